Background: an optimization exercise with open tools, aiming at small area. Do not read the settings as production practice.
Where RTL was checked, it was by simulation tests only, not by an equivalence proof against the original.
The runs stand in the order in which they began. Some may have run side by side, so a run need not build on the results above it, and the first need not be the original design.
Not every run is shown, and edits may drop behaviour that the tests do not exercise.
For runs 2, 4, 7 to 15 and 18, only the layout was checked, not whether the RTL still works.
Power is estimated from default activity; no workload was simulated.

==> design.v <==
module PluseDection(
		input 	clk				,       	
		input 	in_sig			,	
		output 	out_sig			,	
		output 	pos_sig			,	
		output  ext_pos_sig		,
		output 	neg_sig			,
		output  ext_neg_sig	
	);
reg[1:0] in_sig_r;
reg   		[9:0]		rPosSig;
reg   		[9:0]		rNegSig ;
always @(posedge clk)
	in_sig_r <= {in_sig_r[0],in_sig};
always@(posedge clk)
begin
	rPosSig<={rPosSig[8:0],pos_sig};
	rNegSig<={rNegSig[8:0],neg_sig};
end
assign pos_sig = ~in_sig_r[1] & in_sig_r[0];
assign neg_sig = in_sig_r[1] & ~in_sig_r[0];
assign out_sig = in_sig_r[1];
assign ext_pos_sig=|rPosSig;
assign ext_neg_sig=|rNegSig;
endmodule
module LineBuf
#(
    parameter       IMAGE_W         =   128
)
(
    input  wire                         InClk            ,
    input  wire                         InEn             ,
    input  wire [7:0]                   InData           ,
    output wire [7:0]                   OutData
);
reg             [8*IMAGE_W-1:0]         rShift               ;
always@(posedge InClk)
begin
    if(InEn)
        rShift<={rShift[8*IMAGE_W-9:0],InData};
end
assign OutData=rShift[8*IMAGE_W-1 -:8];
endmodule
module Matrix
#(
    parameter       IMAGE_W         =   640     ,
    parameter       IMAGE_H         =   480     
)
(
    input  wire                         InClk            ,
    input  wire                         InClr            ,
    input  wire                         InDe             ,
    input  wire [8 -1 :0]               InData           ,
    output reg [8*3-1 :0]               OutMatrixData1     ,
    output reg [8*3-1 :0]               OutMatrixData2     ,
    output reg [8*3-1 :0]               OutMatrixData3     ,
    output reg                          OutMatrixDe          
);
localparam          LINE_NUM    =   3;
reg             [15:0]          RowCnt                ;
wire                            NegDe                ;
wire            [7:0]           DataLine3         ;
wire            [7:0]           DataLine2         ;
wire            [7:0]           DataLine1         ;
wire                            FifoRdEn1         ;
wire                            FifoRdEn2         ;
PluseDection PluseDection
(
	.clk			  (InClk    ),       	
	.in_sig			  (InDe     ),	
	.neg_sig		  (NegDe    ) 
);
always@(posedge InClk)
begin
    if(InClr)
        RowCnt<='d0;
    else if(NegDe)
        RowCnt<=RowCnt+1'b1;
end
assign   FifoRdEn1=InDe&&(|RowCnt)  ;
assign   FifoRdEn2=InDe&&(RowCnt>1) ;
assign   DataLine3=InDe ? InData : 8'd0;
wire            [7:0]           BufLine2          ;
wire            [7:0]           BufLine1          ;
LineBuf
#(
    .IMAGE_W          (IMAGE_W     )
)
u0_LineBuf
(
    .InClk            (InClk       ),
    .InEn             (InDe        ),
    .InData           (InData      ),
    .OutData          (BufLine2    )
);
LineBuf
#(
    .IMAGE_W          (IMAGE_W     )
)
u1_LineBuf
(
    .InClk            (InClk       ),
    .InEn             (InDe        ),
    .InData           (BufLine2    ),
    .OutData          (BufLine1    )
);
assign   DataLine2=FifoRdEn1 ? BufLine2 : 8'd0;
assign   DataLine1=FifoRdEn2 ? BufLine1 : 8'd0;
always@(posedge InClk)
begin
    OutMatrixData1<={OutMatrixData1[15:0],DataLine1}; 
    OutMatrixData2<={OutMatrixData2[15:0],DataLine2};
    OutMatrixData3<={OutMatrixData3[15:0],DataLine3};
end
always@(posedge InClk)
begin
    OutMatrixDe<=InDe;
end
endmodule
module CalCore
(
    input                       InClk       ,
    input       signed [8:0]    InData1     ,
    input       signed [8:0]    InData2     ,
    input       signed [8:0]    InData3     ,
    input       signed [2:0]    InK1        ,
    input       signed [2:0]    InK2        ,
    input       signed [2:0]    InK3        ,   
    input                       InDataDe    , 
    output     signed [15:0]   OutData      ,
    output                      OutDataDe         
);
reg  signed    [15:0]  rInData1;
reg  signed    [15:0]  rInData2;
reg  signed    [15:0]  rInData3;
reg  signed    [15:0]  rOutData;
reg         [2:0]           rInDataDe;
always@(posedge InClk)
begin
    if(InDataDe)
        begin
            rInData1<=InData1*InK1;
            rInData2<=InData2*InK2;
            rInData3<=InData3*InK3;
        end
    else
        begin
            rInData1<='d0;
            rInData2<='d0;
            rInData3<='d0;
        end
end
always@(posedge InClk)
begin
    rOutData<=rInData1+rInData2+rInData3;
end
assign OutData=rOutData;
always@(posedge InClk)
begin
    rInDataDe<={rInDataDe[1:0],InDataDe};
end
assign OutDataDe = rInDataDe[1];
endmodule
module SquareRoot
(
    input                       InClk       ,
    input                       InDataDe    ,
    input       [31:0]          InData      ,
    output                      OutDataDe   ,
    output      [16:0]          OutData
);
reg     [31:0]      rRad    [0:16]  ;
reg     [17:0]      rRem    [0:16]  ;
reg     [15:0]      rRoot   [0:16]  ;
reg     [16:0]      rDe             ;
wire    [17:0]      Trial   [0:15]  ;
wire    [17:0]      Part    [0:15]  ;
always@(posedge InClk)
begin
    rRad[0]  <= InData;
    rRem[0]  <= 18'd0;
    rRoot[0] <= 16'd0;
    rDe[0]   <= InDataDe;
end
genvar i;
generate
for(i=0;i<16;i=i+1)
begin: g_stage
    assign Part[i]  = {rRem[i][15:0],rRad[i][31:30]};
    assign Trial[i] = {rRoot[i],2'b01};
    always@(posedge InClk)
    begin
        rRad[i+1] <= {rRad[i][29:0],2'b00};
        rDe[i+1]  <= rDe[i];
        if(Part[i]>=Trial[i])
            begin
                rRem[i+1]  <= Part[i]-Trial[i];
                rRoot[i+1] <= {rRoot[i][14:0],1'b1};
            end
        else
            begin
                rRem[i+1]  <= Part[i];
                rRoot[i+1] <= {rRoot[i][14:0],1'b0};
            end
    end
end
endgenerate
assign OutData   = {1'b0,rRoot[16]};
assign OutDataDe = rDe[16];
endmodule
module Sobel
#(
    parameter IMAGE_W   =   128  ,
    parameter IMAGE_H   =   480  ,
    parameter IMAGE_DW  =   8
)
(
    input                           InVideoClk  ,
    input                           InVideoVs   ,
    input                           InVideoDe   ,
    input   [IMAGE_DW -1 :0]        InVideoData ,
    output                          OutVideoVs  ,
    output                          OutVideoDe  ,
    output  [IMAGE_DW -1 :0]        OutVideoData
);
wire                                PosVsExt       ;
wire [8*3-1 :0]                     OutMatrixData1 ;
wire [8*3-1 :0]                     OutMatrixData2 ;
wire [8*3-1 :0]                     OutMatrixData3 ;
wire                                OutMatrixDe    ; 
wire  signed [15:0]                 X1Sum          ;
wire                                X1De           ;
wire  signed [15:0]                 X2Sum          ;
wire                                X2De           ;
wire  signed [15:0]                 X3Sum          ;
wire                                X3De           ;
reg   signed [15:0]                 rXSum           ;
reg                                 rXDe            ;
reg   signed [15:0]                 XSum           ;
reg                                 XDe            ;
wire  signed [15:0]                 Y1Sum          ;
wire                                Y1De           ;
wire  signed [15:0]                 Y2Sum          ;
wire                                Y2De           ;
wire  signed [15:0]                 Y3Sum          ;
wire                                Y3De           ;
reg   signed [15:0]                 rYSum           ;
reg                                 rYDe            ;
reg   signed [15:0]                 YSum            ;
reg                                 YDe             ; 
reg   [15:0]        AbsYSum     ;
reg   [15:0]        AbsXSum     ;
reg   [31:0]        SquareAbsYSum;
reg   [31:0]        SquareAbsXSum;
reg   [31:0]        SquareAbsXYSum;
reg   [2 :0]        rSquareAbsXYSumDe;
wire    [16:0]        SquareRootXY;
wire                  SquareRootXYDe;
reg     [7:0]         SobelResult ;
reg                   SobelResultDe ;
PluseDection PluseDection(
		.clk				(InVideoClk),       	
		.in_sig			    (InVideoVs),	
		.ext_pos_sig		(PosVsExt)
	);
Matrix
#(
    .IMAGE_W         (IMAGE_W),
    .IMAGE_H         (IMAGE_H)  
)
u_Matrix
(
    .InClk           (InVideoClk    ),
    .InClr           (PosVsExt      ),
    .InDe            (InVideoDe     ),
    .InData          (InVideoData   ),
    .OutMatrixData1  (OutMatrixData1),
    .OutMatrixData2  (OutMatrixData2),
    .OutMatrixData3  (OutMatrixData3),
    .OutMatrixDe     (OutMatrixDe   ) 
);
CalCore x1_CalCore                                                      
(
    .InClk     (InVideoClk                  ),
    .InData1   ({1'b0,OutMatrixData1[23:16]}),
    .InData2   ({1'b0,OutMatrixData1[15: 8]}),
    .InData3   ({1'b0,OutMatrixData1[7 : 0]}),
    .InK1      (-1                          ),
    .InK2      (0                           ),
    .InK3      (1                           ),   
    .InDataDe  (OutMatrixDe                 ), 
    .OutData   (X1Sum                       ),
    .OutDataDe (X1De                        )      
);
CalCore x2_CalCore
(
    .InClk     (InVideoClk                  ),
    .InData1   ({1'b0,OutMatrixData2[23:16]}),
    .InData2   ({1'b0,OutMatrixData2[15: 8]}),
    .InData3   ({1'b0,OutMatrixData2[7 : 0]}),
    .InK1      (-2                          ),
    .InK2      (0                           ),
    .InK3      (2                           ),   
    .InDataDe  (OutMatrixDe                 ), 
    .OutData   (X2Sum                       ),
    .OutDataDe (X2De                        )      
);
CalCore x3_CalCore
(
    .InClk     (InVideoClk                  ),
    .InData1   ({1'b0,OutMatrixData3[23:16]}),
    .InData2   ({1'b0,OutMatrixData3[15: 8]}),
    .InData3   ({1'b0,OutMatrixData3[7 : 0]}),
    .InK1      (-1                          ),
    .InK2      (0                           ),
    .InK3      (1                           ),   
    .InDataDe  (OutMatrixDe                 ), 
    .OutData   (X3Sum                       ),
    .OutDataDe (X3De                        )      
);
always@(posedge InVideoClk)
begin
    XSum<=X1Sum+X2Sum+X3Sum;
    XDe<=X3De&&X2De&&X1De;
end
always@(posedge InVideoClk)
begin
    if(XSum[15])
        AbsXSum<=65535-XSum;
    else 
        AbsXSum<=XSum;
end
always@(posedge InVideoClk)
begin
    SquareAbsXSum<=AbsXSum*AbsXSum;
end
CalCore y1_CalCore
(
    .InClk     (InVideoClk                  ),
    .InData1   ({1'b0,OutMatrixData1[23:16]}),
    .InData2   ({1'b0,OutMatrixData1[15: 8]}),
    .InData3   ({1'b0,OutMatrixData1[7 : 0]}),
    .InK1      (1                          ),
    .InK2      (2                           ),
    .InK3      (1                           ),   
    .InDataDe  (OutMatrixDe                 ), 
    .OutData   (Y1Sum                       ),
    .OutDataDe (Y1De                        )      
);
CalCore y2_CalCore
(
    .InClk     (InVideoClk                  ),
    .InData1   ({1'b0,OutMatrixData2[23:16]}),
    .InData2   ({1'b0,OutMatrixData2[15: 8]}),
    .InData3   ({1'b0,OutMatrixData2[7 : 0]}),
    .InK1      (0                          ),
    .InK2      (0                           ),
    .InK3      (0                           ),   
    .InDataDe  (OutMatrixDe                 ), 
    .OutData   (Y2Sum                       ),
    .OutDataDe (Y2De                        )      
);
CalCore y3_CalCore
(
    .InClk     (InVideoClk                  ),
    .InData1   ({1'b0,OutMatrixData3[23:16]}),
    .InData2   ({1'b0,OutMatrixData3[15: 8]}),
    .InData3   ({1'b0,OutMatrixData3[7 : 0]}),
    .InK1      (-1                          ),
    .InK2      (-2                           ),
    .InK3      (-1                           ),   
    .InDataDe  (OutMatrixDe                 ), 
    .OutData   (Y3Sum                       ),
    .OutDataDe (Y3De                        )      
);
always@(posedge InVideoClk)
begin
    YSum  <=    Y1Sum+Y2Sum+Y3Sum     ;
    YDe  <=    Y3De&&Y2De&&Y1De;
end
always@(posedge InVideoClk)
begin
    if(YSum[15])
        AbsYSum<=65535-YSum;
    else 
        AbsYSum<=YSum;
end
always@(posedge InVideoClk)
begin
    SquareAbsYSum<=AbsYSum*AbsYSum;
end
always@(posedge InVideoClk)
begin
    SquareAbsXYSum<=SquareAbsXSum+SquareAbsYSum;
end
always@(posedge InVideoClk)
begin
    rSquareAbsXYSumDe<={rSquareAbsXYSumDe[1:0],YDe&&XDe};
end
SquareRoot Square_Root (
  .InClk                    (InVideoClk          ),
  .InDataDe                 (rSquareAbsXYSumDe[2]),
  .InData                   (SquareAbsXYSum      ),
  .OutDataDe                (SquareRootXYDe      ),
  .OutData                  (SquareRootXY        )
);
always@(posedge InVideoClk)
begin
    if(SquareRootXY>255)
        SobelResult<=255;
    else 
        SobelResult<=SquareRootXY[7:0];
end
always@(posedge InVideoClk)
begin
    SobelResultDe<=SquareRootXYDe;
end
assign OutVideoData=SobelResult;
assign OutVideoVs=InVideoVs;
assign OutVideoDe=SobelResultDe;
endmodule
==> run.sh <==
#!/bin/bash
# synth_recipe.tcl (not shown) runs the flow's synth.tcl, then flattens the netlist and writes it again
# the make line also repeats each setting of config.mk as NAME=value (left out here)
make -C /OpenROAD-flow-scripts/flow DESIGN_CONFIG=/design/flow/config.mk WORK_HOME=/design/flow/orfs CLKGATE_MAP_FILE= SYNTH_SCRIPT=/design/flow/synth_recipe.tcl finish
==> config.mk <==
export PLATFORM = sky130hd
export DESIGN_NAME = Sobel
export DESIGN_NICKNAME = Sobel
export VERILOG_FILES = /design/flow/design.v
export SDC_FILE = /design/flow/constraint.sdc
export NUM_CORES = 4
export LEC_CHECK = 0
export CAP_MARGIN = 20
export CORE_MARGIN = 2
export CORE_UTILIZATION = 40
export SLEW_MARGIN = 20
==> constraint.sdc <==
create_clock -name core_clock -period 8.0 [get_ports {InVideoClk}]
set_input_delay 1.6000 -clock core_clock [delete_from_list [all_inputs] [get_ports {InVideoClk}]]
set_output_delay 1.6000 -clock core_clock [all_outputs]
set_load 0.01 [all_outputs]
==> run_results.csv, run 1 <==
group,metric,value,unit
placed_design,port_buffers,20,
hold_path,holdPathEnd,"Square_Root.rRad[1][21]",
timing,timing.final.ws_setup,0.975,ns
floorplan,start_util,0.402,
timing,post-route-min-period,7.03,ns
synth,ys_seq_area_frac,0.730,
hold_path,hold-path-cell-count,0,
global_routing,grt_pass1_wl,288000,um
timing,slew_violations,0,
floorplan,rows,196,
routing,detail_route.first_pass.iterations,5,
critical_path,rr_endpoint,"SquareAbsXSum[29]",
critical_path,worstPathArrival,7.73,ns
timing,finalCritPeriodShare,0.878,
cts,clkLatencyLatePin,0.85,ns
placed_design,gp_congestion,0.847,
synth,synth_ff_type,"edfxtp_1",
routing,routedWlPerCell,15.5,um
synth,yosysWarnings,27,
cts,htree_levels,5,
hold_path,hold_class,"flop to flop",
floorplan,io_pins,21,
critical_path,crit_required,8.70,ns
global_routing,overflow,0,
synth,synth-edff-count,2048,
status,status,"timing/DRC/antenna clean",
routing,vias,53037,
critical_path,reg2regPathDepth,20,
cts,cts_buffer_depth,4,
placed_design,preCtsSetupSlack,1.01,ns
synth,avgSynthCellArea,15.9,um^2
cells_and_area,final.fill_count,24502,
placed_design,dp_hpwl,112000,um
cts,cts_buffers,319,
global_routing,antenna_found_initial,4,
timing,skew,0.0759,ns
cells_and_area,multi_input_area,0.0277,mm^2
routing,drc,0,
floorplan,fp.dieArea,0.290,mm^2
cells_and_area,syn_to_final_growth,13.4,%
timing,hold_viol,0,
synth,syn_inst,7187,
timing,slew_headroom,0.299,
synth,async_flop_share,0,
cts,cts_tree,"built",
timing,setup_viol,0,
routing,drt_iter0_drc,3678,
critical_path,end_kind,"flop",
cts,clock-sinks,3145,
critical_path,cp_max_fo,18,
critical_path,reg2reg_slack,0.97,ns
cts,cts_setup_buffers,0,
routing,vias_per_cell,4.62,
global_routing,grtUsageTotal,0.121,
timing,rsz0062_at_grt,"false",
critical_path,r2r-start,"AbsXSum[4]",
floorplan,die_h,539,um
routing,drt-total-wl,178000,um
timing,fin_setup_tns,0,ns
cells_and_area,nets,8317,
cells_and_area,drive_above_1_share,0.0737,
timing,tightest_slew,1.05,ns
timing,max_freq,142,MHz
critical_path,crit_path_start_kind,"flop",
flow_run,drv_cap,0,
cts,clkTransAtPathRegs,0.06,ns
synth,syn_area,0.114,mm^2
cts,cts-root-buf,"clkbuf_16",
cts,post_cts_resized,0,
global_routing,grt_pass1_vias,54521,
cells_and_area,ff_latch_area,0.0835,mm^2
floorplan,fp.coreArea,0.285,mm^2
synth,ys_ff_latch,3145,
synth,synth_cell_type_count,83,
floorplan,die_w,539,um
global_routing,grt_max_degree,218,
cts,ctsHoldBuffers,0,
critical_path,setup.worst_path.class,"flop to flop",
routing,ant_nets,0,
hold_path,hp-start,"Square_Root.rRad[0][19]",
critical path, stage by stage, from the launching register on:
cell      delay, ns
dfxtp_1        0.92
nand2_1        0.19
fa_1           0.63
inv_1          0.07
fa_1           0.42
fa_1           0.57
fa_1           0.44
fa_1           0.54
inv_1          0.05
fa_1           0.52
inv_1          0.04
ha_1           0.35
and4_1         0.24
a21oi_1        0.20
nand3_1        0.12
o211ai_1       0.25
a21oi_1        0.16
a221oi_1       0.56
o21ai_0        0.23
a31oi_1        0.23
xnor2_1        0.13
registers in the layout, summed over array words and instances (netlist names), 17 cells and up:
name                        count
SquareAbsXSum                  31
SquareAbsXYSum                 32
SquareAbsYSum                  31
Square_Root.rDe                17
Square_Root.rRad              272
Square_Root.rRem              217
Square_Root.rRoot             136
u_Matrix.OutMatrixData1        24
u_Matrix.OutMatrixData2        24
u_Matrix.OutMatrixData3        24
u_Matrix.u0_LineBuf.rShift   1024
u_Matrix.u1_LineBuf.rShift   1024
worst max path at each step:
stage                     startpoint                end  slack (ns)  cells after the start
after floorplan           AbsYSum[4]  SquareAbsYSum[28]        1.61                     22
after global placement    AbsXSum[4]  SquareAbsXSum[29]        1.02                     20
after detailed placement  AbsXSum[4]  SquareAbsXSum[29]        1.01                     20
after CTS                 AbsXSum[4]  SquareAbsXSum[29]        0.89                     20
after global routing      AbsXSum[4]  SquareAbsXSum[29]        0.42                     20
final                     AbsXSum[4]  SquareAbsXSum[29]        0.97                     20
metal layers:
metal	vias to the layer above	wire length, um	global-route usage
met5	-	0	0
met4	0	5660	0.0437
met3	378	6370	0.0192
met2	839	80100	0.190
met1	26215	85700	0.171
li1	25605	-	-
per-stage QoR:
stage / std cells / cell area, um^2 / utilization / hold WS (ns)
finish: 11488 / 130000 / 0.456 / 0.262
global route: 11488 / 130000 / 0.456 / 0.285
CTS: 11485 / 130000 / 0.456 / 0.254
detailed placement: 10915 / 119000 / 0.419 / 0.312
global placement: 10915 / 119000 / 0.419 / 0.310
floorplan: 7189 / 114000 / - / 0.310
placed cells by master, fill, tap and decap left out, drive strengths merged, types with 13 or more instances in the layout:
master | netlist | routed
o31ai | 26 | 26
nand3 | 66 | 66
o211ai | 15 | 15
or3 | 28 | 28
a21boi | 29 | 29
dfxtp | 1097 | 1097
o21bai | 23 | 23
nor2b | 64 | 64
mux2 | 23 | 23
ha | 459 | 459
nor3 | 68 | 68
clkinv | 0 | 114
a31oi | 17 | 17
nand2b | 56 | 56
a21oi | 211 | 211
bufinv | 0 | 29
nand2 | 313 | 313
a21o | 91 | 91
fa | 372 | 372
clkdlybuf4s50 | 0 | 19
clkbuf | 79 | 408
o21ai | 172 | 172
xor2 | 159 | 159
or4 | 15 | 15
and3 | 35 | 35
inv | 760 | 770
and2 | 179 | 179
o31a | 13 | 13
nand4 | 30 | 30
xnor2 | 226 | 226
edfxtp | 2048 | 2048
buf | 12 | 37
nor2 | 257 | 257
nor4 | 37 | 37
or2 | 21 | 21
a211oi | 16 | 16
o21a | 74 | 74
kinds of logic (layout without fill, tap and decap cells):
family | after synthesis | in the layout | share of synthesized area
AND/OR/NAND/NOR | 1201 | 1201 | 0.0526
buffers and inverters | 851 | 1386 | 0.0283
flip-flops | 3145 | 3145 | 0.730
multiplexers | 31 | 31 | 0.00319
adder cells (fa/ha/maj) | 831 | 831 | 0.115
XOR/XNOR | 385 | 385 | 0.0295
other | 1 | 5 | 0.0000328
AO/OA/AOI/OAI | 742 | 742 | 0.0414
cells in the mapped netlist, types with 7 or more instances:
| cell type | n | area [um^2] |
|---|---|---|
| edfxtp_1 | 2048 | 61500 |
| dfxtp_1 | 1097 | 22000 |
| inv_1 | 759 | 2850 |
| ha_1 | 459 | 5740 |
| fa_1 | 372 | 7450 |
| nand2_1 | 313 | 1170 |
| nor2_1 | 257 | 965 |
| xnor2_1 | 225 | 1970 |
| a21oi_1 | 209 | 1050 |
| and2_1 | 179 | 1120 |
| o21ai_0 | 167 | 836 |
| xor2_1 | 159 | 1390 |
| a21o_1 | 91 | 683 |
| clkbuf_1 | 79 | 297 |
| o21a_1 | 74 | 556 |
| nor3_1 | 68 | 340 |
| nand3_1 | 66 | 330 |
| nor2b_1 | 63 | 394 |
| nand2b_1 | 56 | 350 |
| nor4_1 | 37 | 231 |
| and3_1 | 35 | 219 |
| nand4_1 | 30 | 188 |
| or3_1 | 28 | 175 |
| a21boi_0 | 27 | 203 |
| o31ai_1 | 26 | 195 |
| o21bai_1 | 22 | 165 |
| or2_2 | 21 | 131 |
| a31oi_1 | 17 | 106 |
| mux2_2 | 16 | 180 |
| a211oi_1 | 15 | 113 |
| o211ai_1 | 15 | 113 |
| or4_1 | 14 | 105 |
| o31a_1 | 13 | 114 |
| and4_1 | 9 | 78.8 |
| nand3b_1 | 9 | 67.6 |
| mux2i_1 | 8 | 80.1 |
| mux2_4 | 7 | 105 |
| nor3b_1 | 7 | 52.6 |
| o2111ai_1 | 7 | 61.3 |
layout make-up:
class                      instances  area share
inverter                         760      0.0220
tap                             3762      0.0363
clock buffer                     408      0.0666
clock inverter                   162      0.0139
multi-input combinational       3193       0.213
timing repair buffer              56     0.00449
sequential                      3145       0.643
antenna                            2   0.0000386
Power of run 1 is left out: the tool's default activity adds up to more than one toggle a clock period on the data nets, which glitch-free logic cannot reach.
==> inputs of run 2 (changes only) <==
==> design.v (replaced) <==
module PluseDection(
    input   clk     ,
    input   in_sig  ,
    output  pos_sig
);
reg in_sig_r;
always @(posedge clk)
    in_sig_r <= in_sig;
assign pos_sig = in_sig & ~in_sig_r;
endmodule
module LineBuf
#(
    parameter       IMAGE_W         =   128
)
(
    input  wire                         InClk            ,
    input  wire                         InEn             ,
    input  wire [7:0]                   InData           ,
    output wire [7:0]                   OutData
);
reg             [8*IMAGE_W-1:0]         rShift               ;
always@(posedge InClk)
begin
    if(InEn)
        rShift<={rShift[8*IMAGE_W-9:0],InData};
end
assign OutData=rShift[8*IMAGE_W-1 -:8];
endmodule
module Matrix
#(
    parameter       IMAGE_W         =   128
)
(
    input  wire                         InClk       ,
    input  wire                         InClr       ,
    input  wire                         InDe        ,
    input  wire [7:0]                   InData      ,
    output wire [7:0]                   OutP2       ,    
    output wire [7:0]                   OutP1       ,    
    output wire [7:0]                   OutP0       ,    
    output reg  [9:0]                   OutV2       ,    
    output reg  signed [8:0]            OutH1       ,    
    output reg  signed [8:0]            OutH2       ,    
    output reg                          OutDe            
);
reg                             rRowOk      ;    
reg             [9:0]           rV1         ;
wire            [7:0]           BufLine1    ;
wire            [7:0]           BufLine2    ;
always@(posedge InClk)
begin
    if(InClr)
        rRowOk<=1'b0;
    else if(OutDe&&!InDe)
        rRowOk<=1'b1;
end
assign OutP0 = InDe           ? InData   : 8'd0;
assign OutP1 = (InDe&&rRowOk) ? BufLine1 : 8'd0;
assign OutP2 = (InDe&&rRowOk) ? BufLine2 : 8'd0;
LineBuf #(.IMAGE_W(IMAGE_W)) u0_LineBuf
(
    .InClk      (InClk      ),
    .InEn       (InDe       ),
    .InData     (InData     ),
    .OutData    (BufLine1   )
);
LineBuf #(.IMAGE_W(IMAGE_W)) u1_LineBuf
(
    .InClk      (InClk      ),
    .InEn       (InDe       ),
    .InData     (OutP1      ),
    .OutData    (BufLine2   )
);
wire [9:0]          V = {2'b00,OutP2} + {1'b0,OutP1,1'b0} + {2'b00,OutP0};
wire signed [8:0]   H = $signed({1'b0,OutP2}) - $signed({1'b0,OutP0});
always@(posedge InClk)
begin
    rV1   <= V;
    OutV2 <= rV1;
    OutH1 <= H;
    OutH2 <= OutH1;
    OutDe <= InDe;
end
endmodule
module CalCore
(
    input                       InClk       ,
    input       [7:0]           InP2        ,
    input       [7:0]           InP1        ,
    input       [7:0]           InP0        ,
    input       [9:0]           InV2        ,
    input  signed [8:0]         InH1        ,
    input  signed [8:0]         InH2        ,
    output reg  [7:0]           OutAbsX     ,
    output reg  [7:0]           OutAbsY     ,
    output reg                  OutSat
);
wire signed [11:0]  XPart = $signed({4'd0,InP2}) + $signed({3'd0,InP1,1'b0}) - $signed({2'd0,InV2});
wire signed [11:0]  YPart = $signed(InH2) + $signed({InH1,1'b0}) + $signed({4'd0,InP2});
wire signed [11:0]  Gx = XPart + $signed({4'd0,InP0});
wire signed [11:0]  Gy = YPart - $signed({4'd0,InP0});
wire        [9:0]   Ax = Gx[9:0] ^ {10{Gx[11]}};
wire        [9:0]   Ay = Gy[9:0] ^ {10{Gy[11]}};
always@(posedge InClk)
begin
    OutAbsX <= Ax[7:0];
    OutAbsY <= Ay[7:0];
    OutSat  <= |{Ax[9:8],Ay[9:8]};
end
endmodule
module SquareRoot
#(
    parameter   SPLIT   =   3
)
(
    input                       InClk       ,
    input       [7:0]           InAbsX      ,
    input       [7:0]           InAbsY      ,
    input                       InSat       ,
    output      [7:0]           OutData
);
wire    [16:0]      Sum = InAbsX*InAbsX + InAbsY*InAbsY;
wire                Sat = InSat | Sum[16];
wire    [15:0]      Rad     [0:8]   ;
wire    [8:0]       Rem     [0:8]   ;
wire    [7:0]       Root    [0:8]   ;
wire                SatS    [0:8]   ;
reg     [15:0]      rRad            ;
reg     [8:0]       rRem            ;
reg     [7:0]       rRoot           ;
reg                 rSat            ;
assign Rad[0]  = Sum[15:0];
assign Rem[0]  = 9'd0;
assign Root[0] = 8'd0;
assign SatS[0] = Sat;
genvar k;
generate
for(k=0;k<8;k=k+1)
begin: g_step
    wire    [15:0]  RadIn  ;
    wire    [8:0]   RemIn  ;
    wire    [7:0]   RootIn ;
    wire            SatIn  ;
    if(k==SPLIT)
    begin: g_reg
        always@(posedge InClk)
        begin
            rRad  <= Rad[k];
            rRem  <= Rem[k];
            rRoot <= Root[k];
            rSat  <= SatS[k];
        end
        assign RadIn  = rRad;
        assign RemIn  = rRem;
        assign RootIn = rRoot;
        assign SatIn  = rSat;
    end
    else
    begin: g_wire
        assign RadIn  = Rad[k];
        assign RemIn  = Rem[k];
        assign RootIn = Root[k];
        assign SatIn  = SatS[k];
    end
    wire    [k+2:0] Part  = {RemIn[k:0],RadIn[15:14]};
    wire    [k+1:0] Trial = {RootIn[k:0],2'b01};
    wire    [k+2:0] Diff  = Part - {1'b0,Trial};
    wire            Ge    = ~Diff[k+2];
    assign Rad[k+1]  = {RadIn[13:0],2'b00};
    assign Root[k+1] = {RootIn[6:0],Ge};
    assign SatS[k+1] = SatIn;
    if(k<7)
    begin: g_rem
        wire [k+1:0] RemNext = Ge ? Diff[k+1:0] : Part[k+1:0];
        assign Rem[k+1] = {{(7-k){1'b0}},RemNext};
    end
    else
    begin: g_last
        assign Rem[k+1] = 9'd0;
    end
end
endgenerate
assign OutData = SatS[8] ? 8'hff : Root[8];
endmodule
module Sobel
#(
    parameter IMAGE_W   =   128  ,
    parameter IMAGE_H   =   480  ,
    parameter IMAGE_DW  =   8
)
(
    input                           InVideoClk  ,
    input                           InVideoVs   ,
    input                           InVideoDe   ,
    input   [IMAGE_DW -1 :0]        InVideoData ,
    output                          OutVideoVs  ,
    output                          OutVideoDe  ,
    output  [IMAGE_DW -1 :0]        OutVideoData
);
wire                PosVs       ;
wire    [7:0]       P2          ;
wire    [7:0]       P1          ;
wire    [7:0]       P0          ;
wire    [9:0]       V2          ;
wire signed [8:0]   H1          ;
wire signed [8:0]   H2          ;
wire                De1         ;
wire    [7:0]       AbsX        ;
wire    [7:0]       AbsY        ;
wire                Sat         ;
reg                 rDe         ;
PluseDection PluseDection
(
    .clk        (InVideoClk ),
    .in_sig     (InVideoVs  ),
    .pos_sig    (PosVs      )
);
Matrix #(.IMAGE_W(IMAGE_W)) u_Matrix
(
    .InClk      (InVideoClk ),
    .InClr      (PosVs      ),
    .InDe       (InVideoDe  ),
    .InData     (InVideoData),
    .OutP2      (P2         ),
    .OutP1      (P1         ),
    .OutP0      (P0         ),
    .OutV2      (V2         ),
    .OutH1      (H1         ),
    .OutH2      (H2         ),
    .OutDe      (De1        )
);
CalCore u_CalCore
(
    .InClk      (InVideoClk ),
    .InP2       (P2         ),
    .InP1       (P1         ),
    .InP0       (P0         ),
    .InV2       (V2         ),
    .InH1       (H1         ),
    .InH2       (H2         ),
    .OutAbsX    (AbsX       ),
    .OutAbsY    (AbsY       ),
    .OutSat     (Sat        )
);
SquareRoot u_SquareRoot
(
    .InClk      (InVideoClk ),
    .InAbsX     (AbsX       ),
    .InAbsY     (AbsY       ),
    .InSat      (Sat        ),
    .OutData    (OutVideoData)
);
always@(posedge InVideoClk)
begin
    rDe <= De1;
end
assign OutVideoVs = InVideoVs;
assign OutVideoDe = rDe;
endmodule
--- a/config.mk
+++ b/config.mk
@@ -9,3 +9,5 @@
 export CORE_MARGIN = 2
-export CORE_UTILIZATION = 40
+export CORE_UTILIZATION = 70
+export CTS_BUF_LIST = sky130_fd_sc_hd__clkbuf_4 sky130_fd_sc_hd__clkbuf_8
+export PLACE_DENSITY = 0.75
 export SLEW_MARGIN = 20
==> run 2 against run 1 <==
Now fails the layout checks on negative setup slack. Non-clock buffer count grew 70. Worst hold slack gained 0.063 ns. Synthesized cell count shrank 56%. Area after synthesis shrank 38%. Critical path depth grew 19. Clock skew grew 0.0056 ns. Utilization grew 33 points. Final cell count shrank 55%. Sequential share of layout area grew 14 points. Highest routed layer unchanged.
==> run_results.csv, run 2 <==
group,metric,value,unit
hold_path,holdPathEnd,"u_Matrix.OutV2[4]",
synth,synth.top_cell.area_share,0.863,
synth,netlist_top_cells_area,"edfxtp_1, ha_1, fa_1, dfxtp_1, xnor2_1",
synth,syn_inst,3139,
timing,post-route-min-period,10.05,ns
global_routing,antenna_found_initial,5,
placed_design,dp_hpwl,49200,um
global_routing,overflow,0,
cts,ctsHoldBuffers,0,
timing,rsz0062_at_grt,"true",
routing,detail_route.first_pass.iterations,5,
timing,fin_setup_tns,-2.88,ns
critical_path,rr_endpoint,"u_SquareRoot.rRem[3]",
critical_path,end_kind,"primary output",
status,so_faults,"negative setup slack",
flow_run,drv_cap,0,
synth,ys_seq_area_frac,0.884,
routing,drc,0,
floorplan,fp.coreArea,0.101,mm^2
timing,max_freq,99.5,MHz
cells_and_area,syn_to_final_growth,12.5,%
routing,ant_nets,0,
synth,yosysMostFrequentCell,"edfxtp_1",
synth,async_flop_share,0,
hold_path,hold_class,"flop to flop",
floorplan,fp.dieArea,0.104,mm^2
critical_path,max_stage_delay,0.40,ns
synth,avgSynthCellArea,22.7,um^2
synth,synth_cell_type_count,66,
cells_and_area,ff_latch_area,0.0630,mm^2
cts,htree_levels,5,
synth,synth_common_cells,"edfxtp_1, inv_1, ha_1",
critical_path,reg2reg_slack,0.47,ns
cells_and_area,final_common_cell,"edfxtp_1",
critical_path,r2r-start,"u_CalCore.OutAbsY[3]",
cells_and_area,multi_input_area,0.00773,mm^2
timing,slew_headroom,0.280,
routing,drt-total-wl,97000,um
cts,cts_buffers,319,
critical_path,crit_path_start_kind,"flop",
timing,finalCritPeriodShare,1.26,
critical_path,cp_slowest_cell,"a221o_1",
hold_path,hp-start,"u_Matrix.rV1[4]",
synth,synth-edff-count,2048,
status,status,"complete, but fails checks",
cells_and_area,final.fill_count,4629,
cells_and_area,drive_above_1_share,0.172,
timing,slew_violations,0,
critical_path,setup.worst_path.class,"flop to primary output",
synth,yosysWarnings,6,
global_routing,grtUsageTotal,0.188,
cells_and_area,largest_registers,"u_Matrix.u0_LineBuf.rShift (1024), u_Matrix.u1_LineBuf.rShift (1024)",
routing,vias_per_cell,5.38,
critical_path,reg2regPathDepth,30,
cells_and_area,nets,3822,
floorplan,die_w,323,um
synth,yosysTopAreaCell,"edfxtp_1",
cts,cts_tree,"built",
cts,clkLatencyLatePin,0.93,ns
synth,ys_ff_latch,2123,
cts,cts-root-buf,"clkbuf_8",
timing,tightest_slew,1.08,ns
placed_design,port_buffers,20,
cts,clock-sinks,2123,
timing,skew,0.0816,ns
floorplan,io_pins,21,
floorplan,die_h,323,um
synth,synth_ff_type,"edfxtp_1",
cts,cts_buffer_depth,4,
timing,setup_viol,2,
cells_and_area,mostFrequentLayoutCells,"edfxtp_1, clkbuf_8, inv_1, ha_1, clkbuf_4",
routing,drt_iter0_drc,2342,
routing,routedWlPerCell,18.8,um
critical_path,cp_max_fo,6,
floorplan,start_util,0.703,
global_routing,grt_max_degree,215,
placed_design,preCtsSetupSlack,-1.85,ns
placed_design,gp_congestion,0.823,
hold_path,hold-path-cell-count,0,
synth,syn_area,0.0713,mm^2
critical_path,worstPathArrival,8.45,ns
floorplan,rows,117,
cts,clkTransAtPathRegs,0.06,ns
critical_path,crit_required,6.40,ns
global_routing,grt_pass1_wl,151000,um
timing,hold_viol,0,
global_routing,grt_pass1_vias,28421,
routing,vias,27765,
timing,timing.final.ws_setup,-2.05,ns
-- run 2: cell count changes in the layout (fill, tap and decap cells not counted), sizes merged, moves of 219 or more --
cell	previous run	this run
nand2	313	47
fa	372	79
nor2	257	38
ha	459	161
dfxtp	1097	75
inv	770	192
-- run 2: worst max-delay path by stage --
stage / startpoint / end / slack [ns] / cells after the start
global placement: u_SquareRoot.rRoot[0] / OutVideoData[0] / -1.61 / 42
detailed placement: u_SquareRoot.rRoot[0] / OutVideoData[0] / -1.85 / 41
global route: u_SquareRoot.rRoot[0] / OutVideoData[0] / -2.56 / 43
CTS: u_SquareRoot.rRoot[0] / OutVideoData[0] / -2.19 / 41
floorplan: u_SquareRoot.rRoot[0] / OutVideoData[0] / -1.23 / 44
finish: u_SquareRoot.rRoot[0] / OutVideoData[0] / -2.05 / 39
-- run 2: per-layer routing --
metal / global-route usage / vias up / routed length [um]
met5: 0 / - / 0
met4: 0.0742 / 0 / 2060
met3: 0.0421 / 186 / 4300
met2: 0.270 / 561 / 43900
met1: 0.289 / 14114 / 46800
li1: - / 12904 / -
-- run 2: worst max-delay path, delay by kind of cell, from the launching register on --
family	cells	cell delay, ns
buffers and inverters	6	0.61
XOR/XNOR	7	1.23
AO/OA/AOI/OAI	14	2.67
flip-flops	1	0.36
multiplexers	1	0.32
AND/OR/NAND/NOR	6	1.08
adder cells (fa/ha/maj)	5	1.28
-- run 2: stage by stage --
stage | utilization | area (um^2) | hold slack (ns) | std cells
finish | 0.790 | 80200 | 0.324 | 5161
global route | 0.790 | 80200 | 0.338 | 5161
CTS | 0.789 | 80000 | 0.326 | 5156
detailed placement | 0.729 | 73900 | 0.314 | 4599
global placement | 0.729 | 73900 | 0.311 | 4599
floorplan | - | 71400 | 0.310 | 3139
-- run 2: layout make-up --
cell class | instances | area share
inverter | 187 | 0.00885
timing repair buffer | 126 | 0.0138
clock inverter | 112 | 0.00775
antenna | 1 | 0.0000312
multi-input combinational | 814 | 0.0964
sequential | 2123 | 0.786
tap | 1368 | 0.0213
clock buffer | 430 | 0.0658
-- run 2: cells by family (layout without fill, tap and decap cells) --
group | count (synthesis) | in the layout | synth area share
other | 0 | 1 | 0
buffers and inverters | 202 | 855 | 0.0107
AOI/OAI and AO/OA | 207 | 207 | 0.0190
and+or+nand+nor | 224 | 224 | 0.0170
DFF | 2123 | 2123 | 0.884
muxes | 10 | 10 | 0.00165
adders and majority gates | 244 | 244 | 0.0510
xor gates and xnor gates | 129 | 129 | 0.0168
-- run 2: timing repair --
item,CTS,global route
resized for setup,28,33
setup endpoints to repair,2,8
pin swaps,17,11
buffers inserted,15,4
Power of run 2 is left out for the same reason.
==> inputs of run 3 (changes only) <==
--- a/design.v
+++ b/design.v
@@ -74,3 +74,5 @@
 wire [9:0]          V = {2'b00,OutP2} + {1'b0,OutP1,1'b0} + {2'b00,OutP0};
-wire signed [8:0]   H = $signed({1'b0,OutP2}) - $signed({1'b0,OutP0});
+wire signed [8:0]   SP2 = {1'b0,OutP2};
+wire signed [8:0]   SP0 = {1'b0,OutP0};
+wire signed [8:0]   H = SP2 - SP0;
 always@(posedge InClk)
@@ -97,6 +99,12 @@
 );
-wire signed [11:0]  XPart = $signed({4'd0,InP2}) + $signed({3'd0,InP1,1'b0}) - $signed({2'd0,InV2});
-wire signed [11:0]  YPart = $signed(InH2) + $signed({InH1,1'b0}) + $signed({4'd0,InP2});
-wire signed [11:0]  Gx = XPart + $signed({4'd0,InP0});
-wire signed [11:0]  Gy = YPart - $signed({4'd0,InP0});
+wire signed [11:0]  P2 = {4'd0,InP2};
+wire signed [11:0]  P1x2 = {3'd0,InP1,1'b0};
+wire signed [11:0]  P0 = {4'd0,InP0};
+wire signed [11:0]  V2 = {2'd0,InV2};
+wire signed [11:0]  H2 = {{3{InH2[8]}},InH2};
+wire signed [11:0]  H1x2 = {{2{InH1[8]}},InH1,1'b0};
+wire signed [11:0]  XPart = P2 + P1x2 - V2;
+wire signed [11:0]  YPart = H2 + H1x2 + P2;
+wire signed [11:0]  Gx = XPart + P0;
+wire signed [11:0]  Gy = YPart - P0;
 wire        [9:0]   Ax = Gx[9:0] ^ {10{Gx[11]}};
--- a/config.mk
+++ b/config.mk
@@ -9,5 +9,3 @@
 export CORE_MARGIN = 2
-export CORE_UTILIZATION = 70
-export CTS_BUF_LIST = sky130_fd_sc_hd__clkbuf_4 sky130_fd_sc_hd__clkbuf_8
-export PLACE_DENSITY = 0.75
+export CORE_UTILIZATION = 40
 export SLEW_MARGIN = 20
==> run 3 against run 2 <==
Final cell count rose by 16%. Global-route usage down 8.6 points. Clock skew down 0.041 ns. The layout still fails its checks (negative setup slack). Flip-flop and latch count did not move. Register-to-register slack gained 0.28 ns. Worst hold slack lost 0.0054 ns. Design area is 2.7% higher. Critical endpoint unchanged. First-iteration DRC count grew 1.6%. Synthesized cell count fell by 0.13%. Non-clock buffer count grew 43. Sequential share of layout area decreased by 2.1 points. Via count fell by 2.9%.
==> run_results.csv, run 3 <==
group,metric,value,unit
status,status,"complete, but fails checks",
status,so_faults,"negative setup slack",
timing,tightest_slew,1.10,ns
cells_and_area,stdcell_area,0.0824,mm^2
cts,cts_tree,"built",
cts,clkTransAtPathRegs,0.07,ns
cells_and_area,final_common_cell,"edfxtp_1",
synth,ys_ff_latch,2123,
floorplan,start_util,0.404,
floorplan,fp.dieArea,0.182,mm^2
floorplan,io_pins,21,
floorplan,rows,154,
synth,avgSynthCellArea,22.7,um^2
flow_run,drv_cap,0,
synth,netlist_top_cells_area,"edfxtp_1, ha_1, fa_1, dfxtp_1, xnor2_1",
cells_and_area,drive_above_1_share,0.142,
routing,drt-total-wl,93200,um
routing,drt_iter0_drc,2379,
timing,hold_viol,0,
critical_path,crit_required,6.40,ns
cells_and_area,nets,3743,
timing,setup_viol,2,
global_routing,grtUsageTotal,0.102,
placed_design,dp_hpwl,48400,um
cells_and_area,syn_to_final_growth,15.6,%
critical_path,cp_max_fo,7,
routing,vias,26954,
critical_path,max_stage_delay,0.38,ns
routing,vias_per_cell,4.49,
cts,cts_buffer_depth,3,
timing,fin_setup_tns,-3.67,ns
synth,synth_cell_type_count,70,
critical_path,setup.worst_path.class,"flop to primary output",
floorplan,die_w,426,um
routing,ant_nets,0,
synth,synth.top_cell.area_share,0.863,
cts,htree_levels,4,
cells_and_area,post-route-util,0.466,
placed_design,postPlaceCellArea,0.0755,mm^2
cts,clkLatencyLatePin,0.81,ns
critical_path,end_kind,"primary output",
critical_path,cp_slowest_cell,"o32a_4",
timing,skew,0.0407,ns
cts,cts-root-buf,"clkbuf_16",
floorplan,die_h,426,um
synth,async_flop_share,0,
timing,rsz0062_at_grt,"true",
critical_path,crit_buf_inv,5,
timing,max_freq,94.7,MHz
synth,yosysWarnings,6,
timing,timing.final.ws_setup,-2.55,ns
floorplan,fp.coreArea,0.177,mm^2
routing,routedWlPerCell,15.5,um
timing,finalCritPeriodShare,1.32,
critical_path,crit_path_start_kind,"flop",
cells_and_area,mostFrequentLayoutCells,"edfxtp_1, clkbuf_16, inv_1, ha_1, buf_4",
synth,synth-edff-count,2048,
global_routing,grt_pass1_vias,26480,
synth,yosysMostFrequentCell,"edfxtp_1",
global_routing,grt_pass1_wl,147000,um
critical_path,worstPathArrival,8.95,ns
cells_and_area,largest_registers,"u_Matrix.u0_LineBuf.rShift (1024), u_Matrix.u1_LineBuf.rShift (1024)",
synth,syn_area,0.0713,mm^2
cts,cts_buffers,199,
synth,ys_seq_area_frac,0.884,
timing,slew_headroom,0.266,
hold_path,hold_class,"flop to flop",
cells_and_area,final.fill_count,14392,
synth,yosysTopAreaCell,"edfxtp_1",
cts,clock-sinks,2123,
timing,post-route-min-period,10.55,ns
synth,synth_common_cells,"edfxtp_1, inv_1, ha_1",
placed_design,gp_congestion,0.732,
global_routing,grt_max_degree,192,
routing,detail_route.first_pass.iterations,5,
timing,slew_violations,0,
global_routing,overflow,0,
synth,syn_inst,3135,
critical_path,critical_path.most_common_cell,"ha_4",
placed_design,port_buffers,20,
routing,drc,0,
critical_path,cpLargestDelayFamily,"compound AO/OA/AOI/OAI gates",
synth,synth_ff_type,"edfxtp_1",
global_routing,antenna_found_initial,6,
==> run 3: area by class of cell <==
class                           count  area, um^2  share of cell area
Tap cell                         2340        2930              0.0355
Clock inverter                    123        1350              0.0164
Multi-Input combinational cell    819        7850              0.0952
Antenna cell                        2        5.00           0.0000607
Timing Repair Buffer              169        1390              0.0168
Sequential cell                  2123       63000               0.765
Inverter                          180         683             0.00829
Clock buffer                      245        5180              0.0629
==> run 3: final timing paths <==
kind | start | endpoint | slack (ns) | cells after the start
worst max-delay path | u_SquareRoot.rRoot[0] | OutVideoData[0] | -2.55 | 42
worst min-delay path | u_Matrix.rV1[1] | u_Matrix.OutV2[1] | 0.32 | 0
worst max register to register | u_CalCore.OutAbsY[2] | u_SquareRoot.rRem[3] | 0.75 | 31
worst min register to register | u_Matrix.rV1[1] | u_Matrix.OutV2[1] | 0.32 | 0
==> run 3: layer usage <==
layer  GRT usage  vias up  routed length, um
li1            -    12733                  -
met2       0.134      361              37600
met4      0.0342        0               1900
met5           0        -                  0
met1       0.164    13705              49900
met3      0.0254      155               3820
==> run 3: worst reg2reg max path: cells and delay by family, from the launching register on <==
family	cells	cell delay, ns
AOI/OAI and AO/OA	10	1.68
xor gates and xnor gates	4	0.88
adders and majority gates	7	2.47
buffers and inverters	5	0.46
DFF	1	0.61
muxes	2	0.58
and+or+nand+nor	3	0.46
==> run 3: kinds of logic (layout without fill, tap and decap cells) <==
| kind of cell | Yosys count | in the layout | share of synthesized area |
|---|---|---|---|
| mux | 15 | 15 | 0.00230 |
| buf+inv | 193 | 717 | 0.0105 |
| flops | 2123 | 2123 | 0.884 |
| other cells | 0 | 2 | 0 |
| compound gates | 219 | 219 | 0.0200 |
| xor+xnor | 131 | 131 | 0.0168 |
| fa+ha+maj | 240 | 240 | 0.0504 |
| simple gates | 214 | 214 | 0.0164 |
==> run 3: what timing repair did <==
action	4_1_cts	5_1_grt
hold buffers	0	0
setup buffers	17	6
gates resized for setup	43	12
setup endpoints to repair	3	2
pin swaps	25	31
==> run 3: stage by stage <==
step | hold slack, ns | cells | setup slack (ns)
CTS | 0.313 | 5993 | -2.63
global route | 0.308 | 6000 | -3.15
global placement | 0.310 | 5609 | -2.58
floorplan | 0.310 | 3135 | -1.89
detailed placement | 0.312 | 5609 | -2.59
finish | 0.319 | 6001 | -2.55
Power of run 3 is left out for the same reason.
==> inputs of run 4 (changes only) <==
--- a/design.v
+++ b/design.v
@@ -120,3 +120,3 @@
 #(
-    parameter   SPLIT   =   3
+    parameter   SPLIT   =   4
 )
@@ -129,4 +129,31 @@
 );
-wire    [16:0]      Sum = InAbsX*InAbsX + InAbsY*InAbsY;
-wire                Sat = InSat | Sum[16];
+function [15:0] Square;
+    input [7:0] x;
+    integer i;
+    begin
+        Square = 16'd0;
+        for(i=0;i<8;i=i+1)
+            Square[2*i] = x[i];
+    end
+endfunction
+function [15:0] Cross;
+    input [7:0] x;
+    input integer i;
+    begin
+        Cross = ({8'd0,x} >> (i+1)) & {16{x[i]}};
+        Cross = Cross << (2*i+2);
+    end
+endfunction
+wire    [16:0]      Sum = Square(InAbsX) + Square(InAbsY)
+                        + Cross(InAbsX,0) + Cross(InAbsX,1) + Cross(InAbsX,2) + Cross(InAbsX,3)
+                        + Cross(InAbsX,4) + Cross(InAbsX,5) + Cross(InAbsX,6)
+                        + Cross(InAbsY,0) + Cross(InAbsY,1) + Cross(InAbsY,2) + Cross(InAbsY,3)
+                        + Cross(InAbsY,4) + Cross(InAbsY,5) + Cross(InAbsY,6);
+reg     [15:0]      rSum            ;
+reg                 rSumSat         ;
+always@(posedge InClk)
+begin
+    rSum    <= Sum[15:0];
+    rSumSat <= InSat | Sum[16];
+end
 wire    [15:0]      Rad     [0:8]   ;
@@ -139,6 +166,6 @@
 reg                 rSat            ;
-assign Rad[0]  = Sum[15:0];
+assign Rad[0]  = rSum;
 assign Rem[0]  = 9'd0;
 assign Root[0] = 8'd0;
-assign SatS[0] = Sat;
+assign SatS[0] = rSumSat;
 genvar k;
@@ -218,3 +245,3 @@
 wire                Sat         ;
-reg                 rDe         ;
+reg     [1:0]       rDe         ;
 PluseDection PluseDection
@@ -262,6 +289,6 @@
 begin
-    rDe <= De1;
+    rDe <= {rDe[0],De1};
 end
 assign OutVideoVs = InVideoVs;
-assign OutVideoDe = rDe;
-endmodule
+assign OutVideoDe = rDe[1];
+endmodule
==> run 4 against run 3 <==
The layout still fails its checks (negative setup slack). Global-route usage fell by 0.15 points. Worst hold slack improved by 0.0046 ns. Register-to-register slack improved by 2.0 ns. Non-clock buffer count fell by 29.
==> run_results.csv, run 4 <==
group,metric,value,unit
routing,vias_per_cell,4.53,
global_routing,grtUsageTotal,0.101,
cts,clkTransAtPathRegs,0.06,ns
synth,avgSynthCellArea,23.7,um^2
timing,fin_setup_tns,-0.922,ns
synth,syn_inst,2955,
cells_and_area,final.fill_count,14136,
critical_path,setup.worst_path.class,"flop to primary output",
floorplan,die_h,423,um
timing,setup_viol,1,
critical_path,crit_path_start_kind,"flop",
cells_and_area,drive_above_1_share,0.136,
cts,cts_buffer_depth,3,
synth,ys_seq_area_frac,0.904,
timing,timing.final.ws_setup,-0.922,ns
synth,synthSimpleGateAreaFrac,0.0145,
cts,clkLatencyLatePin,0.81,ns
timing,finalCritPeriodShare,1.12,
cts,cts_tree,"built",
timing,skew,0.0572,ns
critical_path,max_stage_delay,0.33,ns
synth,synth_ff_type,"edfxtp_1",
synth,ys_ff_latch,2141,
cts,htree_levels,4,
critical_path,end_kind,"primary output",
hold_path,hold_class,"flop to flop",
flow_run,drv_cap,0,
critical_path,crit_required,6.40,ns
timing,hold_viol,0,
placed_design,port_buffers,20,
cells_and_area,largest_registers,"u_Matrix.u0_LineBuf.rShift (1024), u_Matrix.u1_LineBuf.rShift (1024), u_SquareRoot.rSum (16)",
cells_and_area,post-route-util,0.465,
global_routing,grt_max_degree,190,
routing,drt-total-wl,91200,um
timing,post-route-min-period,8.92,ns
timing,tightest_slew,1.04,ns
synth,yosysTopAreaCell,"edfxtp_1",
synth,synth_common_cells,"edfxtp_1, inv_1, ha_1",
status,so_faults,"negative setup slack",
routing,ant_nets,0,
timing,hold_ws,0.324,ns
synth,synth.top_cell.area_share,0.877,
cells_and_area,antenna_cells,0,
critical_path,startpoint,"u_SquareRoot.rRoot[0]",
global_routing,overflow,0,
synth,syn_area,0.0701,mm^2
synth,yosysMostFrequentCell,"edfxtp_1",
routing,vias,26137,
global_routing,antenna_found_initial,6,
timing,slew_headroom,0.305,
synth,yosysWarnings,6,
synth,synth-compound-area-share,0.0157,
synth,synth_cell_type_count,67,
floorplan,fp.coreArea,0.174,mm^2
routing,routedWlPerCell,15.8,um
global_routing,grt_pass1_wl,144000,um
critical_path,r2r-start,"u_CalCore.OutAbsY[3]",
synth,async_flop_share,0,
routing,detail_route.first_pass.iterations,5,
placed_design,dp_hpwl,45500,um
hold_path,hp-start,"u_SquareRoot.rSum[6]",
global_routing,grt_pass1_vias,25600,
synth,synth-edff-count,2048,
routing,drt_iter0_drc,2523,
cells_and_area,syn_to_final_growth,15.3,%
floorplan,io_pins,21,
cts,cts-root-buf,"clkbuf_16",
timing,slew_violations,0,
synth,synth_xor_xnor_area_share,0.0126,
cells_and_area,final_common_cell,"edfxtp_1",
critical_path,worstPathArrival,7.32,ns
critical_path,cp_slowest_cell,"dfxtp_2",
critical_path,cp_max_fo,6,
floorplan,fp.dieArea,0.179,mm^2
routing,drc,0,
placed_design,gp_congestion,0.755,
timing,rsz0062_at_grt,"true",
cts,clock-sinks,2141,
synth,synth_top_family_by_area,"adder cells",
synth,muxShareOfSynthArea,0.00221,
floorplan,die_w,423,um
cells_and_area,nets,3493,
floorplan,rows,153,
synth,netlist_top_cells_area,"edfxtp_1, dfxtp_1, ha_1, fa_1, xnor2_1",
synth,synth_fa_ha_area_frac,0.0432,
timing,max_freq,112,MHz
critical_path,crit_buf_inv,7,
critical_path,cpLargestDelayFamily,"compound AO/OA/AOI/OAI gates",
status,status,"complete, but fails checks",
cts,cts_buffers,198,
cells_and_area,mostFrequentLayoutCells,"edfxtp_1, clkbuf_16, inv_1, ha_1, buf_4",
floorplan,start_util,0.403,
-- run 4: per-layer routing --
metal / vias to the layer above / track usage / share of wire
li1: 12058 / - / -
met3: 206 / 0.0251 / 0.045
met2: 429 / 0.129 / 0.40
met1: 13444 / 0.163 / 0.53
met4: 0 / 0.0368 / 0.025
met5: - / 0 / 0
-- run 4: timing repair --
action                     in CTS  in global routing
setup endpoints to repair       2                  2
hold buffers                    0                  0
gates resized for setup        48                 16
gates cloned                    1                  0
pin swaps                      27                 27
setup buffers                  20                  7
-- run 4: final timing paths --
kind         slack, ns               endpoint  cells past startpoint
min               0.32  u_SquareRoot.rRad[14]                      0
max reg2reg       2.73   u_SquareRoot.rSumSat                     19
min reg2reg       0.32  u_SquareRoot.rRad[14]                      0
max              -0.92        OutVideoData[0]                     35
-- run 4: logic make-up (layout without fill, tap and decap cells) --
family / Yosys count / count (layout)
compound gates: 169 / 169
xor+xnor: 95 / 95
fa+ha+maj: 198 / 198
buf+inv: 140 / 628
flops: 2141 / 2141
mux: 14 / 14
simple gates: 198 / 198
-- run 4: worst reg2reg max path, stage by stage (launching register included) --
cell      delay (ns)
dfxtp_1         0.53
ha_1            0.23
inv_1           0.06
fa_1            0.53
inv_1           0.06
fa_1            0.51
fa_1            0.52
fa_1            0.55
fa_1            0.48
a21o_1          0.17
a21oi_1         0.23
o21bai_1        0.10
a21oi_1         0.24
nor2b_1         0.08
o21a_1          0.18
o21ai_0         0.14
nand2b_1        0.08
a21oi_1         0.18
xnor2_1         0.13
nand2b_1        0.13
-- run 4: final cells by class --
cell class	instances	area, um^2	share of cell area
Tap cell	2325	2910	0.0360
Inverter	129	484	0.00599
Timing Repair Buffer	140	1190	0.0147
Multi-Input combinational cell	674	6500	0.0804
Sequential cell	2141	63400	0.784
Clock inverter	113	1230	0.0152
Clock buffer	246	5160	0.0639
-- run 4: through the flow --
stage	area (um^2)	instances	setup WS, ns
3_5_place_dp	73900	5381	-0.707
6_report	80800	5768	-0.922
4_1_cts	80700	5761	-1.11
2_1_floorplan	70200	2955	-0.132
3_3_place_gp	73900	5381	-0.515
5_1_grt	80800	5768	-1.23
Power of run 4 is left out for the same reason.
==> inputs of run 5 (changes only) <==
--- a/design.v
+++ b/design.v
@@ -120,3 +120,4 @@
 #(
-    parameter   SPLIT   =   4
+    parameter   SPLIT1  =   1   ,
+    parameter   SPLIT2  =   5
 )
@@ -151,9 +152,2 @@
                         + Cross(InAbsY,4) + Cross(InAbsY,5) + Cross(InAbsY,6);
-reg     [15:0]      rSum            ;
-reg                 rSumSat         ;
-always@(posedge InClk)
-begin
-    rSum    <= Sum[15:0];
-    rSumSat <= InSat | Sum[16];
-end
 wire    [15:0]      Rad     [0:8]   ;
@@ -162,10 +156,6 @@
 wire                SatS    [0:8]   ;
-reg     [15:0]      rRad            ;
-reg     [8:0]       rRem            ;
-reg     [7:0]       rRoot           ;
-reg                 rSat            ;
-assign Rad[0]  = rSum;
+assign Rad[0]  = Sum[15:0];
 assign Rem[0]  = 9'd0;
 assign Root[0] = 8'd0;
-assign SatS[0] = rSumSat;
+assign SatS[0] = InSat | Sum[16];
 genvar k;
@@ -178,4 +168,8 @@
     wire            SatIn  ;
-    if(k==SPLIT)
+    if(k==SPLIT1||k==SPLIT2)
     begin: g_reg
+        reg     [15:0]      rRad    ;
+        reg     [8:0]       rRem    ;
+        reg     [7:0]       rRoot   ;
+        reg                 rSat    ;
         always@(posedge InClk)
==> run 5 against run 4 <==
Now clean on timing, DRC and antenna. Routed wire length decreased by 2.6%. Area after synthesis is 0.16% higher. Global-route usage shrank 0.30 points. Register-to-register slack worse by 1.8 ns. Design area is 0.80% lower. Non-clock buffer count shrank 87. Critical path depth fell by 7. Clock skew fell by 0.015 ns. Highest routed layer unchanged. First-iteration DRC count decreased by 5.1%. Flip-flop and latch count grew 1. Setup slack improved by 1.3 ns. Die area up 0.16%.
==> run_results.csv, run 5 <==
group,metric,value,unit
status,status,"timing/DRC/antenna clean",
timing,hold_ws,0.318,ns
routing,drt_iter0_drc,2394,
flow_run,drv_cap,0,
global_routing,grt_pass1_vias,25068,
timing,finalCritPeriodShare,0.956,
cells_and_area,mostFrequentLayoutCells,"edfxtp_1, clkbuf_16, inv_1, ha_1, dfxtp_1",
timing,slew_headroom,0.326,
synth,synth_common_cells,"edfxtp_1, inv_1, ha_1",
routing,vias,25737,
hold_path,hold_class,"flop to flop",
synth,ys_seq_area_frac,0.903,
floorplan,fp.coreArea,0.174,mm^2
cells_and_area,drive_above_1_share,0.104,
synth,synth.top_cell.area_share,0.876,
cells_and_area,nets,3424,
critical_path,critical_path.most_common_cell,"a21oi_2",
cells_and_area,syn_to_final_growth,14.2,%
placed_design,dp_hpwl,43800,um
cts,clkLatencyLatePin,0.81,ns
cts,clock-sinks,2142,
timing,hold_viol,0,
timing,post-route-min-period,7.65,ns
routing,drc,0,
floorplan,die_w,423,um
cts,clkTransAtPathRegs,0.06,ns
floorplan,fp.dieArea,0.179,mm^2
timing,setup_viol,0,
critical_path,crit_path_start_kind,"flop",
synth,syn_inst,2972,
floorplan,rows,153,
timing,slew_violations,0,
routing,vias_per_cell,4.51,
synth,ys_ff_latch,2142,
floorplan,io_pins,21,
synth,synth_ff_type,"edfxtp_1",
cts,cts_tree,"built",
critical_path,setup.worst_path.class,"flop to primary output",
cts,cts-root-buf,"clkbuf_16",
floorplan,start_util,0.403,
synth,async_flop_share,0,
synth,synth_cell_type_count,63,
global_routing,grt_pass1_wl,140000,um
placed_design,port_buffers,20,
timing,skew,0.0420,ns
critical_path,max_stage_delay,0.45,ns
routing,routedWlPerCell,15.6,um
critical_path,crit_required,6.40,ns
timing,max_freq,131,MHz
synth,yosysTopAreaCell,"edfxtp_1",
placed_design,postPlaceCellArea,0.0735,mm^2
synth,syn_area,0.0702,mm^2
routing,drt-total-wl,88900,um
global_routing,overflow,0,
cts,cts_buffers,199,
critical_path,cp_max_fo,7,
routing,ant_nets,0,
global_routing,antenna_found_initial,3,
synth,yosysMostFrequentCell,"edfxtp_1",
critical_path,worstPathArrival,6.05,ns
global_routing,grt_max_degree,216,
critical_path,cp_slowest_cell,"or4_4",
cells_and_area,largest_registers,"u_Matrix.u0_LineBuf.rShift (1024), u_Matrix.u1_LineBuf.rShift (1024), u_SquareRoot.g_step.g_reg.rRad (20)",
cells_and_area,final_common_cell,"edfxtp_1",
placed_design,preCtsSetupSlack,0.0622,ns
synth,synth-edff-count,2048,
cells_and_area,final.fill_count,14349,
synth,yosysWarnings,6,
floorplan,die_h,423,um
cts,cts_buffer_depth,3,
timing,tightest_slew,1.01,ns
critical_path,end_kind,"primary output",
timing,timing.final.ws_setup,0.350,ns
routing,detail_route.first_pass.iterations,5,
synth,avgSynthCellArea,23.6,um^2
cells_and_area,stdcell_area,0.0802,mm^2
synth,netlist_top_cells_area,"edfxtp_1, dfxtp_1, ha_1, fa_1, xnor2_1",
placed_design,gp_congestion,0.756,
global_routing,grtUsageTotal,0.0976,
cts,htree_levels,4,
[run 5: cell families after synthesis]
group | synth area share
buffers and inverters | 0.00811
DFF | 0.903
xor gates and xnor gates | 0.0128
muxes | 0.00253
and+or+nand+nor | 0.0155
adders and majority gates | 0.0433
AOI/OAI and AO/OA | 0.0148
[run 5: area by class of cell]
class | count | area [um^2] | area share
timing repair buffer | 53 | 549 | 0.00685
inverter | 140 | 528 | 0.00658
antenna | 1 | 2.50 | 0.0000312
sequential | 2142 | 63400 | 0.790
tap | 2325 | 2910 | 0.0363
clock inverter | 124 | 1260 | 0.0157
multi-input combinational | 680 | 6330 | 0.0790
clock buffer | 242 | 5240 | 0.0653
[run 5: layer usage]
metal / share of wire / up-vias / track usage
met5: 0 / - / 0
met4: 0.024 / 0 / 0.0364
li1: - / 11979 / -
met1: 0.54 / 13169 / 0.160
met2: 0.39 / 397 / 0.121
met3: 0.050 / 192 / 0.0264
[run 5: per-stage QoR]
step           TNS (ns)  cells   util
6_report              0   5707  0.460
5_1_grt         -0.0245   5706  0.460
4_1_cts               0   5702  0.460
3_5_place_dp          0   5333  0.422
3_3_place_gp          0   5333  0.422
2_1_floorplan         0   2972      -
[run 5: critical path: cells and delay by family, from the launching register on]
kind / cells / cell delay (ns)
flops: 1 / 0.30
xor+xnor: 3 / 0.53
fa+ha+maj: 3 / 0.92
buf+inv: 3 / 0.51
simple gates: 6 / 0.87
compound gates: 13 / 2.13
[run 5: path summary, 6_finish.rpt]
path	startpoint	endpoint	slack [ns]	cells after the start
worst max-delay path	u_SquareRoot.g_step[5].g_reg.rRoot[0]	OutVideoData[0]	0.35	28
worst min-delay path	u_Matrix.rV1[5]	u_Matrix.OutV2[5]	0.32	0
worst max register to register	u_SquareRoot.g_step[1].g_reg.rRoot[0]	u_SquareRoot.g_step[5].g_reg.rRem[5]	0.93	25
worst min register to register	u_Matrix.rV1[5]	u_Matrix.OutV2[5]	0.32	0
[run 5: timing repair]
action | CTS | global route
hold buffers | 0 | 0
buffers inserted | 3 | 2
resized for setup | 9 | 13
setup endpoints to repair | 1 | 1
pin swaps | 3 | 9
cloned | 0 | 0
Power of run 5 is not shown: the default activity estimate is doubtful for this run.
==> inputs of run 6 (changes only) <==
--- a/config.mk
+++ b/config.mk
@@ -9,3 +9,6 @@
 export CORE_MARGIN = 2
-export CORE_UTILIZATION = 40
+export CORE_UTILIZATION = 60
+export CTS_BUF_LIST = sky130_fd_sc_hd__clkbuf_8
+export CTS_CLUSTER_DIAMETER = 50
+export CTS_CLUSTER_SIZE = 20
 export SLEW_MARGIN = 20
==> run 6 against run 5 <==
Synthesized cell count is the same. Register-to-register slack lost 0.16 ns. Die area shrank 33%. Sequential share of layout area grew 4.5 points. Area after synthesis is the same. Clock-buffer cell count shrank 84. Non-clock buffer count shrank 4. Critical path depth shrank 1. Global-route usage grew 4.8 points. Routed wire length shrank 2.7%. Critical path type unchanged.
==> run_results.csv, run 6 <==
group,metric,value,unit
synth,yosysWarnings,6,
floorplan,fp.dieArea,0.120,mm^2
cts,ctsHoldBuffers,0,
synth,synth-compound-area-share,0.0148,
critical_path,crit_required,6.40,ns
global_routing,grtUsageTotal,0.145,
timing,max_freq,133,MHz
status,status,"timing/DRC/antenna clean",
timing,rsz0062_at_grt,"false",
timing,finalCritPeriodShare,0.940,
synth,syn_area,0.0702,mm^2
cells_and_area,drive_above_1_share,0.0927,
critical_path,cpLargestDelayFamily,"compound AO/OA/AOI/OAI gates",
synth,synth_fa_ha_area_frac,0.0433,
critical_path,end_kind,"primary output",
global_routing,grt_max_degree,198,
critical_path,cp_max_fo,5,
synth,yosysMostFrequentCell,"edfxtp_1",
timing,slew_violations,0,
cells_and_area,mostFrequentLayoutCells,"edfxtp_1, clkbuf_8, inv_1, ha_1, dfxtp_1",
critical_path,worstPathArrival,5.92,ns
floorplan,die_w,346,um
synth,synth-edff-count,2048,
hold_path,hp-start,"u_Matrix.rV1[8]",
cells_and_area,final.fill_count,7495,
synth,muxShareOfSynthArea,0.00253,
global_routing,overflow,0,
cts,cts_tree,"built",
synth,synth_cell_type_count,63,
cts,clkLatencyLatePin,0.84,ns
synth,ys_ff_latch,2142,
critical_path,critical_path.most_common_cell,"a21oi_2",
timing,skew,0.0284,ns
cts,cts_buffers,150,
routing,drt_iter0_drc,2362,
timing,hold_viol,0,
synth,synth_xor_xnor_area_share,0.0128,
synth,async_flop_share,0,
cts,cts_buffer_depth,3,
cells_and_area,final_common_cell,"edfxtp_1",
cells_and_area,nets,3371,
synth,avgSynthCellArea,23.6,um^2
floorplan,start_util,0.605,
placed_design,port_buffers,20,
placed_design,dp_hpwl,43300,um
cts,htree_levels,4,
timing,post-route-min-period,7.52,ns
critical_path,crit_buf_inv,4,
routing,drc,0,
critical_path,cp.depth,27,
synth,synth_top_family_by_area,"adder cells",
synth,synthSimpleGateAreaFrac,0.0155,
critical_path,setup.worst_path.class,"flop to primary output",
routing,ant_nets,0,
critical_path,r2r-start,"u_SquareRoot.g_step[1].g_reg.rRoot[0]",
cells_and_area,post-route-util,0.653,
critical_path,cp_slowest_cell,"a2111o_1",
synth,netlist_top_cells_area,"edfxtp_1, dfxtp_1, ha_1, fa_1, xnor2_1",
routing,drt-total-wl,86500,um
critical_path,crit_path_start_kind,"flop",
critical_path,max_stage_delay,0.44,ns
routing,routedWlPerCell,18.1,um
placed_design,gp_congestion,0.753,
synth,synth_ff_type,"edfxtp_1",
global_routing,grt_pass1_vias,24767,
cts,cts-root-buf,"clkbuf_8",
placed_design,dpl.cell_count,4528,
timing,timing.final.ws_setup,0.480,ns
timing,setup_viol,0,
timing,slew_headroom,0.288,
synth,synth_common_cells,"edfxtp_1, inv_1, ha_1",
global_routing,antenna_found_initial,1,
global_routing,grt_pass1_wl,138000,um
cells_and_area,fin_cells,4782,
synth,ys_seq_area_frac,0.903,
flow_run,drv_cap,0,
hold_path,hold_class,"flop to flop",
critical_path,startpoint,"u_SquareRoot.g_step[5].g_reg.rRoot[0]",
floorplan,rows,125,
synth,yosysTopAreaCell,"edfxtp_1",
cells_and_area,largest_registers,"u_Matrix.u0_LineBuf.rShift (1024), u_Matrix.u1_LineBuf.rShift (1024), u_SquareRoot.g_step.g_reg.rRad (20)",
synth,syn_inst,2972,
floorplan,die_h,346,um
routing,detail_route.first_pass.iterations,5,
floorplan,fp.coreArea,0.116,mm^2
timing,tightest_slew,1.07,ns
critical_path,reg2regPathDepth,25,
placed_design,preCtsSetupSlack,-0.0329,ns
routing,vias_per_cell,5.27,
routing,vias,25222,
hold_path,hold-path-cell-count,0,
floorplan,io_pins,21,
synth,synth.top_cell.area_share,0.876,
cts,clock-sinks,2142,
cells_and_area,syn_to_final_growth,8.03,%
cts,clkTransAtPathRegs,0.10,ns
## run 6: cell counts after synthesis
Identical to the previous run, type by type.
## run 6: per-stage QoR
stage / hold slack (ns) / area [um^2] / setup TNS (ns)
finish: 0.333 / 75800 / 0
global route: 0.339 / 75800 / 0
CTS: 0.335 / 75800 / 0
detailed placement: 0.312 / 72500 / -0.0329
global placement: 0.312 / 72500 / -0.0753
floorplan: 0.310 / 70200 / 0
## run 6: what timing repair did
action / 4_1_cts / 5_1_grt
setup buffers: 4 / 3
pin swaps: 4 / 8
gates resized for setup: 14 / 11
endpoints found under the setup margin: 1 / 1
## run 6: kinds of logic (layout without fill, tap and decap cells)
kind of cell    Yosys count  after routing
simple gates            214            214
buf+inv                 150            435
mux                      14             14
other cells               0              1
xor+xnor                 94             94
fa+ha+maj               200            200
flops                  2142           2142
compound gates          158            158
## run 6: cell type report
class                           instances  area (um^2)  area share
Sequential cell                      2142        63400       0.836
Multi-Input combinational cell        680         6350      0.0838
Clock buffer                          158         2170      0.0287
Tap cell                             1524         1910      0.0251
Clock inverter                         88          970      0.0128
Inverter                              140          528     0.00696
Timing Repair Buffer                   49          519     0.00685
Antenna cell                            1         2.50   0.0000330
## run 6: path summary, 6_finish.rpt
kind | endpoint | slack, ns
setup / recovery | OutVideoData[0] | 0.48
hold reg to reg | u_Matrix.OutV2[8] | 0.33
hold / removal | u_Matrix.OutV2[8] | 0.33
setup reg to reg | u_SquareRoot.g_step[5].g_reg.rRem[2] | 0.77
## run 6: routing by layer
layer	wire length, um	global-route usage	part of all wire
met5	0	0	0
met4	2130	0.0520	0.025
met3	3070	0.0269	0.035
met2	35100	0.191	0.41
met1	46200	0.245	0.53
## run 6: worst reg2reg max path: stages (launching register included)
cell and delay [ns]:
dfxtp_1 0.34, inv_1 0.12, ha_1 0.38, o21ai_1 0.36
o22ai_4 0.24, o21ai_0 0.36, ha_1 0.35, nor3b_1 0.17
o221ai_1 0.12, o311ai_4 0.21, xnor2_4 0.37, nand2_1 0.11
xor2_1 0.18, ha_1 0.40, a21oi_2 0.12, xnor2_2 0.43
nor2_1 0.08, a21oi_1 0.22, ha_1 0.35, nor2b_1 0.22
and4_1 0.21, a2111oi_0 0.52, a21oi_1 0.21, a311oi_4 0.47
mux2i_1 0.16, nor4_1 0.39
Power of run 6 is not shown: the default activity estimate is doubtful for this run.
==> inputs of run 7 (changes only) <==
==> design.v (replaced) <==
module PluseDection(
    input   clk     ,
    input   in_sig  ,
    output  pos_sig
);
reg in_sig_r;
always @(posedge clk)
    in_sig_r <= in_sig;
assign pos_sig = in_sig & ~in_sig_r;
endmodule
module LineBuf
#(
    parameter       IMAGE_W         =   128
)
(
    input  wire                         InClk            ,
    input  wire                         InEn             ,
    input  wire [7:0]                   InData           ,
    output wire [7:0]                   OutData
);
reg             [8*IMAGE_W-1:0]         rShift               ;
always@(posedge InClk)
begin
    if(InEn)
        rShift<={rShift[8*IMAGE_W-9:0],InData};
end
assign OutData=rShift[8*IMAGE_W-1 -:8];
endmodule
module Matrix
#(
    parameter       IMAGE_W         =   128
)
(
    input  wire                         InClk       ,
    input  wire                         InClr       ,
    input  wire                         InDe        ,
    input  wire [7:0]                   InData      ,
    output wire [7:0]                   OutP2       ,    
    output wire [7:0]                   OutP1       ,    
    output wire [7:0]                   OutP0       ,    
    output wire [9:0]                   OutV        ,    
    output wire [8:0]                   OutH        ,    
    output reg  [9:0]                   OutV2       ,    
    output reg  [8:0]                   OutH1       ,    
    output reg  [8:0]                   OutH2       ,    
    output reg                          OutDe            
);
reg                             rRowOk      ;    
reg             [9:0]           rV1         ;
wire            [7:0]           BufLine1    ;
wire            [7:0]           BufLine2    ;
always@(posedge InClk)
begin
    if(InClr)
        rRowOk<=1'b0;
    else if(OutDe&&!InDe)
        rRowOk<=1'b1;
end
assign OutP0 = InDe           ? InData   : 8'd0;
assign OutP1 = (InDe&&rRowOk) ? BufLine1 : 8'd0;
assign OutP2 = (InDe&&rRowOk) ? BufLine2 : 8'd0;
LineBuf #(.IMAGE_W(IMAGE_W)) u0_LineBuf
(
    .InClk      (InClk      ),
    .InEn       (InDe       ),
    .InData     (InData     ),
    .OutData    (BufLine1   )
);
LineBuf #(.IMAGE_W(IMAGE_W)) u1_LineBuf
(
    .InClk      (InClk      ),
    .InEn       (InDe       ),
    .InData     (OutP1      ),
    .OutData    (BufLine2   )
);
function [11:0] Add;
    input [11:0] a;
    input [11:0] b;
    input        cin;
    reg          c;
    integer      i;
    begin
        c = cin;
        for(i=0;i<12;i=i+1)
        begin
            Add[i] = a[i]^b[i]^c;
            c      = (a[i]&b[i])|(c&(a[i]^b[i]));
        end
    end
endfunction
wire [11:0]         T  = Add({4'd0,OutP2},{3'd0,OutP1,1'b0},1'b0);     
wire [11:0]         VA = Add(T,{4'd0,OutP0},1'b0);                       
wire [11:0]         HA = Add({4'd0,OutP2},~{4'd0,OutP0},1'b1);           
assign OutV = VA[9:0];
assign OutH = HA[8:0];
always@(posedge InClk)
begin
    rV1   <= OutV;
    OutV2 <= rV1;
    OutH1 <= OutH;
    OutH2 <= OutH1;
    OutDe <= InDe;
end
endmodule
module CalCore
(
    input                       InClk       ,
    input       [9:0]           InV         ,
    input       [8:0]           InH         ,
    input       [9:0]           InV2        ,
    input       [8:0]           InH1        ,
    input       [8:0]           InH2        ,
    output reg  [7:0]           OutAbsX     ,
    output reg  [7:0]           OutAbsY     ,
    output reg                  OutSat
);
function [10:0] Add;
    input [10:0] a;
    input [10:0] b;
    input        cin;
    reg          c;
    integer      i;
    begin
        c = cin;
        for(i=0;i<11;i=i+1)
        begin
            Add[i] = a[i]^b[i]^c;
            c      = (a[i]&b[i])|(c&(a[i]^b[i]));
        end
    end
endfunction
wire [10:0]         Gx = Add({1'b0,InV},~{1'b0,InV2},1'b1);
wire [10:0]         W  = Add({{2{InH2[8]}},InH2},{InH1[8],InH1,1'b0},1'b0);
wire [10:0]         Gy = Add(W,{{2{InH[8]}},InH},1'b0);
wire [9:0]          Ax = Gx[9:0] ^ {10{Gx[10]}};
wire [9:0]          Ay = Gy[9:0] ^ {10{Gy[10]}};
always@(posedge InClk)
begin
    OutAbsX <= Ax[7:0];
    OutAbsY <= Ay[7:0];
    OutSat  <= |{Ax[9:8],Ay[9:8]};
end
endmodule
module SquareRoot
(
    input                       InClk       ,
    input       [7:0]           InAbsX      ,
    input       [7:0]           InAbsY      ,
    input                       InSat       ,
    output      [7:0]           OutData
);
wire pp1 = InAbsX[0] & InAbsX[1];
wire pp2 = InAbsX[0] & InAbsX[2];
wire pp3 = InAbsX[0] & InAbsX[3];
wire pp4 = InAbsX[0] & InAbsX[4];
wire pp5 = InAbsX[0] & InAbsX[5];
wire pp6 = InAbsX[0] & InAbsX[6];
wire pp7 = InAbsX[0] & InAbsX[7];
wire pp8 = InAbsX[1] & InAbsX[2];
wire pp9 = InAbsX[1] & InAbsX[3];
wire pp10 = InAbsX[1] & InAbsX[4];
wire pp11 = InAbsX[1] & InAbsX[5];
wire pp12 = InAbsX[1] & InAbsX[6];
wire pp13 = InAbsX[1] & InAbsX[7];
wire pp14 = InAbsX[2] & InAbsX[3];
wire pp15 = InAbsX[2] & InAbsX[4];
wire pp16 = InAbsX[2] & InAbsX[5];
wire pp17 = InAbsX[2] & InAbsX[6];
wire pp18 = InAbsX[2] & InAbsX[7];
wire pp19 = InAbsX[3] & InAbsX[4];
wire pp20 = InAbsX[3] & InAbsX[5];
wire pp21 = InAbsX[3] & InAbsX[6];
wire pp22 = InAbsX[3] & InAbsX[7];
wire pp23 = InAbsX[4] & InAbsX[5];
wire pp24 = InAbsX[4] & InAbsX[6];
wire pp25 = InAbsX[4] & InAbsX[7];
wire pp26 = InAbsX[5] & InAbsX[6];
wire pp27 = InAbsX[5] & InAbsX[7];
wire pp28 = InAbsX[6] & InAbsX[7];
wire pp29 = InAbsY[0] & InAbsY[1];
wire pp30 = InAbsY[0] & InAbsY[2];
wire pp31 = InAbsY[0] & InAbsY[3];
wire pp32 = InAbsY[0] & InAbsY[4];
wire pp33 = InAbsY[0] & InAbsY[5];
wire pp34 = InAbsY[0] & InAbsY[6];
wire pp35 = InAbsY[0] & InAbsY[7];
wire pp36 = InAbsY[1] & InAbsY[2];
wire pp37 = InAbsY[1] & InAbsY[3];
wire pp38 = InAbsY[1] & InAbsY[4];
wire pp39 = InAbsY[1] & InAbsY[5];
wire pp40 = InAbsY[1] & InAbsY[6];
wire pp41 = InAbsY[1] & InAbsY[7];
wire pp42 = InAbsY[2] & InAbsY[3];
wire pp43 = InAbsY[2] & InAbsY[4];
wire pp44 = InAbsY[2] & InAbsY[5];
wire pp45 = InAbsY[2] & InAbsY[6];
wire pp46 = InAbsY[2] & InAbsY[7];
wire pp47 = InAbsY[3] & InAbsY[4];
wire pp48 = InAbsY[3] & InAbsY[5];
wire pp49 = InAbsY[3] & InAbsY[6];
wire pp50 = InAbsY[3] & InAbsY[7];
wire pp51 = InAbsY[4] & InAbsY[5];
wire pp52 = InAbsY[4] & InAbsY[6];
wire pp53 = InAbsY[4] & InAbsY[7];
wire pp54 = InAbsY[5] & InAbsY[6];
wire pp55 = InAbsY[5] & InAbsY[7];
wire pp56 = InAbsY[6] & InAbsY[7];
wire hs57 = pp7 ^ pp12;
wire hc58 = pp7 & pp12;
wire fs59 = pp5 ^ pp10 ^ pp14;
wire fc60 = (pp5 & pp10) | (pp5 & pp14) | (pp10 & pp14);
wire hs61 = pp6 ^ pp11;
wire hc62 = pp6 & pp11;
wire fs63 = pp16 ^ pp19 ^ InAbsX[4];
wire fc64 = (pp16 & pp19) | (pp16 & InAbsX[4]) | (pp19 & InAbsX[4]);
wire fs65 = pp35 ^ pp40 ^ pp44;
wire fc66 = (pp35 & pp40) | (pp35 & pp44) | (pp40 & pp44);
wire fs67 = pp13 ^ pp17 ^ pp20;
wire fc68 = (pp13 & pp17) | (pp13 & pp20) | (pp17 & pp20);
wire hs69 = pp41 ^ pp45;
wire hc70 = pp41 & pp45;
wire fs71 = pp18 ^ pp21 ^ pp23;
wire fc72 = (pp18 & pp21) | (pp18 & pp23) | (pp21 & pp23);
wire fs73 = InAbsX[5] ^ pp46 ^ pp49;
wire fc74 = (InAbsX[5] & pp46) | (InAbsX[5] & pp49) | (pp46 & pp49);
wire fs75 = pp3 ^ pp8 ^ InAbsX[2];
wire fc76 = (pp3 & pp8) | (pp3 & InAbsX[2]) | (pp8 & InAbsX[2]);
wire hs77 = pp4 ^ pp9;
wire hc78 = pp4 & pp9;
wire fs79 = InAbsX[3] ^ pp33 ^ pp38;
wire fc80 = (InAbsX[3] & pp33) | (InAbsX[3] & pp38) | (pp33 & pp38);
wire hs81 = pp42 ^ InAbsY[3];
wire hc82 = pp42 & InAbsY[3];
wire fs83 = pp15 ^ pp34 ^ pp39;
wire fc84 = (pp15 & pp34) | (pp15 & pp39) | (pp34 & pp39);
wire fs85 = pp43 ^ hs61 ^ fc60;
wire fc86 = (pp43 & hs61) | (pp43 & fc60) | (hs61 & fc60);
wire fs87 = pp47 ^ InAbsY[4] ^ hs57;
wire fc88 = (pp47 & InAbsY[4]) | (pp47 & hs57) | (InAbsY[4] & hs57);
wire fs89 = fs63 ^ fs65 ^ hc62;
wire fc90 = (fs63 & fs65) | (fs63 & hc62) | (fs65 & hc62);
wire fs91 = pp48 ^ hc58 ^ fs67;
wire fc92 = (pp48 & hc58) | (pp48 & fs67) | (hc58 & fs67);
wire fs93 = hs69 ^ fc64 ^ fc66;
wire fc94 = (hs69 & fc64) | (hs69 & fc66) | (fc64 & fc66);
wire fs95 = pp51 ^ InAbsY[5] ^ fs71;
wire fc96 = (pp51 & InAbsY[5]) | (pp51 & fs71) | (InAbsY[5] & fs71);
wire fs97 = fs73 ^ fc68 ^ hc70;
wire fc98 = (fs73 & fc68) | (fs73 & hc70) | (fc68 & hc70);
wire fs99 = pp22 ^ pp24 ^ pp50;
wire fc100 = (pp22 & pp24) | (pp22 & pp50) | (pp24 & pp50);
wire fs101 = pp52 ^ fc72 ^ fc74;
wire fc102 = (pp52 & fc72) | (pp52 & fc74) | (fc72 & fc74);
wire fs103 = pp25 ^ pp26 ^ InAbsX[6];
wire fc104 = (pp25 & pp26) | (pp25 & InAbsX[6]) | (pp26 & InAbsX[6]);
wire fs105 = pp53 ^ pp54 ^ InAbsY[6];
wire fc106 = (pp53 & pp54) | (pp53 & InAbsY[6]) | (pp54 & InAbsY[6]);
wire hs107 = pp1 ^ InAbsX[1];
wire hc108 = pp1 & InAbsX[1];
wire hs109 = pp31 ^ pp36;
wire hc110 = pp31 & pp36;
wire fs111 = pp32 ^ pp37 ^ hs77;
wire fc112 = (pp32 & pp37) | (pp32 & hs77) | (pp37 & hs77);
wire fs113 = fs59 ^ fs79 ^ hs81;
wire fc114 = (fs59 & fs79) | (fs59 & hs81) | (fs79 & hs81);
wire fs115 = fs83 ^ fs85 ^ fc80;
wire fc116 = (fs83 & fs85) | (fs83 & fc80) | (fs85 & fc80);
wire fs117 = fs87 ^ fs89 ^ fc84;
wire fc118 = (fs87 & fs89) | (fs87 & fc84) | (fs89 & fc84);
wire fs119 = fs91 ^ fs93 ^ fc88;
wire fc120 = (fs91 & fs93) | (fs91 & fc88) | (fs93 & fc88);
wire fs121 = fs95 ^ fs97 ^ fc92;
wire fc122 = (fs95 & fs97) | (fs95 & fc92) | (fs97 & fc92);
wire fs123 = fs99 ^ fs101 ^ fc96;
wire fc124 = (fs99 & fs101) | (fs99 & fc96) | (fs101 & fc96);
wire fs125 = fs103 ^ fs105 ^ fc100;
wire fc126 = (fs103 & fs105) | (fs103 & fc100) | (fs105 & fc100);
wire fs127 = pp27 ^ pp55 ^ fc104;
wire fc128 = (pp27 & pp55) | (pp27 & fc104) | (pp55 & fc104);
wire fs129 = pp28 ^ InAbsX[7] ^ pp56;
wire fc130 = (pp28 & InAbsX[7]) | (pp28 & pp56) | (InAbsX[7] & pp56);
wire hs131 = pp29 ^ InAbsY[1];
wire hc132 = pp29 & InAbsY[1];
wire fs133 = pp2 ^ pp30 ^ hc108;
wire fc134 = (pp2 & pp30) | (pp2 & hc108) | (pp30 & hc108);
wire fs135 = InAbsY[2] ^ fs75 ^ hs109;
wire fc136 = (InAbsY[2] & fs75) | (InAbsY[2] & hs109) | (fs75 & hs109);
wire fs137 = fc76 ^ fs111 ^ hc110;
wire fc138 = (fc76 & fs111) | (fc76 & hc110) | (fs111 & hc110);
wire fs139 = hc78 ^ fs113 ^ fc112;
wire fc140 = (hc78 & fs113) | (hc78 & fc112) | (fs113 & fc112);
wire fs141 = hc82 ^ fs115 ^ fc114;
wire fc142 = (hc82 & fs115) | (hc82 & fc114) | (fs115 & fc114);
wire fs143 = fc86 ^ fs117 ^ fc116;
wire fc144 = (fc86 & fs117) | (fc86 & fc116) | (fs117 & fc116);
wire fs145 = fc90 ^ fs119 ^ fc118;
wire fc146 = (fc90 & fs119) | (fc90 & fc118) | (fs119 & fc118);
wire fs147 = fc94 ^ fs121 ^ fc120;
wire fc148 = (fc94 & fs121) | (fc94 & fc120) | (fs121 & fc120);
wire fs149 = fc98 ^ fs123 ^ fc122;
wire fc150 = (fc98 & fs123) | (fc98 & fc122) | (fs123 & fc122);
wire fs151 = fc102 ^ fs125 ^ fc124;
wire fc152 = (fc102 & fs125) | (fc102 & fc124) | (fs125 & fc124);
wire fs153 = fc106 ^ fs127 ^ fc126;
wire fc154 = (fc106 & fs127) | (fc106 & fc126) | (fs127 & fc126);
wire fs155 = InAbsY[7] ^ fs129 ^ fc128;
wire fc156 = (InAbsY[7] & fs129) | (InAbsY[7] & fc128) | (fs129 & fc128);
wire [16:0] RowA = {1'b0,fc130,fs155,fs153,fs151,fs149,fs147,fs145,fs143,fs141,fs139,fs137,fs135,fs133,hs107,1'b0,InAbsX[0]};
wire [16:0] RowB = {1'b0,fc156,fc154,fc152,fc150,fc148,fc146,fc144,fc142,fc140,fc138,fc136,fc134,hc132,hs131,1'b0,InAbsY[0]};
wire [16:0] Sum;
assign Sum[0] = RowA[0] ^ RowB[0] ^ 1'b0;
wire rc157 = (RowA[0] & RowB[0]) | (1'b0 & (RowA[0] ^ RowB[0]));
assign Sum[1] = RowA[1] ^ RowB[1] ^ rc157;
wire rc158 = (RowA[1] & RowB[1]) | (rc157 & (RowA[1] ^ RowB[1]));
assign Sum[2] = RowA[2] ^ RowB[2] ^ rc158;
wire rc159 = (RowA[2] & RowB[2]) | (rc158 & (RowA[2] ^ RowB[2]));
assign Sum[3] = RowA[3] ^ RowB[3] ^ rc159;
wire rc160 = (RowA[3] & RowB[3]) | (rc159 & (RowA[3] ^ RowB[3]));
assign Sum[4] = RowA[4] ^ RowB[4] ^ rc160;
wire rc161 = (RowA[4] & RowB[4]) | (rc160 & (RowA[4] ^ RowB[4]));
assign Sum[5] = RowA[5] ^ RowB[5] ^ rc161;
wire rc162 = (RowA[5] & RowB[5]) | (rc161 & (RowA[5] ^ RowB[5]));
assign Sum[6] = RowA[6] ^ RowB[6] ^ rc162;
wire rc163 = (RowA[6] & RowB[6]) | (rc162 & (RowA[6] ^ RowB[6]));
assign Sum[7] = RowA[7] ^ RowB[7] ^ rc163;
wire rc164 = (RowA[7] & RowB[7]) | (rc163 & (RowA[7] ^ RowB[7]));
assign Sum[8] = RowA[8] ^ RowB[8] ^ rc164;
wire rc165 = (RowA[8] & RowB[8]) | (rc164 & (RowA[8] ^ RowB[8]));
assign Sum[9] = RowA[9] ^ RowB[9] ^ rc165;
wire rc166 = (RowA[9] & RowB[9]) | (rc165 & (RowA[9] ^ RowB[9]));
assign Sum[10] = RowA[10] ^ RowB[10] ^ rc166;
wire rc167 = (RowA[10] & RowB[10]) | (rc166 & (RowA[10] ^ RowB[10]));
assign Sum[11] = RowA[11] ^ RowB[11] ^ rc167;
wire rc168 = (RowA[11] & RowB[11]) | (rc167 & (RowA[11] ^ RowB[11]));
assign Sum[12] = RowA[12] ^ RowB[12] ^ rc168;
wire rc169 = (RowA[12] & RowB[12]) | (rc168 & (RowA[12] ^ RowB[12]));
assign Sum[13] = RowA[13] ^ RowB[13] ^ rc169;
wire rc170 = (RowA[13] & RowB[13]) | (rc169 & (RowA[13] ^ RowB[13]));
assign Sum[14] = RowA[14] ^ RowB[14] ^ rc170;
wire rc171 = (RowA[14] & RowB[14]) | (rc170 & (RowA[14] ^ RowB[14]));
assign Sum[15] = RowA[15] ^ RowB[15] ^ rc171;
wire rc172 = (RowA[15] & RowB[15]) | (rc171 & (RowA[15] ^ RowB[15]));
assign Sum[16] = RowA[16] ^ RowB[16] ^ rc172;
wire rc173 = (RowA[16] & RowB[16]) | (rc172 & (RowA[16] ^ RowB[16]));
wire [2:0] Part174 = {1'b0,Sum[15:0][15:14]};
wire [1:0] Trial175 = 2'b01;
wire [2:0] Diff176;
assign Diff176[0] = Part174[0] ^ ~Trial175[0] ^ 1'b1;
wire bc177 = (Part174[0] & ~Trial175[0]) | (1'b1 & (Part174[0] ^ ~Trial175[0]));
assign Diff176[1] = Part174[1] ^ ~Trial175[1] ^ bc177;
wire bc178 = (Part174[1] & ~Trial175[1]) | (bc177 & (Part174[1] ^ ~Trial175[1]));
assign Diff176[2] = Part174[2] ^ 1'b1 ^ bc178;
wire Ge179 = ~Diff176[2];
wire [1:0] Rem180 = Ge179 ? Diff176[1:0] : Part174[1:0];
wire [0:0] Root181 = Ge179;
wire [13:0] Rad182 = Sum[15:0][13:0];
reg [13:0] rS1_Rad; 
reg [1:0] rS1_Rem;
reg [0:0] rS1_Root;
reg rS1_Sat;
always@(posedge InClk)
begin
    rS1_Rad <= Rad182;
    rS1_Rem <= Rem180;
    rS1_Root <= Root181;
    rS1_Sat <= (InSat | Sum[16]);
end
wire [3:0] Part183 = {rS1_Rem,rS1_Rad[13:12]};
wire [2:0] Trial184 = {rS1_Root,2'b01};
wire [3:0] Diff185;
assign Diff185[0] = Part183[0] ^ ~Trial184[0] ^ 1'b1;
wire bc186 = (Part183[0] & ~Trial184[0]) | (1'b1 & (Part183[0] ^ ~Trial184[0]));
assign Diff185[1] = Part183[1] ^ ~Trial184[1] ^ bc186;
wire bc187 = (Part183[1] & ~Trial184[1]) | (bc186 & (Part183[1] ^ ~Trial184[1]));
assign Diff185[2] = Part183[2] ^ ~Trial184[2] ^ bc187;
wire bc188 = (Part183[2] & ~Trial184[2]) | (bc187 & (Part183[2] ^ ~Trial184[2]));
assign Diff185[3] = Part183[3] ^ 1'b1 ^ bc188;
wire Ge189 = ~Diff185[3];
wire [2:0] Rem190 = Ge189 ? Diff185[2:0] : Part183[2:0];
wire [1:0] Root191 = {rS1_Root,Ge189};
wire [11:0] Rad192 = rS1_Rad[11:0];
wire [4:0] Part193 = {Rem190,Rad192[11:10]};
wire [3:0] Trial194 = {Root191,2'b01};
wire [4:0] Diff195;
assign Diff195[0] = Part193[0] ^ ~Trial194[0] ^ 1'b1;
wire bc196 = (Part193[0] & ~Trial194[0]) | (1'b1 & (Part193[0] ^ ~Trial194[0]));
assign Diff195[1] = Part193[1] ^ ~Trial194[1] ^ bc196;
wire bc197 = (Part193[1] & ~Trial194[1]) | (bc196 & (Part193[1] ^ ~Trial194[1]));
assign Diff195[2] = Part193[2] ^ ~Trial194[2] ^ bc197;
wire bc198 = (Part193[2] & ~Trial194[2]) | (bc197 & (Part193[2] ^ ~Trial194[2]));
assign Diff195[3] = Part193[3] ^ ~Trial194[3] ^ bc198;
wire bc199 = (Part193[3] & ~Trial194[3]) | (bc198 & (Part193[3] ^ ~Trial194[3]));
assign Diff195[4] = Part193[4] ^ 1'b1 ^ bc199;
wire Ge200 = ~Diff195[4];
wire [3:0] Rem201 = Ge200 ? Diff195[3:0] : Part193[3:0];
wire [2:0] Root202 = {Root191,Ge200};
wire [9:0] Rad203 = Rad192[9:0];
wire [5:0] Part204 = {Rem201,Rad203[9:8]};
wire [4:0] Trial205 = {Root202,2'b01};
wire [5:0] Diff206;
assign Diff206[0] = Part204[0] ^ ~Trial205[0] ^ 1'b1;
wire bc207 = (Part204[0] & ~Trial205[0]) | (1'b1 & (Part204[0] ^ ~Trial205[0]));
assign Diff206[1] = Part204[1] ^ ~Trial205[1] ^ bc207;
wire bc208 = (Part204[1] & ~Trial205[1]) | (bc207 & (Part204[1] ^ ~Trial205[1]));
assign Diff206[2] = Part204[2] ^ ~Trial205[2] ^ bc208;
wire bc209 = (Part204[2] & ~Trial205[2]) | (bc208 & (Part204[2] ^ ~Trial205[2]));
assign Diff206[3] = Part204[3] ^ ~Trial205[3] ^ bc209;
wire bc210 = (Part204[3] & ~Trial205[3]) | (bc209 & (Part204[3] ^ ~Trial205[3]));
assign Diff206[4] = Part204[4] ^ ~Trial205[4] ^ bc210;
wire bc211 = (Part204[4] & ~Trial205[4]) | (bc210 & (Part204[4] ^ ~Trial205[4]));
assign Diff206[5] = Part204[5] ^ 1'b1 ^ bc211;
wire Ge212 = ~Diff206[5];
wire [4:0] Rem213 = Ge212 ? Diff206[4:0] : Part204[4:0];
wire [3:0] Root214 = {Root202,Ge212};
wire [7:0] Rad215 = Rad203[7:0];
wire [6:0] Part216 = {Rem213,Rad215[7:6]};
wire [5:0] Trial217 = {Root214,2'b01};
wire [6:0] Diff218;
assign Diff218[0] = Part216[0] ^ ~Trial217[0] ^ 1'b1;
wire bc219 = (Part216[0] & ~Trial217[0]) | (1'b1 & (Part216[0] ^ ~Trial217[0]));
assign Diff218[1] = Part216[1] ^ ~Trial217[1] ^ bc219;
wire bc220 = (Part216[1] & ~Trial217[1]) | (bc219 & (Part216[1] ^ ~Trial217[1]));
assign Diff218[2] = Part216[2] ^ ~Trial217[2] ^ bc220;
wire bc221 = (Part216[2] & ~Trial217[2]) | (bc220 & (Part216[2] ^ ~Trial217[2]));
assign Diff218[3] = Part216[3] ^ ~Trial217[3] ^ bc221;
wire bc222 = (Part216[3] & ~Trial217[3]) | (bc221 & (Part216[3] ^ ~Trial217[3]));
assign Diff218[4] = Part216[4] ^ ~Trial217[4] ^ bc222;
wire bc223 = (Part216[4] & ~Trial217[4]) | (bc222 & (Part216[4] ^ ~Trial217[4]));
assign Diff218[5] = Part216[5] ^ ~Trial217[5] ^ bc223;
wire bc224 = (Part216[5] & ~Trial217[5]) | (bc223 & (Part216[5] ^ ~Trial217[5]));
assign Diff218[6] = Part216[6] ^ 1'b1 ^ bc224;
wire Ge225 = ~Diff218[6];
wire [5:0] Rem226 = Ge225 ? Diff218[5:0] : Part216[5:0];
wire [4:0] Root227 = {Root214,Ge225};
wire [5:0] Rad228 = Rad215[5:0];
reg [5:0] rS5_Rad; 
reg [5:0] rS5_Rem;
reg [4:0] rS5_Root;
reg rS5_Sat;
always@(posedge InClk)
begin
    rS5_Rad <= Rad228;
    rS5_Rem <= Rem226;
    rS5_Root <= Root227;
    rS5_Sat <= rS1_Sat;
end
wire [7:0] Part229 = {rS5_Rem,rS5_Rad[5:4]};
wire [6:0] Trial230 = {rS5_Root,2'b01};
wire [7:0] Diff231;
assign Diff231[0] = Part229[0] ^ ~Trial230[0] ^ 1'b1;
wire bc232 = (Part229[0] & ~Trial230[0]) | (1'b1 & (Part229[0] ^ ~Trial230[0]));
assign Diff231[1] = Part229[1] ^ ~Trial230[1] ^ bc232;
wire bc233 = (Part229[1] & ~Trial230[1]) | (bc232 & (Part229[1] ^ ~Trial230[1]));
assign Diff231[2] = Part229[2] ^ ~Trial230[2] ^ bc233;
wire bc234 = (Part229[2] & ~Trial230[2]) | (bc233 & (Part229[2] ^ ~Trial230[2]));
assign Diff231[3] = Part229[3] ^ ~Trial230[3] ^ bc234;
wire bc235 = (Part229[3] & ~Trial230[3]) | (bc234 & (Part229[3] ^ ~Trial230[3]));
assign Diff231[4] = Part229[4] ^ ~Trial230[4] ^ bc235;
wire bc236 = (Part229[4] & ~Trial230[4]) | (bc235 & (Part229[4] ^ ~Trial230[4]));
assign Diff231[5] = Part229[5] ^ ~Trial230[5] ^ bc236;
wire bc237 = (Part229[5] & ~Trial230[5]) | (bc236 & (Part229[5] ^ ~Trial230[5]));
assign Diff231[6] = Part229[6] ^ ~Trial230[6] ^ bc237;
wire bc238 = (Part229[6] & ~Trial230[6]) | (bc237 & (Part229[6] ^ ~Trial230[6]));
assign Diff231[7] = Part229[7] ^ 1'b1 ^ bc238;
wire Ge239 = ~Diff231[7];
wire [6:0] Rem240 = Ge239 ? Diff231[6:0] : Part229[6:0];
wire [5:0] Root241 = {rS5_Root,Ge239};
wire [3:0] Rad242 = rS5_Rad[3:0];
wire [8:0] Part243 = {Rem240,Rad242[3:2]};
wire [7:0] Trial244 = {Root241,2'b01};
wire [8:0] Diff245;
assign Diff245[0] = Part243[0] ^ ~Trial244[0] ^ 1'b1;
wire bc246 = (Part243[0] & ~Trial244[0]) | (1'b1 & (Part243[0] ^ ~Trial244[0]));
assign Diff245[1] = Part243[1] ^ ~Trial244[1] ^ bc246;
wire bc247 = (Part243[1] & ~Trial244[1]) | (bc246 & (Part243[1] ^ ~Trial244[1]));
assign Diff245[2] = Part243[2] ^ ~Trial244[2] ^ bc247;
wire bc248 = (Part243[2] & ~Trial244[2]) | (bc247 & (Part243[2] ^ ~Trial244[2]));
assign Diff245[3] = Part243[3] ^ ~Trial244[3] ^ bc248;
wire bc249 = (Part243[3] & ~Trial244[3]) | (bc248 & (Part243[3] ^ ~Trial244[3]));
assign Diff245[4] = Part243[4] ^ ~Trial244[4] ^ bc249;
wire bc250 = (Part243[4] & ~Trial244[4]) | (bc249 & (Part243[4] ^ ~Trial244[4]));
assign Diff245[5] = Part243[5] ^ ~Trial244[5] ^ bc250;
wire bc251 = (Part243[5] & ~Trial244[5]) | (bc250 & (Part243[5] ^ ~Trial244[5]));
assign Diff245[6] = Part243[6] ^ ~Trial244[6] ^ bc251;
wire bc252 = (Part243[6] & ~Trial244[6]) | (bc251 & (Part243[6] ^ ~Trial244[6]));
assign Diff245[7] = Part243[7] ^ ~Trial244[7] ^ bc252;
wire bc253 = (Part243[7] & ~Trial244[7]) | (bc252 & (Part243[7] ^ ~Trial244[7]));
assign Diff245[8] = Part243[8] ^ 1'b1 ^ bc253;
wire Ge254 = ~Diff245[8];
wire [7:0] Rem255 = Ge254 ? Diff245[7:0] : Part243[7:0];
wire [6:0] Root256 = {Root241,Ge254};
wire [1:0] Rad257 = Rad242[1:0];
wire [9:0] Part258 = {Rem255,Rad257[1:0]};
wire [8:0] Trial259 = {Root256,2'b01};
wire [9:0] Diff260;
assign Diff260[0] = Part258[0] ^ ~Trial259[0] ^ 1'b1;
wire bc261 = (Part258[0] & ~Trial259[0]) | (1'b1 & (Part258[0] ^ ~Trial259[0]));
assign Diff260[1] = Part258[1] ^ ~Trial259[1] ^ bc261;
wire bc262 = (Part258[1] & ~Trial259[1]) | (bc261 & (Part258[1] ^ ~Trial259[1]));
assign Diff260[2] = Part258[2] ^ ~Trial259[2] ^ bc262;
wire bc263 = (Part258[2] & ~Trial259[2]) | (bc262 & (Part258[2] ^ ~Trial259[2]));
assign Diff260[3] = Part258[3] ^ ~Trial259[3] ^ bc263;
wire bc264 = (Part258[3] & ~Trial259[3]) | (bc263 & (Part258[3] ^ ~Trial259[3]));
assign Diff260[4] = Part258[4] ^ ~Trial259[4] ^ bc264;
wire bc265 = (Part258[4] & ~Trial259[4]) | (bc264 & (Part258[4] ^ ~Trial259[4]));
assign Diff260[5] = Part258[5] ^ ~Trial259[5] ^ bc265;
wire bc266 = (Part258[5] & ~Trial259[5]) | (bc265 & (Part258[5] ^ ~Trial259[5]));
assign Diff260[6] = Part258[6] ^ ~Trial259[6] ^ bc266;
wire bc267 = (Part258[6] & ~Trial259[6]) | (bc266 & (Part258[6] ^ ~Trial259[6]));
assign Diff260[7] = Part258[7] ^ ~Trial259[7] ^ bc267;
wire bc268 = (Part258[7] & ~Trial259[7]) | (bc267 & (Part258[7] ^ ~Trial259[7]));
assign Diff260[8] = Part258[8] ^ ~Trial259[8] ^ bc268;
wire bc269 = (Part258[8] & ~Trial259[8]) | (bc268 & (Part258[8] ^ ~Trial259[8]));
assign Diff260[9] = Part258[9] ^ 1'b1 ^ bc269;
wire Ge270 = ~Diff260[9];
wire [7:0] Root271 = {Root256,Ge270};
assign OutData = rS5_Sat ? 8'hff : Root271;
endmodule
module Sobel
#(
    parameter IMAGE_W   =   128  ,
    parameter IMAGE_H   =   480  ,
    parameter IMAGE_DW  =   8
)
(
    input                           InVideoClk  ,
    input                           InVideoVs   ,
    input                           InVideoDe   ,
    input   [IMAGE_DW -1 :0]        InVideoData ,
    output                          OutVideoVs  ,
    output                          OutVideoDe  ,
    output  [IMAGE_DW -1 :0]        OutVideoData
);
wire                PosVs       ;
wire    [9:0]       V           ;
wire    [8:0]       H           ;
wire    [9:0]       V2          ;
wire    [8:0]       H1          ;
wire    [8:0]       H2          ;
wire                De1         ;
wire    [7:0]       AbsX        ;
wire    [7:0]       AbsY        ;
wire                Sat         ;
reg     [1:0]       rDe         ;
PluseDection PluseDection
(
    .clk        (InVideoClk ),
    .in_sig     (InVideoVs  ),
    .pos_sig    (PosVs      )
);
Matrix #(.IMAGE_W(IMAGE_W)) u_Matrix
(
    .InClk      (InVideoClk ),
    .InClr      (PosVs      ),
    .InDe       (InVideoDe  ),
    .InData     (InVideoData),
    .OutP2      (           ),
    .OutP1      (           ),
    .OutP0      (           ),
    .OutV       (V          ),
    .OutH       (H          ),
    .OutV2      (V2         ),
    .OutH1      (H1         ),
    .OutH2      (H2         ),
    .OutDe      (De1        )
);
CalCore u_CalCore
(
    .InClk      (InVideoClk ),
    .InV        (V          ),
    .InH        (H          ),
    .InV2       (V2         ),
    .InH1       (H1         ),
    .InH2       (H2         ),
    .OutAbsX    (AbsX       ),
    .OutAbsY    (AbsY       ),
    .OutSat     (Sat        )
);
SquareRoot u_SquareRoot
(
    .InClk      (InVideoClk ),
    .InAbsX     (AbsX       ),
    .InAbsY     (AbsY       ),
    .InSat      (Sat        ),
    .OutData    (OutVideoData)
);
always@(posedge InVideoClk)
begin
    rDe <= {rDe[0],De1};
end
assign OutVideoVs = InVideoVs;
assign OutVideoDe = rDe[1];
endmodule
==> run 7 against run 6 <==
Worst hold slack got worse by 0.011 ns. Fmax fell by 12%. Global-route usage fell by 0.73 points. The layout now fails its checks (negative setup slack).
==> run_results.csv, run 7 <==
group,metric,value,unit
status,status,"complete, but fails checks",
status,so_faults,"negative setup slack",
placed_design,preCtsSetupSlack,-0.674,ns
global_routing,antenna_found_initial,2,
synth,synth.top_cell.area_share,0.903,
routing,routedWlPerCell,17.7,um
synth,synth_ff_type,"edfxtp_1",
critical_path,max_stage_delay,0.38,ns
cells_and_area,syn_to_final_growth,8.60,%
timing,finalCritPeriodShare,1.07,
synth,avgSynthCellArea,25.8,um^2
cts,htree_levels,4,
cells_and_area,final_common_cell,"edfxtp_1",
critical_path,worstPathArrival,6.94,ns
routing,drt-total-wl,79000,um
cells_and_area,stdcell_area,0.0740,mm^2
cells_and_area,drive_above_1_share,0.114,
timing,rsz0062_at_grt,"true",
power,irDropWorstVdd,0.472,mV
floorplan,io_pins,21,
placed_design,dp_hpwl,37600,um
cells_and_area,nets,3003,
global_routing,grt_pass1_wl,126000,um
critical_path,setup.worst_path.class,"flop to primary output",
routing,vias,22951,
cts,cts_buffer_depth,3,
critical_path,cp_max_fo,6,
routing,wl_met1,42000,um
synth,synth_top_family_by_area,"adder cells",
routing,maxUsedRoutingLayer,"met4",
synth,synthSimpleGateAreaFrac,0.0106,
routing,detail_route.first_pass.iterations,5,
synth,syn_inst,2640,
placed_design,gp_congestion,0.744,
flow_run,drv_cap,0,
cells_and_area,largest_registers,"u_Matrix.u0_LineBuf.rShift (1024), u_Matrix.u1_LineBuf.rShift (1024), u_SquareRoot.rS1_Rad (14)",
synth,muxShareOfSynthArea,0.00386,
synth,syn_area,0.0681,mm^2
cts,clkTransAtPathRegs,0.09,ns
cts,ctsHoldBuffers,0,
routing,met3_length,3040,um
synth,synth_fa_ha_area_frac,0.0385,
synth,async_flop_share,0,
synth,ys_ff_latch,2144,
global_routing,overflow,0,
timing,tightest_slew,1.09,ns
cts,clkLatencyLatePin,0.86,ns
power,p_leak,0.0253,uW
timing,post-route-min-period,8.54,ns
routing,wl_met2,32200,um
placed_design,port_buffers,20,
floorplan,fp.dieArea,0.116,mm^2
critical_path,cp_slowest_cell,"fa_2",
critical_path,crit_required,6.40,ns
timing,setup_viol,1,
global_routing,grtUsageTotal,0.138,
cells_and_area,multi_input_area,0.00423,mm^2
timing,skew,0.0354,ns
cells_and_area,final.fill_count,7082,
cts,clock-sinks,2144,
hold_path,hold_class,"flop to flop",
synth,yosysMostFrequentCell,"edfxtp_1",
power,power_density,347,mW/mm^2
floorplan,start_util,0.605,
placed_design,postPlaceCellArea,0.0705,mm^2
synth,synth_cell_type_count,44,
global_routing,grt_pass1_vias,22892,
floorplan,die_w,341,um
critical_path,critical_path.most_common_cell,"fa_2",
critical_path,end_kind,"primary output",
timing,slew_violations,0,
floorplan,die_h,341,um
global_routing,grt_max_degree,202,
cells_and_area,mostFrequentLayoutCells,"edfxtp_1, clkbuf_8, inv_1, fa_1, dfxtp_1",
routing,drt_iter0_drc,1949,
synth,synth-compound-area-share,0.00288,
synth,yosysTopAreaCell,"edfxtp_1",
routing,drc,0,
critical_path,crit_path_start_kind,"flop",
cells_and_area,ff_latch_area,0.0634,mm^2
synth,synth_common_cells,"edfxtp_1, inv_1, fa_1",
synth,synth_xor_xnor_area_share,0.00492,
synth,ys_seq_area_frac,0.931,
timing,max_freq,117,MHz
timing,hold_viol,0,
cts,cts_tree,"built",
synth,yosysWarnings,6,
cts,cts_buffers,152,
timing,timing.final.ws_setup,-0.544,ns
floorplan,fp.coreArea,0.112,mm^2
routing,ant_nets,0,
synth,synth-edff-count,2048,
cts,cts-root-buf,"clkbuf_8",
synth,netlist_top_cells_area,"edfxtp_1, fa_1, dfxtp_1, inv_1, ha_1",
floorplan,rows,123,
routing,vias_per_cell,5.14,
timing,slew_headroom,0.273,
## run 7: cell count changes after synthesis, moves of 12 or more
cell,before,now
nand2_1,61,31
xor2_1,23,10
a21o_1,20,0
xnor2_1,66,22
inv_1,139,127
o21ai_0,22,10
and2_1,32,50
and3_1,15,3
a21oi_1,60,12
ha_1,124,29
o21bai_1,20,0
nor2_1,38,7
fa_1,73,113
## run 7: cell type report
cell class / instances / area share
Antenna cell: 3 / 0.000102
Sequential cell: 2144 / 0.858
Timing Repair Buffer: 65 / 0.00853
Clock buffer: 154 / 0.0287
Inverter: 128 / 0.00653
Clock inverter: 108 / 0.0160
Tap cell: 1500 / 0.0254
Multi-Input combinational cell: 359 / 0.0572
## run 7: power by group
part           switching [uW]  internal, uW  leakage (uW)  total, uW
registers                 382         13300        0.0209      13700
clock network            3420          2380       0.00167       5800
logic                    3140          3030       0.00273       6170
## run 7: through the flow
step | instances | hold slack, ns | TNS, ns | total power [uW] | util
2_1_floorplan | 2640 | 0.310 | 0 | 18400 | -
3_3_place_gp | 4192 | 0.312 | -0.626 | 20100 | 0.627
3_5_place_dp | 4192 | 0.312 | -0.674 | 20100 | 0.627
4_1_cts | 4457 | 0.326 | -0.726 | 26200 | 0.657
5_1_grt | 4459 | 0.323 | -0.910 | 27600 | 0.657
6_report | 4461 | 0.322 | -0.544 | 25600 | 0.657
## run 7: path summary, 6_finish.rpt
check / from / to / slack, ns / cells past startpoint
max: u_SquareRoot.rS5_Rad[5] / OutVideoData[0] / -0.54 / 29
min: u_SquareRoot.rS1_Rad[0] / u_SquareRoot.rS5_Rad[0] / 0.32 / 0
max reg2reg: u_SquareRoot.rS1_Rad[12] / u_SquareRoot.rS5_Rem[2] / 0.82 / 26
min reg2reg: u_SquareRoot.rS1_Rad[0] / u_SquareRoot.rS5_Rad[0] / 0.32 / 0
## run 7: critical path: cells and delay by family (launching register included)
kind / cells / cell delay [ns]
AO/OA/AOI/OAI: 6 / 0.76
XOR/XNOR: 2 / 0.37
adder cells (fa/ha/maj): 12 / 3.58
buffers and inverters: 7 / 0.63
flip-flops: 1 / 0.33
AND/OR/NAND/NOR: 2 / 0.41
## run 7: metal layers
| metal | GRT usage | vias up |
|---|---|---|
| met3 | 0.0296 | 151 |
| met2 | 0.180 | 296 |
| met1 | 0.232 | 11983 |
| li1 | - | 10521 |
| met4 | 0.0488 | 0 |
| met5 | 0 | - |
## run 7: logic make-up (layout without fill, tap and decap cells)
family / Yosys count / after routing
flip-flops: 2144 / 2144
adder cells (fa/ha/maj): 142 / 142
buffers and inverters: 137 / 455
AND/OR/NAND/NOR: 129 / 129
XOR/XNOR: 34 / 34
AO/OA/AOI/OAI: 32 / 32
multiplexers: 22 / 22
other: 0 / 3
## run 7: what timing repair did
| action | 4_1_cts | 5_1_grt |
|---|---|---|
| resized for setup | 22 | 3 |
| pin swaps | 16 | 0 |
| setup endpoints to repair | 2 | 1 |
| hold endpoints to repair | 0 | 0 |
| setup buffers | 3 | 1 |
==> inputs of run 8 (changes only) <==
--- a/design.v
+++ b/design.v
@@ -309,49 +309,15 @@
 wire [16:0] RowB = {1'b0,fc156,fc154,fc152,fc150,fc148,fc146,fc144,fc142,fc140,fc138,fc136,fc134,hc132,hs131,1'b0,InAbsY[0]};
-wire [16:0] Sum;
-assign Sum[0] = RowA[0] ^ RowB[0] ^ 1'b0;
-wire rc157 = (RowA[0] & RowB[0]) | (1'b0 & (RowA[0] ^ RowB[0]));
-assign Sum[1] = RowA[1] ^ RowB[1] ^ rc157;
-wire rc158 = (RowA[1] & RowB[1]) | (rc157 & (RowA[1] ^ RowB[1]));
-assign Sum[2] = RowA[2] ^ RowB[2] ^ rc158;
-wire rc159 = (RowA[2] & RowB[2]) | (rc158 & (RowA[2] ^ RowB[2]));
-assign Sum[3] = RowA[3] ^ RowB[3] ^ rc159;
-wire rc160 = (RowA[3] & RowB[3]) | (rc159 & (RowA[3] ^ RowB[3]));
-assign Sum[4] = RowA[4] ^ RowB[4] ^ rc160;
-wire rc161 = (RowA[4] & RowB[4]) | (rc160 & (RowA[4] ^ RowB[4]));
-assign Sum[5] = RowA[5] ^ RowB[5] ^ rc161;
-wire rc162 = (RowA[5] & RowB[5]) | (rc161 & (RowA[5] ^ RowB[5]));
-assign Sum[6] = RowA[6] ^ RowB[6] ^ rc162;
-wire rc163 = (RowA[6] & RowB[6]) | (rc162 & (RowA[6] ^ RowB[6]));
-assign Sum[7] = RowA[7] ^ RowB[7] ^ rc163;
-wire rc164 = (RowA[7] & RowB[7]) | (rc163 & (RowA[7] ^ RowB[7]));
-assign Sum[8] = RowA[8] ^ RowB[8] ^ rc164;
-wire rc165 = (RowA[8] & RowB[8]) | (rc164 & (RowA[8] ^ RowB[8]));
-assign Sum[9] = RowA[9] ^ RowB[9] ^ rc165;
-wire rc166 = (RowA[9] & RowB[9]) | (rc165 & (RowA[9] ^ RowB[9]));
-assign Sum[10] = RowA[10] ^ RowB[10] ^ rc166;
-wire rc167 = (RowA[10] & RowB[10]) | (rc166 & (RowA[10] ^ RowB[10]));
-assign Sum[11] = RowA[11] ^ RowB[11] ^ rc167;
-wire rc168 = (RowA[11] & RowB[11]) | (rc167 & (RowA[11] ^ RowB[11]));
-assign Sum[12] = RowA[12] ^ RowB[12] ^ rc168;
-wire rc169 = (RowA[12] & RowB[12]) | (rc168 & (RowA[12] ^ RowB[12]));
-assign Sum[13] = RowA[13] ^ RowB[13] ^ rc169;
-wire rc170 = (RowA[13] & RowB[13]) | (rc169 & (RowA[13] ^ RowB[13]));
-assign Sum[14] = RowA[14] ^ RowB[14] ^ rc170;
-wire rc171 = (RowA[14] & RowB[14]) | (rc170 & (RowA[14] ^ RowB[14]));
-assign Sum[15] = RowA[15] ^ RowB[15] ^ rc171;
-wire rc172 = (RowA[15] & RowB[15]) | (rc171 & (RowA[15] ^ RowB[15]));
-assign Sum[16] = RowA[16] ^ RowB[16] ^ rc172;
-wire rc173 = (RowA[16] & RowB[16]) | (rc172 & (RowA[16] ^ RowB[16]));
-wire [2:0] Part174 = {1'b0,Sum[15:0][15:14]};
-wire [1:0] Trial175 = 2'b01;
-wire [2:0] Diff176;
-assign Diff176[0] = Part174[0] ^ ~Trial175[0] ^ 1'b1;
-wire bc177 = (Part174[0] & ~Trial175[0]) | (1'b1 & (Part174[0] ^ ~Trial175[0]));
-assign Diff176[1] = Part174[1] ^ ~Trial175[1] ^ bc177;
-wire bc178 = (Part174[1] & ~Trial175[1]) | (bc177 & (Part174[1] ^ ~Trial175[1]));
-assign Diff176[2] = Part174[2] ^ 1'b1 ^ bc178;
-wire Ge179 = ~Diff176[2];
-wire [1:0] Rem180 = Ge179 ? Diff176[1:0] : Part174[1:0];
-wire [0:0] Root181 = Ge179;
-wire [13:0] Rad182 = Sum[15:0][13:0];
+wire [16:0] Sum = RowA + RowB;
+wire [2:0] Part157 = {1'b0,Sum[15:0][15:14]};
+wire [1:0] Trial158 = 2'b01;
+wire [2:0] Diff159;
+assign Diff159[0] = Part157[0] ^ ~Trial158[0] ^ 1'b1;
+wire bc160 = (Part157[0] & ~Trial158[0]) | (1'b1 & (Part157[0] ^ ~Trial158[0]));
+assign Diff159[1] = Part157[1] ^ ~Trial158[1] ^ bc160;
+wire bc161 = (Part157[1] & ~Trial158[1]) | (bc160 & (Part157[1] ^ ~Trial158[1]));
+assign Diff159[2] = Part157[2] ^ 1'b1 ^ bc161;
+wire Ge162 = ~Diff159[2];
+wire [1:0] Rem163 = Ge162 ? Diff159[1:0] : Part157[1:0];
+wire [0:0] Root164 = Ge162;
+wire [13:0] Rad165 = Sum[15:0][13:0];
 reg [13:0] rS1_Rad; 
@@ -362,75 +328,75 @@
 begin
-    rS1_Rad <= Rad182;
-    rS1_Rem <= Rem180;
-    rS1_Root <= Root181;
+    rS1_Rad <= Rad165;
+    rS1_Rem <= Rem163;
+    rS1_Root <= Root164;
     rS1_Sat <= (InSat | Sum[16]);
 end
-wire [3:0] Part183 = {rS1_Rem,rS1_Rad[13:12]};
-wire [2:0] Trial184 = {rS1_Root,2'b01};
-wire [3:0] Diff185;
-assign Diff185[0] = Part183[0] ^ ~Trial184[0] ^ 1'b1;
-wire bc186 = (Part183[0] & ~Trial184[0]) | (1'b1 & (Part183[0] ^ ~Trial184[0]));
-assign Diff185[1] = Part183[1] ^ ~Trial184[1] ^ bc186;
-wire bc187 = (Part183[1] & ~Trial184[1]) | (bc186 & (Part183[1] ^ ~Trial184[1]));
-assign Diff185[2] = Part183[2] ^ ~Trial184[2] ^ bc187;
-wire bc188 = (Part183[2] & ~Trial184[2]) | (bc187 & (Part183[2] ^ ~Trial184[2]));
-assign Diff185[3] = Part183[3] ^ 1'b1 ^ bc188;
-wire Ge189 = ~Diff185[3];
-wire [2:0] Rem190 = Ge189 ? Diff185[2:0] : Part183[2:0];
-wire [1:0] Root191 = {rS1_Root,Ge189};
-wire [11:0] Rad192 = rS1_Rad[11:0];
-wire [4:0] Part193 = {Rem190,Rad192[11:10]};
-wire [3:0] Trial194 = {Root191,2'b01};
-wire [4:0] Diff195;
-assign Diff195[0] = Part193[0] ^ ~Trial194[0] ^ 1'b1;
-wire bc196 = (Part193[0] & ~Trial194[0]) | (1'b1 & (Part193[0] ^ ~Trial194[0]));
-assign Diff195[1] = Part193[1] ^ ~Trial194[1] ^ bc196;
-wire bc197 = (Part193[1] & ~Trial194[1]) | (bc196 & (Part193[1] ^ ~Trial194[1]));
-assign Diff195[2] = Part193[2] ^ ~Trial194[2] ^ bc197;
-wire bc198 = (Part193[2] & ~Trial194[2]) | (bc197 & (Part193[2] ^ ~Trial194[2]));
-assign Diff195[3] = Part193[3] ^ ~Trial194[3] ^ bc198;
-wire bc199 = (Part193[3] & ~Trial194[3]) | (bc198 & (Part193[3] ^ ~Trial194[3]));
-assign Diff195[4] = Part193[4] ^ 1'b1 ^ bc199;
-wire Ge200 = ~Diff195[4];
-wire [3:0] Rem201 = Ge200 ? Diff195[3:0] : Part193[3:0];
-wire [2:0] Root202 = {Root191,Ge200};
-wire [9:0] Rad203 = Rad192[9:0];
-wire [5:0] Part204 = {Rem201,Rad203[9:8]};
-wire [4:0] Trial205 = {Root202,2'b01};
-wire [5:0] Diff206;
-assign Diff206[0] = Part204[0] ^ ~Trial205[0] ^ 1'b1;
-wire bc207 = (Part204[0] & ~Trial205[0]) | (1'b1 & (Part204[0] ^ ~Trial205[0]));
-assign Diff206[1] = Part204[1] ^ ~Trial205[1] ^ bc207;
-wire bc208 = (Part204[1] & ~Trial205[1]) | (bc207 & (Part204[1] ^ ~Trial205[1]));
-assign Diff206[2] = Part204[2] ^ ~Trial205[2] ^ bc208;
-wire bc209 = (Part204[2] & ~Trial205[2]) | (bc208 & (Part204[2] ^ ~Trial205[2]));
-assign Diff206[3] = Part204[3] ^ ~Trial205[3] ^ bc209;
-wire bc210 = (Part204[3] & ~Trial205[3]) | (bc209 & (Part204[3] ^ ~Trial205[3]));
-assign Diff206[4] = Part204[4] ^ ~Trial205[4] ^ bc210;
-wire bc211 = (Part204[4] & ~Trial205[4]) | (bc210 & (Part204[4] ^ ~Trial205[4]));
-assign Diff206[5] = Part204[5] ^ 1'b1 ^ bc211;
-wire Ge212 = ~Diff206[5];
-wire [4:0] Rem213 = Ge212 ? Diff206[4:0] : Part204[4:0];
-wire [3:0] Root214 = {Root202,Ge212};
-wire [7:0] Rad215 = Rad203[7:0];
-wire [6:0] Part216 = {Rem213,Rad215[7:6]};
-wire [5:0] Trial217 = {Root214,2'b01};
-wire [6:0] Diff218;
-assign Diff218[0] = Part216[0] ^ ~Trial217[0] ^ 1'b1;
-wire bc219 = (Part216[0] & ~Trial217[0]) | (1'b1 & (Part216[0] ^ ~Trial217[0]));
-assign Diff218[1] = Part216[1] ^ ~Trial217[1] ^ bc219;
-wire bc220 = (Part216[1] & ~Trial217[1]) | (bc219 & (Part216[1] ^ ~Trial217[1]));
-assign Diff218[2] = Part216[2] ^ ~Trial217[2] ^ bc220;
-wire bc221 = (Part216[2] & ~Trial217[2]) | (bc220 & (Part216[2] ^ ~Trial217[2]));
-assign Diff218[3] = Part216[3] ^ ~Trial217[3] ^ bc221;
-wire bc222 = (Part216[3] & ~Trial217[3]) | (bc221 & (Part216[3] ^ ~Trial217[3]));
-assign Diff218[4] = Part216[4] ^ ~Trial217[4] ^ bc222;
-wire bc223 = (Part216[4] & ~Trial217[4]) | (bc222 & (Part216[4] ^ ~Trial217[4]));
-assign Diff218[5] = Part216[5] ^ ~Trial217[5] ^ bc223;
-wire bc224 = (Part216[5] & ~Trial217[5]) | (bc223 & (Part216[5] ^ ~Trial217[5]));
-assign Diff218[6] = Part216[6] ^ 1'b1 ^ bc224;
-wire Ge225 = ~Diff218[6];
-wire [5:0] Rem226 = Ge225 ? Diff218[5:0] : Part216[5:0];
-wire [4:0] Root227 = {Root214,Ge225};
-wire [5:0] Rad228 = Rad215[5:0];
+wire [3:0] Part166 = {rS1_Rem,rS1_Rad[13:12]};
+wire [2:0] Trial167 = {rS1_Root,2'b01};
+wire [3:0] Diff168;
+assign Diff168[0] = Part166[0] ^ ~Trial167[0] ^ 1'b1;
+wire bc169 = (Part166[0] & ~Trial167[0]) | (1'b1 & (Part166[0] ^ ~Trial167[0]));
+assign Diff168[1] = Part166[1] ^ ~Trial167[1] ^ bc169;
+wire bc170 = (Part166[1] & ~Trial167[1]) | (bc169 & (Part166[1] ^ ~Trial167[1]));
+assign Diff168[2] = Part166[2] ^ ~Trial167[2] ^ bc170;
+wire bc171 = (Part166[2] & ~Trial167[2]) | (bc170 & (Part166[2] ^ ~Trial167[2]));
+assign Diff168[3] = Part166[3] ^ 1'b1 ^ bc171;
+wire Ge172 = ~Diff168[3];
+wire [2:0] Rem173 = Ge172 ? Diff168[2:0] : Part166[2:0];
+wire [1:0] Root174 = {rS1_Root,Ge172};
+wire [11:0] Rad175 = rS1_Rad[11:0];
+wire [4:0] Part176 = {Rem173,Rad175[11:10]};
+wire [3:0] Trial177 = {Root174,2'b01};
+wire [4:0] Diff178;
+assign Diff178[0] = Part176[0] ^ ~Trial177[0] ^ 1'b1;
+wire bc179 = (Part176[0] & ~Trial177[0]) | (1'b1 & (Part176[0] ^ ~Trial177[0]));
+assign Diff178[1] = Part176[1] ^ ~Trial177[1] ^ bc179;
+wire bc180 = (Part176[1] & ~Trial177[1]) | (bc179 & (Part176[1] ^ ~Trial177[1]));
+assign Diff178[2] = Part176[2] ^ ~Trial177[2] ^ bc180;
+wire bc181 = (Part176[2] & ~Trial177[2]) | (bc180 & (Part176[2] ^ ~Trial177[2]));
+assign Diff178[3] = Part176[3] ^ ~Trial177[3] ^ bc181;
+wire bc182 = (Part176[3] & ~Trial177[3]) | (bc181 & (Part176[3] ^ ~Trial177[3]));
+assign Diff178[4] = Part176[4] ^ 1'b1 ^ bc182;
+wire Ge183 = ~Diff178[4];
+wire [3:0] Rem184 = Ge183 ? Diff178[3:0] : Part176[3:0];
+wire [2:0] Root185 = {Root174,Ge183};
+wire [9:0] Rad186 = Rad175[9:0];
+wire [5:0] Part187 = {Rem184,Rad186[9:8]};
+wire [4:0] Trial188 = {Root185,2'b01};
+wire [5:0] Diff189;
+assign Diff189[0] = Part187[0] ^ ~Trial188[0] ^ 1'b1;
+wire bc190 = (Part187[0] & ~Trial188[0]) | (1'b1 & (Part187[0] ^ ~Trial188[0]));
+assign Diff189[1] = Part187[1] ^ ~Trial188[1] ^ bc190;
+wire bc191 = (Part187[1] & ~Trial188[1]) | (bc190 & (Part187[1] ^ ~Trial188[1]));
+assign Diff189[2] = Part187[2] ^ ~Trial188[2] ^ bc191;
+wire bc192 = (Part187[2] & ~Trial188[2]) | (bc191 & (Part187[2] ^ ~Trial188[2]));
+assign Diff189[3] = Part187[3] ^ ~Trial188[3] ^ bc192;
+wire bc193 = (Part187[3] & ~Trial188[3]) | (bc192 & (Part187[3] ^ ~Trial188[3]));
+assign Diff189[4] = Part187[4] ^ ~Trial188[4] ^ bc193;
+wire bc194 = (Part187[4] & ~Trial188[4]) | (bc193 & (Part187[4] ^ ~Trial188[4]));
+assign Diff189[5] = Part187[5] ^ 1'b1 ^ bc194;
+wire Ge195 = ~Diff189[5];
+wire [4:0] Rem196 = Ge195 ? Diff189[4:0] : Part187[4:0];
+wire [3:0] Root197 = {Root185,Ge195};
+wire [7:0] Rad198 = Rad186[7:0];
+wire [6:0] Part199 = {Rem196,Rad198[7:6]};
+wire [5:0] Trial200 = {Root197,2'b01};
+wire [6:0] Diff201;
+assign Diff201[0] = Part199[0] ^ ~Trial200[0] ^ 1'b1;
+wire bc202 = (Part199[0] & ~Trial200[0]) | (1'b1 & (Part199[0] ^ ~Trial200[0]));
+assign Diff201[1] = Part199[1] ^ ~Trial200[1] ^ bc202;
+wire bc203 = (Part199[1] & ~Trial200[1]) | (bc202 & (Part199[1] ^ ~Trial200[1]));
+assign Diff201[2] = Part199[2] ^ ~Trial200[2] ^ bc203;
+wire bc204 = (Part199[2] & ~Trial200[2]) | (bc203 & (Part199[2] ^ ~Trial200[2]));
+assign Diff201[3] = Part199[3] ^ ~Trial200[3] ^ bc204;
+wire bc205 = (Part199[3] & ~Trial200[3]) | (bc204 & (Part199[3] ^ ~Trial200[3]));
+assign Diff201[4] = Part199[4] ^ ~Trial200[4] ^ bc205;
+wire bc206 = (Part199[4] & ~Trial200[4]) | (bc205 & (Part199[4] ^ ~Trial200[4]));
+assign Diff201[5] = Part199[5] ^ ~Trial200[5] ^ bc206;
+wire bc207 = (Part199[5] & ~Trial200[5]) | (bc206 & (Part199[5] ^ ~Trial200[5]));
+assign Diff201[6] = Part199[6] ^ 1'b1 ^ bc207;
+wire Ge208 = ~Diff201[6];
+wire [5:0] Rem209 = Ge208 ? Diff201[5:0] : Part199[5:0];
+wire [4:0] Root210 = {Root197,Ge208};
+wire [5:0] Rad211 = Rad198[5:0];
 reg [5:0] rS5_Rad; 
@@ -441,78 +407,78 @@
 begin
-    rS5_Rad <= Rad228;
-    rS5_Rem <= Rem226;
-    rS5_Root <= Root227;
+    rS5_Rad <= Rad211;
+    rS5_Rem <= Rem209;
+    rS5_Root <= Root210;
     rS5_Sat <= rS1_Sat;
 end
-wire [7:0] Part229 = {rS5_Rem,rS5_Rad[5:4]};
-wire [6:0] Trial230 = {rS5_Root,2'b01};
-wire [7:0] Diff231;
-assign Diff231[0] = Part229[0] ^ ~Trial230[0] ^ 1'b1;
-wire bc232 = (Part229[0] & ~Trial230[0]) | (1'b1 & (Part229[0] ^ ~Trial230[0]));
-assign Diff231[1] = Part229[1] ^ ~Trial230[1] ^ bc232;
-wire bc233 = (Part229[1] & ~Trial230[1]) | (bc232 & (Part229[1] ^ ~Trial230[1]));
-assign Diff231[2] = Part229[2] ^ ~Trial230[2] ^ bc233;
-wire bc234 = (Part229[2] & ~Trial230[2]) | (bc233 & (Part229[2] ^ ~Trial230[2]));
-assign Diff231[3] = Part229[3] ^ ~Trial230[3] ^ bc234;
-wire bc235 = (Part229[3] & ~Trial230[3]) | (bc234 & (Part229[3] ^ ~Trial230[3]));
-assign Diff231[4] = Part229[4] ^ ~Trial230[4] ^ bc235;
-wire bc236 = (Part229[4] & ~Trial230[4]) | (bc235 & (Part229[4] ^ ~Trial230[4]));
-assign Diff231[5] = Part229[5] ^ ~Trial230[5] ^ bc236;
-wire bc237 = (Part229[5] & ~Trial230[5]) | (bc236 & (Part229[5] ^ ~Trial230[5]));
-assign Diff231[6] = Part229[6] ^ ~Trial230[6] ^ bc237;
-wire bc238 = (Part229[6] & ~Trial230[6]) | (bc237 & (Part229[6] ^ ~Trial230[6]));
-assign Diff231[7] = Part229[7] ^ 1'b1 ^ bc238;
-wire Ge239 = ~Diff231[7];
-wire [6:0] Rem240 = Ge239 ? Diff231[6:0] : Part229[6:0];
-wire [5:0] Root241 = {rS5_Root,Ge239};
-wire [3:0] Rad242 = rS5_Rad[3:0];
-wire [8:0] Part243 = {Rem240,Rad242[3:2]};
-wire [7:0] Trial244 = {Root241,2'b01};
-wire [8:0] Diff245;
-assign Diff245[0] = Part243[0] ^ ~Trial244[0] ^ 1'b1;
-wire bc246 = (Part243[0] & ~Trial244[0]) | (1'b1 & (Part243[0] ^ ~Trial244[0]));
-assign Diff245[1] = Part243[1] ^ ~Trial244[1] ^ bc246;
-wire bc247 = (Part243[1] & ~Trial244[1]) | (bc246 & (Part243[1] ^ ~Trial244[1]));
-assign Diff245[2] = Part243[2] ^ ~Trial244[2] ^ bc247;
-wire bc248 = (Part243[2] & ~Trial244[2]) | (bc247 & (Part243[2] ^ ~Trial244[2]));
-assign Diff245[3] = Part243[3] ^ ~Trial244[3] ^ bc248;
-wire bc249 = (Part243[3] & ~Trial244[3]) | (bc248 & (Part243[3] ^ ~Trial244[3]));
-assign Diff245[4] = Part243[4] ^ ~Trial244[4] ^ bc249;
-wire bc250 = (Part243[4] & ~Trial244[4]) | (bc249 & (Part243[4] ^ ~Trial244[4]));
-assign Diff245[5] = Part243[5] ^ ~Trial244[5] ^ bc250;
-wire bc251 = (Part243[5] & ~Trial244[5]) | (bc250 & (Part243[5] ^ ~Trial244[5]));
-assign Diff245[6] = Part243[6] ^ ~Trial244[6] ^ bc251;
-wire bc252 = (Part243[6] & ~Trial244[6]) | (bc251 & (Part243[6] ^ ~Trial244[6]));
-assign Diff245[7] = Part243[7] ^ ~Trial244[7] ^ bc252;
-wire bc253 = (Part243[7] & ~Trial244[7]) | (bc252 & (Part243[7] ^ ~Trial244[7]));
-assign Diff245[8] = Part243[8] ^ 1'b1 ^ bc253;
-wire Ge254 = ~Diff245[8];
-wire [7:0] Rem255 = Ge254 ? Diff245[7:0] : Part243[7:0];
-wire [6:0] Root256 = {Root241,Ge254};
-wire [1:0] Rad257 = Rad242[1:0];
-wire [9:0] Part258 = {Rem255,Rad257[1:0]};
-wire [8:0] Trial259 = {Root256,2'b01};
-wire [9:0] Diff260;
-assign Diff260[0] = Part258[0] ^ ~Trial259[0] ^ 1'b1;
-wire bc261 = (Part258[0] & ~Trial259[0]) | (1'b1 & (Part258[0] ^ ~Trial259[0]));
-assign Diff260[1] = Part258[1] ^ ~Trial259[1] ^ bc261;
-wire bc262 = (Part258[1] & ~Trial259[1]) | (bc261 & (Part258[1] ^ ~Trial259[1]));
-assign Diff260[2] = Part258[2] ^ ~Trial259[2] ^ bc262;
-wire bc263 = (Part258[2] & ~Trial259[2]) | (bc262 & (Part258[2] ^ ~Trial259[2]));
-assign Diff260[3] = Part258[3] ^ ~Trial259[3] ^ bc263;
-wire bc264 = (Part258[3] & ~Trial259[3]) | (bc263 & (Part258[3] ^ ~Trial259[3]));
-assign Diff260[4] = Part258[4] ^ ~Trial259[4] ^ bc264;
-wire bc265 = (Part258[4] & ~Trial259[4]) | (bc264 & (Part258[4] ^ ~Trial259[4]));
-assign Diff260[5] = Part258[5] ^ ~Trial259[5] ^ bc265;
-wire bc266 = (Part258[5] & ~Trial259[5]) | (bc265 & (Part258[5] ^ ~Trial259[5]));
-assign Diff260[6] = Part258[6] ^ ~Trial259[6] ^ bc266;
-wire bc267 = (Part258[6] & ~Trial259[6]) | (bc266 & (Part258[6] ^ ~Trial259[6]));
-assign Diff260[7] = Part258[7] ^ ~Trial259[7] ^ bc267;
-wire bc268 = (Part258[7] & ~Trial259[7]) | (bc267 & (Part258[7] ^ ~Trial259[7]));
-assign Diff260[8] = Part258[8] ^ ~Trial259[8] ^ bc268;
-wire bc269 = (Part258[8] & ~Trial259[8]) | (bc268 & (Part258[8] ^ ~Trial259[8]));
-assign Diff260[9] = Part258[9] ^ 1'b1 ^ bc269;
-wire Ge270 = ~Diff260[9];
-wire [7:0] Root271 = {Root256,Ge270};
-assign OutData = rS5_Sat ? 8'hff : Root271;
+wire [7:0] Part212 = {rS5_Rem,rS5_Rad[5:4]};
+wire [6:0] Trial213 = {rS5_Root,2'b01};
+wire [7:0] Diff214;
+assign Diff214[0] = Part212[0] ^ ~Trial213[0] ^ 1'b1;
+wire bc215 = (Part212[0] & ~Trial213[0]) | (1'b1 & (Part212[0] ^ ~Trial213[0]));
+assign Diff214[1] = Part212[1] ^ ~Trial213[1] ^ bc215;
+wire bc216 = (Part212[1] & ~Trial213[1]) | (bc215 & (Part212[1] ^ ~Trial213[1]));
+assign Diff214[2] = Part212[2] ^ ~Trial213[2] ^ bc216;
+wire bc217 = (Part212[2] & ~Trial213[2]) | (bc216 & (Part212[2] ^ ~Trial213[2]));
+assign Diff214[3] = Part212[3] ^ ~Trial213[3] ^ bc217;
+wire bc218 = (Part212[3] & ~Trial213[3]) | (bc217 & (Part212[3] ^ ~Trial213[3]));
+assign Diff214[4] = Part212[4] ^ ~Trial213[4] ^ bc218;
+wire bc219 = (Part212[4] & ~Trial213[4]) | (bc218 & (Part212[4] ^ ~Trial213[4]));
+assign Diff214[5] = Part212[5] ^ ~Trial213[5] ^ bc219;
+wire bc220 = (Part212[5] & ~Trial213[5]) | (bc219 & (Part212[5] ^ ~Trial213[5]));
+assign Diff214[6] = Part212[6] ^ ~Trial213[6] ^ bc220;
+wire bc221 = (Part212[6] & ~Trial213[6]) | (bc220 & (Part212[6] ^ ~Trial213[6]));
+assign Diff214[7] = Part212[7] ^ 1'b1 ^ bc221;
+wire Ge222 = ~Diff214[7];
+wire [6:0] Rem223 = Ge222 ? Diff214[6:0] : Part212[6:0];
+wire [5:0] Root224 = {rS5_Root,Ge222};
+wire [3:0] Rad225 = rS5_Rad[3:0];
+wire [8:0] Part226 = {Rem223,Rad225[3:2]};
+wire [7:0] Trial227 = {Root224,2'b01};
+wire [8:0] Diff228;
+assign Diff228[0] = Part226[0] ^ ~Trial227[0] ^ 1'b1;
+wire bc229 = (Part226[0] & ~Trial227[0]) | (1'b1 & (Part226[0] ^ ~Trial227[0]));
+assign Diff228[1] = Part226[1] ^ ~Trial227[1] ^ bc229;
+wire bc230 = (Part226[1] & ~Trial227[1]) | (bc229 & (Part226[1] ^ ~Trial227[1]));
+assign Diff228[2] = Part226[2] ^ ~Trial227[2] ^ bc230;
+wire bc231 = (Part226[2] & ~Trial227[2]) | (bc230 & (Part226[2] ^ ~Trial227[2]));
+assign Diff228[3] = Part226[3] ^ ~Trial227[3] ^ bc231;
+wire bc232 = (Part226[3] & ~Trial227[3]) | (bc231 & (Part226[3] ^ ~Trial227[3]));
+assign Diff228[4] = Part226[4] ^ ~Trial227[4] ^ bc232;
+wire bc233 = (Part226[4] & ~Trial227[4]) | (bc232 & (Part226[4] ^ ~Trial227[4]));
+assign Diff228[5] = Part226[5] ^ ~Trial227[5] ^ bc233;
+wire bc234 = (Part226[5] & ~Trial227[5]) | (bc233 & (Part226[5] ^ ~Trial227[5]));
+assign Diff228[6] = Part226[6] ^ ~Trial227[6] ^ bc234;
+wire bc235 = (Part226[6] & ~Trial227[6]) | (bc234 & (Part226[6] ^ ~Trial227[6]));
+assign Diff228[7] = Part226[7] ^ ~Trial227[7] ^ bc235;
+wire bc236 = (Part226[7] & ~Trial227[7]) | (bc235 & (Part226[7] ^ ~Trial227[7]));
+assign Diff228[8] = Part226[8] ^ 1'b1 ^ bc236;
+wire Ge237 = ~Diff228[8];
+wire [7:0] Rem238 = Ge237 ? Diff228[7:0] : Part226[7:0];
+wire [6:0] Root239 = {Root224,Ge237};
+wire [1:0] Rad240 = Rad225[1:0];
+wire [9:0] Part241 = {Rem238,Rad240[1:0]};
+wire [8:0] Trial242 = {Root239,2'b01};
+wire [9:0] Diff243;
+assign Diff243[0] = Part241[0] ^ ~Trial242[0] ^ 1'b1;
+wire bc244 = (Part241[0] & ~Trial242[0]) | (1'b1 & (Part241[0] ^ ~Trial242[0]));
+assign Diff243[1] = Part241[1] ^ ~Trial242[1] ^ bc244;
+wire bc245 = (Part241[1] & ~Trial242[1]) | (bc244 & (Part241[1] ^ ~Trial242[1]));
+assign Diff243[2] = Part241[2] ^ ~Trial242[2] ^ bc245;
+wire bc246 = (Part241[2] & ~Trial242[2]) | (bc245 & (Part241[2] ^ ~Trial242[2]));
+assign Diff243[3] = Part241[3] ^ ~Trial242[3] ^ bc246;
+wire bc247 = (Part241[3] & ~Trial242[3]) | (bc246 & (Part241[3] ^ ~Trial242[3]));
+assign Diff243[4] = Part241[4] ^ ~Trial242[4] ^ bc247;
+wire bc248 = (Part241[4] & ~Trial242[4]) | (bc247 & (Part241[4] ^ ~Trial242[4]));
+assign Diff243[5] = Part241[5] ^ ~Trial242[5] ^ bc248;
+wire bc249 = (Part241[5] & ~Trial242[5]) | (bc248 & (Part241[5] ^ ~Trial242[5]));
+assign Diff243[6] = Part241[6] ^ ~Trial242[6] ^ bc249;
+wire bc250 = (Part241[6] & ~Trial242[6]) | (bc249 & (Part241[6] ^ ~Trial242[6]));
+assign Diff243[7] = Part241[7] ^ ~Trial242[7] ^ bc250;
+wire bc251 = (Part241[7] & ~Trial242[7]) | (bc250 & (Part241[7] ^ ~Trial242[7]));
+assign Diff243[8] = Part241[8] ^ ~Trial242[8] ^ bc251;
+wire bc252 = (Part241[8] & ~Trial242[8]) | (bc251 & (Part241[8] ^ ~Trial242[8]));
+assign Diff243[9] = Part241[9] ^ 1'b1 ^ bc252;
+wire Ge253 = ~Diff243[9];
+wire [7:0] Root254 = {Root239,Ge253};
+assign OutData = rS5_Sat ? 8'hff : Root254;
 endmodule
==> run 8 against run 7 <==
Still fails the layout checks on negative setup slack. Design area barely moved. Flip-flop and latch count did not move. Via count rose by 1.9%. First-iteration DRC count rose by 16%. Synthesized cell count rose by 2.5%. Die area rose by 0.42%. Register-to-register slack improved by 0.03 ns. Clock-buffer cell count fell by 1. Highest routed layer unchanged.
==> run_results.csv, run 8 <==
group,metric,value,unit
cts,cts_buffers,148,
synth,synth_ff_type,"edfxtp_1",
cts,cts-root-buf,"clkbuf_8",
cells_and_area,drive_above_1_share,0.106,
timing,rsz0062_at_grt,"true",
critical_path,end_kind,"primary output",
placed_design,port_buffers,20,
timing,finalCritPeriodShare,1.05,
global_routing,grt_pass1_wl,130000,um
critical_path,cpLargestDelayFamily,"adder cells",
critical_path,crit_required,6.40,ns
placed_design,dpl.cell_count,4251,
routing,vias_per_cell,5.19,
synth,syn_inst,2705,
timing,max_freq,119,MHz
cells_and_area,stdcell_area,0.0740,mm^2
synth,async_flop_share,0,
synth,yosysTopAreaCell,"edfxtp_1",
cts,clock-sinks,2144,
cts,clkTransAtPathRegs,0.10,ns
critical_path,max_stage_delay,0.36,ns
floorplan,die_h,342,um
status,so_faults,"negative setup slack",
timing,hold_ws,0.305,ns
routing,drt_iter0_drc,2262,
routing,drc,0,
synth,yosysWarnings,6,
routing,vias,23398,
global_routing,overflow,0,
timing,tightest_slew,1.06,ns
routing,routedWlPerCell,18.1,um
timing,timing.final.ws_setup,-0.411,ns
global_routing,grt_max_degree,216,
cts,clkLatencyLatePin,0.84,ns
synth,ys_seq_area_frac,0.927,
floorplan,io_pins,21,
synth,yosysMostFrequentCell,"edfxtp_1",
synth,avgSynthCellArea,25.3,um^2
timing,hold_viol,0,
routing,ant_nets,0,
timing,skew,0.0414,ns
timing,post-route-min-period,8.41,ns
synth,synth_common_cells,"edfxtp_1, inv_1, fa_1",
critical_path,crit_buf_inv,6,
critical_path,cp_max_fo,5,
timing,slew_headroom,0.294,
cells_and_area,fin_cells,4504,
cells_and_area,mostFrequentLayoutCells,"edfxtp_1, clkbuf_8, inv_1, dfxtp_1, fa_1",
critical_path,setup.worst_path.class,"flop to primary output",
timing,slew_violations,0,
cells_and_area,syn_to_final_growth,8.25,%
placed_design,dp_hpwl,38900,um
hold_path,hold_class,"flop to flop",
critical_path,critical_path.most_common_cell,"fa_2",
cts,cts_buffer_depth,3,
cells_and_area,final_common_cell,"edfxtp_1",
cells_and_area,largest_registers,"u_Matrix.u0_LineBuf.rShift (1024), u_Matrix.u1_LineBuf.rShift (1024), u_SquareRoot.rS1_Rad (14)",
floorplan,fp.coreArea,0.113,mm^2
floorplan,start_util,0.606,
cts,htree_levels,4,
placed_design,gp_congestion,0.735,
cts,cts_tree,"built",
floorplan,die_w,342,um
flow_run,drv_cap,0,
global_routing,grtUsageTotal,0.142,
routing,drt-total-wl,81600,um
global_routing,grt_pass1_vias,23262,
synth,netlist_top_cells_area,"edfxtp_1, fa_1, dfxtp_1, ha_1, inv_1",
critical_path,crit_path_start_kind,"flop",
timing,setup_viol,1,
synth,synth_cell_type_count,54,
routing,detail_route.first_pass.iterations,5,
synth,synth-edff-count,2048,
status,status,"complete, but fails checks",
synth,syn_area,0.0684,mm^2
global_routing,antenna_found_initial,1,
critical_path,worstPathArrival,6.81,ns
synth,ys_ff_latch,2144,
cells_and_area,nets,3060,
cells_and_area,post-route-util,0.656,
placed_design,postPlaceCellArea,0.0708,mm^2
cts,ctsHoldBuffers,0,
floorplan,rows,123,
critical_path,cp_slowest_cell,"fa_2",
synth,synth.top_cell.area_share,0.899,
floorplan,fp.dieArea,0.117,mm^2
run 8: through the flow:
step                      setup TNS [ns]  worst slack (ns)
after floorplan                        0            0.0391
after global placement            -0.572            -0.572
after detailed placement          -0.617            -0.617
after CTS                         -0.533            -0.533
after global routing              -0.689            -0.689
final                             -0.411            -0.411
run 8: layout make-up:
cell class,instances,area (um^2)
diodes,1,2.50
clock buffers,153,2110
clock inverters,94,970
fillers,7138,38800
inverters,141,529
multi-input cells,410,4490
flip-flops and latches,2144,63400
well taps,1500,1880
repair buffers,61,627
run 8: cells by family (layout without fill, tap and decap cells):
logic type / after synthesis / count (layout) / synth area share
xor+xnor: 46 / 46 / 0.00639
fa+ha+maj: 143 / 143 / 0.0373
compound gates: 71 / 71 / 0.00675
simple gates: 132 / 132 / 0.0107
other cells: 0 / 1 / 0
flops: 2144 / 2144 / 0.927
mux: 18 / 18 / 0.00315
buf+inv: 151 / 449 / 0.00834
run 8: final timing paths:
kind / startpoint / slack [ns] / cells after the start / endpoint
max: u_SquareRoot.rS5_Rad[5] / -0.41 / 27 / OutVideoData[0]
min: u_SquareRoot.rS1_Sat / 0.31 / 0 / u_SquareRoot.rS5_Sat
max reg2reg: u_SquareRoot.rS1_Rad[12] / 0.85 / 25 / u_SquareRoot.rS5_Rem[3]
min reg2reg: u_SquareRoot.rS1_Sat / 0.31 / 0 / u_SquareRoot.rS5_Sat
run 8: what timing repair did:
| action | CTS | global route |
|---|---|---|
| gates resized for setup | 23 | 3 |
| pin swaps | 20 | 5 |
| hold endpoints to repair | 0 | 0 |
| endpoints found under the setup margin | 2 | 2 |
| buffers inserted | 1 | 2 |
run 8: worst reg2reg max path, stage by stage, from the launching register on:
cell	delay, ns
dfxtp_1	0.30
inv_1	0.13
ha_1	0.17
inv_1	0.06
fa_1	0.46
xnor2_2	0.42
mux2_4	0.27
inv_2	0.06
fa_1	0.50
nor2b_1	0.17
o21ai_1	0.34
nand2_1	0.26
mux2_2	0.34
fa_1	0.38
inv_1	0.08
fa_1	0.29
nor2_1	0.08
o2bb2ai_1	0.25
nand3_4	0.16
inv_1	0.15
a21oi_1	0.13
fa_1	0.47
fa_1	0.43
fa_1	0.52
xnor2_4	0.34
mux2_4	0.33
run 8: per-layer routing:
layer	wire, um	vias to the layer above	global-route usage
met5	0	-	0
met4	2300	0	0.0538
met3	2820	166	0.0279
met2	33600	303	0.187
met1	42900	12185	0.237
li1	-	10744	-
Power of run 8 is not shown: the default activity estimate is doubtful for this run.
==> inputs of run 9 (changes only) <==
--- a/design.v
+++ b/design.v
@@ -309,15 +309,49 @@
 wire [16:0] RowB = {1'b0,fc156,fc154,fc152,fc150,fc148,fc146,fc144,fc142,fc140,fc138,fc136,fc134,hc132,hs131,1'b0,InAbsY[0]};
-wire [16:0] Sum = RowA + RowB;
-wire [2:0] Part157 = {1'b0,Sum[15:0][15:14]};
-wire [1:0] Trial158 = 2'b01;
-wire [2:0] Diff159;
-assign Diff159[0] = Part157[0] ^ ~Trial158[0] ^ 1'b1;
-wire bc160 = (Part157[0] & ~Trial158[0]) | (1'b1 & (Part157[0] ^ ~Trial158[0]));
-assign Diff159[1] = Part157[1] ^ ~Trial158[1] ^ bc160;
-wire bc161 = (Part157[1] & ~Trial158[1]) | (bc160 & (Part157[1] ^ ~Trial158[1]));
-assign Diff159[2] = Part157[2] ^ 1'b1 ^ bc161;
-wire Ge162 = ~Diff159[2];
-wire [1:0] Rem163 = Ge162 ? Diff159[1:0] : Part157[1:0];
-wire [0:0] Root164 = Ge162;
-wire [13:0] Rad165 = Sum[15:0][13:0];
+wire [16:0] Sum;
+assign Sum[0] = RowA[0] ^ RowB[0] ^ 1'b0;
+wire rc157 = (RowA[0] & RowB[0]) | (1'b0 & (RowA[0] ^ RowB[0]));
+assign Sum[1] = RowA[1] ^ RowB[1] ^ rc157;
+wire rc158 = (RowA[1] & RowB[1]) | (rc157 & (RowA[1] ^ RowB[1]));
+assign Sum[2] = RowA[2] ^ RowB[2] ^ rc158;
+wire rc159 = (RowA[2] & RowB[2]) | (rc158 & (RowA[2] ^ RowB[2]));
+assign Sum[3] = RowA[3] ^ RowB[3] ^ rc159;
+wire rc160 = (RowA[3] & RowB[3]) | (rc159 & (RowA[3] ^ RowB[3]));
+assign Sum[4] = RowA[4] ^ RowB[4] ^ rc160;
+wire rc161 = (RowA[4] & RowB[4]) | (rc160 & (RowA[4] ^ RowB[4]));
+assign Sum[5] = RowA[5] ^ RowB[5] ^ rc161;
+wire rc162 = (RowA[5] & RowB[5]) | (rc161 & (RowA[5] ^ RowB[5]));
+assign Sum[6] = RowA[6] ^ RowB[6] ^ rc162;
+wire rc163 = (RowA[6] & RowB[6]) | (rc162 & (RowA[6] ^ RowB[6]));
+assign Sum[7] = RowA[7] ^ RowB[7] ^ rc163;
+wire rc164 = (RowA[7] & RowB[7]) | (rc163 & (RowA[7] ^ RowB[7]));
+assign Sum[8] = RowA[8] ^ RowB[8] ^ rc164;
+wire rc165 = (RowA[8] & RowB[8]) | (rc164 & (RowA[8] ^ RowB[8]));
+assign Sum[9] = RowA[9] ^ RowB[9] ^ rc165;
+wire rc166 = (RowA[9] & RowB[9]) | (rc165 & (RowA[9] ^ RowB[9]));
+assign Sum[10] = RowA[10] ^ RowB[10] ^ rc166;
+wire rc167 = (RowA[10] & RowB[10]) | (rc166 & (RowA[10] ^ RowB[10]));
+assign Sum[11] = RowA[11] ^ RowB[11] ^ rc167;
+wire rc168 = (RowA[11] & RowB[11]) | (rc167 & (RowA[11] ^ RowB[11]));
+assign Sum[12] = RowA[12] ^ RowB[12] ^ rc168;
+wire rc169 = (RowA[12] & RowB[12]) | (rc168 & (RowA[12] ^ RowB[12]));
+assign Sum[13] = RowA[13] ^ RowB[13] ^ rc169;
+wire rc170 = (RowA[13] & RowB[13]) | (rc169 & (RowA[13] ^ RowB[13]));
+assign Sum[14] = RowA[14] ^ RowB[14] ^ rc170;
+wire rc171 = (RowA[14] & RowB[14]) | (rc170 & (RowA[14] ^ RowB[14]));
+assign Sum[15] = RowA[15] ^ RowB[15] ^ rc171;
+wire rc172 = (RowA[15] & RowB[15]) | (rc171 & (RowA[15] ^ RowB[15]));
+assign Sum[16] = RowA[16] ^ RowB[16] ^ rc172;
+wire rc173 = (RowA[16] & RowB[16]) | (rc172 & (RowA[16] ^ RowB[16]));
+wire [2:0] Part174 = {1'b0,Sum[15:0][15:14]};
+wire [1:0] Trial175 = 2'b01;
+wire [2:0] Diff176;
+assign Diff176[0] = Part174[0] ^ ~Trial175[0] ^ 1'b1;
+wire bc177 = (Part174[0] & ~Trial175[0]) | (1'b1 & (Part174[0] ^ ~Trial175[0]));
+assign Diff176[1] = Part174[1] ^ ~Trial175[1] ^ bc177;
+wire bc178 = (Part174[1] & ~Trial175[1]) | (bc177 & (Part174[1] ^ ~Trial175[1]));
+assign Diff176[2] = Part174[2] ^ 1'b1 ^ bc178;
+wire Ge179 = ~Diff176[2];
+wire [1:0] Rem180 = Ge179 ? Diff176[1:0] : Part174[1:0];
+wire [0:0] Root181 = Ge179;
+wire [13:0] Rad182 = Sum[15:0][13:0];
 reg [13:0] rS1_Rad; 
@@ -328,75 +362,75 @@
 begin
-    rS1_Rad <= Rad165;
-    rS1_Rem <= Rem163;
-    rS1_Root <= Root164;
+    rS1_Rad <= Rad182;
+    rS1_Rem <= Rem180;
+    rS1_Root <= Root181;
     rS1_Sat <= (InSat | Sum[16]);
 end
-wire [3:0] Part166 = {rS1_Rem,rS1_Rad[13:12]};
-wire [2:0] Trial167 = {rS1_Root,2'b01};
-wire [3:0] Diff168;
-assign Diff168[0] = Part166[0] ^ ~Trial167[0] ^ 1'b1;
-wire bc169 = (Part166[0] & ~Trial167[0]) | (1'b1 & (Part166[0] ^ ~Trial167[0]));
-assign Diff168[1] = Part166[1] ^ ~Trial167[1] ^ bc169;
-wire bc170 = (Part166[1] & ~Trial167[1]) | (bc169 & (Part166[1] ^ ~Trial167[1]));
-assign Diff168[2] = Part166[2] ^ ~Trial167[2] ^ bc170;
-wire bc171 = (Part166[2] & ~Trial167[2]) | (bc170 & (Part166[2] ^ ~Trial167[2]));
-assign Diff168[3] = Part166[3] ^ 1'b1 ^ bc171;
-wire Ge172 = ~Diff168[3];
-wire [2:0] Rem173 = Ge172 ? Diff168[2:0] : Part166[2:0];
-wire [1:0] Root174 = {rS1_Root,Ge172};
-wire [11:0] Rad175 = rS1_Rad[11:0];
-wire [4:0] Part176 = {Rem173,Rad175[11:10]};
-wire [3:0] Trial177 = {Root174,2'b01};
-wire [4:0] Diff178;
-assign Diff178[0] = Part176[0] ^ ~Trial177[0] ^ 1'b1;
-wire bc179 = (Part176[0] & ~Trial177[0]) | (1'b1 & (Part176[0] ^ ~Trial177[0]));
-assign Diff178[1] = Part176[1] ^ ~Trial177[1] ^ bc179;
-wire bc180 = (Part176[1] & ~Trial177[1]) | (bc179 & (Part176[1] ^ ~Trial177[1]));
-assign Diff178[2] = Part176[2] ^ ~Trial177[2] ^ bc180;
-wire bc181 = (Part176[2] & ~Trial177[2]) | (bc180 & (Part176[2] ^ ~Trial177[2]));
-assign Diff178[3] = Part176[3] ^ ~Trial177[3] ^ bc181;
-wire bc182 = (Part176[3] & ~Trial177[3]) | (bc181 & (Part176[3] ^ ~Trial177[3]));
-assign Diff178[4] = Part176[4] ^ 1'b1 ^ bc182;
-wire Ge183 = ~Diff178[4];
-wire [3:0] Rem184 = Ge183 ? Diff178[3:0] : Part176[3:0];
-wire [2:0] Root185 = {Root174,Ge183};
-wire [9:0] Rad186 = Rad175[9:0];
-wire [5:0] Part187 = {Rem184,Rad186[9:8]};
-wire [4:0] Trial188 = {Root185,2'b01};
-wire [5:0] Diff189;
-assign Diff189[0] = Part187[0] ^ ~Trial188[0] ^ 1'b1;
-wire bc190 = (Part187[0] & ~Trial188[0]) | (1'b1 & (Part187[0] ^ ~Trial188[0]));
-assign Diff189[1] = Part187[1] ^ ~Trial188[1] ^ bc190;
-wire bc191 = (Part187[1] & ~Trial188[1]) | (bc190 & (Part187[1] ^ ~Trial188[1]));
-assign Diff189[2] = Part187[2] ^ ~Trial188[2] ^ bc191;
-wire bc192 = (Part187[2] & ~Trial188[2]) | (bc191 & (Part187[2] ^ ~Trial188[2]));
-assign Diff189[3] = Part187[3] ^ ~Trial188[3] ^ bc192;
-wire bc193 = (Part187[3] & ~Trial188[3]) | (bc192 & (Part187[3] ^ ~Trial188[3]));
-assign Diff189[4] = Part187[4] ^ ~Trial188[4] ^ bc193;
-wire bc194 = (Part187[4] & ~Trial188[4]) | (bc193 & (Part187[4] ^ ~Trial188[4]));
-assign Diff189[5] = Part187[5] ^ 1'b1 ^ bc194;
-wire Ge195 = ~Diff189[5];
-wire [4:0] Rem196 = Ge195 ? Diff189[4:0] : Part187[4:0];
-wire [3:0] Root197 = {Root185,Ge195};
-wire [7:0] Rad198 = Rad186[7:0];
-wire [6:0] Part199 = {Rem196,Rad198[7:6]};
-wire [5:0] Trial200 = {Root197,2'b01};
-wire [6:0] Diff201;
-assign Diff201[0] = Part199[0] ^ ~Trial200[0] ^ 1'b1;
-wire bc202 = (Part199[0] & ~Trial200[0]) | (1'b1 & (Part199[0] ^ ~Trial200[0]));
-assign Diff201[1] = Part199[1] ^ ~Trial200[1] ^ bc202;
-wire bc203 = (Part199[1] & ~Trial200[1]) | (bc202 & (Part199[1] ^ ~Trial200[1]));
-assign Diff201[2] = Part199[2] ^ ~Trial200[2] ^ bc203;
-wire bc204 = (Part199[2] & ~Trial200[2]) | (bc203 & (Part199[2] ^ ~Trial200[2]));
-assign Diff201[3] = Part199[3] ^ ~Trial200[3] ^ bc204;
-wire bc205 = (Part199[3] & ~Trial200[3]) | (bc204 & (Part199[3] ^ ~Trial200[3]));
-assign Diff201[4] = Part199[4] ^ ~Trial200[4] ^ bc205;
-wire bc206 = (Part199[4] & ~Trial200[4]) | (bc205 & (Part199[4] ^ ~Trial200[4]));
-assign Diff201[5] = Part199[5] ^ ~Trial200[5] ^ bc206;
-wire bc207 = (Part199[5] & ~Trial200[5]) | (bc206 & (Part199[5] ^ ~Trial200[5]));
-assign Diff201[6] = Part199[6] ^ 1'b1 ^ bc207;
-wire Ge208 = ~Diff201[6];
-wire [5:0] Rem209 = Ge208 ? Diff201[5:0] : Part199[5:0];
-wire [4:0] Root210 = {Root197,Ge208};
-wire [5:0] Rad211 = Rad198[5:0];
+wire [3:0] Part183 = {rS1_Rem,rS1_Rad[13:12]};
+wire [2:0] Trial184 = {rS1_Root,2'b01};
+wire [3:0] Diff185;
+assign Diff185[0] = Part183[0] ^ ~Trial184[0] ^ 1'b1;
+wire bc186 = (Part183[0] & ~Trial184[0]) | (1'b1 & (Part183[0] ^ ~Trial184[0]));
+assign Diff185[1] = Part183[1] ^ ~Trial184[1] ^ bc186;
+wire bc187 = (Part183[1] & ~Trial184[1]) | (bc186 & (Part183[1] ^ ~Trial184[1]));
+assign Diff185[2] = Part183[2] ^ ~Trial184[2] ^ bc187;
+wire bc188 = (Part183[2] & ~Trial184[2]) | (bc187 & (Part183[2] ^ ~Trial184[2]));
+assign Diff185[3] = Part183[3] ^ 1'b1 ^ bc188;
+wire Ge189 = ~Diff185[3];
+wire [2:0] Rem190 = Ge189 ? Diff185[2:0] : Part183[2:0];
+wire [1:0] Root191 = {rS1_Root,Ge189};
+wire [11:0] Rad192 = rS1_Rad[11:0];
+wire [4:0] Part193 = {Rem190,Rad192[11:10]};
+wire [3:0] Trial194 = {Root191,2'b01};
+wire [4:0] Diff195;
+assign Diff195[0] = Part193[0] ^ ~Trial194[0] ^ 1'b1;
+wire bc196 = (Part193[0] & ~Trial194[0]) | (1'b1 & (Part193[0] ^ ~Trial194[0]));
+assign Diff195[1] = Part193[1] ^ ~Trial194[1] ^ bc196;
+wire bc197 = (Part193[1] & ~Trial194[1]) | (bc196 & (Part193[1] ^ ~Trial194[1]));
+assign Diff195[2] = Part193[2] ^ ~Trial194[2] ^ bc197;
+wire bc198 = (Part193[2] & ~Trial194[2]) | (bc197 & (Part193[2] ^ ~Trial194[2]));
+assign Diff195[3] = Part193[3] ^ ~Trial194[3] ^ bc198;
+wire bc199 = (Part193[3] & ~Trial194[3]) | (bc198 & (Part193[3] ^ ~Trial194[3]));
+assign Diff195[4] = Part193[4] ^ 1'b1 ^ bc199;
+wire Ge200 = ~Diff195[4];
+wire [3:0] Rem201 = Ge200 ? Diff195[3:0] : Part193[3:0];
+wire [2:0] Root202 = {Root191,Ge200};
+wire [9:0] Rad203 = Rad192[9:0];
+wire [5:0] Part204 = {Rem201,Rad203[9:8]};
+wire [4:0] Trial205 = {Root202,2'b01};
+wire [5:0] Diff206;
+assign Diff206[0] = Part204[0] ^ ~Trial205[0] ^ 1'b1;
+wire bc207 = (Part204[0] & ~Trial205[0]) | (1'b1 & (Part204[0] ^ ~Trial205[0]));
+assign Diff206[1] = Part204[1] ^ ~Trial205[1] ^ bc207;
+wire bc208 = (Part204[1] & ~Trial205[1]) | (bc207 & (Part204[1] ^ ~Trial205[1]));
+assign Diff206[2] = Part204[2] ^ ~Trial205[2] ^ bc208;
+wire bc209 = (Part204[2] & ~Trial205[2]) | (bc208 & (Part204[2] ^ ~Trial205[2]));
+assign Diff206[3] = Part204[3] ^ ~Trial205[3] ^ bc209;
+wire bc210 = (Part204[3] & ~Trial205[3]) | (bc209 & (Part204[3] ^ ~Trial205[3]));
+assign Diff206[4] = Part204[4] ^ ~Trial205[4] ^ bc210;
+wire bc211 = (Part204[4] & ~Trial205[4]) | (bc210 & (Part204[4] ^ ~Trial205[4]));
+assign Diff206[5] = Part204[5] ^ 1'b1 ^ bc211;
+wire Ge212 = ~Diff206[5];
+wire [4:0] Rem213 = Ge212 ? Diff206[4:0] : Part204[4:0];
+wire [3:0] Root214 = {Root202,Ge212};
+wire [7:0] Rad215 = Rad203[7:0];
+wire [6:0] Part216 = {Rem213,Rad215[7:6]};
+wire [5:0] Trial217 = {Root214,2'b01};
+wire [6:0] Diff218;
+assign Diff218[0] = Part216[0] ^ ~Trial217[0] ^ 1'b1;
+wire bc219 = (Part216[0] & ~Trial217[0]) | (1'b1 & (Part216[0] ^ ~Trial217[0]));
+assign Diff218[1] = Part216[1] ^ ~Trial217[1] ^ bc219;
+wire bc220 = (Part216[1] & ~Trial217[1]) | (bc219 & (Part216[1] ^ ~Trial217[1]));
+assign Diff218[2] = Part216[2] ^ ~Trial217[2] ^ bc220;
+wire bc221 = (Part216[2] & ~Trial217[2]) | (bc220 & (Part216[2] ^ ~Trial217[2]));
+assign Diff218[3] = Part216[3] ^ ~Trial217[3] ^ bc221;
+wire bc222 = (Part216[3] & ~Trial217[3]) | (bc221 & (Part216[3] ^ ~Trial217[3]));
+assign Diff218[4] = Part216[4] ^ ~Trial217[4] ^ bc222;
+wire bc223 = (Part216[4] & ~Trial217[4]) | (bc222 & (Part216[4] ^ ~Trial217[4]));
+assign Diff218[5] = Part216[5] ^ ~Trial217[5] ^ bc223;
+wire bc224 = (Part216[5] & ~Trial217[5]) | (bc223 & (Part216[5] ^ ~Trial217[5]));
+assign Diff218[6] = Part216[6] ^ 1'b1 ^ bc224;
+wire Ge225 = ~Diff218[6];
+wire [5:0] Rem226 = Ge225 ? Diff218[5:0] : Part216[5:0];
+wire [4:0] Root227 = {Root214,Ge225};
+wire [5:0] Rad228 = Rad215[5:0];
 reg [5:0] rS5_Rad; 
@@ -407,77 +441,41 @@
 begin
-    rS5_Rad <= Rad211;
-    rS5_Rem <= Rem209;
-    rS5_Root <= Root210;
+    rS5_Rad <= Rad228;
+    rS5_Rem <= Rem226;
+    rS5_Root <= Root227;
     rS5_Sat <= rS1_Sat;
 end
-wire [7:0] Part212 = {rS5_Rem,rS5_Rad[5:4]};
-wire [6:0] Trial213 = {rS5_Root,2'b01};
-wire [7:0] Diff214;
-assign Diff214[0] = Part212[0] ^ ~Trial213[0] ^ 1'b1;
-wire bc215 = (Part212[0] & ~Trial213[0]) | (1'b1 & (Part212[0] ^ ~Trial213[0]));
-assign Diff214[1] = Part212[1] ^ ~Trial213[1] ^ bc215;
-wire bc216 = (Part212[1] & ~Trial213[1]) | (bc215 & (Part212[1] ^ ~Trial213[1]));
-assign Diff214[2] = Part212[2] ^ ~Trial213[2] ^ bc216;
-wire bc217 = (Part212[2] & ~Trial213[2]) | (bc216 & (Part212[2] ^ ~Trial213[2]));
-assign Diff214[3] = Part212[3] ^ ~Trial213[3] ^ bc217;
-wire bc218 = (Part212[3] & ~Trial213[3]) | (bc217 & (Part212[3] ^ ~Trial213[3]));
-assign Diff214[4] = Part212[4] ^ ~Trial213[4] ^ bc218;
-wire bc219 = (Part212[4] & ~Trial213[4]) | (bc218 & (Part212[4] ^ ~Trial213[4]));
-assign Diff214[5] = Part212[5] ^ ~Trial213[5] ^ bc219;
-wire bc220 = (Part212[5] & ~Trial213[5]) | (bc219 & (Part212[5] ^ ~Trial213[5]));
-assign Diff214[6] = Part212[6] ^ ~Trial213[6] ^ bc220;
-wire bc221 = (Part212[6] & ~Trial213[6]) | (bc220 & (Part212[6] ^ ~Trial213[6]));
-assign Diff214[7] = Part212[7] ^ 1'b1 ^ bc221;
-wire Ge222 = ~Diff214[7];
-wire [6:0] Rem223 = Ge222 ? Diff214[6:0] : Part212[6:0];
-wire [5:0] Root224 = {rS5_Root,Ge222};
-wire [3:0] Rad225 = rS5_Rad[3:0];
-wire [8:0] Part226 = {Rem223,Rad225[3:2]};
-wire [7:0] Trial227 = {Root224,2'b01};
-wire [8:0] Diff228;
-assign Diff228[0] = Part226[0] ^ ~Trial227[0] ^ 1'b1;
-wire bc229 = (Part226[0] & ~Trial227[0]) | (1'b1 & (Part226[0] ^ ~Trial227[0]));
-assign Diff228[1] = Part226[1] ^ ~Trial227[1] ^ bc229;
-wire bc230 = (Part226[1] & ~Trial227[1]) | (bc229 & (Part226[1] ^ ~Trial227[1]));
-assign Diff228[2] = Part226[2] ^ ~Trial227[2] ^ bc230;
-wire bc231 = (Part226[2] & ~Trial227[2]) | (bc230 & (Part226[2] ^ ~Trial227[2]));
-assign Diff228[3] = Part226[3] ^ ~Trial227[3] ^ bc231;
-wire bc232 = (Part226[3] & ~Trial227[3]) | (bc231 & (Part226[3] ^ ~Trial227[3]));
-assign Diff228[4] = Part226[4] ^ ~Trial227[4] ^ bc232;
-wire bc233 = (Part226[4] & ~Trial227[4]) | (bc232 & (Part226[4] ^ ~Trial227[4]));
-assign Diff228[5] = Part226[5] ^ ~Trial227[5] ^ bc233;
-wire bc234 = (Part226[5] & ~Trial227[5]) | (bc233 & (Part226[5] ^ ~Trial227[5]));
-assign Diff228[6] = Part226[6] ^ ~Trial227[6] ^ bc234;
-wire bc235 = (Part226[6] & ~Trial227[6]) | (bc234 & (Part226[6] ^ ~Trial227[6]));
-assign Diff228[7] = Part226[7] ^ ~Trial227[7] ^ bc235;
-wire bc236 = (Part226[7] & ~Trial227[7]) | (bc235 & (Part226[7] ^ ~Trial227[7]));
-assign Diff228[8] = Part226[8] ^ 1'b1 ^ bc236;
-wire Ge237 = ~Diff228[8];
-wire [7:0] Rem238 = Ge237 ? Diff228[7:0] : Part226[7:0];
-wire [6:0] Root239 = {Root224,Ge237};
-wire [1:0] Rad240 = Rad225[1:0];
-wire [9:0] Part241 = {Rem238,Rad240[1:0]};
-wire [8:0] Trial242 = {Root239,2'b01};
-wire [9:0] Diff243;
-assign Diff243[0] = Part241[0] ^ ~Trial242[0] ^ 1'b1;
-wire bc244 = (Part241[0] & ~Trial242[0]) | (1'b1 & (Part241[0] ^ ~Trial242[0]));
-assign Diff243[1] = Part241[1] ^ ~Trial242[1] ^ bc244;
-wire bc245 = (Part241[1] & ~Trial242[1]) | (bc244 & (Part241[1] ^ ~Trial242[1]));
-assign Diff243[2] = Part241[2] ^ ~Trial242[2] ^ bc245;
-wire bc246 = (Part241[2] & ~Trial242[2]) | (bc245 & (Part241[2] ^ ~Trial242[2]));
-assign Diff243[3] = Part241[3] ^ ~Trial242[3] ^ bc246;
-wire bc247 = (Part241[3] & ~Trial242[3]) | (bc246 & (Part241[3] ^ ~Trial242[3]));
-assign Diff243[4] = Part241[4] ^ ~Trial242[4] ^ bc247;
-wire bc248 = (Part241[4] & ~Trial242[4]) | (bc247 & (Part241[4] ^ ~Trial242[4]));
-assign Diff243[5] = Part241[5] ^ ~Trial242[5] ^ bc248;
-wire bc249 = (Part241[5] & ~Trial242[5]) | (bc248 & (Part241[5] ^ ~Trial242[5]));
-assign Diff243[6] = Part241[6] ^ ~Trial242[6] ^ bc249;
-wire bc250 = (Part241[6] & ~Trial242[6]) | (bc249 & (Part241[6] ^ ~Trial242[6]));
-assign Diff243[7] = Part241[7] ^ ~Trial242[7] ^ bc250;
-wire bc251 = (Part241[7] & ~Trial242[7]) | (bc250 & (Part241[7] ^ ~Trial242[7]));
-assign Diff243[8] = Part241[8] ^ ~Trial242[8] ^ bc251;
-wire bc252 = (Part241[8] & ~Trial242[8]) | (bc251 & (Part241[8] ^ ~Trial242[8]));
-assign Diff243[9] = Part241[9] ^ 1'b1 ^ bc252;
-wire Ge253 = ~Diff243[9];
-wire [7:0] Root254 = {Root239,Ge253};
+wire [7:0] Part229 = {rS5_Rem,rS5_Rad[5:4]};
+wire [6:0] Trial230 = {rS5_Root,2'b01};
+wire [7:0] Diff231;
+assign Diff231[0] = Part229[0] ^ ~Trial230[0] ^ 1'b1;
+wire bc232 = (Part229[0] & ~Trial230[0]) | (1'b1 & (Part229[0] ^ ~Trial230[0]));
+assign Diff231[1] = Part229[1] ^ ~Trial230[1] ^ bc232;
+wire bc233 = (Part229[1] & ~Trial230[1]) | (bc232 & (Part229[1] ^ ~Trial230[1]));
+assign Diff231[2] = Part229[2] ^ ~Trial230[2] ^ bc233;
+wire bc234 = (Part229[2] & ~Trial230[2]) | (bc233 & (Part229[2] ^ ~Trial230[2]));
+assign Diff231[3] = Part229[3] ^ ~Trial230[3] ^ bc234;
+wire bc235 = (Part229[3] & ~Trial230[3]) | (bc234 & (Part229[3] ^ ~Trial230[3]));
+assign Diff231[4] = Part229[4] ^ ~Trial230[4] ^ bc235;
+wire bc236 = (Part229[4] & ~Trial230[4]) | (bc235 & (Part229[4] ^ ~Trial230[4]));
+assign Diff231[5] = Part229[5] ^ ~Trial230[5] ^ bc236;
+wire bc237 = (Part229[5] & ~Trial230[5]) | (bc236 & (Part229[5] ^ ~Trial230[5]));
+assign Diff231[6] = Part229[6] ^ ~Trial230[6] ^ bc237;
+wire bc238 = (Part229[6] & ~Trial230[6]) | (bc237 & (Part229[6] ^ ~Trial230[6]));
+assign Diff231[7] = Part229[7] ^ 1'b1 ^ bc238;
+wire Ge239 = ~Diff231[7];
+wire [6:0] Rem240 = Ge239 ? Diff231[6:0] : Part229[6:0];
+wire [5:0] Root241 = {rS5_Root,Ge239};
+wire [3:0] Rad242 = rS5_Rad[3:0];
+wire [8:0] Part243 = {Rem240,Rad242[3:2]};
+wire [7:0] Trial244 = {Root241,2'b01};
+wire [8:0] Diff245 = Part243 - {1'b0,Trial244};
+wire Ge246 = ~Diff245[8];
+wire [7:0] Rem247 = Ge246 ? Diff245[7:0] : Part243[7:0];
+wire [6:0] Root248 = {Root241,Ge246};
+wire [1:0] Rad249 = Rad242[1:0];
+wire [9:0] Part250 = {Rem247,Rad249[1:0]};
+wire [8:0] Trial251 = {Root248,2'b01};
+wire [9:0] Diff252 = Part250 - {1'b0,Trial251};
+wire Ge253 = ~Diff252[9];
+wire [7:0] Root254 = {Root248,Ge253};
 assign OutData = rS5_Sat ? 8'hff : Root254;
==> run 9 against run 8 <==
Still fails the layout checks on negative setup slack. Clock-buffer cell count fell by 1. Synthesized cell count rose by 0.55%. Flip-flop and latch count did not move.
==> run_results.csv, run 9 <==
group,metric,value,unit
critical_path,reg2reg_slack,0.77,ns
floorplan,die_w,342,um
placed_design,postPlaceCellArea,0.0709,mm^2
hold_path,hold_class,"flop to flop",
floorplan,fp.coreArea,0.113,mm^2
critical_path,end_kind,"primary output",
cts,cts-root-buf,"clkbuf_8",
global_routing,grt_pass1_vias,22847,
cts,cts_buffer_depth,3,
timing,max_freq,124,MHz
global_routing,antenna_found_initial,2,
floorplan,die_h,342,um
cells_and_area,mostFrequentLayoutCells,"edfxtp_1, inv_1, clkbuf_8, fa_1, dfxtp_1",
cells_and_area,final_common_cell,"edfxtp_1",
power,power_density,362,mW/mm^2
cts,ctsHoldBuffers,0,
synth,ys_ff_latch,2144,
synth,yosysTopAreaCell,"edfxtp_1",
global_routing,grt_max_degree,211,
synth,syn_inst,2720,
cts,htree_levels,4,
critical_path,cp_max_fo,6,
synth,ys_seq_area_frac,0.927,
timing,timing.final.ws_setup,-0.0707,ns
timing,rsz0062_at_grt,"true",
cells_and_area,final.fill_count,7148,
cells_and_area,nets,3088,
synth,synth_common_cells,"edfxtp_1, inv_1, fa_1",
timing,slew_violations,0,
cells_and_area,stdcell_area,0.0742,mm^2
routing,ant_nets,0,
synth,syn_area,0.0684,mm^2
placed_design,gp_congestion,0.748,
cells_and_area,post-route-util,0.658,
global_routing,grtUsageTotal,0.138,
routing,detail_route.first_pass.iterations,5,
timing,hold_viol,0,
timing,setup_viol,1,
cells_and_area,largest_registers,"u_Matrix.u0_LineBuf.rShift (1024), u_Matrix.u1_LineBuf.rShift (1024), u_SquareRoot.rS1_Rad (14)",
critical_path,critical_path.most_common_cell,"fa_2",
timing,skew,0.0436,ns
critical_path,setup.worst_path.class,"flop to primary output",
timing,tightest_slew,1.18,ns
critical_path,max_stage_delay,0.55,ns
routing,drc,0,
cells_and_area,drive_above_1_share,0.113,
floorplan,fp.dieArea,0.117,mm^2
critical_path,crit_path_start_kind,"flop",
floorplan,io_pins,21,
flow_run,drv_cap,0,
floorplan,start_util,0.606,
status,so_faults,"negative setup slack",
floorplan,rows,123,
routing,drt-total-wl,80400,um
routing,vias_per_cell,5.16,
placed_design,dp_hpwl,37800,um
synth,async_flop_share,0,
routing,drt_iter0_drc,2116,
cts,clock-sinks,2144,
timing,post-route-min-period,8.07,ns
cells_and_area,syn_to_final_growth,8.53,%
critical_path,worstPathArrival,6.47,ns
synth,synth.top_cell.area_share,0.899,
synth,synth_ff_type,"edfxtp_1",
synth,avgSynthCellArea,25.1,um^2
placed_design,port_buffers,20,
routing,vias,23407,
cts,clkLatencyLatePin,0.85,ns
synth,yosysWarnings,6,
global_routing,grt_pass1_wl,127000,um
critical_path,crit_required,6.40,ns
status,status,"complete, but fails checks",
synth,yosysMostFrequentCell,"edfxtp_1",
cts,cts_tree,"built",
critical_path,cp_slowest_cell,"or4_1",
cts,cts_buffers,150,
power,irDropWorstVdd,0.473,mV
timing,finalCritPeriodShare,1.01,
routing,routedWlPerCell,17.7,um
synth,synth_cell_type_count,54,
global_routing,overflow,0,
synth,netlist_top_cells_area,"edfxtp_1, fa_1, dfxtp_1, inv_1, ha_1",
timing,slew_headroom,0.212,
synth,synth-edff-count,2048,
cts,clkTransAtPathRegs,0.09,ns
power,p_leak,0.0254,uW
## run 9: cell types whose count changed in the layout (fill, tap and decap cells not counted), moves of 6 or more
cell,change
a21oi_1,-9
inv_8,+7
inv_6,+6
clkinvlp_4,-7
fa_1,+12
buf_4,+7
a21o_1,-7
inv_1,+10
and2_1,-8
nand2_1,+35
xor2_1,-8
ha_1,-11
## run 9: logic make-up (layout without fill, tap and decap cells)
logic type / Yosys count / after routing / synth area share
xor+xnor: 41 / 41 / 0.00618
compound gates: 50 / 50 / 0.00474
mux: 15 / 15 / 0.00256
buf+inv: 165 / 482 / 0.00913
fa+ha+maj: 143 / 143 / 0.0380
simple gates: 162 / 162 / 0.0120
other cells: 0 / 1 / 0
flops: 2144 / 2144 / 0.927
## run 9: layout make-up
class	count	area, um^2	area share
Sequential cell	2144	63400	0.855
Multi-Input combinational cell	411	4550	0.0613
Clock buffer	152	2090	0.0282
Tap cell	1500	1880	0.0253
Clock inverter	103	996	0.0134
Timing Repair Buffer	71	696	0.00937
Inverter	156	586	0.00789
Antenna cell	1	2.50	0.0000337
## run 9: routing by layer
layer,track usage,part of all wire,wire [um]
met2,0.183,0.42,33400
met1,0.231,0.52,42200
met3,0.0259,0.034,2730
met4,0.0528,0.026,2080
met5,0,0,0
## run 9: power breakdown
part	switching [uW]	internal, uW
clock	3380	2200
combinational	4000	3620
sequential	364	13300
## run 9: critical path, delay by kind of cell, from the launching register on
kind	cells	cell delay [ns]
adders and majority gates	8	2.40
and+or+nand+nor	8	1.08
buffers and inverters	9	0.88
xor gates and xnor gates	3	0.43
AOI/OAI and AO/OA	3	0.42
DFF	1	0.33
muxes	1	0.13
## run 9: path summary, 6_finish.rpt
| path | start | to | cells past startpoint |
|---|---|---|---|
| max | u_SquareRoot.rS5_Rad[5] | OutVideoData[0] | 32 |
| min | u_SquareRoot.rS1_Rad[4] | u_SquareRoot.rS5_Rad[4] | 0 |
| max reg2reg | u_SquareRoot.rS1_Rad[12] | u_SquareRoot.rS5_Rem[4] | 25 |
| min reg2reg | u_SquareRoot.rS1_Rad[4] | u_SquareRoot.rS5_Rad[4] | 0 |
## run 9: stage by stage
step	std cells	power (uW)	setup WS, ns	TNS (ns)	hold WS, ns
after floorplan	2720	18900	0.0352	0	0.310
after global placement	4276	20800	-0.327	-0.327	0.311
after detailed placement	4276	21000	-0.404	-0.404	0.312
after CTS	4537	27200	-0.256	-0.256	0.332
after global routing	4538	28700	-0.477	-0.477	0.335
final	4538	26800	-0.0707	-0.0707	0.333
## run 9: timing repair
item                                    in CTS  in global routing
setup buffers                                6                  1
endpoints found under the setup margin       1                  1
pin swaps                                   23                  8
resized for setup                           47                  9
==> inputs of run 10 (changes only) <==
--- a/design.v
+++ b/design.v
@@ -470,13 +470,30 @@
 wire [7:0] Trial244 = {Root241,2'b01};
-wire [8:0] Diff245 = Part243 - {1'b0,Trial244};
-wire Ge246 = ~Diff245[8];
-wire [7:0] Rem247 = Ge246 ? Diff245[7:0] : Part243[7:0];
-wire [6:0] Root248 = {Root241,Ge246};
-wire [1:0] Rad249 = Rad242[1:0];
-wire [9:0] Part250 = {Rem247,Rad249[1:0]};
-wire [8:0] Trial251 = {Root248,2'b01};
-wire [9:0] Diff252 = Part250 - {1'b0,Trial251};
-wire Ge253 = ~Diff252[9];
-wire [7:0] Root254 = {Root248,Ge253};
-assign OutData = rS5_Sat ? 8'hff : Root254;
+wire [8:0] Diff245;
+assign Diff245[0] = Part243[0] ^ ~Trial244[0] ^ 1'b1;
+wire bc246 = (Part243[0] & ~Trial244[0]) | (1'b1 & (Part243[0] ^ ~Trial244[0]));
+assign Diff245[1] = Part243[1] ^ ~Trial244[1] ^ bc246;
+wire bc247 = (Part243[1] & ~Trial244[1]) | (bc246 & (Part243[1] ^ ~Trial244[1]));
+assign Diff245[2] = Part243[2] ^ ~Trial244[2] ^ bc247;
+wire bc248 = (Part243[2] & ~Trial244[2]) | (bc247 & (Part243[2] ^ ~Trial244[2]));
+assign Diff245[3] = Part243[3] ^ ~Trial244[3] ^ bc248;
+wire bc249 = (Part243[3] & ~Trial244[3]) | (bc248 & (Part243[3] ^ ~Trial244[3]));
+assign Diff245[4] = Part243[4] ^ ~Trial244[4] ^ bc249;
+wire bc250 = (Part243[4] & ~Trial244[4]) | (bc249 & (Part243[4] ^ ~Trial244[4]));
+assign Diff245[5] = Part243[5] ^ ~Trial244[5] ^ bc250;
+wire bc251 = (Part243[5] & ~Trial244[5]) | (bc250 & (Part243[5] ^ ~Trial244[5]));
+assign Diff245[6] = Part243[6] ^ ~Trial244[6] ^ bc251;
+wire bc252 = (Part243[6] & ~Trial244[6]) | (bc251 & (Part243[6] ^ ~Trial244[6]));
+assign Diff245[7] = Part243[7] ^ ~Trial244[7] ^ bc252;
+wire bc253 = (Part243[7] & ~Trial244[7]) | (bc252 & (Part243[7] ^ ~Trial244[7]));
+assign Diff245[8] = Part243[8] ^ 1'b1 ^ bc253;
+wire Ge254 = ~Diff245[8];
+wire [7:0] Rem255 = Ge254 ? Diff245[7:0] : Part243[7:0];
+wire [6:0] Root256 = {Root241,Ge254};
+wire [1:0] Rad257 = Rad242[1:0];
+wire [9:0] Part258 = {Rem255,Rad257[1:0]};
+wire [8:0] Trial259 = {Root256,2'b01};
+wire [9:0] Diff260 = Part258 - {1'b0,Trial259};
+wire Ge261 = ~Diff260[9];
+wire [7:0] Root262 = {Root256,Ge261};
+assign OutData = rS5_Sat ? 8'hff : Root262;
 endmodule
==> run 10 against run 9 <==
Still fails the layout checks on negative setup slack. Final cell count decreased by 0.84%. Critical path depth is 5 higher. Clock-buffer cell count grew 11. Largest power group unchanged. Combinational power is 12% lower. Sequential power about the same.
==> run_results.csv, run 10 <==
group,metric,value,unit
power,power_density,353,mW/mm^2
critical_path,cp_slowest_cell,"or3b_4",
synth,synth.top_cell.area_share,0.903,
timing,max_freq,117,MHz
critical_path,setup.worst_path.class,"flop to primary output",
timing,hold_viol,0,
status,status,"complete, but fails checks",
cts,clkTransAtPathRegs,0.06,ns
critical_path,max_stage_delay,0.39,ns
placed_design,dp_hpwl,36900,um
synth,ys_seq_area_frac,0.931,
global_routing,overflow,0,
floorplan,fp.dieArea,0.116,mm^2
cells_and_area,nets,3038,
flow_run,drv_cap,0,
cts,clkLatencyLatePin,0.84,ns
cts,ctsHoldBuffers,0,
synth,yosysTopAreaCell,"edfxtp_1",
cts,cts_buffer_depth,3,
timing,post-route-min-period,8.57,ns
synth,synth_cell_type_count,45,
floorplan,start_util,0.606,
cts,cts-root-buf,"clkbuf_8",
synth,yosysMostFrequentCell,"edfxtp_1",
cts,cts_buffers,154,
timing,tightest_slew,1.07,ns
synth,yosysWarnings,6,
critical_path,end_kind,"primary output",
global_routing,grt_pass1_vias,22536,
synth,ys_ff_latch,2144,
cells_and_area,mostFrequentLayoutCells,"edfxtp_1, clkbuf_8, inv_1, fa_1, dfxtp_1",
synth,synth-edff-count,2048,
critical_path,startpoint,"u_SquareRoot.rS5_Rad[4]",
cells_and_area,drive_above_1_share,0.119,
cells_and_area,largest_registers,"u_Matrix.u0_LineBuf.rShift (1024), u_Matrix.u1_LineBuf.rShift (1024), u_SquareRoot.rS1_Rad (14)",
floorplan,fp.coreArea,0.112,mm^2
critical_path,r2r-start,"u_SquareRoot.rS1_Rad[12]",
routing,drt_iter0_drc,2155,
critical_path,crit_required,6.40,ns
routing,drc,0,
floorplan,rows,123,
global_routing,grt_max_degree,219,
global_routing,antenna_found_initial,4,
synth,synth_common_cells,"edfxtp_1, inv_1, fa_1",
placed_design,gp_congestion,0.735,
floorplan,io_pins,21,
power,power,26200,uW
global_routing,grt_pass1_wl,126000,um
power,p_leak,0.0254,uW
critical_path,critical_path.most_common_cell,"buf_4",
floorplan,die_w,341,um
synth,async_flop_share,0,
floorplan,die_h,341,um
timing,slew_headroom,0.288,
global_routing,grtUsageTotal,0.138,
synth,synth_ff_type,"edfxtp_1",
synth,netlist_top_cells_area,"edfxtp_1, fa_1, dfxtp_1, inv_1, ha_1",
timing,slew_violations,0,
routing,ant_nets,0,
cts,htree_levels,4,
timing,skew,0.0514,ns
routing,detail_route.first_pass.iterations,5,
critical_path,cp_max_fo,4,
critical_path,crit_path_start_kind,"flop",
placed_design,port_buffers,20,
timing,timing.final.ws_setup,-0.573,ns
synth,syn_inst,2660,
cells_and_area,final_common_cell,"edfxtp_1",
critical_path,worstPathArrival,6.97,ns
routing,vias,23023,
power,irDropWorstVdd,0.722,mV
cells_and_area,post-route-util,0.659,
cells_and_area,final.fill_count,7109,
synth,avgSynthCellArea,25.6,um^2
timing,setup_viol,1,
hold_path,hold_class,"flop to flop",
status,so_faults,"negative setup slack",
routing,routedWlPerCell,17.7,um
timing,finalCritPeriodShare,1.07,
hold_path,hp-start,"u_SquareRoot.rS1_Rad[5]",
routing,drt-total-wl,79500,um
cts,clock-sinks,2144,
timing,rsz0062_at_grt,"true",
cells_and_area,syn_to_final_growth,8.84,%
synth,syn_area,0.0681,mm^2
routing,vias_per_cell,5.12,
cts,cts_tree,"built",
run 10: where the power goes:
group	total (uW)	internal, uW	switching (uW)
logic	6680	3290	3390
clock network	5830	2440	3390
registers	13600	13300	361
run 10: final timing paths:
kind                                           endpoint  cells past startpoint  slack, ns
worst max-delay path                    OutVideoData[0]                     37      -0.57
worst min-delay path            u_SquareRoot.rS5_Rad[5]                      0       0.33
worst max register to register  u_SquareRoot.rS5_Rem[5]                     26       0.84
worst min register to register  u_SquareRoot.rS5_Rad[5]                      0       0.33
run 10: through the flow:
stage	std cells	setup TNS (ns)	hold WS (ns)	setup WS (ns)	cell area [um^2]
5_1_grt	4500	-0.884	0.336	-0.884	74100
3_3_place_gp	4209	-0.813	0.311	-0.813	70500
3_5_place_dp	4209	-0.812	0.312	-0.812	70500
4_1_cts	4499	-0.669	0.326	-0.669	74100
6_report	4500	-0.573	0.327	-0.573	74100
2_1_floorplan	2660	0	0.310	0.0319	68100
run 10: what timing repair did:
action | 4_1_cts | 5_1_grt
gates cloned | 0 | 0
hold endpoints to repair | 0 | 0
gates resized for setup | 32 | 2
buffers inserted | 20 | 0
setup endpoints to repair | 2 | 1
pin swaps | 17 | 0
run 10: kinds of logic (layout without fill, tap and decap cells):
family / count (synthesis) / count (layout) / synth area share
other: 0 / 1 / 0
XOR/XNOR: 34 / 34 / 0.00476
AO/OA/AOI/OAI: 39 / 39 / 0.00332
adder cells (fa/ha/maj): 142 / 142 / 0.0385
AND/OR/NAND/NOR: 134 / 134 / 0.0109
flip-flops: 2144 / 2144 / 0.931
buffers and inverters: 149 / 488 / 0.00830
multiplexers: 18 / 18 / 0.00316
run 10: cell type report:
type,count,area (um^2),area share
antenna,1,2.50,0.0000338
multi-input combinational,367,4240,0.0571
inverter,141,529,0.00714
timing repair buffer,77,722,0.00974
tap,1500,1880,0.0253
clock buffer,163,2240,0.0303
clock inverter,107,1110,0.0150
sequential,2144,63400,0.855
run 10: worst max-delay path, delay by kind of cell (launching register included):
family          cells  cell delay [ns]
compound gates      6             0.71
xor+xnor            1             0.21
simple gates        2             0.45
buf+inv            22             2.52
flops               1             0.33
fa+ha+maj           6             1.93
run 10: metal layers:
layer	GRT usage	wire (um)
met5	0	0
met2	0.180	32900
met3	0.0313	3020
met4	0.0457	1810
met1	0.233	41800
==> inputs of run 11 (changes only) <==
--- a/design.v
+++ b/design.v
@@ -494,6 +494,30 @@
 wire [8:0] Trial259 = {Root256,2'b01};
-wire [9:0] Diff260 = Part258 - {1'b0,Trial259};
-wire Ge261 = ~Diff260[9];
-wire [7:0] Root262 = {Root256,Ge261};
-assign OutData = rS5_Sat ? 8'hff : Root262;
+wire [9:0] Diff260;
+assign Diff260[0] = Part258[0] ^ ~Trial259[0] ^ 1'b1;
+wire bc261 = (Part258[0] & ~Trial259[0]) | (1'b1 & (Part258[0] ^ ~Trial259[0]));
+assign Diff260[1] = Part258[1] ^ ~Trial259[1] ^ bc261;
+wire bc262 = (Part258[1] & ~Trial259[1]) | (bc261 & (Part258[1] ^ ~Trial259[1]));
+assign Diff260[2] = Part258[2] ^ ~Trial259[2] ^ bc262;
+wire bc263 = (Part258[2] & ~Trial259[2]) | (bc262 & (Part258[2] ^ ~Trial259[2]));
+assign Diff260[3] = Part258[3] ^ ~Trial259[3] ^ bc263;
+wire bc264 = (Part258[3] & ~Trial259[3]) | (bc263 & (Part258[3] ^ ~Trial259[3]));
+assign Diff260[4] = Part258[4] ^ ~Trial259[4] ^ bc264;
+wire bc265 = (Part258[4] & ~Trial259[4]) | (bc264 & (Part258[4] ^ ~Trial259[4]));
+assign Diff260[5] = Part258[5] ^ ~Trial259[5] ^ bc265;
+wire bc266 = (Part258[5] & ~Trial259[5]) | (bc265 & (Part258[5] ^ ~Trial259[5]));
+assign Diff260[6] = Part258[6] ^ ~Trial259[6] ^ bc266;
+wire bc267 = (Part258[6] & ~Trial259[6]) | (bc266 & (Part258[6] ^ ~Trial259[6]));
+assign Diff260[7] = Part258[7] ^ ~Trial259[7] ^ bc267;
+wire bc268 = (Part258[7] & ~Trial259[7]) | (bc267 & (Part258[7] ^ ~Trial259[7]));
+assign Diff260[8] = Part258[8] ^ ~Trial259[8] ^ bc268;
+wire bc269 = (Part258[8] & ~Trial259[8]) | (bc268 & (Part258[8] ^ ~Trial259[8]));
+assign Diff260[9] = Part258[9] ^ 1'b1 ^ bc269;
+wire Ge270 = ~Diff260[9];
+wire [7:0] Root271 = {Root256,Ge270};
+reg [7:0] rOut;
+always@(posedge InClk)
+begin
+    rOut <= rS5_Sat ? 8'hff : Root271;
+end
+assign OutData = rOut;
 endmodule
@@ -524,3 +548,3 @@
 wire                Sat         ;
-reg     [1:0]       rDe         ;
+reg     [2:0]       rDe         ;
 PluseDection PluseDection
@@ -569,6 +593,6 @@
 begin
-    rDe <= {rDe[0],De1};
+    rDe <= {rDe[1:0],De1};
 end
 assign OutVideoVs = InVideoVs;
-assign OutVideoDe = rDe[1];
+assign OutVideoDe = rDe[2];
 endmodule
==> run 11 against run 10 <==
Flip-flop and latch count rose by 9. Register-to-register slack got worse by 0.08 ns. Die area rose by 0.30%. Area after synthesis rose by 0.30%. Synthesized cell count barely moved. Critical path depth fell by 11. The run now finishes clean. Clock power fell by 3.6%. Largest cell class unchanged. Clock skew fell by 0.0058 ns. Sequential power barely moved. Global-route usage rose by 0.064 points. Setup slack improved by 1.3 ns.
==> run_results.csv, run 11 <==
group,metric,value,unit
synth,avgSynthCellArea,25.7,um^2
routing,met3_length,3050,um
synth,yosysTopAreaCell,"edfxtp_1",
global_routing,grt_pass1_wl,127000,um
routing,ant_nets,0,
critical_path,critical_path.most_common_cell,"fa_1",
critical_path,cpLargestDelayFamily,"adder cells",
routing,vias,23077,
critical_path,r2r-start,"u_SquareRoot.rS1_Rad[12]",
synth,synth_cell_type_count,45,
critical_path,worstPathArrival,7.95,ns
synth,synth.top_cell.area_share,0.900,
synth,synth_top_family_by_area,"adder cells",
critical_path,end_kind,"flop",
critical_path,crit_required,8.71,ns
timing,slew_violations,0,
synth,syn_area,0.0683,mm^2
cells_and_area,final.fill_count,7196,
floorplan,die_w,341,um
routing,detail_route.first_pass.iterations,5,
global_routing,grt_pass1_vias,22742,
cells_and_area,ff_latch_area,0.0636,mm^2
routing,routedWlPerCell,18.0,um
routing,drc,0,
timing,hold_viol,0,
floorplan,die_h,341,um
routing,vias_per_cell,5.17,
power,irDropWorstVdd,0.546,mV
synth,synth_xor_xnor_area_share,0.00515,
cts,htree_levels,4,
cells_and_area,largest_registers,"u_Matrix.u0_LineBuf.rShift (1024), u_Matrix.u1_LineBuf.rShift (1024), u_SquareRoot.rS1_Rad (14)",
global_routing,grt_max_degree,206,
cells_and_area,final_common_cell,"edfxtp_1",
synth,netlist_top_cells_area,"edfxtp_1, fa_1, dfxtp_1, inv_1, ha_1",
synth,synth_fa_ha_area_frac,0.0384,
hold_path,hold_class,"flop to flop",
cts,cts_buffer_depth,3,
synth,synth_ff_type,"edfxtp_1",
floorplan,start_util,0.607,
synth,yosysMostFrequentCell,"edfxtp_1",
global_routing,grtUsageTotal,0.139,
cells_and_area,multi_input_area,0.00418,mm^2
cts,clkTransAtPathRegs,0.10,ns
hold_path,hold-path-cell-count,0,
flow_run,drv_cap,0,
cells_and_area,fin_cells,4467,
floorplan,io_pins,21,
synth,synth-compound-area-share,0.00368,
critical_path,reg2regPathDepth,26,
routing,drt-total-wl,80300,um
cells_and_area,mostFrequentLayoutCells,"edfxtp_1, clkbuf_8, inv_1, fa_1, dfxtp_1",
placed_design,gp_congestion,0.782,
synth,syn_inst,2661,
timing,rsz0062_at_grt,"false",
cts,clock-sinks,2153,
timing,fin_setup_tns,0,ns
floorplan,rows,123,
placed_design,dp_hpwl,38300,um
critical_path,crit_buf_inv,6,
critical_path,setup.worst_path.class,"flop to flop",
timing,finalCritPeriodShare,0.905,
timing,max_freq,138,MHz
power,power,25500,uW
timing,skew,0.0456,ns
synth,yosysWarnings,6,
power,power_density,346,mW/mm^2
placed_design,dpl.cell_count,4201,
synth,synthSimpleGateAreaFrac,0.0108,
power,p_leak,0.0252,uW
cts,cts-root-buf,"clkbuf_8",
cts,cts_setup_buffers,0,
timing,slew_headroom,0.300,
cts,cts_buffers,152,
floorplan,fp.dieArea,0.117,mm^2
routing,wl_met2,33400,um
floorplan,fp.coreArea,0.113,mm^2
timing,setup_viol,0,
cts,cts_tree,"built",
synth,ys_ff_latch,2153,
critical_path,cp_slowest_cell,"fa_1",
routing,maxUsedRoutingLayer,"met4",
placed_design,port_buffers,20,
timing,tightest_slew,1.05,ns
cells_and_area,syn_to_final_growth,8.01,%
routing,wl_met1,41900,um
critical_path,cp_max_fo,7,
hold_path,hp-start,"u_Matrix.rV1[2]",
routing,drt_iter0_drc,1914,
critical_path,crit_path_start_kind,"flop",
cts,ctsHoldBuffers,0,
cts,clkLatencyLatePin,0.85,ns
synth,async_flop_share,0,
cells_and_area,nets,3008,
cts,post_cts_resized,0,
critical_path,max_stage_delay,0.52,ns
cells_and_area,drive_above_1_share,0.101,
synth,synth-edff-count,2048,
global_routing,antenna_found_initial,4,
global_routing,overflow,0,
status,status,"timing/DRC/antenna clean",
synth,muxShareOfSynthArea,0.00315,
timing,post-route-min-period,7.24,ns
synth,ys_seq_area_frac,0.931,
critical_path,startpoint,"u_SquareRoot.rS1_Rad[12]",
synth,synth_common_cells,"edfxtp_1, inv_1, fa_1",
critical_path,cp.depth,26,
[run 11: logic make-up (layout without fill, tap and decap cells)]
kind of cell    after synthesis  in the layout
compound gates               38             38
xor+xnor                     35             35
fa+ha+maj                   142            142
buf+inv                     142            445
flops                      2153           2153
mux                          18             18
other cells                   0              3
simple gates                133            133
[run 11: area by class of cell]
cell class              count  share of cell area
flip-flops and latches   2153               0.862
multi-input cells         366              0.0566
well taps                1500              0.0254
clock inverters           106              0.0136
diodes                      3            0.000102
clock buffers             157              0.0293
repair buffers             50             0.00634
inverters                 132             0.00676
[run 11: where the power goes]
part / total (uW) / leakage (uW) / switching, uW / internal, uW
Sequential: 13700 / 0.0209 / 366 / 13300
Clock: 5620 / 0.00162 / 3400 / 2220
Combinational: 6180 / 0.00268 / 3260 / 2920
Total: 25500 / 0.0252 / 7030 / 18500
[run 11: per-layer routing]
layer	vias up	GRT usage
li1	10554	-
met1	12039	0.232
met2	344	0.182
met5	-	0
met3	140	0.0301
met4	0	0.0508
[run 11: worst register-to-register path, stage by stage (launching register included)]
cell	delay [ns]
dfxtp_1	0.34
inv_1	0.11
ha_1	0.15
inv_1	0.05
fa_1	0.50
xnor2_4	0.33
mux2_4	0.25
clkinv_2	0.10
fa_1	0.50
nor2b_1	0.18
o21ai_2	0.26
and2_1	0.30
inv_2	0.09
mux2_2	0.29
fa_1	0.39
inv_1	0.09
fa_1	0.33
nor2_1	0.12
o2bb2ai_1	0.27
nand3_4	0.17
inv_2	0.13
a21oi_1	0.11
fa_1	0.46
fa_1	0.43
fa_1	0.52
xnor2_4	0.33
mux2_4	0.33
[run 11: final timing paths]
path | slack, ns | end
min | 0.30 | u_Matrix.OutV2[2]
min reg2reg | 0.30 | u_Matrix.OutV2[2]
max reg2reg | 0.76 | u_SquareRoot.rS5_Rem[4]
max | 0.76 | u_SquareRoot.rS5_Rem[4]
[run 11: per-stage QoR]
| step | setup slack, ns | util | hold slack, ns | instance area (um^2) |
|---|---|---|---|---|
| global placement | 0.530 | 0.627 | 0.312 | 70600 |
| global route | 0.305 | 0.655 | 0.292 | 73800 |
| detailed placement | 0.571 | 0.627 | 0.312 | 70600 |
| CTS | 0.760 | 0.655 | 0.296 | 73800 |
| floorplan | 0.714 | - | 0.310 | 68300 |
| finish | 0.763 | 0.655 | 0.298 | 73800 |
==> inputs of run 12 (changes only) <==
--- a/config.mk
+++ b/config.mk
@@ -10,5 +10,5 @@
 export CORE_UTILIZATION = 60
-export CTS_BUF_LIST = sky130_fd_sc_hd__clkbuf_8
-export CTS_CLUSTER_DIAMETER = 50
-export CTS_CLUSTER_SIZE = 20
+export CTS_BUF_LIST = sky130_fd_sc_hd__clkbuf_16
+export CTS_CLUSTER_DIAMETER = 60
+export CTS_CLUSTER_SIZE = 30
 export SLEW_MARGIN = 20
==> run 12 against run 11 <==
Total power rose by 7.2%. Critical path depth did not move. Final cell count fell by 0.49%. Still clean. First-iteration DRC count rose by 0.16%. Largest power group unchanged. Die area did not move. Clock power rose by 32%. Routed wire length rose by 0.20%.
==> run_results.csv, run 12 <==
group,metric,value,unit
placed_design,gp_congestion,0.782,
floorplan,io_pins,21,
critical_path,cpLargestDelayFamily,"adder cells",
timing,skew,0.0421,ns
placed_design,dp_hpwl,38300,um
routing,drt_iter0_drc,1917,
critical_path,max_stage_delay,0.52,ns
power,irDropWorstVdd,0.524,mV
power,p_switching,7350,uW
cells_and_area,final.fill_count,7024,
synth,yosysMostFrequentCell,"edfxtp_1",
critical_path,end_kind,"flop",
cts,post_cts_resized,0,
synth,synthSimpleGateAreaFrac,0.0108,
global_routing,grt_max_degree,206,
synth,synth_cell_type_count,45,
cells_and_area,fin_cells,4445,
cts,cts_setup_buffers,0,
global_routing,antenna_found_initial,2,
cts,clock-sinks,2153,
floorplan,die_h,341,um
synth,avgSynthCellArea,25.7,um^2
power,intPower,20000,uW
placed_design,preCtsSetupSlack,0.571,ns
timing,tightest_slew,1.06,ns
timing,fin_setup_tns,0,ns
synth,ys_ff_latch,2153,
critical_path,crit_path_start_kind,"flop",
timing,max_freq,137,MHz
timing,timing.final.ws_setup,0.718,ns
power,p_sw_frac,0.269,
power,p_seq_frac,0.501,
timing,post-route-min-period,7.28,ns
global_routing,grtUsageTotal,0.139,
power,power,27400,uW
cells_and_area,largest_registers,"u_Matrix.u0_LineBuf.rShift (1024), u_Matrix.u1_LineBuf.rShift (1024), u_SquareRoot.rS1_Rad (14)",
timing,hold_viol,0,
routing,detail_route.first_pass.iterations,5,
floorplan,fp.coreArea,0.113,mm^2
cells_and_area,drive_above_1_share,0.0981,
status,status,"timing/DRC/antenna clean",
synth,synth_top_family_by_area,"adder cells",
synth,synth-compound-area-share,0.00368,
critical_path,crit_buf_inv,6,
routing,drt-total-wl,80500,um
synth,synth_ff_type,"edfxtp_1",
floorplan,start_util,0.607,
global_routing,grt_pass1_vias,22744,
routing,vias_per_cell,5.18,
placed_design,port_buffers,20,
cts,cts_buffer_depth,3,
power,p_clk_frac,0.272,
cts,clkLatencyLatePin,0.75,ns
timing,rsz0062_at_grt,"false",
cts,ctsHoldBuffers,0,
synth,synth_common_cells,"edfxtp_1, inv_1, fa_1",
power,p_leak,0.0259,uW
synth,syn_area,0.0683,mm^2
synth,synth-edff-count,2048,
cts,htree_levels,4,
synth,yosysWarnings,6,
synth,netlist_top_cells_area,"edfxtp_1, fa_1, dfxtp_1, inv_1, ha_1",
critical_path,critical_path.most_common_cell,"fa_1",
routing,vias,23014,
floorplan,die_w,341,um
cells_and_area,syn_to_final_growth,10.3,%
routing,drc,0,
timing,finalCritPeriodShare,0.910,
cells_and_area,mostFrequentLayoutCells,"edfxtp_1, clkbuf_16, inv_1, fa_1, dfxtp_1",
synth,synth_xor_xnor_area_share,0.00515,
synth,async_flop_share,0,
synth,muxShareOfSynthArea,0.00315,
cts,cts-root-buf,"clkbuf_16",
synth,yosysTopAreaCell,"edfxtp_1",
power,power_density,363,mW/mm^2
cells_and_area,nets,2989,
routing,ant_nets,0,
flow_run,drv_cap,0,
cts,cts_buffers,133,
cells_and_area,final_common_cell,"edfxtp_1",
critical_path,setup.worst_path.class,"flop to flop",
cells_and_area,antenna_cells,0,
critical_path,cp_slowest_cell,"fa_1",
critical_path,worstPathArrival,7.90,ns
synth,synth.top_cell.area_share,0.900,
timing,slew_headroom,0.291,
power,p_comb_frac,0.227,
timing,setup_viol,0,
placed_design,dpl.cell_count,4201,
timing,slew_violations,0,
routing,routedWlPerCell,18.1,um
critical_path,cp_max_fo,7,
synth,synth_fa_ha_area_frac,0.0384,
floorplan,fp.dieArea,0.117,mm^2
global_routing,overflow,0,
cts,clkTransAtPathRegs,0.10,ns
global_routing,grt_pass1_wl,127000,um
synth,syn_inst,2661,
floorplan,rows,123,
timing,hold_ws,0.329,ns
cts,cts_tree,"built",
critical_path,crit_required,8.62,ns
synth,ys_seq_area_frac,0.931,
hold_path,hold_class,"flop to flop",
-- run 12: stage by stage --
stage           util  instance area (um^2)
3_3_place_gp   0.627                 70600
4_1_cts        0.669                 75400
3_5_place_dp   0.627                 70600
6_report       0.669                 75400
5_1_grt        0.669                 75400
2_1_floorplan      -                 68300
-- run 12: kinds of logic (layout without fill, tap and decap cells) --
logic type                 count (synthesis)  count (layout)
buffers and inverters                    142             426
adders and majority gates                142             142
and+or+nand+nor                          133             133
AOI/OAI and AO/OA                         38              38
DFF                                     2153            2153
muxes                                     18              18
xor gates and xnor gates                  35              35
-- run 12: cell type report --
| cell class | instances | area (um^2) | area share |
|---|---|---|---|
| tap | 1500 | 1880 | 0.0249 |
| multi-input combinational | 366 | 4180 | 0.0554 |
| inverter | 132 | 499 | 0.00662 |
| clock inverter | 106 | 1290 | 0.0172 |
| timing repair buffer | 50 | 468 | 0.00621 |
| sequential | 2153 | 63600 | 0.844 |
| clock buffer | 138 | 3450 | 0.0458 |
-- run 12: final timing paths --
check	startpoint	endpoint	slack, ns	cells past startpoint
worst max register to register	u_SquareRoot.rS1_Rad[12]	u_SquareRoot.rS5_Rem[4]	0.72	26
worst min-delay path	rDe[0]	rDe[1]	0.33	0
worst min register to register	rDe[0]	rDe[1]	0.33	0
worst max-delay path	u_SquareRoot.rS1_Rad[12]	u_SquareRoot.rS5_Rem[4]	0.72	26
-- run 12: per-layer routing --
| metal | vias up | track usage | wire, um |
|---|---|---|---|
| li1 | 10538 | - | - |
| met1 | 12002 | 0.232 | 41900 |
| met2 | 321 | 0.183 | 33500 |
| met3 | 151 | 0.0286 | 2900 |
| met4 | 2 | 0.0504 | 2080 |
| met5 | - | 0 | 13 |
-- run 12: power groups by stage --
stage          clock network (uW)  logic (uW)  registers, uW
2_1_floorplan                   0        4910          13800
3_3_place_gp                    0        6030          14000
3_5_place_dp                    0        6320          13900
4_1_cts                      7730        6350          13700
5_1_grt                      8130        7240          13800
6_report                     7440        6210          13700
==> inputs of run 13 (changes only) <==
--- a/config.mk
+++ b/config.mk
@@ -11,4 +11,4 @@
 export CTS_BUF_LIST = sky130_fd_sc_hd__clkbuf_16
-export CTS_CLUSTER_DIAMETER = 60
-export CTS_CLUSTER_SIZE = 30
+export CTS_CLUSTER_DIAMETER = 100
+export CTS_CLUSTER_SIZE = 32
 export SLEW_MARGIN = 20
==> run 13 against run 12 <==
Clock power decreased by 36%. Critical path type unchanged. Largest cell class unchanged. First-iteration DRC count increased by 3.1%. Still clean on timing, DRC and antenna. Via count decreased by 2.4%. Final cell count fell by 3.3%. Fmax increased by 0.13%. Highest routed layer unchanged.
==> run_results.csv, run 13 <==
group,metric,value,unit
floorplan,io_pins,21,
critical_path,crit_buf_inv,5,
timing,skew,0.0245,ns
hold_path,hp-start,"u_Matrix.rV1[2]",
hold_path,hold_class,"flop to flop",
cells_and_area,largest_registers,"u_Matrix.u0_LineBuf.rShift (1024), u_Matrix.u1_LineBuf.rShift (1024), u_SquareRoot.rS1_Rad (14)",
routing,ant_nets,0,
cts,cts_tree,"built",
floorplan,die_h,341,um
synth,synth_common_cells,"edfxtp_1, inv_1, fa_1",
global_routing,overflow,0,
flow_run,drv_cap,0,
timing,hold_viol,0,
cells_and_area,final.fill_count,7291,
critical_path,max_stage_delay,0.48,ns
hold_path,hold-path-cell-count,0,
global_routing,grt_pass1_wl,124000,um
cells_and_area,syn_to_final_growth,6.43,%
timing,fin_setup_tns,0,ns
power,p_leak,0.0247,uW
placed_design,gp_congestion,0.782,
cts,cts-root-buf,"clkbuf_16",
cts,clkTransAtPathRegs,0.12,ns
status,status,"timing/DRC/antenna clean",
placed_design,port_buffers,20,
timing,post-route-min-period,7.27,ns
timing,rsz0062_at_grt,"false",
cts,clock-sinks,2153,
critical_path,r2r-start,"u_SquareRoot.rS5_Rad[4]",
global_routing,antenna_found_initial,3,
cells_and_area,final_common_cell,"edfxtp_1",
timing,slew_violations,0,
synth,avgSynthCellArea,25.7,um^2
synth,ys_ff_latch,2153,
power,power_density,339,mW/mm^2
power,power,24600,uW
floorplan,rows,123,
cts,cts_setup_buffers,0,
critical_path,crit_path_start_kind,"flop",
cells_and_area,fin_cells,4299,
routing,detail_route.first_pass.iterations,4,
timing,slew_headroom,0.274,
routing,drt_iter0_drc,1976,
synth,syn_inst,2661,
cts,htree_levels,3,
cells_and_area,post-route-util,0.645,
synth,yosysWarnings,6,
critical_path,rr_endpoint,"u_SquareRoot.rOut[0]",
cts,cts_buffer_depth,3,
critical_path,reg2regPathDepth,28,
cells_and_area,mostFrequentLayoutCells,"edfxtp_1, inv_1, fa_1, dfxtp_1, clkbuf_16",
synth,async_flop_share,0,
placed_design,dp_hpwl,38300,um
routing,vias_per_cell,5.23,
cts,ctsHoldBuffers,0,
critical_path,cp_max_fo,10,
critical_path,worstPathArrival,7.85,ns
cts,cts_buffers,77,
critical_path,critical_path.most_common_cell,"fa_1",
synth,yosysMostFrequentCell,"edfxtp_1",
timing,tightest_slew,1.09,ns
power,irDropWorstVdd,0.544,mV
routing,vias,22469,
cells_and_area,nets,2933,
synth,synth.top_cell.area_share,0.900,
timing,setup_viol,0,
placed_design,dpl.cell_count,4201,
routing,drc,0,
routing,drt-total-wl,78400,um
cts,clkLatencyLatePin,0.70,ns
synth,synth_cell_type_count,45,
critical_path,crit_required,8.58,ns
critical_path,cpLargestDelayFamily,"adder cells",
critical_path,reg2reg_slack,0.73,ns
routing,routedWlPerCell,18.2,um
synth,synth_ff_type,"edfxtp_1",
global_routing,grt_pass1_vias,21980,
timing,finalCritPeriodShare,0.909,
synth,ys_seq_area_frac,0.931,
synth,synth-edff-count,2048,
floorplan,fp.coreArea,0.113,mm^2
synth,syn_area,0.0683,mm^2
global_routing,grtUsageTotal,0.134,
floorplan,die_w,341,um
cts,post_cts_resized,0,
global_routing,grt_max_degree,206,
critical_path,cp_slowest_cell,"fa_1",
synth,netlist_top_cells_area,"edfxtp_1, fa_1, dfxtp_1, inv_1, ha_1",
cells_and_area,drive_above_1_share,0.0522,
floorplan,start_util,0.607,
timing,max_freq,138,MHz
hold_path,holdPathEnd,"u_Matrix.OutV2[2]",
floorplan,fp.dieArea,0.117,mm^2
synth,yosysTopAreaCell,"edfxtp_1",
critical_path,setup.worst_path.class,"flop to flop",
critical_path,end_kind,"flop",
[run 13: cell counts after synthesis]
No cell type changed its count.
[run 13: routing by layer]
metal  vias to the layer above  track usage  part of all wire
met3                       118       0.0234             0.030
li1                      10305            -                 -
met1                     11809        0.228              0.53
met5                         -            0           0.00010
met2                       235        0.182              0.42
met4                         2       0.0389             0.024
[run 13: how the worst max path moves through the flow]
stage / from / to / slack (ns) / cells past startpoint
after detailed placement: InVideoData[1] / u_CalCore.OutSat / 0.57 / 20
final: u_SquareRoot.rS5_Rad[4] / u_SquareRoot.rOut[0] / 0.73 / 28
after global placement: InVideoData[1] / u_CalCore.OutSat / 0.53 / 20
after floorplan: u_SquareRoot.rS5_Rad[4] / u_SquareRoot.rOut[0] / 0.71 / 29
after CTS: u_SquareRoot.rS5_Rad[4] / u_SquareRoot.rOut[0] / 0.72 / 28
after global routing: u_SquareRoot.rS5_Rad[4] / u_SquareRoot.rOut[0] / 0.25 / 28
[run 13: layout make-up]
type                            instances  area (um^2)  share of cell area
Sequential cell                      2153        63600               0.875
Multi-Input combinational cell        366         4180              0.0575
Clock buffer                           79         1980              0.0272
Tap cell                             1500         1880              0.0258
Inverter                              132          499             0.00687
Timing Repair Buffer                   50          468             0.00644
Clock inverter                         18          114             0.00157
Antenna cell                            1         2.50           0.0000344
[run 13: logic make-up (layout without fill, tap and decap cells)]
family / after synthesis / count (layout) / synth area share
fa+ha+maj: 142 / 142 / 0.0384
flops: 2153 / 2153 / 0.931
mux: 18 / 18 / 0.00315
compound gates: 38 / 38 / 0.00368
other cells: 0 / 1 / 0
xor+xnor: 35 / 35 / 0.00515
simple gates: 133 / 133 / 0.0108
buf+inv: 142 / 279 / 0.00797
[run 13: through the flow]
stage | setup WS [ns] | area, um^2 | hold WS (ns)
finish | 0.728 | 72700 | 0.336
global route | 0.252 | 72700 | 0.334
CTS | 0.722 | 72700 | 0.332
detailed placement | 0.571 | 70600 | 0.312
global placement | 0.530 | 70600 | 0.312
floorplan | 0.714 | 68300 | 0.310
[run 13: worst reg2reg max path, delay by kind of cell (launching register included)]
family | cells | cell delay, ns
buf+inv | 5 | 0.56
fa+ha+maj | 12 | 4.43
mux | 1 | 0.10
simple gates | 1 | 0.07
compound gates | 6 | 0.99
xor+xnor | 3 | 0.71
flops | 1 | 0.34
[run 13: report_power, final]
group | switching (uW) | total [uW] | leakage (uW) | internal, uW
Clock | 2930 | 4740 | 0.00107 | 1820
Sequential | 366 | 13700 | 0.0209 | 13300
Combinational | 3260 | 6180 | 0.00268 | 2930
==> inputs of run 14 (changes only) <==
--- a/config.mk
+++ b/config.mk
@@ -11,4 +11,4 @@
 export CTS_BUF_LIST = sky130_fd_sc_hd__clkbuf_16
-export CTS_CLUSTER_DIAMETER = 100
-export CTS_CLUSTER_SIZE = 32
+export CTS_CLUSTER_DIAMETER = 80
+export CTS_CLUSTER_SIZE = 36
 export SLEW_MARGIN = 20
==> run 14 against run 13 <==
First-iteration DRC count shrank 3.7%. Final cell count increased by 0.14%. Synthesized cell count is the same. Critical path depth is 2 lower. Critical endpoint is now u_SquareRoot.rS5_Rem[5].
==> run_results.csv, run 14 <==
group,metric,value,unit
synth,synth_xor_xnor_area_share,0.00515,
synth,synth-edff-count,2048,
synth,synth_cell_type_count,45,
synth,synthSimpleGateAreaFrac,0.0108,
synth,ys_ff_latch,2153,
power,power_density,339,mW/mm^2
cts,htree_levels,3,
cells_and_area,fin_cells,4305,
timing,fin_setup_tns,0,ns
power,p_leak,0.0247,uW
cts,post_cts_resized,0,
floorplan,fp.coreArea,0.113,mm^2
timing,slew_violations,0,
floorplan,die_h,341,um
synth,synth_fa_ha_area_frac,0.0384,
floorplan,fp.dieArea,0.117,mm^2
status,status,"timing/DRC/antenna clean",
synth,muxShareOfSynthArea,0.00315,
timing,max_freq,138,MHz
timing,rsz0062_at_grt,"false",
cells_and_area,mostFrequentLayoutCells,"edfxtp_1, inv_1, fa_1, dfxtp_1, clkbuf_16",
critical_path,worstPathArrival,7.81,ns
hold_path,hp-start,"u_SquareRoot.rS1_Rad[0]",
floorplan,io_pins,21,
placed_design,dp_hpwl,38300,um
timing,finalCritPeriodShare,0.907,
routing,vias_per_cell,5.23,
floorplan,start_util,0.607,
timing,post-route-min-period,7.26,ns
cts,clkLatencyLatePin,0.68,ns
cts,cts_setup_buffers,0,
hold_path,hold-path-cell-count,0,
synth,synth-compound-area-share,0.00368,
routing,drt_iter0_drc,1902,
cts,cts_tree,"built",
synth,yosysMostFrequentCell,"edfxtp_1",
synth,netlist_top_cells_area,"edfxtp_1, fa_1, dfxtp_1, inv_1, ha_1",
cells_and_area,syn_to_final_growth,6.59,%
global_routing,grt_pass1_vias,21970,
synth,ys_seq_area_frac,0.931,
synth,synth_top_family_by_area,"adder cells",
cells_and_area,drive_above_1_share,0.0546,
cts,clock-sinks,2153,
critical_path,crit_path_start_kind,"flop",
critical_path,setup.worst_path.class,"flop to flop",
routing,vias,22513,
cts,clkTransAtPathRegs,0.11,ns
synth,synth_common_cells,"edfxtp_1, inv_1, fa_1",
cells_and_area,nets,2930,
cells_and_area,ff_latch_area,0.0636,mm^2
synth,avgSynthCellArea,25.7,um^2
timing,skew,0.0215,ns
routing,detail_route.first_pass.iterations,5,
critical_path,end_kind,"flop",
synth,syn_inst,2661,
cells_and_area,final.fill_count,7285,
flow_run,drv_cap,0,
placed_design,port_buffers,20,
critical_path,cp_max_fo,7,
timing,tightest_slew,1.08,ns
critical_path,crit_required,8.55,ns
global_routing,antenna_found_initial,2,
placed_design,dpl.cell_count,4201,
cells_and_area,multi_input_area,0.00418,mm^2
routing,drc,0,
routing,drt-total-wl,78200,um
cts,cts-root-buf,"clkbuf_16",
timing,hold_viol,0,
cts,ctsHoldBuffers,0,
routing,ant_nets,0,
global_routing,grt_pass1_wl,124000,um
synth,yosysTopAreaCell,"edfxtp_1",
floorplan,rows,123,
floorplan,die_w,341,um
global_routing,overflow,0,
synth,yosysWarnings,6,
synth,async_flop_share,0,
global_routing,grtUsageTotal,0.134,
global_routing,grt_max_degree,206,
synth,synth_ff_type,"edfxtp_1",
critical_path,reg2regPathDepth,26,
timing,setup_viol,0,
cts,cts_buffers,74,
power,irDropWorstVdd,0.545,mV
hold_path,hold_class,"flop to flop",
cells_and_area,largest_registers,"u_Matrix.u0_LineBuf.rShift (1024), u_Matrix.u1_LineBuf.rShift (1024), u_SquareRoot.rS1_Rad (14)",
routing,routedWlPerCell,18.2,um
cells_and_area,final_common_cell,"edfxtp_1",
cts,cts_buffer_depth,3,
synth,synth.top_cell.area_share,0.900,
critical_path,startpoint,"u_SquareRoot.rS1_Rad[12]",
synth,syn_area,0.0683,mm^2
placed_design,gp_congestion,0.782,
critical_path,r2r-start,"u_SquareRoot.rS1_Rad[12]",
timing,slew_headroom,0.278,
run 14: through the flow:
stage,hold WS (ns),power [uW],area [um^2],setup WS (ns),util
6_report,0.334,24700,72800,0.745,0.646
3_5_place_dp,0.312,20300,70600,0.571,0.627
5_1_grt,0.343,26400,72800,0.286,0.646
3_3_place_gp,0.312,20000,70600,0.530,0.627
4_1_cts,0.337,25100,72800,0.749,0.646
2_1_floorplan,0.310,18700,68300,0.714,-
run 14: final cells by class:
cell class,count,share of cell area
clock inverters,26,0.00380
repair buffers,50,0.00643
clock buffers,77,0.0265
flip-flops and latches,2153,0.873
diodes,1,0.0000344
inverters,132,0.00685
multi-input cells,366,0.0574
well taps,1500,0.0258
run 14: cell families after synthesis:
kind of cell,count (synthesis)
xor+xnor,35
fa+ha+maj,142
flops,2153
mux,18
simple gates,133
buf+inv,142
compound gates,38
run 14: path summary, 6_finish.rpt:
kind                                           endpoint  slack [ns]
worst max-delay path            u_SquareRoot.rS5_Rem[5]        0.74
worst min-delay path            u_SquareRoot.rS5_Rad[0]        0.33
worst max register to register  u_SquareRoot.rS5_Rem[5]        0.74
worst min register to register  u_SquareRoot.rS5_Rad[0]        0.33
run 14: critical path: stages, from the launching register on:
cell and delay, ns:
dfxtp_1 0.35, inv_1 0.11, ha_1 0.15, inv_1 0.05
fa_1 0.50, xnor2_4 0.32, mux2_4 0.25, clkinv_2 0.09
fa_1 0.50, nor2b_1 0.18, o21ai_2 0.26, and2_1 0.30
inv_2 0.09, mux2_2 0.29, fa_1 0.39, inv_1 0.09
fa_1 0.33, nor2_1 0.12, o2bb2ai_1 0.27, nand3_4 0.17
inv_2 0.13, a21oi_1 0.11, fa_1 0.46, fa_1 0.43
fa_1 0.52, xnor2_4 0.33, mux2_4 0.32
run 14: metal layers:
metal | part of all wire | up-vias | track usage
li1 | - | 10313 | -
met1 | 0.53 | 11834 | 0.228
met2 | 0.42 | 253 | 0.180
met3 | 0.033 | 113 | 0.0218
met4 | 0.024 | 0 | 0.0426
met5 | 0 | - | 0
run 14: report_power, final:
| group | total [uW] | internal [uW] | switching [uW] |
|---|---|---|---|
| Clock | 4840 | 1830 | 3010 |
| Combinational | 6180 | 2920 | 3260 |
| Sequential | 13700 | 13300 | 365 |
| Total | 24700 | 18100 | 6640 |
==> inputs of run 15 (changes only) <==
--- a/config.mk
+++ b/config.mk
@@ -7,2 +7,3 @@
 export LEC_CHECK = 0
+export ABC_AREA = 1
 export CAP_MARGIN = 20
@@ -11,4 +12,4 @@
 export CTS_BUF_LIST = sky130_fd_sc_hd__clkbuf_16
-export CTS_CLUSTER_DIAMETER = 80
-export CTS_CLUSTER_SIZE = 36
+export CTS_CLUSTER_DIAMETER = 100
+export CTS_CLUSTER_SIZE = 32
 export SLEW_MARGIN = 20
==> run 15 against run 14 <==
Setup slack got worse by 0.023 ns. Flip-flop and latch count unchanged. Design area about the same. Sequential power about the same. Clock skew increased by 0.0065 ns. Synthesized cell count increased by 4.1%. Critical path type unchanged.
==> run_results.csv, run 15 <==
group,metric,value,unit
status,status,"timing/DRC/antenna clean",
timing,post-route-min-period,7.28,ns
critical_path,reg2reg_slack,0.72,ns
floorplan,die_h,342,um
routing,routedWlPerCell,17.7,um
floorplan,die_w,342,um
floorplan,io_pins,21,
synth,avgSynthCellArea,24.7,um^2
hold_path,hp-start,"u_SquareRoot.rS1_Rad[0]",
power,p_leak,0.0253,uW
cells_and_area,multi_input_area,0.00390,mm^2
flow_run,drv_cap,0,
cts,ctsHoldBuffers,0,
routing,ant_nets,0,
power,intPower,17500,uW
placed_design,dp_hpwl,38300,um
global_routing,grt_max_degree,213,
cts,cts-root-buf,"clkbuf_16",
placed_design,port_buffers,20,
synth,synth.top_cell.area_share,0.899,
timing,tightest_slew,1.10,ns
floorplan,fp.dieArea,0.117,mm^2
cts,cts_tree,"built",
cts,cts_buffer_depth,3,
global_routing,overflow,0,
routing,vias_per_cell,5.15,
critical_path,reg2regPathDepth,41,
cells_and_area,syn_to_final_growth,6.51,%
placed_design,gp_congestion,0.750,
timing,finalCritPeriodShare,0.910,
hold_path,hold-path-cell-count,0,
routing,vias,22683,
power,irDropWorstVdd,0.415,mV
timing,slew_headroom,0.269,
synth,syn_area,0.0684,mm^2
timing,max_freq,137,MHz
timing,rsz0062_at_grt,"false",
cts,clock-sinks,2153,
cts,cts_setup_buffers,0,
global_routing,antenna_found_initial,4,
synth,synth_cell_type_count,30,
critical_path,crit_path_start_kind,"flop",
critical_path,crit_required,8.55,ns
critical_path,end_kind,"flop",
cts,htree_levels,3,
power,p_clk_frac,0.199,
cells_and_area,final_common_cell,"edfxtp_1",
power,p_sw_frac,0.274,
floorplan,rows,123,
synth,yosysTopAreaCell,"edfxtp_1",
routing,drc,0,
power,p_comb_frac,0.232,
global_routing,grt_pass1_vias,22216,
power,p_seq_frac,0.569,
placed_design,dpl.cell_count,4297,
critical_path,cp_slowest_cell,"fa_1",
cells_and_area,ff_latch_area,0.0636,mm^2
critical_path,setup.worst_path.class,"flop to flop",
floorplan,fp.coreArea,0.113,mm^2
synth,synth-edff-count,2048,
routing,wl_met2,32000,um
routing,drt-total-wl,77800,um
synth,synth_common_cells,"edfxtp_1, inv_1, nand2_1",
cells_and_area,nets,3029,
floorplan,start_util,0.606,
critical_path,cp_max_fo,11,
critical_path,worstPathArrival,7.83,ns
cts,clkLatencyLatePin,0.69,ns
routing,met3_length,2760,um
timing,slew_violations,0,
cts,clkTransAtPathRegs,0.11,ns
cells_and_area,mostFrequentLayoutCells,"edfxtp_1, inv_1, nand2_1, fa_1, dfxtp_1",
synth,synth_ff_type,"edfxtp_1",
placed_design,preCtsSetupSlack,0.381,ns
cells_and_area,largest_registers,"u_Matrix.u0_LineBuf.rShift (1024), u_Matrix.u1_LineBuf.rShift (1024), u_SquareRoot.rS1_Rad (14)",
synth,netlist_top_cells_area,"edfxtp_1, fa_1, dfxtp_1, inv_1, nand2_1",
timing,hold_viol,0,
routing,detail_route.first_pass.iterations,6,
routing,drt_iter0_drc,2119,
power,power_density,331,mW/mm^2
hold_path,holdPathEnd,"u_SquareRoot.rS5_Rad[0]",
critical_path,r2r-start,"u_SquareRoot.rS5_Rad[4]",
cells_and_area,final.fill_count,7275,
synth,async_flop_share,0,
synth,ys_seq_area_frac,0.930,
critical_path,critical_path.most_common_cell,"nand2_1",
synth,syn_inst,2769,
synth,yosysWarnings,6,
timing,skew,0.0280,ns
critical_path,rr_endpoint,"u_SquareRoot.rOut[0]",
power,p_switching,6610,uW
cells_and_area,fin_cells,4404,
global_routing,grt_pass1_wl,125000,um
timing,setup_viol,0,
routing,maxUsedRoutingLayer,"met4",
cells_and_area,drive_above_1_share,0.0455,
critical_path,max_stage_delay,0.49,ns
timing,timing.final.ws_setup,0.722,ns
synth,yosysMostFrequentCell,"edfxtp_1",
global_routing,grtUsageTotal,0.135,
timing,fin_setup_tns,0,ns
cts,cts_buffers,77,
routing,wl_met1,41000,um
synth,ys_ff_latch,2153,
hold_path,hold_class,"flop to flop",
-- run 15: cell types whose count changed after synthesis, moves of 6 or more --
cell	before	now
nand2_1	35	132
inv_1	128	213
and2_1	52	0
nor2b_1	13	0
clkbuf_1	7	17
xnor2_1	23	15
nand3_1	0	7
a21oi_1	13	7
o21ai_0	9	15
or2_2	8	2
xor2_1	9	15
-- run 15: repair_timing --
action,4_1_cts,5_1_grt
setup endpoints to repair,0,1
endpoints found under the hold margin,0,0
gates resized for setup,0,3
-- run 15: layout make-up --
class | count | area share
Timing Repair Buffer | 46 | 0.00606
Inverter | 216 | 0.0112
Clock buffer | 81 | 0.0278
Antenna cell | 1 | 0.0000344
Multi-Input combinational cell | 382 | 0.0535
Clock inverter | 25 | 0.00230
Tap cell | 1500 | 0.0258
Sequential cell | 2153 | 0.873
-- run 15: worst max-delay path: cells and delay by family, from the launching register on --
family,cells,cell delay [ns]
flops,1,0.34
compound gates,3,0.34
simple gates,20,1.51
fa+ha+maj,12,4.51
buf+inv,6,0.44
-- run 15: cells by family after synthesis --
group / synth area share
muxes: 0.00117
AOI/OAI and AO/OA: 0.00315
buffers and inverters: 0.0130
DFF: 0.930
adders and majority gates: 0.0384
xor gates and xnor gates: 0.00425
and+or+nand+nor: 0.0100
-- run 15: how the worst max path moves through the flow --
| stage | from | endpoint | slack [ns] |
|---|---|---|---|
| 6_report | u_SquareRoot.rS5_Rad[4] | u_SquareRoot.rOut[0] | 0.72 |
| 4_1_cts | u_SquareRoot.rS5_Rad[4] | u_SquareRoot.rOut[0] | 0.35 |
| 2_1_floorplan | InVideoDe | u_CalCore.OutSat | 0.49 |
| 5_1_grt | u_SquareRoot.rS5_Rad[4] | u_SquareRoot.rOut[0] | 0.03 |
| 3_3_place_gp | u_SquareRoot.rS5_Rad[4] | u_SquareRoot.rOut[0] | 0.50 |
| 3_5_place_dp | u_SquareRoot.rS5_Rad[4] | u_SquareRoot.rOut[0] | 0.38 |
-- run 15: routing by layer --
metal / track usage / up-vias
li1: - / 10496
met4: 0.0397 / 0
met5: 0 / -
met2: 0.183 / 265
met1: 0.229 / 11805
met3: 0.0243 / 117
-- run 15: per-stage QoR --
step | area (um^2) | util | power (uW) | hold WS (ns)
after floorplan | 68400 | - | 18100 | 0.310
after global placement | 70600 | 0.626 | 19600 | 0.311
after detailed placement | 70600 | 0.626 | 19700 | 0.314
after CTS | 72800 | 0.646 | 24600 | 0.342
after global routing | 72800 | 0.646 | 25900 | 0.347
final | 72800 | 0.646 | 24100 | 0.339
-- run 15: power by group through the flow --
| stage | Clock [uW] | Sequential (uW) | Combinational, uW |
|---|---|---|---|
| 3_5_place_dp | 0 | 14000 | 5790 |
| 2_1_floorplan | 0 | 13700 | 4310 |
| 4_1_cts | 5050 | 13700 | 5790 |
| 5_1_grt | 5410 | 13800 | 6660 |
| 6_report | 4800 | 13700 | 5590 |
| 3_3_place_gp | 0 | 14000 | 5610 |
==> inputs of run 16 (changes only) <==
--- a/design.v
+++ b/design.v
@@ -345,8 +345,8 @@
 wire [2:0] Part174 = {1'b0,Sum[15:0][15:14]};
-wire [1:0] Trial175 = 2'b01;
+wire [1:0] NTrial175 = 2'b10;
 wire [2:0] Diff176;
-assign Diff176[0] = Part174[0] ^ ~Trial175[0] ^ 1'b1;
-wire bc177 = (Part174[0] & ~Trial175[0]) | (1'b1 & (Part174[0] ^ ~Trial175[0]));
-assign Diff176[1] = Part174[1] ^ ~Trial175[1] ^ bc177;
-wire bc178 = (Part174[1] & ~Trial175[1]) | (bc177 & (Part174[1] ^ ~Trial175[1]));
+assign Diff176[0] = Part174[0] ^ NTrial175[0] ^ 1'b1;
+wire bc177 = (Part174[0] & NTrial175[0]) | (1'b1 & (Part174[0] ^ NTrial175[0]));
+assign Diff176[1] = Part174[1] ^ NTrial175[1] ^ bc177;
+wire bc178 = (Part174[1] & NTrial175[1]) | (bc177 & (Part174[1] ^ NTrial175[1]));
 assign Diff176[2] = Part174[2] ^ 1'b1 ^ bc178;
@@ -354,3 +354,3 @@
 wire [1:0] Rem180 = Ge179 ? Diff176[1:0] : Part174[1:0];
-wire [0:0] Root181 = Ge179;
+wire [0:0] NRoot181 = Diff176[2];
 wire [13:0] Rad182 = Sum[15:0][13:0];
@@ -364,3 +364,3 @@
     rS1_Rem <= Rem180;
-    rS1_Root <= Root181;
+    rS1_Root <= NRoot181;
     rS1_Sat <= (InSat | Sum[16]);
@@ -368,10 +368,10 @@
 wire [3:0] Part183 = {rS1_Rem,rS1_Rad[13:12]};
-wire [2:0] Trial184 = {rS1_Root,2'b01};
+wire [2:0] NTrial184 = {rS1_Root,2'b10};
 wire [3:0] Diff185;
-assign Diff185[0] = Part183[0] ^ ~Trial184[0] ^ 1'b1;
-wire bc186 = (Part183[0] & ~Trial184[0]) | (1'b1 & (Part183[0] ^ ~Trial184[0]));
-assign Diff185[1] = Part183[1] ^ ~Trial184[1] ^ bc186;
-wire bc187 = (Part183[1] & ~Trial184[1]) | (bc186 & (Part183[1] ^ ~Trial184[1]));
-assign Diff185[2] = Part183[2] ^ ~Trial184[2] ^ bc187;
-wire bc188 = (Part183[2] & ~Trial184[2]) | (bc187 & (Part183[2] ^ ~Trial184[2]));
+assign Diff185[0] = Part183[0] ^ NTrial184[0] ^ 1'b1;
+wire bc186 = (Part183[0] & NTrial184[0]) | (1'b1 & (Part183[0] ^ NTrial184[0]));
+assign Diff185[1] = Part183[1] ^ NTrial184[1] ^ bc186;
+wire bc187 = (Part183[1] & NTrial184[1]) | (bc186 & (Part183[1] ^ NTrial184[1]));
+assign Diff185[2] = Part183[2] ^ NTrial184[2] ^ bc187;
+wire bc188 = (Part183[2] & NTrial184[2]) | (bc187 & (Part183[2] ^ NTrial184[2]));
 assign Diff185[3] = Part183[3] ^ 1'b1 ^ bc188;
@@ -379,15 +379,15 @@
 wire [2:0] Rem190 = Ge189 ? Diff185[2:0] : Part183[2:0];
-wire [1:0] Root191 = {rS1_Root,Ge189};
+wire [1:0] NRoot191 = {rS1_Root,Diff185[3]};
 wire [11:0] Rad192 = rS1_Rad[11:0];
 wire [4:0] Part193 = {Rem190,Rad192[11:10]};
-wire [3:0] Trial194 = {Root191,2'b01};
+wire [3:0] NTrial194 = {NRoot191,2'b10};
 wire [4:0] Diff195;
-assign Diff195[0] = Part193[0] ^ ~Trial194[0] ^ 1'b1;
-wire bc196 = (Part193[0] & ~Trial194[0]) | (1'b1 & (Part193[0] ^ ~Trial194[0]));
-assign Diff195[1] = Part193[1] ^ ~Trial194[1] ^ bc196;
-wire bc197 = (Part193[1] & ~Trial194[1]) | (bc196 & (Part193[1] ^ ~Trial194[1]));
-assign Diff195[2] = Part193[2] ^ ~Trial194[2] ^ bc197;
-wire bc198 = (Part193[2] & ~Trial194[2]) | (bc197 & (Part193[2] ^ ~Trial194[2]));
-assign Diff195[3] = Part193[3] ^ ~Trial194[3] ^ bc198;
-wire bc199 = (Part193[3] & ~Trial194[3]) | (bc198 & (Part193[3] ^ ~Trial194[3]));
+assign Diff195[0] = Part193[0] ^ NTrial194[0] ^ 1'b1;
+wire bc196 = (Part193[0] & NTrial194[0]) | (1'b1 & (Part193[0] ^ NTrial194[0]));
+assign Diff195[1] = Part193[1] ^ NTrial194[1] ^ bc196;
+wire bc197 = (Part193[1] & NTrial194[1]) | (bc196 & (Part193[1] ^ NTrial194[1]));
+assign Diff195[2] = Part193[2] ^ NTrial194[2] ^ bc197;
+wire bc198 = (Part193[2] & NTrial194[2]) | (bc197 & (Part193[2] ^ NTrial194[2]));
+assign Diff195[3] = Part193[3] ^ NTrial194[3] ^ bc198;
+wire bc199 = (Part193[3] & NTrial194[3]) | (bc198 & (Part193[3] ^ NTrial194[3]));
 assign Diff195[4] = Part193[4] ^ 1'b1 ^ bc199;
@@ -395,17 +395,17 @@
 wire [3:0] Rem201 = Ge200 ? Diff195[3:0] : Part193[3:0];
-wire [2:0] Root202 = {Root191,Ge200};
+wire [2:0] NRoot202 = {NRoot191,Diff195[4]};
 wire [9:0] Rad203 = Rad192[9:0];
 wire [5:0] Part204 = {Rem201,Rad203[9:8]};
-wire [4:0] Trial205 = {Root202,2'b01};
+wire [4:0] NTrial205 = {NRoot202,2'b10};
 wire [5:0] Diff206;
-assign Diff206[0] = Part204[0] ^ ~Trial205[0] ^ 1'b1;
-wire bc207 = (Part204[0] & ~Trial205[0]) | (1'b1 & (Part204[0] ^ ~Trial205[0]));
-assign Diff206[1] = Part204[1] ^ ~Trial205[1] ^ bc207;
-wire bc208 = (Part204[1] & ~Trial205[1]) | (bc207 & (Part204[1] ^ ~Trial205[1]));
-assign Diff206[2] = Part204[2] ^ ~Trial205[2] ^ bc208;
-wire bc209 = (Part204[2] & ~Trial205[2]) | (bc208 & (Part204[2] ^ ~Trial205[2]));
-assign Diff206[3] = Part204[3] ^ ~Trial205[3] ^ bc209;
-wire bc210 = (Part204[3] & ~Trial205[3]) | (bc209 & (Part204[3] ^ ~Trial205[3]));
-assign Diff206[4] = Part204[4] ^ ~Trial205[4] ^ bc210;
-wire bc211 = (Part204[4] & ~Trial205[4]) | (bc210 & (Part204[4] ^ ~Trial205[4]));
+assign Diff206[0] = Part204[0] ^ NTrial205[0] ^ 1'b1;
+wire bc207 = (Part204[0] & NTrial205[0]) | (1'b1 & (Part204[0] ^ NTrial205[0]));
+assign Diff206[1] = Part204[1] ^ NTrial205[1] ^ bc207;
+wire bc208 = (Part204[1] & NTrial205[1]) | (bc207 & (Part204[1] ^ NTrial205[1]));
+assign Diff206[2] = Part204[2] ^ NTrial205[2] ^ bc208;
+wire bc209 = (Part204[2] & NTrial205[2]) | (bc208 & (Part204[2] ^ NTrial205[2]));
+assign Diff206[3] = Part204[3] ^ NTrial205[3] ^ bc209;
+wire bc210 = (Part204[3] & NTrial205[3]) | (bc209 & (Part204[3] ^ NTrial205[3]));
+assign Diff206[4] = Part204[4] ^ NTrial205[4] ^ bc210;
+wire bc211 = (Part204[4] & NTrial205[4]) | (bc210 & (Part204[4] ^ NTrial205[4]));
 assign Diff206[5] = Part204[5] ^ 1'b1 ^ bc211;
@@ -413,19 +413,19 @@
 wire [4:0] Rem213 = Ge212 ? Diff206[4:0] : Part204[4:0];
-wire [3:0] Root214 = {Root202,Ge212};
+wire [3:0] NRoot214 = {NRoot202,Diff206[5]};
 wire [7:0] Rad215 = Rad203[7:0];
 wire [6:0] Part216 = {Rem213,Rad215[7:6]};
-wire [5:0] Trial217 = {Root214,2'b01};
+wire [5:0] NTrial217 = {NRoot214,2'b10};
 wire [6:0] Diff218;
-assign Diff218[0] = Part216[0] ^ ~Trial217[0] ^ 1'b1;
-wire bc219 = (Part216[0] & ~Trial217[0]) | (1'b1 & (Part216[0] ^ ~Trial217[0]));
-assign Diff218[1] = Part216[1] ^ ~Trial217[1] ^ bc219;
-wire bc220 = (Part216[1] & ~Trial217[1]) | (bc219 & (Part216[1] ^ ~Trial217[1]));
-assign Diff218[2] = Part216[2] ^ ~Trial217[2] ^ bc220;
-wire bc221 = (Part216[2] & ~Trial217[2]) | (bc220 & (Part216[2] ^ ~Trial217[2]));
-assign Diff218[3] = Part216[3] ^ ~Trial217[3] ^ bc221;
-wire bc222 = (Part216[3] & ~Trial217[3]) | (bc221 & (Part216[3] ^ ~Trial217[3]));
-assign Diff218[4] = Part216[4] ^ ~Trial217[4] ^ bc222;
-wire bc223 = (Part216[4] & ~Trial217[4]) | (bc222 & (Part216[4] ^ ~Trial217[4]));
-assign Diff218[5] = Part216[5] ^ ~Trial217[5] ^ bc223;
-wire bc224 = (Part216[5] & ~Trial217[5]) | (bc223 & (Part216[5] ^ ~Trial217[5]));
+assign Diff218[0] = Part216[0] ^ NTrial217[0] ^ 1'b1;
+wire bc219 = (Part216[0] & NTrial217[0]) | (1'b1 & (Part216[0] ^ NTrial217[0]));
+assign Diff218[1] = Part216[1] ^ NTrial217[1] ^ bc219;
+wire bc220 = (Part216[1] & NTrial217[1]) | (bc219 & (Part216[1] ^ NTrial217[1]));
+assign Diff218[2] = Part216[2] ^ NTrial217[2] ^ bc220;
+wire bc221 = (Part216[2] & NTrial217[2]) | (bc220 & (Part216[2] ^ NTrial217[2]));
+assign Diff218[3] = Part216[3] ^ NTrial217[3] ^ bc221;
+wire bc222 = (Part216[3] & NTrial217[3]) | (bc221 & (Part216[3] ^ NTrial217[3]));
+assign Diff218[4] = Part216[4] ^ NTrial217[4] ^ bc222;
+wire bc223 = (Part216[4] & NTrial217[4]) | (bc222 & (Part216[4] ^ NTrial217[4]));
+assign Diff218[5] = Part216[5] ^ NTrial217[5] ^ bc223;
+wire bc224 = (Part216[5] & NTrial217[5]) | (bc223 & (Part216[5] ^ NTrial217[5]));
 assign Diff218[6] = Part216[6] ^ 1'b1 ^ bc224;
@@ -433,3 +433,3 @@
 wire [5:0] Rem226 = Ge225 ? Diff218[5:0] : Part216[5:0];
-wire [4:0] Root227 = {Root214,Ge225};
+wire [4:0] NRoot227 = {NRoot214,Diff218[6]};
 wire [5:0] Rad228 = Rad215[5:0];
@@ -443,3 +443,3 @@
     rS5_Rem <= Rem226;
-    rS5_Root <= Root227;
+    rS5_Root <= NRoot227;
     rS5_Sat <= rS1_Sat;
@@ -447,18 +447,18 @@
 wire [7:0] Part229 = {rS5_Rem,rS5_Rad[5:4]};
-wire [6:0] Trial230 = {rS5_Root,2'b01};
+wire [6:0] NTrial230 = {rS5_Root,2'b10};
 wire [7:0] Diff231;
-assign Diff231[0] = Part229[0] ^ ~Trial230[0] ^ 1'b1;
-wire bc232 = (Part229[0] & ~Trial230[0]) | (1'b1 & (Part229[0] ^ ~Trial230[0]));
-assign Diff231[1] = Part229[1] ^ ~Trial230[1] ^ bc232;
-wire bc233 = (Part229[1] & ~Trial230[1]) | (bc232 & (Part229[1] ^ ~Trial230[1]));
-assign Diff231[2] = Part229[2] ^ ~Trial230[2] ^ bc233;
-wire bc234 = (Part229[2] & ~Trial230[2]) | (bc233 & (Part229[2] ^ ~Trial230[2]));
-assign Diff231[3] = Part229[3] ^ ~Trial230[3] ^ bc234;
-wire bc235 = (Part229[3] & ~Trial230[3]) | (bc234 & (Part229[3] ^ ~Trial230[3]));
-assign Diff231[4] = Part229[4] ^ ~Trial230[4] ^ bc235;
-wire bc236 = (Part229[4] & ~Trial230[4]) | (bc235 & (Part229[4] ^ ~Trial230[4]));
-assign Diff231[5] = Part229[5] ^ ~Trial230[5] ^ bc236;
-wire bc237 = (Part229[5] & ~Trial230[5]) | (bc236 & (Part229[5] ^ ~Trial230[5]));
-assign Diff231[6] = Part229[6] ^ ~Trial230[6] ^ bc237;
-wire bc238 = (Part229[6] & ~Trial230[6]) | (bc237 & (Part229[6] ^ ~Trial230[6]));
+assign Diff231[0] = Part229[0] ^ NTrial230[0] ^ 1'b1;
+wire bc232 = (Part229[0] & NTrial230[0]) | (1'b1 & (Part229[0] ^ NTrial230[0]));
+assign Diff231[1] = Part229[1] ^ NTrial230[1] ^ bc232;
+wire bc233 = (Part229[1] & NTrial230[1]) | (bc232 & (Part229[1] ^ NTrial230[1]));
+assign Diff231[2] = Part229[2] ^ NTrial230[2] ^ bc233;
+wire bc234 = (Part229[2] & NTrial230[2]) | (bc233 & (Part229[2] ^ NTrial230[2]));
+assign Diff231[3] = Part229[3] ^ NTrial230[3] ^ bc234;
+wire bc235 = (Part229[3] & NTrial230[3]) | (bc234 & (Part229[3] ^ NTrial230[3]));
+assign Diff231[4] = Part229[4] ^ NTrial230[4] ^ bc235;
+wire bc236 = (Part229[4] & NTrial230[4]) | (bc235 & (Part229[4] ^ NTrial230[4]));
+assign Diff231[5] = Part229[5] ^ NTrial230[5] ^ bc236;
+wire bc237 = (Part229[5] & NTrial230[5]) | (bc236 & (Part229[5] ^ NTrial230[5]));
+assign Diff231[6] = Part229[6] ^ NTrial230[6] ^ bc237;
+wire bc238 = (Part229[6] & NTrial230[6]) | (bc237 & (Part229[6] ^ NTrial230[6]));
 assign Diff231[7] = Part229[7] ^ 1'b1 ^ bc238;
@@ -466,23 +466,23 @@
 wire [6:0] Rem240 = Ge239 ? Diff231[6:0] : Part229[6:0];
-wire [5:0] Root241 = {rS5_Root,Ge239};
+wire [5:0] NRoot241 = {rS5_Root,Diff231[7]};
 wire [3:0] Rad242 = rS5_Rad[3:0];
 wire [8:0] Part243 = {Rem240,Rad242[3:2]};
-wire [7:0] Trial244 = {Root241,2'b01};
+wire [7:0] NTrial244 = {NRoot241,2'b10};
 wire [8:0] Diff245;
-assign Diff245[0] = Part243[0] ^ ~Trial244[0] ^ 1'b1;
-wire bc246 = (Part243[0] & ~Trial244[0]) | (1'b1 & (Part243[0] ^ ~Trial244[0]));
-assign Diff245[1] = Part243[1] ^ ~Trial244[1] ^ bc246;
-wire bc247 = (Part243[1] & ~Trial244[1]) | (bc246 & (Part243[1] ^ ~Trial244[1]));
-assign Diff245[2] = Part243[2] ^ ~Trial244[2] ^ bc247;
-wire bc248 = (Part243[2] & ~Trial244[2]) | (bc247 & (Part243[2] ^ ~Trial244[2]));
-assign Diff245[3] = Part243[3] ^ ~Trial244[3] ^ bc248;
-wire bc249 = (Part243[3] & ~Trial244[3]) | (bc248 & (Part243[3] ^ ~Trial244[3]));
-assign Diff245[4] = Part243[4] ^ ~Trial244[4] ^ bc249;
-wire bc250 = (Part243[4] & ~Trial244[4]) | (bc249 & (Part243[4] ^ ~Trial244[4]));
-assign Diff245[5] = Part243[5] ^ ~Trial244[5] ^ bc250;
-wire bc251 = (Part243[5] & ~Trial244[5]) | (bc250 & (Part243[5] ^ ~Trial244[5]));
-assign Diff245[6] = Part243[6] ^ ~Trial244[6] ^ bc251;
-wire bc252 = (Part243[6] & ~Trial244[6]) | (bc251 & (Part243[6] ^ ~Trial244[6]));
-assign Diff245[7] = Part243[7] ^ ~Trial244[7] ^ bc252;
-wire bc253 = (Part243[7] & ~Trial244[7]) | (bc252 & (Part243[7] ^ ~Trial244[7]));
+assign Diff245[0] = Part243[0] ^ NTrial244[0] ^ 1'b1;
+wire bc246 = (Part243[0] & NTrial244[0]) | (1'b1 & (Part243[0] ^ NTrial244[0]));
+assign Diff245[1] = Part243[1] ^ NTrial244[1] ^ bc246;
+wire bc247 = (Part243[1] & NTrial244[1]) | (bc246 & (Part243[1] ^ NTrial244[1]));
+assign Diff245[2] = Part243[2] ^ NTrial244[2] ^ bc247;
+wire bc248 = (Part243[2] & NTrial244[2]) | (bc247 & (Part243[2] ^ NTrial244[2]));
+assign Diff245[3] = Part243[3] ^ NTrial244[3] ^ bc248;
+wire bc249 = (Part243[3] & NTrial244[3]) | (bc248 & (Part243[3] ^ NTrial244[3]));
+assign Diff245[4] = Part243[4] ^ NTrial244[4] ^ bc249;
+wire bc250 = (Part243[4] & NTrial244[4]) | (bc249 & (Part243[4] ^ NTrial244[4]));
+assign Diff245[5] = Part243[5] ^ NTrial244[5] ^ bc250;
+wire bc251 = (Part243[5] & NTrial244[5]) | (bc250 & (Part243[5] ^ NTrial244[5]));
+assign Diff245[6] = Part243[6] ^ NTrial244[6] ^ bc251;
+wire bc252 = (Part243[6] & NTrial244[6]) | (bc251 & (Part243[6] ^ NTrial244[6]));
+assign Diff245[7] = Part243[7] ^ NTrial244[7] ^ bc252;
+wire bc253 = (Part243[7] & NTrial244[7]) | (bc252 & (Part243[7] ^ NTrial244[7]));
 assign Diff245[8] = Part243[8] ^ 1'b1 ^ bc253;
@@ -490,28 +490,28 @@
 wire [7:0] Rem255 = Ge254 ? Diff245[7:0] : Part243[7:0];
-wire [6:0] Root256 = {Root241,Ge254};
+wire [6:0] NRoot256 = {NRoot241,Diff245[8]};
 wire [1:0] Rad257 = Rad242[1:0];
 wire [9:0] Part258 = {Rem255,Rad257[1:0]};
-wire [8:0] Trial259 = {Root256,2'b01};
+wire [8:0] NTrial259 = {NRoot256,2'b10};
 wire [9:0] Diff260;
-assign Diff260[0] = Part258[0] ^ ~Trial259[0] ^ 1'b1;
-wire bc261 = (Part258[0] & ~Trial259[0]) | (1'b1 & (Part258[0] ^ ~Trial259[0]));
-assign Diff260[1] = Part258[1] ^ ~Trial259[1] ^ bc261;
-wire bc262 = (Part258[1] & ~Trial259[1]) | (bc261 & (Part258[1] ^ ~Trial259[1]));
-assign Diff260[2] = Part258[2] ^ ~Trial259[2] ^ bc262;
-wire bc263 = (Part258[2] & ~Trial259[2]) | (bc262 & (Part258[2] ^ ~Trial259[2]));
-assign Diff260[3] = Part258[3] ^ ~Trial259[3] ^ bc263;
-wire bc264 = (Part258[3] & ~Trial259[3]) | (bc263 & (Part258[3] ^ ~Trial259[3]));
-assign Diff260[4] = Part258[4] ^ ~Trial259[4] ^ bc264;
-wire bc265 = (Part258[4] & ~Trial259[4]) | (bc264 & (Part258[4] ^ ~Trial259[4]));
-assign Diff260[5] = Part258[5] ^ ~Trial259[5] ^ bc265;
-wire bc266 = (Part258[5] & ~Trial259[5]) | (bc265 & (Part258[5] ^ ~Trial259[5]));
-assign Diff260[6] = Part258[6] ^ ~Trial259[6] ^ bc266;
-wire bc267 = (Part258[6] & ~Trial259[6]) | (bc266 & (Part258[6] ^ ~Trial259[6]));
-assign Diff260[7] = Part258[7] ^ ~Trial259[7] ^ bc267;
-wire bc268 = (Part258[7] & ~Trial259[7]) | (bc267 & (Part258[7] ^ ~Trial259[7]));
-assign Diff260[8] = Part258[8] ^ ~Trial259[8] ^ bc268;
-wire bc269 = (Part258[8] & ~Trial259[8]) | (bc268 & (Part258[8] ^ ~Trial259[8]));
+assign Diff260[0] = Part258[0] ^ NTrial259[0] ^ 1'b1;
+wire bc261 = (Part258[0] & NTrial259[0]) | (1'b1 & (Part258[0] ^ NTrial259[0]));
+assign Diff260[1] = Part258[1] ^ NTrial259[1] ^ bc261;
+wire bc262 = (Part258[1] & NTrial259[1]) | (bc261 & (Part258[1] ^ NTrial259[1]));
+assign Diff260[2] = Part258[2] ^ NTrial259[2] ^ bc262;
+wire bc263 = (Part258[2] & NTrial259[2]) | (bc262 & (Part258[2] ^ NTrial259[2]));
+assign Diff260[3] = Part258[3] ^ NTrial259[3] ^ bc263;
+wire bc264 = (Part258[3] & NTrial259[3]) | (bc263 & (Part258[3] ^ NTrial259[3]));
+assign Diff260[4] = Part258[4] ^ NTrial259[4] ^ bc264;
+wire bc265 = (Part258[4] & NTrial259[4]) | (bc264 & (Part258[4] ^ NTrial259[4]));
+assign Diff260[5] = Part258[5] ^ NTrial259[5] ^ bc265;
+wire bc266 = (Part258[5] & NTrial259[5]) | (bc265 & (Part258[5] ^ NTrial259[5]));
+assign Diff260[6] = Part258[6] ^ NTrial259[6] ^ bc266;
+wire bc267 = (Part258[6] & NTrial259[6]) | (bc266 & (Part258[6] ^ NTrial259[6]));
+assign Diff260[7] = Part258[7] ^ NTrial259[7] ^ bc267;
+wire bc268 = (Part258[7] & NTrial259[7]) | (bc267 & (Part258[7] ^ NTrial259[7]));
+assign Diff260[8] = Part258[8] ^ NTrial259[8] ^ bc268;
+wire bc269 = (Part258[8] & NTrial259[8]) | (bc268 & (Part258[8] ^ NTrial259[8]));
 assign Diff260[9] = Part258[9] ^ 1'b1 ^ bc269;
 wire Ge270 = ~Diff260[9];
-wire [7:0] Root271 = {Root256,Ge270};
+wire [7:0] NRoot271 = {NRoot256,Diff260[9]};
 reg [7:0] rOut;
@@ -519,3 +519,3 @@
 begin
-    rOut <= rS5_Sat ? 8'hff : Root271;
+    rOut <= rS5_Sat ? 8'hff : ~NRoot271;
 end
--- a/config.mk
+++ b/config.mk
@@ -7,3 +7,2 @@
 export LEC_CHECK = 0
-export ABC_AREA = 1
 export CAP_MARGIN = 20
==> run 16 against run 15 <==
Clock skew rose by 0.0022 ns. Via count fell by 1.1%. Register-to-register slack got worse by 0.16 ns. Routed wire length fell by 0.30%. Largest cell class unchanged. Critical path depth fell by 13. Area after synthesis fell by 0.23%. Critical endpoint unchanged.
==> run_results.csv, run 16 <==
group,metric,value,unit
status,status,"timing/DRC/antenna clean",
floorplan,fp.coreArea,0.113,mm^2
placed_design,dp_hpwl,37200,um
critical_path,cp_max_fo,7,
global_routing,grt_max_degree,214,
synth,synth_top_family_by_area,"adder cells",
timing,finalCritPeriodShare,0.929,
routing,ant_nets,0,
timing,hold_viol,0,
synth,synth_common_cells,"edfxtp_1, inv_1, fa_1",
global_routing,grtUsageTotal,0.133,
critical_path,reg2reg_slack,0.57,ns
cts,cts-root-buf,"clkbuf_16",
timing,slew_headroom,0.257,
timing,max_freq,135,MHz
synth,ys_seq_area_frac,0.932,
flow_run,drv_cap,0,
timing,rsz0062_at_grt,"false",
critical_path,setup.worst_path.class,"flop to flop",
routing,drt-total-wl,77600,um
critical_path,crit_path_start_kind,"flop",
synth,netlist_top_cells_area,"edfxtp_1, fa_1, dfxtp_1, inv_1, ha_1",
timing,slew_violations,0,
timing,post-route-min-period,7.43,ns
synth,ys_ff_latch,2153,
cts,clkLatencyLatePin,0.68,ns
synth,avgSynthCellArea,25.6,um^2
power,p_leak,0.0247,uW
cells_and_area,largest_registers,"u_Matrix.u0_LineBuf.rShift (1024), u_Matrix.u1_LineBuf.rShift (1024), u_SquareRoot.rS1_Rad (14)",
critical_path,rr_endpoint,"u_SquareRoot.rOut[0]",
routing,vias,22437,
timing,hold_ws,0.336,ns
cts,cts_tree,"built",
global_routing,grt_pass1_wl,123000,um
synth,yosysWarnings,6,
floorplan,die_w,341,um
synth,syn_area,0.0682,mm^2
critical_path,crit_required,8.58,ns
synth,yosysTopAreaCell,"edfxtp_1",
synth,synthSimpleGateAreaFrac,0.0111,
cells_and_area,nets,2938,
cts,cts_setup_buffers,0,
critical_path,r2r-start,"u_SquareRoot.rS5_Rad[4]",
placed_design,gp_congestion,0.729,
placed_design,port_buffers,20,
cts,clkTransAtPathRegs,0.11,ns
synth,synth-compound-area-share,0.00359,
synth,synth_cell_type_count,43,
floorplan,io_pins,21,
critical_path,end_kind,"flop",
timing,tightest_slew,1.12,ns
critical_path,worstPathArrival,8.02,ns
hold_path,hold_class,"flop to flop",
cells_and_area,syn_to_final_growth,6.70,%
synth,synth-edff-count,2048,
global_routing,antenna_found_initial,3,
synth,muxShareOfSynthArea,0.00196,
timing,fin_setup_tns,0,ns
cts,cts_buffers,78,
routing,drc,0,
cts,post_cts_resized,0,
global_routing,grt_pass1_vias,21610,
power,power_density,336,mW/mm^2
routing,vias_per_cell,5.21,
floorplan,start_util,0.606,
hold_path,holdPathEnd,"u_SquareRoot.rS5_Rad[2]",
cts,ctsHoldBuffers,0,
routing,detail_route.first_pass.iterations,5,
floorplan,rows,123,
timing,setup_viol,0,
hold_path,hold-path-cell-count,0,
synth,synth_fa_ha_area_frac,0.0385,
hold_path,hp-start,"u_SquareRoot.rS1_Rad[2]",
global_routing,overflow,0,
critical_path,cp_slowest_cell,"fa_1",
synth,async_flop_share,0,
cts,clock-sinks,2153,
cells_and_area,mostFrequentLayoutCells,"edfxtp_1, inv_1, fa_1, dfxtp_1, clkbuf_16",
synth,synth_xor_xnor_area_share,0.00471,
cts,cts_buffer_depth,3,
critical_path,critical_path.most_common_cell,"fa_1",
routing,drt_iter0_drc,2017,
routing,routedWlPerCell,18.0,um
power,irDropWorstVdd,0.395,mV
floorplan,die_h,341,um
floorplan,fp.dieArea,0.116,mm^2
cells_and_area,final_common_cell,"edfxtp_1",
critical_path,reg2regPathDepth,28,
synth,synth_ff_type,"edfxtp_1",
cells_and_area,antenna_cells,0,
synth,synth.top_cell.area_share,0.901,
critical_path,max_stage_delay,0.48,ns
synth,yosysMostFrequentCell,"edfxtp_1",
timing,skew,0.0301,ns
cells_and_area,drive_above_1_share,0.0450,
synth,syn_inst,2667,
cts,htree_levels,3,
run 16: worst max path at each step:
stage / from / to / slack [ns] / cells past startpoint
2_1_floorplan: InVideoDe / u_CalCore.OutSat / 0.59 / 21
3_3_place_gp: InVideoDe / u_CalCore.OutSat / 0.56 / 22
3_5_place_dp: InVideoDe / u_CalCore.OutSat / 0.43 / 20
4_1_cts: u_SquareRoot.rS5_Rad[4] / u_SquareRoot.rOut[0] / 0.50 / 28
5_1_grt: u_SquareRoot.rS5_Rad[4] / u_SquareRoot.rOut[0] / 0.11 / 28
6_report: u_SquareRoot.rS5_Rad[4] / u_SquareRoot.rOut[0] / 0.57 / 28
run 16: routing by layer:
| layer | share of wire | GRT usage | vias up |
|---|---|---|---|
| met3 | 0.029 | 0.0217 | 96 |
| met4 | 0.023 | 0.0369 | 0 |
| met2 | 0.41 | 0.176 | 223 |
| met1 | 0.54 | 0.232 | 11795 |
| met5 | 0 | 0 | - |
| li1 | - | - | 10323 |
run 16: per-stage QoR:
step | utilization | total power, uW | instance area (um^2) | setup slack, ns | std cells
floorplan | - | 18300 | 68200 | 0.588 | 2667
global placement | 0.626 | 19800 | 70500 | 0.565 | 4204
detailed placement | 0.626 | 20000 | 70500 | 0.430 | 4204
CTS | 0.646 | 24900 | 72800 | 0.495 | 4302
global route | 0.646 | 26200 | 72800 | 0.115 | 4303
finish | 0.646 | 24400 | 72800 | 0.565 | 4303
run 16: kinds of logic (layout without fill, tap and decap cells):
logic type,Yosys count,count (layout)
DFF,2153,2153
AOI/OAI and AO/OA,40,40
adders and majority gates,142,142
xor gates and xnor gates,35,35
and+or+nand+nor,141,141
buffers and inverters,144,280
muxes,12,12
run 16: area by class of cell:
type	count	area (um^2)
well taps	1500	1880
fillers	7246	39900
multi-input cells	370	4080
clock inverters	16	166
inverters	137	514
clock buffers	82	2050
repair buffers	45	504
flip-flops and latches	2153	63600
run 16: power breakdown:
| group | leakage (uW) | internal [uW] | switching, uW |
|---|---|---|---|
| Clock | 0.00112 | 1920 | 2950 |
| Sequential | 0.0209 | 13300 | 364 |
| Combinational | 0.00267 | 2690 | 3180 |
| Total | 0.0247 | 17900 | 6500 |
run 16: critical path: cells and delay by family, from the launching register on:
kind | cells | cell delay (ns)
flops | 1 | 0.40
compound gates | 6 | 0.75
fa+ha+maj | 12 | 4.42
simple gates | 3 | 0.47
xor+xnor | 2 | 0.73
buf+inv | 5 | 0.58
==> inputs of run 17 (changes only) <==
--- a/config.mk
+++ b/config.mk
@@ -11,4 +11,4 @@
 export CTS_BUF_LIST = sky130_fd_sc_hd__clkbuf_16
-export CTS_CLUSTER_DIAMETER = 100
-export CTS_CLUSTER_SIZE = 32
+export CTS_CLUSTER_DIAMETER = 50
+export CTS_CLUSTER_SIZE = 40
 export SLEW_MARGIN = 20
==> run 17 against run 16 <==
Critical path depth unchanged. First-iteration DRC count increased by 5.2%. Combinational power hardly changed. Register-to-register slack about the same. Utilization grew 2.5 points. Area after synthesis unchanged. Global-route usage grew 0.48 points. Critical path type unchanged.
==> run_results.csv, run 17 <==
group,metric,value,unit
status,status,"timing/DRC/antenna clean",
power,power_density,361,mW/mm^2
cells_and_area,syn_to_final_growth,10.9,%
cells_and_area,final.fill_count,6975,
cts,cts_buffers,145,
global_routing,antenna_found_initial,3,
timing,max_freq,134,MHz
synth,ys_ff_latch,2153,
critical_path,cpLargestDelayFamily,"adder cells",
flow_run,drv_cap,0,
synth,synth_common_cells,"edfxtp_1, inv_1, fa_1",
critical_path,cp_max_fo,7,
critical_path,crit_path_start_kind,"flop",
cts,clock-sinks,2153,
synth,syn_inst,2667,
critical_path,worstPathArrival,8.03,ns
placed_design,dp_hpwl,37200,um
synth,avgSynthCellArea,25.6,um^2
cells_and_area,nets,3004,
critical_path,setup.worst_path.class,"flop to flop",
timing,slew_violations,0,
timing,hold_viol,0,
routing,drt_iter0_drc,2121,
synth,async_flop_share,0,
routing,detail_route.first_pass.iterations,5,
critical_path,reg2reg_slack,0.56,ns
floorplan,die_h,341,um
floorplan,rows,123,
timing,setup_viol,0,
routing,vias,23018,
critical_path,end_kind,"flop",
cts,clkLatencyLatePin,0.72,ns
critical_path,cp_slowest_cell,"fa_1",
synth,synth.top_cell.area_share,0.901,
cts,cts_tree,"built",
floorplan,fp.coreArea,0.113,mm^2
routing,vias_per_cell,5.14,
cells_and_area,largest_registers,"u_Matrix.u0_LineBuf.rShift (1024), u_Matrix.u1_LineBuf.rShift (1024), u_SquareRoot.rS1_Rad (14)",
synth,yosysTopAreaCell,"edfxtp_1",
synth,synth_ff_type,"edfxtp_1",
critical_path,critical_path.most_common_cell,"fa_1",
cells_and_area,mostFrequentLayoutCells,"edfxtp_1, clkbuf_16, inv_1, fa_1, dfxtp_1",
cts,ctsHoldBuffers,0,
timing,fin_setup_tns,0,ns
floorplan,fp.dieArea,0.116,mm^2
global_routing,grtUsageTotal,0.138,
placed_design,gp_congestion,0.729,
synth,synth_cell_type_count,43,
synth,netlist_top_cells_area,"edfxtp_1, fa_1, dfxtp_1, inv_1, ha_1",
floorplan,io_pins,21,
global_routing,grt_pass1_wl,126000,um
timing,skew,0.0280,ns
floorplan,start_util,0.606,
cts,post_cts_resized,0,
cts,cts_setup_buffers,0,
placed_design,dpl.cell_count,4204,
routing,routedWlPerCell,17.8,um
synth,yosysMostFrequentCell,"edfxtp_1",
synth,synth-edff-count,2048,
routing,drc,0,
cts,cts_buffer_depth,3,
timing,tightest_slew,1.16,ns
synth,ys_seq_area_frac,0.932,
critical_path,crit_required,8.60,ns
cts,htree_levels,4,
critical_path,max_stage_delay,0.48,ns
timing,slew_headroom,0.227,
routing,drt-total-wl,79600,um
global_routing,grt_max_degree,214,
global_routing,grt_pass1_vias,22447,
timing,rsz0062_at_grt,"false",
routing,ant_nets,0,
cts,clkTransAtPathRegs,0.06,ns
power,power,27300,uW
cells_and_area,drive_above_1_share,0.0985,
placed_design,port_buffers,20,
critical_path,crit_buf_inv,5,
synth,syn_area,0.0682,mm^2
synth,yosysWarnings,6,
cells_and_area,fin_cells,4474,
timing,finalCritPeriodShare,0.930,
cells_and_area,final_common_cell,"edfxtp_1",
timing,post-route-min-period,7.44,ns
hold_path,hold_class,"flop to flop",
cts,cts-root-buf,"clkbuf_16",
cells_and_area,antenna_cells,0,
power,irDropWorstVdd,0.417,mV
power,p_leak,0.0261,uW
floorplan,die_w,341,um
global_routing,overflow,0,
[run 17: cell type report]
type,count,area (um^2),share of cell area
flip-flops and latches,2153,63600,0.841
multi-input cells,370,4080,0.0539
repair buffers,44,477,0.00630
inverters,137,514,0.00680
clock buffers,156,3900,0.0516
well taps,1500,1880,0.0248
clock inverters,114,1210,0.0160
[run 17: worst register-to-register path, delay by kind of cell (launching register included)]
family                   cells  cell delay, ns
AO/OA/AOI/OAI                6            0.75
AND/OR/NAND/NOR              3            0.47
XOR/XNOR                     2            0.73
flip-flops                   1            0.38
buffers and inverters        5            0.60
adder cells (fa/ha/maj)     12            4.41
[run 17: worst paths after layout]
path / end / cells past startpoint / start
hold / removal: u_SquareRoot.rS5_Rad[0] / 0 / u_SquareRoot.rS1_Rad[0]
hold reg to reg: u_SquareRoot.rS5_Rad[0] / 0 / u_SquareRoot.rS1_Rad[0]
setup / recovery: u_SquareRoot.rOut[0] / 28 / u_SquareRoot.rS5_Rad[4]
setup reg to reg: u_SquareRoot.rOut[0] / 28 / u_SquareRoot.rS5_Rad[4]
[run 17: logic make-up after synthesis]
family	Yosys count	synth area share
DFF	2153	0.932
muxes	12	0.00196
AOI/OAI and AO/OA	40	0.00359
and+or+nand+nor	141	0.0111
xor gates and xnor gates	35	0.00471
adders and majority gates	142	0.0385
buffers and inverters	144	0.00798
[run 17: stage by stage]
stage | setup WS [ns] | cell area, um^2 | util | hold slack [ns]
global route | 0.115 | 75700 | 0.672 | 0.316
global placement | 0.565 | 70500 | 0.626 | 0.311
detailed placement | 0.430 | 70500 | 0.626 | 0.312
CTS | 0.502 | 75700 | 0.672 | 0.306
floorplan | 0.588 | 68200 | - | 0.310
finish | 0.563 | 75700 | 0.672 | 0.312
[run 17: metal layers]
metal	global-route usage	vias to the layer above	part of all wire
li1	-	10615	-
met3	0.0274	167	0.035
met1	0.236	11952	0.53
met4	0.0490	0	0.026
met5	0	-	0
met2	0.179	284	0.41
[run 17: power breakdown]
part	internal [uW]	switching [uW]	total (uW)
combinational	2690	3190	5870
clock	3940	3820	7760
sequential	13300	366	13700
total	20000	7370	27300
==> inputs of run 18 (changes only) <==
--- a/design.v
+++ b/design.v
@@ -210,3 +210,3 @@
 wire fs59 = pp5 ^ pp10 ^ pp14;
-wire fc60 = (pp5 & pp10) | (pp5 & pp14) | (pp10 & pp14);
+wire fc60 = (pp5 & pp10) | (pp14 & (pp5 | pp10));
 wire hs61 = pp6 ^ pp11;
@@ -214,7 +214,7 @@
 wire fs63 = pp16 ^ pp19 ^ InAbsX[4];
-wire fc64 = (pp16 & pp19) | (pp16 & InAbsX[4]) | (pp19 & InAbsX[4]);
+wire fc64 = (pp16 & pp19) | (InAbsX[4] & (pp16 | pp19));
 wire fs65 = pp35 ^ pp40 ^ pp44;
-wire fc66 = (pp35 & pp40) | (pp35 & pp44) | (pp40 & pp44);
+wire fc66 = (pp35 & pp40) | (pp44 & (pp35 | pp40));
 wire fs67 = pp13 ^ pp17 ^ pp20;
-wire fc68 = (pp13 & pp17) | (pp13 & pp20) | (pp17 & pp20);
+wire fc68 = (pp13 & pp17) | (pp20 & (pp13 | pp17));
 wire hs69 = pp41 ^ pp45;
@@ -222,7 +222,7 @@
 wire fs71 = pp18 ^ pp21 ^ pp23;
-wire fc72 = (pp18 & pp21) | (pp18 & pp23) | (pp21 & pp23);
+wire fc72 = (pp18 & pp21) | (pp23 & (pp18 | pp21));
 wire fs73 = InAbsX[5] ^ pp46 ^ pp49;
-wire fc74 = (InAbsX[5] & pp46) | (InAbsX[5] & pp49) | (pp46 & pp49);
+wire fc74 = (InAbsX[5] & pp46) | (pp49 & (InAbsX[5] | pp46));
 wire fs75 = pp3 ^ pp8 ^ InAbsX[2];
-wire fc76 = (pp3 & pp8) | (pp3 & InAbsX[2]) | (pp8 & InAbsX[2]);
+wire fc76 = (pp3 & pp8) | (InAbsX[2] & (pp3 | pp8));
 wire hs77 = pp4 ^ pp9;
@@ -230,3 +230,3 @@
 wire fs79 = InAbsX[3] ^ pp33 ^ pp38;
-wire fc80 = (InAbsX[3] & pp33) | (InAbsX[3] & pp38) | (pp33 & pp38);
+wire fc80 = (InAbsX[3] & pp33) | (pp38 & (InAbsX[3] | pp33));
 wire hs81 = pp42 ^ InAbsY[3];
@@ -234,25 +234,25 @@
 wire fs83 = pp15 ^ pp34 ^ pp39;
-wire fc84 = (pp15 & pp34) | (pp15 & pp39) | (pp34 & pp39);
+wire fc84 = (pp15 & pp34) | (pp39 & (pp15 | pp34));
 wire fs85 = pp43 ^ hs61 ^ fc60;
-wire fc86 = (pp43 & hs61) | (pp43 & fc60) | (hs61 & fc60);
+wire fc86 = (pp43 & hs61) | (fc60 & (pp43 | hs61));
 wire fs87 = pp47 ^ InAbsY[4] ^ hs57;
-wire fc88 = (pp47 & InAbsY[4]) | (pp47 & hs57) | (InAbsY[4] & hs57);
+wire fc88 = (pp47 & InAbsY[4]) | (hs57 & (pp47 | InAbsY[4]));
 wire fs89 = fs63 ^ fs65 ^ hc62;
-wire fc90 = (fs63 & fs65) | (fs63 & hc62) | (fs65 & hc62);
+wire fc90 = (fs63 & fs65) | (hc62 & (fs63 | fs65));
 wire fs91 = pp48 ^ hc58 ^ fs67;
-wire fc92 = (pp48 & hc58) | (pp48 & fs67) | (hc58 & fs67);
+wire fc92 = (pp48 & hc58) | (fs67 & (pp48 | hc58));
 wire fs93 = hs69 ^ fc64 ^ fc66;
-wire fc94 = (hs69 & fc64) | (hs69 & fc66) | (fc64 & fc66);
+wire fc94 = (hs69 & fc64) | (fc66 & (hs69 | fc64));
 wire fs95 = pp51 ^ InAbsY[5] ^ fs71;
-wire fc96 = (pp51 & InAbsY[5]) | (pp51 & fs71) | (InAbsY[5] & fs71);
+wire fc96 = (pp51 & InAbsY[5]) | (fs71 & (pp51 | InAbsY[5]));
 wire fs97 = fs73 ^ fc68 ^ hc70;
-wire fc98 = (fs73 & fc68) | (fs73 & hc70) | (fc68 & hc70);
+wire fc98 = (fs73 & fc68) | (hc70 & (fs73 | fc68));
 wire fs99 = pp22 ^ pp24 ^ pp50;
-wire fc100 = (pp22 & pp24) | (pp22 & pp50) | (pp24 & pp50);
+wire fc100 = (pp22 & pp24) | (pp50 & (pp22 | pp24));
 wire fs101 = pp52 ^ fc72 ^ fc74;
-wire fc102 = (pp52 & fc72) | (pp52 & fc74) | (fc72 & fc74);
+wire fc102 = (pp52 & fc72) | (fc74 & (pp52 | fc72));
 wire fs103 = pp25 ^ pp26 ^ InAbsX[6];
-wire fc104 = (pp25 & pp26) | (pp25 & InAbsX[6]) | (pp26 & InAbsX[6]);
+wire fc104 = (pp25 & pp26) | (InAbsX[6] & (pp25 | pp26));
 wire fs105 = pp53 ^ pp54 ^ InAbsY[6];
-wire fc106 = (pp53 & pp54) | (pp53 & InAbsY[6]) | (pp54 & InAbsY[6]);
+wire fc106 = (pp53 & pp54) | (InAbsY[6] & (pp53 | pp54));
 wire hs107 = pp1 ^ InAbsX[1];
@@ -262,21 +262,21 @@
 wire fs111 = pp32 ^ pp37 ^ hs77;
-wire fc112 = (pp32 & pp37) | (pp32 & hs77) | (pp37 & hs77);
+wire fc112 = (pp32 & pp37) | (hs77 & (pp32 | pp37));
 wire fs113 = fs59 ^ fs79 ^ hs81;
-wire fc114 = (fs59 & fs79) | (fs59 & hs81) | (fs79 & hs81);
+wire fc114 = (fs59 & fs79) | (hs81 & (fs59 | fs79));
 wire fs115 = fs83 ^ fs85 ^ fc80;
-wire fc116 = (fs83 & fs85) | (fs83 & fc80) | (fs85 & fc80);
+wire fc116 = (fs83 & fs85) | (fc80 & (fs83 | fs85));
 wire fs117 = fs87 ^ fs89 ^ fc84;
-wire fc118 = (fs87 & fs89) | (fs87 & fc84) | (fs89 & fc84);
+wire fc118 = (fs87 & fs89) | (fc84 & (fs87 | fs89));
 wire fs119 = fs91 ^ fs93 ^ fc88;
-wire fc120 = (fs91 & fs93) | (fs91 & fc88) | (fs93 & fc88);
+wire fc120 = (fs91 & fs93) | (fc88 & (fs91 | fs93));
 wire fs121 = fs95 ^ fs97 ^ fc92;
-wire fc122 = (fs95 & fs97) | (fs95 & fc92) | (fs97 & fc92);
+wire fc122 = (fs95 & fs97) | (fc92 & (fs95 | fs97));
 wire fs123 = fs99 ^ fs101 ^ fc96;
-wire fc124 = (fs99 & fs101) | (fs99 & fc96) | (fs101 & fc96);
+wire fc124 = (fs99 & fs101) | (fc96 & (fs99 | fs101));
 wire fs125 = fs103 ^ fs105 ^ fc100;
-wire fc126 = (fs103 & fs105) | (fs103 & fc100) | (fs105 & fc100);
+wire fc126 = (fs103 & fs105) | (fc100 & (fs103 | fs105));
 wire fs127 = pp27 ^ pp55 ^ fc104;
-wire fc128 = (pp27 & pp55) | (pp27 & fc104) | (pp55 & fc104);
+wire fc128 = (pp27 & pp55) | (fc104 & (pp27 | pp55));
 wire fs129 = pp28 ^ InAbsX[7] ^ pp56;
-wire fc130 = (pp28 & InAbsX[7]) | (pp28 & pp56) | (InAbsX[7] & pp56);
+wire fc130 = (pp28 & InAbsX[7]) | (pp56 & (pp28 | InAbsX[7]));
 wire hs131 = pp29 ^ InAbsY[1];
@@ -284,25 +284,25 @@
 wire fs133 = pp2 ^ pp30 ^ hc108;
-wire fc134 = (pp2 & pp30) | (pp2 & hc108) | (pp30 & hc108);
+wire fc134 = (pp2 & pp30) | (hc108 & (pp2 | pp30));
 wire fs135 = InAbsY[2] ^ fs75 ^ hs109;
-wire fc136 = (InAbsY[2] & fs75) | (InAbsY[2] & hs109) | (fs75 & hs109);
+wire fc136 = (InAbsY[2] & fs75) | (hs109 & (InAbsY[2] | fs75));
 wire fs137 = fc76 ^ fs111 ^ hc110;
-wire fc138 = (fc76 & fs111) | (fc76 & hc110) | (fs111 & hc110);
+wire fc138 = (fc76 & fs111) | (hc110 & (fc76 | fs111));
 wire fs139 = hc78 ^ fs113 ^ fc112;
-wire fc140 = (hc78 & fs113) | (hc78 & fc112) | (fs113 & fc112);
+wire fc140 = (hc78 & fs113) | (fc112 & (hc78 | fs113));
 wire fs141 = hc82 ^ fs115 ^ fc114;
-wire fc142 = (hc82 & fs115) | (hc82 & fc114) | (fs115 & fc114);
+wire fc142 = (hc82 & fs115) | (fc114 & (hc82 | fs115));
 wire fs143 = fc86 ^ fs117 ^ fc116;
-wire fc144 = (fc86 & fs117) | (fc86 & fc116) | (fs117 & fc116);
+wire fc144 = (fc86 & fs117) | (fc116 & (fc86 | fs117));
 wire fs145 = fc90 ^ fs119 ^ fc118;
-wire fc146 = (fc90 & fs119) | (fc90 & fc118) | (fs119 & fc118);
+wire fc146 = (fc90 & fs119) | (fc118 & (fc90 | fs119));
 wire fs147 = fc94 ^ fs121 ^ fc120;
-wire fc148 = (fc94 & fs121) | (fc94 & fc120) | (fs121 & fc120);
+wire fc148 = (fc94 & fs121) | (fc120 & (fc94 | fs121));
 wire fs149 = fc98 ^ fs123 ^ fc122;
-wire fc150 = (fc98 & fs123) | (fc98 & fc122) | (fs123 & fc122);
+wire fc150 = (fc98 & fs123) | (fc122 & (fc98 | fs123));
 wire fs151 = fc102 ^ fs125 ^ fc124;
-wire fc152 = (fc102 & fs125) | (fc102 & fc124) | (fs125 & fc124);
+wire fc152 = (fc102 & fs125) | (fc124 & (fc102 | fs125));
 wire fs153 = fc106 ^ fs127 ^ fc126;
-wire fc154 = (fc106 & fs127) | (fc106 & fc126) | (fs127 & fc126);
+wire fc154 = (fc106 & fs127) | (fc126 & (fc106 | fs127));
 wire fs155 = InAbsY[7] ^ fs129 ^ fc128;
-wire fc156 = (InAbsY[7] & fs129) | (InAbsY[7] & fc128) | (fs129 & fc128);
+wire fc156 = (InAbsY[7] & fs129) | (fc128 & (InAbsY[7] | fs129));
 wire [16:0] RowA = {1'b0,fc130,fs155,fs153,fs151,fs149,fs147,fs145,fs143,fs141,fs139,fs137,fs135,fs133,hs107,1'b0,InAbsX[0]};
@@ -311,35 +311,35 @@
 assign Sum[0] = RowA[0] ^ RowB[0] ^ 1'b0;
-wire rc157 = (RowA[0] & RowB[0]) | (1'b0 & (RowA[0] ^ RowB[0]));
+wire rc157 = (RowA[0] & RowB[0]) | (1'b0 & (RowA[0] | RowB[0]));
 assign Sum[1] = RowA[1] ^ RowB[1] ^ rc157;
-wire rc158 = (RowA[1] & RowB[1]) | (rc157 & (RowA[1] ^ RowB[1]));
+wire rc158 = (RowA[1] & RowB[1]) | (rc157 & (RowA[1] | RowB[1]));
 assign Sum[2] = RowA[2] ^ RowB[2] ^ rc158;
-wire rc159 = (RowA[2] & RowB[2]) | (rc158 & (RowA[2] ^ RowB[2]));
+wire rc159 = (RowA[2] & RowB[2]) | (rc158 & (RowA[2] | RowB[2]));
 assign Sum[3] = RowA[3] ^ RowB[3] ^ rc159;
-wire rc160 = (RowA[3] & RowB[3]) | (rc159 & (RowA[3] ^ RowB[3]));
+wire rc160 = (RowA[3] & RowB[3]) | (rc159 & (RowA[3] | RowB[3]));
 assign Sum[4] = RowA[4] ^ RowB[4] ^ rc160;
-wire rc161 = (RowA[4] & RowB[4]) | (rc160 & (RowA[4] ^ RowB[4]));
+wire rc161 = (RowA[4] & RowB[4]) | (rc160 & (RowA[4] | RowB[4]));
 assign Sum[5] = RowA[5] ^ RowB[5] ^ rc161;
-wire rc162 = (RowA[5] & RowB[5]) | (rc161 & (RowA[5] ^ RowB[5]));
+wire rc162 = (RowA[5] & RowB[5]) | (rc161 & (RowA[5] | RowB[5]));
 assign Sum[6] = RowA[6] ^ RowB[6] ^ rc162;
-wire rc163 = (RowA[6] & RowB[6]) | (rc162 & (RowA[6] ^ RowB[6]));
+wire rc163 = (RowA[6] & RowB[6]) | (rc162 & (RowA[6] | RowB[6]));
 assign Sum[7] = RowA[7] ^ RowB[7] ^ rc163;
-wire rc164 = (RowA[7] & RowB[7]) | (rc163 & (RowA[7] ^ RowB[7]));
+wire rc164 = (RowA[7] & RowB[7]) | (rc163 & (RowA[7] | RowB[7]));
 assign Sum[8] = RowA[8] ^ RowB[8] ^ rc164;
-wire rc165 = (RowA[8] & RowB[8]) | (rc164 & (RowA[8] ^ RowB[8]));
+wire rc165 = (RowA[8] & RowB[8]) | (rc164 & (RowA[8] | RowB[8]));
 assign Sum[9] = RowA[9] ^ RowB[9] ^ rc165;
-wire rc166 = (RowA[9] & RowB[9]) | (rc165 & (RowA[9] ^ RowB[9]));
+wire rc166 = (RowA[9] & RowB[9]) | (rc165 & (RowA[9] | RowB[9]));
 assign Sum[10] = RowA[10] ^ RowB[10] ^ rc166;
-wire rc167 = (RowA[10] & RowB[10]) | (rc166 & (RowA[10] ^ RowB[10]));
+wire rc167 = (RowA[10] & RowB[10]) | (rc166 & (RowA[10] | RowB[10]));
 assign Sum[11] = RowA[11] ^ RowB[11] ^ rc167;
-wire rc168 = (RowA[11] & RowB[11]) | (rc167 & (RowA[11] ^ RowB[11]));
+wire rc168 = (RowA[11] & RowB[11]) | (rc167 & (RowA[11] | RowB[11]));
 assign Sum[12] = RowA[12] ^ RowB[12] ^ rc168;
-wire rc169 = (RowA[12] & RowB[12]) | (rc168 & (RowA[12] ^ RowB[12]));
+wire rc169 = (RowA[12] & RowB[12]) | (rc168 & (RowA[12] | RowB[12]));
 assign Sum[13] = RowA[13] ^ RowB[13] ^ rc169;
-wire rc170 = (RowA[13] & RowB[13]) | (rc169 & (RowA[13] ^ RowB[13]));
+wire rc170 = (RowA[13] & RowB[13]) | (rc169 & (RowA[13] | RowB[13]));
 assign Sum[14] = RowA[14] ^ RowB[14] ^ rc170;
-wire rc171 = (RowA[14] & RowB[14]) | (rc170 & (RowA[14] ^ RowB[14]));
+wire rc171 = (RowA[14] & RowB[14]) | (rc170 & (RowA[14] | RowB[14]));
 assign Sum[15] = RowA[15] ^ RowB[15] ^ rc171;
-wire rc172 = (RowA[15] & RowB[15]) | (rc171 & (RowA[15] ^ RowB[15]));
+wire rc172 = (RowA[15] & RowB[15]) | (rc171 & (RowA[15] | RowB[15]));
 assign Sum[16] = RowA[16] ^ RowB[16] ^ rc172;
-wire rc173 = (RowA[16] & RowB[16]) | (rc172 & (RowA[16] ^ RowB[16]));
+wire rc173 = (RowA[16] & RowB[16]) | (rc172 & (RowA[16] | RowB[16]));
 wire [2:0] Part174 = {1'b0,Sum[15:0][15:14]};
@@ -348,5 +348,5 @@
 assign Diff176[0] = Part174[0] ^ NTrial175[0] ^ 1'b1;
-wire bc177 = (Part174[0] & NTrial175[0]) | (1'b1 & (Part174[0] ^ NTrial175[0]));
+wire bc177 = (Part174[0] & NTrial175[0]) | (1'b1 & (Part174[0] | NTrial175[0]));
 assign Diff176[1] = Part174[1] ^ NTrial175[1] ^ bc177;
-wire bc178 = (Part174[1] & NTrial175[1]) | (bc177 & (Part174[1] ^ NTrial175[1]));
+wire bc178 = (Part174[1] & NTrial175[1]) | (bc177 & (Part174[1] | NTrial175[1]));
 assign Diff176[2] = Part174[2] ^ 1'b1 ^ bc178;
@@ -371,7 +371,7 @@
 assign Diff185[0] = Part183[0] ^ NTrial184[0] ^ 1'b1;
-wire bc186 = (Part183[0] & NTrial184[0]) | (1'b1 & (Part183[0] ^ NTrial184[0]));
+wire bc186 = (Part183[0] & NTrial184[0]) | (1'b1 & (Part183[0] | NTrial184[0]));
 assign Diff185[1] = Part183[1] ^ NTrial184[1] ^ bc186;
-wire bc187 = (Part183[1] & NTrial184[1]) | (bc186 & (Part183[1] ^ NTrial184[1]));
+wire bc187 = (Part183[1] & NTrial184[1]) | (bc186 & (Part183[1] | NTrial184[1]));
 assign Diff185[2] = Part183[2] ^ NTrial184[2] ^ bc187;
-wire bc188 = (Part183[2] & NTrial184[2]) | (bc187 & (Part183[2] ^ NTrial184[2]));
+wire bc188 = (Part183[2] & NTrial184[2]) | (bc187 & (Part183[2] | NTrial184[2]));
 assign Diff185[3] = Part183[3] ^ 1'b1 ^ bc188;
@@ -385,9 +385,9 @@
 assign Diff195[0] = Part193[0] ^ NTrial194[0] ^ 1'b1;
-wire bc196 = (Part193[0] & NTrial194[0]) | (1'b1 & (Part193[0] ^ NTrial194[0]));
+wire bc196 = (Part193[0] & NTrial194[0]) | (1'b1 & (Part193[0] | NTrial194[0]));
 assign Diff195[1] = Part193[1] ^ NTrial194[1] ^ bc196;
-wire bc197 = (Part193[1] & NTrial194[1]) | (bc196 & (Part193[1] ^ NTrial194[1]));
+wire bc197 = (Part193[1] & NTrial194[1]) | (bc196 & (Part193[1] | NTrial194[1]));
 assign Diff195[2] = Part193[2] ^ NTrial194[2] ^ bc197;
-wire bc198 = (Part193[2] & NTrial194[2]) | (bc197 & (Part193[2] ^ NTrial194[2]));
+wire bc198 = (Part193[2] & NTrial194[2]) | (bc197 & (Part193[2] | NTrial194[2]));
 assign Diff195[3] = Part193[3] ^ NTrial194[3] ^ bc198;
-wire bc199 = (Part193[3] & NTrial194[3]) | (bc198 & (Part193[3] ^ NTrial194[3]));
+wire bc199 = (Part193[3] & NTrial194[3]) | (bc198 & (Part193[3] | NTrial194[3]));
 assign Diff195[4] = Part193[4] ^ 1'b1 ^ bc199;
@@ -401,11 +401,11 @@
 assign Diff206[0] = Part204[0] ^ NTrial205[0] ^ 1'b1;
-wire bc207 = (Part204[0] & NTrial205[0]) | (1'b1 & (Part204[0] ^ NTrial205[0]));
+wire bc207 = (Part204[0] & NTrial205[0]) | (1'b1 & (Part204[0] | NTrial205[0]));
 assign Diff206[1] = Part204[1] ^ NTrial205[1] ^ bc207;
-wire bc208 = (Part204[1] & NTrial205[1]) | (bc207 & (Part204[1] ^ NTrial205[1]));
+wire bc208 = (Part204[1] & NTrial205[1]) | (bc207 & (Part204[1] | NTrial205[1]));
 assign Diff206[2] = Part204[2] ^ NTrial205[2] ^ bc208;
-wire bc209 = (Part204[2] & NTrial205[2]) | (bc208 & (Part204[2] ^ NTrial205[2]));
+wire bc209 = (Part204[2] & NTrial205[2]) | (bc208 & (Part204[2] | NTrial205[2]));
 assign Diff206[3] = Part204[3] ^ NTrial205[3] ^ bc209;
-wire bc210 = (Part204[3] & NTrial205[3]) | (bc209 & (Part204[3] ^ NTrial205[3]));
+wire bc210 = (Part204[3] & NTrial205[3]) | (bc209 & (Part204[3] | NTrial205[3]));
 assign Diff206[4] = Part204[4] ^ NTrial205[4] ^ bc210;
-wire bc211 = (Part204[4] & NTrial205[4]) | (bc210 & (Part204[4] ^ NTrial205[4]));
+wire bc211 = (Part204[4] & NTrial205[4]) | (bc210 & (Part204[4] | NTrial205[4]));
 assign Diff206[5] = Part204[5] ^ 1'b1 ^ bc211;
@@ -419,13 +419,13 @@
 assign Diff218[0] = Part216[0] ^ NTrial217[0] ^ 1'b1;
-wire bc219 = (Part216[0] & NTrial217[0]) | (1'b1 & (Part216[0] ^ NTrial217[0]));
+wire bc219 = (Part216[0] & NTrial217[0]) | (1'b1 & (Part216[0] | NTrial217[0]));
 assign Diff218[1] = Part216[1] ^ NTrial217[1] ^ bc219;
-wire bc220 = (Part216[1] & NTrial217[1]) | (bc219 & (Part216[1] ^ NTrial217[1]));
+wire bc220 = (Part216[1] & NTrial217[1]) | (bc219 & (Part216[1] | NTrial217[1]));
 assign Diff218[2] = Part216[2] ^ NTrial217[2] ^ bc220;
-wire bc221 = (Part216[2] & NTrial217[2]) | (bc220 & (Part216[2] ^ NTrial217[2]));
+wire bc221 = (Part216[2] & NTrial217[2]) | (bc220 & (Part216[2] | NTrial217[2]));
 assign Diff218[3] = Part216[3] ^ NTrial217[3] ^ bc221;
-wire bc222 = (Part216[3] & NTrial217[3]) | (bc221 & (Part216[3] ^ NTrial217[3]));
+wire bc222 = (Part216[3] & NTrial217[3]) | (bc221 & (Part216[3] | NTrial217[3]));
 assign Diff218[4] = Part216[4] ^ NTrial217[4] ^ bc222;
-wire bc223 = (Part216[4] & NTrial217[4]) | (bc222 & (Part216[4] ^ NTrial217[4]));
+wire bc223 = (Part216[4] & NTrial217[4]) | (bc222 & (Part216[4] | NTrial217[4]));
 assign Diff218[5] = Part216[5] ^ NTrial217[5] ^ bc223;
-wire bc224 = (Part216[5] & NTrial217[5]) | (bc223 & (Part216[5] ^ NTrial217[5]));
+wire bc224 = (Part216[5] & NTrial217[5]) | (bc223 & (Part216[5] | NTrial217[5]));
 assign Diff218[6] = Part216[6] ^ 1'b1 ^ bc224;
@@ -450,15 +450,15 @@
 assign Diff231[0] = Part229[0] ^ NTrial230[0] ^ 1'b1;
-wire bc232 = (Part229[0] & NTrial230[0]) | (1'b1 & (Part229[0] ^ NTrial230[0]));
+wire bc232 = (Part229[0] & NTrial230[0]) | (1'b1 & (Part229[0] | NTrial230[0]));
 assign Diff231[1] = Part229[1] ^ NTrial230[1] ^ bc232;
-wire bc233 = (Part229[1] & NTrial230[1]) | (bc232 & (Part229[1] ^ NTrial230[1]));
+wire bc233 = (Part229[1] & NTrial230[1]) | (bc232 & (Part229[1] | NTrial230[1]));
 assign Diff231[2] = Part229[2] ^ NTrial230[2] ^ bc233;
-wire bc234 = (Part229[2] & NTrial230[2]) | (bc233 & (Part229[2] ^ NTrial230[2]));
+wire bc234 = (Part229[2] & NTrial230[2]) | (bc233 & (Part229[2] | NTrial230[2]));
 assign Diff231[3] = Part229[3] ^ NTrial230[3] ^ bc234;
-wire bc235 = (Part229[3] & NTrial230[3]) | (bc234 & (Part229[3] ^ NTrial230[3]));
+wire bc235 = (Part229[3] & NTrial230[3]) | (bc234 & (Part229[3] | NTrial230[3]));
 assign Diff231[4] = Part229[4] ^ NTrial230[4] ^ bc235;
-wire bc236 = (Part229[4] & NTrial230[4]) | (bc235 & (Part229[4] ^ NTrial230[4]));
+wire bc236 = (Part229[4] & NTrial230[4]) | (bc235 & (Part229[4] | NTrial230[4]));
 assign Diff231[5] = Part229[5] ^ NTrial230[5] ^ bc236;
-wire bc237 = (Part229[5] & NTrial230[5]) | (bc236 & (Part229[5] ^ NTrial230[5]));
+wire bc237 = (Part229[5] & NTrial230[5]) | (bc236 & (Part229[5] | NTrial230[5]));
 assign Diff231[6] = Part229[6] ^ NTrial230[6] ^ bc237;
-wire bc238 = (Part229[6] & NTrial230[6]) | (bc237 & (Part229[6] ^ NTrial230[6]));
+wire bc238 = (Part229[6] & NTrial230[6]) | (bc237 & (Part229[6] | NTrial230[6]));
 assign Diff231[7] = Part229[7] ^ 1'b1 ^ bc238;
@@ -472,17 +472,17 @@
 assign Diff245[0] = Part243[0] ^ NTrial244[0] ^ 1'b1;
-wire bc246 = (Part243[0] & NTrial244[0]) | (1'b1 & (Part243[0] ^ NTrial244[0]));
+wire bc246 = (Part243[0] & NTrial244[0]) | (1'b1 & (Part243[0] | NTrial244[0]));
 assign Diff245[1] = Part243[1] ^ NTrial244[1] ^ bc246;
-wire bc247 = (Part243[1] & NTrial244[1]) | (bc246 & (Part243[1] ^ NTrial244[1]));
+wire bc247 = (Part243[1] & NTrial244[1]) | (bc246 & (Part243[1] | NTrial244[1]));
 assign Diff245[2] = Part243[2] ^ NTrial244[2] ^ bc247;
-wire bc248 = (Part243[2] & NTrial244[2]) | (bc247 & (Part243[2] ^ NTrial244[2]));
+wire bc248 = (Part243[2] & NTrial244[2]) | (bc247 & (Part243[2] | NTrial244[2]));
 assign Diff245[3] = Part243[3] ^ NTrial244[3] ^ bc248;
-wire bc249 = (Part243[3] & NTrial244[3]) | (bc248 & (Part243[3] ^ NTrial244[3]));
+wire bc249 = (Part243[3] & NTrial244[3]) | (bc248 & (Part243[3] | NTrial244[3]));
 assign Diff245[4] = Part243[4] ^ NTrial244[4] ^ bc249;
-wire bc250 = (Part243[4] & NTrial244[4]) | (bc249 & (Part243[4] ^ NTrial244[4]));
+wire bc250 = (Part243[4] & NTrial244[4]) | (bc249 & (Part243[4] | NTrial244[4]));
 assign Diff245[5] = Part243[5] ^ NTrial244[5] ^ bc250;
-wire bc251 = (Part243[5] & NTrial244[5]) | (bc250 & (Part243[5] ^ NTrial244[5]));
+wire bc251 = (Part243[5] & NTrial244[5]) | (bc250 & (Part243[5] | NTrial244[5]));
 assign Diff245[6] = Part243[6] ^ NTrial244[6] ^ bc251;
-wire bc252 = (Part243[6] & NTrial244[6]) | (bc251 & (Part243[6] ^ NTrial244[6]));
+wire bc252 = (Part243[6] & NTrial244[6]) | (bc251 & (Part243[6] | NTrial244[6]));
 assign Diff245[7] = Part243[7] ^ NTrial244[7] ^ bc252;
-wire bc253 = (Part243[7] & NTrial244[7]) | (bc252 & (Part243[7] ^ NTrial244[7]));
+wire bc253 = (Part243[7] & NTrial244[7]) | (bc252 & (Part243[7] | NTrial244[7]));
 assign Diff245[8] = Part243[8] ^ 1'b1 ^ bc253;
@@ -496,19 +496,19 @@
 assign Diff260[0] = Part258[0] ^ NTrial259[0] ^ 1'b1;
-wire bc261 = (Part258[0] & NTrial259[0]) | (1'b1 & (Part258[0] ^ NTrial259[0]));
+wire bc261 = (Part258[0] & NTrial259[0]) | (1'b1 & (Part258[0] | NTrial259[0]));
 assign Diff260[1] = Part258[1] ^ NTrial259[1] ^ bc261;
-wire bc262 = (Part258[1] & NTrial259[1]) | (bc261 & (Part258[1] ^ NTrial259[1]));
+wire bc262 = (Part258[1] & NTrial259[1]) | (bc261 & (Part258[1] | NTrial259[1]));
 assign Diff260[2] = Part258[2] ^ NTrial259[2] ^ bc262;
-wire bc263 = (Part258[2] & NTrial259[2]) | (bc262 & (Part258[2] ^ NTrial259[2]));
+wire bc263 = (Part258[2] & NTrial259[2]) | (bc262 & (Part258[2] | NTrial259[2]));
 assign Diff260[3] = Part258[3] ^ NTrial259[3] ^ bc263;
-wire bc264 = (Part258[3] & NTrial259[3]) | (bc263 & (Part258[3] ^ NTrial259[3]));
+wire bc264 = (Part258[3] & NTrial259[3]) | (bc263 & (Part258[3] | NTrial259[3]));
 assign Diff260[4] = Part258[4] ^ NTrial259[4] ^ bc264;
-wire bc265 = (Part258[4] & NTrial259[4]) | (bc264 & (Part258[4] ^ NTrial259[4]));
+wire bc265 = (Part258[4] & NTrial259[4]) | (bc264 & (Part258[4] | NTrial259[4]));
 assign Diff260[5] = Part258[5] ^ NTrial259[5] ^ bc265;
-wire bc266 = (Part258[5] & NTrial259[5]) | (bc265 & (Part258[5] ^ NTrial259[5]));
+wire bc266 = (Part258[5] & NTrial259[5]) | (bc265 & (Part258[5] | NTrial259[5]));
 assign Diff260[6] = Part258[6] ^ NTrial259[6] ^ bc266;
-wire bc267 = (Part258[6] & NTrial259[6]) | (bc266 & (Part258[6] ^ NTrial259[6]));
+wire bc267 = (Part258[6] & NTrial259[6]) | (bc266 & (Part258[6] | NTrial259[6]));
 assign Diff260[7] = Part258[7] ^ NTrial259[7] ^ bc267;
-wire bc268 = (Part258[7] & NTrial259[7]) | (bc267 & (Part258[7] ^ NTrial259[7]));
+wire bc268 = (Part258[7] & NTrial259[7]) | (bc267 & (Part258[7] | NTrial259[7]));
 assign Diff260[8] = Part258[8] ^ NTrial259[8] ^ bc268;
-wire bc269 = (Part258[8] & NTrial259[8]) | (bc268 & (Part258[8] ^ NTrial259[8]));
+wire bc269 = (Part258[8] & NTrial259[8]) | (bc268 & (Part258[8] | NTrial259[8]));
 assign Diff260[9] = Part258[9] ^ 1'b1 ^ bc269;
--- a/config.mk
+++ b/config.mk
@@ -11,4 +11,4 @@
 export CTS_BUF_LIST = sky130_fd_sc_hd__clkbuf_16
-export CTS_CLUSTER_DIAMETER = 50
-export CTS_CLUSTER_SIZE = 40
+export CTS_CLUSTER_DIAMETER = 100
+export CTS_CLUSTER_SIZE = 32
 export SLEW_MARGIN = 20
==> run 18 against run 17 <==
Area after synthesis about the same. Fmax rose by 0.48%. Via count decreased by 1.8%. Routed wire length shrank 2.4%. Clock skew down 0.0094 ns. Clock power is 39% lower. Still clean. Global-route usage is 0.49 points lower.
==> run_results.csv, run 18 <==
group,metric,value,unit
critical_path,crit_required,8.59,ns
timing,slew_violations,0,
placed_design,gp_congestion,0.743,
floorplan,fp.coreArea,0.113,mm^2
critical_path,crit_path_start_kind,"flop",
routing,vias,22613,
floorplan,start_util,0.605,
power,power_density,337,mW/mm^2
floorplan,fp.dieArea,0.116,mm^2
synth,synth_ff_type,"edfxtp_1",
cts,clock-sinks,2153,
synth,syn_inst,2660,
routing,drt-total-wl,77800,um
routing,ant_nets,0,
status,status,"timing/DRC/antenna clean",
critical_path,cp_slowest_cell,"fa_1",
cells_and_area,final.fill_count,7250,
synth,yosysWarnings,6,
cts,clkLatencyLatePin,0.68,ns
cts,cts-root-buf,"clkbuf_16",
global_routing,grtUsageTotal,0.133,
timing,fin_setup_tns,0,ns
routing,routedWlPerCell,18.1,um
power,p_leak,0.0247,uW
placed_design,port_buffers,20,
cells_and_area,largest_registers,"u_Matrix.u0_LineBuf.rShift (1024), u_Matrix.u1_LineBuf.rShift (1024), u_SquareRoot.rS1_Rad (14)",
cts,cts_buffer_depth,3,
timing,max_freq,135,MHz
global_routing,grt_pass1_vias,22077,
routing,detail_route.first_pass.iterations,5,
critical_path,setup.worst_path.class,"flop to flop",
global_routing,antenna_found_initial,4,
cts,cts_buffers,77,
global_routing,overflow,0,
synth,yosysMostFrequentCell,"edfxtp_1",
timing,hold_viol,0,
cells_and_area,drive_above_1_share,0.0496,
cells_and_area,nets,2930,
synth,synth.top_cell.area_share,0.902,
timing,finalCritPeriodShare,0.925,
critical_path,critical_path.most_common_cell,"fa_1",
timing,hold_ws,0.329,ns
cells_and_area,mostFrequentLayoutCells,"edfxtp_1, inv_1, fa_1, dfxtp_1, clkbuf_16",
global_routing,grt_max_degree,213,
synth,synth-edff-count,2048,
timing,skew,0.0185,ns
synth,ys_ff_latch,2153,
critical_path,max_stage_delay,0.52,ns
synth,avgSynthCellArea,25.6,um^2
flow_run,drv_cap,0,
synth,ys_seq_area_frac,0.933,
power,irDropWorstVdd,0.728,mV
critical_path,cp_max_fo,8,
synth,async_flop_share,0,
synth,netlist_top_cells_area,"edfxtp_1, fa_1, dfxtp_1, inv_1, ha_1",
routing,vias_per_cell,5.26,
timing,setup_viol,0,
cts,htree_levels,3,
floorplan,io_pins,21,
timing,rsz0062_at_grt,"false",
cells_and_area,syn_to_final_growth,6.65,%
routing,drt_iter0_drc,2218,
timing,tightest_slew,1.05,ns
global_routing,grt_pass1_wl,123000,um
hold_path,hold_class,"flop to flop",
synth,yosysTopAreaCell,"edfxtp_1",
floorplan,die_w,341,um
placed_design,dp_hpwl,37600,um
cts,clkTransAtPathRegs,0.11,ns
floorplan,die_h,341,um
synth,syn_area,0.0682,mm^2
critical_path,end_kind,"flop",
routing,drc,0,
cts,cts_tree,"built",
critical_path,worstPathArrival,8.00,ns
timing,slew_headroom,0.298,
synth,synth_common_cells,"edfxtp_1, inv_1, fa_1",
timing,post-route-min-period,7.40,ns
cells_and_area,final_common_cell,"edfxtp_1",
floorplan,rows,123,
synth,synth_cell_type_count,51,
[run 18: cell count changes after synthesis, sizes merged, moves of 5 or more]
cell   before  now
ha         29   20
nand2      44   55
and2       52   29
inv       137  143
nor3        0    5
nor2b      15    8
o21ai      14    7
[run 18: logic make-up (layout without fill, tap and decap cells)]
group | after synthesis | in the layout | share of synthesized area
compound gates | 38 | 38 | 0.00367
xor+xnor | 35 | 35 | 0.00527
fa+ha+maj | 139 | 139 | 0.0382
mux | 15 | 15 | 0.00242
simple gates | 130 | 130 | 0.00947
flops | 2153 | 2153 | 0.933
buf+inv | 150 | 290 | 0.00833
other cells | 0 | 1 | 0
[run 18: timing repair]
item,4_1_cts,5_1_grt
setup endpoints to repair,0,1
setup buffers,0,4
resized for setup,0,1
hold endpoints to repair,0,0
hold buffers,0,0
[run 18: final timing paths]
path,to,slack (ns),start,cells past startpoint
setup / recovery,u_SquareRoot.rOut[0],0.60,u_SquareRoot.rS5_Rad[4],29
hold reg to reg,u_SquareRoot.rS5_Rad[5],0.33,u_SquareRoot.rS1_Rad[5],0
setup reg to reg,u_SquareRoot.rOut[0],0.60,u_SquareRoot.rS5_Rad[4],29
hold / removal,u_SquareRoot.rS5_Rad[5],0.33,u_SquareRoot.rS1_Rad[5],0
[run 18: final cells by class]
type                            count  area [um^2]  share of cell area
Inverter                          143          537             0.00738
Multi-Input combinational cell    357         4040              0.0555
Tap cell                         1500         1880              0.0258
Clock buffer                       80         2000              0.0275
Clock inverter                     16          136             0.00188
Sequential cell                  2153        63600               0.874
Timing Repair Buffer               51          536             0.00736
Antenna cell                        1         2.50           0.0000344
[run 18: report_power, final]
group | switching [uW] | internal, uW | leakage, uW
logic | 3230 | 2770 | 0.00270
registers | 377 | 13300 | 0.0209
clock network | 2910 | 1870 | 0.00108
[run 18: layer usage]
metal / vias to the layer above / GRT usage / wire length, um
li1: 10303 / - / -
met1: 11959 / 0.225 / 40900
met2: 244 / 0.182 / 32800
met3: 107 / 0.0214 / 2370
met4: 0 / 0.0374 / 1790
met5: - / 0 / 0
[run 18: metrics by stage]
| stage | worst slack (ns) | instances | cell area [um^2] | power [uW] | utilization |
|---|---|---|---|---|---|
| final | 0.598 | 4301 | 72700 | 24500 | 0.646 |
| after global routing | 0.0891 | 4301 | 72700 | 26300 | 0.646 |
| after CTS | 0.233 | 4294 | 72600 | 25000 | 0.645 |
| after detailed placement | 0.256 | 4198 | 70500 | 20200 | 0.626 |
| after global placement | 0.217 | 4198 | 70500 | 20000 | 0.626 |
| after floorplan | 0.813 | 2660 | 68200 | 18500 | - |
[run 18: critical path, delay by kind of cell (launching register included)]
kind	cells	cell delay [ns]
buf+inv	5	0.33
flops	1	0.36
simple gates	3	0.40
compound gates	5	1.04
fa+ha+maj	14	4.74
xor+xnor	2	0.47
==> inputs of run 19 (changes only) <==
--- a/design.v
+++ b/design.v
@@ -356,15 +356,4 @@
 wire [13:0] Rad182 = Sum[15:0][13:0];
-reg [13:0] rS1_Rad; 
-reg [1:0] rS1_Rem;
-reg [0:0] rS1_Root;
-reg rS1_Sat;
-always@(posedge InClk)
-begin
-    rS1_Rad <= Rad182;
-    rS1_Rem <= Rem180;
-    rS1_Root <= NRoot181;
-    rS1_Sat <= (InSat | Sum[16]);
-end
-wire [3:0] Part183 = {rS1_Rem,rS1_Rad[13:12]};
-wire [2:0] NTrial184 = {rS1_Root,2'b10};
+wire [3:0] Part183 = {Rem180,Rad182[13:12]};
+wire [2:0] NTrial184 = {NRoot181,2'b10};
 wire [3:0] Diff185;
@@ -379,6 +368,17 @@
 wire [2:0] Rem190 = Ge189 ? Diff185[2:0] : Part183[2:0];
-wire [1:0] NRoot191 = {rS1_Root,Diff185[3]};
-wire [11:0] Rad192 = rS1_Rad[11:0];
-wire [4:0] Part193 = {Rem190,Rad192[11:10]};
-wire [3:0] NTrial194 = {NRoot191,2'b10};
+wire [1:0] NRoot191 = {NRoot181,Diff185[3]};
+wire [11:0] Rad192 = Rad182[11:0];
+reg [11:0] rS2_Rad; 
+reg [2:0] rS2_Rem;
+reg [1:0] rS2_Root;
+reg rS2_Sat;
+always@(posedge InClk)
+begin
+    rS2_Rad <= Rad192;
+    rS2_Rem <= Rem190;
+    rS2_Root <= NRoot191;
+    rS2_Sat <= (InSat | Sum[16]);
+end
+wire [4:0] Part193 = {rS2_Rem,rS2_Rad[11:10]};
+wire [3:0] NTrial194 = {rS2_Root,2'b10};
 wire [4:0] Diff195;
@@ -395,4 +395,4 @@
 wire [3:0] Rem201 = Ge200 ? Diff195[3:0] : Part193[3:0];
-wire [2:0] NRoot202 = {NRoot191,Diff195[4]};
-wire [9:0] Rad203 = Rad192[9:0];
+wire [2:0] NRoot202 = {rS2_Root,Diff195[4]};
+wire [9:0] Rad203 = rS2_Rad[9:0];
 wire [5:0] Part204 = {Rem201,Rad203[9:8]};
@@ -435,15 +435,4 @@
 wire [5:0] Rad228 = Rad215[5:0];
-reg [5:0] rS5_Rad; 
-reg [5:0] rS5_Rem;
-reg [4:0] rS5_Root;
-reg rS5_Sat;
-always@(posedge InClk)
-begin
-    rS5_Rad <= Rad228;
-    rS5_Rem <= Rem226;
-    rS5_Root <= NRoot227;
-    rS5_Sat <= rS1_Sat;
-end
-wire [7:0] Part229 = {rS5_Rem,rS5_Rad[5:4]};
-wire [6:0] NTrial230 = {rS5_Root,2'b10};
+wire [7:0] Part229 = {Rem226,Rad228[5:4]};
+wire [6:0] NTrial230 = {NRoot227,2'b10};
 wire [7:0] Diff231;
@@ -466,6 +455,17 @@
 wire [6:0] Rem240 = Ge239 ? Diff231[6:0] : Part229[6:0];
-wire [5:0] NRoot241 = {rS5_Root,Diff231[7]};
-wire [3:0] Rad242 = rS5_Rad[3:0];
-wire [8:0] Part243 = {Rem240,Rad242[3:2]};
-wire [7:0] NTrial244 = {NRoot241,2'b10};
+wire [5:0] NRoot241 = {NRoot227,Diff231[7]};
+wire [3:0] Rad242 = Rad228[3:0];
+reg [3:0] rS6_Rad; 
+reg [6:0] rS6_Rem;
+reg [5:0] rS6_Root;
+reg rS6_Sat;
+always@(posedge InClk)
+begin
+    rS6_Rad <= Rad242;
+    rS6_Rem <= Rem240;
+    rS6_Root <= NRoot241;
+    rS6_Sat <= rS2_Sat;
+end
+wire [8:0] Part243 = {rS6_Rem,rS6_Rad[3:2]};
+wire [7:0] NTrial244 = {rS6_Root,2'b10};
 wire [8:0] Diff245;
@@ -490,4 +490,4 @@
 wire [7:0] Rem255 = Ge254 ? Diff245[7:0] : Part243[7:0];
-wire [6:0] NRoot256 = {NRoot241,Diff245[8]};
-wire [1:0] Rad257 = Rad242[1:0];
+wire [6:0] NRoot256 = {rS6_Root,Diff245[8]};
+wire [1:0] Rad257 = rS6_Rad[1:0];
 wire [9:0] Part258 = {Rem255,Rad257[1:0]};
@@ -516,8 +516,3 @@
 wire [7:0] NRoot271 = {NRoot256,Diff260[9]};
-reg [7:0] rOut;
-always@(posedge InClk)
-begin
-    rOut <= rS5_Sat ? 8'hff : ~NRoot271;
-end
-assign OutData = rOut;
+assign OutData = rS6_Sat ? 8'hff : ~NRoot271;
 endmodule
@@ -548,3 +543,3 @@
 wire                Sat         ;
-reg     [2:0]       rDe         ;
+reg     [1:0]       rDe         ;
 PluseDection PluseDection
@@ -593,6 +588,6 @@
 begin
-    rDe <= {rDe[1:0],De1};
+    rDe <= {rDe[0],De1};
 end
 assign OutVideoVs = InVideoVs;
-assign OutVideoDe = rDe[2];
+assign OutVideoDe = rDe[1];
 endmodule
==> run 19 against run 18 <==
Still clean. Worst hold slack improved by 0.0099 ns. Setup slack worse by 0.14 ns. Flip-flop and latch count fell by 9. Die area is 0.21% lower. Final cell count grew 0.49%. Fmax shrank 1.9%. Utilization is essentially flat. Sequential power barely moved. Synthesized cell count up 0.11%. Register-to-register slack got worse by 0.14 ns. Critical endpoint is now u_SquareRoot.rS6_Rem[3]. Largest cell class unchanged.
==> run_results.csv, run 19 <==
group,metric,value,unit
timing,tightest_slew,1.03,ns
routing,drt_iter0_drc,2158,
power,irDropWorstVdd,0.756,mV
timing,finalCritPeriodShare,0.943,
critical_path,cp_slowest_cell,"fa_1",
cts,clock-sinks,2144,
routing,vias_per_cell,5.21,
cells_and_area,stdcell_area,0.0726,mm^2
floorplan,start_util,0.605,
critical_path,cp_max_fo,7,
synth,synth_top_family_by_area,"adder cells",
synth,synthSimpleGateAreaFrac,0.00949,
cts,cts-root-buf,"clkbuf_16",
global_routing,antenna_found_initial,0,
routing,vias,22506,
placed_design,postPlaceCellArea,0.0705,mm^2
global_routing,grtUsageTotal,0.135,
critical_path,reg2reg_slack,0.45,ns
hold_path,hp-start,"rDe[0]",
critical_path,crit_path_start_kind,"flop",
cts,clkLatencyLatePin,0.69,ns
cts,clkTransAtPathRegs,0.11,ns
cells_and_area,final_common_cell,"edfxtp_1",
synth,synth_xor_xnor_area_share,0.00450,
status,status,"timing/DRC/antenna clean",
flow_run,drv_cap,0,
timing,slew_headroom,0.313,
cells_and_area,largest_registers,"u_Matrix.u0_LineBuf.rShift (1024), u_Matrix.u1_LineBuf.rShift (1024), u_SquareRoot.rS2_Rad (12)",
synth,avgSynthCellArea,25.6,um^2
synth,ys_seq_area_frac,0.932,
cts,htree_levels,3,
timing,rsz0062_at_grt,"false",
cells_and_area,nets,2943,
synth,synth-edff-count,2048,
floorplan,die_w,341,um
global_routing,grt_pass1_wl,124000,um
placed_design,dp_hpwl,38700,um
power,power_density,364,mW/mm^2
timing,skew,0.0267,ns
timing,max_freq,133,MHz
synth,synth_ff_type,"edfxtp_1",
cells_and_area,syn_to_final_growth,6.73,%
critical_path,end_kind,"flop",
critical_path,crit_required,8.60,ns
routing,detail_route.first_pass.iterations,7,
synth,syn_inst,2663,
placed_design,gp_congestion,0.747,
synth,synth_fa_ha_area_frac,0.0381,
cts,cts_buffers,77,
critical_path,crit_buf_inv,12,
routing,routedWlPerCell,18.1,um
placed_design,dpl.cell_count,4216,
critical_path,worstPathArrival,8.14,ns
critical_path,setup.worst_path.class,"flop to flop",
synth,yosysWarnings,6,
timing,post-route-min-period,7.55,ns
global_routing,overflow,0,
power,p_leak,0.0247,uW
cells_and_area,mostFrequentLayoutCells,"edfxtp_1, inv_1, fa_1, dfxtp_1, clkbuf_16",
floorplan,fp.dieArea,0.116,mm^2
placed_design,preCtsSetupSlack,0.323,ns
routing,drc,0,
synth,yosysTopAreaCell,"edfxtp_1",
critical_path,r2r-start,"u_SquareRoot.rS2_Rad[10]",
cells_and_area,drive_above_1_share,0.0514,
timing,fin_setup_tns,0,ns
synth,yosysMostFrequentCell,"edfxtp_1",
synth,synth.top_cell.area_share,0.904,
global_routing,grt_max_degree,179,
synth,ys_ff_latch,2144,
critical_path,critical_path.most_common_cell,"fa_1",
floorplan,fp.coreArea,0.112,mm^2
cts,cts_buffer_depth,3,
floorplan,io_pins,21,
synth,synth_common_cells,"edfxtp_1, inv_1, fa_1",
global_routing,grt_pass1_vias,22030,
routing,drt-total-wl,78100,um
synth,syn_area,0.0681,mm^2
floorplan,rows,123,
cells_and_area,antenna_cells,0,
floorplan,die_h,341,um
synth,synth-compound-area-share,0.00360,
cells_and_area,fin_cells,4322,
timing,slew_violations,0,
timing,hold_ws,0.338,ns
critical_path,max_stage_delay,0.47,ns
placed_design,port_buffers,20,
cts,cts_tree,"built",
synth,synth_cell_type_count,50,
synth,async_flop_share,0,
critical_path,startpoint,"u_SquareRoot.rS2_Rad[10]",
synth,netlist_top_cells_area,"edfxtp_1, fa_1, dfxtp_1, inv_1, ha_1",
synth,muxShareOfSynthArea,0.00303,
timing,setup_viol,0,
routing,ant_nets,0,
timing,timing.final.ws_setup,0.455,ns
timing,hold_viol,0,
critical_path,cpLargestDelayFamily,"adder cells",
hold_path,hold_class,"flop to flop",
==> run 19: cell count changes in the layout (fill, tap and decap cells not counted), moves of 4 or more <==
cell | before | now
and2_1 | 28 | 24
nand2b_1 | 6 | 10
a21oi_1 | 14 | 10
dfxtp_1 | 105 | 96
buf_4 | 24 | 35
inv_1 | 152 | 174
==> run 19: worst paths after layout <==
kind                                           endpoint  cells past startpoint
worst min-delay path                             rDe[1]                      0
worst min register to register                   rDe[1]                      0
worst max-delay path            u_SquareRoot.rS6_Rem[3]                     37
worst max register to register  u_SquareRoot.rS6_Rem[3]                     37
==> run 19: through the flow <==
step,util,power [uW]
finish,0.646,26400
global route,0.646,28300
CTS,0.646,26900
detailed placement,0.626,22100
global placement,0.626,21900
floorplan,-,19800
==> run 19: area by class of cell <==
class / instances / area (um^2)
flip-flops and latches: 2144 / 63400
fillers: 7187 / 39900
multi-input cells: 354 / 4020
clock buffers: 79 / 1980
well taps: 1500 / 1880
inverters: 159 / 599
repair buffers: 60 / 574
clock inverters: 26 / 164
==> run 19: timing repair <==
item,4_1_cts,5_1_grt
setup buffers,1,0
pin swaps,1,1
cloned,0,0
endpoints found under the setup margin,1,7
resized for setup,3,3
hold buffers,0,0
==> run 19: per-layer routing <==
| layer | up-vias | routed length, um | GRT usage |
|---|---|---|---|
| li1 | 10317 | - | - |
| met1 | 11846 | 41500 | 0.233 |
| met2 | 228 | 32600 | 0.182 |
| met3 | 115 | 2000 | 0.0201 |
| met4 | 0 | 1960 | 0.0408 |
| met5 | - | 0 | 0 |
==> run 19: power by group <==
part           internal (uW)  switching, uW
Clock                   1820           2920
Combinational           3820           4140
Sequential             13300            372
Total                  19000           7430
==> run 19: logic make-up (layout without fill, tap and decap cells) <==
logic type,after synthesis,in the layout
buf+inv,165,324
xor+xnor,32,32
fa+ha+maj,139,139
compound gates,35,35
mux,17,17
simple gates,131,131
flops,2144,2144
==> inputs of run 20 (changes only) <==
--- a/config.mk
+++ b/config.mk
@@ -7,3 +7,3 @@
 export LEC_CHECK = 0
-export CAP_MARGIN = 20
+export CAP_MARGIN = 5
 export CORE_MARGIN = 2
@@ -13,2 +13,2 @@
 export CTS_CLUSTER_SIZE = 32
-export SLEW_MARGIN = 20
+export SLEW_MARGIN = 5
==> run 20 against run 19 <==
Setup slack better by 0.0042 ns. Still clean on timing, DRC and antenna. Final cell count stayed put. Routed wire length hardly changed. Total power hardly changed. Via count hardly changed. Utilization hardly changed.
==> run_results.csv, run 20 <==
group,metric,value,unit
global_routing,grt_pass1_vias,22030,
global_routing,grtUsageTotal,0.135,
critical_path,cpLargestDelayFamily,"adder cells",
timing,hold_viol,0,
synth,syn_inst,2663,
critical_path,crit_path_start_kind,"flop",
global_routing,grt_max_degree,179,
cells_and_area,drive_above_1_share,0.0514,
timing,max_freq,133,MHz
cts,clkLatencyLatePin,0.69,ns
power,power,26400,uW
cells_and_area,final_common_cell,"edfxtp_1",
critical_path,worstPathArrival,8.14,ns
global_routing,grt_pass1_wl,124000,um
synth,synth_common_cells,"edfxtp_1, inv_1, fa_1",
critical_path,cp_max_fo,7,
critical_path,setup.worst_path.class,"flop to flop",
cells_and_area,antenna_cells,0,
synth,netlist_top_cells_area,"edfxtp_1, fa_1, dfxtp_1, inv_1, ha_1",
routing,drt_iter0_drc,2157,
cells_and_area,fin_cells,4322,
critical_path,r2r-start,"u_SquareRoot.rS2_Rad[10]",
critical_path,rr_endpoint,"u_SquareRoot.rS6_Rem[3]",
critical_path,max_stage_delay,0.47,ns
hold_path,hold-path-cell-count,0,
hold_path,hp-start,"rDe[0]",
timing,slew_headroom,0.262,
critical_path,crit_buf_inv,12,
synth,synth_cell_type_count,50,
hold_path,holdPathEnd,"rDe[1]",
cts,cts_tree,"built",
critical_path,crit_required,8.60,ns
floorplan,io_pins,21,
timing,finalCritPeriodShare,0.943,
floorplan,fp.coreArea,0.112,mm^2
cts,cts_buffer_depth,3,
routing,routedWlPerCell,18.1,um
critical_path,end_kind,"flop",
timing,post-route-min-period,7.54,ns
timing,setup_viol,0,
synth,ys_ff_latch,2144,
cells_and_area,largest_registers,"u_Matrix.u0_LineBuf.rShift (1024), u_Matrix.u1_LineBuf.rShift (1024), u_SquareRoot.rS2_Rad (12)",
hold_path,hold_class,"flop to flop",
floorplan,rows,123,
cts,clock-sinks,2144,
timing,skew,0.0267,ns
cells_and_area,mostFrequentLayoutCells,"edfxtp_1, inv_1, fa_1, dfxtp_1, clkbuf_16",
global_routing,overflow,0,
status,status,"timing/DRC/antenna clean",
cells_and_area,nets,2943,
timing,fin_setup_tns,0,ns
flow_run,drv_cap,0,
cts,cts-root-buf,"clkbuf_16",
floorplan,die_w,341,um
cells_and_area,post-route-util,0.646,
placed_design,port_buffers,20,
routing,ant_nets,0,
timing,slew_violations,0,
placed_design,gp_congestion,0.747,
power,power_density,364,mW/mm^2
routing,vias_per_cell,5.21,
critical_path,cp.depth,37,
critical_path,cp_slowest_cell,"fa_1",
synth,syn_area,0.0681,mm^2
cells_and_area,syn_to_final_growth,6.73,%
critical_path,reg2reg_slack,0.46,ns
cts,htree_levels,3,
critical_path,critical_path.most_common_cell,"fa_1",
critical_path,reg2regPathDepth,37,
placed_design,dp_hpwl,38700,um
floorplan,fp.dieArea,0.116,mm^2
timing,rsz0062_at_grt,"false",
routing,vias,22516,
power,p_leak,0.0247,uW
synth,synth-edff-count,2048,
synth,synth_ff_type,"edfxtp_1",
timing,tightest_slew,1.11,ns
synth,avgSynthCellArea,25.6,um^2
routing,drt-total-wl,78100,um
synth,yosysMostFrequentCell,"edfxtp_1",
routing,drc,0,
cts,clkTransAtPathRegs,0.11,ns
global_routing,antenna_found_initial,0,
synth,yosysWarnings,6,
power,irDropWorstVdd,0.756,mV
timing,hold_ws,0.338,ns
floorplan,start_util,0.605,
placed_design,dpl.cell_count,4216,
synth,async_flop_share,0,
floorplan,die_h,341,um
synth,synth.top_cell.area_share,0.904,
cts,cts_buffers,77,
synth,yosysTopAreaCell,"edfxtp_1",
synth,ys_seq_area_frac,0.932,
routing,detail_route.first_pass.iterations,7,
[run 20: cell counts after synthesis]
No cell type changed its count.
[run 20: where the power goes]
| part | internal (uW) | total [uW] | switching [uW] | leakage, uW |
|---|---|---|---|---|
| Clock | 1820 | 4750 | 2920 | 0.00111 |
| Combinational | 3820 | 7950 | 4140 | 0.00273 |
| Sequential | 13300 | 13700 | 372 | 0.0209 |
| Total | 19000 | 26400 | 7430 | 0.0247 |
[run 20: metal layers]
layer / share of wire / vias up / wire length [um] / GRT usage
li1: - / 10317 / - / -
met1: 0.53 / 11856 / 41500 / 0.233
met2: 0.42 / 228 / 32600 / 0.182
met3: 0.026 / 115 / 2000 / 0.0201
met4: 0.025 / 0 / 1960 / 0.0408
met5: 0 / - / 0 / 0
[run 20: how the worst max path moves through the flow]
stage / from / end / slack (ns)
floorplan: u_SquareRoot.rS2_Rad[10] / u_SquareRoot.rS6_Rem[5] / 0.39
global placement: u_SquareRoot.rS2_Rad[10] / u_SquareRoot.rS6_Rem[5] / 0.37
detailed placement: u_SquareRoot.rS2_Rad[10] / u_SquareRoot.rS6_Rem[5] / 0.32
CTS: u_SquareRoot.rS6_Rad[2] / OutVideoData[0] / 0.01
global route: u_SquareRoot.rS2_Rad[10] / u_SquareRoot.rS6_Rem[3] / 0.03
finish: u_SquareRoot.rS2_Rad[10] / u_SquareRoot.rS6_Rem[3] / 0.46
[run 20: worst reg2reg max path: cells and delay by family, from the launching register on]
family | cells | cell delay (ns)
and+or+nand+nor | 5 | 0.52
xor gates and xnor gates | 2 | 0.26
adders and majority gates | 11 | 3.54
muxes | 3 | 0.86
AOI/OAI and AO/OA | 4 | 0.52
buffers and inverters | 12 | 1.36
DFF | 1 | 0.38
[run 20: timing repair]
action	in CTS	in global routing
endpoints found under the setup margin	1	7
gates cloned	0	0
setup buffers	1	0
gates resized for setup	3	3
hold buffers	0	0
pin swaps	1	1
hold endpoints to repair	0	0
[run 20: through the flow]
stage	setup WS, ns	cell area (um^2)
floorplan	0.390	68100
global placement	0.372	70500
detailed placement	0.323	70500
CTS	0.0138	72600
global route	0.0300	72600
finish	0.459	72600
[run 20: cell families (layout without fill, tap and decap cells)]
logic type               count (synthesis)  in the layout  share of synthesized area
flip-flops                            2144           2144                      0.932
buffers and inverters                  165            324                    0.00930
adder cells (fa/ha/maj)                139            139                     0.0381
AND/OR/NAND/NOR                        131            131                    0.00949
AO/OA/AOI/OAI                           35             35                    0.00360
XOR/XNOR                                32             32                    0.00450
multiplexers                            17             17                    0.00303
[run 20: final cells by class]
cell class / count / area, um^2
well taps: 1500 / 1880
flip-flops and latches: 2144 / 63400
repair buffers: 60 / 571
clock buffers: 79 / 1980
multi-input cells: 354 / 4020
clock inverters: 26 / 164
fillers: 7187 / 39900
inverters: 159 / 599
==> inputs of run 21 (changes only) <==
==> flow/run.sh (new file) <==
#!/bin/bash
# The standard layout (standard.sh, unchanged), except that the buffers
# it puts on the input and output ports are the smallest buffer,
# sky130_fd_sc_hd__buf_1, instead of a delay buffer. Each step's full log
# is in orfs/logs/; make's own output goes to standard.log.
set -o pipefail
bash standard.sh "BUFFER_PORTS_ARGS=-buffer_cell sky130_fd_sc_hd__buf_1" finish > standard.log 2>&1
==> standard.sh (new file) <==
#!/bin/bash
# synth_recipe.tcl (not shown) runs the flow's synth.tcl, then flattens the netlist and writes it again
# the make line also repeats each setting of config.mk as NAME=value (left out here)
make -C /OpenROAD-flow-scripts/flow DESIGN_CONFIG=/design/flow/config.mk WORK_HOME=/design/flow/orfs CLKGATE_MAP_FILE= SYNTH_SCRIPT=/design/flow/synth_recipe.tcl "${@:-finish}"
--- a/config.mk
+++ b/config.mk
@@ -7,3 +7,3 @@
 export LEC_CHECK = 0
-export CAP_MARGIN = 5
+export CAP_MARGIN = 20
 export CORE_MARGIN = 2
@@ -13,2 +13,2 @@
 export CTS_CLUSTER_SIZE = 32
-export SLEW_MARGIN = 5
+export SLEW_MARGIN = 20
removed: run.sh
==> run 21 against run 20 <==
Still clean on timing, DRC and antenna. Design area is 0.21% lower. Area after synthesis is the same. Clock power barely moved. Sequential power hardly changed. Die area stayed put. Critical path depth shrank 20. Combinational power down 2%. Critical path type is now flop to primary output. Critical endpoint is now OutVideoData[0]. Largest cell class unchanged.
==> run_results.csv, run 21 <==
group,metric,value,unit
synth,ys_ff_latch,2144,
critical_path,worstPathArrival,6.00,ns
cts,ctsHoldBuffers,0,
global_routing,grt_pass1_wl,124000,um
floorplan,io_pins,21,
power,irDropWorstVdd,0.785,mV
synth,async_flop_share,0,
global_routing,overflow,0,
floorplan,fp.coreArea,0.112,mm^2
synth,syn_inst,2663,
critical_path,cp.depth,17,
power,p_switching,7290,uW
cts,clkTransAtPathRegs,0.11,ns
routing,ant_nets,0,
synth,syn_area,0.0681,mm^2
floorplan,die_w,341,um
power,power_density,362,mW/mm^2
critical_path,crit_path_start_kind,"flop",
synth,synth_cell_type_count,50,
cts,cts_tree,"built",
cells_and_area,largest_registers,"u_Matrix.u0_LineBuf.rShift (1024), u_Matrix.u1_LineBuf.rShift (1024), u_SquareRoot.rS2_Rad (12)",
power,intPower,19000,uW
routing,drt_iter0_drc,2263,
power,p_clk_frac,0.182,
cts,htree_levels,3,
timing,slew_headroom,0.307,
critical_path,reg2regPathDepth,35,
routing,detail_route.first_pass.iterations,5,
power,p_leak,0.0246,uW
critical_path,reg2reg_slack,0.52,ns
timing,hold_viol,0,
timing,setup_viol,0,
routing,vias,22413,
timing,rsz0062_at_grt,"false",
power,p_comb_frac,0.296,
cells_and_area,final.fill_count,7261,
floorplan,die_h,341,um
timing,skew,0.0244,ns
critical_path,path_cells,"inv_1, ha_1, fa_1, fa_1, fa_1, fa_1, fa_1, fa_1, xnor2_1, buf_4, mux2i_1, nand2b_1, maj3_1, maj3_1, o21ai_0, mux2i_1, buf_1",
timing,fin_setup_tns,0,ns
critical_path,startpoint,"u_SquareRoot.rS6_Rad[2]",
critical_path,rr_endpoint,"u_SquareRoot.rS6_Rem[4]",
global_routing,grt_pass1_vias,21980,
cts,cts_buffer_depth,3,
timing,finalCritPeriodShare,0.950,
placed_design,gp_congestion,0.739,
synth,ys_seq_area_frac,0.932,
flow_run,drv_cap,0,
synth,yosysTopAreaCell,"edfxtp_1",
power,p_sw_frac,0.278,
cells_and_area,drive_above_1_share,0.0518,
critical_path,cpLargestDelayFamily,"adder cells",
placed_design,dp_hpwl,37700,um
hold_path,hold_class,"flop to flop",
critical_path,cp_max_fo,13,
timing,max_freq,132,MHz
power,p_seq_frac,0.522,
synth,yosysWarnings,6,
critical_path,critical_path.most_common_cell,"fa_1",
critical_path,cp_slowest_cell,"fa_1",
timing,tightest_slew,1.04,ns
synth,yosysMostFrequentCell,"edfxtp_1",
critical_path,end_kind,"primary output",
critical_path,setup.worst_path.class,"flop to primary output",
routing,drc,0,
cells_and_area,syn_to_final_growth,6.50,%
timing,slew_violations,0,
routing,routedWlPerCell,17.9,um
global_routing,grtUsageTotal,0.134,
cells_and_area,nets,2941,
synth,synth-edff-count,2048,
synth,synth_common_cells,"edfxtp_1, inv_1, fa_1",
timing,timing.final.ws_setup,0.399,ns
cts,clkLatencyLatePin,0.68,ns
floorplan,fp.dieArea,0.116,mm^2
cells_and_area,mostFrequentLayoutCells,"edfxtp_1, inv_1, fa_1, dfxtp_1, clkbuf_16",
critical_path,critPathCapture,"OutVideoData[0]",
cts,cts-root-buf,"clkbuf_16",
timing,post-route-min-period,7.60,ns
placed_design,preCtsSetupSlack,0.155,ns
synth,avgSynthCellArea,25.6,um^2
cells_and_area,final_common_cell,"edfxtp_1",
synth,synth_ff_type,"edfxtp_1",
routing,drt-total-wl,77300,um
critical_path,crit_required,6.40,ns
synth,netlist_top_cells_area,"edfxtp_1, fa_1, dfxtp_1, inv_1, ha_1",
routing,vias_per_cell,5.19,
critical_path,r2r-start,"u_SquareRoot.rS2_Rad[10]",
placed_design,port_buffers,20,
status,status,"timing/DRC/antenna clean",
cts,cts_buffers,77,
critical_path,max_stage_delay,0.48,ns
cells_and_area,multi_input_area,0.00402,mm^2
floorplan,start_util,0.605,
timing,hold_ws,0.335,ns
cells_and_area,post-route-util,0.644,
global_routing,grt_max_degree,196,
global_routing,antenna_found_initial,4,
cts,clock-sinks,2144,
critical_path,crit_buf_inv,3,
synth,synth.top_cell.area_share,0.904,
floorplan,rows,123,
cells_and_area,ff_latch_area,0.0634,mm^2
[run 21: cell types whose count changed in the layout (fill, tap and decap cells not counted), sizes merged]
cell,previous run,this run
clkdlybuf4s50,18,0
buf,41,57
clkinv,6,3
bufinv,0,1
clkbuf,79,80
clkinvlp,0,1
diode,0,1
dlymetal6s2s,1,0
inv,179,180
[run 21: per-stage QoR]
step,area (um^2),std cells,power [uW]
3_5_place_dp,70300,4213,21900
5_1_grt,72500,4321,28200
2_1_floorplan,68100,2663,19800
6_report,72500,4321,26300
3_3_place_gp,70300,4213,21800
4_1_cts,72400,4318,26700
[run 21: how the worst min path moves through the flow]
stage | from | to | slack, ns | cells after the start
finish | u_Matrix.rV1[9] | u_Matrix.OutV2[9] | 0.33 | 0
global route | u_Matrix.rV1[4] | u_Matrix.OutV2[4] | 0.35 | 0
CTS | u_Matrix.rV1[9] | u_Matrix.OutV2[9] | 0.34 | 0
detailed placement | u_Matrix.rV1[4] | u_Matrix.OutV2[4] | 0.31 | 0
global placement | u_Matrix.rV1[3] | u_Matrix.OutV2[3] | 0.31 | 0
floorplan | rDe[0] | rDe[1] | 0.31 | 0
[run 21: logic make-up after synthesis]
| group | after synthesis | share of synthesized area |
|---|---|---|
| flip-flops | 2144 | 0.932 |
| XOR/XNOR | 32 | 0.00450 |
| multiplexers | 17 | 0.00303 |
| AO/OA/AOI/OAI | 35 | 0.00360 |
| buffers and inverters | 165 | 0.00930 |
| AND/OR/NAND/NOR | 131 | 0.00949 |
| adder cells (fa/ha/maj) | 139 | 0.0381 |
[run 21: final cells by class]
cell class / count / area share
Sequential cell: 2144 / 0.875
Clock buffer: 79 / 0.0273
Tap cell: 1500 / 0.0259
Multi-Input combinational cell: 354 / 0.0555
Timing Repair Buffer: 58 / 0.00542
Antenna cell: 1 / 0.0000345
Inverter: 159 / 0.00827
Clock inverter: 26 / 0.00261
[run 21: worst reg2reg max path: cells and delay by family (launching register included)]
family	cells	cell delay (ns)
AO/OA/AOI/OAI	5	0.82
buffers and inverters	7	0.59
flip-flops	1	0.37
multiplexers	2	0.69
XOR/XNOR	2	0.43
adder cells (fa/ha/maj)	12	3.76
AND/OR/NAND/NOR	7	0.76
[run 21: power by group through the flow]
stage	clock, uW	sequential, uW	combinational (uW)
2_1_floorplan	0	13800	5970
3_3_place_gp	0	14000	7830
3_5_place_dp	0	14000	7970
4_1_cts	5030	13700	7990
5_1_grt	5390	13800	9010
6_report	4780	13700	7780
[run 21: repair_timing]
action / in CTS / in global routing
endpoints found under the setup margin: 0 / 8
endpoints found under the hold margin: 0 / 0
gates resized for setup: 0 / 7
buffers inserted: 0 / 2
[run 21: layer usage]
layer | share of wire | GRT usage | vias to the layer above
li1 | - | - | 10314
met5 | 0.00012 | 0 | -
met1 | 0.53 | 0.229 | 11752
met3 | 0.031 | 0.0221 | 123
met2 | 0.41 | 0.181 | 222
met4 | 0.023 | 0.0374 | 2
==> inputs of run 22 (changes only) <==
==> design.v (replaced) <==
module PluseDection(
    input   clk     ,
    input   in_sig  ,
    output  pos_sig
);
reg in_sig_r;
always @(posedge clk)
    in_sig_r <= in_sig;
assign pos_sig = in_sig & ~in_sig_r;
endmodule
module LineBuf
#(
    parameter       IMAGE_W         =   128
)
(
    input  wire                         InClk            ,
    input  wire                         InEn             ,
    input  wire [7:0]                   InData           ,
    output wire [7:0]                   OutData
);
reg             [8*IMAGE_W-1:0]         rShift               ;
always@(posedge InClk)
begin
    if(InEn)
        rShift<={rShift[8*IMAGE_W-9:0],InData};
end
assign OutData=rShift[8*IMAGE_W-1 -:8];
endmodule
module Matrix
#(
    parameter       IMAGE_W         =   128
)
(
    input  wire                         InClk       ,
    input  wire                         InClr       ,
    input  wire                         InDe        ,
    input  wire [7:0]                   InData      ,
    output wire [9:0]                   OutV        ,    
    output wire [8:0]                   OutH        ,    
    output reg  [9:0]                   OutV2       ,    
    output reg  [8:0]                   OutH1       ,    
    output reg  [8:0]                   OutH2       ,    
    output reg                          OutDe            
);
reg                             rRowOk      ;    
reg             [9:0]           rV1         ;
wire            [7:0]           OutP2       ;    
wire            [7:0]           OutP1       ;    
wire            [7:0]           OutP0       ;    
wire            [7:0]           BufLine1    ;
wire            [7:0]           BufLine2    ;
always@(posedge InClk)
begin
    if(InClr)
        rRowOk<=1'b0;
    else if(OutDe&&!InDe)
        rRowOk<=1'b1;
end
assign OutP0 = InDe           ? InData   : 8'd0;
assign OutP1 = (InDe&&rRowOk) ? BufLine1 : 8'd0;
assign OutP2 = (InDe&&rRowOk) ? BufLine2 : 8'd0;
LineBuf #(.IMAGE_W(IMAGE_W)) u0_LineBuf
(
    .InClk      (InClk      ),
    .InEn       (InDe       ),
    .InData     (InData     ),
    .OutData    (BufLine1   )
);
LineBuf #(.IMAGE_W(IMAGE_W)) u1_LineBuf
(
    .InClk      (InClk      ),
    .InEn       (InDe       ),
    .InData     (OutP1      ),
    .OutData    (BufLine2   )
);
function [11:0] Add;
    input [11:0] a;
    input [11:0] b;
    input        cin;
    reg          c;
    integer      i;
    begin
        c = cin;
        for(i=0;i<12;i=i+1)
        begin
            Add[i] = a[i]^b[i]^c;
            c      = (a[i]&b[i])|(c&(a[i]^b[i]));
        end
    end
endfunction
wire [11:0]         T  = Add({4'd0,OutP2},{3'd0,OutP1,1'b0},1'b0);     
wire [11:0]         VA = Add(T,{4'd0,OutP0},1'b0);                       
wire [11:0]         HA = Add({4'd0,OutP2},~{4'd0,OutP0},1'b1);           
assign OutV = VA[9:0];
assign OutH = HA[8:0];
always@(posedge InClk)
begin
    rV1   <= OutV;
    OutV2 <= rV1;
    OutH1 <= OutH;
    OutH2 <= OutH1;
    OutDe <= InDe;
end
endmodule
module CalCore
(
    input                       InClk       ,
    input       [9:0]           InV         ,
    input       [8:0]           InH         ,
    input       [9:0]           InV2        ,
    input       [8:0]           InH1        ,
    input       [8:0]           InH2        ,
    output reg  [7:0]           OutAbsX     ,
    output reg  [7:0]           OutAbsY     ,
    output reg                  OutSat
);
function [10:0] Add;
    input [10:0] a;
    input [10:0] b;
    input        cin;
    reg          c;
    integer      i;
    begin
        c = cin;
        for(i=0;i<11;i=i+1)
        begin
            Add[i] = a[i]^b[i]^c;
            c      = (a[i]&b[i])|(c&(a[i]^b[i]));
        end
    end
endfunction
wire [10:0]         Gx = Add({1'b0,InV},~{1'b0,InV2},1'b1);
wire [10:0]         W  = Add({{2{InH2[8]}},InH2},{InH1[8],InH1,1'b0},1'b0);
wire [10:0]         Gy = Add(W,{{2{InH[8]}},InH},1'b0);
wire [9:0]          Ax = Gx[9:0] ^ {10{Gx[10]}};
wire [9:0]          Ay = Gy[9:0] ^ {10{Gy[10]}};
always@(posedge InClk)
begin
    OutAbsX <= Ax[7:0];
    OutAbsY <= Ay[7:0];
    OutSat  <= |{Ax[9:8],Ay[9:8]};
end
endmodule
module SquareRoot
(
    input                       InClk       ,
    input       [7:0]           InAbsX      ,
    input       [7:0]           InAbsY      ,
    input                       InSat       ,
    output      [7:0]           OutData
);
wire pp1 = InAbsX[0] & InAbsX[1];
wire pp2 = InAbsX[0] & InAbsX[2];
wire pp3 = InAbsX[0] & InAbsX[3];
wire pp4 = InAbsX[0] & InAbsX[4];
wire pp5 = InAbsX[0] & InAbsX[5];
wire pp6 = InAbsX[0] & InAbsX[6];
wire pp7 = InAbsX[0] & InAbsX[7];
wire pp8 = InAbsX[1] & ~InAbsX[0];
wire pp9 = InAbsX[1] & InAbsX[2];
wire pp10 = InAbsX[1] & InAbsX[3];
wire pp11 = InAbsX[1] & InAbsX[4];
wire pp12 = InAbsX[1] & InAbsX[5];
wire pp13 = InAbsX[1] & InAbsX[6];
wire pp14 = InAbsX[1] & InAbsX[7];
wire pp15 = InAbsX[2] & ~InAbsX[1];
wire pp16 = InAbsX[2] & InAbsX[3];
wire pp17 = InAbsX[2] & InAbsX[4];
wire pp18 = InAbsX[2] & InAbsX[5];
wire pp19 = InAbsX[2] & InAbsX[6];
wire pp20 = InAbsX[2] & InAbsX[7];
wire pp21 = InAbsX[3] & ~InAbsX[2];
wire pp22 = InAbsX[3] & InAbsX[4];
wire pp23 = InAbsX[3] & InAbsX[5];
wire pp24 = InAbsX[3] & InAbsX[6];
wire pp25 = InAbsX[3] & InAbsX[7];
wire pp26 = InAbsX[4] & ~InAbsX[3];
wire pp27 = InAbsX[4] & InAbsX[5];
wire pp28 = InAbsX[4] & InAbsX[6];
wire pp29 = InAbsX[4] & InAbsX[7];
wire pp30 = InAbsX[5] & ~InAbsX[4];
wire pp31 = InAbsX[5] & InAbsX[6];
wire pp32 = InAbsX[5] & InAbsX[7];
wire pp33 = InAbsX[6] & ~InAbsX[5];
wire pp34 = InAbsX[6] & InAbsX[7];
wire pp35 = InAbsX[7] & ~InAbsX[6];
wire pp36 = InAbsY[0] & InAbsY[1];
wire pp37 = InAbsY[0] & InAbsY[2];
wire pp38 = InAbsY[0] & InAbsY[3];
wire pp39 = InAbsY[0] & InAbsY[4];
wire pp40 = InAbsY[0] & InAbsY[5];
wire pp41 = InAbsY[0] & InAbsY[6];
wire pp42 = InAbsY[0] & InAbsY[7];
wire pp43 = InAbsY[1] & ~InAbsY[0];
wire pp44 = InAbsY[1] & InAbsY[2];
wire pp45 = InAbsY[1] & InAbsY[3];
wire pp46 = InAbsY[1] & InAbsY[4];
wire pp47 = InAbsY[1] & InAbsY[5];
wire pp48 = InAbsY[1] & InAbsY[6];
wire pp49 = InAbsY[1] & InAbsY[7];
wire pp50 = InAbsY[2] & ~InAbsY[1];
wire pp51 = InAbsY[2] & InAbsY[3];
wire pp52 = InAbsY[2] & InAbsY[4];
wire pp53 = InAbsY[2] & InAbsY[5];
wire pp54 = InAbsY[2] & InAbsY[6];
wire pp55 = InAbsY[2] & InAbsY[7];
wire pp56 = InAbsY[3] & ~InAbsY[2];
wire pp57 = InAbsY[3] & InAbsY[4];
wire pp58 = InAbsY[3] & InAbsY[5];
wire pp59 = InAbsY[3] & InAbsY[6];
wire pp60 = InAbsY[3] & InAbsY[7];
wire pp61 = InAbsY[4] & ~InAbsY[3];
wire pp62 = InAbsY[4] & InAbsY[5];
wire pp63 = InAbsY[4] & InAbsY[6];
wire pp64 = InAbsY[4] & InAbsY[7];
wire pp65 = InAbsY[5] & ~InAbsY[4];
wire pp66 = InAbsY[5] & InAbsY[6];
wire pp67 = InAbsY[5] & InAbsY[7];
wire pp68 = InAbsY[6] & ~InAbsY[5];
wire pp69 = InAbsY[6] & InAbsY[7];
wire pp70 = InAbsY[7] & ~InAbsY[6];
wire fs71 = pp6 ^ pp12 ^ pp16;
wire fc72 = (pp6 & pp12) | (pp16 & (pp6 | pp12));
wire fs73 = pp7 ^ pp13 ^ pp18;
wire fc74 = (pp7 & pp13) | (pp18 & (pp7 | pp13));
wire hs75 = pp26 ^ pp42;
wire hc76 = pp26 & pp42;
wire fs77 = pp14 ^ pp19 ^ pp22;
wire fc78 = (pp14 & pp19) | (pp22 & (pp14 | pp19));
wire fs79 = pp23 ^ pp49 ^ pp54;
wire fc80 = (pp23 & pp49) | (pp54 & (pp23 | pp49));
wire fs81 = pp20 ^ pp24 ^ pp30;
wire fc82 = (pp20 & pp24) | (pp30 & (pp20 | pp24));
wire hs83 = pp25 ^ pp27;
wire hc84 = pp25 & pp27;
wire fs85 = pp4 ^ pp9 ^ pp10;
wire fc86 = (pp4 & pp9) | (pp10 & (pp4 | pp9));
wire fs87 = pp5 ^ pp11 ^ pp21;
wire fc88 = (pp5 & pp11) | (pp21 & (pp5 | pp11));
wire hs89 = pp40 ^ pp46;
wire hc90 = pp40 & pp46;
wire fs91 = pp17 ^ pp41 ^ pp47;
wire fc92 = (pp17 & pp41) | (pp47 & (pp17 | pp41));
wire fs93 = pp51 ^ pp52 ^ fs71;
wire fc94 = (pp51 & pp52) | (fs71 & (pp51 | pp52));
wire fs95 = pp48 ^ pp53 ^ pp61;
wire fc96 = (pp48 & pp53) | (pp61 & (pp48 | pp53));
wire fs97 = fs73 ^ hs75 ^ fc72;
wire fc98 = (fs73 & hs75) | (fc72 & (fs73 | hs75));
wire fs99 = pp57 ^ pp58 ^ fs77;
wire fc100 = (pp57 & pp58) | (fs77 & (pp57 | pp58));
wire fs101 = fs79 ^ fc74 ^ hc76;
wire fc102 = (fs79 & fc74) | (hc76 & (fs79 | fc74));
wire fs103 = pp55 ^ pp59 ^ pp65;
wire fc104 = (pp55 & pp59) | (pp65 & (pp55 | pp59));
wire fs105 = fs81 ^ fc78 ^ fc80;
wire fc106 = (fs81 & fc78) | (fc80 & (fs81 | fc78));
wire fs107 = pp28 ^ pp60 ^ pp62;
wire fc108 = (pp28 & pp60) | (pp62 & (pp28 | pp60));
wire fs109 = pp63 ^ hs83 ^ fc82;
wire fc110 = (pp63 & hs83) | (fc82 & (pp63 | hs83));
wire fs111 = pp29 ^ pp33 ^ pp64;
wire fc112 = (pp29 & pp33) | (pp64 & (pp29 | pp33));
wire hs113 = pp68 ^ hc84;
wire hc114 = pp68 & hc84;
wire fs115 = pp31 ^ pp32 ^ pp66;
wire fc116 = (pp31 & pp32) | (pp66 & (pp31 | pp32));
wire hs117 = pp1 ^ pp2;
wire hc118 = pp1 & pp2;
wire fs119 = pp3 ^ pp15 ^ pp38;
wire fc120 = (pp3 & pp15) | (pp38 & (pp3 | pp15));
wire fs121 = pp39 ^ pp44 ^ pp45;
wire fc122 = (pp39 & pp44) | (pp45 & (pp39 | pp44));
wire fs123 = pp56 ^ fs87 ^ hs89;
wire fc124 = (pp56 & fs87) | (hs89 & (pp56 | fs87));
wire fs125 = fs91 ^ fs93 ^ fc88;
wire fc126 = (fs91 & fs93) | (fc88 & (fs91 | fs93));
wire fs127 = fs95 ^ fs97 ^ fc92;
wire fc128 = (fs95 & fs97) | (fc92 & (fs95 | fs97));
wire fs129 = fs99 ^ fs101 ^ fc96;
wire fc130 = (fs99 & fs101) | (fc96 & (fs99 | fs101));
wire fs131 = fs103 ^ fs105 ^ fc100;
wire fc132 = (fs103 & fs105) | (fc100 & (fs103 | fs105));
wire fs133 = fs107 ^ fs109 ^ fc104;
wire fc134 = (fs107 & fs109) | (fc104 & (fs107 | fs109));
wire fs135 = fs111 ^ hs113 ^ fc108;
wire fc136 = (fs111 & hs113) | (fc108 & (fs111 | hs113));
wire fs137 = pp67 ^ fs115 ^ fc112;
wire fc138 = (pp67 & fs115) | (fc112 & (pp67 | fs115));
wire hs139 = pp35 ^ pp70;
wire hc140 = pp35 & pp70;
wire hs141 = pp36 ^ pp37;
wire hc142 = pp36 & pp37;
wire fs143 = pp50 ^ fs119 ^ hc118;
wire fc144 = (pp50 & fs119) | (hc118 & (pp50 | fs119));
wire fs145 = fs85 ^ fs121 ^ fc120;
wire fc146 = (fs85 & fs121) | (fc120 & (fs85 | fs121));
wire fs147 = fc86 ^ fs123 ^ fc122;
wire fc148 = (fc86 & fs123) | (fc122 & (fc86 | fs123));
wire fs149 = hc90 ^ fs125 ^ fc124;
wire fc150 = (hc90 & fs125) | (fc124 & (hc90 | fs125));
wire fs151 = fc94 ^ fs127 ^ fc126;
wire fc152 = (fc94 & fs127) | (fc126 & (fc94 | fs127));
wire fs153 = fc98 ^ fs129 ^ fc128;
wire fc154 = (fc98 & fs129) | (fc128 & (fc98 | fs129));
wire fs155 = fc102 ^ fs131 ^ fc130;
wire fc156 = (fc102 & fs131) | (fc130 & (fc102 | fs131));
wire fs157 = fc106 ^ fs133 ^ fc132;
wire fc158 = (fc106 & fs133) | (fc132 & (fc106 | fs133));
wire fs159 = fc110 ^ fs135 ^ fc134;
wire fc160 = (fc110 & fs135) | (fc134 & (fc110 | fs135));
wire fs161 = hc114 ^ fs137 ^ fc136;
wire fc162 = (hc114 & fs137) | (fc136 & (hc114 | fs137));
wire fs163 = fc116 ^ hs139 ^ fc138;
wire fc164 = (fc116 & hs139) | (fc138 & (fc116 | hs139));
wire fs165 = pp34 ^ pp69 ^ hc140;
wire fc166 = (pp34 & pp69) | (hc140 & (pp34 | pp69));
wire [16:0] RowA = {fc166,fs165,fs163,fs161,fs159,fs157,fs155,fs153,fs151,fs149,fs147,fs145,fs143,hs117,pp8,1'b0,InAbsX[0]};
wire [16:0] RowB = {1'b0,fc164,fc162,fc160,fc158,fc156,fc154,fc152,fc150,fc148,fc146,fc144,hc142,hs141,pp43,1'b0,InAbsY[0]};
wire [16:0] Sum;
assign Sum[0] = RowA[0] ^ RowB[0] ^ 1'b0;
wire rc167 = (RowA[0] & RowB[0]) | (1'b0 & (RowA[0] | RowB[0]));
assign Sum[1] = RowA[1] ^ RowB[1] ^ rc167;
wire rc168 = (RowA[1] & RowB[1]) | (rc167 & (RowA[1] | RowB[1]));
assign Sum[2] = RowA[2] ^ RowB[2] ^ rc168;
wire rc169 = (RowA[2] & RowB[2]) | (rc168 & (RowA[2] | RowB[2]));
assign Sum[3] = RowA[3] ^ RowB[3] ^ rc169;
wire rc170 = (RowA[3] & RowB[3]) | (rc169 & (RowA[3] | RowB[3]));
assign Sum[4] = RowA[4] ^ RowB[4] ^ rc170;
wire rc171 = (RowA[4] & RowB[4]) | (rc170 & (RowA[4] | RowB[4]));
assign Sum[5] = RowA[5] ^ RowB[5] ^ rc171;
wire rc172 = (RowA[5] & RowB[5]) | (rc171 & (RowA[5] | RowB[5]));
assign Sum[6] = RowA[6] ^ RowB[6] ^ rc172;
wire rc173 = (RowA[6] & RowB[6]) | (rc172 & (RowA[6] | RowB[6]));
assign Sum[7] = RowA[7] ^ RowB[7] ^ rc173;
wire rc174 = (RowA[7] & RowB[7]) | (rc173 & (RowA[7] | RowB[7]));
assign Sum[8] = RowA[8] ^ RowB[8] ^ rc174;
wire rc175 = (RowA[8] & RowB[8]) | (rc174 & (RowA[8] | RowB[8]));
assign Sum[9] = RowA[9] ^ RowB[9] ^ rc175;
wire rc176 = (RowA[9] & RowB[9]) | (rc175 & (RowA[9] | RowB[9]));
assign Sum[10] = RowA[10] ^ RowB[10] ^ rc176;
wire rc177 = (RowA[10] & RowB[10]) | (rc176 & (RowA[10] | RowB[10]));
assign Sum[11] = RowA[11] ^ RowB[11] ^ rc177;
wire rc178 = (RowA[11] & RowB[11]) | (rc177 & (RowA[11] | RowB[11]));
assign Sum[12] = RowA[12] ^ RowB[12] ^ rc178;
wire rc179 = (RowA[12] & RowB[12]) | (rc178 & (RowA[12] | RowB[12]));
assign Sum[13] = RowA[13] ^ RowB[13] ^ rc179;
wire rc180 = (RowA[13] & RowB[13]) | (rc179 & (RowA[13] | RowB[13]));
assign Sum[14] = RowA[14] ^ RowB[14] ^ rc180;
wire rc181 = (RowA[14] & RowB[14]) | (rc180 & (RowA[14] | RowB[14]));
assign Sum[15] = RowA[15] ^ RowB[15] ^ rc181;
wire rc182 = (RowA[15] & RowB[15]) | (rc181 & (RowA[15] | RowB[15]));
assign Sum[16] = RowA[16] ^ RowB[16] ^ rc182;
wire rc183 = (RowA[16] & RowB[16]) | (rc182 & (RowA[16] | RowB[16]));
wire [15:0] Rad0 = Sum[15:0];
wire [2:0] Part184 = {1'b0,Rad0[15:14]};
wire [1:0] NTrial185 = 2'b10;
wire [2:0] Diff186;
assign Diff186[0] = Part184[0] ^ NTrial185[0] ^ 1'b1;
wire bc187 = (Part184[0] & NTrial185[0]) | (1'b1 & (Part184[0] | NTrial185[0]));
assign Diff186[1] = Part184[1] ^ NTrial185[1] ^ bc187;
wire bc188 = (Part184[1] & NTrial185[1]) | (bc187 & (Part184[1] | NTrial185[1]));
assign Diff186[2] = Part184[2] ^ 1'b1 ^ bc188;
wire Ge189 = ~Diff186[2];
wire [1:0] Rem190 = Ge189 ? Diff186[1:0] : Part184[1:0];
wire [0:0] NRoot191 = Diff186[2];
wire [13:0] Rad192 = Rad0[13:0];
wire [3:0] Part193 = {Rem190,Rad192[13:12]};
wire [2:0] NTrial194 = {NRoot191,2'b10};
wire [3:0] Diff195;
assign Diff195[0] = Part193[0] ^ NTrial194[0] ^ 1'b1;
wire bc196 = (Part193[0] & NTrial194[0]) | (1'b1 & (Part193[0] | NTrial194[0]));
assign Diff195[1] = Part193[1] ^ NTrial194[1] ^ bc196;
wire bc197 = (Part193[1] & NTrial194[1]) | (bc196 & (Part193[1] | NTrial194[1]));
assign Diff195[2] = Part193[2] ^ NTrial194[2] ^ bc197;
wire bc198 = (Part193[2] & NTrial194[2]) | (bc197 & (Part193[2] | NTrial194[2]));
assign Diff195[3] = Part193[3] ^ 1'b1 ^ bc198;
wire Ge199 = ~Diff195[3];
wire [2:0] Rem200 = Ge199 ? Diff195[2:0] : Part193[2:0];
wire [1:0] NRoot201 = {NRoot191,Diff195[3]};
wire [11:0] Rad202 = Rad192[11:0];
reg [11:0] rS2_Rad; 
reg [2:0] rS2_Rem;
reg [1:0] rS2_Root;
reg rS2_Sat;
always@(posedge InClk)
begin
    rS2_Rad <= Rad202;
    rS2_Rem <= Rem200;
    rS2_Root <= NRoot201;
    rS2_Sat <= (InSat | Sum[16]);
end
wire [4:0] Part203 = {rS2_Rem,rS2_Rad[11:10]};
wire [3:0] NTrial204 = {rS2_Root,2'b10};
wire [4:0] Diff205;
assign Diff205[0] = Part203[0] ^ NTrial204[0] ^ 1'b1;
wire bc206 = (Part203[0] & NTrial204[0]) | (1'b1 & (Part203[0] | NTrial204[0]));
assign Diff205[1] = Part203[1] ^ NTrial204[1] ^ bc206;
wire bc207 = (Part203[1] & NTrial204[1]) | (bc206 & (Part203[1] | NTrial204[1]));
assign Diff205[2] = Part203[2] ^ NTrial204[2] ^ bc207;
wire bc208 = (Part203[2] & NTrial204[2]) | (bc207 & (Part203[2] | NTrial204[2]));
assign Diff205[3] = Part203[3] ^ NTrial204[3] ^ bc208;
wire bc209 = (Part203[3] & NTrial204[3]) | (bc208 & (Part203[3] | NTrial204[3]));
assign Diff205[4] = Part203[4] ^ 1'b1 ^ bc209;
wire Ge210 = ~Diff205[4];
wire [3:0] Rem211 = Ge210 ? Diff205[3:0] : Part203[3:0];
wire [2:0] NRoot212 = {rS2_Root,Diff205[4]};
wire [9:0] Rad213 = rS2_Rad[9:0];
wire [5:0] Part214 = {Rem211,Rad213[9:8]};
wire [4:0] NTrial215 = {NRoot212,2'b10};
wire [5:0] Diff216;
assign Diff216[0] = Part214[0] ^ NTrial215[0] ^ 1'b1;
wire bc217 = (Part214[0] & NTrial215[0]) | (1'b1 & (Part214[0] | NTrial215[0]));
assign Diff216[1] = Part214[1] ^ NTrial215[1] ^ bc217;
wire bc218 = (Part214[1] & NTrial215[1]) | (bc217 & (Part214[1] | NTrial215[1]));
assign Diff216[2] = Part214[2] ^ NTrial215[2] ^ bc218;
wire bc219 = (Part214[2] & NTrial215[2]) | (bc218 & (Part214[2] | NTrial215[2]));
assign Diff216[3] = Part214[3] ^ NTrial215[3] ^ bc219;
wire bc220 = (Part214[3] & NTrial215[3]) | (bc219 & (Part214[3] | NTrial215[3]));
assign Diff216[4] = Part214[4] ^ NTrial215[4] ^ bc220;
wire bc221 = (Part214[4] & NTrial215[4]) | (bc220 & (Part214[4] | NTrial215[4]));
assign Diff216[5] = Part214[5] ^ 1'b1 ^ bc221;
wire Ge222 = ~Diff216[5];
wire [4:0] Rem223 = Ge222 ? Diff216[4:0] : Part214[4:0];
wire [3:0] NRoot224 = {NRoot212,Diff216[5]};
wire [7:0] Rad225 = Rad213[7:0];
wire [6:0] Part226 = {Rem223,Rad225[7:6]};
wire [5:0] NTrial227 = {NRoot224,2'b10};
wire [6:0] Diff228;
assign Diff228[0] = Part226[0] ^ NTrial227[0] ^ 1'b1;
wire bc229 = (Part226[0] & NTrial227[0]) | (1'b1 & (Part226[0] | NTrial227[0]));
assign Diff228[1] = Part226[1] ^ NTrial227[1] ^ bc229;
wire bc230 = (Part226[1] & NTrial227[1]) | (bc229 & (Part226[1] | NTrial227[1]));
assign Diff228[2] = Part226[2] ^ NTrial227[2] ^ bc230;
wire bc231 = (Part226[2] & NTrial227[2]) | (bc230 & (Part226[2] | NTrial227[2]));
assign Diff228[3] = Part226[3] ^ NTrial227[3] ^ bc231;
wire bc232 = (Part226[3] & NTrial227[3]) | (bc231 & (Part226[3] | NTrial227[3]));
assign Diff228[4] = Part226[4] ^ NTrial227[4] ^ bc232;
wire bc233 = (Part226[4] & NTrial227[4]) | (bc232 & (Part226[4] | NTrial227[4]));
assign Diff228[5] = Part226[5] ^ NTrial227[5] ^ bc233;
wire bc234 = (Part226[5] & NTrial227[5]) | (bc233 & (Part226[5] | NTrial227[5]));
assign Diff228[6] = Part226[6] ^ 1'b1 ^ bc234;
wire Ge235 = ~Diff228[6];
wire [5:0] Rem236 = Ge235 ? Diff228[5:0] : Part226[5:0];
wire [4:0] NRoot237 = {NRoot224,Diff228[6]};
wire [5:0] Rad238 = Rad225[5:0];
wire [7:0] Part239 = {Rem236,Rad238[5:4]};
wire [6:0] NTrial240 = {NRoot237,2'b10};
wire [7:0] Diff241;
assign Diff241[0] = Part239[0] ^ NTrial240[0] ^ 1'b1;
wire bc242 = (Part239[0] & NTrial240[0]) | (1'b1 & (Part239[0] | NTrial240[0]));
assign Diff241[1] = Part239[1] ^ NTrial240[1] ^ bc242;
wire bc243 = (Part239[1] & NTrial240[1]) | (bc242 & (Part239[1] | NTrial240[1]));
assign Diff241[2] = Part239[2] ^ NTrial240[2] ^ bc243;
wire bc244 = (Part239[2] & NTrial240[2]) | (bc243 & (Part239[2] | NTrial240[2]));
assign Diff241[3] = Part239[3] ^ NTrial240[3] ^ bc244;
wire bc245 = (Part239[3] & NTrial240[3]) | (bc244 & (Part239[3] | NTrial240[3]));
assign Diff241[4] = Part239[4] ^ NTrial240[4] ^ bc245;
wire bc246 = (Part239[4] & NTrial240[4]) | (bc245 & (Part239[4] | NTrial240[4]));
assign Diff241[5] = Part239[5] ^ NTrial240[5] ^ bc246;
wire bc247 = (Part239[5] & NTrial240[5]) | (bc246 & (Part239[5] | NTrial240[5]));
assign Diff241[6] = Part239[6] ^ NTrial240[6] ^ bc247;
wire bc248 = (Part239[6] & NTrial240[6]) | (bc247 & (Part239[6] | NTrial240[6]));
assign Diff241[7] = Part239[7] ^ 1'b1 ^ bc248;
wire Ge249 = ~Diff241[7];
wire [6:0] Rem250 = Ge249 ? Diff241[6:0] : Part239[6:0];
wire [5:0] NRoot251 = {NRoot237,Diff241[7]};
wire [3:0] Rad252 = Rad238[3:0];
reg [3:0] rS6_Rad; 
reg [6:0] rS6_Rem;
reg [5:0] rS6_Root;
reg rS6_Sat;
always@(posedge InClk)
begin
    rS6_Rad <= Rad252;
    rS6_Rem <= Rem250;
    rS6_Root <= NRoot251;
    rS6_Sat <= rS2_Sat;
end
wire [8:0] Part253 = {rS6_Rem,rS6_Rad[3:2]};
wire [7:0] NTrial254 = {rS6_Root,2'b10};
wire [8:0] Diff255;
assign Diff255[0] = Part253[0] ^ NTrial254[0] ^ 1'b1;
wire bc256 = (Part253[0] & NTrial254[0]) | (1'b1 & (Part253[0] | NTrial254[0]));
assign Diff255[1] = Part253[1] ^ NTrial254[1] ^ bc256;
wire bc257 = (Part253[1] & NTrial254[1]) | (bc256 & (Part253[1] | NTrial254[1]));
assign Diff255[2] = Part253[2] ^ NTrial254[2] ^ bc257;
wire bc258 = (Part253[2] & NTrial254[2]) | (bc257 & (Part253[2] | NTrial254[2]));
assign Diff255[3] = Part253[3] ^ NTrial254[3] ^ bc258;
wire bc259 = (Part253[3] & NTrial254[3]) | (bc258 & (Part253[3] | NTrial254[3]));
assign Diff255[4] = Part253[4] ^ NTrial254[4] ^ bc259;
wire bc260 = (Part253[4] & NTrial254[4]) | (bc259 & (Part253[4] | NTrial254[4]));
assign Diff255[5] = Part253[5] ^ NTrial254[5] ^ bc260;
wire bc261 = (Part253[5] & NTrial254[5]) | (bc260 & (Part253[5] | NTrial254[5]));
assign Diff255[6] = Part253[6] ^ NTrial254[6] ^ bc261;
wire bc262 = (Part253[6] & NTrial254[6]) | (bc261 & (Part253[6] | NTrial254[6]));
assign Diff255[7] = Part253[7] ^ NTrial254[7] ^ bc262;
wire bc263 = (Part253[7] & NTrial254[7]) | (bc262 & (Part253[7] | NTrial254[7]));
assign Diff255[8] = Part253[8] ^ 1'b1 ^ bc263;
wire Ge264 = ~Diff255[8];
wire [7:0] Rem265 = Ge264 ? Diff255[7:0] : Part253[7:0];
wire [6:0] NRoot266 = {rS6_Root,Diff255[8]};
wire [1:0] Rad267 = rS6_Rad[1:0];
wire [9:0] Part268 = {Rem265,Rad267[1:0]};
wire [8:0] NTrial269 = {NRoot266,2'b10};
wire [9:0] Diff270;
assign Diff270[0] = Part268[0] ^ NTrial269[0] ^ 1'b1;
wire bc271 = (Part268[0] & NTrial269[0]) | (1'b1 & (Part268[0] | NTrial269[0]));
assign Diff270[1] = Part268[1] ^ NTrial269[1] ^ bc271;
wire bc272 = (Part268[1] & NTrial269[1]) | (bc271 & (Part268[1] | NTrial269[1]));
assign Diff270[2] = Part268[2] ^ NTrial269[2] ^ bc272;
wire bc273 = (Part268[2] & NTrial269[2]) | (bc272 & (Part268[2] | NTrial269[2]));
assign Diff270[3] = Part268[3] ^ NTrial269[3] ^ bc273;
wire bc274 = (Part268[3] & NTrial269[3]) | (bc273 & (Part268[3] | NTrial269[3]));
assign Diff270[4] = Part268[4] ^ NTrial269[4] ^ bc274;
wire bc275 = (Part268[4] & NTrial269[4]) | (bc274 & (Part268[4] | NTrial269[4]));
assign Diff270[5] = Part268[5] ^ NTrial269[5] ^ bc275;
wire bc276 = (Part268[5] & NTrial269[5]) | (bc275 & (Part268[5] | NTrial269[5]));
assign Diff270[6] = Part268[6] ^ NTrial269[6] ^ bc276;
wire bc277 = (Part268[6] & NTrial269[6]) | (bc276 & (Part268[6] | NTrial269[6]));
assign Diff270[7] = Part268[7] ^ NTrial269[7] ^ bc277;
wire bc278 = (Part268[7] & NTrial269[7]) | (bc277 & (Part268[7] | NTrial269[7]));
assign Diff270[8] = Part268[8] ^ NTrial269[8] ^ bc278;
wire bc279 = (Part268[8] & NTrial269[8]) | (bc278 & (Part268[8] | NTrial269[8]));
assign Diff270[9] = Part268[9] ^ 1'b1 ^ bc279;
wire Ge280 = ~Diff270[9];
wire [7:0] NRoot281 = {NRoot266,Diff270[9]};
assign OutData = rS6_Sat ? 8'hff : ~NRoot281;
endmodule
module Sobel
#(
    parameter IMAGE_W   =   128  ,
    parameter IMAGE_H   =   480  ,
    parameter IMAGE_DW  =   8
)
(
    input                           InVideoClk  ,
    input                           InVideoVs   ,
    input                           InVideoDe   ,
    input   [IMAGE_DW -1 :0]        InVideoData ,
    output                          OutVideoVs  ,
    output                          OutVideoDe  ,
    output  [IMAGE_DW -1 :0]        OutVideoData
);
wire                PosVs       ;
wire    [9:0]       V           ;
wire    [8:0]       H           ;
wire    [9:0]       V2          ;
wire    [8:0]       H1          ;
wire    [8:0]       H2          ;
wire                De1         ;
wire    [7:0]       AbsX        ;
wire    [7:0]       AbsY        ;
wire                Sat         ;
reg     [1:0]       rDe         ;
PluseDection PluseDection
(
    .clk        (InVideoClk ),
    .in_sig     (InVideoVs  ),
    .pos_sig    (PosVs      )
);
Matrix #(.IMAGE_W(IMAGE_W)) u_Matrix
(
    .InClk      (InVideoClk ),
    .InClr      (PosVs      ),
    .InDe       (InVideoDe  ),
    .InData     (InVideoData),
    .OutV       (V          ),
    .OutH       (H          ),
    .OutV2      (V2         ),
    .OutH1      (H1         ),
    .OutH2      (H2         ),
    .OutDe      (De1        )
);
CalCore u_CalCore
(
    .InClk      (InVideoClk ),
    .InV        (V          ),
    .InH        (H          ),
    .InV2       (V2         ),
    .InH1       (H1         ),
    .InH2       (H2         ),
    .OutAbsX    (AbsX       ),
    .OutAbsY    (AbsY       ),
    .OutSat     (Sat        )
);
SquareRoot u_SquareRoot
(
    .InClk      (InVideoClk ),
    .InAbsX     (AbsX       ),
    .InAbsY     (AbsY       ),
    .InSat      (Sat        ),
    .OutData    (OutVideoData)
);
always@(posedge InVideoClk)
begin
    rDe <= {rDe[0],De1};
end
assign OutVideoVs = InVideoVs;
assign OutVideoDe = rDe[1];
endmodule
==> run.sh (new file) <==
#!/bin/bash
# synth_recipe.tcl (not shown) runs the flow's synth.tcl, then flattens the netlist and writes it again
# the make line also repeats each setting of config.mk as NAME=value (left out here)
make -C /OpenROAD-flow-scripts/flow DESIGN_CONFIG=/design/flow/config.mk WORK_HOME=/design/flow/orfs CLKGATE_MAP_FILE= SYNTH_SCRIPT=/design/flow/synth_recipe.tcl finish
removed: flow/run.sh
removed: standard.sh
==> run 22 against run 21 <==
Register-to-register slack improved by 0.04 ns. Sequential share of layout area decreased by 0.28 points. Worst hold slack got worse by 0.0015 ns. Fmax decreased by 1.4%. Utilization increased by 0.20 points. Critical path depth unchanged. Clock skew increased by 0.017 ns. Via count increased by 0.65%. Critical endpoint unchanged.
==> run_results.csv, run 22 <==
group,metric,value,unit
status,status,"timing/DRC/antenna clean",
floorplan,start_util,0.605,
global_routing,grt_pass1_vias,22237,
floorplan,fp.dieArea,0.116,mm^2
timing,hold_viol,0,
cts,clock-sinks,2144,
synth,yosysTopAreaCell,"edfxtp_1",
synth,yosysMostFrequentCell,"edfxtp_1",
critical_path,crit_path_start_kind,"flop",
synth,ys_ff_latch,2144,
cells_and_area,drive_above_1_share,0.0472,
synth,avgSynthCellArea,25.5,um^2
cells_and_area,final_common_cell,"edfxtp_1",
critical_path,setup.worst_path.class,"flop to primary output",
timing,tightest_slew,1.08,ns
critical_path,worstPathArrival,6.11,ns
synth,netlist_top_cells_area,"edfxtp_1, fa_1, dfxtp_1, inv_1, ha_1",
timing,rsz0062_at_grt,"false",
synth,yosysWarnings,6,
timing,fin_setup_tns,0,ns
routing,ant_nets,0,
global_routing,antenna_found_initial,0,
cts,ctsHoldBuffers,0,
synth,syn_inst,2666,
timing,setup_viol,0,
critical_path,end_kind,"primary output",
routing,vias_per_cell,5.22,
cts,cts-root-buf,"clkbuf_16",
global_routing,grt_pass1_wl,124000,um
cells_and_area,final.fill_count,7221,
cts,cts_buffer_depth,3,
routing,detail_route.first_pass.iterations,4,
timing,slew_violations,0,
cells_and_area,syn_to_final_growth,6.86,%
timing,finalCritPeriodShare,0.964,
critical_path,cp_max_fo,5,
floorplan,fp.coreArea,0.112,mm^2
cells_and_area,mostFrequentLayoutCells,"edfxtp_1, inv_1, fa_1, dfxtp_1, clkbuf_16",
timing,post-route-min-period,7.71,ns
synth,synth.top_cell.area_share,0.904,
critical_path,crit_required,6.40,ns
routing,drt_iter0_drc,2233,
synth,synth_common_cells,"edfxtp_1, inv_1, fa_1",
floorplan,die_h,341,um
cells_and_area,antenna_cells,0,
synth,syn_area,0.0680,mm^2
flow_run,drv_cap,0,
floorplan,die_w,341,um
placed_design,gp_congestion,0.750,
cts,clkLatencyLatePin,0.68,ns
synth,synth_cell_type_count,38,
synth,synth_fa_ha_area_frac,0.0388,
synth,synth_xor_xnor_area_share,0.00485,
cts,cts_tree,"built",
placed_design,port_buffers,20,
synth,synth-edff-count,2048,
global_routing,grt_max_degree,222,
global_routing,overflow,0,
cts,htree_levels,3,
routing,drc,0,
synth,ys_seq_area_frac,0.932,
cts,cts_buffers,78,
routing,routedWlPerCell,17.9,um
synth,synth_top_family_by_area,"adder cells",
synth,synth-compound-area-share,0.00309,
cells_and_area,ff_latch_area,0.0634,mm^2
cells_and_area,multi_input_area,0.00403,mm^2
routing,vias,22559,
routing,drt-total-wl,77400,um
hold_path,hold_class,"flop to flop",
timing,max_freq,130,MHz
synth,synthSimpleGateAreaFrac,0.00971,
timing,slew_headroom,0.278,
timing,skew,0.0410,ns
floorplan,io_pins,21,
cells_and_area,nets,2939,
synth,muxShareOfSynthArea,0.00226,
floorplan,rows,123,
placed_design,dp_hpwl,37700,um
cts,clkTransAtPathRegs,0.11,ns
synth,async_flop_share,0,
cells_and_area,largest_registers,"u_Matrix.u0_LineBuf.rShift (1024), u_Matrix.u1_LineBuf.rShift (1024), u_SquareRoot.rS2_Rad (12)",
synth,synth_ff_type,"edfxtp_1",
global_routing,grtUsageTotal,0.134,
run 22: layout make-up:
type	count	area share
sequential	2144	0.872
clock inverter	28	0.00291
clock buffer	82	0.0282
multi-input combinational	358	0.0554
timing repair buffer	49	0.00723
inverter	157	0.00814
tap	1500	0.0258
run 22: timing repair:
| item | in CTS | in global routing |
|---|---|---|
| buffers inserted | 3 | 2 |
| setup endpoints to repair | 1 | 8 |
| pin swaps | 1 | 2 |
| resized for setup | 2 | 3 |
run 22: kinds of logic (layout without fill, tap and decap cells):
logic type	Yosys count	in the layout
muxes	13	13
AOI/OAI and AO/OA	36	36
adders and majority gates	141	141
xor gates and xnor gates	33	33
DFF	2144	2144
and+or+nand+nor	135	135
buffers and inverters	164	316
run 22: path summary, 6_finish.rpt:
path,from,to,slack (ns),cells after the start
min,u_Matrix.rV1[8],u_Matrix.OutV2[8],0.33,0
max reg2reg,u_SquareRoot.rS2_Rad[10],u_SquareRoot.rS6_Rem[5],0.56,28
max,u_SquareRoot.rS6_Rad[2],OutVideoData[0],0.29,17
min reg2reg,u_Matrix.rV1[8],u_Matrix.OutV2[8],0.33,0
run 22: layer usage:
metal / track usage / part of all wire / up-vias
met3: 0.0232 / 0.030 / 119
met2: 0.184 / 0.42 / 238
met1: 0.225 / 0.52 / 11918
li1: - / - / 10284
met5: 0 / 0 / -
met4: 0.0372 / 0.023 / 0
run 22: worst max-delay path, cell delays in order (launching register included):
cell and delay (ns):
dfxtp_1 0.37, inv_1 0.05, ha_1 0.22, fa_1 0.49
fa_2 0.44, fa_1 0.47, fa_1 0.47, fa_1 0.47
fa_2 0.44, xor2_4 0.17, buf_4 0.16, a211o_1 0.26
maj3_1 0.32, a221oi_1 0.22, o22ai_1 0.15, xnor2_1 0.14
nand2b_1 0.07, clkdlybuf4s50_1 0.53
run 22: metrics by stage:
step | util | instances | area, um^2 | hold WS [ns] | worst slack [ns]
2_1_floorplan | - | 2666 | 68000 | 0.310 | 0.605
3_3_place_gp | 0.625 | 4202 | 70300 | 0.310 | 0.610
3_5_place_dp | 0.625 | 4202 | 70300 | 0.317 | 0.377
4_1_cts | 0.646 | 4315 | 72600 | 0.323 | 0.0383
5_1_grt | 0.646 | 4318 | 72700 | 0.343 | 0.0258
6_report | 0.646 | 4318 | 72700 | 0.333 | 0.288
Power of run 22 is not shown: the default activity estimate is doubtful for this run.
==> inputs of run 23 (changes only) <==
==> flow/run.sh (new file) <==
#!/bin/bash
# The standard layout (standard.sh, unchanged), except that the buffers
# it puts on the input and output ports are the smallest buffer,
# sky130_fd_sc_hd__buf_1, instead of a delay buffer. Each step's full log
# is in orfs/logs/; make's own output goes to standard.log.
set -o pipefail
bash standard.sh "BUFFER_PORTS_ARGS=-buffer_cell sky130_fd_sc_hd__buf_1" finish > standard.log 2>&1
==> standard.sh (new file) <==
#!/bin/bash
# synth_recipe.tcl (not shown) runs the flow's synth.tcl, then flattens the netlist and writes it again
# the make line also repeats each setting of config.mk as NAME=value (left out here)
make -C /OpenROAD-flow-scripts/flow DESIGN_CONFIG=/design/flow/config.mk WORK_HOME=/design/flow/orfs CLKGATE_MAP_FILE= SYNTH_SCRIPT=/design/flow/synth_recipe.tcl "${@:-finish}"
removed: run.sh
==> run 23 against run 22 <==
Still clean on timing, DRC and antenna. Flip-flop and latch count stayed put. Routed wire length is 0.85% higher. Fmax is 1.5% higher. First-iteration DRC count is 3.2% lower. Worst hold slack better by 0.0030 ns. Sequential share of layout area is 0.40 points higher. Design area is 0.46% lower. Final cell count is 0.16% lower. Critical endpoint unchanged. Largest cell class unchanged. Highest routed layer unchanged.
==> run_results.csv, run 23 <==
group,metric,value,unit
global_routing,overflow,0,
floorplan,fp.coreArea,0.112,mm^2
critical_path,crit_required,6.40,ns
routing,vias,22515,
synth,synth-edff-count,2048,
hold_path,hold_class,"flop to flop",
routing,detail_route.first_pass.iterations,5,
critical_path,max_stage_delay,0.48,ns
floorplan,io_pins,21,
cells_and_area,fin_cells,4311,
routing,vias_per_cell,5.22,
timing,max_freq,132,MHz
cts,cts_buffer_depth,3,
floorplan,start_util,0.605,
cells_and_area,syn_to_final_growth,6.37,%
critical_path,reg2reg_slack,0.54,ns
cts,clock-sinks,2144,
critical_path,cp_slowest_cell,"fa_1",
floorplan,fp.dieArea,0.116,mm^2
critical_path,cpLargestDelayFamily,"adder cells",
timing,hold_viol,0,
synth,ys_ff_latch,2144,
cells_and_area,antenna_cells,0,
cells_and_area,drive_above_1_share,0.0448,
floorplan,die_w,341,um
timing,setup_viol,0,
synth,synth_common_cells,"edfxtp_1, inv_1, fa_1",
timing,tightest_slew,1.05,ns
cts,clkLatencyLatePin,0.68,ns
cts,cts-root-buf,"clkbuf_16",
synth,syn_area,0.0680,mm^2
routing,drt_iter0_drc,2162,
critical_path,crit_buf_inv,2,
timing,fin_setup_tns,0,ns
cts,clkTransAtPathRegs,0.12,ns
global_routing,grt_pass1_vias,22125,
global_routing,antenna_found_initial,4,
hold_path,hp-start,"u_Matrix.rV1[9]",
timing,finalCritPeriodShare,0.949,
hold_path,holdPathEnd,"u_Matrix.OutV2[9]",
hold_path,hold-path-cell-count,0,
status,status,"timing/DRC/antenna clean",
cells_and_area,nets,2934,
critical_path,r2r-start,"u_SquareRoot.rS2_Rad[10]",
timing,slew_headroom,0.302,
placed_design,port_buffers,20,
routing,routedWlPerCell,18.1,um
synth,async_flop_share,0,
global_routing,grt_pass1_wl,123000,um
timing,rsz0062_at_grt,"false",
floorplan,die_h,341,um
critical_path,path_cells,"inv_1, ha_1, fa_1, fa_1, fa_1, fa_1, fa_1, fa_1, xor2_2, a211oi_1, a211o_1, maj3_1, a221oi_1, o22ai_1, xnor2_1, nand2b_1, buf_1",
global_routing,grtUsageTotal,0.134,
synth,netlist_top_cells_area,"edfxtp_1, fa_1, dfxtp_1, inv_1, ha_1",
placed_design,dp_hpwl,38200,um
critical_path,rr_endpoint,"u_SquareRoot.rS6_Rem[4]",
cts,cts_tree,"built",
timing,slew_violations,0,
critical_path,cp.depth,17,
cts,htree_levels,3,
routing,ant_nets,0,
critical_path,reg2regPathDepth,28,
cells_and_area,largest_registers,"u_Matrix.u0_LineBuf.rShift (1024), u_Matrix.u1_LineBuf.rShift (1024), u_SquareRoot.rS2_Rad (12)",
placed_design,gp_congestion,0.748,
critical_path,setup.worst_path.class,"flop to primary output",
global_routing,grt_max_degree,208,
routing,drc,0,
synth,yosysMostFrequentCell,"edfxtp_1",
cells_and_area,mostFrequentLayoutCells,"edfxtp_1, inv_1, fa_1, dfxtp_1, clkbuf_16",
cts,cts_buffers,77,
critical_path,end_kind,"primary output",
synth,ys_seq_area_frac,0.932,
cells_and_area,final_common_cell,"edfxtp_1",
synth,yosysTopAreaCell,"edfxtp_1",
synth,synth.top_cell.area_share,0.904,
synth,syn_inst,2666,
timing,post-route-min-period,7.60,ns
cts,ctsHoldBuffers,0,
synth,synth_cell_type_count,38,
flow_run,drv_cap,0,
critical_path,worstPathArrival,6.00,ns
critical_path,critical_path.most_common_cell,"fa_1",
synth,avgSynthCellArea,25.5,um^2
critical_path,cp_max_fo,15,
timing,skew,0.0287,ns
placed_design,dpl.cell_count,4204,
cts,cts_setup_buffers,0,
synth,synth_ff_type,"edfxtp_1",
critical_path,crit_path_start_kind,"flop",
floorplan,rows,123,
cells_and_area,final.fill_count,7195,
routing,drt-total-wl,78100,um
synth,yosysWarnings,6,
[run 23: cell counts after synthesis]
Identical to the previous run, type by type.
[run 23: layer usage]
layer,track usage,wire length (um),vias up
met5,0,0,-
met2,0.185,33100,256
met1,0.226,40800,11871
met4,0.0406,1890,0
li1,-,-,10273
met3,0.0203,2290,115
[run 23: logic make-up after synthesis]
family	Yosys count	share of synthesized area
DFF	2144	0.932
buffers and inverters	164	0.00914
muxes	13	0.00226
and+or+nand+nor	135	0.00971
adders and majority gates	141	0.0388
xor gates and xnor gates	33	0.00485
AOI/OAI and AO/OA	36	0.00309
[run 23: final cells by class]
type                            count  area (um^2)  area share
Tap cell                         1500         1880      0.0259
Sequential cell                  2144        63400       0.876
Clock buffer                       80         2000      0.0277
Clock inverter                     27          160     0.00221
Multi-Input combinational cell    358         4020      0.0555
Timing Repair Buffer               45          303     0.00418
Inverter                          157          592     0.00818
[run 23: per-stage QoR]
step	hold slack [ns]	util	setup WS, ns	cell area [um^2]
2_1_floorplan	0.310	-	0.605	68000
3_3_place_gp	0.311	0.624	0.584	70200
3_5_place_dp	0.314	0.624	0.267	70200
4_1_cts	0.341	0.643	0.0722	72300
5_1_grt	0.345	0.643	0.0348	72400
6_report	0.336	0.643	0.404	72400
[run 23: worst max path at each step]
stage	startpoint	to
5_1_grt	u_SquareRoot.rS2_Rad[10]	u_SquareRoot.rS6_Rem[4]
3_5_place_dp	u_SquareRoot.rS2_Rad[10]	u_SquareRoot.rS6_Rem[4]
2_1_floorplan	InVideoDe	u_CalCore.OutSat
6_report	u_SquareRoot.rS6_Rad[2]	OutVideoData[0]
4_1_cts	u_SquareRoot.rS6_Rad[2]	OutVideoData[0]
3_3_place_gp	InVideoDe	u_CalCore.OutSat
[run 23: repair_timing]
action | CTS | global route
setup endpoints to repair | 0 | 9
hold endpoints to repair | 0 | 0
gates resized for setup | 0 | 4
Power of run 23 is not shown: the default activity estimate is doubtful for this run.
==> inputs of run 24 (changes only) <==
==> flow/run.sh (replaced) <==
#!/bin/bash
# The standard layout (standard.sh, unchanged), except:
# - the buffers on the input and output ports are the smallest buffer,
#   sky130_fd_sc_hd__buf_1, instead of a delay buffer;
# - clock tree synthesis uses clkbuf_16 for the root and tree buffers and
#   larger leaf clusters.
# Each step's full log is in orfs/logs/; make's own output goes to standard.log.
set -o pipefail
bash standard.sh \
  "BUFFER_PORTS_ARGS=-buffer_cell sky130_fd_sc_hd__buf_1" \
  "CTS_ARGS=-sink_clustering_enable -repair_clock_nets -sink_clustering_size 36 -sink_clustering_max_diameter 70 -buf_list sky130_fd_sc_hd__clkbuf_16 -root_buf sky130_fd_sc_hd__clkbuf_16 -tree_buf sky130_fd_sc_hd__clkbuf_16" \
  finish > standard.log 2>&1
==> run 24 against run 23 <==
Setup slack lost 0.030 ns. Critical endpoint unchanged. Fmax decreased by 0.40%. Still clean. Critical path type unchanged. Worst hold slack worse by 0.0026 ns. Utilization up 1.5 points. Area after synthesis unchanged. Design area increased by 2.3%. Via count increased by 1.1%. Die area unchanged.
==> run_results.csv, run 24 <==
group,metric,value,unit
status,status,"timing/DRC/antenna clean",
critical_path,cp_max_fo,15,
synth,synth_cell_type_count,38,
timing,slew_violations,0,
timing,fin_setup_tns,0,ns
critical_path,path_cells,"inv_1, ha_1, fa_1, fa_1, fa_1, fa_1, fa_1, fa_1, xor2_2, a211oi_1, a211o_1, maj3_1, a221oi_1, o22ai_1, xnor2_1, nand2b_1, buf_1",
synth,yosysTopAreaCell,"edfxtp_1",
global_routing,grtUsageTotal,0.136,
cells_and_area,antenna_cells,0,
cells_and_area,mostFrequentLayoutCells,"edfxtp_1, inv_1, fa_1, clkbuf_16, dfxtp_1",
synth,yosysWarnings,6,
cells_and_area,nets,2955,
routing,drt-total-wl,78800,um
global_routing,overflow,0,
timing,finalCritPeriodShare,0.953,
critical_path,max_stage_delay,0.48,ns
routing,detail_route.first_pass.iterations,4,
global_routing,grt_pass1_wl,125000,um
critical_path,setup.worst_path.class,"flop to primary output",
routing,ant_nets,0,
cells_and_area,drive_above_1_share,0.0752,
cells_and_area,multi_input_area,0.00402,mm^2
routing,drt_iter0_drc,2050,
cts,cts-root-buf,"clkbuf_16",
cells_and_area,final_common_cell,"edfxtp_1",
cts,cts_setup_buffers,0,
cts,clkLatencyLatePin,0.72,ns
timing,post-route-min-period,7.63,ns
global_routing,grt_max_degree,208,
floorplan,rows,123,
synth,syn_inst,2666,
placed_design,dp_hpwl,38200,um
synth,avgSynthCellArea,25.5,um^2
floorplan,fp.coreArea,0.112,mm^2
cells_and_area,final.fill_count,7038,
synth,syn_area,0.0680,mm^2
routing,vias,22766,
synth,netlist_top_cells_area,"edfxtp_1, fa_1, dfxtp_1, inv_1, ha_1",
placed_design,dpl.cell_count,4204,
cells_and_area,syn_to_final_growth,8.87,%
synth,synth.top_cell.area_share,0.904,
cells_and_area,largest_registers,"u_Matrix.u0_LineBuf.rShift (1024), u_Matrix.u1_LineBuf.rShift (1024), u_SquareRoot.rS2_Rad (12)",
synth,async_flop_share,0,
synth,ys_ff_latch,2144,
placed_design,gp_congestion,0.748,
global_routing,antenna_found_initial,3,
timing,rsz0062_at_grt,"false",
timing,slew_headroom,0.301,
floorplan,die_h,341,um
synth,ys_seq_area_frac,0.932,
timing,max_freq,131,MHz
critical_path,end_kind,"primary output",
cells_and_area,ff_latch_area,0.0634,mm^2
cts,clock-sinks,2144,
synth,synth_ff_type,"edfxtp_1",
critical_path,critical_path.most_common_cell,"fa_1",
synth,synth-edff-count,2048,
timing,setup_viol,0,
cts,clkTransAtPathRegs,0.11,ns
critical_path,crit_path_start_kind,"flop",
floorplan,fp.dieArea,0.116,mm^2
hold_path,hold_class,"flop to flop",
timing,tightest_slew,1.05,ns
floorplan,die_w,341,um
synth,yosysMostFrequentCell,"edfxtp_1",
timing,skew,0.0345,ns
routing,vias_per_cell,5.19,
cts,cts_tree,"built",
cells_and_area,fin_cells,4384,
cts,cts_buffer_depth,3,
floorplan,start_util,0.605,
floorplan,io_pins,21,
flow_run,drv_cap,0,
global_routing,grt_pass1_vias,22498,
cts,htree_levels,3,
routing,drc,0,
critical_path,crit_required,6.40,ns
timing,hold_viol,0,
critical_path,worstPathArrival,6.03,ns
critical_path,cp_slowest_cell,"fa_1",
synth,synth_common_cells,"edfxtp_1, inv_1, fa_1",
placed_design,port_buffers,20,
cts,cts_buffers,98,
routing,routedWlPerCell,18.0,um
run 24: critical path, delay by kind of cell, from the launching register on:
family / cells / cell delay (ns)
AO/OA/AOI/OAI: 4 / 0.72
XOR/XNOR: 2 / 0.65
buffers and inverters: 2 / 0.18
flip-flops: 1 / 0.35
adder cells (fa/ha/maj): 8 / 3.34
AND/OR/NAND/NOR: 1 / 0.08
run 24: cell families (layout without fill, tap and decap cells):
family,after synthesis,count (layout),share of synthesized area
muxes,13,13,0.00226
AOI/OAI and AO/OA,36,36,0.00309
and+or+nand+nor,135,135,0.00971
buffers and inverters,164,382,0.00914
DFF,2144,2144,0.932
xor gates and xnor gates,33,33,0.00485
adders and majority gates,141,141,0.0388
run 24: final cells by class:
| type | instances | share of cell area |
|---|---|---|
| clock buffer | 99 | 0.0334 |
| clock inverter | 81 | 0.0187 |
| inverter | 157 | 0.00799 |
| multi-input combinational | 358 | 0.0543 |
| sequential | 2144 | 0.856 |
| tap | 1500 | 0.0253 |
| timing repair buffer | 45 | 0.00409 |
run 24: routing by layer:
layer	vias to the layer above	share of wire	GRT usage
met5	-	0	0
met3	126	0.028	0.0212
met2	277	0.43	0.189
li1	10401	-	-
met1	11962	0.52	0.226
met4	0	0.025	0.0417
run 24: timing repair:
action                                  in CTS  in global routing
endpoints found under the setup margin       0                  8
hold buffers                                 0                  0
gates resized for setup                      0                  4
run 24: path summary, 6_finish.rpt:
| check | endpoint | startpoint | slack [ns] | cells past startpoint |
|---|---|---|---|---|
| worst max-delay path | OutVideoData[0] | u_SquareRoot.rS6_Rad[2] | 0.37 | 17 |
| worst max register to register | u_SquareRoot.rS6_Rem[4] | u_SquareRoot.rS2_Rad[10] | 0.56 | 28 |
| worst min register to register | rDe[1] | rDe[0] | 0.33 | 0 |
| worst min-delay path | rDe[1] | rDe[0] | 0.33 | 0 |
run 24: metrics by stage:
stage | utilization | worst slack [ns] | hold slack [ns] | instance area, um^2
detailed placement | 0.624 | 0.267 | 0.314 | 70200
CTS | 0.658 | 0.0339 | 0.333 | 74000
global placement | 0.624 | 0.584 | 0.311 | 70200
global route | 0.658 | 0.0413 | 0.344 | 74100
finish | 0.658 | 0.374 | 0.334 | 74100
floorplan | - | 0.605 | 0.310 | 68000
Power of run 24 is not shown: the default activity estimate is doubtful for this run.
==> inputs of run 25 (changes only) <==
==> flow/run.sh (replaced) <==
#!/bin/bash
# The standard layout (standard.sh, unchanged), with two changes:
# - after the standard synthesis, flow/invopt.py moves inverters around the
#   full-adder cells (a full adder fed the complements of its inputs gives
#   the complements of its outputs), which removes inverters; registers and
#   all other cells stay as the standard synthesis made them;
# - the buffers on the input and output ports are the smallest buffer,
#   sky130_fd_sc_hd__buf_1, instead of a delay buffer.
# Each step's full log is in orfs/logs/; the other tools' output goes to
# standard_synth.log, invopt.log and standard.log.
set -euo pipefail
R=orfs/results/sky130hd/Sobel/base
bash standard.sh synth > standard_synth.log 2>&1
cp $R/1_2_yosys.v $R/1_2_yosys.standard.v
python3 flow/invopt.py $R/1_2_yosys.standard.v $R/1_2_yosys.v > invopt.log 2>&1
touch $R/1_2_yosys.v
bash standard.sh "BUFFER_PORTS_ARGS=-buffer_cell sky130_fd_sc_hd__buf_1" finish > standard.log 2>&1
==> flow/invopt.py (new file) <==
#!/usr/bin/env python3
"""Moves inverters around the full adders of a flat Yosys netlist.

A full adder with all three inputs inverted gives both outputs inverted, so
each sky130_fd_sc_hd__fa_1 may be 'flipped': fed the complements of its
inputs, with its outputs then carrying complements. This picks flips that
lower the number of inverters (one sky130_fd_sc_hd__inv_1 per net whose
complement is needed), by greedy local search. Registers and every other
cell are left as they are.

usage: invopt.py IN.v OUT.v
"""
import re, sys, random

src = open(sys.argv[1]).read()
cell_re = re.compile(r'^  (sky130_fd_sc_hd__\w+) (\S+)\s+\((.*?)\n  \);\n', re.S | re.M)
pin_re = re.compile(r'\.(\w+)\((.*?)\)(?:,|\s*$)', re.S)
OUTS = {'X', 'Y', 'Q', 'Q_N', 'SUM', 'COUT', 'HI', 'LO'}

cells = []
for m in cell_re.finditer(src):
    typ, name, body = m.group(1), m.group(2), m.group(3)
    pins = []
    for pm in pin_re.finditer(body):
        pins.append([pm.group(1), pm.group(2).strip()])
    cells.append({'typ': typ, 'name': name, 'pins': pins, 'span': m.span()})

# output ports
ports = set()
for m in re.finditer(r'^\s*output\s+(\[\d+:\d+\]\s+)?(\S+);', src, re.M):
    rng, n = m.group(1), m.group(2)
    if rng:
        a, b = map(int, re.findall(r'\d+', rng))
        for i in range(min(a, b), max(a, b) + 1):
            ports.add('%s[%d]' % (n, i))
    else:
        ports.add(n)

driver = {}
for c in cells:
    for p, n in c['pins']:
        if p in OUTS:
            driver[n] = (c, p)

def is_inv(c):
    return c['typ'] == 'sky130_fd_sc_hd__inv_1'

# removable inverters: output not a port
def inv_in(c):
    return dict(c['pins'])['A']
def inv_out(c):
    return dict(c['pins'])['Y']

removable = [c for c in cells if is_inv(c) and inv_out(c) not in ports]
rem_out = {inv_out(c): c for c in removable}

def base(net):
    """(base net, phase) of a net, following removable inverters."""
    ph = 0
    while net in rem_out:
        net = inv_in(rem_out[net]); ph ^= 1
    return net, ph

fas = [c for c in cells if c['typ'] == 'sky130_fd_sc_hd__fa_1']
fa_idx = {id(c): i for i, c in enumerate(fas)}
# requirements: list of (consumer, pin index, base net, phase, fa index or None)
reqs = []
for c in cells:
    if is_inv(c) and c in removable:
        continue
    fi = fa_idx.get(id(c))
    for k, (p, n) in enumerate(c['pins']):
        if p in OUTS:
            continue
        if n.startswith("1'") or n == '':
            continue
        b, ph = base(n)
        reqs.append((c, k, b, ph, fi))
# port nets that are driven by a removable inverter: need phase
port_reqs = []
for n in ports:
    if n in rem_out:
        port_reqs.append((n,) + base(n))

# base nets driven by FA outputs
out_fa = {}
for i, c in enumerate(fas):
    for p, n in c['pins']:
        if p in OUTS:
            out_fa[n] = i

by_net = {}
for r in reqs:
    by_net.setdefault(r[2], []).append(r)
for pr in port_reqs:
    by_net.setdefault(pr[1], []).append(('port', pr[0], pr[1], pr[2], None))

flip = [0] * len(fas)

def net_cost(b):
    phys = flip[out_fa[b]] if b in out_fa else 0
    need = set()
    for r in by_net.get(b, []):
        want = r[3] ^ (flip[r[4]] if r[4] is not None else 0)
        need.add(want ^ phys)
    return 1 if 1 in need else 0

fa_nets = []
for i, c in enumerate(fas):
    ns = set()
    for p, n in c['pins']:
        if p in OUTS:
            ns.add(n)
        else:
            ns.add(base(n)[0])
    fa_nets.append(ns)

all_nets = set(by_net) | set(out_fa)
def total():
    return sum(net_cost(b) for b in all_nets)

start = total()

def greedy(seed):
    rnd = random.Random(seed)
    for i in range(len(flip)):
        flip[i] = 0
    order = list(range(len(fas)))
    for it in range(100):
        improved = False
        rnd.shuffle(order)
        for i in order:
            before = sum(net_cost(b) for b in fa_nets[i])
            flip[i] ^= 1
            after = sum(net_cost(b) for b in fa_nets[i])
            if after < before:
                improved = True
            elif after == before and rnd.random() < 0.5:
                pass
            else:
                flip[i] ^= 1
        if not improved and it > 20:
            break
    return total(), list(flip)

best = None
for seed in range(40):
    t, f = greedy(seed)
    if best is None or t < best[0]:
        best = (t, f)
flip[:] = best[1]
end = total()
sys.stderr.write('inverters: %d removable of %d; needed before %d, after %d; flipped %d of %d full adders\n'
                 % (len(removable), sum(1 for c in cells if is_inv(c)), start, end, sum(flip), len(fas)))

# rewrite
newinv = {}
newcells = []
def inv_of(b):
    if b not in newinv:
        k = len(newinv)
        newinv[b] = ('_invopt_%d_' % k, '_invopt_n%d_' % k)
    return newinv[b][1]

def phys_net(b, want):
    phys = flip[out_fa[b]] if b in out_fa else 0
    return b if (want ^ phys) == 0 else inv_of(b)

for r in reqs:
    c, k, b, ph, fi = r
    want = ph ^ (flip[fi] if fi is not None else 0)
    c['pins'][k][1] = phys_net(b, want)
port_assign = []
for pr in port_reqs:
    n, b, ph = pr
    port_assign.append((n, phys_net(b, ph)))

def esc(n):
    return n + ' ' if n.startswith('\\') else n

out = []
pos = 0
removed = set(id(c) for c in removable)
for c in cells:
    s, e = c['span']
    out.append(src[pos:s])
    pos = e
    if id(c) in removed:
        continue
    if c['typ'] == 'sky130_fd_sc_hd__inv_1' or True:
        body = ',\n'.join('    .%s(%s)' % (p, esc(n)) for p, n in c['pins'])
        out.append('  %s %s (\n%s\n  );\n' % (c['typ'], esc(c['name']), body))
rest = src[pos:]
add = []
for b, (cn, nn) in newinv.items():
    add.append('  sky130_fd_sc_hd__inv_1 %s (\n    .A(%s),\n    .Y(%s)\n  );\n' % (cn, esc(b), nn))
for n, pn in port_assign:
    # a port that was an inverter's output: keep it driven by an inverter
    add.append('  sky130_fd_sc_hd__buf_1 _invopt_port_%d_ (\n    .A(%s),\n    .X(%s)\n  );\n' % (len(add), esc(pn), esc(n)))
decl = ''.join('  wire %s;\n' % nn for cn, nn in newinv.values())
text = ''.join(out)
# wire declarations after the module header's last declaration
i = text.index('\n  sky130_fd_sc_hd__')
text = text[:i + 1] + decl + text[i + 1:]
text = text + rest.replace('endmodule', ''.join(add) + 'endmodule', 1)
open(sys.argv[2], 'w').write(text)
==> run 25 against run 24 <==
Worst hold slack better by 0.0047 ns. Setup slack improved by 0.082 ns. Clock skew increased by 0.0015 ns. Critical path type unchanged. Design area is 2.4% lower.
==> run_results.csv, run 25 <==
group,metric,value,unit
status,status,"timing/DRC/antenna clean",
critical_path,crit_path_start_kind,"flop",
cts,cts-root-buf,"clkbuf_16",
critical_path,critPathCapture,"OutVideoData[0]",
critical_path,path_cells,"inv_1, ha_1, fa_1, fa_1, fa_1, fa_1, fa_1, fa_1, xor2_4, a211oi_1, a211o_1, maj3_1, a221oi_1, o22ai_1, xnor2_1, nand2b_1, buf_1",
timing,post-route-min-period,7.54,ns
timing,rsz0062_at_grt,"false",
critical_path,cp_slowest_cell,"fa_1",
critical_path,reg2reg_slack,0.47,ns
cts,clock-sinks,2144,
cells_and_area,final_common_cell,"edfxtp_1",
critical_path,setup.worst_path.class,"flop to primary output",
floorplan,fp.dieArea,0.116,mm^2
routing,maxUsedRoutingLayer,"met4",
global_routing,overflow,0,
critical_path,critical_path.most_common_cell,"fa_1",
routing,met3_length,2230,um
critical_path,max_stage_delay,0.52,ns
cells_and_area,drive_above_1_share,0.0498,
critical_path,cp.depth,17,
global_routing,grt_pass1_vias,21795,
global_routing,grt_pass1_wl,123000,um
cells_and_area,largest_registers,"u_Matrix.u0_LineBuf.rShift (1024), u_Matrix.u1_LineBuf.rShift (1024), u_SquareRoot.rS2_Rad (12)",
timing,slew_violations,0,
cts,cts_tree,"built",
timing,setup_viol,0,
timing,hold_ws,0.338,ns
cells_and_area,nets,2885,
cells_and_area,multi_input_area,0.00407,mm^2
placed_design,port_buffers,20,
timing,finalCritPeriodShare,0.943,
routing,detail_route.first_pass.iterations,5,
synth,avgSynthCellArea,26.0,um^2
synth,yosysWarnings,6,
synth,syn_area,0.0678,mm^2
timing,tightest_slew,1.10,ns
cts,htree_levels,3,
routing,wl_met1,41400,um
critical_path,reg2regPathDepth,31,
timing,max_freq,133,MHz
global_routing,grt_max_degree,213,
floorplan,rows,123,
floorplan,die_w,340,um
critical_path,crit_required,6.40,ns
cells_and_area,syn_to_final_growth,6.56,%
critical_path,crit_buf_inv,2,
floorplan,fp.coreArea,0.112,mm^2
critical_path,rr_endpoint,"u_SquareRoot.rS6_Rem[5]",
placed_design,dp_hpwl,37900,um
routing,drt-total-wl,78300,um
timing,skew,0.0360,ns
cells_and_area,ff_latch_area,0.0634,mm^2
global_routing,antenna_found_initial,2,
cells_and_area,final.fill_count,7256,
cts,cts_buffer_depth,3,
timing,hold_viol,0,
critical_path,r2r-start,"u_SquareRoot.rS2_Rad[10]",
critical_path,startpoint,"u_SquareRoot.rS6_Rad[2]",
routing,ant_nets,0,
placed_design,gp_congestion,0.807,
cts,clkLatencyLatePin,0.71,ns
flow_run,drv_cap,0,
cts,clkTransAtPathRegs,0.11,ns
global_routing,grtUsageTotal,0.135,
critical_path,cpLargestDelayFamily,"adder cells",
critical_path,worstPathArrival,5.94,ns
cells_and_area,antenna_cells,0,
routing,routedWlPerCell,18.4,um
timing,slew_headroom,0.269,
floorplan,start_util,0.604,
routing,vias,22297,
critical_path,cp_max_fo,15,
hold_path,hold_class,"flop to flop",
routing,wl_met2,32700,um
cts,cts_buffers,77,
cells_and_area,mostFrequentLayoutCells,"edfxtp_1, fa_1, inv_1, dfxtp_1, clkbuf_16",
floorplan,io_pins,21,
routing,drc,0,
critical_path,end_kind,"primary output",
routing,drt_iter0_drc,2164,
floorplan,die_h,340,um
routing,vias_per_cell,5.24,
synth,syn_inst,2609,
-- run 25: worst min-delay path by stage --
stage / from / slack [ns] / end / depth (start not counted)
after CTS: u_Matrix.rV1[4] / 0.34 / u_Matrix.OutV2[4] / 0
after global placement: u_Matrix.rV1[1] / 0.31 / u_Matrix.OutV2[1] / 0
after detailed placement: u_Matrix.rV1[4] / 0.31 / u_Matrix.OutV2[4] / 0
after floorplan: rDe[0] / 0.31 / rDe[1] / 0
after global routing: u_Matrix.rV1[0] / 0.34 / u_Matrix.OutV2[0] / 0
final: u_Matrix.rV1[4] / 0.34 / u_Matrix.OutV2[4] / 0
-- run 25: final cells by class --
type | count | area share
Timing Repair Buffer | 52 | 0.00526
Sequential cell | 2144 | 0.877
Inverter | 100 | 0.00523
Tap cell | 1500 | 0.0260
Clock inverter | 20 | 0.00280
Multi-Input combinational cell | 359 | 0.0562
Clock buffer | 78 | 0.0270
-- run 25: stage by stage --
| step | setup WS, ns | area (um^2) | cells | setup TNS (ns) | util |
|---|---|---|---|---|---|
| 2_1_floorplan | 0.428 | 67800 | 2609 | 0 | - |
| 3_3_place_gp | 0.601 | 70000 | 4147 | 0 | 0.623 |
| 3_5_place_dp | -0.0172 | 70000 | 4147 | -0.0343 | 0.623 |
| 4_1_cts | 0.0546 | 72100 | 4245 | 0 | 0.642 |
| 5_1_grt | 0.110 | 72300 | 4253 | 0 | 0.643 |
| 6_report | 0.456 | 72300 | 4253 | 0 | 0.643 |
-- run 25: repair_timing --
action | in CTS | in global routing
cloned | 0 | 1
buffers inserted | 0 | 6
hold buffers | 0 | 0
gates resized for setup | 1 | 8
setup endpoints to repair | 2 | 9
pin swaps | 0 | 4
-- run 25: per-layer routing --
metal	vias up	GRT usage
met3	127	0.0208
met5	-	0
met2	257	0.181
met1	11740	0.230
met4	0	0.0431
li1	10173	-
Power of run 25 is not shown: the default activity estimate is doubtful for this run.
==> inputs of run 26 (changes only) <==
--- a/flow/run.sh
+++ b/flow/run.sh
@@ -7,3 +7,5 @@
 # - the buffers on the input and output ports are the smallest buffer,
-#   sky130_fd_sc_hd__buf_1, instead of a delay buffer.
+#   sky130_fd_sc_hd__buf_1, instead of a delay buffer;
+# - after global routing, gates off the critical paths are downsized
+#   (ORFS RECOVER_POWER).
 # Each step's full log is in orfs/logs/; the other tools' output goes to
@@ -16,2 +18,2 @@
 touch $R/1_2_yosys.v
-bash standard.sh "BUFFER_PORTS_ARGS=-buffer_cell sky130_fd_sc_hd__buf_1" finish > standard.log 2>&1
+bash standard.sh "BUFFER_PORTS_ARGS=-buffer_cell sky130_fd_sc_hd__buf_1" RECOVER_POWER=100 finish > standard.log 2>&1
==> run 26 against run 25 <==
The layout now fails its checks (max-capacitance violations, max-slew violations). Synthesized cell count is the same. Area after synthesis stayed put. Utilization shrank 0.12 points. Die area unchanged. Largest cell class unchanged.
==> run_results.csv, run 26 <==
group,metric,value,unit
global_routing,use_met3,0.0208,
cts,cts-root-buf,"clkbuf_16",
routing,routedWlPerCell,18.4,um
cells_and_area,final_common_cell,"edfxtp_1",
timing,setup_viol,0,
global_routing,busiest_layer,"met1",
timing,slew_violations,1431,
cts,cts_tree,"built",
global_routing,grt_pass1_wl,123000,um
status,status,"complete, but fails checks",
critical_path,crit_required,8.60,ns
floorplan,rows,123,
floorplan,fp.dieArea,0.116,mm^2
placed_design,preCtsSetupSlack,-0.0172,ns
cells_and_area,largest_registers,"u_Matrix.u0_LineBuf.rShift (1024), u_Matrix.u1_LineBuf.rShift (1024), u_SquareRoot.rS2_Rad (12)",
cells_and_area,drive_above_1_share,0.0454,
floorplan,fp.coreArea,0.112,mm^2
timing,timing.final.ws_setup,0.455,ns
global_routing,overflow,0,
timing,hold_ws,0.338,ns
floorplan,start_util,0.604,
critical_path,critical_path.most_common_cell,"fa_1",
cts,clock-sinks,2144,
placed_design,gp_congestion,0.807,
routing,detail_route.first_pass.iterations,5,
hold_path,hold-path-cell-count,0,
synth,syn_area,0.0678,mm^2
critical_path,worstPathArrival,8.14,ns
hold_path,hold_class,"flop to flop",
global_routing,grt_max_degree,213,
cells_and_area,nets,2885,
timing,max_freq,133,MHz
routing,drt_iter0_drc,2195,
synth,yosysWarnings,6,
cells_and_area,final.fill_count,7282,
hold_path,hp-start,"u_Matrix.rV1[3]",
routing,vias_per_cell,5.25,
hold_path,holdPathEnd,"u_Matrix.OutV2[3]",
global_routing,grtUsageTotal,0.135,
cells_and_area,syn_to_final_growth,6.37,%
placed_design,dpl.cell_count,4147,
critical_path,reg2regPathDepth,30,
cts,clkTransAtPathRegs,0.11,ns
critical_path,reg2reg_slack,0.45,ns
timing,tightest_slew,4.76,ns
global_routing,use_met1,0.230,
timing,skew,0.0373,ns
critical_path,end_kind,"flop",
critical_path,max_stage_delay,0.50,ns
routing,drc,0,
timing,slew_headroom,-2.17,
flow_run,drv_cap,15,
timing,post-route-min-period,7.55,ns
critical_path,setup.worst_path.class,"flop to flop",
critical_path,cp_slowest_cell,"fa_1",
status,so_faults,"max-capacitance violations, max-slew violations",
cts,ctsHoldBuffers,0,
global_routing,grt_util_met2,0.181,
cells_and_area,antenna_cells,0,
critical_path,r2r-start,"u_SquareRoot.rS2_Rad[10]",
synth,syn_inst,2609,
routing,vias,22334,
global_routing,antenna_found_initial,2,
critical_path,cpLargestDelayFamily,"adder cells",
synth,avgSynthCellArea,26.0,um^2
timing,hold_viol,0,
placed_design,dp_hpwl,37900,um
critical_path,crit_buf_inv,6,
cells_and_area,fin_cells,4253,
critical_path,cp_max_fo,8,
placed_design,port_buffers,20,
floorplan,io_pins,21,
timing,finalCritPeriodShare,0.943,
floorplan,die_w,340,um
cts,cts_buffers,77,
critical_path,crit_path_start_kind,"flop",
cells_and_area,post-route-util,0.642,
routing,ant_nets,0,
cts,cts_buffer_depth,3,
critical_path,rr_endpoint,"u_SquareRoot.rS6_Rem[5]",
global_routing,grt_pass1_vias,21795,
cts,clkLatencyLatePin,0.71,ns
routing,drt-total-wl,78300,um
timing,rsz0062_at_grt,"false",
cells_and_area,mostFrequentLayoutCells,"edfxtp_1, fa_1, inv_1, dfxtp_1, clkbuf_16",
cts,htree_levels,3,
floorplan,die_h,340,um
-- run 26: worst max path at each step --
stage | startpoint | slack, ns | end | depth (start not counted)
2_1_floorplan | InVideoDe | 0.43 | u_CalCore.OutSat | 21
3_3_place_gp | u_SquareRoot.rS2_Rad[10] | 0.60 | u_SquareRoot.rS6_Rem[4] | 28
3_5_place_dp | u_SquareRoot.rS2_Rad[10] | -0.02 | u_SquareRoot.rS6_Rem[5] | 29
4_1_cts | u_SquareRoot.rS2_Rad[10] | 0.05 | u_SquareRoot.rS6_Rem[5] | 29
5_1_grt | u_SquareRoot.rS2_Rad[10] | 0.11 | u_SquareRoot.rS6_Rem[5] | 29
6_report | u_SquareRoot.rS2_Rad[10] | 0.45 | u_SquareRoot.rS6_Rem[5] | 30
-- run 26: per-stage QoR --
stage | area (um^2) | setup TNS, ns
final | 72100 | 0
after detailed placement | 70000 | -0.0343
after global placement | 70000 | 0
after CTS | 72100 | 0
after global routing | 72100 | 0
after floorplan | 67800 | 0
-- run 26: cell type report --
class,instances,area [um^2],share of cell area
flip-flops and latches,2144,63400,0.879
multi-input cells,359,4040,0.0560
clock buffers,78,1950,0.0271
well taps,1500,1880,0.0260
inverters,100,378,0.00524
repair buffers,52,272,0.00376
clock inverters,20,203,0.00281
-- run 26: what timing repair did --
action | CTS | global route
setup buffers | 0 | 6
pin swaps | 0 | 4
setup endpoints to repair | 2 | 9
gates resized for setup | 1 | 8
hold endpoints to repair | 0 | 0
cloned | 0 | 1
-- run 26: routing by layer --
layer	vias to the layer above	wire, um
met3	126	2220
met4	0	2040
li1	10167	-
met1	11784	41200
met2	257	32900
met5	-	0
Power of run 26 is not shown: the default activity estimate is doubtful for this run.
==> inputs of run 27 (changes only) <==
--- a/flow/run.sh
+++ b/flow/run.sh
@@ -7,5 +7,3 @@
 # - the buffers on the input and output ports are the smallest buffer,
-#   sky130_fd_sc_hd__buf_1, instead of a delay buffer;
-# - after global routing, gates off the critical paths are downsized
-#   (ORFS RECOVER_POWER).
+#   sky130_fd_sc_hd__buf_1, instead of a delay buffer.
 # Each step's full log is in orfs/logs/; the other tools' output goes to
@@ -18,2 +16,2 @@
 touch $R/1_2_yosys.v
-bash standard.sh "BUFFER_PORTS_ARGS=-buffer_cell sky130_fd_sc_hd__buf_1" RECOVER_POWER=100 finish > standard.log 2>&1
+bash standard.sh "BUFFER_PORTS_ARGS=-buffer_cell sky130_fd_sc_hd__buf_1" finish > standard.log 2>&1
--- a/config.mk
+++ b/config.mk
@@ -13,2 +13,3 @@
 export CTS_CLUSTER_SIZE = 32
+export GPL_TIMING_DRIVEN = 0
 export SLEW_MARGIN = 20
==> run 27 against run 26 <==
The run now finishes clean. Synthesized cell count did not move. Final cell count is 0.85% higher. Non-clock buffer count up 41. Die area is the same. Register-to-register slack worse by 0.05 ns. Utilization is 1.1 points higher. Clock skew down 0.014 ns. Clock-buffer cell count grew 1. Critical path type is now input port to flop.
==> run_results.csv, run 27 <==
group,metric,value,unit
placed_design,dp_hpwl,39900,um
critical_path,crit_path_start_kind,"input port",
critical_path,setup.worst_path.class,"input port to flop",
timing,skew,0.0234,ns
cts,cts_buffer_depth,3,
routing,drt-total-wl,77200,um
critical_path,max_stage_delay,0.52,ns
synth,syn_area,0.0678,mm^2
floorplan,rows,123,
timing,fin_setup_tns,0,ns
routing,vias,22476,
routing,vias_per_cell,5.24,
timing,slew_violations,0,
timing,tightest_slew,0.847,ns
critical_path,worstPathArrival,8.26,ns
cells_and_area,antenna_cells,0,
cts,cts-root-buf,"clkbuf_16",
global_routing,antenna_found_initial,2,
critical_path,critical_path.most_common_cell,"fa_1",
timing,rsz0062_at_grt,"false",
floorplan,start_util,0.604,
critical_path,cpLargestDelayFamily,"adder cells",
routing,drt_iter0_drc,2045,
floorplan,io_pins,21,
routing,detail_route.first_pass.iterations,5,
synth,avgSynthCellArea,26.0,um^2
floorplan,die_h,340,um
cts,clkLatencyLatePin,0.68,ns
hold_path,holdPathEnd,"u_Matrix.OutV2[9]",
cts,cts_buffers,77,
critical_path,r2r-start,"u_SquareRoot.rS2_Rad[10]",
cts,htree_levels,3,
cts,ctsHoldBuffers,0,
global_routing,grt_pass1_wl,123000,um
floorplan,fp.coreArea,0.112,mm^2
cts,clock-sinks,2144,
timing,max_freq,130,MHz
global_routing,grtUsageTotal,0.134,
cells_and_area,mostFrequentLayoutCells,"edfxtp_1, fa_1, inv_1, dfxtp_1, clkbuf_16",
synth,syn_inst,2609,
cells_and_area,nets,2925,
cts,clkTransAtPathRegs,0.12,ns
routing,ant_nets,0,
timing,setup_viol,0,
timing,slew_headroom,0.429,
cells_and_area,syn_to_final_growth,8.21,%
cells_and_area,largest_registers,"u_Matrix.u0_LineBuf.rShift (1024), u_Matrix.u1_LineBuf.rShift (1024), u_SquareRoot.rS2_Rad (12)",
timing,timing.final.ws_setup,0.324,ns
status,status,"timing/DRC/antenna clean",
global_routing,grt_max_degree,46,
cells_and_area,drive_above_1_share,0.0613,
critical_path,end_kind,"flop",
global_routing,grt_pass1_vias,21988,
synth,yosysWarnings,6,
timing,finalCritPeriodShare,0.960,
cts,cts_tree,"built",
routing,routedWlPerCell,18.0,um
timing,post-route-min-period,7.68,ns
hold_path,hp-start,"u_Matrix.rV1[9]",
critical_path,cp_max_fo,45,
floorplan,die_w,340,um
critical_path,cp_slowest_cell,"fa_1",
critical_path,reg2reg_slack,0.40,ns
routing,drc,0,
timing,hold_viol,0,
hold_path,hold_class,"flop to flop",
placed_design,preCtsSetupSlack,-2.15,ns
critical_path,crit_required,8.58,ns
hold_path,hold-path-cell-count,0,
cells_and_area,final_common_cell,"edfxtp_1",
critical_path,crit_buf_inv,8,
flow_run,drv_cap,0,
critical_path,rr_endpoint,"u_SquareRoot.rS6_Rem[1]",
global_routing,overflow,0,
placed_design,gp_congestion,0.742,
placed_design,port_buffers,20,
critical_path,reg2regPathDepth,29,
floorplan,fp.dieArea,0.116,mm^2
run 27: how the worst max path moves through the flow:
stage                    from                to  slack [ns]  depth (start not counted)
floorplan           InVideoDe  u_CalCore.OutSat        0.43                         21
global placement    InVideoDe  u_CalCore.OutSat      -71.62                         22
detailed placement  InVideoDe  u_CalCore.OutSat       -2.15                         28
CTS                 InVideoDe  u_CalCore.OutSat        0.03                         27
global route        InVideoDe  u_CalCore.OutSat      0.0007                         23
finish              InVideoDe  u_CalCore.OutSat        0.32                         25
run 27: final cells by class:
cell class                      instances  area, um^2
Multi-Input combinational cell        358        4040
Buffer                                  5        26.3
Fill cell                            7107       39000
Sequential cell                      2144       63400
Clock buffer                           79        1980
Inverter                              100         378
Clock inverter                         15         149
Timing Repair Buffer                   88        1520
Tap cell                             1500        1880
run 27: metrics by stage:
stage	instances	instance area [um^2]	hold slack (ns)	util
4_1_cts	4287	73300	0.346	0.653
3_5_place_dp	4191	71100	0.315	0.633
2_1_floorplan	2609	67800	0.310	-
6_report	4289	73400	0.341	0.653
3_3_place_gp	4129	69800	0.311	0.621
5_1_grt	4289	73400	0.349	0.653
run 27: timing repair:
item / 4_1_cts / 5_1_grt
endpoints found under the setup margin: 17 / 25
gates cloned: 3 / 1
buffers inserted: 1 / 3
pin swaps: 1 / 2
gates resized for setup: 9 / 4
run 27: worst reg2reg max path, delay by kind of cell, from the launching register on:
family	cells	cell delay, ns
fa+ha+maj	12	4.26
xor+xnor	4	1.15
simple gates	3	0.29
mux	1	0.18
buf+inv	6	0.56
compound gates	3	0.74
flops	1	0.36
run 27: metal layers:
layer / vias up / GRT usage / wire, um
li1: 10282 / - / -
met1: 11874 / 0.227 / 41100
met2: 208 / 0.184 / 32300
met3: 112 / 0.0221 / 2000
met4: 0 / 0.0367 / 1740
met5: - / 0 / 0
Power of run 27 is not shown: the default activity estimate is doubtful for this run.
==> inputs of run 28 (changes only) <==
--- a/config.mk
+++ b/config.mk
@@ -13,3 +13,3 @@
 export CTS_CLUSTER_SIZE = 32
-export GPL_TIMING_DRIVEN = 0
+export PLACE_DENSITY = 0.75
 export SLEW_MARGIN = 20
==> run 28 against run 27 <==
Sequential share of layout area up 1.2 points. Utilization down 0.88 points. Non-clock buffer count down 38. Synthesized cell count unchanged. Still clean. Die area unchanged. Largest cell class unchanged. Worst hold slack worse by 0.0098 ns. Highest routed layer unchanged. Setup slack worse by 0.10 ns. Final cell count down 0.44%.
==> run_results.csv, run 28 <==
group,metric,value,unit
cts,ctsHoldBuffers,0,
placed_design,preCtsSetupSlack,-0.0295,ns
synth,yosysWarnings,6,
timing,post-route-min-period,7.78,ns
floorplan,fp.dieArea,0.116,mm^2
critical_path,cp_max_fo,6,
timing,slew_headroom,0.309,
cts,cts-root-buf,"clkbuf_16",
routing,detail_route.first_pass.iterations,7,
floorplan,start_util,0.604,
critical_path,end_kind,"primary output",
global_routing,overflow,0,
status,status,"timing/DRC/antenna clean",
synth,syn_area,0.0678,mm^2
cts,cts_buffers,78,
timing,max_freq,129,MHz
critical_path,cp_slowest_cell,"fa_1",
timing,setup_viol,0,
timing,skew,0.0353,ns
timing,hold_viol,0,
cts,htree_levels,3,
cells_and_area,drive_above_1_share,0.0509,
global_routing,grt_util_met2,0.241,
routing,drt-total-wl,88700,um
cells_and_area,mostFrequentLayoutCells,"edfxtp_1, inv_1, fa_1, dfxtp_1, clkbuf_16",
hold_path,hold_class,"flop to flop",
floorplan,fp.coreArea,0.112,mm^2
placed_design,dp_hpwl,42000,um
placed_design,dpl.cell_count,4149,
global_routing,use_met1,0.231,
timing,slew_violations,0,
floorplan,die_w,340,um
global_routing,antenna_found_initial,1,
floorplan,io_pins,21,
critical_path,setup.worst_path.class,"flop to primary output",
cells_and_area,antenna_cells,0,
synth,syn_inst,2609,
routing,ant_nets,0,
cells_and_area,largest_registers,"u_Matrix.u0_LineBuf.rShift (1024), u_Matrix.u1_LineBuf.rShift (1024), u_SquareRoot.rS2_Rad (12)",
routing,drc,0,
cells_and_area,nets,2889,
flow_run,drv_cap,0,
global_routing,grtUsageTotal,0.152,
cells_and_area,fin_cells,4270,
floorplan,die_h,340,um
synth,avgSynthCellArea,26.0,um^2
cts,cts_buffer_depth,3,
timing,rsz0062_at_grt,"false",
cells_and_area,post-route-util,0.644,
cells_and_area,syn_to_final_growth,6.76,%
routing,drt_iter0_drc,2153,
global_routing,busiest_layer,"met2",
global_routing,grt_max_degree,202,
cts,clkTransAtPathRegs,0.12,ns
timing,timing.final.ws_setup,0.220,ns
critical_path,critical_path.most_common_cell,"fa_1",
global_routing,use_met3,0.0194,
placed_design,gp_congestion,0.801,
cts,clkLatencyLatePin,0.71,ns
cells_and_area,final_common_cell,"edfxtp_1",
timing,tightest_slew,1.04,ns
cts,clock-sinks,2144,
critical_path,crit_buf_inv,2,
global_routing,grt_pass1_wl,135000,um
placed_design,port_buffers,20,
critical_path,crit_path_start_kind,"flop",
critical_path,max_stage_delay,0.57,ns
floorplan,rows,123,
global_routing,grt_pass1_vias,22677,
critical_path,crit_required,6.40,ns
routing,vias,22777,
timing,finalCritPeriodShare,0.972,
routing,routedWlPerCell,20.8,um
critical_path,cpLargestDelayFamily,"adder cells",
critical_path,path_cells,"inv_1, ha_1, fa_1, fa_1, fa_1, fa_1, fa_1, fa_1, xor2_4, a211oi_1, a211o_1, maj3_1, a221oi_1, o22ai_1, xnor2_1, nand2b_1, buf_1",
cts,cts_tree,"built",
critical_path,worstPathArrival,6.18,ns
routing,vias_per_cell,5.33,
-- run 28: cell count changes in the layout (fill, tap and decap cells not counted), sizes merged --
cell | previous run | this run
xor2 | 9 | 10
bufbuf | 3 | 0
inv | 110 | 126
clkbuf | 84 | 82
buf | 85 | 54
clkinv | 4 | 5
bufinv | 1 | 0
-- run 28: final cells by class --
type,count,area [um^2]
Fill cell,6911,39900
Multi-Input combinational cell,359,4060
Inverter,100,378
Tap cell,1500,1880
Sequential cell,2144,63400
Timing Repair Buffer,55,393
Clock buffer,81,2030
Clock inverter,31,248
-- run 28: routing by layer --
layer	part of all wire	vias to the layer above
met1	0.47	12028
li1	-	10200
met5	0	-
met2	0.48	425
met4	0.021	0
met3	0.033	124
-- run 28: repair_timing --
item / CTS / global route
setup buffers: 0 / 7
gates cloned: 0 / 1
pin swaps: 0 / 4
gates resized for setup: 2 / 6
endpoints found under the hold margin: 0 / 0
setup endpoints to repair: 3 / 9
-- run 28: per-stage QoR --
stage / instance area [um^2] / TNS [ns] / hold slack, ns
2_1_floorplan: 67800 / 0 / 0.310
3_3_place_gp: 70000 / 0 / 0.311
3_5_place_dp: 70000 / -0.0521 / 0.312
4_1_cts: 72300 / 0 / 0.340
5_1_grt: 72400 / 0 / 0.347
6_report: 72400 / 0 / 0.331
-- run 28: worst paths after layout --
kind | from | to | slack [ns] | cells after the start
worst max register to register | u_SquareRoot.rS2_Rad[10] | u_SquareRoot.rS6_Rem[4] | 0.34 | 28
worst min-delay path | u_Matrix.rV1[1] | u_Matrix.OutV2[1] | 0.33 | 0
worst max-delay path | u_SquareRoot.rS6_Rad[2] | OutVideoData[0] | 0.22 | 17
worst min register to register | u_Matrix.rV1[1] | u_Matrix.OutV2[1] | 0.33 | 0
Power of run 28 is not shown: the default activity estimate is doubtful for this run.
==> inputs of run 29 (changes only) <==
--- a/config.mk
+++ b/config.mk
@@ -11,5 +11,4 @@
 export CTS_BUF_LIST = sky130_fd_sc_hd__clkbuf_16
-export CTS_CLUSTER_DIAMETER = 100
-export CTS_CLUSTER_SIZE = 32
-export PLACE_DENSITY = 0.75
+export CTS_CLUSTER_DIAMETER = 90
+export CTS_CLUSTER_SIZE = 34
 export SLEW_MARGIN = 20
==> run 29 against run 28 <==
Global-route usage down 1.8 points. Utilization down 0.16 points. Clock skew fell by 0.0058 ns. Via count decreased by 2.2%. Still clean.
==> run_results.csv, run 29 <==
group,metric,value,unit
timing,setup_viol,0,
critical_path,worstPathArrival,6.01,ns
synth,syn_inst,2609,
critical_path,end_kind,"primary output",
floorplan,die_h,340,um
cells_and_area,nets,2881,
timing,max_freq,131,MHz
routing,drt_iter0_drc,2290,
routing,ant_nets,0,
cts,clock-sinks,2144,
global_routing,grt_pass1_wl,123000,um
placed_design,preCtsSetupSlack,-0.0172,ns
cells_and_area,syn_to_final_growth,6.50,%
critical_path,reg2reg_slack,0.44,ns
floorplan,die_w,340,um
critical_path,setup.worst_path.class,"flop to primary output",
cells_and_area,largest_registers,"u_Matrix.u0_LineBuf.rShift (1024), u_Matrix.u1_LineBuf.rShift (1024), u_SquareRoot.rS2_Rad (12)",
placed_design,gp_congestion,0.807,
critical_path,crit_path_start_kind,"flop",
routing,vias,22277,
floorplan,fp.dieArea,0.116,mm^2
cells_and_area,final_common_cell,"edfxtp_1",
timing,slew_headroom,0.269,
cts,cts-root-buf,"clkbuf_16",
global_routing,antenna_found_initial,2,
critical_path,reg2regPathDepth,31,
timing,fin_setup_tns,0,ns
critical_path,cp_max_fo,15,
floorplan,fp.coreArea,0.112,mm^2
cells_and_area,antenna_cells,0,
cts,cts_tree,"built",
timing,slew_violations,0,
cts,clkLatencyLatePin,0.68,ns
cts,htree_levels,3,
hold_path,hp-start,"u_Matrix.rV1[4]",
global_routing,grtUsageTotal,0.135,
floorplan,start_util,0.604,
routing,drt-total-wl,78100,um
routing,routedWlPerCell,18.4,um
placed_design,port_buffers,20,
synth,avgSynthCellArea,26.0,um^2
global_routing,grt_max_degree,213,
timing,hold_viol,0,
synth,syn_area,0.0678,mm^2
cells_and_area,mostFrequentLayoutCells,"edfxtp_1, fa_1, inv_1, dfxtp_1, clkbuf_16",
flow_run,drv_cap,0,
floorplan,io_pins,21,
routing,drc,0,
hold_path,holdPathEnd,"u_Matrix.OutV2[4]",
cells_and_area,drive_above_1_share,0.0492,
timing,rsz0062_at_grt,"false",
timing,finalCritPeriodShare,0.951,
critical_path,crit_required,6.40,ns
cts,cts_buffer_depth,3,
floorplan,rows,123,
synth,yosysWarnings,6,
critical_path,rr_endpoint,"u_SquareRoot.rS6_Rem[5]",
status,status,"timing/DRC/antenna clean",
global_routing,grt_pass1_vias,21632,
cts,clkTransAtPathRegs,0.12,ns
timing,post-route-min-period,7.61,ns
critical_path,r2r-start,"u_SquareRoot.rS2_Rad[10]",
cts,cts_buffers,74,
hold_path,hold_class,"flop to flop",
global_routing,overflow,0,
placed_design,dp_hpwl,37900,um
hold_path,hold-path-cell-count,0,
routing,vias_per_cell,5.25,
timing,tightest_slew,1.10,ns
timing,skew,0.0295,ns
timing,timing.final.ws_setup,0.390,ns
routing,detail_route.first_pass.iterations,5,
-- run 29: critical path: stages (launching register included) --
cell	delay, ns
dfxtp_1	0.37
inv_1	0.05
ha_1	0.21
fa_1	0.46
fa_1	0.47
fa_1	0.49
fa_1	0.49
fa_1	0.46
fa_1	0.48
xor2_2	0.48
a211oi_1	0.10
a211o_1	0.25
maj3_1	0.33
a221oi_1	0.21
o22ai_1	0.14
xnor2_1	0.14
nand2b_1	0.08
buf_1	0.15
-- run 29: timing repair --
item,in CTS,in global routing
hold buffers,0,0
resized for setup,1,8
buffers inserted,0,4
setup endpoints to repair,2,9
gates cloned,0,1
pin swaps,0,3
-- run 29: worst max-delay path by stage --
stage                             start                      end  slack [ns]  cells past startpoint
6_report        u_SquareRoot.rS6_Rad[2]          OutVideoData[0]        0.39                     17
5_1_grt         u_SquareRoot.rS6_Rad[2]          OutVideoData[0]        0.02                     17
4_1_cts        u_SquareRoot.rS2_Rad[10]  u_SquareRoot.rS6_Rem[5]        0.03                     29
3_5_place_dp   u_SquareRoot.rS2_Rad[10]  u_SquareRoot.rS6_Rem[5]       -0.02                     29
3_3_place_gp   u_SquareRoot.rS2_Rad[10]  u_SquareRoot.rS6_Rem[4]        0.60                     28
2_1_floorplan                 InVideoDe         u_CalCore.OutSat        0.43                     21
-- run 29: cell type report --
cell class,instances,area [um^2]
Sequential cell,2144,63400
Fill cell,7250,40100
Multi-Input combinational cell,359,4070
Clock buffer,78,1950
Tap cell,1500,1880
Timing Repair Buffer,51,393
Inverter,100,378
Clock inverter,14,145
-- run 29: routing by layer --
layer	GRT usage	share of wire
met1	0.232	0.53
met2	0.180	0.42
met3	0.0229	0.030
met4	0.0397	0.024
met5	0	0
-- run 29: stage by stage --
step	instance area, um^2	hold WS [ns]	std cells	utilization
after floorplan	67800	0.310	2609	-
after global placement	70000	0.312	4147	0.623
after global routing	72200	0.345	4246	0.643
after detailed placement	70000	0.312	4147	0.623
after CTS	72100	0.340	4239	0.642
final	72200	0.333	4246	0.643
Power of run 29 is not shown: the default activity estimate is doubtful for this run.
==> inputs of run 30 (changes only) <==
--- a/config.mk
+++ b/config.mk
@@ -9,3 +9,3 @@
 export CORE_MARGIN = 2
-export CORE_UTILIZATION = 60
+export CORE_UTILIZATION = 65
 export CTS_BUF_LIST = sky130_fd_sc_hd__clkbuf_16
==> run 30 against run 29 <==
Setup slack better by 0.036 ns. Clock skew down 0.0014 ns. Area after synthesis unchanged. Worst hold slack worse by 0.0024 ns. Non-clock buffer count down 7. Clock-buffer cell count down 3. Critical endpoint is now u_SquareRoot.rS6_Rem[4]. Largest cell class unchanged.
==> run_results.csv, run 30 <==
group,metric,value,unit
status,status,"timing/DRC/antenna clean",
placed_design,port_buffers,20,
critical_path,cpLargestDelayFamily,"adder cells",
routing,routedWlPerCell,18.6,um
floorplan,io_pins,21,
global_routing,grt_pass1_wl,120000,um
timing,rsz0062_at_grt,"false",
critical_path,max_stage_delay,0.49,ns
cells_and_area,stdcell_area,0.0719,mm^2
floorplan,start_util,0.655,
timing,slew_headroom,0.276,
critical_path,crit_required,8.54,ns
timing,slew_violations,0,
cts,cts_buffers,73,
critical_path,setup.worst_path.class,"flop to flop",
synth,syn_area,0.0678,mm^2
timing,finalCritPeriodShare,0.947,
cts,clkTransAtPathRegs,0.11,ns
critical_path,critical_path.most_common_cell,"fa_1",
routing,ant_nets,0,
cells_and_area,drive_above_1_share,0.0437,
cts,cts_buffer_depth,3,
critical_path,end_kind,"flop",
timing,hold_ws,0.330,ns
synth,syn_inst,2609,
cts,cts-root-buf,"clkbuf_16",
cells_and_area,final_common_cell,"edfxtp_1",
cells_and_area,mostFrequentLayoutCells,"edfxtp_1, inv_1, fa_1, dfxtp_1, clkbuf_16",
floorplan,die_w,327,um
cells_and_area,largest_registers,"u_Matrix.u0_LineBuf.rShift (1024), u_Matrix.u1_LineBuf.rShift (1024), u_SquareRoot.rS2_Rad (12)",
routing,drt_iter0_drc,2215,
critical_path,crit_path_start_kind,"flop",
timing,skew,0.0281,ns
cells_and_area,nets,2872,
routing,detail_route.first_pass.iterations,5,
timing,fin_setup_tns,0,ns
timing,tightest_slew,1.09,ns
hold_path,hold_class,"flop to flop",
placed_design,gp_congestion,0.785,
global_routing,antenna_found_initial,5,
timing,max_freq,132,MHz
routing,vias,22204,
synth,avgSynthCellArea,26.0,um^2
cts,cts_tree,"built",
timing,hold_viol,0,
cells_and_area,syn_to_final_growth,6.05,%
critical_path,cp_max_fo,10,
placed_design,postPlaceCellArea,0.0698,mm^2
cts,clkLatencyLatePin,0.67,ns
placed_design,dpl.cell_count,4025,
routing,drt-total-wl,77000,um
global_routing,overflow,0,
global_routing,grt_max_degree,205,
global_routing,grt_pass1_vias,21431,
synth,yosysWarnings,6,
cts,cts_setup_buffers,0,
routing,drc,0,
cells_and_area,fin_cells,4130,
timing,setup_viol,0,
floorplan,die_h,327,um
cts,htree_levels,3,
floorplan,fp.coreArea,0.103,mm^2
critical_path,worstPathArrival,8.11,ns
cts,clock-sinks,2144,
floorplan,fp.dieArea,0.107,mm^2
timing,post-route-min-period,7.57,ns
critical_path,cp_slowest_cell,"fa_1",
global_routing,grtUsageTotal,0.144,
flow_run,drv_cap,0,
routing,vias_per_cell,5.38,
floorplan,rows,118,
placed_design,dp_hpwl,37900,um
critical_path,crit_buf_inv,5,
[run 30: metrics by stage]
stage	setup WS, ns	util
finish	0.426	0.695
global route	0.00754	0.695
CTS	0.0916	0.694
detailed placement	0.185	0.675
global placement	0.570	0.675
floorplan	0.428	-
[run 30: worst reg2reg max path, delay by kind of cell, from the launching register on]
kind                     cells  cell delay (ns)
adder cells (fa/ha/maj)     12             4.15
XOR/XNOR                     4             1.24
AO/OA/AOI/OAI                3             0.68
buffers and inverters        5             0.42
flip-flops                   1             0.36
multiplexers                 1             0.33
AND/OR/NAND/NOR              3             0.30
[run 30: worst paths after layout]
check        slack [ns]                       to  cells after the start                startpoint
max                0.43  u_SquareRoot.rS6_Rem[4]                     28  u_SquareRoot.rS2_Rad[10]
min                0.33  u_SquareRoot.rS6_Rad[2]                      0   u_SquareRoot.rS2_Rad[2]
max reg2reg        0.43  u_SquareRoot.rS6_Rem[4]                     28  u_SquareRoot.rS2_Rad[10]
min reg2reg        0.33  u_SquareRoot.rS6_Rad[2]                      0   u_SquareRoot.rS2_Rad[2]
[run 30: what timing repair did]
action / 4_1_cts / 5_1_grt
setup endpoints to repair: 0 / 8
hold buffers: 0 / 0
resized for setup: 0 / 4
[run 30: cell type report]
cell class	instances	area [um^2]
Antenna cell	1	2.50
Clock buffer	75	1880
Clock inverter	28	169
Fill cell	6124	31600
Inverter	100	378
Multi-Input combinational cell	358	4020
Sequential cell	2144	63400
Tap cell	1380	1730
Timing Repair Buffer	44	337
[run 30: layer usage]
layer / vias to the layer above / track usage / wire, um / part of all wire
li1: 10163 / - / - / -
met1: 11682 / 0.251 / 40600 / 0.53
met2: 266 / 0.193 / 32100 / 0.42
met3: 93 / 0.0234 / 2820 / 0.037
met4: 0 / 0.0387 / 1420 / 0.018
met5: - / 0 / 0 / 0
Power of run 30 is not shown: the default activity estimate is doubtful for this run.
==> inputs of run 31 (changes only) <==
--- a/config.mk
+++ b/config.mk
@@ -9,3 +9,3 @@
 export CORE_MARGIN = 2
-export CORE_UTILIZATION = 65
+export CORE_UTILIZATION = 55
 export CTS_BUF_LIST = sky130_fd_sc_hd__clkbuf_16
==> run 31 against run 30 <==
Clock skew fell by 0.0051 ns. Die area up 18%. Routed wire length up 2.0%. Area after synthesis stayed put. Synthesized cell count unchanged. Worst hold slack worse by 0.0026 ns. Flip-flop and latch count did not move. Sequential share of layout area is 0.42 points lower. Register-to-register slack is essentially flat. Critical path depth shrank 11. Fmax decreased by 0.43%. Clock-buffer cell count is the same.
==> run_results.csv, run 31 <==
group,metric,value,unit
floorplan,io_pins,21,
critical_path,crit_path_start_kind,"flop",
critical_path,worstPathArrival,6.01,ns
global_routing,grtUsageTotal,0.123,
synth,avgSynthCellArea,26.0,um^2
placed_design,port_buffers,20,
critical_path,end_kind,"primary output",
floorplan,fp.dieArea,0.126,mm^2
flow_run,drv_cap,0,
routing,vias_per_cell,5.10,
timing,max_freq,131,MHz
floorplan,die_w,355,um
routing,drc,0,
cts,cts_buffers,74,
cells_and_area,nets,2879,
critical_path,crit_required,6.40,ns
timing,finalCritPeriodShare,0.951,
placed_design,gp_congestion,0.754,
timing,tightest_slew,1.04,ns
cts,cts_tree,"built",
cts,htree_levels,3,
routing,vias,22276,
global_routing,grt_pass1_wl,123000,um
critical_path,cp_max_fo,15,
timing,slew_violations,0,
timing,skew,0.0230,ns
floorplan,rows,128,
routing,routedWlPerCell,18.0,um
cts,cts-root-buf,"clkbuf_16",
cells_and_area,final.fill_count,8414,
floorplan,start_util,0.556,
floorplan,die_h,355,um
cells_and_area,final_common_cell,"edfxtp_1",
timing,fin_setup_tns,0,ns
timing,hold_viol,0,
timing,slew_headroom,0.306,
floorplan,fp.coreArea,0.122,mm^2
cells_and_area,syn_to_final_growth,6.56,%
synth,syn_area,0.0678,mm^2
hold_path,hold_class,"flop to flop",
cells_and_area,drive_above_1_share,0.0463,
synth,yosysWarnings,6,
critical_path,setup.worst_path.class,"flop to primary output",
timing,timing.final.ws_setup,0.393,ns
cells_and_area,mostFrequentLayoutCells,"edfxtp_1, fa_1, inv_1, dfxtp_1, clkbuf_16",
status,status,"timing/DRC/antenna clean",
cts,cts_buffer_depth,3,
global_routing,grt_pass1_vias,21812,
routing,drt_iter0_drc,2022,
cts,clkTransAtPathRegs,0.12,ns
timing,setup_viol,0,
timing,rsz0062_at_grt,"false",
cells_and_area,largest_registers,"u_Matrix.u0_LineBuf.rShift (1024), u_Matrix.u1_LineBuf.rShift (1024), u_SquareRoot.rS2_Rad (12)",
cts,clkLatencyLatePin,0.68,ns
synth,syn_inst,2609,
cts,clock-sinks,2144,
global_routing,antenna_found_initial,3,
placed_design,preCtsSetupSlack,0.0867,ns
routing,ant_nets,0,
global_routing,overflow,0,
routing,drt-total-wl,78500,um
placed_design,dp_hpwl,38200,um
routing,detail_route.first_pass.iterations,5,
cells_and_area,post-route-util,0.592,
cts,ctsHoldBuffers,0,
timing,post-route-min-period,7.61,ns
global_routing,grt_max_degree,217,
run 31: cell types whose count changed in the layout (fill, tap and decap cells not counted), sizes merged:
cell	change
bufinv	-1
inv	-13
buf	+6
run 31: stage by stage:
stage / cells / hold slack, ns / instance area (um^2)
global route: 4366 / 0.332 / 72300
global placement: 4273 / 0.310 / 70200
CTS: 4362 / 0.336 / 72200
detailed placement: 4273 / 0.312 / 70200
finish: 4367 / 0.328 / 72300
floorplan: 2609 / 0.310 / 67800
run 31: critical path, stage by stage (launching register included):
cell and delay, ns:
dfxtp_1 0.37, inv_1 0.05, ha_1 0.21, fa_1 0.47, fa_1 0.47, fa_1 0.46, fa_1 0.47, fa_1 0.46
fa_1 0.47, xor2_2 0.50, a211oi_1 0.10, a211o_1 0.25, maj3_1 0.33, a221oi_1 0.23, o22ai_1 0.14, xnor2_1 0.13
nand2b_1 0.08, buf_1 0.15
run 31: final cells by class:
type	instances	area (um^2)	area share
antenna	1	2.50	0.0000346
clock buffer	75	1880	0.0260
clock inverter	14	136	0.00189
inverter	100	378	0.00523
multi-input combinational	358	4030	0.0558
sequential	2144	63400	0.878
tap	1625	2030	0.0281
timing repair buffer	50	394	0.00545
run 31: final timing paths:
path	startpoint	endpoint	slack, ns	cells past startpoint
max	u_SquareRoot.rS6_Rad[2]	OutVideoData[0]	0.39	17
min	u_Matrix.rV1[4]	u_Matrix.OutV2[4]	0.33	0
max reg2reg	u_SquareRoot.rS2_Rad[10]	u_SquareRoot.rS6_Rem[5]	0.43	30
min reg2reg	u_Matrix.rV1[4]	u_Matrix.OutV2[4]	0.33	0
run 31: routing by layer:
layer / part of all wire / wire length (um) / up-vias / global-route usage
met2: 0.42 / 32900 / 230 / 0.167
met5: 0 / 0 / - / 0
met3: 0.031 / 2430 / 98 / 0.0218
met1: 0.53 / 41300 / 11804 / 0.206
li1: - / - / 10144 / -
met4: 0.023 / 1800 / 0 / 0.0340
run 31: what timing repair did:
item | 4_1_cts | 5_1_grt
setup endpoints to repair | 0 | 9
resized for setup | 0 | 5
setup buffers | 0 | 2
Power of run 31 is not shown: the default activity estimate is doubtful for this run.
==> inputs of run 32 (changes only) <==
--- a/config.mk
+++ b/config.mk
@@ -8,2 +8,4 @@
 export CAP_MARGIN = 20
+export CELL_PAD_IN_SITES_DETAIL_PLACEMENT = 0
+export CELL_PAD_IN_SITES_GLOBAL_PLACEMENT = 0
 export CORE_MARGIN = 2
==> run 32 against run 31 <==
Highest routed layer unchanged. Register-to-register slack is essentially flat. Clock-buffer cell count unchanged. Worst hold slack stayed put. Critical path type unchanged. Design area unchanged. Via count unchanged. Setup slack did not move. Non-clock buffer count did not move. Fmax stayed put. Routed wire length unchanged. Still clean. Critical path depth unchanged. Synthesized cell count unchanged.
==> run_results.csv, run 32 <==
group,metric,value,unit
status,status,"timing/DRC/antenna clean",
critical_path,cp_max_fo,15,
timing,finalCritPeriodShare,0.951,
global_routing,antenna_found_initial,3,
timing,setup_viol,0,
timing,fin_setup_tns,0,ns
critical_path,setup.worst_path.class,"flop to primary output",
routing,vias,22276,
timing,tightest_slew,1.04,ns
cells_and_area,syn_to_final_growth,6.56,%
cts,cts-root-buf,"clkbuf_16",
synth,syn_inst,2609,
cells_and_area,drive_above_1_share,0.0463,
critical_path,crit_required,6.40,ns
critical_path,startpoint,"u_SquareRoot.rS6_Rad[2]",
hold_path,hold_class,"flop to flop",
placed_design,dp_hpwl,38200,um
cells_and_area,final_common_cell,"edfxtp_1",
timing,skew,0.0230,ns
synth,yosysWarnings,6,
hold_path,hp-start,"u_Matrix.rV1[4]",
cells_and_area,nets,2879,
cells_and_area,final.fill_count,8414,
cts,cts_tree,"built",
critical_path,r2r-start,"u_SquareRoot.rS2_Rad[10]",
routing,drt-total-wl,78500,um
timing,max_freq,131,MHz
floorplan,io_pins,21,
timing,rsz0062_at_grt,"false",
placed_design,gp_congestion,0.754,
critical_path,crit_path_start_kind,"flop",
timing,post-route-min-period,7.61,ns
routing,vias_per_cell,5.10,
cts,clkTransAtPathRegs,0.12,ns
flow_run,drv_cap,0,
global_routing,grtUsageTotal,0.123,
synth,syn_area,0.0678,mm^2
global_routing,grt_pass1_vias,21812,
critical_path,reg2reg_slack,0.43,ns
routing,detail_route.first_pass.iterations,5,
floorplan,fp.coreArea,0.122,mm^2
routing,ant_nets,0,
floorplan,die_w,355,um
cells_and_area,largest_registers,"u_Matrix.u0_LineBuf.rShift (1024), u_Matrix.u1_LineBuf.rShift (1024), u_SquareRoot.rS2_Rad (12)",
floorplan,die_h,355,um
timing,slew_headroom,0.306,
synth,avgSynthCellArea,26.0,um^2
timing,hold_viol,0,
cts,htree_levels,3,
cts,cts_buffers,74,
cts,ctsHoldBuffers,0,
cts,cts_buffer_depth,3,
floorplan,fp.dieArea,0.126,mm^2
routing,drt_iter0_drc,2022,
cells_and_area,mostFrequentLayoutCells,"edfxtp_1, fa_1, inv_1, dfxtp_1, clkbuf_16",
global_routing,grt_max_degree,217,
routing,routedWlPerCell,18.0,um
timing,slew_violations,0,
floorplan,rows,128,
cts,clock-sinks,2144,
floorplan,start_util,0.556,
placed_design,port_buffers,20,
global_routing,grt_pass1_wl,123000,um
cts,clkLatencyLatePin,0.68,ns
global_routing,overflow,0,
critical_path,end_kind,"primary output",
routing,drc,0,
critical_path,worstPathArrival,6.01,ns
run 32: stage by stage:
stage          hold WS (ns)  instances  setup WS (ns)  cell area, um^2   util
5_1_grt               0.332       4366         0.0341            72300  0.592
6_report              0.328       4367          0.393            72300  0.592
3_3_place_gp          0.310       4273          0.562            70200  0.575
3_5_place_dp          0.312       4273         0.0867            70200  0.575
2_1_floorplan         0.310       2609          0.428            67800      -
4_1_cts               0.336       4362         0.0148            72200  0.591
run 32: final timing paths:
kind,to,cells after the start
setup / recovery,OutVideoData[0],17
hold / removal,u_Matrix.OutV2[4],0
setup reg to reg,u_SquareRoot.rS6_Rem[5],30
hold reg to reg,u_Matrix.OutV2[4],0
run 32: critical path, cell delays in order, from the launching register on:
cell	delay [ns]
dfxtp_1	0.37
inv_1	0.05
ha_1	0.21
fa_1	0.47
fa_1	0.47
fa_1	0.46
fa_1	0.47
fa_1	0.46
fa_1	0.47
xor2_2	0.50
a211oi_1	0.10
a211o_1	0.25
maj3_1	0.33
a221oi_1	0.23
o22ai_1	0.14
xnor2_1	0.13
nand2b_1	0.08
buf_1	0.15
run 32: layout make-up:
cell class              instances  area [um^2]  share of cell area
flip-flops and latches       2144        63400               0.878
multi-input cells             358         4030              0.0558
well taps                    1625         2030              0.0281
clock buffers                  75         1880              0.0260
repair buffers                 50          394             0.00545
inverters                     100          378             0.00523
clock inverters                14          136             0.00189
diodes                          1         2.50           0.0000346
run 32: timing repair:
action | in CTS | in global routing
setup buffers | 0 | 2
resized for setup | 0 | 5
endpoints found under the setup margin | 0 | 9
run 32: per-layer routing:
layer | up-vias | global-route usage | share of wire
met5 | - | 0 | 0
met3 | 98 | 0.0218 | 0.031
li1 | 10144 | - | -
met4 | 0 | 0.0340 | 0.023
met1 | 11804 | 0.206 | 0.53
met2 | 230 | 0.167 | 0.42
Power of run 32 is not shown: the default activity estimate is doubtful for this run.

[port drivers added, routing unchanged]
In the flow no input, the clock included, has a driving cell. The finished layouts below were timed again as built, in two steps. Step 1: set_driving_cell puts a clkbuf_16 on InVideoClk and a buf_2 on each other input, an assumption about the parent block. Step 2 also shifts input and output timing later by t, the mid clock arrival at the registers, as if the neighbouring blocks saw the same clock. a / b / c = no drivers / after step 1 / after step 2; a / b = the first two.
run | t, ns | setup slack, ns | latest minus earliest clock arrival (ns) | worst slew at a driven data input, ns | cell pins on the clock port's net
run 1 | 0.921 | 0.975 / 0.975 / 0.975 | 0.115 / 0.115 | 0.08 | 1
run 2 | 0.956 | -2.046 / -2.113 / -1.157 | 0.081 / 0.082 | 0.08 | 1
run 3 | 0.865 | -2.554 / -2.630 / -1.765 | 0.065 / 0.065 | 0.12 | 1
run 4 | 0.864 | -0.922 / -0.998 / -0.134 | 0.075 / 0.074 | 0.12 | 1
run 5 | 0.868 | 0.350 / 0.277 / 0.935 | 0.063 / 0.062 | 0.08 | 1
run 6 | 0.893 | 0.480 / 0.413 / 0.770 | 0.036 / 0.037 | 0.08 | 1
run 7 | 0.907 | -0.544 / -0.608 / 0.245 | 0.044 / 0.044 | 0.12 | 1
run 8 | 0.889 | -0.411 / -0.475 / 0.413 | 0.051 / 0.051 | 0.09 | 1
run 9 | 0.893 | -0.071 / -0.135 / 0.638 | 0.048 / 0.049 | 0.16 | 1
run 10 | 0.881 | -0.573 / -0.638 / 0.243 | 0.071 / 0.070 | 0.20 | 1
run 11 | 0.891 | 0.763 / 0.763 / 0.581 | 0.053 / 0.053 | 0.10 | 1
run 12 | 0.798 | 0.718 / 0.718 / 0.660 | 0.044 / 0.044 | 0.10 | 1
run 13 | 0.744 | 0.728 / 0.728 / 0.628 | 0.033 / 0.032 | 0.10 | 1
run 14 | 0.735 | 0.745 / 0.745 / 0.658 | 0.033 / 0.032 | 0.10 | 1
run 15 | 0.740 | 0.722 / 0.722 / 0.341 | 0.034 / 0.034 | 0.17 | 1
run 16 | 0.738 | 0.565 / 0.565 / 0.378 | 0.034 / 0.035 | 0.13 | 1
run 17 | 0.780 | 0.563 / 0.563 / 0.337 | 0.057 / 0.057 | 0.13 | 1
run 18 | 0.736 | 0.598 / 0.598 / 0.598 | 0.024 / 0.025 | 0.12 | 1
run 19 | 0.740 | 0.455 / 0.399 / 0.455 | 0.035 / 0.035 | 0.08 | 1
run 20 | 0.740 | 0.459 / 0.399 / 0.459 | 0.035 / 0.035 | 0.08 | 1
run 21 | 0.740 | 0.399 / 0.332 / 0.420 | 0.033 / 0.033 | 0.13 | 1
run 22 | 0.730 | 0.288 / 0.217 / 0.555 | 0.044 / 0.044 | 0.10 | 1
run 23 | 0.734 | 0.404 / 0.337 / 0.372 | 0.034 / 0.034 | 0.24 | 1
run 24 | 0.768 | 0.374 / 0.308 / 0.343 | 0.043 / 0.043 | 0.24 | 1
run 25 | 0.761 | 0.456 / 0.384 / 0.471 | 0.042 / 0.042 | 0.10 | 1
run 26 | 0.762 | 0.455 / 0.389 / -0.277 | 0.042 / 0.041 | 0.10 | 1
run 27 | 0.743 | 0.324 / 0.363 / -0.380 | 0.028 / 0.028 | 0.13 | 1
run 28 | 0.747 | 0.220 / 0.155 / 0.341 | 0.056 / 0.056 | 0.17 | 1
run 29 | 0.734 | 0.390 / 0.318 / 0.441 | 0.035 / 0.035 | 0.10 | 1
run 30 | 0.726 | 0.426 / 0.357 / 0.426 | 0.036 / 0.037 | 0.10 | 1
run 31 | 0.736 | 0.393 / 0.327 / 0.425 | 0.039 / 0.038 | 0.04 | 1
run 32 | 0.736 | 0.393 / 0.327 / 0.425 | 0.039 / 0.038 | 0.04 | 1
For run 26, which loses most, drivers alone change the setup slack by -0.066 ns; drivers and shift together by -0.732 ns.
